Background: an optimization exercise with open tools, aiming at small area, a short achievable clock period and few clock cycles. Do not read the settings as production practice.
RTL that was checked went through simulation tests only; none was proved equivalent to the original.
Order is by start time. A run may have started before the one above it ended, and the first run may already hold edits.
Not every run is shown, and edits may drop behaviour that the tests do not exercise.
Function not checked in runs 4 to 10, 16, 17, 19, 20, 29, 30 and 33: the RTL went through the layout flow alone.

[flow/design.v]
module convolution_core (
input clk,
input reset,
input [31:0] value0,
input [31:0] value1,
input [31:0] value2,
input [31:0] value3,
input [31:0] value4,
input [31:0] value5,
input [31:0] value6,
input [31:0] value7,
input [31:0] value8,
input caculating_start,
output reg caculating_done,
input res_done,
output reg [31:0] ret
);
	parameter kernel0 = 8'd1;
	parameter kernel1 = 8'd2;
	parameter kernel2 = 8'd3;
	parameter kernel3 = 8'd4;
	parameter kernel4 = 8'd5;
	parameter kernel5 = 8'd6;
	parameter kernel6 = 8'd7;
	parameter kernel7 = 8'd8;
	parameter kernel8 = 8'd9;
	reg [31:0] Add0,Add1,Add2,Add3,Add4,Add5,Add6,Add7,Add8;
	reg [1:0] status;
	reg [31:0] reg_31, reg_32, reg_33;
	always @(posedge clk) begin
		if (reset) begin
			status <= 2'b00;
			ret <= 32'hffffffff;
			caculating_done <= 1'b0;
		end else if (status == 2'b00 && caculating_start) begin
			Add0 <= value0 * kernel0;
			Add1 <= value1 * kernel1;
			Add2 <= value2 * kernel2;
			Add3 <= value3 * kernel3;
			Add4 <= value4 * kernel4;
			Add5 <= value5 * kernel5;
			Add6 <= value6 * kernel6;
			Add7 <= value7 * kernel7;
			Add8 <= value8 * kernel8;
			status <= 1'b01;
		end else if (status == 2'b01 && caculating_start) begin
			reg_31 <= Add0+Add1+Add2;
			reg_32 <= Add3+Add4+Add5;
			reg_33 <= Add6+Add7+Add8;
			status <= 2'b10;
		end else if (status == 2'b10 && caculating_start) begin
			ret <= reg_31 + reg_32 + reg_33;
			status <= 2'b11;  
			caculating_done <= 1'b1;
		end else  if (caculating_start == 1'b0)begin
			caculating_done <= 1'b0;
			status <= 2'b00;
		end
	end 
endmodule
`timescale 1 ps / 1 ps
module chris_slave (
		input  wire [3:0]  avs_s0_address,      
		input  wire        avs_s0_read,         
		output wire [31:0] avs_s0_readdata,     
		input  wire        avs_s0_write,        
		input  wire [31:0] avs_s0_writedata,    
		output wire        avs_s0_waitrequest,  
		input  wire        clock_clk,           
		input  wire        reset_reset,         
		output wire        LEDR                 
	);
	reg [31:0] reg_out;
	assign avs_s0_readdata = reg_out;
   reg			Reg_Status_Read;
   reg			Reg_Status_Write;
	reg 			reg_write_done;
	reg 			reg_read_done;
   reg [31:0] 		reg_value[8:0];
	reg 				led_out;
	reg [31:0] reg_res;
   assign avs_s0_waitrequest = Reg_Status_Read&Reg_Status_Write;
	assign LEDR = led_out;
	reg reg_module_caculation_end;
	reg reg_modue_caculating_start;
	reg reg_module_end;
	reg reg_module_start;
   convolution_core instance_convolution(.clk(clock_clk),
	.reset(reset_reset),
	.value0(reg_value[0]),
	.value1(reg_value[1]),
	.value2(reg_value[2]),
	.value3(reg_value[3]),
	.value4(reg_value[4]),
	.value5(reg_value[5]),
	.value6(reg_value[6]),
	.value7(reg_value[7]),
	.value8(reg_value[8]),
	.caculating_start(reg_modue_caculating_start),
	.caculating_done(reg_module_caculation_end),
	.res_done(reg_module_end),
	.ret(reg_res)
	);
	 reg [3:0] reg_current_status, reg_next_status;
	 parameter IDLE = 4'b0001;
    parameter CALCULATING = 4'b0010;
    parameter WAITTING = 4'b0100;
    parameter FINISH = 4'b1000;
	 always@(posedge clock_clk)
    begin
        if(reset_reset)
            reg_current_status <= IDLE;
        else
            reg_current_status <= reg_next_status;
    end
    always@(reg_current_status or reg_read_done or reg_module_caculation_end or reg_write_done or reset_reset)
    begin
        if(reset_reset)
            reg_next_status = IDLE;
        else
        begin
            case(reg_current_status)
                IDLE:reg_next_status = reg_read_done?CALCULATING:IDLE;
                CALCULATING:reg_next_status = reg_module_caculation_end?WAITTING:CALCULATING;
                WAITTING:reg_next_status = reg_write_done?FINISH:WAITTING;
                FINISH: reg_next_status = IDLE;
                default: reg_next_status = IDLE;
            endcase
        end
    end
	 always@(posedge clock_clk) begin
		if (reset_reset) begin
			led_out <= 1'b0;
			reg_module_start<= 1'b0;
			reg_module_end	<= 1'b0;
			reg_modue_caculating_start <= 1'b0;
		end else begin
		case(reg_current_status)
			IDLE: begin
				reg_module_start<= 1'b0;
				reg_module_end	<= 1'b0;
				reg_modue_caculating_start <= 1'b0;
			end
			CALCULATING: begin
				led_out <= 1'b1;
				reg_module_start <= 1'b1;
				reg_modue_caculating_start <= 1'b1;
			end
			WAITTING:begin
				reg_modue_caculating_start <= 1'b0;
				reg_module_end <= 1'b1;
			end
			FINISH:begin
				reg_module_start <= 1'b0;
				reg_module_end	<= 1'b0;
				reg_modue_caculating_start <= 1'b0;
				led_out <= 1'b0;
			end
			default:begin
			end
		endcase
	 end 
	 end
	always @(posedge clock_clk)
	  if (reset_reset) begin
			Reg_Status_Write <= 1'b1;
			reg_read_done <= 1'b0;
			reg_value[0] <= 32'h00000000;
			reg_value[1] <= 32'h00000000;
			reg_value[2] <= 32'h00000000;
			reg_value[3] <= 32'h00000000;
			reg_value[4] <= 32'h00000000;
			reg_value[5] <= 32'h00000000;
			reg_value[6] <= 32'h00000000;
			reg_value[7] <= 32'h00000000;
			reg_value[8] <= 32'h00000000;			
	  end else if (!avs_s0_waitrequest && avs_s0_write) begin
			case (avs_s0_address[3:0])
				4'b0000: reg_value[0] <= avs_s0_writedata;
				4'b0001: reg_value[1] <= avs_s0_writedata;
				4'b0010: reg_value[2] <= avs_s0_writedata;
				4'b0011: reg_value[3] <= avs_s0_writedata;
				4'b0100: reg_value[4] <= avs_s0_writedata;
				4'b0101: reg_value[5] <= avs_s0_writedata;
				4'b0110: reg_value[6] <= avs_s0_writedata;
				4'b0111: reg_value[7] <= avs_s0_writedata;
				4'b1000:begin
					reg_value[8] <= avs_s0_writedata;
					reg_read_done <= 1'b1;  
				end
			endcase		
			Reg_Status_Write <= 1'b1;
	  end else if (avs_s0_waitrequest && avs_s0_write)begin
			Reg_Status_Write <= 1'b0;
	  end else begin
			if(reg_module_end) begin
				reg_read_done <= 1'b0;
			end 
			Reg_Status_Write <= 1'b1;	
	  end
   always @(posedge clock_clk)
	if (reset_reset) begin
		Reg_Status_Read <= 1'b1;	
		reg_write_done <= 1'b0;
		reg_out <= 32'hffffffff;
	end else if (!avs_s0_waitrequest && avs_s0_read) begin
		Reg_Status_Read <= 1'b1;
		reg_write_done <= 1'b1;	
	end else if(avs_s0_waitrequest && avs_s0_read && reg_current_status == WAITTING) begin
		case (avs_s0_address[3:0])
				4'b0000: reg_out <= reg_value[0];
				4'b0001: reg_out <= reg_value[1];
				4'b0010: reg_out <= reg_value[2];
				4'b0011: reg_out <= reg_value[3];
				4'b0100: reg_out <= reg_value[4];
				4'b0101: reg_out <= reg_value[5];
				4'b0110: reg_out <= reg_value[6];
				4'b0111: reg_out <= reg_value[7];
				4'b1000: reg_out <= reg_value[8];
				4'b1001: reg_out <= reg_res;
			default:reg_out <= 32'hffffffff;
		endcase
		Reg_Status_Read <= 1'b0;	
	end else begin
		Reg_Status_Read <= 1'b1;
		if (reg_module_end) begin
			reg_write_done <= 1'b0;
		end
	end
endmodule
[flow/run.sh]
#!/bin/bash
# synth_recipe.tcl (not shown) runs the flow's synth.tcl, then flattens the netlist and writes it again
# the make line also repeats each setting of config.mk as NAME=value (left out here)
make -C /OpenROAD-flow-scripts/flow DESIGN_CONFIG=/design/flow/config.mk WORK_HOME=/design/flow/orfs CLKGATE_MAP_FILE= SYNTH_SCRIPT=/design/flow/synth_recipe.tcl finish
[flow/config.mk]
export PLATFORM = sky130hd
export DESIGN_NAME = chris_slave
export DESIGN_NICKNAME = chris_slave
export VERILOG_FILES = /design/flow/design.v
export SDC_FILE = /design/flow/constraint.sdc
export NUM_CORES = 4
export LEC_CHECK = 0
export CAP_MARGIN = 20
export CORE_MARGIN = 2
export CORE_UTILIZATION = 40
export SLEW_MARGIN = 20
[flow/constraint.sdc]
create_clock -name core_clock -period 6.0 [get_ports {clock_clk}]
set_input_delay 1.2000 -clock core_clock [delete_from_list [all_inputs] [get_ports {clock_clk}]]
set_output_delay 1.2000 -clock core_clock [all_outputs]
set_load 0.01 [all_outputs]
==> results of run 1 <==
[layout make-up]
| type | count | area (µm²) |
|---|---|---|
| Fill cell | 9829 | 57900 |
| Multi-Input combinational cell | 3204 | 22600 |
| Sequential cell | 743 | 18600 |
| Clock buffer | 108 | 2310 |
| Tap cell | 1391 | 1740 |
| Timing Repair Buffer | 118 | 1110 |
| Clock inverter | 43 | 362 |
| Inverter | 84 | 328 |
| Antenna cell | 2 | 5.00 |
[kinds of logic after synthesis]
logic type	count (synthesis)
AOI/OAI and AO/OA	1224
xor gates and xnor gates	248
adders and majority gates	481
buffers and inverters	287
DFF	743
muxes	3
and+or+nand+nor	1248
[worst min path at each step]
stage | from | endpoint | slack, ns | cells past startpoint
5_1_grt | instance_convolution.Add4[0] | instance_convolution.reg_32[0] | 0.42 | 0
6_report | instance_convolution.Add4[0] | instance_convolution.reg_32[0] | 0.42 | 0
3_3_place_gp | instance_convolution.Add4[0] | instance_convolution.reg_32[0] | 0.40 | 0
2_1_floorplan | instance_convolution.Add4[0] | instance_convolution.reg_32[0] | 0.40 | 0
4_1_cts | instance_convolution.Add4[0] | instance_convolution.reg_32[0] | 0.42 | 0
3_5_place_dp | instance_convolution.Add4[0] | instance_convolution.reg_32[0] | 0.41 | 0
[cell usage after synthesis (14+ instances only)]
cell | count | area (µm²)
edfxtp_1 | 377 | 11300
xor2_1 | 69 | 604
nand2_1 | 777 | 2920
a21o_1 | 136 | 1020
a221oi_1 | 35 | 307
o21ai_0 | 129 | 646
o21bai_1 | 32 | 240
nand3_1 | 48 | 240
nand2b_1 | 29 | 181
inv_1 | 83 | 312
o21ai_1 | 19 | 95.1
fa_1 | 156 | 3120
ha_1 | 325 | 4070
a21oi_1 | 532 | 2660
a211oi_1 | 24 | 180
xnor2_1 | 179 | 1570
clkbuf_1 | 199 | 747
and3_1 | 26 | 163
a31oi_1 | 24 | 150
dfxtp_1 | 366 | 7330
a22oi_1 | 131 | 983
o31ai_1 | 14 | 105
o211ai_1 | 34 | 255
nor2b_1 | 28 | 175
o21a_1 | 22 | 165
nor3_1 | 54 | 270
nor2_1 | 153 | 574
nand4_1 | 57 | 357
[stage by stage]
step	instance area (µm²)	util, %	hold WS [ns]	setup slack [ns]
2_1_floorplan	42300	-	0.400	-2.58
4_1_cts	47100	44.9	0.421	1.85
5_1_grt	47100	44.9	0.423	1.60
6_report	47100	44.9	0.418	1.81
3_3_place_gp	44400	42.3	0.403	1.87
3_5_place_dp	44400	42.3	0.407	1.82
[critical path: cells and delay by family (launching register included)]
family	cells	cell delay, ns
AO/OA/AOI/OAI	7	2.33
adder cells (fa/ha/maj)	3	0.91
flip-flops	1	0.40
XOR/XNOR	1	0.14
buffers and inverters	1	0.08
AND/OR/NAND/NOR	1	0.06
[per-layer routing]
layer | wire [µm] | part of all wire (%) | vias up
met4 | 2780 | 2.1 | 4
met5 | 27 | 0.021 | -
met3 | 11700 | 8.9 | 188
met2 | 56600 | 43 | 1341
li1 | - | - | 15400
met1 | 59700 | 46 | 16000
==> results.py, run 1 <==
metrics = {
    "status": {
        "status": "finished clean",
    },
    "die": {
        "die_area_um2": 108000,
        "die_width_um": 329,
        "die_h_um": 329,
        "start_util_pct": 40.2,
        "std_cell_rows": 119,
        "io_pins": 74,
        "core_area_um2": 105000,
    },
    "synth": {
        "synth_compound_area_share_pct": 18.2,
        "synth_nets": 4755,
        "synth_mux_area_share_pct": 0.0711,
        "ys_ff_latch": 743,
        "avgSynthCellArea_um2": 9.97,
        "synth_xor_xnor_area_share_pct": 5.14,
        "synthSimpleGateAreaFrac_pct": 12.8,
        "synth_cell_types": 80,
        "synth_ff_type": "edfxtp_1",
        "synth_top_family_by_area": "compound AO/OA/AOI/OAI gates",
        "synth_edf_count": 377,
        "ys_seq_area_share_pct": 44.2,
        "synth_warnings": 4,
        "syn-instance-count": 4234,
        "synth_fa_ha_area_share_pct": 17.0,
        "synthArstFlopShare_pct": 0,
        "synth_area_um2": 42200,
    },
    "global_route": {
        "use_met3_pct": 4.88,
        "grt_util_met2_pct": 36.2,
        "grt_pass1_wl_um": 196000,
        "gr-usage-met1_pct": 35.2,
        "groute.usage.overall_pct": 24.0,
        "grt_start_max_net_pins": 97,
        "antenna_found_initial": 4,
        "first_global_vias": 31500,
        "grt-busiest-layer": "met2",
        "grt-ovfl-total": 0,
    },
    "timing": {
        "setup_tns_ns": 0,
        "rsz0062_at_grt": "no",
        "period_share_pct": 69.9,
        "setup_viol": 0,
        "worstMarginPinSlew_ns": 1.19,
        "max_freq_mhz": 239,
        "finalHoldViolCount": 0,
        "fin_skew_ns": 0.0257,
        "maxSlewHeadroom_pct": 20.8,
        "final-max-slew-violation-count": 0,
        "min_period_ns": 4.19,
    },
    "clock_network": {
        "clock_latency_ns": 0.65,
        "ctsHoldBuffers": 0,
        "clkSinkCount": 743,
        "cts_root_buf": "clkbuf_16",
        "htree_num_levels": 3,
        "cts_buffers": 81,
        "clkSlewWorstSetupHoldPaths_ns": 0.06,
        "cts_setup_buffers": 0,
        "clk_path_buf_depth": 3,
        "cts_tree": "yes",
        "cts_resized": 0,
    },
    "finish": {
        "final_common_cell": "nand2_1",
        "drive_gt1_share_pct": 5.42,
        "layout_common_cells": "775 x nand2_1, 532 x a21oi_1, 377 x edfxtp_1, 366 x dfxtp_1, 325 x ha_1",
        "syn2layout_area_growth_pct": 11.6,
        "nNetsFinal": 4753,
        "fin_cells": 5693,
        "top_register": "reg_value",
        "largest_reg_flops": 288,
    },
    "place": {
        "finalWeightedCongestion": 0.910,
        "placedCellCount": 5540,
        "io_buffers": 73,
        "dp_hpwl_um": 96500,
    },
    "routing": {
        "wl_per_cell_um": 23.0,
        "firstDrtPassIters": 6,
        "antenna_left": 0,
        "drt_iter0_drc": 3548,
        "routed_wl_um": 131000,
        "route.vias.total": 32800,
        "via_per_inst": 5.77,
        "drcViolationCount": 0,
    },
    "worst_setup_path": {
        "reg2reg_to": "instance_convolution.reg_32[30]",
        "required_ns": 6.39,
        "timing.rr.start": "instance_convolution.Add5[2]",
        "critPathCapture": "instance_convolution.reg_32[30]",
        "critPathMaxFanout": 3,
        "reg2reg_depth": 13,
        "cp-startpoint": "instance_convolution.Add5[2]",
        "path_cells": "fa_1, ha_1, inv_1, fa_1, nor2b_1, o21ai_1, a211oi_1, o31ai_1, o21ai_1, a2111oi_0, o31a_1, o21ai_1, xor2_1",
        "cp-end-kind": "flop",
        "crit_slowest_cell": "a2111oi_0",
        "crit_arrival_ns": 4.58,
        "cpMostUsedCell": "o21ai_1",
        "rrSetupSlack_ns": 1.81,
        "cpPeakStageDelay_ns": 0.85,
        "cp-start-kind": "flop",
        "critPathKind": "flop to flop",
    },
    "hold_path": {
        "hp-class": "flop to flop",
    },
    "run": {
        "drv_cap": 0,
    },
}
Testbench counts, summed over its fixed seeds: cycles 143,798.
Power of run 1 is not shown: the default activity estimate is doubtful for this run.
==> run 2: changes to the inputs <==
==> flow/design.v (replaced) <==
module convolution_core (
input clk,
input reset,
input add_en,
input [3:0] add_addr,
input [31:0] add_val,
input sub_en,
input [3:0] sub_addr,
input [31:0] sub_val,
output [31:0] ret
);
	reg [31:0] acc_s, acc_c;
	assign ret = acc_s + acc_c;
	function [4:0] wdec;    
		input [3:0] a;
		case (a)
			4'd0: wdec = 5'b00_0_00;    
			4'd1: wdec = 5'b00_0_01;    
			4'd2: wdec = 5'b10_0_01;    
			4'd3: wdec = 5'b00_0_10;    
			4'd4: wdec = 5'b10_0_10;    
			4'd5: wdec = 5'b10_1_10;    
			4'd6: wdec = 5'b11_0_11;    
			4'd7: wdec = 5'b00_0_11;    
			4'd8: wdec = 5'b10_0_11;    
			default: wdec = 5'b00_0_00;
		endcase
	endfunction
	function [31:0] shl;
		input [31:0] x;
		input [1:0] s;
		case (s)
			2'd0: shl = x;
			2'd1: shl = {x[30:0], 1'b0};
			2'd2: shl = {x[29:0], 2'b0};
			default: shl = {x[28:0], 3'b0};
		endcase
	endfunction
	wire       a_on = add_en & ~add_addr[3] | add_en & (add_addr == 4'd8);
	wire [4:0] aw   = wdec(add_addr);
	wire [4:0] sw   = wdec(sub_addr);
	wire [31:0] a1  = a_on ? shl(add_val, aw[1:0]) : 32'd0;
	wire [31:0] a2p = aw[2] ? {add_val[30:0], 1'b0} : add_val;
	wire [31:0] a2  = (a_on & aw[4]) ? (aw[3] ? ~a2p : a2p) : 32'd0;
	wire        a_k = a_on & aw[4] & aw[3];
	wire [31:0] b1  = sub_en ? ~shl(sub_val, sw[1:0]) : 32'd0;
	wire        b1k = sub_en;
	wire [31:0] b2p = sw[2] ? {sub_val[30:0], 1'b0} : sub_val;
	wire [31:0] b2  = (sub_en & sw[4]) ? (sw[3] ? b2p : ~b2p) : 32'd0;
	wire        b2k = sub_en & sw[4] & ~sw[3];
	wire [31:0] s1 = acc_s ^ acc_c ^ b1;
	wire [31:0] c1 = {(acc_s[30:0] & acc_c[30:0]) | (acc_s[30:0] & b1[30:0]) | (acc_c[30:0] & b1[30:0]), b1k};
	wire [31:0] s2 = s1 ^ c1 ^ b2;
	wire [31:0] c2 = {(s1[30:0] & c1[30:0]) | (s1[30:0] & b2[30:0]) | (c1[30:0] & b2[30:0]), b2k};
	wire [31:0] s3 = s2 ^ a1 ^ a2;
	wire [31:0] c3 = {(s2[30:0] & a1[30:0]) | (s2[30:0] & a2[30:0]) | (a1[30:0] & a2[30:0]), a_k};
	wire [31:0] s4 = s3 ^ c3 ^ c2;
	wire [31:0] c4 = {(s3[30:0] & c3[30:0]) | (s3[30:0] & c2[30:0]) | (c3[30:0] & c2[30:0]), 1'b0};
	always @(posedge clk) begin
		if (reset) begin
			acc_s <= 32'd0;
			acc_c <= 32'd0;
		end else begin
			acc_s <= s4;
			acc_c <= c4;
		end
	end
endmodule
`timescale 1 ps / 1 ps
module chris_slave (
		input  wire [3:0]  avs_s0_address,
		input  wire        avs_s0_read,
		output wire [31:0] avs_s0_readdata,
		input  wire        avs_s0_write,
		input  wire [31:0] avs_s0_writedata,
		output wire        avs_s0_waitrequest,
		input  wire        clock_clk,
		input  wire        reset_reset,
		output wire        LEDR
	);
	wire [3:0]  a   = avs_s0_address;
	wire [31:0] wd  = avs_s0_writedata;
	wire        rst = reset_reset;
	reg  [31:0] v0, v1, v2, v3, v4, v5, v6, v7, v8;
	reg  [31:0] rdata;
	reg         wait_q;    
	reg         led_q;     
	reg         rdone;     
	reg         pv;        
	reg  [3:0]  pa;        
	assign avs_s0_readdata    = rdata;
	assign avs_s0_waitrequest = wait_q;
	assign LEDR               = led_q;
	wire [31:0] wdm = wd & {32{~rst}};
	wire        wr  = avs_s0_write;
	always @(posedge clock_clk) begin
		if (rst | (wr && a == 4'd0)) v0 <= wdm;
		if (rst | (wr && a == 4'd1)) v1 <= wdm;
		if (rst | (wr && a == 4'd2)) v2 <= wdm;
		if (rst | (wr && a == 4'd3)) v3 <= wdm;
		if (rst | (wr && a == 4'd4)) v4 <= wdm;
		if (rst | (wr && a == 4'd5)) v5 <= wdm;
		if (rst | (wr && a == 4'd6)) v6 <= wdm;
		if (rst | (wr && a == 4'd7)) v7 <= wdm;
		if (rst | (wr && a == 4'd8)) v8 <= wdm;
	end
	wire [31:0] res;
	wire [3:0] ra = rdone ? 4'd8 : a;
	reg  [31:0] rmux;
	always @(*) begin
		case (ra)
			4'd0: rmux = v0;
			4'd1: rmux = v1;
			4'd2: rmux = v2;
			4'd3: rmux = v3;
			4'd4: rmux = v4;
			4'd5: rmux = v5;
			4'd6: rmux = v6;
			4'd7: rmux = v7;
			4'd8: rmux = v8;
			4'd9: rmux = res;
			default: rmux = 32'hffffffff;
		endcase
	end
	always @(posedge clock_clk) rdata <= rmux;
	always @(posedge clock_clk) begin
		if (rst) begin
			wait_q <= 1'b0;
			led_q  <= 1'b0;
			rdone  <= 1'b0;
			pv     <= 1'b0;
			pa     <= 4'd0;
		end else begin
			if (wr && a == 4'd8) begin
				wait_q <= 1'b1;
				led_q  <= 1'b1;
			end else begin
				if (avs_s0_read && wait_q) wait_q <= 1'b0;
				if (rdone) led_q <= 1'b0;
			end
			rdone <= avs_s0_read && wait_q;
			pv    <= (wr && a[3] == 1'b0) || rdone;
			pa    <= ra;
		end
	end
	convolution_core acc (
		.clk(clock_clk),
		.reset(rst),
		.add_en(wr),
		.add_addr(a),
		.add_val(wd),
		.sub_en(pv),
		.sub_addr(pa),
		.sub_val(rdata),
		.ret(res)
	);
endmodule
==> run 2 against run 1 <==
First-iteration DRC count decreased by 62%. Final area decreased by 47%. Synthesized area is 48% lower. Via count decreased by 56%. Cell count decreased by 56%. Global-route usage fell by 2.7 points. Synthesized cell count decreased by 59%. Die area is 47% lower. Critical path type is now primary input to flop.
==> results.py, run 2 <==
metrics = {
    "worst_setup_path": {
        "required_ns": 6.50,
        "cp_num_buf_inv": 3,
        "timing.rr.start": "acc.sw[0]",
        "cp-start-kind": "primary input",
        "critPathMaxFanout": 34,
        "critPathTopFamily": "XOR/XNOR gates",
        "path_cells": "clkdlybuf4s50_1, inv_1, ha_1, nor2b_1, nand2b_1, a21boi_4, buf_12, mux4_2, nand3_1, fa_1, xor2_1, xnor2_1, xnor2_1, xnor2_1, xnor3_1, nor2_1",
        "cpMostUsedCell": "xnor2_1",
        "cp-end-kind": "flop",
        "cp-startpoint": "avs_s0_address[1]",
        "cpPeakStageDelay_ns": 0.43,
        "rrSetupSlack_ns": 1.92,
        "reg2reg_depth": 10,
        "crit_arrival_ns": 4.90,
        "reg2reg_to": "acc.acc_s[4]",
        "critPathKind": "primary input to flop",
        "crit_slowest_cell": "clkdlybuf4s50_1",
    },
    "clock_network": {
        "clkSinkCount": 392,
        "clock_latency_ns": 0.57,
        "htree_num_levels": 2,
        "clkSlewWorstSetupHoldPaths_ns": 0.06,
        "ctsHoldBuffers": 0,
        "cts_buffers": 41,
        "cts_resized": 0,
        "cts_root_buf": "clkbuf_16",
        "clk_path_buf_depth": 3,
        "cts_setup_buffers": 0,
        "cts_tree": "yes",
    },
    "place": {
        "finalWeightedCongestion": 0.872,
        "dp_hpwl_um": 40000,
        "io_buffers": 73,
        "dp_slack_ns": 0.983,
    },
    "routing": {
        "routed_wl_um": 60200,
        "via_per_inst": 5.67,
        "met3_length_um": 3690,
        "wl_met1_um": 26400,
        "wl_met2_um": 28900,
        "route.vias.total": 14300,
        "antenna_left": 0,
        "drcViolationCount": 0,
        "drt_iter0_drc": 1361,
        "wl_per_cell_um": 23.9,
        "top_layer_used": "met5",
        "firstDrtPassIters": 6,
    },
    "synth": {
        "synth_top_cells_by_count": "288 x edfxtp_1, 133 x inv_1, 124 x fa_1",
        "syn-instance-count": 1748,
        "avgSynthCellArea_um2": 12.6,
        "synth_area_um2": 22000,
        "ys_seq_area_share_pct": 48.8,
        "synthArstFlopShare_pct": 0,
        "synth_nets": 1949,
        "synthMostInstantiatedCell": "edfxtp_1",
        "yosysTopAreaCell": "edfxtp_1",
        "synth_area_leaders": "edfxtp_1 39%, fa_1 11%, dfxtp_1 9.5%",
        "synth_cell_types": 78,
        "synth_edf_count": 288,
        "yosysTopAreaCellShare_pct": 39.3,
        "synth_ff_type": "edfxtp_1",
        "synth_warnings": 2,
        "ys_ff_latch": 392,
    },
    "hold_path": {
        "holdCritStartpoint": "v1[17]",
        "min_path_cells": 2,
        "hp-class": "flop to flop",
        "holdPathEnd": "rdata[17]",
    },
    "timing": {
        "hold-worst-slack_ns": 0.480,
        "setup_ws_ns": 1.59,
        "min_period_ns": 4.41,
        "fin_skew_ns": 0.0428,
        "setup_tns_ns": 0,
        "setup_viol": 0,
        "rsz0062_at_grt": "no",
        "max_freq_mhz": 227,
        "finalHoldViolCount": 0,
        "worstMarginPinSlew_ns": 1.06,
        "maxSlewHeadroom_pct": 29.1,
        "final-max-slew-violation-count": 0,
        "period_share_pct": 73.4,
    },
    "finish": {
        "final_common_cell": "edfxtp_1",
        "layout_common_cells": "288 x edfxtp_1, 133 x inv_1, 124 x fa_1, 119 x nor2b_1, 101 x dfxtp_1",
        "fillCellCount": 4838,
        "final_core_util_pct": 46.0,
        "seqCellArea_um2": 10700,
        "antennaDiodeCount": 0,
        "multi_input_area_um2": 10300,
        "nNetsFinal": 1995,
        "syn2layout_area_growth_pct": 13.1,
        "drive_gt1_share_pct": 11.4,
    },
    "die": {
        "die_width_um": 238,
        "die_h_um": 238,
        "core_area_um2": 54000,
        "start_util_pct": 40.7,
        "die_area_um2": 56800,
        "io_pins": 74,
        "std_cell_rows": 85,
    },
    "global_route": {
        "grt_start_max_net_pins": 66,
        "first_global_vias": 14600,
        "grt-ovfl-total": 0,
        "grt_pass1_wl_um": 91400,
        "groute.usage.overall_pct": 21.3,
        "antenna_found_initial": 3,
    },
    "status": {
        "status": "finished clean",
    },
    "run": {
        "drv_cap": 0,
    },
}
-- run 2: cell types whose count changed in the layout (fill, tap and decap cells not counted), sizes merged, moves of 124 or more --
cell | previous run | this run
nand2 | 777 | 74
a21oi | 532 | 45
ha | 325 | 37
dfxtp | 366 | 104
xnor2 | 179 | 45
a21o | 136 | 12
-- run 2: area by class of cell --
class                           instances  area share (%)
Clock buffer                           53            4.43
Clock inverter                         21            1.02
Inverter                              134            2.02
Multi-Input combinational cell       1113            41.6
Sequential cell                       392            43.2
Tap cell                              696            3.50
Timing Repair Buffer                  112            4.25
-- run 2: worst max path at each step --
stage                                to  slack, ns  cells after the start
after floorplan           acc.acc_s[16]       1.62                     12
after global placement    acc.acc_s[31]       1.04                     16
after detailed placement  acc.acc_s[31]       0.98                     16
after CTS                 acc.acc_s[31]       1.57                     16
after global routing      acc.acc_s[31]       1.32                     16
final                     acc.acc_s[31]       1.59                     16
-- run 2: metal layers --
metal  vias up  GRT usage [%]
li1       6439              -
met1      7314           29.3
met2       459           35.5
met3        84           3.35
met4         2           5.04
met5         -              0
-- run 2: cells by family after synthesis --
family / count (synthesis) / share of synthesized area, %
AND/OR/NAND/NOR: 404 / 9.51
multiplexers: 153 / 9.68
XOR/XNOR: 92 / 3.73
AO/OA/AOI/OAI: 303 / 10.4
adder cells (fa/ha/maj): 161 / 13.4
buffers and inverters: 243 / 4.43
flip-flops: 392 / 48.8
-- run 2: through the flow --
| stage | cell area (µm²) | std cells |
|---|---|---|
| 5_1_grt | 24900 | 2521 |
| 2_1_floorplan | 22000 | 1748 |
| 4_1_cts | 24900 | 2520 |
| 3_5_place_dp | 23500 | 2446 |
| 6_report | 24900 | 2521 |
| 3_3_place_gp | 23500 | 2446 |
-- run 2: worst register-to-register path: cells and delay by family (launching register included) --
kind	cells	cell delay (ns)
simple gates	2	0.27
flops	1	0.72
buf+inv	3	0.67
fa+ha+maj	4	1.70
mux	1	0.57
Testbench counts for the RTL of run 2, summed over its fixed seeds: cycles 55,899.
Power of run 2 is not shown: the default activity estimate is doubtful for this run.
==> run 3: changes to the inputs <==
--- a/flow/config.mk
+++ b/flow/config.mk
@@ -5,7 +5,9 @@
 export SDC_FILE = /design/flow/constraint.sdc
 export NUM_CORES = 4
 export LEC_CHECK = 0
+export ABC_CLOCK_PERIOD_IN_PS = 2000
 export CAP_MARGIN = 20
 export CORE_MARGIN = 2
 export CORE_UTILIZATION = 40
+export SETUP_SLACK_MARGIN = 3.6
 export SLEW_MARGIN = 20
==> run 3 against run 2 <==
Count of clock-buffer cells in the layout fell by 1. Global-route usage up 3.0 points. Critical endpoint is now acc.acc_s[29]. Cell count up 5.4%. Synthesized area did not move. Register-to-register slack better by 0.43 ns. Synthesized cell count stayed put. Still clean. Highest routed layer is now met4. Utilization up 5.8 points. Clock skew fell by 0.026 ns. Worst setup slack better by 0.63 ns.
==> results.py, run 3 <==
metrics = {
    "synth": {
        "synth_nets": 1949,
        "ys_seq_area_share_pct": 48.8,
        "synth_top_cells_by_count": "288 x edfxtp_1, 133 x inv_1, 124 x fa_1",
        "synth_area_um2": 22000,
        "synth_area_leaders": "edfxtp_1 39%, fa_1 11%, dfxtp_1 9.5%",
        "synth_xor_xnor_area_share_pct": 3.73,
        "avgSynthCellArea_um2": 12.6,
        "synth_cell_types": 78,
        "yosysTopAreaCell": "edfxtp_1",
        "synth_compound_area_share_pct": 10.4,
        "synth_warnings": 2,
        "ys_ff_latch": 392,
        "synthMostInstantiatedCell": "edfxtp_1",
        "synthSimpleGateAreaFrac_pct": 9.51,
        "synthArstFlopShare_pct": 0,
        "synth_fa_ha_area_share_pct": 13.4,
        "yosysTopAreaCellShare_pct": 39.3,
        "synth_top_family_by_area": "adder cells",
        "syn-instance-count": 1748,
        "synth_ff_type": "edfxtp_1",
        "synth_mux_area_share_pct": 9.68,
        "synth_edf_count": 288,
    },
    "clock_network": {
        "cts_buffers": 42,
        "cts_root_buf": "clkbuf_16",
        "clk_path_buf_depth": 3,
        "ctsHoldBuffers": 0,
        "clkSlewWorstSetupHoldPaths_ns": 0.06,
        "clkSinkCount": 392,
        "cts_tree": "yes",
        "htree_num_levels": 2,
        "clock_latency_ns": 0.56,
    },
    "status": {
        "status": "finished clean",
    },
    "global_route": {
        "antenna_found_initial": 2,
        "first_global_vias": 15700,
        "grt-ovfl-total": 0,
        "groute.usage.overall_pct": 24.3,
        "grt_pass1_wl_um": 103000,
        "grt_start_max_net_pins": 68,
    },
    "worst_setup_path": {
        "critPathTopFamily": "adder cells",
        "crit_arrival_ns": 4.19,
        "required_ns": 6.42,
        "cp-startpoint": "avs_s0_address[1]",
        "cp-start-kind": "primary input",
        "critPathCapture": "acc.acc_s[29]",
        "reg2reg_to": "acc.acc_s[31]",
        "critPathMaxFanout": 8,
        "path_cells": "buf_8, clkinvlp_4, ha_4, nor2b_4, nand2b_4, a21boi_4, buf_12, buf_12, buf_16, buf_12, mux2_4, nor2_4, a211oi_2, fa_2, fa_2, nor2b_1",
        "cpPeakStageDelay_ns": 0.58,
        "timing.rr.start": "acc.sw[0]",
        "cp.depth": 16,
        "cp-end-kind": "flop",
        "critPathKind": "primary input to flop",
        "cpMostUsedCell": "buf_12",
        "crit_slowest_cell": "fa_2",
        "rrSetupSlack_ns": 2.35,
        "reg2reg_depth": 13,
        "cp_num_buf_inv": 6,
    },
    "routing": {
        "drt_iter0_drc": 1544,
        "via_per_inst": 5.83,
        "firstDrtPassIters": 7,
        "wl_per_cell_um": 26.1,
        "antenna_left": 0,
        "drcViolationCount": 0,
        "routed_wl_um": 69400,
        "route.vias.total": 15500,
    },
    "die": {
        "io_pins": 74,
        "start_util_pct": 40.7,
        "die_area_um2": 56800,
        "core_area_um2": 54000,
        "std_cell_rows": 85,
        "die_width_um": 238,
        "die_h_um": 238,
    },
    "timing": {
        "setup_ws_ns": 2.22,
        "min_period_ns": 3.78,
        "fin_skew_ns": 0.0170,
        "final-max-slew-violation-count": 0,
        "max_freq_mhz": 265,
        "setup_tns_ns": 0,
        "hold-worst-slack_ns": 0.478,
        "period_share_pct": 62.9,
        "worstMarginPinSlew_ns": 1.06,
        "finalHoldViolCount": 0,
        "rsz0062_at_grt": "yes",
        "maxSlewHeadroom_pct": 29.0,
        "setup_viol": 0,
    },
    "hold_path": {
        "hp-class": "flop to flop",
    },
    "place": {
        "io_buffers": 73,
        "dp_slack_ns": 0.893,
        "dp_hpwl_um": 40200,
        "finalWeightedCongestion": 0.908,
    },
    "run": {
        "drv_cap": 0,
    },
    "finish": {
        "final_core_util_pct": 51.9,
        "nNetsFinal": 2128,
        "fillCellCount": 4459,
        "final_common_cell": "edfxtp_1",
        "syn2layout_area_growth_pct": 27.5,
        "layout_common_cells": "288 x edfxtp_1, 128 x inv_1, 102 x nor2b_1, 95 x buf_4",
        "drive_gt1_share_pct": 31.2,
    },
}
run 3: cell counts after synthesis:
Identical to the previous run, type by type.
run 3: worst register-to-register path: stages, from the launching register on:
cell     delay (ns)
dfxtp_4        0.42
buf_12         0.12
mux4_2         0.49
nor2_1         0.15
fa_1           0.47
fa_1           0.50
inv_1          0.06
fa_2           0.37
xor2_2         0.16
xnor2_1        0.14
xnor2_1        0.23
xnor2_1        0.16
xnor3_1        0.23
nor2_1         0.08
run 3: final cells by class:
| cell class | count | area (µm²) | area share [%] |
|---|---|---|---|
| antenna | 1 | 2.50 | 0.00893 |
| clock buffer | 52 | 1120 | 4.00 |
| clock inverter | 26 | 289 | 1.03 |
| inverter | 134 | 518 | 1.85 |
| multi-input combinational | 1115 | 11600 | 41.4 |
| sequential | 392 | 10800 | 38.7 |
| tap | 696 | 871 | 3.11 |
| timing repair buffer | 242 | 2770 | 9.90 |
run 3: repair_timing:
action	4_1_cts	5_1_grt
resized for setup	403	114
pin swaps	78	67
cloned	18	2
setup endpoints to repair	639	529
buffers inserted	91	25
endpoints found under the hold margin	0	0
run 3: kinds of logic (layout without fill, tap and decap cells):
kind of cell | count (synthesis) | count (layout)
simple gates | 404 | 404
mux | 153 | 153
other cells | 0 | 1
flops | 392 | 392
buf+inv | 243 | 454
xor+xnor | 92 | 92
fa+ha+maj | 161 | 161
compound gates | 303 | 305
run 3: per-stage QoR:
step,cell area [µm²],std cells
final,28000,2658
after CTS,27500,2630
after global routing,28000,2658
after detailed placement,23800,2443
after floorplan,22500,1748
after global placement,23800,2443
run 3: worst min-delay path by stage:
stage	from	cells after the start	to	slack [ns]
CTS	led_q	2	led_q	0.48
global route	v3[17]	2	rdata[17]	0.51
floorplan	v8[3]	2	rdata[3]	0.43
global placement	v8[3]	2	rdata[3]	0.45
finish	v8[3]	2	rdata[3]	0.48
detailed placement	v8[3]	2	rdata[3]	0.46
run 3: metal layers:
layer / vias up / track usage [%] / wire (µm)
met2: 673 / 40.8 / 33500
met1: 7954 / 32.8 / 28700
li1: 6724 / - / -
met5: - / 0 / 0
met3: 154 / 2.72 / 4160
met4: 0 / 8.48 / 2970
Power of run 3 is not shown: the default activity estimate is doubtful for this run.
==> run 4: changes to the inputs <==
==> flow/design.v (replaced) <==
module convolution_core (
input clk,
input reset,
input upd,
input [3:0] upd_addr,
input [31:0] new_val,
input [31:0] old_val,
output [31:0] ret
);
	reg [31:0] acc_s, acc_c;
	assign ret = acc_s + acc_c;
	function [31:0] shl;
		input [31:0] x;
		input [1:0] s;
		case (s)
			2'd0: shl = x;
			2'd1: shl = {x[30:0], 1'b0};
			2'd2: shl = {x[29:0], 2'b0};
			default: shl = {x[28:0], 3'b0};
		endcase
	endfunction
	reg [4:0] w;
	always @(*) begin
		case (upd_addr)
			4'd0: w = 5'b00_0_00;    
			4'd1: w = 5'b00_0_01;    
			4'd2: w = 5'b11_0_10;    
			4'd3: w = 5'b00_0_10;    
			4'd4: w = 5'b10_0_10;    
			4'd5: w = 5'b10_1_10;    
			4'd6: w = 5'b11_0_11;    
			4'd7: w = 5'b00_0_11;    
			default: w = 5'b10_0_11;    
		endcase
	end
	wire en  = upd & ~reset;
	wire two = en & w[4];
	wire neg = w[3];
	wire [31:0] n2 = w[2] ? {new_val[30:0], 1'b0} : new_val;
	wire [31:0] t1 = en ? shl(new_val, w[1:0]) : 32'd0;
	wire [31:0] t2 = two ? (neg ? ~n2 : n2) : 32'd0;
	wire [31:0] o2 = w[2] ? {old_val[30:0], 1'b0} : old_val;
	wire [31:0] t3 = en ? ~shl(old_val, w[1:0]) : 32'd0;
	wire [31:0] t4 = two ? (neg ? o2 : ~o2) : 32'd0;
	wire k1 = two & neg;     
	wire k2 = en;            
	wire k3 = two & ~neg;    
	wire [31:0] xs = acc_s & {32{~reset}};
	wire [31:0] xc = acc_c & {32{~reset}};
	wire [31:0] sa = xs ^ xc ^ t1;
	wire [31:0] ca = {(xs[30:0] & xc[30:0]) | (xs[30:0] & t1[30:0]) | (xc[30:0] & t1[30:0]), k1};
	wire [31:0] sb = t2 ^ t3 ^ t4;
	wire [31:0] cb = {(t2[30:0] & t3[30:0]) | (t2[30:0] & t4[30:0]) | (t3[30:0] & t4[30:0]), k2};
	wire [31:0] sc = sa ^ ca ^ sb;
	wire [31:0] cc = {(sa[30:0] & ca[30:0]) | (sa[30:0] & sb[30:0]) | (ca[30:0] & sb[30:0]), k3};
	wire [31:0] sd = sc ^ cc ^ cb;
	wire [31:0] cd = {(sc[30:0] & cc[30:0]) | (sc[30:0] & cb[30:0]) | (cc[30:0] & cb[30:0]), 1'b0};
	always @(posedge clk) begin
		acc_s <= sd;
		acc_c <= cd;
	end
endmodule
`timescale 1 ps / 1 ps
module chris_slave (
		input  wire [3:0]  avs_s0_address,
		input  wire        avs_s0_read,
		output wire [31:0] avs_s0_readdata,
		input  wire        avs_s0_write,
		input  wire [31:0] avs_s0_writedata,
		output wire        avs_s0_waitrequest,
		input  wire        clock_clk,
		input  wire        reset_reset,
		output wire        LEDR
	);
	wire [3:0]  a   = avs_s0_address;
	wire [31:0] wd  = avs_s0_writedata;
	wire        rst = reset_reset;
	wire        wr  = avs_s0_write;
	wire        rd  = avs_s0_read;
	reg  [31:0] v0, v1, v2, v3, v4, v5, v6, v7, v8;
	reg  [31:0] rdata;     
	reg  [31:0] dreg;      
	reg         wait_q;    
	reg         wait2;     
	reg         led_q;     
	reg         pv;        
	reg  [3:0]  pa;        
	assign avs_s0_readdata    = rdata;
	assign avs_s0_waitrequest = wait_q;
	assign LEDR               = led_q;
	wire [31:0] wdm = wd & {32{~rst}};
	always @(posedge clock_clk) begin
		if (rst | (wr && a == 4'd0)) v0 <= wdm;
		if (rst | (wr && a == 4'd1)) v1 <= wdm;
		if (rst | (wr && a == 4'd2)) v2 <= wdm;
		if (rst | (wr && a == 4'd3)) v3 <= wdm;
		if (rst | (wr && a == 4'd4)) v4 <= wdm;
		if (rst | (wr && a == 4'd5)) v5 <= wdm;
		if (rst | (wr && a == 4'd6)) v6 <= wdm;
		if (rst | (wr && a == 4'd7)) v7 <= wdm;
		if (rst | (wr && a == 4'd8)) v8 <= wdm;
	end
	wire [31:0] res;
	reg  [31:0] rmux;
	always @(*) begin
		case (a)
			4'd0: rmux = v0;
			4'd1: rmux = v1;
			4'd2: rmux = v2;
			4'd3: rmux = v3;
			4'd4: rmux = v4;
			4'd5: rmux = v5;
			4'd6: rmux = v6;
			4'd7: rmux = v7;
			4'd8: rmux = v8;
			4'd9: rmux = res;
			default: rmux = 32'hffffffff;
		endcase
	end
	always @(posedge clock_clk) begin
		rdata <= rmux;
		dreg  <= wd;
	end
	always @(posedge clock_clk) begin
		if (rst) begin
			wait_q <= 1'b0;
			wait2  <= 1'b0;
			led_q  <= 1'b0;
			pv     <= 1'b0;
			pa     <= 4'd0;
		end else begin
			if (wr && a == 4'd8) begin
				wait_q <= 1'b1;
				wait2  <= 1'b0;
				led_q  <= 1'b1;
			end else if (rd) begin
				if (wait_q) begin
					wait2 <= 1'b1;
					if (wait2) wait_q <= 1'b0;
				end else begin
					led_q <= 1'b0;
				end
			end
			pv <= wr && (a[3] == 1'b0 || a == 4'd8);
			pa <= a;
		end
	end
	convolution_core acc (
		.clk(clock_clk),
		.reset(rst),
		.upd(pv),
		.upd_addr(pa),
		.new_val(dreg),
		.old_val(rdata),
		.ret(res)
	);
endmodule
--- a/flow/config.mk
+++ b/flow/config.mk
@@ -5,9 +5,9 @@
 export SDC_FILE = /design/flow/constraint.sdc
 export NUM_CORES = 4
 export LEC_CHECK = 0
-export ABC_CLOCK_PERIOD_IN_PS = 2000
+export ABC_CLOCK_PERIOD_IN_PS = 2500
 export CAP_MARGIN = 20
 export CORE_MARGIN = 2
 export CORE_UTILIZATION = 40
-export SETUP_SLACK_MARGIN = 3.6
+export SETUP_SLACK_MARGIN = 3.5
 export SLEW_MARGIN = 20
==> run 4 against run 3 <==
Still clean. First-iteration DRC count grew 12%. Synthesized cell count grew 17%. Critical path depth shrank 3. Critical path type unchanged. Critical endpoint is now acc.acc_s[20]. Highest routed layer is now met5.
==> results.py, run 4 <==
metrics = {
    "status": {
        "status": "finished clean",
    },
    "synth": {
        "avgSynthCellArea_um2": 11.3,
        "synth_fa_ha_area_share_pct": 12.5,
        "synth_cell_types": 77,
        "synthArstFlopShare_pct": 0,
        "synth_top_family_by_area": "compound AO/OA/AOI/OAI gates",
        "synthSimpleGateAreaFrac_pct": 9.30,
        "synth_ff_type": "edfxtp_1",
        "synth_edf_count": 288,
        "synth_warnings": 2,
        "synthMostInstantiatedCell": "edfxtp_1",
        "synth_area_leaders": "edfxtp_1 38%, dfxtp_1 12%, fa_1 11%",
        "synth_area_um2": 23000,
        "syn-instance-count": 2037,
        "synth_nets": 2232,
        "yosysTopAreaCellShare_pct": 37.6,
        "ys_ff_latch": 425,
        "ys_seq_area_share_pct": 49.5,
        "yosysTopAreaCell": "edfxtp_1",
        "synth_mux_area_share_pct": 5.51,
        "synth_top_cells_by_count": "288 x edfxtp_1, 168 x inv_1, 152 x a21oi_1",
        "synth_xor_xnor_area_share_pct": 3.35,
        "synth_compound_area_share_pct": 14.8,
    },
    "global_route": {
        "grt_pass1_wl_um": 112000,
        "grt-ovfl-total": 0,
        "grt_start_max_net_pins": 56,
        "antenna_found_initial": 2,
        "gr-usage-met1_pct": 32.5,
        "groute.usage.overall_pct": 25.2,
        "use_met3_pct": 4.38,
        "first_global_vias": 17300,
        "grt_util_met2_pct": 41.9,
        "grt-busiest-layer": "met2",
    },
    "die": {
        "die_area_um2": 59500,
        "die_h_um": 244,
        "io_pins": 74,
        "die_width_um": 244,
        "start_util_pct": 40.7,
        "std_cell_rows": 87,
        "core_area_um2": 56600,
    },
    "place": {
        "io_buffers": 73,
        "finalWeightedCongestion": 0.891,
        "dp_hpwl_um": 45600,
    },
    "timing": {
        "final-max-slew-violation-count": 0,
        "worstMarginPinSlew_ns": 1.03,
        "setup_viol": 0,
        "rsz0062_at_grt": "yes",
        "max_freq_mhz": 301,
        "min_period_ns": 3.32,
        "period_share_pct": 55.3,
        "maxSlewHeadroom_pct": 31.0,
        "finalHoldViolCount": 0,
        "fin_skew_ns": 0.0167,
        "setup_tns_ns": 0,
    },
    "worst_setup_path": {
        "critPathKind": "primary input to flop",
        "cp-end-kind": "flop",
        "critPathMaxFanout": 5,
        "required_ns": 6.53,
        "cp-start-kind": "primary input",
        "crit_arrival_ns": 3.84,
        "rrSetupSlack_ns": 2.73,
        "reg2reg_depth": 13,
    },
    "clock_network": {
        "clkSinkCount": 425,
        "ctsHoldBuffers": 0,
        "cts_buffers": 46,
        "htree_num_levels": 2,
        "clock_latency_ns": 0.59,
        "cts_root_buf": "clkbuf_16",
        "clk_path_buf_depth": 3,
        "cts_tree": "yes",
        "clkSlewWorstSetupHoldPaths_ns": 0.06,
    },
    "run": {
        "drv_cap": 0,
    },
    "finish": {
        "nNetsFinal": 2355,
        "syn2layout_area_growth_pct": 23.9,
        "drive_gt1_share_pct": 21.3,
        "final_common_cell": "edfxtp_1",
        "layout_common_cells": "288 x edfxtp_1, 155 x inv_1, 143 x a21oi_1, 120 x nor2b_1, 117 x mux2i_1",
        "antennaDiodeCount": 0,
    },
    "routing": {
        "route.vias.total": 17200,
        "routed_wl_um": 75700,
        "drcViolationCount": 0,
        "wl_per_cell_um": 25.6,
        "antenna_left": 0,
        "firstDrtPassIters": 6,
        "drt_iter0_drc": 1736,
        "via_per_inst": 5.83,
    },
    "hold_path": {
        "hp-class": "flop to flop",
        "min_path_cells": 2,
    },
}
[run 4: per-stage QoR]
| step | hold WS [ns] | std cells | utilization (%) | cell area (µm²) | setup WS, ns |
|---|---|---|---|---|---|
| floorplan | 0.426 | 2037 | - | 23400 | 2.47 |
| global placement | 0.441 | 2778 | 43.5 | 24600 | 1.55 |
| detailed placement | 0.451 | 2778 | 43.5 | 24600 | 1.39 |
| CTS | 0.488 | 2942 | 49.4 | 28000 | 2.71 |
| global route | 0.518 | 2953 | 50.4 | 28500 | 2.61 |
| finish | 0.486 | 2953 | 50.4 | 28500 | 2.68 |
[run 4: path summary, 6_finish.rpt]
| check | startpoint | end |
|---|---|---|
| min | wait_q | wait_q |
| max reg2reg | pa[3] | acc.acc_s[31] |
| min reg2reg | wait_q | wait_q |
| max | reset_reset | acc.acc_s[20] |
[run 4: critical path, cell delays in order]
cell	delay (ns)
buf_8	0.10
nor2b_4	0.13
bufinv_16	0.19
nor2_4	0.10
buf_12	0.13
buf_12	0.12
buf_4	0.12
buf_16	0.13
nand2_4	0.05
fa_1	0.49
fa_1	0.50
inv_1	0.06
fa_2	0.51
[run 4: area by class of cell]
cell class | instances | area, µm²
clock inverters | 22 | 229
repair inverters | 1 | 8.76
repair buffers | 190 | 2290
inverters | 168 | 677
multi-input cells | 1328 | 11600
clock buffers | 63 | 1230
flip-flops and latches | 425 | 11500
fillers | 4894 | 28100
well taps | 756 | 946
[run 4: metal layers]
metal  vias up  routed length [µm]
met5         -                  26
met2       790               36500
met4         4                3010
met1      8725               30300
met3       154                5910
li1       7549                   -
[run 4: cells by family (layout without fill, tap and decap cells)]
logic type / after synthesis / after routing
xor gates and xnor gates: 88 / 88
buffers and inverters: 291 / 444
DFF: 425 / 425
adders and majority gates: 155 / 155
and+or+nand+nor: 440 / 447
AOI/OAI and AO/OA: 512 / 512
muxes: 126 / 126
[run 4: repair_timing]
action	in CTS	in global routing
pin swaps	46	52
setup endpoints to repair	421	199
resized for setup	313	112
gates cloned	21	2
setup buffers	58	9
Power of run 4 is not shown: the default activity estimate is doubtful for this run.
==> run 5: changes to the inputs <==
--- a/flow/config.mk
+++ b/flow/config.mk
@@ -5,9 +5,9 @@
 export SDC_FILE = /design/flow/constraint.sdc
 export NUM_CORES = 4
 export LEC_CHECK = 0
-export ABC_CLOCK_PERIOD_IN_PS = 2500
+export ABC_CLOCK_PERIOD_IN_PS = 2200
 export CAP_MARGIN = 20
 export CORE_MARGIN = 2
 export CORE_UTILIZATION = 40
-export SETUP_SLACK_MARGIN = 3.5
+export SETUP_SLACK_MARGIN = 3.8
 export SLEW_MARGIN = 20
==> run 5 against run 4 <==
Die area did not move. Hold slack got worse by 0.043 ns. Global-route usage up 1.9 points. Final area is 11% higher. Maximum frequency rose by 1.7%. Critical path depth unchanged. Routed wire length grew 11%. Clock skew shrank 0.00073 ns. First-iteration DRC count grew 22%. Critical path type unchanged. Critical endpoint is now acc.acc_s[5]. Largest cell class unchanged. Highest routed layer is now met4.
==> results.py, run 5 <==
metrics = {
    "clock_network": {
        "cts_root_buf": "clkbuf_16",
        "clk_path_buf_depth": 3,
        "cts_buffers": 45,
        "clkSinkCount": 425,
        "clkSlewWorstSetupHoldPaths_ns": 0.06,
        "cts_tree": "yes",
        "htree_num_levels": 2,
        "ctsHoldBuffers": 0,
        "clock_latency_ns": 0.59,
    },
    "worst_setup_path": {
        "timing.rr.start": "pa[3]",
        "cp-end-kind": "flop",
        "reg2reg_depth": 9,
        "rrSetupSlack_ns": 2.81,
        "cp-start-kind": "primary input",
        "cp-startpoint": "reset_reset",
        "reg2reg_to": "acc.acc_s[1]",
        "required_ns": 6.53,
        "critPathMaxFanout": 5,
        "crit_arrival_ns": 3.79,
        "critPathKind": "primary input to flop",
    },
    "die": {
        "start_util_pct": 40.7,
        "std_cell_rows": 87,
        "die_area_um2": 59500,
        "die_width_um": 244,
        "core_area_um2": 56600,
        "die_h_um": 244,
        "io_pins": 74,
    },
    "synth": {
        "synth_edf_count": 288,
        "synth_cell_types": 77,
        "ys_ff_latch": 425,
        "yosysTopAreaCellShare_pct": 37.6,
        "synth_warnings": 2,
        "synth_top_cells_by_count": "288 x edfxtp_1, 168 x inv_1, 152 x a21oi_1",
        "synth_area_leaders": "edfxtp_1 38%, dfxtp_1 12%, fa_1 11%",
        "synth_ff_type": "edfxtp_1",
        "syn-instance-count": 2037,
        "avgSynthCellArea_um2": 11.3,
        "ys_seq_area_share_pct": 49.5,
        "synthArstFlopShare_pct": 0,
        "yosysTopAreaCell": "edfxtp_1",
        "synth_nets": 2232,
        "synth_area_um2": 23000,
        "synthMostInstantiatedCell": "edfxtp_1",
    },
    "routing": {
        "drcViolationCount": 0,
        "antenna_left": 0,
        "firstDrtPassIters": 6,
        "wl_per_cell_um": 26.8,
        "route.vias.total": 18400,
        "via_per_inst": 5.86,
        "routed_wl_um": 84200,
        "drt_iter0_drc": 2115,
    },
    "timing": {
        "period_share_pct": 54.4,
        "maxSlewHeadroom_pct": 38.5,
        "fin_skew_ns": 0.0160,
        "final-max-slew-violation-count": 0,
        "setup_tns_ns": 0,
        "rsz0062_at_grt": "yes",
        "worstMarginPinSlew_ns": 0.921,
        "min_period_ns": 3.26,
        "max_freq_mhz": 307,
        "finalHoldViolCount": 0,
        "setup_viol": 0,
    },
    "place": {
        "finalWeightedCongestion": 0.881,
        "placed_area_um2": 25000,
        "dp_hpwl_um": 45600,
        "io_buffers": 73,
    },
    "global_route": {
        "grt_util_met2_pct": 44.9,
        "antenna_found_initial": 4,
        "groute.usage.overall_pct": 27.0,
        "use_met3_pct": 5.21,
        "first_global_vias": 18400,
        "grt-ovfl-total": 0,
        "grt-busiest-layer": "met2",
        "grt_pass1_wl_um": 120000,
        "grt_start_max_net_pins": 44,
        "gr-usage-met1_pct": 34.4,
    },
    "finish": {
        "final_common_cell": "edfxtp_1",
        "nNetsFinal": 2538,
        "postLayoutCellArea_um2": 31700,
        "drive_gt1_share_pct": 32.8,
        "layout_common_cells": "288 x edfxtp_1, 155 x inv_1, 150 x buf_4, 135 x a21oi_1, 116 x nor2b_1",
        "final_core_util_pct": 56.1,
        "syn2layout_area_growth_pct": 37.9,
    },
    "hold_path": {
        "holdPathEnd": "rdata[0]",
        "holdCritStartpoint": "v8[0]",
        "min_path_cells": 2,
        "hp-class": "flop to flop",
    },
    "run": {
        "drv_cap": 0,
    },
    "status": {
        "status": "finished clean",
    },
}
run 5: layout make-up:
class	instances	area (µm²)
clock inverter	29	378
sequential	425	11500
timing repair inverter	1	11.3
antenna	3	7.51
timing repair buffer	366	4480
inverter	168	682
multi-input combinational	1336	12500
tap	756	946
clock buffer	55	1180
fill	4517	24900
run 5: logic make-up after synthesis:
family	share of synthesized area, %
AOI/OAI and AO/OA	14.8
and+or+nand+nor	9.30
DFF	49.5
buffers and inverters	5.01
adders and majority gates	12.5
muxes	5.51
xor gates and xnor gates	3.35
run 5: critical path: stages:
cell	delay (ns)
buf_16	0.11
nor2b_4	0.16
buf_12	0.13
inv_12	0.03
nor2_4	0.12
buf_6	0.15
buf_12	0.12
buf_12	0.13
nand2_4	0.05
fa_1	0.50
fa_1	0.50
inv_1	0.05
fa_2	0.51
run 5: worst max-delay path by stage:
stage	endpoint	slack [ns]	cells past startpoint
final	acc.acc_s[5]	2.74	13
after global routing	acc.acc_s[2]	2.68	13
after CTS	acc.acc_s[17]	2.81	11
after detailed placement	acc.acc_s[16]	1.25	10
after global placement	acc.acc_s[17]	1.40	10
after floorplan	acc.acc_s[24]	2.47	11
run 5: per-stage QoR:
stage / hold slack [ns] / setup slack [ns] / instances
2_1_floorplan: 0.431 / 2.47 / 2037
3_3_place_gp: 0.448 / 1.40 / 2776
3_5_place_dp: 0.445 / 1.25 / 2776
4_1_cts: 0.457 / 2.81 / 3069
5_1_grt: 0.472 / 2.68 / 3136
6_report: 0.443 / 2.74 / 3139
run 5: per-layer routing:
layer	vias to the layer above	share of wire (%)
li1	7915	-
met1	9231	38
met2	1011	48
met3	247	8.6
met4	0	4.9
met5	-	0
run 5: what timing repair did:
action | CTS | global route
setup buffers | 176 | 57
gates cloned | 33 | 10
endpoints found under the setup margin | 639 | 331
resized for setup | 552 | 161
pin swaps | 98 | 84
Power of run 5 is not shown: the default activity estimate is doubtful for this run.
==> run 6: changes to the inputs <==
--- a/flow/design.v
+++ b/flow/design.v
@@ -5,10 +5,17 @@
 input [3:0] upd_addr,
 input [31:0] new_val,
 input [31:0] old_val,
+input [31:0] v8,
 output [31:0] ret
 );
 	reg [31:0] acc_s, acc_c;
-	assign ret = acc_s + acc_c;
+	reg        rst_q;    
+	wire [31:0] v8s = {v8[28:0], 3'b0};
+	wire [31:0] rs1 = acc_s ^ acc_c ^ v8;
+	wire [31:0] rc1 = {(acc_s[30:0] & acc_c[30:0]) | (acc_s[30:0] & v8[30:0]) | (acc_c[30:0] & v8[30:0]), 1'b0};
+	wire [31:0] rs2 = rs1 ^ rc1 ^ v8s;
+	wire [31:0] rc2 = {(rs1[30:0] & rc1[30:0]) | (rs1[30:0] & v8s[30:0]) | (rc1[30:0] & v8s[30:0]), 1'b0};
+	assign ret = rs2 + rc2;
 	function [31:0] shl;
 		input [31:0] x;
 		input [1:0] s;
@@ -29,11 +36,10 @@
 			4'd4: w = 5'b10_0_10;    
 			4'd5: w = 5'b10_1_10;    
 			4'd6: w = 5'b11_0_11;    
-			4'd7: w = 5'b00_0_11;    
-			default: w = 5'b10_0_11;    
+			default: w = 5'b00_0_11;    
 		endcase
 	end
-	wire en  = upd & ~reset;
+	wire en  = upd & ~rst_q;
 	wire two = en & w[4];
 	wire neg = w[3];
 	wire [31:0] n2 = w[2] ? {new_val[30:0], 1'b0} : new_val;
@@ -45,8 +51,8 @@
 	wire k1 = two & neg;     
 	wire k2 = en;            
 	wire k3 = two & ~neg;    
-	wire [31:0] xs = acc_s & {32{~reset}};
-	wire [31:0] xc = acc_c & {32{~reset}};
+	wire [31:0] xs = acc_s & {32{~rst_q}};
+	wire [31:0] xc = acc_c & {32{~rst_q}};
 	wire [31:0] sa = xs ^ xc ^ t1;
 	wire [31:0] ca = {(xs[30:0] & xc[30:0]) | (xs[30:0] & t1[30:0]) | (xc[30:0] & t1[30:0]), k1};
 	wire [31:0] sb = t2 ^ t3 ^ t4;
@@ -56,6 +62,7 @@
 	wire [31:0] sd = sc ^ cc ^ cb;
 	wire [31:0] cd = {(sc[30:0] & cc[30:0]) | (sc[30:0] & cb[30:0]) | (cc[30:0] & cb[30:0]), 1'b0};
 	always @(posedge clk) begin
+		rst_q <= reset;
 		acc_s <= sd;
 		acc_c <= cd;
 	end
@@ -81,7 +88,6 @@
 	reg  [31:0] rdata;     
 	reg  [31:0] dreg;      
 	reg         wait_q;    
-	reg         wait2;     
 	reg         led_q;     
 	reg         pv;        
 	reg  [3:0]  pa;        
@@ -124,24 +130,18 @@
 	always @(posedge clock_clk) begin
 		if (rst) begin
 			wait_q <= 1'b0;
-			wait2  <= 1'b0;
 			led_q  <= 1'b0;
 			pv     <= 1'b0;
 			pa     <= 4'd0;
 		end else begin
 			if (wr && a == 4'd8) begin
 				wait_q <= 1'b1;
-				wait2  <= 1'b0;
 				led_q  <= 1'b1;
 			end else if (rd) begin
-				if (wait_q) begin
-					wait2 <= 1'b1;
-					if (wait2) wait_q <= 1'b0;
-				end else begin
-					led_q <= 1'b0;
-				end
+				if (wait_q) wait_q <= 1'b0;
+				else        led_q  <= 1'b0;
 			end
-			pv <= wr && (a[3] == 1'b0 || a == 4'd8);
+			pv <= wr && a[3] == 1'b0;
 			pa <= a;
 		end
 	end
@@ -152,6 +152,7 @@
 		.upd_addr(pa),
 		.new_val(dreg),
 		.old_val(rdata),
+		.v8(v8),
 		.ret(res)
 	);
 endmodule
--- a/flow/config.mk
+++ b/flow/config.mk
@@ -5,9 +5,9 @@
 export SDC_FILE = /design/flow/constraint.sdc
 export NUM_CORES = 4
 export LEC_CHECK = 0
-export ABC_CLOCK_PERIOD_IN_PS = 2200
+export ABC_CLOCK_PERIOD_IN_PS = 2500
 export CAP_MARGIN = 20
 export CORE_MARGIN = 2
 export CORE_UTILIZATION = 40
-export SETUP_SLACK_MARGIN = 3.8
+export SETUP_SLACK_MARGIN = 3.4
 export SLEW_MARGIN = 20
==> run 6 against run 5 <==
Still clean on timing, DRC and antenna. Count of clock-buffer cells in the layout increased by 2. Routed wire length fell by 5.4%. Utilization is 5.0 points lower. Critical path depth decreased by 1. Via count shrank 6.1%. Flip-flop and latch count fell by 2.
==> results.py, run 6 <==
metrics = {
    "timing": {
        "setup_viol": 0,
        "worstMarginPinSlew_ns": 1.08,
        "max_freq_mhz": 283,
        "period_share_pct": 58.8,
        "rsz0062_at_grt": "yes",
        "finalHoldViolCount": 0,
        "fin_skew_ns": 0.0373,
        "setup_tns_ns": 0,
        "final-max-slew-violation-count": 0,
        "maxSlewHeadroom_pct": 28.1,
        "min_period_ns": 3.53,
    },
    "die": {
        "die_width_um": 248,
        "core_area_um2": 58900,
        "start_util_pct": 40.4,
        "std_cell_rows": 89,
        "io_pins": 74,
        "die_h_um": 248,
        "die_area_um2": 61500,
    },
    "place": {
        "dp_hpwl_um": 47900,
        "finalWeightedCongestion": 0.860,
        "io_buffers": 73,
    },
    "synth": {
        "synth_edf_count": 288,
        "synth_nets": 2239,
        "synthArstFlopShare_pct": 0,
        "synth_top_cells_by_count": "288 x edfxtp_1, 182 x fa_1, 167 x inv_1",
        "synthMostInstantiatedCell": "edfxtp_1",
        "ys_ff_latch": 423,
        "synth_area_um2": 23800,
        "yosysTopAreaCellShare_pct": 36.3,
        "ys_seq_area_share_pct": 47.7,
        "synth_warnings": 2,
        "avgSynthCellArea_um2": 12.0,
        "yosysTopAreaCell": "edfxtp_1",
        "synth_ff_type": "edfxtp_1",
        "syn-instance-count": 1984,
        "synth_area_leaders": "edfxtp_1 36%, fa_1 15%, dfxtp_1 11%",
        "synth_cell_types": 78,
    },
    "worst_setup_path": {
        "crit_arrival_ns": 3.98,
        "reg2reg_to": "rdata[25]",
        "required_ns": 6.45,
        "rrSetupSlack_ns": 2.47,
        "cp-startpoint": "v8[9]",
        "timing.rr.start": "v8[9]",
        "reg2reg_depth": 12,
        "critPathCapture": "rdata[25]",
        "cp-start-kind": "flop",
        "cp-end-kind": "flop",
        "critPathMaxFanout": 5,
        "critPathKind": "flop to flop",
    },
    "clock_network": {
        "cts_buffers": 46,
        "htree_num_levels": 2,
        "cts_tree": "yes",
        "clk_path_buf_depth": 3,
        "clkSlewWorstSetupHoldPaths_ns": 0.06,
        "ctsHoldBuffers": 0,
        "clkSinkCount": 423,
        "clock_latency_ns": 0.60,
        "cts_root_buf": "clkbuf_16",
    },
    "run": {
        "drv_cap": 0,
    },
    "finish": {
        "layout_common_cells": "288 x edfxtp_1, 150 x inv_1, 144 x fa_1, 100 x mux2i_1, 99 x dfxtp_1",
        "nNetsFinal": 2402,
        "final_common_cell": "edfxtp_1",
        "fillCellCount": 4963,
        "syn2layout_area_growth_pct": 26.2,
        "antennaDiodeCount": 0,
        "drive_gt1_share_pct": 24.9,
    },
    "status": {
        "status": "finished clean",
    },
    "global_route": {
        "grt_pass1_wl_um": 115000,
        "grt-busiest-layer": "met2",
        "grt_util_met2_pct": 38.7,
        "gr-usage-met1_pct": 35.6,
        "grt_start_max_net_pins": 63,
        "antenna_found_initial": 4,
        "first_global_vias": 17400,
        "use_met3_pct": 7.18,
        "grt-ovfl-total": 0,
        "groute.usage.overall_pct": 25.9,
    },
    "routing": {
        "via_per_inst": 5.84,
        "firstDrtPassIters": 9,
        "drcViolationCount": 0,
        "drt_iter0_drc": 2040,
        "route.vias.total": 17300,
        "antenna_left": 0,
        "wl_per_cell_um": 26.9,
        "routed_wl_um": 79700,
    },
    "hold_path": {
        "hp-class": "flop to flop",
    },
}
[run 6: changes by cell type in the layout (fill, tap and decap cells not counted), moves of 20 or more]
cell,delta
fa_1,+39
a21oi_1,-42
nor2b_1,-20
buf_4,-67
buf_12,-28
dlygate4sd2_1,+27
a211oi_1,+28
o21ai_1,-24
buf_6,-72
o21ai_0,-52
o221a_2,-24
[run 6: worst min path at each step]
stage          cells after the start  startpoint   endpoint
2_1_floorplan                      2      v1[12]  rdata[12]
3_3_place_gp                       2      v7[10]  rdata[10]
3_5_place_dp                       2      v0[17]  rdata[17]
4_1_cts                            2       v0[7]   rdata[7]
5_1_grt                            2       led_q      led_q
6_report                           2       v0[7]   rdata[7]
[run 6: kinds of logic after synthesis]
logic type      count (synthesis)  synth area share [%]
flops                         423                  47.7
compound gates                404                  12.1
simple gates                  420                  8.79
fa+ha+maj                     215                  17.0
xor+xnor                       95                  3.49
buf+inv                       283                  4.86
mux                           144                  6.08
[run 6: through the flow]
step	cells	hold WS, ns	utilization, %	setup slack (ns)	cell area, µm²
after floorplan	1984	0.429	-	2.81	24600
after global placement	2743	0.456	43.8	1.77	25800
after detailed placement	2744	0.462	43.9	1.64	25800
after CTS	2946	0.463	49.7	2.49	29300
after global routing	2958	0.501	51.0	2.36	30100
final	2958	0.475	51.0	2.47	30100
[run 6: layout make-up]
cell class	count	area [µm²]	share of cell area [%]
inverter	169	657	2.19
multi-input combinational	1290	13000	43.1
clock inverter	29	280	0.933
clock buffer	57	1270	4.21
sequential	423	11500	38.2
timing repair buffer	217	2460	8.19
tap	773	967	3.22
[run 6: what timing repair did]
| action | CTS | global route |
|---|---|---|
| gates cloned | 24 | 1 |
| buffers inserted | 92 | 11 |
| endpoints found under the hold margin | 0 | 0 |
| setup endpoints to repair | 419 | 274 |
| resized for setup | 217 | 142 |
| pin swaps | 88 | 75 |
[run 6: worst max-delay path, stage by stage, from the launching register on]
cell and delay, ns:
edfxtp_1 0.52, fa_1 0.47, fa_1 0.54, ha_2 0.34
a21oi_2 0.24, o211ai_1 0.17, a221oi_2 0.26, buf_4 0.19
nand3_4 0.09, buf_6 0.16, a21boi_2 0.13, xor2_1 0.20
o21ai_1 0.07
[run 6: routing by layer]
metal | routed length (µm) | up-vias
met5 | 225 | -
met4 | 2930 | 8
met3 | 8460 | 179
met2 | 35100 | 944
met1 | 32900 | 8746
li1 | - | 7409
Power of run 6 is not shown: the default activity estimate is doubtful for this run.
==> run 7: changes to the inputs <==
--- a/flow/design.v
+++ b/flow/design.v
@@ -5,17 +5,11 @@
 input [3:0] upd_addr,
 input [31:0] new_val,
 input [31:0] old_val,
-input [31:0] v8,
 output [31:0] ret
 );
 	reg [31:0] acc_s, acc_c;
 	reg        rst_q;    
-	wire [31:0] v8s = {v8[28:0], 3'b0};
-	wire [31:0] rs1 = acc_s ^ acc_c ^ v8;
-	wire [31:0] rc1 = {(acc_s[30:0] & acc_c[30:0]) | (acc_s[30:0] & v8[30:0]) | (acc_c[30:0] & v8[30:0]), 1'b0};
-	wire [31:0] rs2 = rs1 ^ rc1 ^ v8s;
-	wire [31:0] rc2 = {(rs1[30:0] & rc1[30:0]) | (rs1[30:0] & v8s[30:0]) | (rc1[30:0] & v8s[30:0]), 1'b0};
-	assign ret = rs2 + rc2;
+	assign ret = acc_s + acc_c;
 	function [31:0] shl;
 		input [31:0] x;
 		input [1:0] s;
@@ -36,7 +30,8 @@
 			4'd4: w = 5'b10_0_10;    
 			4'd5: w = 5'b10_1_10;    
 			4'd6: w = 5'b11_0_11;    
-			default: w = 5'b00_0_11;    
+			4'd7: w = 5'b00_0_11;    
+			default: w = 5'b10_0_11;    
 		endcase
 	end
 	wire en  = upd & ~rst_q;
@@ -88,6 +83,7 @@
 	reg  [31:0] rdata;     
 	reg  [31:0] dreg;      
 	reg         wait_q;    
+	reg         wait2;     
 	reg         led_q;     
 	reg         pv;        
 	reg  [3:0]  pa;        
@@ -130,18 +126,24 @@
 	always @(posedge clock_clk) begin
 		if (rst) begin
 			wait_q <= 1'b0;
+			wait2  <= 1'b0;
 			led_q  <= 1'b0;
 			pv     <= 1'b0;
 			pa     <= 4'd0;
 		end else begin
 			if (wr && a == 4'd8) begin
 				wait_q <= 1'b1;
+				wait2  <= 1'b0;
 				led_q  <= 1'b1;
 			end else if (rd) begin
-				if (wait_q) wait_q <= 1'b0;
-				else        led_q  <= 1'b0;
+				if (wait_q) begin
+					wait2 <= 1'b1;
+					if (wait2) wait_q <= 1'b0;
+				end else begin
+					led_q <= 1'b0;
+				end
 			end
-			pv <= wr && a[3] == 1'b0;
+			pv <= wr && (a[3] == 1'b0 || a == 4'd8);
 			pa <= a;
 		end
 	end
@@ -152,7 +154,6 @@
 		.upd_addr(pa),
 		.new_val(dreg),
 		.old_val(rdata),
-		.v8(v8),
 		.ret(res)
 	);
 endmodule
==> run 7 against run 6 <==
Hold slack better by 0.0013 ns. Cell count down 0.64%. Global-route usage up 1.0 points. Clock skew down 0.023 ns. Worst setup slack better by 0.43 ns. Non-clock buffer count up 1. Maximum frequency up 14%. Synthesized area down 4.1%. First-iteration DRC count up 1.9%. Routed wire length up 1.1%. Flip-flop and latch count up 3. Critical path depth down 2. Critical endpoint is now acc.acc_s[6]. Largest cell class is now registers.
==> results.py, run 7 <==
metrics = {
    "status": {
        "status": "finished clean",
    },
    "synth": {
        "avgSynthCellArea_um2": 11.4,
        "yosysTopAreaCellShare_pct": 37.9,
        "synth_ff_type": "edfxtp_1",
        "synth_area_leaders": "edfxtp_1 38%, dfxtp_1 12%, fa_1 11%",
        "yosysTopAreaCell": "edfxtp_1",
        "ys_seq_area_share_pct": 50.0,
        "synthMostInstantiatedCell": "edfxtp_1",
        "synth_nets": 2198,
        "synth_edf_count": 288,
        "synth_area_um2": 22800,
        "ys_ff_latch": 426,
        "synth_cell_types": 67,
        "synthArstFlopShare_pct": 0,
        "synth_top_cells_by_count": "288 x edfxtp_1, 165 x inv_1, 149 x a21oi_1",
        "syn-instance-count": 2003,
        "synth_warnings": 2,
    },
    "hold_path": {
        "holdPathEnd": "wait2",
        "hp-class": "flop to flop",
        "min_path_cells": 2,
        "holdCritStartpoint": "wait2",
    },
    "timing": {
        "finalHoldViolCount": 0,
        "fin_skew_ns": 0.0142,
        "period_share_pct": 51.7,
        "rsz0062_at_grt": "yes",
        "maxSlewHeadroom_pct": 34.0,
        "setup_tns_ns": 0,
        "worstMarginPinSlew_ns": 0.987,
        "setup_viol": 0,
        "max_freq_mhz": 323,
        "final-max-slew-violation-count": 0,
        "min_period_ns": 3.10,
    },
    "die": {
        "start_util_pct": 40.5,
        "die_area_um2": 59000,
        "std_cell_rows": 87,
        "die_width_um": 243,
        "core_area_um2": 56400,
        "io_pins": 74,
        "die_h_um": 243,
    },
    "worst_setup_path": {
        "rrSetupSlack_ns": 2.90,
        "reg2reg_to": "acc.acc_s[6]",
        "critPathMaxFanout": 8,
        "cp-start-kind": "flop",
        "cp-end-kind": "flop",
        "reg2reg_depth": 10,
        "crit_arrival_ns": 3.64,
        "required_ns": 6.54,
        "critPathKind": "flop to flop",
    },
    "clock_network": {
        "clk_path_buf_depth": 3,
        "cts_root_buf": "clkbuf_16",
        "cts_buffers": 45,
        "clkSlewWorstSetupHoldPaths_ns": 0.06,
        "cts_tree": "yes",
        "clkSinkCount": 426,
        "htree_num_levels": 2,
        "clock_latency_ns": 0.61,
    },
    "routing": {
        "firstDrtPassIters": 7,
        "drt_iter0_drc": 2078,
        "wl_per_cell_um": 27.4,
        "via_per_inst": 5.94,
        "drcViolationCount": 0,
        "antenna_left": 0,
        "route.vias.total": 17500,
        "routed_wl_um": 80500,
    },
    "finish": {
        "fillCellCount": 4856,
        "final_common_cell": "edfxtp_1",
        "drive_gt1_share_pct": 22.0,
        "syn2layout_area_growth_pct": 25.5,
        "seqCellArea_um2": 11500,
        "nNetsFinal": 2341,
        "layout_common_cells": "288 x edfxtp_1, 142 x inv_1, 142 x a21oi_1, 119 x nor2b_1, 98 x dfxtp_1",
        "multi_input_area_um2": 11200,
    },
    "global_route": {
        "groute.usage.overall_pct": 26.9,
        "antenna_found_initial": 4,
        "first_global_vias": 17600,
        "grt-ovfl-total": 0,
        "grt_start_max_net_pins": 63,
        "grt_pass1_wl_um": 118000,
    },
    "place": {
        "finalWeightedCongestion": 0.917,
        "dp_hpwl_um": 45900,
        "io_buffers": 73,
    },
    "run": {
        "drv_cap": 0,
    },
}
==> run 7: cell types whose count changed after synthesis, moves of 23 or more <==
| cell | delta |
|---|---|
| mux2i_1 | -37 |
| fa_1 | -58 |
| nor2b_1 | +31 |
| buf_2 | -26 |
| o21ai_0 | +57 |
| a21oi_1 | +47 |
| o221a_2 | +28 |
| nand2_1 | -23 |
| clkbuf_1 | +42 |
==> run 7: how the worst max path moves through the flow <==
stage	start	end	slack, ns	cells past startpoint
after global placement	avs_s0_address[0]	rdata[28]	1.80	9
after detailed placement	avs_s0_address[0]	rdata[28]	1.83	9
final	flop	acc.acc_s[6]	2.90	10
after floorplan	flop	acc.acc_s[31]	3.05	14
after global routing	flop	acc.acc_s[5]	2.82	11
after CTS	flop	acc.acc_s[5]	2.95	11
==> run 7: repair_timing <==
action | in CTS | in global routing
gates resized for setup | 277 | 115
endpoints found under the hold margin | 0 | 0
setup endpoints to repair | 420 | 128
buffers inserted | 56 | 29
gates cloned | 29 | 4
hold buffers | 0 | 0
pin swaps | 127 | 64
==> run 7: kinds of logic (layout without fill, tap and decap cells) <==
family,after synthesis,in the layout,synth area share (%)
AO/OA/AOI/OAI,502,508,14.8
XOR/XNOR,89,89,3.41
adder cells (fa/ha/maj),155,155,12.6
buffers and inverters,296,467,4.96
flip-flops,426,426,50.0
multiplexers,110,110,4.87
other,0,1,0
AND/OR/NAND/NOR,425,427,9.44
==> run 7: area by class of cell <==
cell class              count  area share (%)
diodes                      1         0.00874
clock buffers              56            4.33
clock inverters            27            1.05
inverters                 166            2.22
multi-input cells        1289            39.2
flip-flops and latches    426            40.2
well taps                 756            3.30
repair buffers            218            9.62
==> run 7: layer usage <==
metal	GRT usage [%]	share of wire (%)	up-vias
li1	-	-	7500
met5	0	0	-
met4	13.0	5.5	0
met3	4.92	8.9	226
met2	43.7	46	1015
met1	34.8	39	8730
==> run 7: critical path, stage by stage, from the launching register on <==
cell and delay (ns):
dfxtp_4 0.48, buf_12 0.19, buf_16 0.17, mux2i_1 0.19, o21ai_1 0.07, o221a_2 0.27
fa_1 0.52, inv_2 0.04, fa_1 0.52, inv_2 0.05, fa_2 0.51
==> run 7: per-stage QoR <==
step           worst slack [ns]  util (%)  instances  hold slack, ns  instance area [µm²]
6_report                   2.90      50.8       2939           0.476                28600
5_1_grt                    2.82      50.8       2938           0.492                28600
4_1_cts                    2.95      49.6       2905           0.475                28000
3_5_place_dp               1.83      43.5       2737           0.454                24500
3_3_place_gp               1.80      43.5       2736           0.450                24500
2_1_floorplan              3.05         -       2003           0.426                23300
Power of run 7 is not shown: the default activity estimate is doubtful for this run.
==> run 8: changes to the inputs <==
==> flow/design.v (replaced) <==
module convolution_core (
input clk,
input reset,
input [31:0] t1,
input [31:0] t2,
input [31:0] t3,
input [31:0] t4,
input [2:0] k,
output [31:0] ret
);
	reg [31:0] acc_s, acc_c;
	reg        rst_q;
	assign ret = acc_s + acc_c;
	wire [31:0] xs = acc_s & {32{~rst_q}};
	wire [31:0] xc = acc_c & {32{~rst_q}};
	wire [31:0] sa = xs ^ xc ^ t1;
	wire [31:0] ca = {(xs[30:0] & xc[30:0]) | (xs[30:0] & t1[30:0]) | (xc[30:0] & t1[30:0]), k[0]};
	wire [31:0] sb = t2 ^ t3 ^ t4;
	wire [31:0] cb = {(t2[30:0] & t3[30:0]) | (t2[30:0] & t4[30:0]) | (t3[30:0] & t4[30:0]), k[1]};
	wire [31:0] sc = sa ^ ca ^ sb;
	wire [31:0] cc = {(sa[30:0] & ca[30:0]) | (sa[30:0] & sb[30:0]) | (ca[30:0] & sb[30:0]), k[2]};
	wire [31:0] sd = sc ^ cc ^ cb;
	wire [31:0] cd = {(sc[30:0] & cc[30:0]) | (sc[30:0] & cb[30:0]) | (cc[30:0] & cb[30:0]), 1'b0};
	always @(posedge clk) begin
		rst_q <= reset;
		acc_s <= sd;
		acc_c <= cd;
	end
endmodule
`timescale 1 ps / 1 ps
module chris_slave (
		input  wire [3:0]  avs_s0_address,
		input  wire        avs_s0_read,
		output wire [31:0] avs_s0_readdata,
		input  wire        avs_s0_write,
		input  wire [31:0] avs_s0_writedata,
		output wire        avs_s0_waitrequest,
		input  wire        clock_clk,
		input  wire        reset_reset,
		output wire        LEDR
	);
	wire [3:0]  a   = avs_s0_address;
	wire [31:0] wd  = avs_s0_writedata;
	wire        rst = reset_reset;
	wire        wr  = avs_s0_write;
	wire        rd  = avs_s0_read;
	reg  [31:0] v0, v1, v2, v3, v4, v5, v6, v7, v8;
	reg  [31:0] rdata;     
	reg  [31:0] n1, n2, o2;
	reg  [2:0]  k;         
	reg         pv;        
	reg         wait_q;    
	reg         wait2;     
	reg         led_q;     
	assign avs_s0_readdata    = rdata;
	assign avs_s0_waitrequest = wait_q;
	assign LEDR               = led_q;
	wire [31:0] wdm = wd & {32{~rst}};
	always @(posedge clock_clk) begin
		if (rst | (wr && a == 4'd0)) v0 <= wdm;
		if (rst | (wr && a == 4'd1)) v1 <= wdm;
		if (rst | (wr && a == 4'd2)) v2 <= wdm;
		if (rst | (wr && a == 4'd3)) v3 <= wdm;
		if (rst | (wr && a == 4'd4)) v4 <= wdm;
		if (rst | (wr && a == 4'd5)) v5 <= wdm;
		if (rst | (wr && a == 4'd6)) v6 <= wdm;
		if (rst | (wr && a == 4'd7)) v7 <= wdm;
		if (rst | (wr && a == 4'd8)) v8 <= wdm;
	end
	wire [31:0] res;
	reg  [31:0] rmux;
	always @(*) begin
		case (a)
			4'd0: rmux = v0;
			4'd1: rmux = v1;
			4'd2: rmux = v2;
			4'd3: rmux = v3;
			4'd4: rmux = v4;
			4'd5: rmux = v5;
			4'd6: rmux = v6;
			4'd7: rmux = v7;
			4'd8: rmux = v8;
			4'd9: rmux = res;
			default: rmux = 32'hffffffff;
		endcase
	end
	function [31:0] shl;
		input [31:0] x;
		input [1:0] s;
		case (s)
			2'd0: shl = x;
			2'd1: shl = {x[30:0], 1'b0};
			2'd2: shl = {x[29:0], 2'b0};
			default: shl = {x[28:0], 3'b0};
		endcase
	endfunction
	reg [4:0] w;
	always @(*) begin
		case (a)
			4'd0: w = 5'b00_0_00;    
			4'd1: w = 5'b00_0_01;    
			4'd2: w = 5'b11_0_10;    
			4'd3: w = 5'b00_0_10;    
			4'd4: w = 5'b10_0_10;    
			4'd5: w = 5'b10_1_10;    
			4'd6: w = 5'b11_0_11;    
			4'd7: w = 5'b00_0_11;    
			default: w = 5'b10_0_11;    
		endcase
	end
	wire on  = wr && (a[3] == 1'b0 || a == 4'd8);
	wire two = on && w[4];
	wire neg = w[3];
	wire [31:0] wd2  = w[2] ? {wd[30:0], 1'b0} : wd;
	wire [31:0] old2 = w[2] ? {rmux[30:0], 1'b0} : rmux;
	always @(posedge clock_clk) begin
		rdata <= on ? ~shl(rmux, w[1:0]) : rmux;
		n1    <= on ? shl(wd, w[1:0]) : 32'd0;
		n2    <= two ? (neg ? ~wd2 : wd2) : 32'd0;
		o2    <= two ? (neg ? old2 : ~old2) : 32'd0;
		k     <= {two & ~neg, on, two & neg};
		pv    <= on;
	end
	always @(posedge clock_clk) begin
		if (rst) begin
			wait_q <= 1'b0;
			wait2  <= 1'b0;
			led_q  <= 1'b0;
		end else begin
			if (wr && a == 4'd8) begin
				wait_q <= 1'b1;
				wait2  <= 1'b0;
				led_q  <= 1'b1;
			end else if (rd) begin
				if (wait_q) begin
					wait2 <= 1'b1;
					if (wait2) wait_q <= 1'b0;
				end else begin
					led_q <= 1'b0;
				end
			end
		end
	end
	convolution_core acc (
		.clk(clock_clk),
		.reset(rst),
		.t1(n1),
		.t2(n2),
		.t3(rdata & {32{pv}}),
		.t4(o2),
		.k(k),
		.ret(res)
	);
endmodule
--- a/flow/config.mk
+++ b/flow/config.mk
@@ -5,9 +5,9 @@
 export SDC_FILE = /design/flow/constraint.sdc
 export NUM_CORES = 4
 export LEC_CHECK = 0
-export ABC_CLOCK_PERIOD_IN_PS = 2500
+export ABC_CLOCK_PERIOD_IN_PS = 2300
 export CAP_MARGIN = 20
 export CORE_MARGIN = 2
 export CORE_UTILIZATION = 40
-export SETUP_SLACK_MARGIN = 3.4
+export SETUP_SLACK_MARGIN = 3.7
 export SLEW_MARGIN = 20
==> run 8 against run 7 <==
Still clean. Critical path depth rose by 1. Clock skew rose by 0.0054 ns. Sequential share of layout area is 0.80 points lower. Global-route usage is 2.8 points higher. Synthesized area grew 3.9%. Maximum frequency up 2.7%. Final area up 13%. Largest cell class is now multi-input combinational cells.
==> results.py, run 8 <==
metrics = {
    "global_route": {
        "first_global_vias": 18400,
        "antenna_found_initial": 1,
        "groute.usage.overall_pct": 29.7,
        "grt-ovfl-total": 0,
        "grt_start_max_net_pins": 74,
        "grt_pass1_wl_um": 131000,
    },
    "synth": {
        "syn-instance-count": 2036,
        "synth_top_cells_by_count": "288 x edfxtp_1, 214 x nand2_1, 198 x dfxtp_1",
        "ys_seq_area_share_pct": 53.2,
        "synth_nets": 2231,
        "ys_ff_latch": 486,
        "avgSynthCellArea_um2": 11.6,
        "synth_edf_count": 288,
        "yosysTopAreaCellShare_pct": 36.5,
        "synth_ff_type": "edfxtp_1",
        "synthMostInstantiatedCell": "edfxtp_1",
        "synth_area_um2": 23700,
        "synth_area_leaders": "edfxtp_1 36%, dfxtp_1 17%, fa_1 10%",
        "synthArstFlopShare_pct": 0,
        "synth_warnings": 2,
        "yosysTopAreaCell": "edfxtp_1",
        "synth_cell_types": 78,
    },
    "timing": {
        "final-max-slew-violation-count": 0,
        "setup_viol": 0,
        "setup_tns_ns": 0,
        "fin_skew_ns": 0.0196,
        "maxSlewHeadroom_pct": 46.1,
        "min_period_ns": 3.02,
        "worstMarginPinSlew_ns": 0.809,
        "hold-worst-slack_ns": 0.490,
        "finalHoldViolCount": 0,
        "max_freq_mhz": 331,
        "period_share_pct": 50.3,
        "rsz0062_at_grt": "yes",
    },
    "die": {
        "die_width_um": 247,
        "die_area_um2": 61200,
        "std_cell_rows": 89,
        "start_util_pct": 40.3,
        "io_pins": 74,
        "die_h_um": 247,
        "core_area_um2": 58800,
    },
    "routing": {
        "wl_met2_um": 41900,
        "drcViolationCount": 0,
        "top_layer_used": "met4",
        "wl_per_cell_um": 29.9,
        "via_per_inst": 6.15,
        "antenna_left": 0,
        "route.vias.total": 19100,
        "wl_met1_um": 37100,
        "met3_length_um": 9590,
        "firstDrtPassIters": 5,
        "drt_iter0_drc": 2581,
        "routed_wl_um": 92900,
    },
    "worst_setup_path": {
        "cp-end-kind": "flop",
        "crit_arrival_ns": 3.55,
        "critPathTopFamily": "compound AO/OA/AOI/OAI gates",
        "critPathMaxFanout": 4,
        "cp_num_buf_inv": 1,
        "required_ns": 6.53,
        "crit_slowest_cell": "a221o_2",
        "critPathKind": "flop to flop",
        "cpPeakStageDelay_ns": 0.41,
        "cp-start-kind": "flop",
        "path_cells": "ha_4, fa_2, a21o_2, a221o_2, a31oi_4, buf_6, o22ai_4, o21ai_4, mux2i_4, or3_1, a21oi_2",
    },
    "clock_network": {
        "cts_buffers": 52,
        "clkSinkCount": 486,
        "cts_tree": "yes",
        "htree_num_levels": 2,
        "cts_root_buf": "clkbuf_16",
        "clock_latency_ns": 0.62,
        "clkSlewWorstSetupHoldPaths_ns": 0.06,
        "clk_path_buf_depth": 3,
    },
    "finish": {
        "fillCellCount": 4698,
        "nNetsFinal": 2485,
        "antennaDiodeCount": 0,
        "seqCellArea_um2": 12700,
        "multi_input_area_um2": 12900,
        "syn2layout_area_growth_pct": 36.0,
        "final_common_cell": "edfxtp_1",
        "layout_common_cells": "288 x edfxtp_1, 204 x nand2_1, 160 x dfxtp_1, 132 x a21oi_1, 117 x buf_4",
        "drive_gt1_share_pct": 33.7,
        "final_core_util_pct": 54.8,
    },
    "run": {
        "drv_cap": 0,
    },
    "place": {
        "dp_hpwl_um": 54700,
        "finalWeightedCongestion": 0.900,
        "io_buffers": 73,
    },
    "status": {
        "status": "finished clean",
    },
    "hold_path": {
        "hp-class": "flop to flop",
    },
}
-- run 8: cell count changes after synthesis, sizes merged, moves of 32 or more --
cell   delta
a31oi    +36
and2     +34
dfxtp    +60
inv     -137
mux2i    -38
nand2   +120
o21ai    -61
xor2     -32
-- run 8: routing by layer --
layer / up-vias / track usage, %
met2: 1241 / 45.8
met1: 9532 / 41.2
li1: 8092 / -
met4: 0 / 12.6
met5: - / 0
met3: 217 / 5.22
-- run 8: final timing paths --
check	cells after the start	end	start	slack, ns
hold / removal	2	led_q	led_q	0.49
setup / recovery	11	o2[27]	acc.acc_s[1]	2.98
hold reg to reg	2	led_q	led_q	0.49
setup reg to reg	11	o2[27]	acc.acc_s[1]	2.98
-- run 8: layout make-up --
cell class	instances	share of cell area (%)
repair buffers	314	11.8
clock inverters	22	0.598
multi-input cells	1407	40.1
well taps	773	3.00
inverters	29	0.357
flip-flops and latches	486	39.4
clock buffers	72	4.68
-- run 8: worst min-delay path: stages (launching register included) --
cell and delay, ns:
dfxtp_1 0.31, o21ai_0 0.07, a21oi_1 0.07
-- run 8: cell families after synthesis --
group	synth area share, %
buffers and inverters	2.66
and+or+nand+nor	12.2
xor gates and xnor gates	1.15
DFF	53.2
muxes	2.99
AOI/OAI and AO/OA	15.7
adders and majority gates	12.1
-- run 8: timing repair --
| action | CTS | global route |
|---|---|---|
| cloned | 39 | 6 |
| hold buffers | 0 | 0 |
| endpoints found under the setup margin | 528 | 467 |
| setup buffers | 121 | 56 |
| gates resized for setup | 599 | 180 |
| pin swaps | 111 | 91 |
-- run 8: metrics by stage --
step	setup slack [ns]	instances	instance area [µm²]
final	2.98	3103	32200
after global routing	2.93	3103	32200
after CTS	3.00	3041	30900
after detailed placement	1.41	2787	25600
after global placement	1.52	2787	25600
after floorplan	3.02	2036	24600
Power of run 8 is not shown: the default activity estimate is doubtful for this run.
==> run 9: changes to the inputs <==
--- a/flow/config.mk
+++ b/flow/config.mk
@@ -5,9 +5,9 @@
 export SDC_FILE = /design/flow/constraint.sdc
 export NUM_CORES = 4
 export LEC_CHECK = 0
-export ABC_CLOCK_PERIOD_IN_PS = 2300
+export ABC_CLOCK_PERIOD_IN_PS = 2500
 export CAP_MARGIN = 20
 export CORE_MARGIN = 2
 export CORE_UTILIZATION = 40
-export SETUP_SLACK_MARGIN = 3.7
+export SETUP_SLACK_MARGIN = 3.4
 export SLEW_MARGIN = 20
==> run 9 against run 8 <==
Global-route usage decreased by 1.2 points. Flip-flop and latch count unchanged. Utilization decreased by 2.7 points. Synthesized area unchanged. Clock skew increased by 0.013 ns. Maximum frequency decreased by 5.4%. Still clean on timing, DRC and antenna. Cell count decreased by 1.8%.
==> results.py, run 9 <==
metrics = {
    "status": {
        "status": "finished clean",
    },
    "routing": {
        "firstDrtPassIters": 6,
        "wl_per_cell_um": 28.9,
        "drt_iter0_drc": 2677,
        "drcViolationCount": 0,
        "routed_wl_um": 88100,
        "antenna_left": 0,
        "route.vias.total": 18800,
        "via_per_inst": 6.17,
    },
    "die": {
        "core_area_um2": 58800,
        "io_pins": 74,
        "die_h_um": 247,
        "std_cell_rows": 89,
        "start_util_pct": 40.3,
        "die_area_um2": 61200,
        "die_width_um": 247,
    },
    "clock_network": {
        "cts_tree": "yes",
        "clock_latency_ns": 0.64,
        "cts_root_buf": "clkbuf_16",
        "clk_path_buf_depth": 3,
        "cts_buffers": 52,
        "ctsHoldBuffers": 0,
        "clkSinkCount": 486,
        "htree_num_levels": 2,
        "clkSlewWorstSetupHoldPaths_ns": 0.06,
    },
    "synth": {
        "synthArstFlopShare_pct": 0,
        "ys_seq_area_share_pct": 53.2,
        "ys_ff_latch": 486,
        "synth_edf_count": 288,
        "synth_warnings": 2,
        "synth_top_cells_by_count": "288 x edfxtp_1, 214 x nand2_1, 198 x dfxtp_1",
        "avgSynthCellArea_um2": 11.6,
        "yosysTopAreaCell": "edfxtp_1",
        "synth_cell_types": 78,
        "yosysTopAreaCellShare_pct": 36.5,
        "synthMostInstantiatedCell": "edfxtp_1",
        "synth_nets": 2231,
        "synth_area_um2": 23700,
        "synth_ff_type": "edfxtp_1",
        "synth_area_leaders": "edfxtp_1 36%, dfxtp_1 17%, fa_1 10%",
        "syn-instance-count": 2036,
    },
    "timing": {
        "setup_tns_ns": 0,
        "min_period_ns": 3.19,
        "setup_viol": 0,
        "finalHoldViolCount": 0,
        "max_freq_mhz": 313,
        "fin_skew_ns": 0.0325,
        "worstMarginPinSlew_ns": 0.953,
        "final-max-slew-violation-count": 0,
        "period_share_pct": 53.2,
        "maxSlewHeadroom_pct": 36.3,
        "rsz0062_at_grt": "yes",
    },
    "worst_setup_path": {
        "cpPeakStageDelay_ns": 0.40,
        "reg2reg_to": "o2[15]",
        "rrSetupSlack_ns": 2.81,
        "cp-end-kind": "flop",
        "critPathCapture": "o2[15]",
        "cp.depth": 10,
        "timing.rr.start": "acc.acc_s[1]",
        "cp-start-kind": "flop",
        "reg2reg_depth": 10,
        "critPathMaxFanout": 5,
        "crit_slowest_cell": "a221o_2",
        "required_ns": 6.49,
        "crit_arrival_ns": 3.69,
        "critPathKind": "flop to flop",
        "cp-startpoint": "acc.acc_s[1]",
        "critPathTopFamily": "compound AO/OA/AOI/OAI gates",
        "cp_num_buf_inv": 0,
        "path_cells": "ha_4, fa_2, a21o_2, a221o_2, a31o_4, a211oi_4, mux2i_4, a211oi_4, mux2i_1, mux2i_1",
    },
    "finish": {
        "multi_input_area_um2": 12100,
        "seqCellArea_um2": 12600,
        "layout_common_cells": "288 x edfxtp_1, 203 x nand2_1, 181 x dfxtp_1, 140 x a21oi_1, 123 x fa_1",
        "fillCellCount": 4992,
        "fin_cells": 3047,
        "syn2layout_area_growth_pct": 29.2,
        "drive_gt1_share_pct": 23.0,
        "final_common_cell": "edfxtp_1",
        "nNetsFinal": 2424,
    },
    "global_route": {
        "grt-ovfl-total": 0,
        "first_global_vias": 18400,
        "grt_start_max_net_pins": 74,
        "groute.usage.overall_pct": 28.5,
        "antenna_found_initial": 2,
        "grt_pass1_wl_um": 127000,
    },
    "place": {
        "finalWeightedCongestion": 0.949,
        "placedCellCount": 2792,
        "dp_hpwl_um": 54600,
        "io_buffers": 73,
    },
    "hold_path": {
        "min_path_cells": 2,
        "hp-class": "flop to flop",
    },
    "run": {
        "drv_cap": 0,
    },
}
## run 9: repair_timing
action	in CTS	in global routing
pin swaps	87	75
setup endpoints to repair	422	97
buffers inserted	94	45
cloned	16	1
gates resized for setup	282	89
## run 9: worst min-delay path, stage by stage (launching register included)
cell and delay, ns:
dfxtp_1 0.32, a21oi_1 0.04, nor2_1 0.07
## run 9: kinds of logic after synthesis
logic type | Yosys count | share of synthesized area, %
mux | 69 | 2.99
compound gates | 546 | 15.7
xor+xnor | 31 | 1.15
buf+inv | 160 | 2.66
flops | 486 | 53.2
fa+ha+maj | 155 | 12.1
simple gates | 589 | 12.2
## run 9: per-stage QoR
step                      cell area [µm²]  util (%)  hold slack (ns)  worst slack, ns
after global routing                30600      52.1            0.519             2.80
final                               30600      52.1            0.473             2.81
after detailed placement            25700      43.7            0.470             1.57
after global placement              25700      43.7            0.462             1.60
after CTS                           29800      50.7            0.484             2.87
after floorplan                     24500         -            0.432             3.02
## run 9: final cells by class
type / instances / area share (%)
Sequential cell: 486 / 41.3
Antenna cell: 2 / 0.0163
Clock inverter: 29 / 1.11
Tap cell: 773 / 3.16
Clock buffer: 68 / 4.75
Inverter: 29 / 0.388
Multi-Input combinational cell: 1393 / 39.4
Timing Repair Buffer: 267 / 9.90
## run 9: worst min-delay path by stage
| stage | startpoint | endpoint | slack (ns) |
|---|---|---|---|
| 2_1_floorplan | v5[27] | o2[28] | 0.43 |
| 3_3_place_gp | wait2 | wait2 | 0.46 |
| 3_5_place_dp | wait2 | wait2 | 0.47 |
| 4_1_cts | wait2 | wait2 | 0.48 |
| 5_1_grt | wait2 | wait2 | 0.52 |
| 6_report | wait2 | wait2 | 0.47 |
## run 9: per-layer routing
metal | track usage, % | wire (µm) | vias up
met5 | 0 | 0 | -
met4 | 11.4 | 4060 | 0
li1 | - | - | 7931
met2 | 42.9 | 38600 | 1281
met1 | 40.4 | 36000 | 9317
met3 | 5.58 | 9400 | 259
Power of run 9 is not shown: the default activity estimate is doubtful for this run.
==> run 10: changes to the inputs <==
--- a/flow/design.v
+++ b/flow/design.v
@@ -67,23 +67,22 @@
 		if (rst | (wr && a == 4'd7)) v7 <= wdm;
 		if (rst | (wr && a == 4'd8)) v8 <= wdm;
 	end
-	wire [31:0] res;
-	reg  [31:0] rmux;
+	reg  [31:0] vmux;
 	always @(*) begin
 		case (a)
-			4'd0: rmux = v0;
-			4'd1: rmux = v1;
-			4'd2: rmux = v2;
-			4'd3: rmux = v3;
-			4'd4: rmux = v4;
-			4'd5: rmux = v5;
-			4'd6: rmux = v6;
-			4'd7: rmux = v7;
-			4'd8: rmux = v8;
-			4'd9: rmux = res;
-			default: rmux = 32'hffffffff;
+			4'd0: vmux = v0;
+			4'd1: vmux = v1;
+			4'd2: vmux = v2;
+			4'd3: vmux = v3;
+			4'd4: vmux = v4;
+			4'd5: vmux = v5;
+			4'd6: vmux = v6;
+			4'd7: vmux = v7;
+			default: vmux = v8;
 		endcase
 	end
+	wire [31:0] res;
+	wire [31:0] rmux = (a == 4'd9) ? res : (a > 4'd9) ? 32'hffffffff : vmux;
 	function [31:0] shl;
 		input [31:0] x;
 		input [1:0] s;
@@ -112,9 +111,9 @@
 	wire two = on && w[4];
 	wire neg = w[3];
 	wire [31:0] wd2  = w[2] ? {wd[30:0], 1'b0} : wd;
-	wire [31:0] old2 = w[2] ? {rmux[30:0], 1'b0} : rmux;
+	wire [31:0] old2 = w[2] ? {vmux[30:0], 1'b0} : vmux;
 	always @(posedge clock_clk) begin
-		rdata <= on ? ~shl(rmux, w[1:0]) : rmux;
+		rdata <= on ? ~shl(vmux, w[1:0]) : rmux;
 		n1    <= on ? shl(wd, w[1:0]) : 32'd0;
 		n2    <= two ? (neg ? ~wd2 : wd2) : 32'd0;
 		o2    <= two ? (neg ? old2 : ~old2) : 32'd0;
--- a/flow/config.mk
+++ b/flow/config.mk
@@ -5,9 +5,9 @@
 export SDC_FILE = /design/flow/constraint.sdc
 export NUM_CORES = 4
 export LEC_CHECK = 0
-export ABC_CLOCK_PERIOD_IN_PS = 2500
+export ABC_CLOCK_PERIOD_IN_PS = 2300
 export CAP_MARGIN = 20
 export CORE_MARGIN = 2
 export CORE_UTILIZATION = 40
-export SETUP_SLACK_MARGIN = 3.4
+export SETUP_SLACK_MARGIN = 3.6
 export SLEW_MARGIN = 20
==> run 10 against run 9 <==
Critical path depth is the same. Critical endpoint is now rdata[30]. Final area grew 3.5%. Die area shrank 0.13%. Cell count grew 1.9%. Flip-flop and latch count is the same. Highest routed layer unchanged. Synthesized area shrank 0.14%. Utilization grew 1.8 points. First-iteration DRC count grew 18%. Global-route usage shrank 1.0 points. Clock skew shrank 0.013 ns. Synthesized cell count grew 0.69%. Sequential share of layout area shrank 1.3 points.
==> results.py, run 10 <==
metrics = {
    "status": {
        "status": "finished clean",
    },
    "global_route": {
        "grt_start_max_net_pins": 66,
        "first_global_vias": 18400,
        "groute.usage.overall_pct": 27.5,
        "antenna_found_initial": 3,
        "grt-ovfl-total": 0,
        "grt_pass1_wl_um": 123000,
    },
    "routing": {
        "wl_met1_um": 33900,
        "met3_length_um": 10900,
        "wl_per_cell_um": 28.9,
        "route.vias.total": 19100,
        "via_per_inst": 6.16,
        "routed_wl_um": 89900,
        "drt_iter0_drc": 3171,
        "drcViolationCount": 0,
        "firstDrtPassIters": 8,
        "antenna_left": 0,
        "top_layer_used": "met4",
        "wl_met2_um": 40100,
    },
    "synth": {
        "synth_nets": 2245,
        "synthArstFlopShare_pct": 0,
        "syn-instance-count": 2050,
        "yosysTopAreaCellShare_pct": 36.5,
        "synth_area_um2": 23700,
        "ys_seq_area_share_pct": 53.3,
        "yosysTopAreaCell": "edfxtp_1",
        "synth_area_leaders": "edfxtp_1 37%, dfxtp_1 17%, fa_1 10%",
        "synth_edf_count": 288,
        "avgSynthCellArea_um2": 11.5,
        "ys_ff_latch": 486,
        "synth_ff_type": "edfxtp_1",
        "synth_top_cells_by_count": "288 x edfxtp_1, 198 x dfxtp_1, 174 x o21ai_0",
        "synthMostInstantiatedCell": "edfxtp_1",
        "synth_warnings": 2,
        "synth_cell_types": 62,
    },
    "clock_network": {
        "ctsHoldBuffers": 0,
        "clkSlewWorstSetupHoldPaths_ns": 0.06,
        "clock_latency_ns": 0.62,
        "cts_root_buf": "clkbuf_16",
        "htree_num_levels": 2,
        "clkSinkCount": 486,
        "clk_path_buf_depth": 3,
        "cts_buffers": 52,
        "cts_tree": "yes",
    },
    "die": {
        "start_util_pct": 40.3,
        "std_cell_rows": 89,
        "die_width_um": 247,
        "io_pins": 74,
        "die_h_um": 247,
        "core_area_um2": 58800,
        "die_area_um2": 61100,
    },
    "finish": {
        "final_core_util_pct": 53.9,
        "nNetsFinal": 2486,
        "syn2layout_area_growth_pct": 33.9,
        "layout_common_cells": "288 x edfxtp_1, 153 x dfxtp_1, 132 x nand2_1, 128 x buf_4, 124 x a21oi_1",
        "drive_gt1_share_pct": 30.0,
        "final_common_cell": "edfxtp_1",
    },
    "timing": {
        "worstMarginPinSlew_ns": 1.01,
        "rsz0062_at_grt": "yes",
        "setup_ws_ns": 3.17,
        "min_period_ns": 2.83,
        "period_share_pct": 47.2,
        "final-max-slew-violation-count": 0,
        "maxSlewHeadroom_pct": 32.3,
        "setup_tns_ns": 0,
        "finalHoldViolCount": 0,
        "fin_skew_ns": 0.0191,
        "max_freq_mhz": 353,
        "setup_viol": 0,
        "hold-worst-slack_ns": 0.469,
    },
    "worst_setup_path": {
        "critPathTopFamily": "compound AO/OA/AOI/OAI gates",
        "required_ns": 6.49,
        "cp_num_buf_inv": 0,
        "critPathMaxFanout": 4,
        "crit_arrival_ns": 3.32,
        "cp-end-kind": "flop",
        "critPathKind": "flop to flop",
        "cpPeakStageDelay_ns": 0.38,
        "path_cells": "ha_4, a21o_1, a221o_1, o2111ai_4, a31oi_4, a311o_1, a21o_1, a31oi_4, xnor2_2, o22a_1",
        "cp-start-kind": "flop",
        "rrSetupSlack_ns": 3.17,
        "crit_slowest_cell": "a221o_1",
    },
    "place": {
        "dp_slack_ns": 1.57,
        "finalWeightedCongestion": 0.902,
        "io_buffers": 73,
        "dp_hpwl_um": 48900,
    },
    "run": {
        "drv_cap": 0,
    },
    "hold_path": {
        "hp-class": "flop to flop",
    },
}
-- run 10: changes by cell type in the layout (fill, tap and decap cells not counted), sizes merged, moves of 12 or more --
cell           delta
nand2            -70
buf              +38
dlygate4sd2      -34
o211ai           -28
o21ai           +124
nand3            -28
nor2             +27
clkdlybuf4s15    +22
nand4            -12
xnor2            +23
o22ai            +19
-- run 10: final timing paths --
| check | cells past startpoint | from | to |
|---|---|---|---|
| setup / recovery | 10 | acc.acc_c[5] | rdata[30] |
| hold / removal | 2 | wait2 | wait2 |
| setup reg to reg | 10 | acc.acc_c[5] | rdata[30] |
| hold reg to reg | 2 | wait2 | wait2 |
-- run 10: timing repair --
item	CTS	global route
gates resized for setup	416	175
buffers inserted	99	73
cloned	28	15
endpoints found under the setup margin	518	246
hold endpoints to repair	0	0
pin swaps	104	134
-- run 10: metal layers --
metal / up-vias / global-route usage (%)
met5: - / 0
met4: 0 / 11.6
met3: 299 / 6.08
met2: 1391 / 41.8
met1: 9420 / 37.8
li1: 8013 / -
-- run 10: per-stage QoR --
stage	area (µm²)	cells
finish	31700	3105
global route	31700	3105
CTS	30000	3016
detailed placement	25400	2795
global placement	25400	2795
floorplan	24400	2050
-- run 10: layout make-up --
cell class,instances,area (µm²)
Clock inverter,30,282
Fill cell,4778,27100
Multi-Input combinational cell,1400,12300
Sequential cell,486,12700
Clock buffer,64,1410
Timing Repair Buffer,310,3860
Tap cell,773,967
Antenna cell,1,2.50
Inverter,41,175
-- run 10: worst min-delay path, delay by kind of cell, from the launching register on --
| kind | cells | cell delay [ns] |
|---|---|---|
| AOI/OAI and AO/OA | 1 | 0.04 |
| DFF | 1 | 0.32 |
| and+or+nand+nor | 1 | 0.07 |
-- run 10: logic make-up after synthesis --
logic type      count (synthesis)  synth area share, %
fa+ha+maj                     158                 12.3
xor+xnor                       59                 2.18
flops                         486                 53.3
compound gates                618                 16.3
simple gates                  483                 9.79
buf+inv                       178                 2.96
mux                            68                 3.22
Power of run 10 is not shown: the default activity estimate is doubtful for this run.
==> run 11: changes to the inputs <==
--- a/flow/design.v
+++ b/flow/design.v
@@ -10,7 +10,42 @@
 );
 	reg [31:0] acc_s, acc_c;
 	reg        rst_q;
-	assign ret = acc_s + acc_c;
+	wire [31:0] g0 = acc_s & acc_c;
+	wire [31:0] p0 = acc_s ^ acc_c;
+	wire [31:0] g1, p1, g2, p2, g3, p3, g4, p4, g5, p5;
+	genvar i;
+	generate for (i = 0; i < 32; i = i + 1) begin : pfx
+		if (i % 2 == 1) begin
+			assign g1[i] = g0[i] | p0[i] & g0[i-1];
+			assign p1[i] = p0[i] & p0[i-1];
+		end else begin
+			assign g1[i] = g0[i]; assign p1[i] = p0[i];
+		end
+		if (i % 4 >= 2) begin
+			assign g2[i] = g1[i] | p1[i] & g1[(i/4)*4+1];
+			assign p2[i] = p1[i] & p1[(i/4)*4+1];
+		end else begin
+			assign g2[i] = g1[i]; assign p2[i] = p1[i];
+		end
+		if (i % 8 >= 4) begin
+			assign g3[i] = g2[i] | p2[i] & g2[(i/8)*8+3];
+			assign p3[i] = p2[i] & p2[(i/8)*8+3];
+		end else begin
+			assign g3[i] = g2[i]; assign p3[i] = p2[i];
+		end
+		if (i % 16 >= 8) begin
+			assign g4[i] = g3[i] | p3[i] & g3[(i/16)*16+7];
+			assign p4[i] = p3[i] & p3[(i/16)*16+7];
+		end else begin
+			assign g4[i] = g3[i]; assign p4[i] = p3[i];
+		end
+		if (i >= 16) begin
+			assign g5[i] = g4[i] | p4[i] & g4[15];
+		end else begin
+			assign g5[i] = g4[i];
+		end
+	end endgenerate
+	assign ret = p0 ^ {g5[30:0], 1'b0};
 	wire [31:0] xs = acc_s & {32{~rst_q}};
 	wire [31:0] xc = acc_c & {32{~rst_q}};
 	wire [31:0] sa = xs ^ xc ^ t1;
--- a/flow/config.mk
+++ b/flow/config.mk
@@ -5,9 +5,8 @@
 export SDC_FILE = /design/flow/constraint.sdc
 export NUM_CORES = 4
 export LEC_CHECK = 0
-export ABC_CLOCK_PERIOD_IN_PS = 2300
 export CAP_MARGIN = 20
 export CORE_MARGIN = 2
 export CORE_UTILIZATION = 40
-export SETUP_SLACK_MARGIN = 3.6
+export SETUP_SLACK_MARGIN = 3.4
 export SLEW_MARGIN = 20
==> run 11 against run 10 <==
Die area is 4.5% lower. Hold slack improved by 0.0094 ns. Utilization down 3.5 points. Highest routed layer is now met5.
==> results.py, run 11 <==
metrics = {
    "status": {
        "status": "finished clean",
    },
    "worst_setup_path": {
        "timing.rr.start": "acc.acc_s[3]",
        "path_cells": "buf_8, buf_12, nor4bb_4, buf_4, buf_8, a22oi_2, nand4_1, mux2_4, maj3_2, nor2_2, a21oi_2, o21ai_2",
        "cp-startpoint": "avs_s0_address[2]",
        "rrSetupSlack_ns": 3.32,
        "critPathKind": "primary input to flop",
        "cp-end-kind": "flop",
        "crit_arrival_ns": 3.27,
        "critPathTopFamily": "buffers and inverters",
        "cpPeakStageDelay_ns": 0.32,
        "cpMostUsedCell": "buf_8",
        "crit_slowest_cell": "mux2_4",
        "critPathMaxFanout": 7,
        "required_ns": 6.53,
        "cp.depth": 12,
        "cp-start-kind": "primary input",
        "reg2reg_to": "rdata[29]",
        "critPathCapture": "rdata[6]",
        "cp_num_buf_inv": 4,
        "reg2reg_depth": 11,
    },
    "die": {
        "die_h_um": 242,
        "std_cell_rows": 87,
        "io_pins": 74,
        "core_area_um2": 56100,
        "start_util_pct": 40.3,
        "die_area_um2": 58400,
        "die_width_um": 242,
    },
    "routing": {
        "antenna_left": 0,
        "route.vias.total": 15900,
        "drcViolationCount": 0,
        "drt_iter0_drc": 1675,
        "firstDrtPassIters": 8,
        "routed_wl_um": 72100,
        "wl_per_cell_um": 26.3,
        "via_per_inst": 5.81,
    },
    "synth": {
        "synth_edf_count": 288,
        "synth_ff_type": "edfxtp_1",
        "synth_area_leaders": "edfxtp_1 38%, dfxtp_1 18%, fa_1 11%",
        "yosysTopAreaCellShare_pct": 38.3,
        "synth_warnings": 2,
        "synth_nets": 1993,
        "synthMostInstantiatedCell": "edfxtp_1",
        "synth_area_um2": 22600,
        "synth_top_cells_by_count": "288 x edfxtp_1, 198 x dfxtp_1, 153 x nand2_1",
        "syn-instance-count": 1795,
        "synth_cell_types": 68,
        "yosysTopAreaCell": "edfxtp_1",
        "ys_seq_area_share_pct": 55.8,
        "avgSynthCellArea_um2": 12.6,
        "ys_ff_latch": 486,
        "synthArstFlopShare_pct": 0,
    },
    "global_route": {
        "antenna_found_initial": 2,
        "grt_pass1_wl_um": 106000,
        "first_global_vias": 16500,
        "groute.usage.overall_pct": 24.2,
        "grt_start_max_net_pins": 63,
        "grt-ovfl-total": 0,
    },
    "finish": {
        "nNetsFinal": 2142,
        "postLayoutCellArea_um2": 28300,
        "drive_gt1_share_pct": 20.5,
        "final_common_cell": "edfxtp_1",
        "syn2layout_area_growth_pct": 25.1,
        "layout_common_cells": "288 x edfxtp_1, 176 x dfxtp_1, 145 x nand2_1, 127 x fa_1, 83 x nor2b_1",
    },
    "timing": {
        "worstMarginPinSlew_ns": 0.746,
        "final-max-slew-violation-count": 0,
        "setup_ws_ns": 3.26,
        "period_share_pct": 45.7,
        "setup_viol": 0,
        "max_freq_mhz": 365,
        "min_period_ns": 2.74,
        "setup_tns_ns": 0,
        "maxSlewHeadroom_pct": 50.1,
        "fin_skew_ns": 0.0218,
        "finalHoldViolCount": 0,
        "rsz0062_at_grt": "yes",
    },
    "clock_network": {
        "cts_root_buf": "clkbuf_16",
        "ctsHoldBuffers": 0,
        "cts_tree": "yes",
        "clock_latency_ns": 0.61,
        "clkSinkCount": 486,
        "clkSlewWorstSetupHoldPaths_ns": 0.06,
        "clk_path_buf_depth": 3,
        "cts_buffers": 50,
        "htree_num_levels": 2,
    },
    "place": {
        "finalWeightedCongestion": 0.840,
        "placed_area_um2": 24400,
        "dp_hpwl_um": 42200,
        "io_buffers": 73,
        "dp_slack_ns": 1.43,
    },
    "hold_path": {
        "hp-class": "flop to flop",
    },
    "run": {
        "drv_cap": 0,
    },
}
[run 11: changes by cell type after synthesis, moves of 28 or more]
cell	delta
o21ai_0	-92
a21oi_1	-80
nor2_1	-55
a31oi_1	-38
a22oi_1	+37
clkbuf_1	-37
nand4_1	+28
[run 11: worst register-to-register path, stage by stage, from the launching register on]
cell	delay, ns
dfxtp_1	0.34
ha_4	0.29
o211ai_1	0.12
o211a_4	0.28
or4_1	0.52
o211ai_1	0.09
buf_4	0.21
a21o_4	0.18
buf_6	0.11
o21ai_4	0.06
nor3b_4	0.17
o31ai_2	0.21
[run 11: per-stage QoR]
stage                     hold slack [ns]  instances  util, %
after floorplan                     0.437       1795        -
after global placement              0.452       2547     43.6
after detailed placement            0.465       2547     43.6
after CTS                           0.479       2725     49.6
after global routing                0.516       2741     50.4
final                               0.478       2743     50.4
[run 11: worst min path at each step]
stage               slack [ns]     to  cells past startpoint  start
floorplan                 0.44  wait2                      2  wait2
global placement          0.45  wait2                      2  wait2
detailed placement        0.47  wait2                      2  wait2
CTS                       0.48  wait2                      2  wait2
global route              0.52  wait2                      2  wait2
finish                    0.48  wait2                      2  wait2
[run 11: routing by layer]
layer  wire length (µm)  vias up  track usage [%]
li1                   -     6918                -
met4               3140        2             10.6
met5                 12        -                0
met2              34000      810             39.5
met3               6480      171             5.11
met1              28500     8035             31.3
[run 11: cell families after synthesis]
group,Yosys count,share of synthesized area (%)
compound gates,430,13.1
xor+xnor,73,2.83
fa+ha+maj,159,13.0
buf+inv,148,2.75
flops,486,55.8
mux,56,2.49
simple gates,443,9.94
[run 11: area by class of cell]
type | count | area (µm²)
fillers | 4749 | 27800
flip-flops and latches | 486 | 12600
multi-input cells | 1165 | 10500
repair buffers | 208 | 2410
clock buffers | 59 | 1350
well taps | 756 | 946
clock inverters | 34 | 315
inverters | 33 | 126
diodes | 2 | 5.00
[run 11: repair_timing]
item	4_1_cts	5_1_grt
setup endpoints to repair	516	127
resized for setup	209	97
cloned	15	1
pin swaps	57	46
endpoints found under the hold margin	0	0
buffers inserted	70	15
Testbench counts for the RTL of run 11, summed over its fixed seeds: cycles 63,899.
Power of run 11 is not shown: the default activity estimate is doubtful for this run.
==> run 12: changes to the inputs <==
--- a/flow/config.mk
+++ b/flow/config.mk
@@ -8,5 +8,6 @@
 export CAP_MARGIN = 20
 export CORE_MARGIN = 2
 export CORE_UTILIZATION = 40
+export CTS_BUF_LIST = sky130_fd_sc_hd__clkbuf_4 sky130_fd_sc_hd__clkbuf_8
 export SETUP_SLACK_MARGIN = 3.4
 export SLEW_MARGIN = 20
==> run 12 against run 11 <==
Critical path depth increased by 1. Cell count grew 2.4%. Critical endpoint is now rdata[13]. Via count up 3.1%. Still clean on timing, DRC and antenna. Register-to-register slack gained 0.03 ns. Routed wire length increased by 1.7%.
==> results.py, run 12 <==
metrics = {
    "routing": {
        "route.vias.total": 16400,
        "routed_wl_um": 73400,
        "wl_per_cell_um": 26.1,
        "antenna_left": 0,
        "drt_iter0_drc": 1845,
        "drcViolationCount": 0,
        "via_per_inst": 5.85,
        "firstDrtPassIters": 8,
    },
    "worst_setup_path": {
        "cpMostUsedCell": "buf_12",
        "cp-end-kind": "flop",
        "cp_num_buf_inv": 5,
        "critPathKind": "primary input to flop",
        "critPathMaxFanout": 14,
        "cpPeakStageDelay_ns": 0.30,
        "crit_arrival_ns": 3.20,
        "cp-startpoint": "avs_s0_address[1]",
        "timing.rr.start": "acc.acc_s[2]",
        "cp-start-kind": "primary input",
        "crit_slowest_cell": "o2111a_1",
        "required_ns": 6.52,
        "critPathTopFamily": "buffers and inverters",
        "path_cells": "buf_12, buf_12, buf_4, nor4b_4, buf_6, buf_12, nand2_1, and3_1, nand4_1, mux2i_2, o2111a_1, a21oi_2, o32ai_1",
    },
    "synth": {
        "synth_cell_types": 68,
        "synth_area_um2": 22600,
        "yosysTopAreaCellShare_pct": 38.3,
        "yosysTopAreaCell": "edfxtp_1",
        "synth_area_leaders": "edfxtp_1 38%, dfxtp_1 18%, fa_1 11%",
        "synth_edf_count": 288,
        "ys_ff_latch": 486,
        "synthMostInstantiatedCell": "edfxtp_1",
        "synth_ff_type": "edfxtp_1",
        "ys_seq_area_share_pct": 55.8,
        "avgSynthCellArea_um2": 12.6,
        "syn-instance-count": 1795,
        "synthArstFlopShare_pct": 0,
        "synth_top_cells_by_count": "288 x edfxtp_1, 198 x dfxtp_1, 153 x nand2_1",
        "synth_nets": 1993,
        "synth_warnings": 2,
    },
    "global_route": {
        "grt_pass1_wl_um": 106000,
        "grt-ovfl-total": 0,
        "first_global_vias": 16700,
        "antenna_found_initial": 2,
        "grt_start_max_net_pins": 63,
        "grt-busiest-layer": "met2",
        "use_met3_pct": 4.92,
        "groute.usage.overall_pct": 24.2,
        "grt_util_met2_pct": 39.4,
        "gr-usage-met1_pct": 31.4,
    },
    "clock_network": {
        "ctsHoldBuffers": 0,
        "clkSinkCount": 486,
        "cts_tree": "yes",
        "cts_buffers": 81,
        "clkSlewWorstSetupHoldPaths_ns": 0.06,
        "clock_latency_ns": 0.68,
        "clk_path_buf_depth": 3,
        "htree_num_levels": 3,
        "cts_root_buf": "clkbuf_8",
    },
    "place": {
        "finalWeightedCongestion": 0.840,
        "placed_area_um2": 24400,
        "io_buffers": 73,
        "dp_hpwl_um": 42200,
        "dp_slack_ns": 1.43,
    },
    "finish": {
        "postLayoutCellArea_um2": 28400,
        "layout_common_cells": "288 x edfxtp_1, 175 x dfxtp_1, 145 x nand2_1, 126 x fa_1, 84 x buf_4",
        "syn2layout_area_growth_pct": 25.5,
        "final_common_cell": "edfxtp_1",
        "fillCellCount": 4759,
        "drive_gt1_share_pct": 23.5,
        "nNetsFinal": 2184,
    },
    "timing": {
        "fin_skew_ns": 0.0277,
        "setup_viol": 0,
        "maxSlewHeadroom_pct": 50.6,
        "min_period_ns": 2.68,
        "setup_tns_ns": 0,
        "finalHoldViolCount": 0,
        "final-max-slew-violation-count": 0,
        "period_share_pct": 44.6,
        "rsz0062_at_grt": "yes",
        "worstMarginPinSlew_ns": 0.739,
        "max_freq_mhz": 374,
        "setup_ws_ns": 3.32,
    },
    "die": {
        "io_pins": 74,
        "std_cell_rows": 87,
        "core_area_um2": 56100,
        "die_h_um": 242,
        "start_util_pct": 40.3,
        "die_width_um": 242,
        "die_area_um2": 58400,
    },
    "hold_path": {
        "hp-class": "flop to flop",
        "holdCritStartpoint": "wait2",
    },
    "status": {
        "status": "finished clean",
    },
    "run": {
        "drv_cap": 0,
    },
}
-- run 12: changes by cell type in the layout (fill, tap and decap cells not counted), sizes merged --
cell and delta:
a21o +3, clkbuf +53, diode -1, clkdlybuf4s15 +1, bufinv -4, clkinvlp -3
dlygate4sd2 -2, buf +5, bufbuf -2, clkinv +15, inv +2
-- run 12: cells by family after synthesis --
| group | synth area share (%) |
|---|---|
| DFF | 55.8 |
| xor gates and xnor gates | 2.83 |
| buffers and inverters | 2.75 |
| AOI/OAI and AO/OA | 13.1 |
| and+or+nand+nor | 9.94 |
| adders and majority gates | 13.0 |
| muxes | 2.49 |
-- run 12: worst paths after layout --
check | cells past startpoint | slack (ns) | end
hold / removal | 2 | 0.49 | wait2
hold reg to reg | 2 | 0.49 | wait2
setup / recovery | 13 | 3.32 | rdata[13]
setup reg to reg | 10 | 3.35 | rdata[30]
-- run 12: cell type report --
class	instances	area, µm²	share of cell area (%)
well taps	756	946	3.34
inverters	33	129	0.455
clock buffers	106	1320	4.64
diodes	1	2.50	0.00883
flip-flops and latches	486	12600	44.6
multi-input cells	1168	10600	37.5
clock inverters	44	259	0.913
repair buffers	216	2440	8.59
-- run 12: repair_timing --
| action | CTS | global route |
|---|---|---|
| endpoints found under the setup margin | 514 | 165 |
| setup buffers | 59 | 31 |
| cloned | 14 | 8 |
| gates resized for setup | 204 | 132 |
| pin swaps | 59 | 75 |
-- run 12: routing by layer --
| layer | vias to the layer above | wire (µm) |
|---|---|---|
| li1 | 7032 | - |
| met1 | 8300 | 29400 |
| met2 | 892 | 34000 |
| met3 | 213 | 6750 |
| met4 | 0 | 3270 |
| met5 | - | 0 |
-- run 12: metrics by stage --
| step | utilization (%) | cells | hold slack [ns] |
|---|---|---|---|
| 2_1_floorplan | - | 1795 | 0.437 |
| 3_3_place_gp | 43.6 | 2547 | 0.452 |
| 3_5_place_dp | 43.6 | 2547 | 0.465 |
| 4_1_cts | 48.9 | 2770 | 0.478 |
| 5_1_grt | 50.6 | 2810 | 0.515 |
| 6_report | 50.6 | 2810 | 0.488 |
-- run 12: tightest hold or removal path: stages (launching register included) --
cell     delay [ns]
dfxtp_1        0.33
a21oi_1        0.05
nor2_1         0.07
Power of run 12 is not shown: the default activity estimate is doubtful for this run.
==> run 13: changes to the inputs <==
--- a/flow/config.mk
+++ b/flow/config.mk
@@ -8,6 +8,8 @@
 export CAP_MARGIN = 20
 export CORE_MARGIN = 2
 export CORE_UTILIZATION = 40
-export CTS_BUF_LIST = sky130_fd_sc_hd__clkbuf_4 sky130_fd_sc_hd__clkbuf_8
+export CTS_BUF_LIST = sky130_fd_sc_hd__clkbuf_8 sky130_fd_sc_hd__clkbuf_16
+export CTS_CLUSTER_DIAMETER = 80
+export CTS_CLUSTER_SIZE = 24
 export SETUP_SLACK_MARGIN = 3.4
 export SLEW_MARGIN = 20
==> run 13 against run 12 <==
Via count down 3.8%. Final area down 2.7%. Register-to-register slack better by 0.03 ns. Non-clock buffer count down 5. Routed wire length down 1.3%. Sequential share of layout area up 1.3 points. Synthesized cell count unchanged. Hold slack about the same. Clock skew down 0.013 ns. Maximum frequency down 0.61%. Synthesized area unchanged. Flip-flop and latch count unchanged. Critical path type unchanged.
==> results.py, run 13 <==
metrics = {
    "finish": {
        "layout_common_cells": "288 x edfxtp_1, 170 x dfxtp_1, 143 x nand2_1, 127 x fa_1, 83 x nor2b_1",
        "final_common_cell": "edfxtp_1",
        "fillCellCount": 4841,
        "nNetsFinal": 2121,
        "fin_cells": 2697,
        "syn2layout_area_growth_pct": 22.2,
        "drive_gt1_share_pct": 20.2,
    },
    "synth": {
        "avgSynthCellArea_um2": 12.6,
        "synth_cell_types": 68,
        "synth_area_leaders": "edfxtp_1 38%, dfxtp_1 18%, fa_1 11%",
        "synthMostInstantiatedCell": "edfxtp_1",
        "synthArstFlopShare_pct": 0,
        "synth_edf_count": 288,
        "synth_warnings": 2,
        "ys_seq_area_share_pct": 55.8,
        "yosysTopAreaCell": "edfxtp_1",
        "ys_ff_latch": 486,
        "synth_top_cells_by_count": "288 x edfxtp_1, 198 x dfxtp_1, 153 x nand2_1",
        "yosysTopAreaCellShare_pct": 38.3,
        "synth_ff_type": "edfxtp_1",
        "synth_nets": 1993,
        "synth_area_um2": 22600,
        "syn-instance-count": 1795,
    },
    "global_route": {
        "antenna_found_initial": 3,
        "grt_start_max_net_pins": 63,
        "groute.usage.overall_pct": 24.0,
        "grt-ovfl-total": 0,
        "grt_pass1_wl_um": 106000,
        "first_global_vias": 16200,
    },
    "worst_setup_path": {
        "required_ns": 6.50,
        "rrSetupSlack_ns": 3.38,
        "cp-startpoint": "avs_s0_address[2]",
        "critPathMaxFanout": 7,
        "reg2reg_to": "rdata[14]",
        "critPathKind": "primary input to flop",
        "cp-start-kind": "primary input",
        "crit_arrival_ns": 3.20,
        "timing.rr.start": "acc.acc_s[2]",
        "critPathCapture": "rdata[6]",
        "cp-end-kind": "flop",
        "reg2reg_depth": 10,
    },
    "clock_network": {
        "cts_tree": "yes",
        "clk_path_buf_depth": 3,
        "htree_num_levels": 1,
        "cts_buffers": 24,
        "clkSlewWorstSetupHoldPaths_ns": 0.10,
        "cts_root_buf": "clkbuf_16",
        "clock_latency_ns": 0.59,
        "clkSinkCount": 486,
    },
    "routing": {
        "routed_wl_um": 72400,
        "drcViolationCount": 0,
        "firstDrtPassIters": 7,
        "antenna_left": 0,
        "wl_per_cell_um": 26.9,
        "via_per_inst": 5.87,
        "route.vias.total": 15800,
        "drt_iter0_drc": 1888,
    },
    "timing": {
        "maxSlewHeadroom_pct": 44.8,
        "final-max-slew-violation-count": 0,
        "max_freq_mhz": 371,
        "setup_tns_ns": 0,
        "fin_skew_ns": 0.0147,
        "setup_viol": 0,
        "worstMarginPinSlew_ns": 0.827,
        "period_share_pct": 44.9,
        "finalHoldViolCount": 0,
        "rsz0062_at_grt": "yes",
        "min_period_ns": 2.69,
    },
    "die": {
        "die_area_um2": 58400,
        "io_pins": 74,
        "die_width_um": 242,
        "std_cell_rows": 87,
        "die_h_um": 242,
        "core_area_um2": 56100,
        "start_util_pct": 40.3,
    },
    "place": {
        "finalWeightedCongestion": 0.840,
        "io_buffers": 73,
        "placedCellCount": 2547,
        "dp_hpwl_um": 42200,
    },
    "hold_path": {
        "hp-class": "flop to flop",
    },
    "run": {
        "drv_cap": 0,
    },
    "status": {
        "status": "finished clean",
    },
}
[run 13: cell counts after synthesis]
No cell type changed its count.
[run 13: how the worst min path moves through the flow]
stage | start | to | slack (ns) | cells after the start
final | wait2 | wait2 | 0.49 | 2
after CTS | wait2 | wait2 | 0.49 | 2
after floorplan | wait2 | wait2 | 0.44 | 2
after global routing | wait2 | wait2 | 0.53 | 2
after detailed placement | wait2 | wait2 | 0.47 | 2
after global placement | wait2 | wait2 | 0.45 | 2
[run 13: cells by family after synthesis]
group	after synthesis	share of synthesized area (%)
compound gates	430	13.1
fa+ha+maj	159	13.0
mux	56	2.49
flops	486	55.8
buf+inv	148	2.75
xor+xnor	73	2.83
simple gates	443	9.94
[run 13: layout make-up]
cell class,instances,area (µm²),share of cell area [%]
Inverter,33,126,0.458
Sequential cell,486,12700,45.9
Antenna cell,1,2.50,0.00907
Timing Repair Buffer,211,2490,9.02
Tap cell,756,946,3.43
Multi-Input combinational cell,1167,10600,38.5
Clock inverter,18,126,0.458
Clock buffer,25,626,2.27
[run 13: critical path, cell delays in order]
cell and delay [ns]:
buf_8 0.11, buf_12 0.14, nor4bb_4 0.17, buf_4 0.17
buf_8 0.13, a22oi_2 0.16, nand4_1 0.18, mux2_4 0.31
maj3_2 0.30, nor2_2 0.10, a21oi_2 0.05, o21ai_2 0.16
[run 13: what timing repair did]
item | CTS | global route
buffers inserted | 61 | 24
hold buffers | 0 | 0
cloned | 16 | 5
endpoints found under the hold margin | 0 | 0
gates resized for setup | 213 | 130
pin swaps | 53 | 72
setup endpoints to repair | 516 | 119
[run 13: per-stage QoR]
step / instance area, µm² / hold WS, ns / worst slack (ns) / util [%]
floorplan: 23100 / 0.437 / 3.13 / -
global placement: 24400 / 0.452 / 1.47 / 43.6
detailed placement: 24400 / 0.465 / 1.43 / 43.6
CTS: 26700 / 0.488 / 3.28 / 47.6
global route: 27600 / 0.526 / 3.27 / 49.2
finish: 27600 / 0.488 / 3.31 / 49.2
[run 13: per-layer routing]
metal	up-vias	GRT usage (%)	share of wire, %
li1	6852	-	-
met5	-	0	0.015
met3	166	3.64	8.1
met1	7973	31.7	40
met2	826	39.6	47
met4	2	9.57	4.7
Power of run 13 is not shown: the default activity estimate is doubtful for this run.
==> run 14: changes to the inputs <==
--- a/flow/config.mk
+++ b/flow/config.mk
@@ -7,7 +7,7 @@
 export LEC_CHECK = 0
 export CAP_MARGIN = 20
 export CORE_MARGIN = 2
-export CORE_UTILIZATION = 40
+export CORE_UTILIZATION = 55
 export CTS_BUF_LIST = sky130_fd_sc_hd__clkbuf_8 sky130_fd_sc_hd__clkbuf_16
 export CTS_CLUSTER_DIAMETER = 80
 export CTS_CLUSTER_SIZE = 24
==> run 14 against run 13 <==
Worst setup slack improved by 0.023 ns. Sequential share of layout area is 0.48 points higher. Synthesized area unchanged.
==> results.py, run 14 <==
metrics = {
    "die": {
        "die_area_um2": 42700,
        "io_pins": 74,
        "core_area_um2": 40600,
        "die_h_um": 207,
        "std_cell_rows": 74,
        "start_util_pct": 55.6,
        "die_width_um": 207,
    },
    "timing": {
        "maxSlewHeadroom_pct": 47.9,
        "worstMarginPinSlew_ns": 0.780,
        "setup_viol": 0,
        "fin_skew_ns": 0.0295,
        "min_period_ns": 2.67,
        "final-max-slew-violation-count": 0,
        "finalHoldViolCount": 0,
        "setup_ws_ns": 3.33,
        "max_freq_mhz": 375,
        "rsz0062_at_grt": "yes",
        "setup_tns_ns": 0,
        "period_share_pct": 44.5,
    },
    "synth": {
        "synth_area_leaders": "edfxtp_1 38%, dfxtp_1 18%, fa_1 11%",
        "yosysTopAreaCellShare_pct": 38.3,
        "synthMostInstantiatedCell": "edfxtp_1",
        "syn-instance-count": 1795,
        "synth_top_cells_by_count": "288 x edfxtp_1, 198 x dfxtp_1, 153 x nand2_1",
        "avgSynthCellArea_um2": 12.6,
        "synth_edf_count": 288,
        "synth_ff_type": "edfxtp_1",
        "synth_warnings": 2,
        "ys_seq_area_share_pct": 55.8,
        "synth_area_um2": 22600,
        "ys_ff_latch": 486,
        "synth_nets": 1993,
        "synthArstFlopShare_pct": 0,
        "yosysTopAreaCell": "edfxtp_1",
        "synth_cell_types": 68,
    },
    "worst_setup_path": {
        "cp-start-kind": "flop",
        "rrSetupSlack_ns": 3.33,
        "reg2reg_depth": 10,
        "crit_arrival_ns": 3.14,
        "cpPeakStageDelay_ns": 0.54,
        "critPathMaxFanout": 4,
        "cp.depth": 10,
        "critPathCapture": "rdata[26]",
        "critPathTopFamily": "simple AND/OR/NAND/NOR gates",
        "required_ns": 6.47,
        "cpMostUsedCell": "o211ai_1",
        "critPathKind": "flop to flop",
        "cp-startpoint": "acc.acc_s[4]",
        "reg2reg_to": "rdata[26]",
        "cp-end-kind": "flop",
        "timing.rr.start": "acc.acc_s[4]",
        "cp_num_buf_inv": 1,
        "path_cells": "ha_4, o211ai_1, o211a_4, or4_4, o211ai_1, buf_4, o211ai_1, a21boi_1, nor3_1, or3_1",
        "crit_slowest_cell": "or4_4",
    },
    "routing": {
        "antenna_left": 0,
        "wl_per_cell_um": 28.4,
        "routed_wl_um": 70700,
        "route.vias.total": 16100,
        "drt_iter0_drc": 2059,
        "drcViolationCount": 0,
        "via_per_inst": 6.44,
        "firstDrtPassIters": 9,
    },
    "global_route": {
        "antenna_found_initial": 2,
        "grt_start_max_net_pins": 63,
        "groute.usage.overall_pct": 32.3,
        "first_global_vias": 15700,
        "grt_pass1_wl_um": 101000,
        "grt-ovfl-total": 0,
    },
    "hold_path": {
        "hp-class": "flop to flop",
    },
    "place": {
        "dp_hpwl_um": 42500,
        "dp_slack_ns": 1.43,
        "finalWeightedCongestion": 0.855,
        "io_buffers": 73,
    },
    "clock_network": {
        "clk_path_buf_depth": 3,
        "clkSlewWorstSetupHoldPaths_ns": 0.10,
        "ctsHoldBuffers": 0,
        "htree_num_levels": 1,
        "cts_buffers": 27,
        "cts_tree": "yes",
        "cts_root_buf": "clkbuf_16",
        "clkSinkCount": 486,
        "clock_latency_ns": 0.60,
    },
    "finish": {
        "fillCellCount": 2961,
        "seqCellArea_um2": 12700,
        "layout_common_cells": "288 x edfxtp_1, 169 x dfxtp_1, 141 x nand2_1, 126 x fa_1, 98 x buf_4",
        "antennaDiodeCount": 0,
        "final_common_cell": "edfxtp_1",
        "drive_gt1_share_pct": 19.4,
        "multi_input_area_um2": 10500,
        "syn2layout_area_growth_pct": 20.9,
        "nNetsFinal": 2137,
    },
    "status": {
        "status": "finished clean",
    },
    "run": {
        "drv_cap": 0,
    },
}
[run 14: worst register-to-register path, delay by kind of cell, from the launching register on]
kind | cells | cell delay [ns]
AOI/OAI and AO/OA | 5 | 0.81
buffers and inverters | 1 | 0.19
and+or+nand+nor | 3 | 0.92
DFF | 1 | 0.35
adders and majority gates | 1 | 0.26
[run 14: worst min-delay path by stage]
| stage | end | from | cells past startpoint |
|---|---|---|---|
| 4_1_cts | wait2 | wait2 | 2 |
| 6_report | wait2 | wait2 | 2 |
| 5_1_grt | wait2 | wait2 | 2 |
| 3_3_place_gp | wait2 | wait2 | 2 |
| 2_1_floorplan | wait2 | wait2 | 2 |
| 3_5_place_dp | wait2 | wait2 | 2 |
[run 14: cell type report]
type | instances | share of cell area (%)
Timing Repair Buffer | 220 | 8.82
Sequential cell | 486 | 46.3
Clock buffer | 30 | 2.75
Inverter | 33 | 0.467
Multi-Input combinational cell | 1171 | 38.5
Clock inverter | 19 | 0.651
Tap cell | 532 | 2.44
[run 14: kinds of logic (layout without fill, tap and decap cells)]
group	after synthesis	in the layout	synth area share, %
AO/OA/AOI/OAI	430	438	13.1
flip-flops	486	486	55.8
XOR/XNOR	73	73	2.83
AND/OR/NAND/NOR	443	445	9.94
buffers and inverters	148	302	2.75
adder cells (fa/ha/maj)	159	159	13.0
multiplexers	56	56	2.49
[run 14: stage by stage]
step	area [µm²]	hold WS (ns)	util, %	instances
4_1_cts	26300	0.489	64.7	2438
2_1_floorplan	23100	0.437	-	1795
3_5_place_dp	24100	0.466	59.4	2326
5_1_grt	27300	0.527	67.2	2491
6_report	27300	0.486	67.2	2491
3_3_place_gp	24100	0.449	59.4	2326
[run 14: timing repair]
action / CTS / global route
setup endpoints to repair: 509 / 209
setup buffers: 55 / 40
gates cloned: 8 / 13
pin swaps: 43 / 49
gates resized for setup: 202 / 101
[run 14: routing by layer]
layer	global-route usage, %	up-vias	routed length [µm]
li1	-	6902	-
met1	47.8	8201	30600
met2	50.6	839	32500
met3	4.24	108	5880
met4	8.39	0	1720
met5	0	-	0
Power of run 14 is not shown: the default activity estimate is doubtful for this run.
==> run 15: changes to the inputs <==
--- a/flow/config.mk
+++ b/flow/config.mk
@@ -7,9 +7,9 @@
 export LEC_CHECK = 0
 export CAP_MARGIN = 20
 export CORE_MARGIN = 2
-export CORE_UTILIZATION = 55
+export CORE_UTILIZATION = 60
 export CTS_BUF_LIST = sky130_fd_sc_hd__clkbuf_8 sky130_fd_sc_hd__clkbuf_16
 export CTS_CLUSTER_DIAMETER = 80
 export CTS_CLUSTER_SIZE = 24
-export SETUP_SLACK_MARGIN = 3.4
+export SETUP_SLACK_MARGIN = 3.2
 export SLEW_MARGIN = 20
==> run 15 against run 14 <==
Die area is 8.2% lower. Via count about the same. Highest routed layer is now met5. Non-clock buffer count shrank 36. Critical path type is now primary input to flop. Final area decreased by 2.3%. Global-route usage up 3.6 points. Count of clock-buffer cells in the layout is 1 lower. Clock skew is 0.0046 ns higher. Sequential share of layout area grew 1.0 points.
==> results.py, run 15 <==
metrics = {
    "status": {
        "status": "finished clean",
    },
    "place": {
        "placed_area_um2": 24000,
        "io_buffers": 73,
        "finalWeightedCongestion": 0.908,
        "dp_hpwl_um": 43300,
    },
    "finish": {
        "nNetsFinal": 2096,
        "seqCellArea_um2": 12600,
        "syn2layout_area_growth_pct": 18.1,
        "final_common_cell": "edfxtp_1",
        "multi_input_area_um2": 10300,
        "drive_gt1_share_pct": 15.9,
        "layout_common_cells": "288 x edfxtp_1, 181 x dfxtp_1, 148 x nand2_1, 127 x fa_1, 83 x nor2b_1",
        "postLayoutCellArea_um2": 26700,
        "fillCellCount": 2545,
    },
    "die": {
        "die_area_um2": 39200,
        "die_h_um": 198,
        "core_area_um2": 37400,
        "die_width_um": 198,
        "io_pins": 74,
        "std_cell_rows": 71,
        "start_util_pct": 60.4,
    },
    "synth": {
        "synth_cell_types": 68,
        "synth_area_um2": 22600,
        "yosysTopAreaCellShare_pct": 38.3,
        "yosysTopAreaCell": "edfxtp_1",
        "ys_seq_area_share_pct": 55.8,
        "syn-instance-count": 1795,
        "synth_edf_count": 288,
        "synth_area_leaders": "edfxtp_1 38%, dfxtp_1 18%, fa_1 11%",
        "synth_nets": 1993,
        "avgSynthCellArea_um2": 12.6,
        "synth_top_cells_by_count": "288 x edfxtp_1, 198 x dfxtp_1, 153 x nand2_1",
        "ys_ff_latch": 486,
        "synthMostInstantiatedCell": "edfxtp_1",
        "synth_ff_type": "edfxtp_1",
        "synthArstFlopShare_pct": 0,
        "synth_warnings": 2,
    },
    "routing": {
        "via_per_inst": 6.61,
        "drt_iter0_drc": 2165,
        "drcViolationCount": 0,
        "firstDrtPassIters": 10,
        "antenna_left": 0,
        "wl_per_cell_um": 29.1,
        "routed_wl_um": 70800,
        "route.vias.total": 16100,
    },
    "clock_network": {
        "cts_root_buf": "clkbuf_16",
        "cts_buffers": 27,
        "cts_tree": "yes",
        "clock_latency_ns": 0.62,
        "htree_num_levels": 1,
        "ctsHoldBuffers": 0,
        "clk_path_buf_depth": 3,
        "clkSinkCount": 486,
        "clkSlewWorstSetupHoldPaths_ns": 0.10,
    },
    "worst_setup_path": {
        "critPathKind": "primary input to flop",
        "required_ns": 6.51,
        "critPathMaxFanout": 7,
        "cp-start-kind": "primary input",
        "crit_slowest_cell": "or3_1",
        "cpMostUsedCell": "buf_12",
        "path_cells": "buf_12, buf_12, nor4_4, buf_4, buf_12, a22o_1, a221oi_2, nand4_1, mux2i_2, buf_4, o21ai_2, a21oi_1, or3_1",
        "cpPeakStageDelay_ns": 0.38,
        "cp_num_buf_inv": 5,
        "cp-end-kind": "flop",
        "crit_arrival_ns": 3.36,
        "rrSetupSlack_ns": 3.27,
        "cp.depth": 13,
        "reg2reg_depth": 10,
        "critPathTopFamily": "simple AND/OR/NAND/NOR gates",
    },
    "timing": {
        "max_freq_mhz": 351,
        "min_period_ns": 2.85,
        "hold-worst-slack_ns": 0.496,
        "maxSlewHeadroom_pct": 39.8,
        "rsz0062_at_grt": "yes",
        "setup_viol": 0,
        "final-max-slew-violation-count": 0,
        "fin_skew_ns": 0.0341,
        "finalHoldViolCount": 0,
        "setup_tns_ns": 0,
        "worstMarginPinSlew_ns": 0.901,
        "period_share_pct": 47.5,
    },
    "global_route": {
        "groute.usage.overall_pct": 35.9,
        "grt-ovfl-total": 0,
        "grt_pass1_wl_um": 102000,
        "grt_start_max_net_pins": 58,
        "antenna_found_initial": 2,
        "first_global_vias": 15700,
    },
    "run": {
        "drv_cap": 0,
    },
    "hold_path": {
        "min_path_cells": 2,
        "hp-class": "flop to flop",
    },
}
-- run 15: worst reg2reg max path, cell delays in order (launching register included) --
cell and delay (ns):
dfxtp_1 0.38, ha_4 0.23, and3_4 0.19, and2_1 0.19, a221oi_4 0.35, o211ai_1 0.12, buf_4 0.18, o211ai_1 0.27
nor3b_4 0.31, nor3_1 0.08, or3_1 0.34
-- run 15: path summary, 6_finish.rpt --
| check | start | to |
|---|---|---|
| worst max-delay path | avs_s0_address[2] | rdata[26] |
| worst min-delay path | wait2 | wait2 |
| worst max register to register | acc.acc_c[14] | rdata[26] |
| worst min register to register | wait2 | wait2 |
-- run 15: cell families after synthesis --
kind of cell	after synthesis	share of synthesized area, %
AO/OA/AOI/OAI	430	13.1
XOR/XNOR	73	2.83
adder cells (fa/ha/maj)	159	13.0
buffers and inverters	148	2.75
flip-flops	486	55.8
multiplexers	56	2.49
AND/OR/NAND/NOR	443	9.94
-- run 15: repair_timing --
| action | 4_1_cts | 5_1_grt |
|---|---|---|
| endpoints found under the setup margin | 448 | 94 |
| gates resized for setup | 150 | 95 |
| pin swaps | 24 | 36 |
| cloned | 11 | 6 |
| setup buffers | 31 | 28 |
-- run 15: layout make-up --
cell class / instances / area share, %
tap: 511 / 2.40
antenna: 2 / 0.0188
sequential: 486 / 47.4
timing repair buffer: 184 / 7.86
clock buffer: 29 / 2.64
clock inverter: 21 / 0.764
multi-input combinational: 1166 / 38.5
inverter: 33 / 0.478
-- run 15: metal layers --
layer  GRT usage (%)  up-vias  routed length, µm
li1                -     6804                  -
met1            52.7     8071              29300
met2            51.7     1023              30200
met3            10.4      164               8830
met4            11.7        2               2440
met5               0        -                 12
-- run 15: stage by stage --
stage	worst slack [ns]	cells	util, %
floorplan	3.06	1795	-
global placement	1.08	2304	64.1
detailed placement	1.06	2304	64.1
CTS	3.17	2396	69.4
global route	3.12	2430	71.3
finish	3.15	2432	71.3
Power of run 15 is not shown: the default activity estimate is doubtful for this run.
==> run 16: changes to the inputs <==
--- a/flow/design.v
+++ b/flow/design.v
@@ -9,7 +9,6 @@
 output [31:0] ret
 );
 	reg [31:0] acc_s, acc_c;
-	reg        rst_q;
 	wire [31:0] g0 = acc_s & acc_c;
 	wire [31:0] p0 = acc_s ^ acc_c;
 	wire [31:0] g1, p1, g2, p2, g3, p3, g4, p4, g5, p5;
@@ -46,8 +45,8 @@
 		end
 	end endgenerate
 	assign ret = p0 ^ {g5[30:0], 1'b0};
-	wire [31:0] xs = acc_s & {32{~rst_q}};
-	wire [31:0] xc = acc_c & {32{~rst_q}};
+	wire [31:0] xs = acc_s;
+	wire [31:0] xc = acc_c;
 	wire [31:0] sa = xs ^ xc ^ t1;
 	wire [31:0] ca = {(xs[30:0] & xc[30:0]) | (xs[30:0] & t1[30:0]) | (xc[30:0] & t1[30:0]), k[0]};
 	wire [31:0] sb = t2 ^ t3 ^ t4;
@@ -57,9 +56,13 @@
 	wire [31:0] sd = sc ^ cc ^ cb;
 	wire [31:0] cd = {(sc[30:0] & cc[30:0]) | (sc[30:0] & cb[30:0]) | (cc[30:0] & cb[30:0]), 1'b0};
 	always @(posedge clk) begin
-		rst_q <= reset;
-		acc_s <= sd;
-		acc_c <= cd;
+		if (reset) begin
+			acc_s <= 32'd0;
+			acc_c <= 32'd0;
+		end else begin
+			acc_s <= sd;
+			acc_c <= cd;
+		end
 	end
 endmodule
 `timescale 1 ps / 1 ps
@@ -83,6 +86,7 @@
 	reg  [31:0] rdata;     
 	reg  [31:0] n1, n2, o2;
 	reg  [2:0]  k;         
+	reg  [1:0]  s1;        
 	reg         pv;        
 	reg         wait_q;    
 	reg         wait2;     
@@ -148,7 +152,8 @@
 	wire [31:0] wd2  = w[2] ? {wd[30:0], 1'b0} : wd;
 	wire [31:0] old2 = w[2] ? {vmux[30:0], 1'b0} : vmux;
 	always @(posedge clock_clk) begin
-		rdata <= on ? ~shl(vmux, w[1:0]) : rmux;
+		rdata <= rmux;
+		s1    <= w[1:0];
 		n1    <= on ? shl(wd, w[1:0]) : 32'd0;
 		n2    <= two ? (neg ? ~wd2 : wd2) : 32'd0;
 		o2    <= two ? (neg ? old2 : ~old2) : 32'd0;
@@ -180,7 +185,7 @@
 		.reset(rst),
 		.t1(n1),
 		.t2(n2),
-		.t3(rdata & {32{pv}}),
+		.t3(pv ? ~shl(rdata, s1) : 32'd0),
 		.t4(o2),
 		.k(k),
 		.ret(res)
--- a/flow/config.mk
+++ b/flow/config.mk
@@ -7,9 +7,9 @@
 export LEC_CHECK = 0
 export CAP_MARGIN = 20
 export CORE_MARGIN = 2
-export CORE_UTILIZATION = 60
+export CORE_UTILIZATION = 55
 export CTS_BUF_LIST = sky130_fd_sc_hd__clkbuf_8 sky130_fd_sc_hd__clkbuf_16
 export CTS_CLUSTER_DIAMETER = 80
 export CTS_CLUSTER_SIZE = 24
-export SETUP_SLACK_MARGIN = 3.2
+export SETUP_SLACK_MARGIN = 3.4
 export SLEW_MARGIN = 20
==> run 16 against run 15 <==
Still clean on timing, DRC and antenna. Synthesized cell count grew 10%. Highest routed layer is now met4. Flip-flop and latch count grew 1. Cell count grew 8.0%. Critical path type is now flop to flop. Global-route usage shrank 3.9 points. Die area grew 14%.
==> results.py, run 16 <==
metrics = {
    "status": {
        "status": "finished clean",
    },
    "worst_setup_path": {
        "critPathTopFamily": "adder cells",
        "cp-start-kind": "flop",
        "cp-startpoint": "s1[0]",
        "reg2reg_depth": 9,
        "timing.rr.start": "s1[0]",
        "cpPeakStageDelay_ns": 0.53,
        "rrSetupSlack_ns": 2.98,
        "cp.depth": 9,
        "reg2reg_to": "acc.acc_s[29]",
        "crit_slowest_cell": "fa_2",
        "path_cells": "buf_12, buf_12, mux4_2, nand2b_4, fa_1, fa_2, inv_1, fa_2, nor2b_1",
        "required_ns": 6.55,
        "critPathMaxFanout": 5,
        "crit_arrival_ns": 3.57,
        "critPathKind": "flop to flop",
        "cp_num_buf_inv": 3,
        "cp-end-kind": "flop",
    },
    "clock_network": {
        "cts_buffers": 28,
        "clkSinkCount": 487,
        "clock_latency_ns": 0.63,
        "clk_path_buf_depth": 3,
        "ctsHoldBuffers": 0,
        "cts_tree": "yes",
        "cts_root_buf": "clkbuf_16",
        "clkSlewWorstSetupHoldPaths_ns": 0.10,
        "htree_num_levels": 1,
    },
    "synth": {
        "yosysTopAreaCellShare_pct": 36.5,
        "synth_ff_type": "edfxtp_1",
        "synth_warnings": 2,
        "synthMostInstantiatedCell": "edfxtp_1",
        "synth_nets": 2181,
        "avgSynthCellArea_um2": 11.9,
        "synth_top_cells_by_count": "288 x edfxtp_1, 251 x inv_1, 199 x dfxtp_1",
        "yosysTopAreaCell": "edfxtp_1",
        "synth_area_leaders": "edfxtp_1 37%, dfxtp_1 17%, fa_1 11%",
        "syn-instance-count": 1983,
        "ys_seq_area_share_pct": 53.4,
        "synth_edf_count": 288,
        "ys_ff_latch": 487,
        "synthArstFlopShare_pct": 0,
        "synth_cell_types": 79,
        "synth_area_um2": 23700,
    },
    "routing": {
        "route.vias.total": 16100,
        "firstDrtPassIters": 7,
        "drcViolationCount": 0,
        "antenna_left": 0,
        "wl_per_cell_um": 27.3,
        "routed_wl_um": 71600,
        "via_per_inst": 6.12,
        "drt_iter0_drc": 1734,
    },
    "global_route": {
        "groute.usage.overall_pct": 32.0,
        "grt-ovfl-total": 0,
        "grt_pass1_wl_um": 104000,
        "first_global_vias": 15700,
        "grt_start_max_net_pins": 62,
        "antenna_found_initial": 3,
    },
    "place": {
        "finalWeightedCongestion": 0.866,
        "io_buffers": 73,
        "dp_slack_ns": 1.65,
        "placed_area_um2": 25000,
        "dp_hpwl_um": 42900,
    },
    "timing": {
        "rsz0062_at_grt": "yes",
        "setup_viol": 0,
        "setup_ws_ns": 2.98,
        "worstMarginPinSlew_ns": 0.818,
        "min_period_ns": 3.02,
        "fin_skew_ns": 0.0429,
        "finalHoldViolCount": 0,
        "max_freq_mhz": 331,
        "period_share_pct": 50.3,
        "maxSlewHeadroom_pct": 45.5,
        "setup_tns_ns": 0,
        "final-max-slew-violation-count": 0,
    },
    "die": {
        "io_pins": 74,
        "die_h_um": 211,
        "start_util_pct": 56.0,
        "core_area_um2": 42200,
        "die_width_um": 211,
        "die_area_um2": 44700,
        "std_cell_rows": 75,
    },
    "hold_path": {
        "holdCritStartpoint": "led_q",
        "min_path_cells": 2,
        "hp-class": "flop to flop",
        "holdPathEnd": "led_q",
    },
    "finish": {
        "antennaDiodeCount": 0,
        "postLayoutCellArea_um2": 27700,
        "drive_gt1_share_pct": 16.8,
        "layout_common_cells": "288 x edfxtp_1, 254 x inv_1, 172 x dfxtp_1, 104 x nand2_1, 100 x fa_1",
        "syn2layout_area_growth_pct": 17.2,
        "final_common_cell": "edfxtp_1",
        "nNetsFinal": 2264,
        "final_core_util_pct": 65.7,
    },
    "run": {
        "drv_cap": 0,
    },
}
==> run 16: per-stage QoR <==
step / hold WS (ns) / instances
after CTS: 0.490 / 2609
after global routing: 0.528 / 2626
after floorplan: 0.437 / 1983
after global placement: 0.448 / 2507
after detailed placement: 0.468 / 2507
final: 0.482 / 2626
==> run 16: how the worst max path moves through the flow <==
stage                    end  slack [ns]
6_report       acc.acc_s[29]        2.98
3_3_place_gp          n1[12]        1.66
2_1_floorplan  acc.acc_s[19]        3.12
4_1_cts         acc.acc_s[2]        2.96
3_5_place_dp          n1[12]        1.65
5_1_grt        acc.acc_s[14]        2.89
==> run 16: worst register-to-register path, stage by stage (launching register included) <==
cell,delay (ns)
dfxtp_4,0.41
buf_12,0.12
buf_12,0.11
mux4_2,0.48
nand2b_4,0.17
fa_1,0.47
fa_2,0.53
inv_1,0.05
fa_2,0.51
nor2b_1,0.11
==> run 16: kinds of logic after synthesis <==
logic type	share of synthesized area, %
compound gates	10.9
xor+xnor	2.59
fa+ha+maj	12.4
buf+inv	5.96
flops	53.4
mux	5.73
simple gates	9.04
==> run 16: what timing repair did <==
action / 4_1_cts / 5_1_grt
resized for setup: 196 / 85
pin swaps: 61 / 49
endpoints found under the setup margin: 517 / 227
cloned: 12 / 6
buffers inserted: 39 / 11
==> run 16: final cells by class <==
type | instances | area (µm²)
Fill cell | 3223 | 14500
Sequential cell | 487 | 12700
Inverter | 252 | 956
Multi-Input combinational cell | 1140 | 10600
Clock inverter | 22 | 185
Timing Repair inverter | 2 | 15.0
Clock buffer | 29 | 714
Timing Repair Buffer | 155 | 1860
Tap cell | 539 | 674
==> run 16: metal layers <==
| metal | vias up | global-route usage (%) | share of wire (%) |
|---|---|---|---|
| li1 | 7083 | - | - |
| met1 | 8107 | 48.2 | 44 |
| met2 | 768 | 48.3 | 44 |
| met3 | 111 | 6.10 | 9.4 |
| met4 | 0 | 7.75 | 2.5 |
| met5 | - | 0 | 0 |
Power of run 16 is not shown: the default activity estimate is doubtful for this run.
==> run 17: changes to the inputs <==
--- a/flow/design.v
+++ b/flow/design.v
@@ -84,9 +84,9 @@
 	wire        rd  = avs_s0_read;
 	reg  [31:0] v0, v1, v2, v3, v4, v5, v6, v7, v8;
 	reg  [31:0] rdata;     
-	reg  [31:0] n1, n2, o2;
+	reg  [31:0] n1, n2;
 	reg  [2:0]  k;         
-	reg  [1:0]  s1;        
+	reg  [4:0]  wq;        
 	reg         pv;        
 	reg         wait_q;    
 	reg         wait2;     
@@ -150,13 +150,11 @@
 	wire two = on && w[4];
 	wire neg = w[3];
 	wire [31:0] wd2  = w[2] ? {wd[30:0], 1'b0} : wd;
-	wire [31:0] old2 = w[2] ? {vmux[30:0], 1'b0} : vmux;
 	always @(posedge clock_clk) begin
 		rdata <= rmux;
-		s1    <= w[1:0];
+		wq    <= {two, w[3:0]};
 		n1    <= on ? shl(wd, w[1:0]) : 32'd0;
 		n2    <= two ? (neg ? ~wd2 : wd2) : 32'd0;
-		o2    <= two ? (neg ? old2 : ~old2) : 32'd0;
 		k     <= {two & ~neg, on, two & neg};
 		pv    <= on;
 	end
@@ -180,13 +178,14 @@
 			end
 		end
 	end
+	wire [31:0] old2 = wq[2] ? {rdata[30:0], 1'b0} : rdata;
 	convolution_core acc (
 		.clk(clock_clk),
 		.reset(rst),
 		.t1(n1),
 		.t2(n2),
-		.t3(pv ? ~shl(rdata, s1) : 32'd0),
-		.t4(o2),
+		.t3(pv ? ~shl(rdata, wq[1:0]) : 32'd0),
+		.t4(wq[4] ? (wq[3] ? old2 : ~old2) : 32'd0),
 		.k(k),
 		.ret(res)
 	);
==> run 17 against run 16 <==
Still clean on timing, DRC and antenna. Cell count decreased by 6.8%. Clock skew is 0.0086 ns lower. Count of clock-buffer cells in the layout is 1 lower. Register-to-register slack worse by 0.04 ns. Die area fell by 3.9%. Hold slack better by 0.010 ns. Flip-flop and latch count decreased by 29. Non-clock buffer count fell by 19.
==> results.py, run 17 <==
metrics = {
    "status": {
        "status": "finished clean",
    },
    "synth": {
        "synth_mux_area_share_pct": 7.19,
        "ys_ff_latch": 458,
        "ys_seq_area_share_pct": 53.1,
        "synth_top_family_by_area": "adder cells",
        "synth_xor_xnor_area_share_pct": 3.51,
        "synthArstFlopShare_pct": 0,
        "avgSynthCellArea_um2": 12.4,
        "synth_edf_count": 288,
        "synth_area_leaders": "edfxtp_1 38%, dfxtp_1 15%, fa_1 11%",
        "synth_ff_type": "edfxtp_1",
        "synthMostInstantiatedCell": "edfxtp_1",
        "synthSimpleGateAreaFrac_pct": 7.71,
        "yosysTopAreaCellShare_pct": 38.1,
        "synth_nets": 2028,
        "synth_area_um2": 22700,
        "synth_top_cells_by_count": "288 x edfxtp_1, 191 x inv_1, 170 x dfxtp_1",
        "synth_fa_ha_area_share_pct": 12.9,
        "synth_cell_types": 69,
        "synth_warnings": 2,
        "synth_compound_area_share_pct": 10.5,
        "syn-instance-count": 1830,
        "yosysTopAreaCell": "edfxtp_1",
    },
    "global_route": {
        "antenna_found_initial": 1,
        "grt_start_max_net_pins": 63,
        "groute.usage.overall_pct": 30.1,
        "first_global_vias": 15000,
        "grt_pass1_wl_um": 96700,
        "grt-ovfl-total": 0,
    },
    "worst_setup_path": {
        "crit_arrival_ns": 3.51,
        "required_ns": 6.45,
        "critPathMaxFanout": 4,
        "cp-end-kind": "flop",
        "rrSetupSlack_ns": 2.94,
        "crit_slowest_cell": "mux4_2",
        "path_cells": "buf_12, buf_16, mux4_2, nor2_2, fa_1, inv_1, fa_1, inv_2, fa_2, nor2b_1",
        "cp-start-kind": "flop",
        "timing.rr.start": "wq[0]",
        "reg2reg_to": "acc.acc_s[15]",
        "reg2reg_depth": 10,
        "cpMostUsedCell": "fa_1",
        "cpPeakStageDelay_ns": 0.50,
        "critPathKind": "flop to flop",
        "cp-startpoint": "wq[0]",
    },
    "clock_network": {
        "clk_path_buf_depth": 3,
        "cts_root_buf": "clkbuf_16",
        "clock_latency_ns": 0.60,
        "cts_buffers": 27,
        "ctsHoldBuffers": 0,
        "clkSinkCount": 458,
        "htree_num_levels": 1,
        "clkSlewWorstSetupHoldPaths_ns": 0.09,
        "cts_tree": "yes",
    },
    "timing": {
        "max_freq_mhz": 327,
        "worstMarginPinSlew_ns": 0.878,
        "rsz0062_at_grt": "yes",
        "maxSlewHeadroom_pct": 41.4,
        "setup_ws_ns": 2.94,
        "final-max-slew-violation-count": 0,
        "fin_skew_ns": 0.0343,
        "setup_tns_ns": 0,
        "min_period_ns": 3.06,
        "setup_viol": 0,
        "period_share_pct": 51.0,
        "finalHoldViolCount": 0,
    },
    "routing": {
        "antenna_left": 0,
        "via_per_inst": 6.09,
        "routed_wl_um": 64900,
        "drcViolationCount": 0,
        "route.vias.total": 14900,
        "wl_per_cell_um": 26.5,
        "firstDrtPassIters": 7,
        "drt_iter0_drc": 1647,
    },
    "finish": {
        "final_core_util_pct": 64.1,
        "final_common_cell": "edfxtp_1",
        "antennaDiodeCount": 0,
        "syn2layout_area_growth_pct": 15.2,
        "drive_gt1_share_pct": 18.6,
        "layout_common_cells": "288 x edfxtp_1, 180 x inv_1, 130 x dfxtp_1, 106 x a21oi_1, 104 x fa_1",
        "nNetsFinal": 2093,
    },
    "place": {
        "dp_slack_ns": 1.63,
        "dp_hpwl_um": 37100,
        "io_buffers": 73,
        "finalWeightedCongestion": 0.798,
    },
    "die": {
        "die_area_um2": 42900,
        "io_pins": 74,
        "core_area_um2": 40800,
        "std_cell_rows": 74,
        "start_util_pct": 55.6,
        "die_h_um": 207,
        "die_width_um": 207,
    },
    "hold_path": {
        "hp-class": "flop to flop",
        "min_path_cells": 2,
        "holdCritStartpoint": "wait2",
        "holdPathEnd": "wait2",
    },
    "run": {
        "drv_cap": 0,
    },
}
[run 17: per-stage QoR]
| step | area (µm²) | hold WS, ns | std cells |
|---|---|---|---|
| 2_1_floorplan | 23000 | 0.432 | 1830 |
| 3_3_place_gp | 24000 | 0.458 | 2354 |
| 3_5_place_dp | 24000 | 0.472 | 2354 |
| 4_1_cts | 25800 | 0.491 | 2441 |
| 5_1_grt | 26200 | 0.535 | 2447 |
| 6_report | 26200 | 0.492 | 2447 |
[run 17: how the worst max path moves through the flow]
stage / endpoint / slack [ns] / depth (start not counted)
after floorplan: acc.acc_s[30] / 3.17 / 8
after global placement: v1[18] / 1.72 / 5
after detailed placement: v1[31] / 1.63 / 5
after CTS: acc.acc_s[18] / 2.95 / 9
after global routing: acc.acc_s[20] / 2.83 / 11
final: acc.acc_s[15] / 2.94 / 10
[run 17: per-layer routing]
metal	vias to the layer above	wire length, µm	global-route usage (%)
li1	6575	-	-
met1	7576	28100	44.1
met2	657	29300	45.9
met3	83	5900	6.94
met4	0	1640	7.44
met5	-	0	0
[run 17: repair_timing]
item | in CTS | in global routing
gates cloned | 11 | 2
endpoints found under the setup margin | 485 | 279
buffers inserted | 27 | 4
resized for setup | 194 | 88
pin swaps | 20 | 30
[run 17: critical path: cells and delay by family (launching register included)]
kind	cells	cell delay [ns]
fa+ha+maj	3	1.25
buf+inv	4	0.46
flops	1	0.42
mux	1	0.50
simple gates	2	0.29
[run 17: kinds of logic (layout without fill, tap and decap cells)]
logic type	count (synthesis)	count (layout)
AOI/OAI and AO/OA	360	364
xor gates and xnor gates	91	91
adders and majority gates	158	158
buffers and inverters	298	377
DFF	458	458
muxes	126	126
and+or+nand+nor	339	341
[run 17: final cells by class]
type                       count  area [µm²]
fill                        3169       14700
sequential                   458       12200
multi-input combinational   1080       10200
timing repair buffer         136        1520
inverter                     192         727
clock buffer                  28         689
tap                          532         666
clock inverter                21         225
Power of run 17 is not shown: the default activity estimate is doubtful for this run.
==> run 18: changes to the inputs <==
--- a/flow/design.v
+++ b/flow/design.v
@@ -9,6 +9,7 @@
 output [31:0] ret
 );
 	reg [31:0] acc_s, acc_c;
+	reg        rst_q;
 	wire [31:0] g0 = acc_s & acc_c;
 	wire [31:0] p0 = acc_s ^ acc_c;
 	wire [31:0] g1, p1, g2, p2, g3, p3, g4, p4, g5, p5;
@@ -45,8 +46,8 @@
 		end
 	end endgenerate
 	assign ret = p0 ^ {g5[30:0], 1'b0};
-	wire [31:0] xs = acc_s;
-	wire [31:0] xc = acc_c;
+	wire [31:0] xs = acc_s & {32{~rst_q}};
+	wire [31:0] xc = acc_c & {32{~rst_q}};
 	wire [31:0] sa = xs ^ xc ^ t1;
 	wire [31:0] ca = {(xs[30:0] & xc[30:0]) | (xs[30:0] & t1[30:0]) | (xc[30:0] & t1[30:0]), k[0]};
 	wire [31:0] sb = t2 ^ t3 ^ t4;
@@ -56,13 +57,9 @@
 	wire [31:0] sd = sc ^ cc ^ cb;
 	wire [31:0] cd = {(sc[30:0] & cc[30:0]) | (sc[30:0] & cb[30:0]) | (cc[30:0] & cb[30:0]), 1'b0};
 	always @(posedge clk) begin
-		if (reset) begin
-			acc_s <= 32'd0;
-			acc_c <= 32'd0;
-		end else begin
-			acc_s <= sd;
-			acc_c <= cd;
-		end
+		rst_q <= reset;
+		acc_s <= sd;
+		acc_c <= cd;
 	end
 endmodule
 `timescale 1 ps / 1 ps
@@ -84,9 +81,8 @@
 	wire        rd  = avs_s0_read;
 	reg  [31:0] v0, v1, v2, v3, v4, v5, v6, v7, v8;
 	reg  [31:0] rdata;     
-	reg  [31:0] n1, n2;
+	reg  [31:0] n1, n2, o2;
 	reg  [2:0]  k;         
-	reg  [4:0]  wq;        
 	reg         pv;        
 	reg         wait_q;    
 	reg         wait2;     
@@ -150,11 +146,12 @@
 	wire two = on && w[4];
 	wire neg = w[3];
 	wire [31:0] wd2  = w[2] ? {wd[30:0], 1'b0} : wd;
+	wire [31:0] old2 = w[2] ? {vmux[30:0], 1'b0} : vmux;
 	always @(posedge clock_clk) begin
-		rdata <= rmux;
-		wq    <= {two, w[3:0]};
+		rdata <= on ? ~shl(vmux, w[1:0]) : rmux;
 		n1    <= on ? shl(wd, w[1:0]) : 32'd0;
 		n2    <= two ? (neg ? ~wd2 : wd2) : 32'd0;
+		o2    <= two ? (neg ? old2 : ~old2) : 32'd0;
 		k     <= {two & ~neg, on, two & neg};
 		pv    <= on;
 	end
@@ -178,14 +175,13 @@
 			end
 		end
 	end
-	wire [31:0] old2 = wq[2] ? {rdata[30:0], 1'b0} : rdata;
 	convolution_core acc (
 		.clk(clock_clk),
 		.reset(rst),
 		.t1(n1),
 		.t2(n2),
-		.t3(pv ? ~shl(rdata, wq[1:0]) : 32'd0),
-		.t4(wq[4] ? (wq[3] ? old2 : ~old2) : 32'd0),
+		.t3(rdata & {32{pv}}),
+		.t4(o2),
 		.k(k),
 		.ret(res)
 	);
--- a/flow/config.mk
+++ b/flow/config.mk
@@ -5,6 +5,7 @@
 export SDC_FILE = /design/flow/constraint.sdc
 export NUM_CORES = 4
 export LEC_CHECK = 0
+export ABC_AREA = 1
 export CAP_MARGIN = 20
 export CORE_MARGIN = 2
 export CORE_UTILIZATION = 55
==> run 18 against run 17 <==
Routed wire length up 8.4%. Register-to-register slack better by 0.59 ns. Flip-flop and latch count up 28. First-iteration DRC count up 48%. Synthesized cell count up 46%. Global-route usage up 0.25 points. Final area up 4.3%. Count of clock-buffer cells in the layout up 1. Die area up 7.0%. Sequential share of layout area down 0.26 points. Via count up 22%.
==> results.py, run 18 <==
metrics = {
    "status": {
        "status": "finished clean",
    },
    "synth": {
        "synthMostInstantiatedCell": "nand2_1",
        "ys_seq_area_share_pct": 51.8,
        "yosysTopAreaCellShare_pct": 35.5,
        "ys_ff_latch": 486,
        "synth_area_leaders": "edfxtp_1 36%, dfxtp_1 16%, nand2_1 13%",
        "avgSynthCellArea_um2": 9.11,
        "yosysTopAreaCell": "edfxtp_1",
        "syn-instance-count": 2672,
        "synth_edf_count": 288,
        "synthArstFlopShare_pct": 0,
        "synth_nets": 2870,
        "synth_top_cells_by_count": "839 x nand2_1, 288 x edfxtp_1, 271 x inv_1",
        "synth_ff_type": "edfxtp_1",
        "synth_warnings": 2,
        "synth_cell_types": 38,
        "synth_area_um2": 24300,
    },
    "clock_network": {
        "clk_path_buf_depth": 3,
        "clkSlewWorstSetupHoldPaths_ns": 0.09,
        "cts_buffers": 29,
        "clock_latency_ns": 0.62,
        "cts_root_buf": "clkbuf_16",
        "htree_num_levels": 1,
        "clkSinkCount": 486,
        "cts_tree": "yes",
        "ctsHoldBuffers": 0,
    },
    "place": {
        "finalWeightedCongestion": 0.921,
        "io_buffers": 73,
        "dp_hpwl_um": 49500,
        "dp_slack_ns": 1.06,
    },
    "die": {
        "core_area_um2": 43900,
        "die_area_um2": 45900,
        "die_width_um": 214,
        "die_h_um": 214,
        "std_cell_rows": 77,
        "start_util_pct": 55.4,
        "io_pins": 74,
    },
    "routing": {
        "firstDrtPassIters": 7,
        "wl_per_cell_um": 21.1,
        "route.vias.total": 18200,
        "drt_iter0_drc": 2444,
        "antenna_left": 0,
        "drcViolationCount": 0,
        "via_per_inst": 5.46,
        "routed_wl_um": 70400,
    },
    "timing": {
        "period_share_pct": 43.5,
        "maxSlewHeadroom_pct": 33.1,
        "max_freq_mhz": 383,
        "min_period_ns": 2.61,
        "rsz0062_at_grt": "yes",
        "setup_tns_ns": 0,
        "setup_viol": 0,
        "fin_skew_ns": 0.0224,
        "finalHoldViolCount": 0,
        "setup_ws_ns": 3.39,
        "final-max-slew-violation-count": 0,
        "worstMarginPinSlew_ns": 1.00,
    },
    "global_route": {
        "grt_start_max_net_pins": 97,
        "grt-ovfl-total": 0,
        "groute.usage.overall_pct": 30.4,
        "grt_pass1_wl_um": 106000,
        "antenna_found_initial": 2,
        "first_global_vias": 17100,
    },
    "worst_setup_path": {
        "path_cells": "clkdlybuf4s50_1, buf_8, nand2_2, a31oi_4, inv_4, buf_12, a21oi_1",
        "crit_arrival_ns": 3.13,
        "crit_slowest_cell": "clkdlybuf4s50_1",
        "critPathKind": "primary input to flop",
        "cp-end-kind": "flop",
        "cp-startpoint": "avs_s0_write",
        "cp-start-kind": "primary input",
        "cpPeakStageDelay_ns": 0.56,
        "timing.rr.start": "k[1]",
        "reg2reg_depth": 6,
        "required_ns": 6.52,
        "critPathMaxFanout": 39,
    },
    "finish": {
        "layout_common_cells": "826 x nand2_1, 288 x edfxtp_1, 259 x inv_1, 230 x nor2_1, 184 x nand3_1",
        "nNetsFinal": 2926,
        "antennaDiodeCount": 0,
        "syn2layout_area_growth_pct": 12.1,
        "final_common_cell": "nand2_1",
        "drive_gt1_share_pct": 8.57,
    },
    "hold_path": {
        "hp-class": "flop to flop",
        "min_path_cells": 2,
        "holdCritStartpoint": "led_q",
    },
    "run": {
        "drv_cap": 0,
    },
}
-- run 18: area by class of cell --
| class | instances | area (µm²) |
|---|---|---|
| clock buffer | 29 | 726 |
| clock inverter | 17 | 194 |
| fill | 3855 | 16600 |
| inverter | 277 | 1110 |
| multi-input combinational | 1799 | 10500 |
| sequential | 486 | 12600 |
| tap | 592 | 741 |
| timing repair buffer | 133 | 1390 |
| timing repair inverter | 2 | 17.5 |
-- run 18: logic make-up after synthesis --
kind of cell / count (synthesis) / synth area share, %
and+or+nand+nor: 1380 / 23.8
DFF: 486 / 51.8
buffers and inverters: 390 / 6.29
AOI/OAI and AO/OA: 244 / 5.58
adders and majority gates: 158 / 12.0
xor gates and xnor gates: 14 / 0.504
-- run 18: path summary, 6_finish.rpt --
kind / end / slack, ns
max: o2[24] / 3.39
min: led_q / 0.48
max reg2reg: acc.acc_s[9] / 3.53
min reg2reg: led_q / 0.48
-- run 18: per-stage QoR --
| step | area (µm²) | hold WS (ns) | cells | utilization, % |
|---|---|---|---|---|
| 2_1_floorplan | 24500 | 0.451 | 2672 | - |
| 4_1_cts | 27000 | 0.486 | 3326 | 61.5 |
| 3_3_place_gp | 25800 | 0.464 | 3256 | 58.6 |
| 5_1_grt | 27300 | 0.516 | 3335 | 62.1 |
| 6_report | 27300 | 0.482 | 3335 | 62.1 |
| 3_5_place_dp | 25800 | 0.474 | 3256 | 58.6 |
-- run 18: metal layers --
layer  up-vias  global-route usage (%)  wire length, µm
li1       8688                       -                -
met1      8600                    50.4            33900
met2       844                    42.6            28500
met3        75                    4.23             6800
met4         2                    5.05             1200
met5         -                       0                9
-- run 18: critical path: cells and delay by family --
| kind | cells | cell delay [ns] |
|---|---|---|
| buf+inv | 4 | 1.22 |
| compound gates | 2 | 0.48 |
| simple gates | 1 | 0.17 |
-- run 18: timing repair --
action                     CTS  global route
gates resized for setup    114            44
pin swaps                    7             8
setup endpoints to repair  517           100
cloned                       4             2
setup buffers               20             7
Testbench counts for the RTL of run 18, summed over its fixed seeds: cycles 63,899.
Power of run 18 is not shown: the default activity estimate is doubtful for this run.
==> run 19: changes to the inputs <==
--- a/flow/design.v
+++ b/flow/design.v
@@ -9,7 +9,6 @@
 output [31:0] ret
 );
 	reg [31:0] acc_s, acc_c;
-	reg        rst_q;
 	wire [31:0] g0 = acc_s & acc_c;
 	wire [31:0] p0 = acc_s ^ acc_c;
 	wire [31:0] g1, p1, g2, p2, g3, p3, g4, p4, g5, p5;
@@ -46,8 +45,8 @@
 		end
 	end endgenerate
 	assign ret = p0 ^ {g5[30:0], 1'b0};
-	wire [31:0] xs = acc_s & {32{~rst_q}};
-	wire [31:0] xc = acc_c & {32{~rst_q}};
+	wire [31:0] xs = acc_s;
+	wire [31:0] xc = acc_c;
 	wire [31:0] sa = xs ^ xc ^ t1;
 	wire [31:0] ca = {(xs[30:0] & xc[30:0]) | (xs[30:0] & t1[30:0]) | (xc[30:0] & t1[30:0]), k[0]};
 	wire [31:0] sb = t2 ^ t3 ^ t4;
@@ -57,9 +56,13 @@
 	wire [31:0] sd = sc ^ cc ^ cb;
 	wire [31:0] cd = {(sc[30:0] & cc[30:0]) | (sc[30:0] & cb[30:0]) | (cc[30:0] & cb[30:0]), 1'b0};
 	always @(posedge clk) begin
-		rst_q <= reset;
-		acc_s <= sd;
-		acc_c <= cd;
+		if (reset) begin
+			acc_s <= 32'd0;
+			acc_c <= 32'd0;
+		end else begin
+			acc_s <= sd;
+			acc_c <= cd;
+		end
 	end
 endmodule
 `timescale 1 ps / 1 ps
--- a/flow/config.mk
+++ b/flow/config.mk
@@ -5,7 +5,6 @@
 export SDC_FILE = /design/flow/constraint.sdc
 export NUM_CORES = 4
 export LEC_CHECK = 0
-export ABC_AREA = 1
 export CAP_MARGIN = 20
 export CORE_MARGIN = 2
 export CORE_UTILIZATION = 55
==> run 19 against run 18 <==
Critical path type is now flop to flop. Register-to-register slack got worse by 0.32 ns. Via count shrank 5.2%. Critical endpoint is now rdata[25]. Critical path depth is 5 higher.
==> results.py, run 19 <==
metrics = {
    "synth": {
        "ys_seq_area_share_pct": 52.5,
        "yosysTopAreaCellShare_pct": 36.0,
        "synth_ff_type": "edfxtp_1",
        "synth_warnings": 2,
        "yosysTopAreaCell": "edfxtp_1",
        "avgSynthCellArea_um2": 11.9,
        "synth_edf_count": 288,
        "synth_top_cells_by_count": "288 x edfxtp_1, 197 x dfxtp_1, 194 x inv_1",
        "syn-instance-count": 2021,
        "synth_area_um2": 24000,
        "ys_ff_latch": 485,
        "synth_cell_types": 80,
        "synthMostInstantiatedCell": "edfxtp_1",
        "synth_area_leaders": "edfxtp_1 36%, dfxtp_1 16%, fa_1 11%",
        "synth_nets": 2219,
        "synthArstFlopShare_pct": 0,
    },
    "place": {
        "dp_hpwl_um": 44900,
        "placedCellCount": 2588,
        "finalWeightedCongestion": 0.888,
        "dp_slack_ns": 1.34,
        "placed_area_um2": 25400,
        "io_buffers": 73,
    },
    "routing": {
        "routed_wl_um": 77900,
        "drcViolationCount": 0,
        "route.vias.total": 17300,
        "wl_per_cell_um": 27.9,
        "drt_iter0_drc": 2109,
        "antenna_left": 0,
        "firstDrtPassIters": 9,
        "via_per_inst": 6.18,
    },
    "die": {
        "core_area_um2": 43100,
        "die_h_um": 213,
        "std_cell_rows": 76,
        "io_pins": 74,
        "start_util_pct": 55.7,
        "die_area_um2": 45300,
        "die_width_um": 213,
    },
    "clock_network": {
        "clock_latency_ns": 0.61,
        "ctsHoldBuffers": 0,
        "clkSinkCount": 485,
        "cts_tree": "yes",
        "clk_path_buf_depth": 3,
        "htree_num_levels": 1,
        "cts_buffers": 28,
        "clkSlewWorstSetupHoldPaths_ns": 0.10,
        "cts_root_buf": "clkbuf_16",
    },
    "timing": {
        "fin_skew_ns": 0.0228,
        "final-max-slew-violation-count": 0,
        "maxSlewHeadroom_pct": 30.2,
        "setup_viol": 0,
        "rsz0062_at_grt": "yes",
        "setup_tns_ns": 0,
        "period_share_pct": 46.5,
        "finalHoldViolCount": 0,
        "worstMarginPinSlew_ns": 1.04,
        "max_freq_mhz": 358,
        "setup_ws_ns": 3.21,
        "min_period_ns": 2.79,
    },
    "worst_setup_path": {
        "cp-start-kind": "flop",
        "critPathMaxFanout": 4,
        "cp-end-kind": "flop",
        "critPathKind": "flop to flop",
        "crit_arrival_ns": 3.29,
        "required_ns": 6.50,
    },
    "finish": {
        "syn2layout_area_growth_pct": 22.5,
        "layout_common_cells": "288 x edfxtp_1, 186 x inv_1, 178 x dfxtp_1, 132 x nor2_1, 125 x fa_1",
        "nNetsFinal": 2381,
        "fin_cells": 2792,
        "drive_gt1_share_pct": 21.3,
        "postLayoutCellArea_um2": 29400,
        "final_common_cell": "edfxtp_1",
    },
    "status": {
        "status": "finished clean",
    },
    "global_route": {
        "grt-ovfl-total": 0,
        "grt_start_max_net_pins": 71,
        "grt_pass1_wl_um": 110000,
        "groute.usage.overall_pct": 33.6,
        "first_global_vias": 16900,
        "antenna_found_initial": 3,
    },
    "hold_path": {
        "hp-class": "flop to flop",
    },
    "run": {
        "drv_cap": 0,
    },
}
-- run 19: changes by cell type in the layout (fill, tap and decap cells not counted), sizes merged, moves of 38 or more --
| cell | delta |
|---|---|
| a222oi | +38 |
| a22oi | +70 |
| buf | +101 |
| inv | -74 |
| mux2i | +77 |
| nand2 | -747 |
| nand3 | -175 |
| nand3b | -39 |
| nor2 | -104 |
| nor2b | +102 |
| or2 | -63 |
| xnor2 | +68 |
-- run 19: final cells by class --
| cell class | instances | area (µm²) |
|---|---|---|
| antenna | 2 | 5.00 |
| fill | 3188 | 13700 |
| clock inverter | 22 | 185 |
| sequential | 485 | 12600 |
| inverter | 196 | 747 |
| tap | 585 | 732 |
| timing repair buffer | 247 | 2950 |
| clock buffer | 30 | 739 |
| multi-input combinational | 1225 | 11400 |
-- run 19: logic make-up (layout without fill, tap and decap cells) --
group,Yosys count,after routing,share of synthesized area [%]
flip-flops,485,485,52.5
multiplexers,95,95,4.42
other,0,2,0
adder cells (fa/ha/maj),158,158,12.2
AND/OR/NAND/NOR,437,444,9.07
XOR/XNOR,80,80,2.92
AO/OA/AOI/OAI,445,448,13.2
buffers and inverters,321,495,5.72
-- run 19: final timing paths --
path | depth (start not counted) | slack (ns) | start | endpoint
max | 12 | 3.21 | acc.acc_s[5] | rdata[25]
min | 2 | 0.48 | wait2 | wait2
max reg2reg | 12 | 3.21 | acc.acc_s[5] | rdata[25]
min reg2reg | 2 | 0.48 | wait2 | wait2
-- run 19: per-stage QoR --
stage | util, % | hold slack (ns)
6_report | 68.2 | 0.481
3_5_place_dp | 58.9 | 0.461
2_1_floorplan | - | 0.437
3_3_place_gp | 58.9 | 0.453
5_1_grt | 68.2 | 0.505
4_1_cts | 65.5 | 0.484
-- run 19: metal layers --
metal	wire length (µm)	track usage [%]
met5	0	0
met4	2600	10.1
met3	7670	6.71
met2	35300	52.0
met1	32400	48.1
-- run 19: what timing repair did --
action | 4_1_cts | 5_1_grt
pin swaps | 71 | 101
cloned | 18 | 11
buffers inserted | 69 | 52
resized for setup | 231 | 136
setup endpoints to repair | 522 | 165
-- run 19: worst max-delay path: stages, from the launching register on --
cell       delay (ns)
dfxtp_1          0.35
ha_4             0.29
o211ai_1         0.09
buf_4            0.16
nor3_4           0.31
o2111ai_4        0.19
buf_12           0.17
a211oi_4         0.25
buf_6            0.16
nor3b_4          0.05
o21bai_1         0.16
xor2_1           0.16
a221o_1          0.34
Power of run 19 is not shown: the default activity estimate is doubtful for this run.
==> run 20: changes to the inputs <==
--- a/flow/design.v
+++ b/flow/design.v
@@ -9,6 +9,7 @@
 output [31:0] ret
 );
 	reg [31:0] acc_s, acc_c;
+	reg        rst_q;
 	wire [31:0] g0 = acc_s & acc_c;
 	wire [31:0] p0 = acc_s ^ acc_c;
 	wire [31:0] g1, p1, g2, p2, g3, p3, g4, p4, g5, p5;
@@ -56,7 +57,8 @@
 	wire [31:0] sd = sc ^ cc ^ cb;
 	wire [31:0] cd = {(sc[30:0] & cc[30:0]) | (sc[30:0] & cb[30:0]) | (cc[30:0] & cb[30:0]), 1'b0};
 	always @(posedge clk) begin
-		if (reset) begin
+		rst_q <= reset;
+		if (rst_q) begin
 			acc_s <= 32'd0;
 			acc_c <= 32'd0;
 		end else begin
--- a/flow/config.mk
+++ b/flow/config.mk
@@ -5,6 +5,7 @@
 export SDC_FILE = /design/flow/constraint.sdc
 export NUM_CORES = 4
 export LEC_CHECK = 0
+export ABC_AREA = 1
 export CAP_MARGIN = 20
 export CORE_MARGIN = 2
 export CORE_UTILIZATION = 55
==> run 20 against run 19 <==
Die area is 5.4% higher. First-iteration DRC count is 4.4% lower. Flip-flop and latch count is 1 higher. Final area is 3.1% lower. Count of clock-buffer cells in the layout is 1 higher. Still clean. Cell count is 31% higher. Hold slack better by 0.017 ns. Critical endpoint is now v8[16]. Highest routed layer unchanged. Routed wire length is 4.5% lower.
==> results.py, run 20 <==
metrics = {
    "die": {
        "die_width_um": 219,
        "die_h_um": 219,
        "core_area_um2": 45400,
        "std_cell_rows": 78,
        "io_pins": 74,
        "die_area_um2": 47800,
        "start_util_pct": 55.8,
    },
    "status": {
        "status": "finished clean",
    },
    "clock_network": {
        "cts_buffers": 31,
        "cts_root_buf": "clkbuf_16",
        "clkSinkCount": 486,
        "clk_path_buf_depth": 3,
        "clock_latency_ns": 0.63,
        "clkSlewWorstSetupHoldPaths_ns": 0.09,
        "cts_tree": "yes",
        "htree_num_levels": 1,
    },
    "finish": {
        "final_common_cell": "nand2_1",
        "multi_input_area_um2": 10600,
        "nNetsFinal": 3222,
        "fillCellCount": 3840,
        "drive_gt1_share_pct": 8.53,
        "syn2layout_area_growth_pct": 12.4,
        "layout_common_cells": "807 x nand2_1, 489 x inv_1, 297 x nand3_1, 288 x edfxtp_1, 221 x nor2_1",
        "seqCellArea_um2": 12600,
        "antennaDiodeCount": 0,
    },
    "synth": {
        "synthArstFlopShare_pct": 0,
        "yosysTopAreaCellShare_pct": 34.2,
        "ys_ff_latch": 486,
        "synth_area_leaders": "edfxtp_1 34%, dfxtp_1 16%, nand2_1 12%",
        "syn-instance-count": 2960,
        "synth_top_cells_by_count": "818 x nand2_1, 495 x inv_1, 297 x nand3_1",
        "yosysTopAreaCell": "edfxtp_1",
        "synth_warnings": 2,
        "synth_nets": 3158,
        "ys_seq_area_share_pct": 49.8,
        "synth_cell_types": 37,
        "synth_ff_type": "edfxtp_1",
        "synthMostInstantiatedCell": "nand2_1",
        "synth_area_um2": 25300,
        "avgSynthCellArea_um2": 8.55,
        "synth_edf_count": 288,
    },
    "timing": {
        "rsz0062_at_grt": "yes",
        "period_share_pct": 43.4,
        "maxSlewHeadroom_pct": 26.8,
        "max_freq_mhz": 384,
        "worstMarginPinSlew_ns": 1.09,
        "fin_skew_ns": 0.0272,
        "setup_tns_ns": 0,
        "final-max-slew-violation-count": 0,
        "setup_viol": 0,
        "min_period_ns": 2.60,
        "finalHoldViolCount": 0,
    },
    "worst_setup_path": {
        "critPathKind": "primary input to flop",
        "cp-end-kind": "flop",
        "crit_arrival_ns": 2.87,
        "critPathMaxFanout": 33,
        "cp-start-kind": "primary input",
        "required_ns": 6.27,
    },
    "routing": {
        "antenna_left": 0,
        "wl_per_cell_um": 20.4,
        "route.vias.total": 19700,
        "drcViolationCount": 0,
        "via_per_inst": 5.41,
        "firstDrtPassIters": 6,
        "drt_iter0_drc": 2016,
        "routed_wl_um": 74400,
    },
    "global_route": {
        "grt-ovfl-total": 0,
        "grt_start_max_net_pins": 98,
        "grt_pass1_wl_um": 113000,
        "antenna_found_initial": 1,
        "groute.usage.overall_pct": 31.5,
        "first_global_vias": 18900,
    },
    "hold_path": {
        "hp-class": "flop to flop",
    },
    "run": {
        "drv_cap": 0,
    },
    "place": {
        "io_buffers": 73,
        "finalWeightedCongestion": 0.901,
        "dp_hpwl_um": 50700,
    },
}
-- run 20: path summary, 6_finish.rpt --
check / from / to / slack (ns) / cells past startpoint
min reg2reg: wait_q / wait_q / 0.50 / 2
max: avs_s0_write / v8[16] / 3.40 / 6
max reg2reg: k[1] / acc.acc_s[11] / 3.52 / 10
min: wait_q / wait_q / 0.50 / 2
-- run 20: timing repair --
action,4_1_cts,5_1_grt
hold buffers,0,0
pin swaps,6,4
setup buffers,20,15
setup endpoints to repair,456,115
gates resized for setup,101,32
gates cloned,3,1
-- run 20: area by class of cell --
class                           instances  share of cell area (%)
Sequential cell                       486                    44.4
Multi-Input combinational cell       1851                    37.2
Inverter                              502                    6.90
Timing Repair Buffer                  149                    5.05
Clock buffer                           31                    2.72
Tap cell                              600                    2.64
Clock inverter                         27                    1.05
Timing Repair inverter                  3                  0.0791
-- run 20: layer usage --
layer  GRT usage [%]  vias up  share of wire (%)
met5               0        -                  0
met4            8.12        0                2.2
met3            4.83      108                9.0
met2            46.8      854                 43
met1            48.3     9381                 46
li1                -     9402                  -
-- run 20: logic make-up (layout without fill, tap and decap cells) --
kind of cell    after synthesis  in the layout  share of synthesized area (%)
compound gates              259            259                           5.43
fa+ha+maj                   158            158                           11.6
xor+xnor                     12             12                          0.415
buf+inv                     624            712                           9.45
flops                       486            486                           49.8
simple gates               1421           1422                           23.3
-- run 20: metrics by stage --
stage	cells	worst slack (ns)	cell area [µm²]	util, %	hold slack, ns
final	3649	3.40	28500	62.7	0.498
after global routing	3649	3.38	28500	62.7	0.522
after CTS	3633	3.41	28200	62.2	0.497
after global placement	3552	1.32	26900	59.2	0.461
after floorplan	2960	3.08	25600	-	0.451
after detailed placement	3552	1.28	26900	59.2	0.487
-- run 20: critical path, stage by stage --
cell             delay (ns)
clkdlybuf4s18_2        0.55
clkinvlp_4             0.20
buf_4                  0.22
nor2_1                 0.14
inv_1                  0.19
nand2_8                0.36
Power of run 20 is not shown: the default activity estimate is doubtful for this run.
==> run 21: changes to the inputs <==
--- a/flow/design.v
+++ b/flow/design.v
@@ -46,8 +46,8 @@
 		end
 	end endgenerate
 	assign ret = p0 ^ {g5[30:0], 1'b0};
-	wire [31:0] xs = acc_s;
-	wire [31:0] xc = acc_c;
+	wire [31:0] xs = acc_s & {32{~rst_q}};
+	wire [31:0] xc = acc_c & {32{~rst_q}};
 	wire [31:0] sa = xs ^ xc ^ t1;
 	wire [31:0] ca = {(xs[30:0] & xc[30:0]) | (xs[30:0] & t1[30:0]) | (xc[30:0] & t1[30:0]), k[0]};
 	wire [31:0] sb = t2 ^ t3 ^ t4;
@@ -58,13 +58,8 @@
 	wire [31:0] cd = {(sc[30:0] & cc[30:0]) | (sc[30:0] & cb[30:0]) | (cc[30:0] & cb[30:0]), 1'b0};
 	always @(posedge clk) begin
 		rst_q <= reset;
-		if (rst_q) begin
-			acc_s <= 32'd0;
-			acc_c <= 32'd0;
-		end else begin
-			acc_s <= sd;
-			acc_c <= cd;
-		end
+		acc_s <= sd;
+		acc_c <= cd;
 	end
 endmodule
 `timescale 1 ps / 1 ps
--- a/flow/config.mk
+++ b/flow/config.mk
@@ -12,5 +12,5 @@
 export CTS_BUF_LIST = sky130_fd_sc_hd__clkbuf_8 sky130_fd_sc_hd__clkbuf_16
 export CTS_CLUSTER_DIAMETER = 80
 export CTS_CLUSTER_SIZE = 24
-export SETUP_SLACK_MARGIN = 3.4
+export SETUP_SLACK_MARGIN = 4.0
 export SLEW_MARGIN = 20
==> run 21 against run 20 <==
Flip-flop and latch count unchanged. Non-clock buffer count up 283. Sequential share of layout area down 9.0 points. Cell count up 0.52%. Hold slack worse by 0.0058 ns. Clock skew up 0.033 ns. Worst setup slack better by 0.013 ns. Die area down 3.8%. Global-route usage up 11 points. Via count up 17%. Register-to-register slack better by 0.05 ns. Critical endpoint is now rdata[4].
==> results.py, run 21 <==
metrics = {
    "clock_network": {
        "clk_path_buf_depth": 3,
        "cts_buffers": 31,
        "clkSlewWorstSetupHoldPaths_ns": 0.09,
        "clock_latency_ns": 0.69,
        "clkSinkCount": 486,
        "cts_tree": "yes",
        "cts_root_buf": "clkbuf_16",
        "htree_num_levels": 1,
    },
    "die": {
        "die_area_um2": 45900,
        "core_area_um2": 43900,
        "start_util_pct": 55.4,
        "std_cell_rows": 77,
        "die_h_um": 214,
        "die_width_um": 214,
        "io_pins": 74,
    },
    "finish": {
        "fin_cells": 3668,
        "layout_common_cells": "640 x nand2_1, 288 x edfxtp_1, 249 x inv_1, 157 x dfxtp_1, 135 x nand3_1",
        "drive_gt1_share_pct": 39.3,
        "nNetsFinal": 3245,
        "seqCellArea_um2": 12700,
        "syn2layout_area_growth_pct": 47.4,
        "fillCellCount": 2465,
        "multi_input_area_um2": 13800,
        "final_common_cell": "nand2_1",
    },
    "synth": {
        "yosysTopAreaCellShare_pct": 35.5,
        "synth_cell_types": 38,
        "synth_fa_ha_area_share_pct": 12.0,
        "synth_ff_type": "edfxtp_1",
        "synth_top_family_by_area": "simple AND/OR/NAND/NOR gates",
        "synth_edf_count": 288,
        "syn-instance-count": 2672,
        "synthMostInstantiatedCell": "nand2_1",
        "yosysTopAreaCell": "edfxtp_1",
        "synth_xor_xnor_area_share_pct": 0.504,
        "synth_warnings": 2,
        "synth_compound_area_share_pct": 5.58,
        "avgSynthCellArea_um2": 9.11,
        "synthSimpleGateAreaFrac_pct": 23.8,
        "synth_area_leaders": "edfxtp_1 36%, dfxtp_1 16%, nand2_1 13%",
        "synth_nets": 2870,
        "synthArstFlopShare_pct": 0,
        "ys_seq_area_share_pct": 51.8,
        "synth_area_um2": 24300,
        "ys_ff_latch": 486,
        "synth_mux_area_share_pct": 0,
        "synth_top_cells_by_count": "839 x nand2_1, 288 x edfxtp_1, 271 x inv_1",
    },
    "routing": {
        "routed_wl_um": 110000,
        "wl_per_cell_um": 29.9,
        "route.vias.total": 23100,
        "firstDrtPassIters": 7,
        "antenna_left": 0,
        "drcViolationCount": 0,
        "drt_iter0_drc": 3239,
        "via_per_inst": 6.29,
    },
    "timing": {
        "setup_viol": 0,
        "rsz0062_at_grt": "yes",
        "maxSlewHeadroom_pct": 51.8,
        "final-max-slew-violation-count": 0,
        "worstMarginPinSlew_ns": 0.715,
        "period_share_pct": 43.1,
        "hold-worst-slack_ns": 0.493,
        "min_period_ns": 2.59,
        "finalHoldViolCount": 0,
        "fin_skew_ns": 0.0607,
        "max_freq_mhz": 386,
        "setup_tns_ns": 0,
    },
    "global_route": {
        "groute.usage.overall_pct": 42.7,
        "grt-ovfl-total": 0,
        "antenna_found_initial": 2,
        "grt_start_max_net_pins": 46,
        "first_global_vias": 21600,
        "grt_pass1_wl_um": 143000,
    },
    "worst_setup_path": {
        "cp-end-kind": "flop",
        "required_ns": 6.57,
        "crit_arrival_ns": 3.16,
        "critPathMaxFanout": 7,
        "cp-start-kind": "primary input",
        "critPathKind": "primary input to flop",
    },
    "place": {
        "io_buffers": 73,
        "finalWeightedCongestion": 0.928,
        "placedCellCount": 3263,
        "dp_hpwl_um": 50400,
    },
    "run": {
        "drv_cap": 0,
    },
    "hold_path": {
        "hp-class": "flop to flop",
    },
    "status": {
        "status": "finished clean",
    },
}
run 21: cell count changes in the layout (fill, tap and decap cells not counted), moves of 77 or more:
cell	delta
inv_1	-240
nand2_1	-167
nand3_1	-162
nor2_1	-112
nand2_2	+109
a21oi_1	-101
buf_6	+88
nor2_4	+86
a21oi_2	+77
run 21: stage by stage:
step                instance area [µm²]  worst slack, ns  util (%)
floorplan                         25200             3.22         -
global placement                  26200             1.26      59.7
detailed placement                26200             1.24      59.7
CTS                               33800             3.60      76.8
global route                      35900             3.38      81.7
finish                            35900             3.41      81.7
run 21: cell type report:
| class | count | area share (%) |
|---|---|---|
| multi-input cells | 1811 | 38.4 |
| well taps | 592 | 2.06 |
| inverters | 277 | 3.33 |
| repair inverters | 8 | 0.234 |
| repair buffers | 432 | 17.6 |
| flip-flops and latches | 486 | 35.4 |
| clock buffers | 32 | 2.23 |
| clock inverters | 26 | 0.753 |
| diodes | 4 | 0.0279 |
run 21: routing by layer:
| metal | track usage (%) | share of wire [%] | vias to the layer above |
|---|---|---|---|
| met2 | 64.7 | 42 | 2070 |
| met4 | 29.2 | 10 | 0 |
| met5 | 0 | 0 | - |
| met3 | 10.8 | 14 | 752 |
| li1 | - | - | 9391 |
| met1 | 54.3 | 33 | 10900 |
run 21: repair_timing:
action	in CTS	in global routing
resized for setup	960	389
gates cloned	78	8
hold endpoints to repair	0	0
pin swaps	255	259
setup buffers	203	54
endpoints found under the setup margin	807	709
hold buffers	0	0
run 21: worst paths after layout:
| path | start | depth (start not counted) | slack (ns) | endpoint |
|---|---|---|---|---|
| setup / recovery | avs_s0_address[1] | 18 | 3.41 | rdata[4] |
| hold / removal | wait2 | 2 | 0.49 | wait2 |
| setup reg to reg | k[1] | 6 | 3.57 | acc.acc_s[4] |
| hold reg to reg | wait2 | 2 | 0.49 | wait2 |
run 21: critical path: stages:
cell	delay (ns)
buf_12	0.12
inv_12	0.07
buf_6	0.10
nor2_4	0.04
buf_12	0.14
nand2_8	0.15
buf_6	0.14
buf_12	0.15
nor2_4	0.04
nor2_1	0.12
nand3_1	0.14
nand2_2	0.14
buf_4	0.12
nand2_1	0.04
o21ai_0	0.14
nand2_1	0.11
nand2_1	0.11
inv_1	0.06
run 21: cells by family (layout without fill, tap and decap cells):
family / after synthesis / in the layout
other: 0 / 4
AOI/OAI and AO/OA: 244 / 244
adders and majority gates: 158 / 158
DFF: 486 / 486
buffers and inverters: 390 / 775
xor gates and xnor gates: 14 / 14
and+or+nand+nor: 1380 / 1395
Testbench counts for the RTL of run 21, summed over its fixed seeds: cycles 63,899.
Power of run 21 is not shown: the default activity estimate is doubtful for this run.
==> run 22: changes to the inputs <==
--- a/flow/config.mk
+++ b/flow/config.mk
@@ -12,5 +12,5 @@
 export CTS_BUF_LIST = sky130_fd_sc_hd__clkbuf_8 sky130_fd_sc_hd__clkbuf_16
 export CTS_CLUSTER_DIAMETER = 80
 export CTS_CLUSTER_SIZE = 24
-export SETUP_SLACK_MARGIN = 4.0
+export SETUP_SLACK_MARGIN = 3.8
 export SLEW_MARGIN = 20
==> run 22 against run 21 <==
Via count fell by 8.1%. Still clean on timing, DRC and antenna. Synthesized cell count is the same. Worst setup slack improved by 0.083 ns. Register-to-register slack got worse by 0.02 ns. Die area unchanged. Largest cell class is now registers. Critical path depth decreased by 1. Synthesized area did not move. Routed wire length decreased by 14%. Maximum frequency up 3.3%.
==> results.py, run 22 <==
metrics = {
    "synth": {
        "synthMostInstantiatedCell": "nand2_1",
        "synth_area_um2": 24300,
        "ys_seq_area_share_pct": 51.8,
        "ys_ff_latch": 486,
        "synthArstFlopShare_pct": 0,
        "syn-instance-count": 2672,
        "synth_edf_count": 288,
        "avgSynthCellArea_um2": 9.11,
        "synth_area_leaders": "edfxtp_1 36%, dfxtp_1 16%, nand2_1 13%",
        "yosysTopAreaCellShare_pct": 35.5,
        "yosysTopAreaCell": "edfxtp_1",
        "synth_top_cells_by_count": "839 x nand2_1, 288 x edfxtp_1, 271 x inv_1",
        "synth_warnings": 2,
        "synth_cell_types": 38,
        "synth_nets": 2870,
        "synth_ff_type": "edfxtp_1",
    },
    "hold_path": {
        "min_path_cells": 2,
        "holdCritStartpoint": "wait2",
        "holdPathEnd": "wait2",
        "hp-class": "flop to flop",
    },
    "finish": {
        "seqCellArea_um2": 12700,
        "antennaDiodeCount": 0,
        "syn2layout_area_growth_pct": 34.6,
        "fillCellCount": 3072,
        "fin_cells": 3559,
        "layout_common_cells": "680 x nand2_1, 288 x edfxtp_1, 244 x inv_1, 161 x dfxtp_1, 139 x nand3_1",
        "nNetsFinal": 3141,
        "final_common_cell": "nand2_1",
        "drive_gt1_share_pct": 32.5,
        "multi_input_area_um2": 12500,
        "final_core_util_pct": 74.5,
        "postLayoutCellArea_um2": 32700,
    },
    "worst_setup_path": {
        "crit_slowest_cell": "nand3b_1",
        "cp-start-kind": "primary input",
        "timing.rr.start": "acc.rst_q",
        "cp-end-kind": "flop",
        "cpMostUsedCell": "buf_12",
        "rrSetupSlack_ns": 3.55,
        "crit_arrival_ns": 3.07,
        "reg2reg_to": "acc.acc_s[26]",
        "path_cells": "buf_12, buf_12, nand2_8, buf_12, nor2_4, buf_12, buf_6, buf_12, nand2_2, nand2_2, nor2_1, nand3b_1, nand3_1, nand3b_1, nand2_1, nand2_2, inv_1",
        "cp-startpoint": "avs_s0_address[2]",
        "critPathMaxFanout": 5,
        "cpPeakStageDelay_ns": 0.21,
        "critPathKind": "primary input to flop",
        "required_ns": 6.57,
        "reg2reg_depth": 7,
    },
    "routing": {
        "top_layer_used": "met4",
        "wl_per_cell_um": 26.6,
        "antenna_left": 0,
        "via_per_inst": 5.96,
        "route.vias.total": 21200,
        "wl_met1_um": 35100,
        "firstDrtPassIters": 6,
        "drcViolationCount": 0,
        "met3_length_um": 12000,
        "drt_iter0_drc": 2841,
        "routed_wl_um": 94500,
        "wl_met2_um": 41600,
    },
    "clock_network": {
        "cts_buffers": 31,
        "clk_path_buf_depth": 3,
        "clkSlewWorstSetupHoldPaths_ns": 0.10,
        "ctsHoldBuffers": 0,
        "htree_num_levels": 1,
        "clock_latency_ns": 0.63,
        "clkSinkCount": 486,
        "cts_tree": "yes",
        "cts_root_buf": "clkbuf_16",
    },
    "global_route": {
        "antenna_found_initial": 1,
        "grt-ovfl-total": 0,
        "groute.usage.overall_pct": 36.8,
        "grt_start_max_net_pins": 59,
        "grt_pass1_wl_um": 125000,
        "first_global_vias": 19500,
    },
    "run": {
        "drv_cap": 0,
    },
    "place": {
        "placedCellCount": 3262,
        "finalWeightedCongestion": 0.916,
        "placed_area_um2": 25900,
        "io_buffers": 73,
        "dp_hpwl_um": 51900,
    },
    "die": {
        "die_area_um2": 45900,
        "die_width_um": 214,
        "start_util_pct": 55.4,
        "std_cell_rows": 77,
        "die_h_um": 214,
        "io_pins": 74,
        "core_area_um2": 43900,
    },
    "timing": {
        "maxSlewHeadroom_pct": 56.8,
        "setup_viol": 0,
        "rsz0062_at_grt": "yes",
        "worstMarginPinSlew_ns": 0.648,
        "period_share_pct": 41.8,
        "fin_skew_ns": 0.0344,
        "max_freq_mhz": 399,
        "final-max-slew-violation-count": 0,
        "finalHoldViolCount": 0,
        "setup_tns_ns": 0,
        "min_period_ns": 2.51,
    },
    "status": {
        "status": "finished clean",
    },
}
-- run 22: layer usage --
layer / vias up / global-route usage (%)
met4: 0 / 13.2
met1: 10200 / 51.0
met2: 1494 / 57.4
li1: 9162 / -
met5: - / 0
met3: 377 / 8.48
-- run 22: cell type report --
| class | count | share of cell area (%) |
|---|---|---|
| multi-input cells | 1809 | 38.2 |
| inverters | 277 | 3.65 |
| repair inverters | 7 | 0.195 |
| repair buffers | 331 | 13.7 |
| clock inverters | 26 | 0.795 |
| flip-flops and latches | 486 | 38.8 |
| clock buffers | 31 | 2.37 |
| well taps | 592 | 2.26 |
-- run 22: worst max path at each step --
| stage | end | slack [ns] | cells past startpoint |
|---|---|---|---|
| final | rdata[16] | 3.49 | 17 |
| after global routing | rdata[9] | 3.45 | 18 |
| after CTS | acc.acc_s[26] | 3.56 | 7 |
| after detailed placement | rdata[24] | 1.37 | 12 |
| after global placement | rdata[24] | 1.46 | 12 |
| after floorplan | v0[0] | 3.22 | 7 |
-- run 22: cells by family (layout without fill, tap and decap cells) --
logic type	after synthesis	count (layout)	share of synthesized area, %
compound gates	244	244	5.58
xor+xnor	14	14	0.504
fa+ha+maj	158	158	12.0
buf+inv	390	672	6.29
flops	486	486	51.8
simple gates	1380	1393	23.8
-- run 22: worst max-delay path, delay by kind of cell --
kind                   cells  cell delay [ns]
buffers and inverters      7             0.80
AND/OR/NAND/NOR           10             1.07
-- run 22: metrics by stage --
stage	worst slack, ns	hold WS, ns
3_3_place_gp	1.46	0.465
2_1_floorplan	3.22	0.451
3_5_place_dp	1.37	0.484
4_1_cts	3.56	0.506
5_1_grt	3.45	0.519
6_report	3.49	0.507
-- run 22: timing repair --
action / CTS / global route
setup endpoints to repair: 753 / 433
setup buffers: 107 / 73
gates cloned: 33 / 27
resized for setup: 666 / 386
pin swaps: 129 / 212
endpoints found under the hold margin: 0 / 0
Power of run 22 is not shown: the default activity estimate is doubtful for this run.
==> run 23: changes to the inputs <==
--- a/flow/config.mk
+++ b/flow/config.mk
@@ -12,5 +12,5 @@
 export CTS_BUF_LIST = sky130_fd_sc_hd__clkbuf_8 sky130_fd_sc_hd__clkbuf_16
 export CTS_CLUSTER_DIAMETER = 80
 export CTS_CLUSTER_SIZE = 24
-export SETUP_SLACK_MARGIN = 3.8
+export SETUP_SLACK_MARGIN = 3.7
 export SLEW_MARGIN = 20
==> run 23 against run 22 <==
Still clean on timing, DRC and antenna. Count of clock-buffer cells in the layout grew 3. Register-to-register slack gained 0.04 ns. Die area is the same. Sequential share of layout area grew 3.5 points. Global-route usage shrank 3.2 points. Synthesized area is the same. Hold slack lost 0.017 ns. Flip-flop and latch count is the same. Critical path type is now flop to flop.
==> results.py, run 23 <==
metrics = {
    "synth": {
        "synth_cell_types": 38,
        "syn-instance-count": 2672,
        "synth_edf_count": 288,
        "synth_area_um2": 24300,
        "synth_top_cells_by_count": "839 x nand2_1, 288 x edfxtp_1, 271 x inv_1",
        "synth_nets": 2870,
        "yosysTopAreaCellShare_pct": 35.5,
        "ys_ff_latch": 486,
        "synth_ff_type": "edfxtp_1",
        "synth_area_leaders": "edfxtp_1 36%, dfxtp_1 16%, nand2_1 13%",
        "avgSynthCellArea_um2": 9.11,
        "ys_seq_area_share_pct": 51.8,
        "synth_warnings": 2,
        "yosysTopAreaCell": "edfxtp_1",
        "synthMostInstantiatedCell": "nand2_1",
        "synthArstFlopShare_pct": 0,
    },
    "worst_setup_path": {
        "crit_arrival_ns": 2.91,
        "critPathKind": "flop to flop",
        "cp-end-kind": "flop",
        "cp-startpoint": "acc.rst_q",
        "cpMostUsedCell": "fa_2",
        "rrSetupSlack_ns": 3.59,
        "critPathMaxFanout": 14,
        "cpPeakStageDelay_ns": 0.60,
        "cp_num_buf_inv": 1,
        "path_cells": "buf_12, nor2_1, fa_1, fa_2, fa_2",
        "reg2reg_depth": 5,
        "required_ns": 6.50,
        "reg2reg_to": "acc.acc_s[6]",
        "timing.rr.start": "acc.rst_q",
        "crit_slowest_cell": "fa_2",
        "cp-start-kind": "flop",
        "critPathTopFamily": "adder cells",
    },
    "finish": {
        "nNetsFinal": 3036,
        "drive_gt1_share_pct": 22.5,
        "fin_cells": 3454,
        "syn2layout_area_growth_pct": 23.5,
        "fillCellCount": 3504,
        "postLayoutCellArea_um2": 30100,
        "seqCellArea_um2": 12700,
        "final_common_cell": "nand2_1",
        "layout_common_cells": "735 x nand2_1, 288 x edfxtp_1, 259 x inv_1, 181 x nor2_1, 161 x nand3_1",
        "multi_input_area_um2": 11400,
    },
    "timing": {
        "setup_viol": 0,
        "setup_tns_ns": 0,
        "max_freq_mhz": 415,
        "min_period_ns": 2.41,
        "worstMarginPinSlew_ns": 0.804,
        "maxSlewHeadroom_pct": 46.2,
        "finalHoldViolCount": 0,
        "fin_skew_ns": 0.0345,
        "final-max-slew-violation-count": 0,
        "rsz0062_at_grt": "yes",
        "period_share_pct": 40.2,
    },
    "global_route": {
        "antenna_found_initial": 1,
        "grt-ovfl-total": 0,
        "grt_start_max_net_pins": 79,
        "groute.usage.overall_pct": 33.6,
        "first_global_vias": 18500,
        "grt_pass1_wl_um": 115000,
    },
    "clock_network": {
        "htree_num_levels": 1,
        "clkSinkCount": 486,
        "ctsHoldBuffers": 0,
        "cts_buffers": 30,
        "clock_latency_ns": 0.64,
        "cts_root_buf": "clkbuf_16",
        "clkSlewWorstSetupHoldPaths_ns": 0.10,
        "clk_path_buf_depth": 3,
        "cts_tree": "yes",
    },
    "die": {
        "die_h_um": 214,
        "io_pins": 74,
        "die_area_um2": 45900,
        "core_area_um2": 43900,
        "std_cell_rows": 77,
        "die_width_um": 214,
        "start_util_pct": 55.4,
    },
    "routing": {
        "wl_per_cell_um": 23.2,
        "drt_iter0_drc": 2405,
        "firstDrtPassIters": 8,
        "route.vias.total": 19400,
        "via_per_inst": 5.62,
        "routed_wl_um": 80200,
        "drcViolationCount": 0,
        "antenna_left": 0,
    },
    "place": {
        "placedCellCount": 3260,
        "finalWeightedCongestion": 0.921,
        "io_buffers": 73,
        "placed_area_um2": 25900,
        "dp_hpwl_um": 50800,
    },
    "hold_path": {
        "holdCritStartpoint": "wait2",
        "hp-class": "flop to flop",
        "min_path_cells": 2,
        "holdPathEnd": "wait2",
    },
    "status": {
        "status": "finished clean",
    },
    "run": {
        "drv_cap": 0,
    },
}
==> run 23: cell count changes in the layout (fill, tap and decap cells not counted), moves of 22 or more <==
cell	before	now
a21oi_1	74	96
fa_2	58	13
buf_4	116	89
nand3_1	139	161
nand2_1	680	735
nor2_2	75	49
a21oi_2	43	19
nand2_2	108	70
o21ai_0	16	41
fa_1	69	114
buf_12	63	34
nor2_1	129	181
nor2_4	37	11
==> run 23: per-layer routing <==
metal,global-route usage (%),wire length [µm],up-vias
li1,-,-,8934
met1,47.7,33200,9339
met2,52.9,36500,963
met3,6.54,7550,184
met4,10.0,2930,0
met5,0,0,-
==> run 23: stage by stage <==
stage	utilization, %	setup WS, ns	hold slack (ns)
finish	68.4	3.59	0.490
global route	68.4	3.53	0.522
CTS	64.6	3.59	0.492
detailed placement	58.9	1.43	0.469
global placement	58.9	1.42	0.463
floorplan	-	3.22	0.451
==> run 23: tightest hold or removal path: stages, from the launching register on <==
cell and delay (ns):
dfxtp_1 0.34, a21oi_1 0.04, nor2_1 0.08
==> run 23: kinds of logic (layout without fill, tap and decap cells) <==
group | after synthesis | in the layout | synth area share (%)
AOI/OAI and AO/OA | 244 | 244 | 5.58
xor gates and xnor gates | 14 | 14 | 0.504
adders and majority gates | 158 | 158 | 12.0
buffers and inverters | 390 | 577 | 6.29
DFF | 486 | 486 | 51.8
other | 0 | 1 | 0
and+or+nand+nor | 1380 | 1382 | 23.8
==> run 23: area by class of cell <==
cell class              count  area share (%)
flip-flops and latches    486            42.4
multi-input cells        1798            38.1
repair buffers            241            9.69
inverters                 277            3.80
clock buffers              34            2.76
well taps                 592            2.46
clock inverters            21           0.712
repair inverters            4           0.117
diodes                      1         0.00832
==> run 23: worst max-delay path by stage <==
stage / to / cells after the start
after floorplan: v6[0] / 2
after global placement: rdata[11] / 13
after detailed placement: v5[23] / 8
after CTS: acc.acc_s[24] / 5
after global routing: acc.acc_s[30] / 6
final: acc.acc_s[6] / 5
==> run 23: timing repair <==
action | 4_1_cts | 5_1_grt
setup buffers | 60 | 56
endpoints found under the setup margin | 554 | 416
pin swaps | 51 | 127
gates resized for setup | 381 | 311
gates cloned | 15 | 7
Power of run 23 is not shown: the default activity estimate is doubtful for this run.
==> run 24: changes to the inputs <==
--- a/flow/config.mk
+++ b/flow/config.mk
@@ -12,5 +12,5 @@
 export CTS_BUF_LIST = sky130_fd_sc_hd__clkbuf_8 sky130_fd_sc_hd__clkbuf_16
 export CTS_CLUSTER_DIAMETER = 80
 export CTS_CLUSTER_SIZE = 24
-export SETUP_SLACK_MARGIN = 3.7
+export SETUP_SLACK_MARGIN = 3.5
 export SLEW_MARGIN = 20
==> run 24 against run 23 <==
Non-clock buffer count decreased by 101. Hold slack hardly changed. Synthesized area unchanged. First-iteration DRC count shrank 13%. Final area down 7.7%. Still clean. Sequential share of layout area rose by 3.2 points. Critical path type is now flop to primary output. Count of clock-buffer cells in the layout rose by 4. Maximum frequency is 3.6% lower. Clock skew increased by 0.0046 ns. Synthesized cell count is the same. Global-route usage shrank 0.70 points.
==> results.py, run 24 <==
metrics = {
    "die": {
        "die_area_um2": 45900,
        "start_util_pct": 55.4,
        "die_width_um": 214,
        "std_cell_rows": 77,
        "die_h_um": 214,
        "io_pins": 74,
        "core_area_um2": 43900,
    },
    "clock_network": {
        "cts_buffers": 34,
        "cts_tree": "yes",
        "clkSinkCount": 486,
        "clock_latency_ns": 0.59,
        "clk_path_buf_depth": 3,
        "htree_num_levels": 2,
        "cts_root_buf": "clkbuf_16",
        "ctsHoldBuffers": 0,
        "clkSlewWorstSetupHoldPaths_ns": 0.10,
    },
    "place": {
        "dp_slack_ns": 1.27,
        "dp_hpwl_um": 50900,
        "io_buffers": 73,
        "finalWeightedCongestion": 0.929,
    },
    "timing": {
        "worstMarginPinSlew_ns": 0.827,
        "setup_ws_ns": 3.50,
        "period_share_pct": 41.7,
        "final-max-slew-violation-count": 0,
        "rsz0062_at_grt": "yes",
        "maxSlewHeadroom_pct": 44.9,
        "finalHoldViolCount": 0,
        "max_freq_mhz": 400,
        "setup_tns_ns": 0,
        "min_period_ns": 2.50,
        "setup_viol": 0,
        "fin_skew_ns": 0.0390,
    },
    "worst_setup_path": {
        "critPathTopFamily": "flip-flops",
        "crit_arrival_ns": 1.30,
        "critPathKind": "flop to primary output",
        "cp-end-kind": "primary output",
        "cp-start-kind": "flop",
        "path_cells": "dlygate4sd2_1",
        "cp_num_buf_inv": 1,
        "crit_slowest_cell": "dfxtp_2",
        "cpPeakStageDelay_ns": 0.41,
        "critPathMaxFanout": 2,
        "required_ns": 4.80,
    },
    "routing": {
        "drt_iter0_drc": 2095,
        "antenna_left": 0,
        "firstDrtPassIters": 8,
        "routed_wl_um": 75800,
        "route.vias.total": 18700,
        "via_per_inst": 5.58,
        "wl_per_cell_um": 22.6,
        "drcViolationCount": 0,
    },
    "global_route": {
        "grt_start_max_net_pins": 97,
        "grt-ovfl-total": 0,
        "grt_pass1_wl_um": 112000,
        "groute.usage.overall_pct": 32.9,
        "first_global_vias": 17800,
        "antenna_found_initial": 0,
    },
    "run": {
        "drv_cap": 0,
    },
    "finish": {
        "fillCellCount": 3763,
        "syn2layout_area_growth_pct": 14.0,
        "seqCellArea_um2": 12700,
        "layout_common_cells": "823 x nand2_1, 288 x edfxtp_1, 266 x inv_1, 212 x nor2_1, 184 x nand3_1",
        "antennaDiodeCount": 0,
        "nNetsFinal": 2937,
        "final_common_cell": "nand2_1",
        "multi_input_area_um2": 10500,
        "drive_gt1_share_pct": 10.3,
    },
    "synth": {
        "synth_warnings": 2,
        "synth_edf_count": 288,
        "yosysTopAreaCell": "edfxtp_1",
        "synth_ff_type": "edfxtp_1",
        "synth_area_leaders": "edfxtp_1 36%, dfxtp_1 16%, nand2_1 13%",
        "synthArstFlopShare_pct": 0,
        "synth_top_cells_by_count": "839 x nand2_1, 288 x edfxtp_1, 271 x inv_1",
        "avgSynthCellArea_um2": 9.11,
        "ys_seq_area_share_pct": 51.8,
        "syn-instance-count": 2672,
        "ys_ff_latch": 486,
        "synth_nets": 2870,
        "synth_area_um2": 24300,
        "synth_cell_types": 38,
        "synthMostInstantiatedCell": "nand2_1",
        "yosysTopAreaCellShare_pct": 35.5,
    },
    "status": {
        "status": "finished clean",
    },
    "hold_path": {
        "hp-class": "flop to flop",
    },
}
run 24: cell counts after synthesis:
Identical to the previous run, type by type.
run 24: final cells by class:
| type | count | share of cell area (%) |
|---|---|---|
| Sequential cell | 486 | 45.6 |
| Multi-Input combinational cell | 1798 | 37.9 |
| Timing Repair Buffer | 140 | 5.53 |
| Inverter | 277 | 4.00 |
| Clock buffer | 38 | 3.39 |
| Tap cell | 592 | 2.67 |
| Clock inverter | 24 | 0.812 |
| Timing Repair inverter | 2 | 0.0631 |
run 24: metal layers:
| metal | vias up | track usage [%] | wire length, µm |
|---|---|---|---|
| met4 | 0 | 10.3 | 2060 |
| met2 | 967 | 49.0 | 32700 |
| met5 | - | 0 | 0 |
| li1 | 8717 | - | - |
| met1 | 8904 | 48.9 | 32900 |
| met3 | 136 | 6.65 | 8170 |
run 24: final timing paths:
check / slack [ns] / endpoint / startpoint / cells past startpoint
max reg2reg: 3.56 / acc.acc_s[24] / k[1] / 6
min: 0.49 / wait2 / wait2 / 2
max: 3.50 / avs_s0_readdata[30] / rdata[30] / 1
min reg2reg: 0.49 / wait2 / wait2 / 2
run 24: metrics by stage:
step,util [%],hold slack [ns],cell area [µm²],cells
after CTS,62.7,0.492,27500,3354
after global routing,63.2,0.535,27800,3357
after floorplan,-,0.451,24600,2672
after global placement,58.8,0.466,25800,3263
final,63.2,0.490,27800,3357
after detailed placement,58.8,0.472,25800,3263
run 24: worst reg2reg max path: cells and delay by family (launching register included):
| family | cells | cell delay [ns] |
|---|---|---|
| buffers and inverters | 2 | 0.26 |
| adders and majority gates | 3 | 1.49 |
| and+or+nand+nor | 1 | 0.09 |
| DFF | 1 | 0.45 |
run 24: timing repair:
action                     in CTS  in global routing
pin swaps                       8                  4
setup endpoints to repair     573                242
cloned                          6                  1
hold endpoints to repair        0                  0
gates resized for setup       152                 52
buffers inserted               23                  2
run 24: cells by family (layout without fill, tap and decap cells):
logic type | count (synthesis) | after routing | share of synthesized area (%)
buffers and inverters | 390 | 481 | 6.29
AOI/OAI and AO/OA | 244 | 244 | 5.58
adders and majority gates | 158 | 158 | 12.0
DFF | 486 | 486 | 51.8
xor gates and xnor gates | 14 | 14 | 0.504
and+or+nand+nor | 1380 | 1382 | 23.8
Power of run 24 is not shown: the default activity estimate is doubtful for this run.
==> run 25: changes to the inputs <==
--- a/flow/config.mk
+++ b/flow/config.mk
@@ -12,5 +12,6 @@
 export CTS_BUF_LIST = sky130_fd_sc_hd__clkbuf_8 sky130_fd_sc_hd__clkbuf_16
 export CTS_CLUSTER_DIAMETER = 80
 export CTS_CLUSTER_SIZE = 24
-export SETUP_SLACK_MARGIN = 3.5
+export SETUP_SLACK_MARGIN = 3.8
 export SLEW_MARGIN = 20
+export TNS_END_PERCENT = 5
==> run 25 against run 24 <==
Clock skew shrank 0.019 ns. Cell count grew 1.2%. Hold slack gained 0.0052 ns. Routed wire length grew 0.80%. Critical path depth grew 11. Die area is the same. Critical endpoint is now n2[20]. Largest cell class unchanged.
==> results.py, run 25 <==
metrics = {
    "worst_setup_path": {
        "required_ns": 6.52,
        "critPathKind": "primary input to flop",
        "cp-start-kind": "primary input",
        "crit_arrival_ns": 2.95,
        "critPathMaxFanout": 22,
        "cp-end-kind": "flop",
        "reg2reg_depth": 7,
    },
    "routing": {
        "via_per_inst": 5.56,
        "wl_per_cell_um": 22.5,
        "drt_iter0_drc": 2341,
        "drcViolationCount": 0,
        "route.vias.total": 18900,
        "firstDrtPassIters": 6,
        "routed_wl_um": 76400,
        "antenna_left": 0,
    },
    "synth": {
        "ys_seq_area_share_pct": 51.8,
        "ys_ff_latch": 486,
        "syn-instance-count": 2672,
        "avgSynthCellArea_um2": 9.11,
        "synth_ff_type": "edfxtp_1",
        "synth_area_leaders": "edfxtp_1 36%, dfxtp_1 16%, nand2_1 13%",
        "synthMostInstantiatedCell": "nand2_1",
        "synth_nets": 2870,
        "synthArstFlopShare_pct": 0,
        "yosysTopAreaCellShare_pct": 35.5,
        "yosysTopAreaCell": "edfxtp_1",
        "synth_edf_count": 288,
        "synth_cell_types": 38,
        "synth_area_um2": 24300,
        "synth_top_cells_by_count": "839 x nand2_1, 288 x edfxtp_1, 271 x inv_1",
        "synth_warnings": 2,
    },
    "clock_network": {
        "cts_tree": "yes",
        "clkSlewWorstSetupHoldPaths_ns": 0.09,
        "cts_buffers": 29,
        "clock_latency_ns": 0.61,
        "htree_num_levels": 1,
        "cts_root_buf": "clkbuf_16",
        "clk_path_buf_depth": 3,
        "clkSinkCount": 486,
        "ctsHoldBuffers": 0,
    },
    "global_route": {
        "first_global_vias": 17900,
        "groute.usage.overall_pct": 32.9,
        "grt-ovfl-total": 0,
        "antenna_found_initial": 0,
        "grt_pass1_wl_um": 114000,
        "grt_start_max_net_pins": 49,
    },
    "hold_path": {
        "hp-class": "flop to flop",
        "min_path_cells": 2,
    },
    "timing": {
        "fin_skew_ns": 0.0200,
        "final-max-slew-violation-count": 0,
        "finalHoldViolCount": 0,
        "setup_viol": 0,
        "worstMarginPinSlew_ns": 0.945,
        "rsz0062_at_grt": "yes",
        "setup_tns_ns": 0,
        "min_period_ns": 2.43,
        "max_freq_mhz": 412,
        "setup_ws_ns": 3.57,
        "period_share_pct": 40.5,
        "maxSlewHeadroom_pct": 36.7,
    },
    "finish": {
        "postLayoutCellArea_um2": 28700,
        "drive_gt1_share_pct": 16.0,
        "final_common_cell": "nand2_1",
        "fillCellCount": 3589,
        "nNetsFinal": 2984,
        "final_core_util_pct": 65.3,
        "syn2layout_area_growth_pct": 18.0,
        "layout_common_cells": "781 x nand2_1, 288 x edfxtp_1, 259 x inv_1, 223 x nor2_1, 176 x nand3_1",
        "antennaDiodeCount": 0,
    },
    "run": {
        "drv_cap": 0,
    },
    "die": {
        "std_cell_rows": 77,
        "core_area_um2": 43900,
        "die_width_um": 214,
        "start_util_pct": 55.4,
        "io_pins": 74,
        "die_area_um2": 45900,
        "die_h_um": 214,
    },
    "place": {
        "io_buffers": 73,
        "dp_slack_ns": 1.20,
        "placed_area_um2": 25800,
        "dp_hpwl_um": 50400,
        "finalWeightedCongestion": 0.961,
    },
    "status": {
        "status": "finished clean",
    },
}
-- run 25: changes by cell type in the layout (fill, tap and decap cells not counted), moves of 12 or more --
cell / change
clkbuf_2: +24
nand2_2: +33
dfxtp_1: -12
dlygate4sd2_1: -32
a21oi_1: -20
nand2_1: -42
a21oi_2: +17
nor2_2: -13
buf_4: +24
-- run 25: kinds of logic (layout without fill, tap and decap cells) --
logic type	Yosys count	count (layout)	synth area share, %
AO/OA/AOI/OAI	244	244	5.58
XOR/XNOR	14	14	0.504
adder cells (fa/ha/maj)	158	158	12.0
buffers and inverters	390	521	6.29
flip-flops	486	486	51.8
AND/OR/NAND/NOR	1380	1381	23.8
-- run 25: path summary, 6_finish.rpt --
check,start,slack (ns),to
max reg2reg,acc.rst_q,3.64,acc.acc_s[29]
min reg2reg,led_q,0.50,led_q
min,led_q,0.50,led_q
max,avs_s0_address[3],3.57,n2[20]
-- run 25: timing repair --
item | CTS | global route
gates cloned | 15 | 3
gates resized for setup | 219 | 209
pin swaps | 26 | 41
endpoints found under the setup margin | 719 | 680
buffers inserted | 45 | 25
-- run 25: layer usage --
metal,vias up,track usage (%),wire (µm)
met1,8989,52.5,34500
met5,-,0,0
li1,8814,-,-
met4,0,7.75,2000
met3,99,4.47,7870
met2,986,47.7,32100
-- run 25: cell type report --
type | count | area (µm²) | share of cell area, %
Timing Repair inverter | 5 | 40.0 | 0.139
Sequential cell | 486 | 12700 | 44.2
Inverter | 277 | 1120 | 3.91
Clock buffer | 31 | 776 | 2.70
Tap cell | 592 | 741 | 2.58
Timing Repair Buffer | 190 | 2240 | 7.81
Clock inverter | 18 | 215 | 0.750
Multi-Input combinational cell | 1797 | 10900 | 37.9
-- run 25: worst max-delay path: stages --
cell	delay [ns]
buf_16	0.12
inv_16	0.05
nor2_2	0.12
nand2_2	0.11
nand2_4	0.10
buf_12	0.15
nand2_4	0.09
buf_8	0.17
a31oi_4	0.23
inv_8	0.10
bufbuf_16	0.32
a21oi_1	0.16
-- run 25: through the flow --
step / instances / hold slack (ns)
floorplan: 2672 / 0.451
global placement: 3259 / 0.463
detailed placement: 3259 / 0.477
CTS: 3368 / 0.496
global route: 3396 / 0.518
finish: 3396 / 0.495
Power of run 25 is not shown: the default activity estimate is doubtful for this run.
==> run 26: changes to the inputs <==
--- a/flow/config.mk
+++ b/flow/config.mk
@@ -12,6 +12,6 @@
 export CTS_BUF_LIST = sky130_fd_sc_hd__clkbuf_8 sky130_fd_sc_hd__clkbuf_16
 export CTS_CLUSTER_DIAMETER = 80
 export CTS_CLUSTER_SIZE = 24
-export SETUP_SLACK_MARGIN = 3.8
+export SETUP_SLACK_MARGIN = 3.6
 export SLEW_MARGIN = 20
 export TNS_END_PERCENT = 5
==> run 26 against run 25 <==
Flip-flop and latch count did not move. Global-route usage fell by 0.87 points. Routed wire length fell by 2.7%. Die area did not move. Non-clock buffer count fell by 19. Count of clock-buffer cells in the layout did not move. Hold slack got worse by 0.0015 ns. Final area fell by 1.9%. Maximum frequency fell by 3.4%. Sequential share of layout area rose by 0.71 points. Clock skew rose by 0.0025 ns. Utilization fell by 1.3 points.
==> results.py, run 26 <==
metrics = {
    "status": {
        "status": "finished clean",
    },
    "routing": {
        "antenna_left": 0,
        "drcViolationCount": 0,
        "routed_wl_um": 74400,
        "firstDrtPassIters": 6,
        "drt_iter0_drc": 2522,
        "via_per_inst": 5.55,
        "wl_per_cell_um": 22.0,
        "route.vias.total": 18700,
    },
    "synth": {
        "synth_top_cells_by_count": "839 x nand2_1, 288 x edfxtp_1, 271 x inv_1",
        "synthArstFlopShare_pct": 0,
        "synth_cell_types": 38,
        "yosysTopAreaCell": "edfxtp_1",
        "synth_edf_count": 288,
        "yosysTopAreaCellShare_pct": 35.5,
        "synthMostInstantiatedCell": "nand2_1",
        "synth_area_um2": 24300,
        "synth_nets": 2870,
        "synth_ff_type": "edfxtp_1",
        "ys_ff_latch": 486,
        "syn-instance-count": 2672,
        "avgSynthCellArea_um2": 9.11,
        "ys_seq_area_share_pct": 51.8,
        "synth_area_leaders": "edfxtp_1 36%, dfxtp_1 16%, nand2_1 13%",
        "synth_warnings": 2,
    },
    "global_route": {
        "first_global_vias": 17600,
        "antenna_found_initial": 0,
        "grt-ovfl-total": 0,
        "grt_util_met2_pct": 45.9,
        "grt_start_max_net_pins": 49,
        "grt-busiest-layer": "met1",
        "gr-usage-met1_pct": 51.7,
        "groute.usage.overall_pct": 32.1,
        "grt_pass1_wl_um": 111000,
        "use_met3_pct": 4.55,
    },
    "place": {
        "placed_area_um2": 25800,
        "io_buffers": 73,
        "finalWeightedCongestion": 0.961,
        "dp_hpwl_um": 50400,
        "placedCellCount": 3259,
    },
    "worst_setup_path": {
        "cpPeakStageDelay_ns": 0.47,
        "cp-start-kind": "primary input",
        "path_cells": "dlygate4sd2_1, inv_1, buf_4, o31ai_4, buf_4",
        "critPathTopFamily": "buffers and inverters",
        "critPathMaxFanout": 32,
        "critPathKind": "primary input to flop",
        "cpMostUsedCell": "buf_4",
        "cp_num_buf_inv": 4,
        "crit_arrival_ns": 2.75,
        "crit_slowest_cell": "buf_4",
        "required_ns": 6.23,
        "cp-end-kind": "flop",
    },
    "clock_network": {
        "clkSinkCount": 486,
        "clock_latency_ns": 0.61,
        "clk_path_buf_depth": 3,
        "cts_root_buf": "clkbuf_16",
        "cts_buffers": 29,
        "clkSlewWorstSetupHoldPaths_ns": 0.09,
        "ctsHoldBuffers": 0,
        "htree_num_levels": 1,
        "cts_tree": "yes",
    },
    "finish": {
        "fillCellCount": 3691,
        "final_core_util_pct": 64.1,
        "layout_common_cells": "803 x nand2_1, 288 x edfxtp_1, 262 x inv_1, 228 x nor2_1, 181 x nand3_1",
        "antennaDiodeCount": 0,
        "nNetsFinal": 2962,
        "final_common_cell": "nand2_1",
        "fin_cells": 3374,
        "postLayoutCellArea_um2": 28200,
        "drive_gt1_share_pct": 11.4,
        "syn2layout_area_growth_pct": 15.7,
    },
    "timing": {
        "min_period_ns": 2.51,
        "setup_tns_ns": 0,
        "fin_skew_ns": 0.0224,
        "finalHoldViolCount": 0,
        "maxSlewHeadroom_pct": 39.5,
        "period_share_pct": 41.9,
        "worstMarginPinSlew_ns": 0.905,
        "final-max-slew-violation-count": 0,
        "setup_viol": 0,
        "rsz0062_at_grt": "yes",
        "max_freq_mhz": 398,
    },
    "die": {
        "die_area_um2": 45900,
        "die_width_um": 214,
        "start_util_pct": 55.4,
        "io_pins": 74,
        "die_h_um": 214,
        "std_cell_rows": 77,
        "core_area_um2": 43900,
    },
    "run": {
        "drv_cap": 0,
    },
    "hold_path": {
        "hp-class": "flop to flop",
    },
}
[run 26: cell families after synthesis]
kind of cell,share of synthesized area [%]
and+or+nand+nor,23.8
DFF,51.8
buffers and inverters,6.29
AOI/OAI and AO/OA,5.58
adders and majority gates,12.0
xor gates and xnor gates,0.504
[run 26: final cells by class]
| cell class | instances | area [µm²] | area share [%] |
|---|---|---|---|
| repair inverters | 2 | 17.5 | 0.0622 |
| clock buffers | 31 | 776 | 2.76 |
| inverters | 277 | 1130 | 4.03 |
| flip-flops and latches | 486 | 12600 | 44.9 |
| multi-input cells | 1797 | 10700 | 37.9 |
| well taps | 592 | 741 | 2.63 |
| clock inverters | 18 | 215 | 0.764 |
| repair buffers | 171 | 1960 | 6.98 |
[run 26: what timing repair did]
| item | in CTS | in global routing |
|---|---|---|
| setup buffers | 28 | 28 |
| pin swaps | 11 | 29 |
| setup endpoints to repair | 528 | 469 |
| gates cloned | 9 | 1 |
| gates resized for setup | 143 | 96 |
[run 26: worst reg2reg max path, delay by kind of cell (launching register included)]
kind	cells	cell delay, ns
and+or+nand+nor	1	0.12
adders and majority gates	3	1.42
buffers and inverters	2	0.29
DFF	1	0.40
[run 26: metal layers]
metal	wire length [µm]	up-vias
li1	-	8769
met1	34200	8900
met2	31100	952
met3	7310	100
met4	1760	0
met5	0	-
[run 26: final timing paths]
path / to / from / depth (start not counted) / slack (ns)
hold reg to reg: led_q / led_q / 2 / 0.49
setup / recovery: v6[7] / avs_s0_write / 5 / 3.49
setup reg to reg: acc.acc_s[1] / acc.rst_q / 6 / 3.67
hold / removal: led_q / led_q / 2 / 0.49
[run 26: per-stage QoR]
stage               hold slack [ns]  setup WS, ns
floorplan                     0.451          3.22
global placement              0.463          1.13
detailed placement            0.477          1.20
CTS                           0.496          3.40
global route                  0.515          3.47
finish                        0.494          3.49
Power of run 26 is not shown: the default activity estimate is doubtful for this run.
==> run 27: changes to the inputs <==
--- a/flow/config.mk
+++ b/flow/config.mk
@@ -14,4 +14,3 @@
 export CTS_CLUSTER_SIZE = 24
 export SETUP_SLACK_MARGIN = 3.6
 export SLEW_MARGIN = 20
-export TNS_END_PERCENT = 5
==> run 27 against run 26 <==
Sequential share of layout area up 0.42 points. First-iteration DRC count fell by 4.2%. Utilization fell by 0.31 points. Final area shrank 0.48%. Flip-flop and latch count unchanged. Non-clock buffer count shrank 5. Register-to-register slack about the same. Critical path depth decreased by 2. Cell count increased by 0.12%. Clock skew up 0.0062 ns. Die area unchanged. Global-route usage increased by 0.99 points.
==> results.py, run 27 <==
metrics = {
    "status": {
        "status": "finished clean",
    },
    "timing": {
        "fin_skew_ns": 0.0287,
        "worstMarginPinSlew_ns": 0.844,
        "min_period_ns": 2.42,
        "maxSlewHeadroom_pct": 43.5,
        "final-max-slew-violation-count": 0,
        "rsz0062_at_grt": "yes",
        "setup_viol": 0,
        "max_freq_mhz": 413,
        "setup_tns_ns": 0,
        "period_share_pct": 40.3,
        "finalHoldViolCount": 0,
    },
    "finish": {
        "seqCellArea_um2": 12700,
        "syn2layout_area_growth_pct": 15.1,
        "layout_common_cells": "817 x nand2_1, 288 x edfxtp_1, 264 x inv_1, 206 x nor2_1, 181 x nand3_1",
        "fillCellCount": 3788,
        "final_common_cell": "nand2_1",
        "multi_input_area_um2": 10700,
        "drive_gt1_share_pct": 13.6,
        "postLayoutCellArea_um2": 28000,
        "nNetsFinal": 2960,
        "antennaDiodeCount": 0,
    },
    "die": {
        "start_util_pct": 55.4,
        "io_pins": 74,
        "die_width_um": 214,
        "die_h_um": 214,
        "die_area_um2": 45900,
        "std_cell_rows": 77,
        "core_area_um2": 43900,
    },
    "clock_network": {
        "cts_buffers": 31,
        "clk_path_buf_depth": 3,
        "cts_tree": "yes",
        "clkSlewWorstSetupHoldPaths_ns": 0.09,
        "clock_latency_ns": 0.63,
        "clkSinkCount": 486,
        "ctsHoldBuffers": 0,
        "cts_root_buf": "clkbuf_16",
        "htree_num_levels": 1,
    },
    "routing": {
        "antenna_left": 0,
        "drcViolationCount": 0,
        "drt_iter0_drc": 2415,
        "routed_wl_um": 76300,
        "firstDrtPassIters": 5,
        "wl_per_cell_um": 22.6,
        "route.vias.total": 18900,
        "via_per_inst": 5.59,
    },
    "synth": {
        "ys_seq_area_share_pct": 51.8,
        "synthArstFlopShare_pct": 0,
        "synth_cell_types": 38,
        "yosysTopAreaCell": "edfxtp_1",
        "synth_nets": 2870,
        "avgSynthCellArea_um2": 9.11,
        "synth_top_cells_by_count": "839 x nand2_1, 288 x edfxtp_1, 271 x inv_1",
        "synth_ff_type": "edfxtp_1",
        "synth_warnings": 2,
        "ys_ff_latch": 486,
        "synth_edf_count": 288,
        "yosysTopAreaCellShare_pct": 35.5,
        "synth_area_leaders": "edfxtp_1 36%, dfxtp_1 16%, nand2_1 13%",
        "synthMostInstantiatedCell": "nand2_1",
        "syn-instance-count": 2672,
        "synth_area_um2": 24300,
    },
    "global_route": {
        "grt_start_max_net_pins": 80,
        "grt_pass1_wl_um": 113000,
        "grt-ovfl-total": 0,
        "antenna_found_initial": 0,
        "groute.usage.overall_pct": 33.1,
        "first_global_vias": 18200,
    },
    "hold_path": {
        "min_path_cells": 2,
        "hp-class": "flop to flop",
        "holdPathEnd": "led_q",
        "holdCritStartpoint": "led_q",
    },
    "worst_setup_path": {
        "rrSetupSlack_ns": 3.68,
        "critPathMaxFanout": 15,
        "critPathKind": "primary input to flop",
        "timing.rr.start": "acc.acc_c[9]",
        "cp-start-kind": "primary input",
        "reg2reg_depth": 14,
        "required_ns": 6.30,
        "cp-end-kind": "flop",
        "reg2reg_to": "rdata[16]",
        "crit_arrival_ns": 2.72,
    },
    "place": {
        "dp_hpwl_um": 52000,
        "placed_area_um2": 25900,
        "io_buffers": 73,
        "finalWeightedCongestion": 0.911,
    },
    "run": {
        "drv_cap": 0,
    },
}
==> run 27: area by class of cell <==
type	instances	share of cell area, %
tap	592	2.64
inverter	277	4.00
multi-input combinational	1798	38.2
clock buffer	33	2.91
sequential	486	45.3
timing repair inverter	2	0.0625
clock inverter	24	0.915
timing repair buffer	166	5.92
==> run 27: worst max path at each step <==
stage | startpoint | slack, ns | end | cells past startpoint
after floorplan | avs_s0_write | 3.22 | v6[0] | 2
after global placement | avs_s0_address[3] | 1.23 | rdata[24] | 14
after detailed placement | avs_s0_address[3] | 1.21 | rdata[24] | 14
after CTS | reset_reset | 3.53 | v8[19] | 4
after global routing | acc.acc_s[9] | 3.53 | rdata[16] | 14
final | reset_reset | 3.58 | v8[8] | 3
==> run 27: timing repair <==
item,4_1_cts,5_1_grt
buffers inserted,33,16
gates resized for setup,268,72
pin swaps,8,10
setup endpoints to repair,636,292
gates cloned,5,2
==> run 27: metal layers <==
| metal | wire length, µm | part of all wire [%] | track usage (%) | vias up |
|---|---|---|---|---|
| met2 | 33900 | 44 | 50.9 | 936 |
| met4 | 2180 | 2.9 | 8.63 | 0 |
| li1 | - | - | - | 8762 |
| met5 | 0 | 0 | 0 | - |
| met1 | 32900 | 43 | 49.2 | 9058 |
| met3 | 7330 | 9.6 | 5.22 | 139 |
==> run 27: critical path: stages <==
cell	delay [ns]
clkdlybuf4s50_1	0.55
buf_4	0.28
nor2_1	0.67
==> run 27: metrics by stage <==
stage,hold slack (ns),setup slack (ns),utilization (%),std cells
after global routing,0.505,3.53,63.8,3378
after global placement,0.462,1.23,58.9,3265
after detailed placement,0.479,1.21,58.9,3265
after CTS,0.489,3.53,62.8,3360
after floorplan,0.451,3.22,-,2672
final,0.485,3.58,63.8,3378
==> run 27: logic make-up after synthesis <==
family | count (synthesis) | synth area share, %
xor gates and xnor gates | 14 | 0.504
AOI/OAI and AO/OA | 244 | 5.58
adders and majority gates | 158 | 12.0
buffers and inverters | 390 | 6.29
and+or+nand+nor | 1380 | 23.8
DFF | 486 | 51.8
Power of run 27 is not shown: the default activity estimate is doubtful for this run.
==> run 28: changes to the inputs <==
--- a/flow/config.mk
+++ b/flow/config.mk
@@ -8,7 +8,7 @@
 export ABC_AREA = 1
 export CAP_MARGIN = 20
 export CORE_MARGIN = 2
-export CORE_UTILIZATION = 55
+export CORE_UTILIZATION = 65
 export CTS_BUF_LIST = sky130_fd_sc_hd__clkbuf_8 sky130_fd_sc_hd__clkbuf_16
 export CTS_CLUSTER_DIAMETER = 80
 export CTS_CLUSTER_SIZE = 24
==> run 28 against run 27 <==
Count of clock-buffer cells in the layout is 5 lower. Sequential share of layout area hardly changed. Routed wire length decreased by 5.4%. Critical path depth is the same.
==> results.py, run 28 <==
metrics = {
    "timing": {
        "final-max-slew-violation-count": 0,
        "setup_viol": 0,
        "setup_tns_ns": 0,
        "worstMarginPinSlew_ns": 0.941,
        "max_freq_mhz": 384,
        "finalHoldViolCount": 0,
        "hold-worst-slack_ns": 0.482,
        "rsz0062_at_grt": "yes",
        "maxSlewHeadroom_pct": 37.0,
        "fin_skew_ns": 0.0167,
        "min_period_ns": 2.60,
        "period_share_pct": 43.4,
    },
    "place": {
        "dp_hpwl_um": 48300,
        "placedCellCount": 3130,
        "io_buffers": 73,
        "finalWeightedCongestion": 0.927,
        "placed_area_um2": 25700,
    },
    "routing": {
        "route.vias.total": 19300,
        "drt_iter0_drc": 2737,
        "routed_wl_um": 72200,
        "drcViolationCount": 0,
        "wl_per_cell_um": 22.2,
        "via_per_inst": 5.94,
        "antenna_left": 0,
        "firstDrtPassIters": 6,
    },
    "global_route": {
        "grt-ovfl-total": 0,
        "grt_pass1_wl_um": 107000,
        "first_global_vias": 18000,
        "antenna_found_initial": 0,
        "groute.usage.overall_pct": 36.9,
        "grt_start_max_net_pins": 97,
    },
    "finish": {
        "nNetsFinal": 2962,
        "multi_input_area_um2": 10800,
        "fin_cells": 3249,
        "postLayoutCellArea_um2": 28000,
        "antennaDiodeCount": 0,
        "syn2layout_area_growth_pct": 14.9,
        "seqCellArea_um2": 12700,
        "drive_gt1_share_pct": 14.5,
        "fillCellCount": 2472,
        "final_common_cell": "nand2_1",
        "layout_common_cells": "774 x nand2_1, 288 x edfxtp_1, 269 x inv_1, 221 x nor2_1, 177 x nand3_1",
    },
    "synth": {
        "synth_area_um2": 24300,
        "synthMostInstantiatedCell": "nand2_1",
        "synth_cell_types": 38,
        "yosysTopAreaCell": "edfxtp_1",
        "synth_ff_type": "edfxtp_1",
        "yosysTopAreaCellShare_pct": 35.5,
        "synthArstFlopShare_pct": 0,
        "synth_nets": 2870,
        "synth_area_leaders": "edfxtp_1 36%, dfxtp_1 16%, nand2_1 13%",
        "ys_ff_latch": 486,
        "synth_warnings": 2,
        "synth_top_cells_by_count": "839 x nand2_1, 288 x edfxtp_1, 271 x inv_1",
        "synth_edf_count": 288,
        "ys_seq_area_share_pct": 51.8,
        "avgSynthCellArea_um2": 9.11,
        "syn-instance-count": 2672,
    },
    "clock_network": {
        "clkSinkCount": 486,
        "clk_path_buf_depth": 3,
        "clock_latency_ns": 0.58,
        "cts_root_buf": "clkbuf_16",
        "cts_tree": "yes",
        "clkSlewWorstSetupHoldPaths_ns": 0.09,
        "htree_num_levels": 1,
        "cts_buffers": 26,
    },
    "worst_setup_path": {
        "cpPeakStageDelay_ns": 0.78,
        "required_ns": 6.25,
        "critPathTopFamily": "buffers and inverters",
        "cp-end-kind": "flop",
        "cp-start-kind": "primary input",
        "cp_num_buf_inv": 2,
        "crit_arrival_ns": 2.85,
        "crit_slowest_cell": "nor2_1",
        "critPathMaxFanout": 35,
        "critPathKind": "primary input to flop",
        "path_cells": "clkdlybuf4s50_1, buf_4, nor2_1",
    },
    "die": {
        "start_util_pct": 66.3,
        "die_h_um": 197,
        "io_pins": 74,
        "die_area_um2": 39000,
        "die_width_um": 197,
        "std_cell_rows": 70,
        "core_area_um2": 36700,
    },
    "hold_path": {
        "hp-class": "flop to flop",
    },
    "run": {
        "drv_cap": 0,
    },
    "status": {
        "status": "finished clean",
    },
}
-- run 28: changes by cell type in the layout (fill, tap and decap cells not counted), moves of 5 or more --
cell | before | now
nand2_1 | 817 | 774
nand2_2 | 14 | 51
nor2_1 | 206 | 221
buf_2 | 28 | 14
nor2_2 | 27 | 13
clkdlybuf4s15_2 | 7 | 17
dfxtp_2 | 20 | 28
dfxtp_4 | 16 | 10
inv_8 | 7 | 1
a21oi_2 | 4 | 9
inv_1 | 264 | 269
-- run 28: path summary, 6_finish.rpt --
path,start,endpoint,slack (ns),cells past startpoint
worst max-delay path,reset_reset,v1[8],3.40,3
worst min-delay path,wait_q,wait_q,0.48,2
worst max register to register,acc.rst_q,acc.acc_s[1],3.68,6
worst min register to register,wait_q,wait_q,0.48,2
-- run 28: kinds of logic after synthesis --
group	after synthesis	share of synthesized area, %
flip-flops	486	51.8
AO/OA/AOI/OAI	244	5.58
adder cells (fa/ha/maj)	158	12.0
XOR/XNOR	14	0.504
AND/OR/NAND/NOR	1380	23.8
buffers and inverters	390	6.29
-- run 28: area by class of cell --
cell class	instances	share of cell area, %
Sequential cell	486	45.4
Multi-Input combinational cell	1800	38.8
Timing Repair Buffer	170	6.79
Inverter	277	3.98
Clock buffer	28	2.47
Tap cell	468	2.09
Clock inverter	17	0.430
Timing Repair inverter	3	0.0895
-- run 28: timing repair --
action,4_1_cts,5_1_grt
buffers inserted,34,27
endpoints found under the setup margin,666,443
hold buffers,0,0
cloned,8,5
pin swaps,14,58
endpoints found under the hold margin,0,0
resized for setup,221,147
-- run 28: tightest hold or removal path, stage by stage (launching register included) --
cell,delay [ns]
dfxtp_2,0.34
nand2_1,0.06
a21oi_1,0.05
-- run 28: stage by stage --
stage                     util [%]  setup WS [ns]
after floorplan                  -           3.22
after global placement        69.9           1.36
after detailed placement      69.9           1.38
after CTS                     74.1           3.50
after global routing          76.2           3.45
final                         76.2           3.40
-- run 28: per-layer routing --
layer  part of all wire, %  wire [µm]  GRT usage (%)  vias to the layer above
met2                    42      30300           52.9                     1385
met1                    40      29200           58.1                     8992
met4                   2.8       2040           9.13                        0
met3                    15      10600           7.14                      147
met5                     0          0              0                        -
li1                      -          -              -                     8774
Power of run 28 is not shown: the default activity estimate is doubtful for this run.
==> run 29: changes to the inputs <==
--- a/flow/design.v
+++ b/flow/design.v
@@ -81,8 +81,9 @@
 	wire        rd  = avs_s0_read;
 	reg  [31:0] v0, v1, v2, v3, v4, v5, v6, v7, v8;
 	reg  [31:0] rdata;     
-	reg  [31:0] n1, n2, o2;
+	reg  [31:0] n1, n2;
 	reg  [2:0]  k;         
+	reg  [4:0]  wq;        
 	reg         pv;        
 	reg         wait_q;    
 	reg         wait2;     
@@ -146,12 +147,11 @@
 	wire two = on && w[4];
 	wire neg = w[3];
 	wire [31:0] wd2  = w[2] ? {wd[30:0], 1'b0} : wd;
-	wire [31:0] old2 = w[2] ? {vmux[30:0], 1'b0} : vmux;
 	always @(posedge clock_clk) begin
-		rdata <= on ? ~shl(vmux, w[1:0]) : rmux;
+		rdata <= rmux;
+		wq    <= {two, w[3:0]};
 		n1    <= on ? shl(wd, w[1:0]) : 32'd0;
 		n2    <= two ? (neg ? ~wd2 : wd2) : 32'd0;
-		o2    <= two ? (neg ? old2 : ~old2) : 32'd0;
 		k     <= {two & ~neg, on, two & neg};
 		pv    <= on;
 	end
@@ -175,13 +175,14 @@
 			end
 		end
 	end
+	wire [31:0] old2 = wq[2] ? {rdata[30:0], 1'b0} : rdata;
 	convolution_core acc (
 		.clk(clock_clk),
 		.reset(rst),
 		.t1(n1),
 		.t2(n2),
-		.t3(rdata & {32{pv}}),
-		.t4(o2),
+		.t3(pv ? ~shl(rdata, wq[1:0]) : 32'd0),
+		.t4(wq[4] ? (wq[3] ? old2 : ~old2) : 32'd0),
 		.k(k),
 		.ret(res)
 	);
--- a/flow/config.mk
+++ b/flow/config.mk
@@ -8,7 +8,7 @@
 export ABC_AREA = 1
 export CAP_MARGIN = 20
 export CORE_MARGIN = 2
-export CORE_UTILIZATION = 65
+export CORE_UTILIZATION = 55
 export CTS_BUF_LIST = sky130_fd_sc_hd__clkbuf_8 sky130_fd_sc_hd__clkbuf_16
 export CTS_CLUSTER_DIAMETER = 80
 export CTS_CLUSTER_SIZE = 24
==> run 29 against run 28 <==
Die area is 9.6% higher. Via count decreased by 10%. Routed wire length down 2.0%.
==> results.py, run 29 <==
metrics = {
    "status": {
        "status": "finished clean",
    },
    "synth": {
        "synth_compound_area_share_pct": 10.6,
        "synth_edf_count": 288,
        "synthArstFlopShare_pct": 0,
        "yosysTopAreaCell": "edfxtp_1",
        "synth_area_leaders": "edfxtp_1 38%, dfxtp_1 15%, fa_1 11%",
        "avgSynthCellArea_um2": 9.83,
        "synthMostInstantiatedCell": "nand2_1",
        "synth_fa_ha_area_share_pct": 13.0,
        "synth_area_um2": 22600,
        "ys_seq_area_share_pct": 53.4,
        "synth_mux_area_share_pct": 0,
        "synth_top_cells_by_count": "600 x nand2_1, 288 x edfxtp_1, 213 x nor2_1",
        "synth_warnings": 2,
        "synth_nets": 2498,
        "synth_cell_types": 44,
        "yosysTopAreaCellShare_pct": 38.2,
        "synth_xor_xnor_area_share_pct": 0.465,
        "synthSimpleGateAreaFrac_pct": 16.8,
        "synth_ff_type": "edfxtp_1",
        "synth_top_family_by_area": "simple AND/OR/NAND/NOR gates",
        "syn-instance-count": 2300,
        "ys_ff_latch": 459,
    },
    "timing": {
        "max_freq_mhz": 353,
        "setup_ws_ns": 3.17,
        "period_share_pct": 47.2,
        "fin_skew_ns": 0.0367,
        "final-max-slew-violation-count": 0,
        "rsz0062_at_grt": "yes",
        "worstMarginPinSlew_ns": 0.952,
        "setup_tns_ns": 0,
        "finalHoldViolCount": 0,
        "maxSlewHeadroom_pct": 36.5,
        "min_period_ns": 2.83,
        "setup_viol": 0,
    },
    "place": {
        "dp_slack_ns": 1.85,
        "io_buffers": 73,
        "placed_area_um2": 24600,
        "dp_hpwl_um": 43400,
        "finalWeightedCongestion": 0.907,
    },
    "clock_network": {
        "clock_latency_ns": 0.62,
        "cts_tree": "yes",
        "ctsHoldBuffers": 0,
        "cts_root_buf": "clkbuf_16",
        "clk_path_buf_depth": 3,
        "htree_num_levels": 1,
        "clkSinkCount": 459,
        "clkSlewWorstSetupHoldPaths_ns": 0.09,
        "cts_buffers": 26,
    },
    "worst_setup_path": {
        "critPathKind": "flop to flop",
        "required_ns": 6.47,
        "cp-end-kind": "flop",
        "cp-start-kind": "flop",
        "crit_arrival_ns": 3.31,
        "critPathMaxFanout": 6,
    },
    "die": {
        "core_area_um2": 40700,
        "start_util_pct": 55.5,
        "std_cell_rows": 74,
        "io_pins": 74,
        "die_h_um": 207,
        "die_width_um": 207,
        "die_area_um2": 42800,
    },
    "finish": {
        "postLayoutCellArea_um2": 27400,
        "final_core_util_pct": 67.4,
        "drive_gt1_share_pct": 17.2,
        "fillCellCount": 3139,
        "final_common_cell": "nand2_1",
        "layout_common_cells": "584 x nand2_1, 288 x edfxtp_1, 210 x nor2_1, 204 x inv_1, 132 x dfxtp_1",
        "syn2layout_area_growth_pct": 21.4,
        "nNetsFinal": 2620,
    },
    "global_route": {
        "antenna_found_initial": 2,
        "gr-usage-met1_pct": 48.2,
        "use_met3_pct": 4.65,
        "grt_start_max_net_pins": 67,
        "grt_pass1_wl_um": 103000,
        "grt-busiest-layer": "met2",
        "first_global_vias": 16400,
        "grt-ovfl-total": 0,
        "groute.usage.overall_pct": 33.0,
        "grt_util_met2_pct": 52.2,
    },
    "routing": {
        "drt_iter0_drc": 1783,
        "via_per_inst": 5.80,
        "routed_wl_um": 70800,
        "drcViolationCount": 0,
        "firstDrtPassIters": 6,
        "antenna_left": 0,
        "route.vias.total": 17300,
        "wl_per_cell_um": 23.8,
    },
    "run": {
        "drv_cap": 0,
    },
    "hold_path": {
        "hp-class": "flop to flop",
    },
}
[run 29: metal layers]
layer	share of wire, %	wire, µm
met1	43	30600
met2	45	32100
met3	8.8	6210
met4	2.7	1910
met5	0	0
[run 29: cells by family (layout without fill, tap and decap cells)]
group                    count (synthesis)  count (layout)
AO/OA/AOI/OAI                          399             403
other                                    0               2
AND/OR/NAND/NOR                        945             948
flip-flops                             459             459
adder cells (fa/ha/maj)                158             158
XOR/XNOR                                12              12
buffers and inverters                  327             462
[run 29: area by class of cell]
type                            instances  area (µm²)  area share (%)
Antenna cell                            2        5.00          0.0182
Clock buffer                           27         664            2.42
Clock inverter                         21         184           0.670
Inverter                              216         947            3.45
Multi-Input combinational cell       1521       10600            38.6
Sequential cell                       459       12200            44.5
Tap cell                              532         666            2.43
Timing Repair Buffer                  194        2140            7.79
Timing Repair inverter                  4        36.3           0.132
[run 29: final timing paths]
check | start | endpoint | slack [ns] | cells past startpoint
min reg2reg | acc.acc_s[0] | rdata[0] | 0.48 | 2
max | wq[0] | acc.acc_s[15] | 3.17 | 9
min | acc.acc_s[0] | rdata[0] | 0.48 | 2
max reg2reg | wq[0] | acc.acc_s[15] | 3.17 | 9
[run 29: repair_timing]
action,in CTS,in global routing
gates resized for setup,358,96
pin swaps,39,22
endpoints found under the setup margin,735,170
gates cloned,9,7
setup buffers,77,11
[run 29: stage by stage]
| step | std cells | hold WS [ns] |
|---|---|---|
| after floorplan | 2300 | 0.450 |
| after detailed placement | 2822 | 0.476 |
| final | 2976 | 0.483 |
| after global placement | 2822 | 0.468 |
| after CTS | 2956 | 0.482 |
| after global routing | 2976 | 0.515 |
[run 29: critical path: stages (launching register included)]
cell,delay (ns)
dfxtp_4,0.39
buf_12,0.14
nand2_8,0.09
buf_12,0.13
buf_16,0.14
o22ai_4,0.08
a2111oi_4,0.24
fa_1,0.50
fa_2,0.55
fa_2,0.44
Power of run 29 is not shown: the default activity estimate is doubtful for this run.
==> run 30: changes to the inputs <==
--- a/flow/design.v
+++ b/flow/design.v
@@ -46,8 +46,8 @@
 		end
 	end endgenerate
 	assign ret = p0 ^ {g5[30:0], 1'b0};
-	wire [31:0] xs = acc_s & {32{~rst_q}};
-	wire [31:0] xc = acc_c & {32{~rst_q}};
+	wire [31:0] xs = acc_s;
+	wire [31:0] xc = acc_c;
 	wire [31:0] sa = xs ^ xc ^ t1;
 	wire [31:0] ca = {(xs[30:0] & xc[30:0]) | (xs[30:0] & t1[30:0]) | (xc[30:0] & t1[30:0]), k[0]};
 	wire [31:0] sb = t2 ^ t3 ^ t4;
@@ -58,8 +58,13 @@
 	wire [31:0] cd = {(sc[30:0] & cc[30:0]) | (sc[30:0] & cb[30:0]) | (cc[30:0] & cb[30:0]), 1'b0};
 	always @(posedge clk) begin
 		rst_q <= reset;
-		acc_s <= sd;
-		acc_c <= cd;
+		if (rst_q) begin
+			acc_s <= 32'd0;
+			acc_c <= 32'd0;
+		end else begin
+			acc_s <= sd;
+			acc_c <= cd;
+		end
 	end
 endmodule
 `timescale 1 ps / 1 ps
@@ -81,9 +86,8 @@
 	wire        rd  = avs_s0_read;
 	reg  [31:0] v0, v1, v2, v3, v4, v5, v6, v7, v8;
 	reg  [31:0] rdata;     
-	reg  [31:0] n1, n2;
+	reg  [31:0] n1, n2, o2;
 	reg  [2:0]  k;         
-	reg  [4:0]  wq;        
 	reg         pv;        
 	reg         wait_q;    
 	reg         wait2;     
@@ -147,11 +151,12 @@
 	wire two = on && w[4];
 	wire neg = w[3];
 	wire [31:0] wd2  = w[2] ? {wd[30:0], 1'b0} : wd;
+	wire [31:0] old2 = w[2] ? {vmux[30:0], 1'b0} : vmux;
 	always @(posedge clock_clk) begin
-		rdata <= rmux;
-		wq    <= {two, w[3:0]};
+		rdata <= on ? ~shl(vmux, w[1:0]) : rmux;
 		n1    <= on ? shl(wd, w[1:0]) : 32'd0;
 		n2    <= two ? (neg ? ~wd2 : wd2) : 32'd0;
+		o2    <= two ? (neg ? old2 : ~old2) : 32'd0;
 		k     <= {two & ~neg, on, two & neg};
 		pv    <= on;
 	end
@@ -175,14 +180,13 @@
 			end
 		end
 	end
-	wire [31:0] old2 = wq[2] ? {rdata[30:0], 1'b0} : rdata;
 	convolution_core acc (
 		.clk(clock_clk),
 		.reset(rst),
 		.t1(n1),
 		.t2(n2),
-		.t3(pv ? ~shl(rdata, wq[1:0]) : 32'd0),
-		.t4(wq[4] ? (wq[3] ? old2 : ~old2) : 32'd0),
+		.t3(rdata & {32{pv}}),
+		.t4(o2),
 		.k(k),
 		.ret(res)
 	);
==> run 30 against run 29 <==
Still clean. Worst setup slack improved by 0.29 ns. Utilization fell by 1.2 points. Flip-flop and latch count rose by 27. Non-clock buffer count fell by 9. Via count rose by 18%. Critical path type unchanged. Highest routed layer unchanged.
==> results.py, run 30 <==
metrics = {
    "worst_setup_path": {
        "reg2reg_depth": 11,
        "crit_arrival_ns": 3.06,
        "path_cells": "buf_6, buf_12, nand2_4, inv_2, fa_2, inv_2, fa_1, inv_1, fa_2, inv_1, nor2_1",
        "required_ns": 6.51,
        "critPathMaxFanout": 6,
        "crit_slowest_cell": "fa_2",
        "reg2reg_to": "acc.acc_s[7]",
        "timing.rr.start": "k[1]",
        "rrSetupSlack_ns": 3.46,
        "critPathKind": "flop to flop",
        "cp-end-kind": "flop",
        "cpPeakStageDelay_ns": 0.56,
        "cp-start-kind": "flop",
    },
    "hold_path": {
        "holdCritStartpoint": "wait_q",
        "hp-class": "flop to flop",
        "min_path_cells": 2,
        "holdPathEnd": "wait_q",
    },
    "synth": {
        "avgSynthCellArea_um2": 8.55,
        "synth_compound_area_share_pct": 5.43,
        "synth_fa_ha_area_share_pct": 11.6,
        "synthSimpleGateAreaFrac_pct": 23.3,
        "ys_seq_area_share_pct": 49.8,
        "synthArstFlopShare_pct": 0,
        "synth_xor_xnor_area_share_pct": 0.415,
        "synth_top_family_by_area": "simple AND/OR/NAND/NOR gates",
        "yosysTopAreaCellShare_pct": 34.2,
        "synth_cell_types": 37,
        "yosysTopAreaCell": "edfxtp_1",
        "synth_nets": 3158,
        "synthMostInstantiatedCell": "nand2_1",
        "synth_top_cells_by_count": "818 x nand2_1, 495 x inv_1, 297 x nand3_1",
        "synth_area_leaders": "edfxtp_1 34%, dfxtp_1 16%, nand2_1 12%",
        "synth_warnings": 2,
        "ys_ff_latch": 486,
        "syn-instance-count": 2960,
        "synth_mux_area_share_pct": 0,
        "synth_area_um2": 25300,
        "synth_ff_type": "edfxtp_1",
        "synth_edf_count": 288,
    },
    "global_route": {
        "first_global_vias": 18700,
        "grt_pass1_wl_um": 114000,
        "grt_start_max_net_pins": 97,
        "grt-ovfl-total": 0,
        "antenna_found_initial": 0,
        "groute.usage.overall_pct": 31.8,
    },
    "clock_network": {
        "cts_tree": "yes",
        "clkSlewWorstSetupHoldPaths_ns": 0.09,
        "clkSinkCount": 486,
        "cts_buffers": 34,
        "clk_path_buf_depth": 3,
        "htree_num_levels": 2,
        "clock_latency_ns": 0.59,
        "cts_root_buf": "clkbuf_16",
    },
    "timing": {
        "setup_viol": 0,
        "fin_skew_ns": 0.0479,
        "setup_ws_ns": 3.46,
        "finalHoldViolCount": 0,
        "rsz0062_at_grt": "yes",
        "final-max-slew-violation-count": 0,
        "min_period_ns": 2.54,
        "period_share_pct": 42.4,
        "maxSlewHeadroom_pct": 37.9,
        "worstMarginPinSlew_ns": 0.928,
        "hold-worst-slack_ns": 0.487,
        "setup_tns_ns": 0,
        "max_freq_mhz": 393,
    },
    "routing": {
        "routed_wl_um": 77000,
        "drt_iter0_drc": 2641,
        "route.vias.total": 20300,
        "antenna_left": 0,
        "drcViolationCount": 0,
        "wl_per_cell_um": 20.9,
        "firstDrtPassIters": 8,
        "via_per_inst": 5.51,
    },
    "place": {
        "io_buffers": 73,
        "dp_hpwl_um": 50300,
        "finalWeightedCongestion": 0.882,
        "dp_slack_ns": 1.29,
    },
    "finish": {
        "drive_gt1_share_pct": 18.3,
        "nNetsFinal": 3265,
        "multi_input_area_um2": 11300,
        "final_core_util_pct": 66.2,
        "syn2layout_area_growth_pct": 18.6,
        "fillCellCount": 3697,
        "final_common_cell": "nand2_1",
        "antennaDiodeCount": 0,
        "seqCellArea_um2": 12700,
        "layout_common_cells": "750 x nand2_1, 423 x inv_1, 288 x edfxtp_1, 257 x nand3_1, 196 x nor2_1",
    },
    "die": {
        "start_util_pct": 55.8,
        "die_area_um2": 47800,
        "die_width_um": 219,
        "core_area_um2": 45400,
        "std_cell_rows": 78,
        "io_pins": 74,
        "die_h_um": 219,
    },
    "status": {
        "status": "finished clean",
    },
    "run": {
        "drv_cap": 0,
    },
}
-- run 30: cell count changes in the layout (fill, tap and decap cells not counted), moves of 26 or more --
cell       change
buf_6         -36
nand2_1      +166
dfxtp_1       +38
or2_2         +56
dfxtp_4       -30
inv_2         +65
inv_1        +219
nand3_2       +36
a2111oi_4     -26
nand2_2       +36
nand3_1      +187
-- run 30: how the worst max path moves through the flow --
stage,start,endpoint,slack [ns],cells after the start
after floorplan,avs_s0_write,v3[0],3.08,3
after global placement,avs_s0_address[3],rdata[14],1.28,13
after detailed placement,avs_s0_address[3],o2[27],1.29,10
after CTS,k[1],acc.acc_s[17],3.46,11
after global routing,k[1],acc.acc_s[14],3.40,11
final,k[1],acc.acc_s[7],3.46,11
-- run 30: stage by stage --
step                area (µm²)  cells
floorplan                25700   2960
global placement         26800   3541
detailed placement       26800   3541
CTS                      29100   3656
global route             30000   3690
finish                   30000   3690
-- run 30: repair_timing --
item	in CTS	in global routing
buffers inserted	41	25
gates cloned	15	9
gates resized for setup	270	251
hold buffers	0	0
endpoints found under the hold margin	0	0
pin swaps	31	66
setup endpoints to repair	503	395
-- run 30: worst max-delay path, delay by kind of cell, from the launching register on --
kind | cells | cell delay (ns)
adder cells (fa/ha/maj) | 3 | 1.55
buffers and inverters | 6 | 0.43
flip-flops | 1 | 0.39
AND/OR/NAND/NOR | 2 | 0.13
-- run 30: kinds of logic (layout without fill, tap and decap cells) --
kind of cell	Yosys count	count (layout)
xor gates and xnor gates	12	12
DFF	486	486
and+or+nand+nor	1421	1425
AOI/OAI and AO/OA	259	260
buffers and inverters	624	749
adders and majority gates	158	158
-- run 30: area by class of cell --
type / count / share of cell area, %
inverter: 502 / 6.49
tap: 600 / 2.50
timing repair inverter: 3 / 0.0833
timing repair buffer: 185 / 7.17
clock buffer: 38 / 3.13
clock inverter: 21 / 0.758
sequential: 486 / 42.1
multi-input combinational: 1855 / 37.7
-- run 30: per-layer routing --
layer | GRT usage (%) | wire length (µm) | share of wire, %
met1 | 50.9 | 35100 | 46
met2 | 44.1 | 31500 | 41
met3 | 5.71 | 8170 | 11
met5 | 0 | 0 | 0
met4 | 8.23 | 2230 | 2.9
Power of run 30 is not shown: the default activity estimate is doubtful for this run.
==> run 31: changes to the inputs <==
--- a/flow/design.v
+++ b/flow/design.v
@@ -46,8 +46,8 @@
 		end
 	end endgenerate
 	assign ret = p0 ^ {g5[30:0], 1'b0};
-	wire [31:0] xs = acc_s;
-	wire [31:0] xc = acc_c;
+	wire [31:0] xs = acc_s & {32{~rst_q}};
+	wire [31:0] xc = acc_c & {32{~rst_q}};
 	wire [31:0] sa = xs ^ xc ^ t1;
 	wire [31:0] ca = {(xs[30:0] & xc[30:0]) | (xs[30:0] & t1[30:0]) | (xc[30:0] & t1[30:0]), k[0]};
 	wire [31:0] sb = t2 ^ t3 ^ t4;
@@ -58,13 +58,8 @@
 	wire [31:0] cd = {(sc[30:0] & cc[30:0]) | (sc[30:0] & cb[30:0]) | (cc[30:0] & cb[30:0]), 1'b0};
 	always @(posedge clk) begin
 		rst_q <= reset;
-		if (rst_q) begin
-			acc_s <= 32'd0;
-			acc_c <= 32'd0;
-		end else begin
-			acc_s <= sd;
-			acc_c <= cd;
-		end
+		acc_s <= sd;
+		acc_c <= cd;
 	end
 endmodule
 `timescale 1 ps / 1 ps
--- a/flow/config.mk
+++ b/flow/config.mk
@@ -5,7 +5,6 @@
 export SDC_FILE = /design/flow/constraint.sdc
 export NUM_CORES = 4
 export LEC_CHECK = 0
-export ABC_AREA = 1
 export CAP_MARGIN = 20
 export CORE_MARGIN = 2
 export CORE_UTILIZATION = 55
==> run 31 against run 30 <==
Highest routed layer unchanged. Worst setup slack got worse by 0.25 ns. Critical path type is now primary input to flop. Cell count fell by 29%. Maximum frequency fell by 9.0%. Register-to-register slack got worse by 0.22 ns. Hold slack got worse by 0.0057 ns.
==> results.py, run 31 <==
metrics = {
    "status": {
        "status": "finished clean",
    },
    "worst_setup_path": {
        "required_ns": 6.54,
        "critPathKind": "primary input to flop",
        "critPathMaxFanout": 5,
        "cp-end-kind": "flop",
        "cp-start-kind": "primary input",
        "crit_arrival_ns": 3.34,
    },
    "die": {
        "die_width_um": 207,
        "die_area_um2": 42700,
        "io_pins": 74,
        "die_h_um": 207,
        "core_area_um2": 40600,
        "std_cell_rows": 74,
        "start_util_pct": 55.6,
    },
    "synth": {
        "yosysTopAreaCellShare_pct": 38.3,
        "ys_seq_area_share_pct": 55.8,
        "synth_nets": 1993,
        "ys_ff_latch": 486,
        "synth_warnings": 2,
        "yosysTopAreaCell": "edfxtp_1",
        "synthMostInstantiatedCell": "edfxtp_1",
        "synth_area_um2": 22600,
        "synth_top_family_by_area": "compound AO/OA/AOI/OAI gates",
        "synth_ff_type": "edfxtp_1",
        "synthSimpleGateAreaFrac_pct": 9.94,
        "synth_mux_area_share_pct": 2.49,
        "synth_fa_ha_area_share_pct": 13.0,
        "synth_cell_types": 68,
        "avgSynthCellArea_um2": 12.6,
        "synth_edf_count": 288,
        "syn-instance-count": 1795,
        "synth_area_leaders": "edfxtp_1 38%, dfxtp_1 18%, fa_1 11%",
        "synth_compound_area_share_pct": 13.1,
        "synthArstFlopShare_pct": 0,
        "synth_xor_xnor_area_share_pct": 2.83,
        "synth_top_cells_by_count": "288 x edfxtp_1, 198 x dfxtp_1, 153 x nand2_1",
    },
    "routing": {
        "antenna_left": 0,
        "route.vias.total": 17300,
        "wl_per_cell_um": 32.0,
        "via_per_inst": 6.61,
        "firstDrtPassIters": 11,
        "drcViolationCount": 0,
        "routed_wl_um": 83900,
        "drt_iter0_drc": 2640,
    },
    "clock_network": {
        "htree_num_levels": 1,
        "cts_buffers": 28,
        "cts_tree": "yes",
        "clk_path_buf_depth": 3,
        "clkSinkCount": 486,
        "clkSlewWorstSetupHoldPaths_ns": 0.10,
        "clock_latency_ns": 0.62,
        "cts_root_buf": "clkbuf_16",
    },
    "place": {
        "io_buffers": 73,
        "placed_area_um2": 24200,
        "dp_hpwl_um": 41000,
        "finalWeightedCongestion": 0.826,
    },
    "global_route": {
        "groute.usage.overall_pct": 37.9,
        "first_global_vias": 17000,
        "grt_pass1_wl_um": 116000,
        "grt-ovfl-total": 0,
        "grt_start_max_net_pins": 60,
        "antenna_found_initial": 2,
    },
    "timing": {
        "setup_tns_ns": 0,
        "maxSlewHeadroom_pct": 48.4,
        "min_period_ns": 2.80,
        "final-max-slew-violation-count": 0,
        "finalHoldViolCount": 0,
        "worstMarginPinSlew_ns": 0.775,
        "period_share_pct": 46.6,
        "fin_skew_ns": 0.0276,
        "max_freq_mhz": 358,
        "setup_viol": 0,
        "rsz0062_at_grt": "yes",
    },
    "run": {
        "drv_cap": 0,
    },
    "finish": {
        "postLayoutCellArea_um2": 30200,
        "nNetsFinal": 2264,
        "syn2layout_area_growth_pct": 33.6,
        "seqCellArea_um2": 12700,
        "fillCellCount": 2589,
        "final_common_cell": "edfxtp_1",
        "layout_common_cells": "288 x edfxtp_1, 149 x dfxtp_1, 140 x nand2_1, 127 x buf_4, 80 x fa_1",
        "final_core_util_pct": 74.2,
        "drive_gt1_share_pct": 36.4,
        "multi_input_area_um2": 11400,
    },
    "hold_path": {
        "hp-class": "flop to flop",
    },
}
==> run 31: changes by cell type after synthesis, sizes merged, moves of 34 or more <==
cell	change
nor2	-162
a21oi	-55
nand3	-283
mux2i	+54
and2	+34
xnor2	+55
nor2b	+83
or2	-64
nand2	-665
a22oi	+97
inv	-467
==> run 31: final timing paths <==
path | from | to | slack (ns) | cells after the start
setup / recovery | avs_s0_address[1] | rdata[14] | 3.20 | 13
hold / removal | wait_q | wait_q | 0.48 | 2
setup reg to reg | acc.acc_c[1] | rdata[30] | 3.24 | 10
hold reg to reg | wait_q | wait_q | 0.48 | 2
==> run 31: metrics by stage <==
stage	cells	hold slack (ns)	worst slack [ns]
after floorplan	1795	0.437	3.13
after global placement	2326	0.453	1.47
after detailed placement	2326	0.471	1.39
after CTS	2565	0.481	3.34
after global routing	2620	0.497	3.17
final	2621	0.481	3.20
==> run 31: repair_timing <==
item	CTS	global route
pin swaps	162	104
hold buffers	0	0
resized for setup	564	176
endpoints found under the setup margin	518	314
gates cloned	35	9
setup buffers	152	46
==> run 31: area by class of cell <==
| cell class | instances | share of cell area (%) |
|---|---|---|
| antenna | 1 | 0.00829 |
| clock buffer | 31 | 2.50 |
| clock inverter | 21 | 0.643 |
| inverter | 33 | 0.460 |
| multi-input combinational | 1172 | 37.7 |
| sequential | 486 | 42.1 |
| tap | 532 | 2.21 |
| timing repair buffer | 345 | 14.4 |
==> run 31: worst max-delay path, stage by stage <==
cell and delay [ns]:
buf_12 0.11, buf_12 0.13, buf_12 0.11, nor4b_4 0.13, buf_6 0.16, buf_12 0.15, a22oi_2 0.28, nand3_2 0.15
o31ai_4 0.24, o2111a_1 0.22, a21oi_1 0.05, mux2_4 0.29, a22oi_2 0.10
==> run 31: per-layer routing <==
metal	GRT usage, %	wire [µm]	up-vias
li1	-	-	7174
met1	54.0	32600	8762
met2	58.7	37700	1206
met3	7.85	10200	178
met4	12.0	3430	0
met5	0	0	-
==> run 31: cell families (layout without fill, tap and decap cells) <==
kind of cell / after synthesis / after routing
buffers and inverters: 148 / 430
and+or+nand+nor: 443 / 446
other: 0 / 1
DFF: 486 / 486
adders and majority gates: 159 / 159
muxes: 56 / 56
AOI/OAI and AO/OA: 430 / 438
xor gates and xnor gates: 73 / 73
Testbench counts for the RTL of run 31, summed over its fixed seeds: cycles 63,899.
Power of run 31 is not shown: the default activity estimate is doubtful for this run.
==> run 32: changes to the inputs <==
--- a/flow/config.mk
+++ b/flow/config.mk
@@ -5,11 +5,13 @@
 export SDC_FILE = /design/flow/constraint.sdc
 export NUM_CORES = 4
 export LEC_CHECK = 0
+export ABC_AREA = 1
 export CAP_MARGIN = 20
 export CORE_MARGIN = 2
 export CORE_UTILIZATION = 55
 export CTS_BUF_LIST = sky130_fd_sc_hd__clkbuf_8 sky130_fd_sc_hd__clkbuf_16
 export CTS_CLUSTER_DIAMETER = 80
 export CTS_CLUSTER_SIZE = 24
+export PLACE_DENSITY = 0.72
 export SETUP_SLACK_MARGIN = 3.6
 export SLEW_MARGIN = 20
==> run 32 against run 31 <==
Still clean on timing, DRC and antenna. First-iteration DRC count fell by 5.4%. Non-clock buffer count shrank 129. Synthesized area is 7.7% higher. Critical path depth up 1. Global-route usage is 4.8 points lower. Routed wire length decreased by 5.6%. Utilization fell by 7.8 points. Via count up 13%. Clock skew fell by 0.00058 ns. Critical endpoint is now o2[7]. Highest routed layer unchanged.
==> results.py, run 32 <==
metrics = {
    "die": {
        "core_area_um2": 43900,
        "io_pins": 74,
        "die_area_um2": 45900,
        "die_h_um": 214,
        "die_width_um": 214,
        "start_util_pct": 55.4,
        "std_cell_rows": 77,
    },
    "timing": {
        "period_share_pct": 41.1,
        "maxSlewHeadroom_pct": 59.0,
        "rsz0062_at_grt": "yes",
        "setup_tns_ns": 0,
        "worstMarginPinSlew_ns": 0.615,
        "max_freq_mhz": 406,
        "setup_viol": 0,
        "finalHoldViolCount": 0,
        "hold-worst-slack_ns": 0.483,
        "final-max-slew-violation-count": 0,
        "min_period_ns": 2.46,
        "fin_skew_ns": 0.0271,
    },
    "hold_path": {
        "hp-class": "flop to flop",
    },
    "synth": {
        "synthMostInstantiatedCell": "nand2_1",
        "synth_ff_type": "edfxtp_1",
        "ys_seq_area_share_pct": 51.8,
        "yosysTopAreaCellShare_pct": 35.5,
        "synth_edf_count": 288,
        "synth_warnings": 2,
        "synth_top_cells_by_count": "839 x nand2_1, 288 x edfxtp_1, 271 x inv_1",
        "synth_nets": 2870,
        "synthArstFlopShare_pct": 0,
        "synth_area_um2": 24300,
        "synth_area_leaders": "edfxtp_1 36%, dfxtp_1 16%, nand2_1 13%",
        "yosysTopAreaCell": "edfxtp_1",
        "ys_ff_latch": 486,
        "syn-instance-count": 2672,
        "synth_cell_types": 38,
        "avgSynthCellArea_um2": 9.11,
    },
    "finish": {
        "layout_common_cells": "758 x nand2_1, 288 x edfxtp_1, 258 x inv_1, 184 x nor2_1, 164 x nand3_1",
        "drive_gt1_share_pct": 19.2,
        "final_common_cell": "nand2_1",
        "fillCellCount": 3371,
        "postLayoutCellArea_um2": 29200,
        "syn2layout_area_growth_pct": 19.9,
        "nNetsFinal": 3012,
        "multi_input_area_um2": 11200,
        "seqCellArea_um2": 12700,
    },
    "run": {
        "drv_cap": 0,
    },
    "clock_network": {
        "cts_buffers": 30,
        "ctsHoldBuffers": 0,
        "clk_path_buf_depth": 3,
        "htree_num_levels": 1,
        "cts_tree": "yes",
        "cts_root_buf": "clkbuf_16",
        "clkSinkCount": 486,
        "clock_latency_ns": 0.62,
        "clkSlewWorstSetupHoldPaths_ns": 0.09,
    },
    "routing": {
        "firstDrtPassIters": 5,
        "via_per_inst": 5.72,
        "drcViolationCount": 0,
        "wl_per_cell_um": 23.1,
        "route.vias.total": 19600,
        "antenna_left": 0,
        "drt_iter0_drc": 2498,
        "routed_wl_um": 79200,
    },
    "place": {
        "placed_area_um2": 25800,
        "io_buffers": 73,
        "finalWeightedCongestion": 0.923,
        "dp_hpwl_um": 51100,
    },
    "worst_setup_path": {
        "critPathKind": "primary input to flop",
        "crit_arrival_ns": 2.98,
        "cp-end-kind": "flop",
        "critPathMaxFanout": 10,
        "rrSetupSlack_ns": 3.62,
        "required_ns": 6.52,
        "cp-start-kind": "primary input",
    },
    "global_route": {
        "grt-ovfl-total": 0,
        "grt_start_max_net_pins": 57,
        "groute.usage.overall_pct": 33.1,
        "grt_pass1_wl_um": 114000,
        "first_global_vias": 18400,
        "antenna_found_initial": 4,
    },
    "status": {
        "status": "finished clean",
    },
}
[run 32: cell count changes after synthesis, moves of 46 or more]
cell	before	now
nand2_1	153	839
or2_2	0	46
nand3_1	14	185
a22oi_1	97	0
mux2i_1	54	0
inv_1	33	271
nor2b_1	83	0
xnor2_1	61	5
nor2_1	70	232
[run 32: area by class of cell]
type                            instances  area share, %
Sequential cell                       486           43.5
Multi-Input combinational cell       1799           38.5
Timing Repair Buffer                  216           8.03
Inverter                              277           3.87
Clock buffer                           31           2.66
Tap cell                              592           2.54
Clock inverter                         18          0.806
Timing Repair inverter                  4          0.116
Antenna cell                            1        0.00858
[run 32: layer usage]
layer  global-route usage, %  share of wire (%)
met1                    49.9                 41
met4                    10.7                3.7
met5                       0                  0
met3                    7.38                 13
met2                    47.7                 43
[run 32: final timing paths]
| path | startpoint | end | cells past startpoint |
|---|---|---|---|
| max | avs_s0_address[3] | o2[7] | 14 |
| max reg2reg | k[1] | acc.acc_s[9] | 6 |
| min | led_q | led_q | 2 |
| min reg2reg | led_q | led_q | 2 |
[run 32: repair_timing]
item	in CTS	in global routing
resized for setup	314	210
buffers inserted	59	42
endpoints found under the setup margin	785	238
gates cloned	10	6
pin swaps	21	90
[run 32: worst max-delay path, stage by stage]
cell and delay (ns):
buf_16 0.13, inv_16 0.07, nand2_8 0.08, nor2_4 0.13, buf_12 0.14, buf_6 0.15, nand2_1 0.10, nand2_1 0.12
nor2_1 0.06, nand3b_1 0.15, nand3_1 0.14, nand2_1 0.09, nand2_1 0.12, a21oi_4 0.30
[run 32: metrics by stage]
| step | instances | worst slack, ns | util (%) |
|---|---|---|---|
| final | 3424 | 3.54 | 66.4 |
| after global routing | 3423 | 3.50 | 66.4 |
| after detailed placement | 3257 | 1.01 | 58.7 |
| after floorplan | 2672 | 3.22 | - |
| after CTS | 3375 | 3.41 | 63.7 |
| after global placement | 3257 | 1.05 | 58.7 |
[run 32: cells by family (layout without fill, tap and decap cells)]
group / after synthesis / in the layout / synth area share, %
simple gates: 1380 / 1383 / 23.8
flops: 486 / 486 / 51.8
buf+inv: 390 / 546 / 6.29
compound gates: 244 / 244 / 5.58
fa+ha+maj: 158 / 158 / 12.0
xor+xnor: 14 / 14 / 0.504
other cells: 0 / 1 / 0
Power of run 32 is not shown: the default activity estimate is doubtful for this run.
==> run 33: changes to the inputs <==
--- a/flow/design.v
+++ b/flow/design.v
@@ -122,7 +122,6 @@
 		input [31:0] x;
 		input [1:0] s;
 		case (s)
-			2'd0: shl = x;
 			2'd1: shl = {x[30:0], 1'b0};
 			2'd2: shl = {x[29:0], 2'b0};
 			default: shl = {x[28:0], 3'b0};
@@ -131,9 +130,9 @@
 	reg [4:0] w;
 	always @(*) begin
 		case (a)
-			4'd0: w = 5'b00_0_00;    
+			4'd0: w = 5'b11_0_01;    
 			4'd1: w = 5'b00_0_01;    
-			4'd2: w = 5'b11_0_10;    
+			4'd2: w = 5'b10_0_01;    
 			4'd3: w = 5'b00_0_10;    
 			4'd4: w = 5'b10_0_10;    
 			4'd5: w = 5'b10_1_10;    
--- a/flow/config.mk
+++ b/flow/config.mk
@@ -12,6 +12,5 @@
 export CTS_BUF_LIST = sky130_fd_sc_hd__clkbuf_8 sky130_fd_sc_hd__clkbuf_16
 export CTS_CLUSTER_DIAMETER = 80
 export CTS_CLUSTER_SIZE = 24
-export PLACE_DENSITY = 0.72
 export SETUP_SLACK_MARGIN = 3.6
 export SLEW_MARGIN = 20
==> run 33 against run 32 <==
Still clean on timing, DRC and antenna. Cell count is 1.7% lower. Register-to-register slack better by 0.02 ns. Global-route usage shrank 2.5 points. Flip-flop and latch count decreased by 1. Non-clock buffer count fell by 5. Utilization down 0.48 points. Hold slack gained 0.0097 ns. Die area rose by 0.79%. Count of clock-buffer cells in the layout down 3. First-iteration DRC count decreased by 20%. Largest cell class unchanged.
==> results.py, run 33 <==
metrics = {
    "routing": {
        "antenna_left": 0,
        "drcViolationCount": 0,
        "firstDrtPassIters": 5,
        "via_per_inst": 5.58,
        "wl_per_cell_um": 21.9,
        "route.vias.total": 18800,
        "drt_iter0_drc": 1996,
        "routed_wl_um": 73600,
    },
    "die": {
        "die_width_um": 215,
        "die_area_um2": 46300,
        "std_cell_rows": 77,
        "io_pins": 74,
        "start_util_pct": 55.6,
        "core_area_um2": 44100,
        "die_h_um": 215,
    },
    "synth": {
        "syn-instance-count": 2615,
        "synth_top_cells_by_count": "582 x nand2_1, 334 x nor2_1, 305 x inv_1",
        "synth_area_um2": 24500,
        "synth_cell_types": 42,
        "synth_area_leaders": "edfxtp_1 35%, dfxtp_1 16%, fa_1 10%",
        "synth_nets": 2814,
        "yosysTopAreaCell": "edfxtp_1",
        "ys_ff_latch": 485,
        "synthMostInstantiatedCell": "nand2_1",
        "synth_ff_type": "edfxtp_1",
        "synth_warnings": 2,
        "synthArstFlopShare_pct": 0,
        "yosysTopAreaCellShare_pct": 35.3,
        "avgSynthCellArea_um2": 9.38,
        "synth_edf_count": 288,
        "ys_seq_area_share_pct": 51.3,
    },
    "worst_setup_path": {
        "cpPeakStageDelay_ns": 0.23,
        "path_cells": "buf_12, inv_12, nor2_4, buf_4, buf_4, nand2_8, buf_12, nor2_1, nor2_1, nand3_2, nand3_2, nand2_1, nand2_1, a21oi_2",
        "critPathKind": "primary input to flop",
        "cp_num_buf_inv": 5,
        "cp-end-kind": "flop",
        "cp-start-kind": "primary input",
        "rrSetupSlack_ns": 3.64,
        "required_ns": 6.53,
        "critPathTopFamily": "simple AND/OR/NAND/NOR gates",
        "crit_slowest_cell": "a21oi_2",
        "critPathMaxFanout": 10,
        "crit_arrival_ns": 2.92,
    },
    "clock_network": {
        "cts_buffers": 28,
        "cts_root_buf": "clkbuf_16",
        "clock_latency_ns": 0.63,
        "clkSlewWorstSetupHoldPaths_ns": 0.10,
        "clkSinkCount": 485,
        "clk_path_buf_depth": 3,
        "cts_tree": "yes",
        "htree_num_levels": 1,
    },
    "place": {
        "dp_slack_ns": 0.841,
        "dp_hpwl_um": 45400,
        "finalWeightedCongestion": 0.876,
        "io_buffers": 73,
    },
    "timing": {
        "setup_tns_ns": 0,
        "rsz0062_at_grt": "yes",
        "final-max-slew-violation-count": 0,
        "fin_skew_ns": 0.0273,
        "worstMarginPinSlew_ns": 0.902,
        "period_share_pct": 39.9,
        "setup_ws_ns": 3.61,
        "setup_viol": 0,
        "max_freq_mhz": 418,
        "min_period_ns": 2.39,
        "finalHoldViolCount": 0,
        "maxSlewHeadroom_pct": 39.6,
    },
    "status": {
        "status": "finished clean",
    },
    "global_route": {
        "antenna_found_initial": 1,
        "grt_pass1_wl_um": 107000,
        "groute.usage.overall_pct": 30.6,
        "grt_start_max_net_pins": 40,
        "grt-ovfl-total": 0,
        "first_global_vias": 18100,
    },
    "finish": {
        "syn2layout_area_growth_pct": 18.5,
        "drive_gt1_share_pct": 18.6,
        "nNetsFinal": 2960,
        "layout_common_cells": "567 x nand2_1, 323 x nor2_1, 298 x inv_1, 288 x edfxtp_1, 183 x nand3_1",
        "antennaDiodeCount": 0,
        "final_common_cell": "nand2_1",
    },
    "hold_path": {
        "hp-class": "flop to flop",
    },
    "run": {
        "drv_cap": 0,
    },
}
-- run 33: cell types whose count changed after synthesis, moves of 33 or more --
cell,delta
nand2_1,-257
inv_1,+34
nand3_1,+33
nor2_1,+102
o21ai_1,+36
nand3_2,+57
a21oi_1,-45
nand3b_1,-37
-- run 33: cell type report --
| type | instances | area (µm²) |
|---|---|---|
| well taps | 592 | 741 |
| repair inverters | 3 | 28.8 |
| fillers | 3492 | 15000 |
| flip-flops and latches | 485 | 12700 |
| repair buffers | 211 | 2430 |
| clock inverters | 15 | 170 |
| clock buffers | 28 | 701 |
| inverters | 315 | 1280 |
| multi-input cells | 1717 | 11100 |
-- run 33: path summary, 6_finish.rpt --
kind | depth (start not counted) | from | end
worst max-delay path | 14 | avs_s0_address[2] | o2[20]
worst min-delay path | 2 | wait2 | wait2
worst max register to register | 6 | k[1] | acc.acc_s[25]
worst min register to register | 2 | wait2 | wait2
-- run 33: worst reg2reg max path: stages (launching register included) --
cell       delay [ns]
dfxtp_4          0.44
clkbuf_16        0.24
nand2_1          0.07
inv_1            0.07
fa_1             0.45
fa_1             0.57
fa_1             0.41
-- run 33: what timing repair did --
| item | CTS | global route |
|---|---|---|
| endpoints found under the setup margin | 516 | 174 |
| pin swaps | 24 | 33 |
| hold buffers | 0 | 0 |
| gates resized for setup | 287 | 80 |
| setup buffers | 51 | 51 |
| gates cloned | 18 | 13 |
-- run 33: layer usage --
| layer | GRT usage [%] | wire [µm] | vias up | share of wire (%) |
|---|---|---|---|---|
| met5 | 0 | 0 | - | 0 |
| met4 | 8.09 | 1840 | 0 | 2.5 |
| met3 | 4.53 | 6350 | 119 | 8.6 |
| met2 | 47.6 | 33500 | 847 | 46 |
| met1 | 45.2 | 31800 | 9077 | 43 |
| li1 | - | - | 8739 | - |
-- run 33: kinds of logic after synthesis --
family,share of synthesized area [%]
AOI/OAI and AO/OA,5.25
DFF,51.3
xor gates and xnor gates,0.464
and+or+nand+nor,23.7
adders and majority gates,12.0
buffers and inverters,7.30
-- run 33: per-stage QoR --
step                      cells  hold slack (ns)  cell area, µm²  utilization [%]
after floorplan            2615            0.451           25100                -
after global placement     3189            0.463           25900             58.7
after detailed placement   3190            0.476           25900             58.8
after CTS                  3302            0.496           28000             63.4
after global routing       3366            0.535           29100             65.9
final                      3366            0.493           29100             65.9
Power of run 33 is not shown: the default activity estimate is doubtful for this run.
==> run 34: changes to the inputs <==
--- a/flow/design.v
+++ b/flow/design.v
@@ -122,6 +122,7 @@
 		input [31:0] x;
 		input [1:0] s;
 		case (s)
+			2'd0: shl = x;
 			2'd1: shl = {x[30:0], 1'b0};
 			2'd2: shl = {x[29:0], 2'b0};
 			default: shl = {x[28:0], 3'b0};
@@ -130,9 +131,9 @@
 	reg [4:0] w;
 	always @(*) begin
 		case (a)
-			4'd0: w = 5'b11_0_01;    
+			4'd0: w = 5'b00_0_00;    
 			4'd1: w = 5'b00_0_01;    
-			4'd2: w = 5'b10_0_01;    
+			4'd2: w = 5'b11_0_10;    
 			4'd3: w = 5'b00_0_10;    
 			4'd4: w = 5'b10_0_10;    
 			4'd5: w = 5'b10_1_10;    
--- a/flow/config.mk
+++ b/flow/config.mk
@@ -11,6 +11,6 @@
 export CORE_UTILIZATION = 55
 export CTS_BUF_LIST = sky130_fd_sc_hd__clkbuf_8 sky130_fd_sc_hd__clkbuf_16
 export CTS_CLUSTER_DIAMETER = 80
-export CTS_CLUSTER_SIZE = 24
-export SETUP_SLACK_MARGIN = 3.6
+export CTS_CLUSTER_SIZE = 28
+export SETUP_SLACK_MARGIN = 3.65
 export SLEW_MARGIN = 20
==> run 34 against run 33 <==
Flip-flop and latch count rose by 1. Routed wire length rose by 5.1%. Utilization fell by 0.17 points. Synthesized cell count rose by 2.2%. First-iteration DRC count rose by 24%. Still clean. Highest routed layer unchanged. Clock skew fell by 0.0065 ns.
==> results.py, run 34 <==
metrics = {
    "finish": {
        "drive_gt1_share_pct": 17.4,
        "final_common_cell": "nand2_1",
        "syn2layout_area_growth_pct": 18.7,
        "final_core_util_pct": 65.7,
        "postLayoutCellArea_um2": 28900,
        "fillCellCount": 3628,
        "nNetsFinal": 2983,
        "layout_common_cells": "767 x nand2_1, 288 x edfxtp_1, 254 x inv_1, 213 x nor2_1, 170 x nand3_1",
    },
    "synth": {
        "synth_area_um2": 24300,
        "synth_warnings": 2,
        "synthArstFlopShare_pct": 0,
        "synth_edf_count": 288,
        "synth_area_leaders": "edfxtp_1 36%, dfxtp_1 16%, nand2_1 13%",
        "synth_cell_types": 38,
        "avgSynthCellArea_um2": 9.11,
        "syn-instance-count": 2672,
        "synthMostInstantiatedCell": "nand2_1",
        "yosysTopAreaCellShare_pct": 35.5,
        "yosysTopAreaCell": "edfxtp_1",
        "synth_top_cells_by_count": "839 x nand2_1, 288 x edfxtp_1, 271 x inv_1",
        "ys_ff_latch": 486,
        "synth_nets": 2870,
        "synth_ff_type": "edfxtp_1",
        "ys_seq_area_share_pct": 51.8,
    },
    "routing": {
        "drcViolationCount": 0,
        "via_per_inst": 5.62,
        "drt_iter0_drc": 2478,
        "wl_per_cell_um": 22.8,
        "route.vias.total": 19100,
        "routed_wl_um": 77300,
        "antenna_left": 0,
        "firstDrtPassIters": 6,
    },
    "place": {
        "dp_hpwl_um": 50800,
        "finalWeightedCongestion": 0.953,
        "io_buffers": 73,
        "placed_area_um2": 25800,
    },
    "worst_setup_path": {
        "critPathTopFamily": "simple AND/OR/NAND/NOR gates",
        "cp-start-kind": "primary input",
        "crit_slowest_cell": "nor2_1",
        "critPathKind": "primary input to flop",
        "reg2reg_depth": 6,
        "cp-startpoint": "reset_reset",
        "rrSetupSlack_ns": 3.55,
        "path_cells": "clkdlybuf4s50_1, buf_4, nor2_1",
        "critPathMaxFanout": 35,
        "crit_arrival_ns": 2.78,
        "required_ns": 6.29,
        "reg2reg_to": "acc.acc_s[9]",
        "cp_num_buf_inv": 2,
        "cp-end-kind": "flop",
        "timing.rr.start": "acc.rst_q",
        "cpPeakStageDelay_ns": 0.79,
    },
    "timing": {
        "setup_tns_ns": 0,
        "final-max-slew-violation-count": 0,
        "setup_viol": 0,
        "max_freq_mhz": 402,
        "worstMarginPinSlew_ns": 0.946,
        "finalHoldViolCount": 0,
        "period_share_pct": 41.4,
        "maxSlewHeadroom_pct": 36.7,
        "rsz0062_at_grt": "yes",
        "min_period_ns": 2.48,
        "fin_skew_ns": 0.0208,
    },
    "global_route": {
        "grt_pass1_wl_um": 113000,
        "first_global_vias": 18000,
        "antenna_found_initial": 4,
        "groute.usage.overall_pct": 32.5,
        "grt_start_max_net_pins": 58,
        "grt-ovfl-total": 0,
    },
    "clock_network": {
        "clk_path_buf_depth": 3,
        "cts_buffers": 29,
        "cts_root_buf": "clkbuf_16",
        "htree_num_levels": 1,
        "clock_latency_ns": 0.62,
        "ctsHoldBuffers": 0,
        "cts_tree": "yes",
        "clkSlewWorstSetupHoldPaths_ns": 0.11,
        "clkSinkCount": 486,
    },
    "status": {
        "status": "finished clean",
    },
    "hold_path": {
        "hp-class": "flop to flop",
        "holdCritStartpoint": "led_q",
        "min_path_cells": 2,
        "holdPathEnd": "led_q",
    },
    "die": {
        "std_cell_rows": 77,
        "start_util_pct": 55.4,
        "io_pins": 74,
        "die_width_um": 214,
        "die_area_um2": 45900,
        "die_h_um": 214,
        "core_area_um2": 43900,
    },
    "run": {
        "drv_cap": 0,
    },
}
## run 34: cell count changes in the layout (fill, tap and decap cells not counted), moves of 29 or more
| cell | before | now |
|---|---|---|
| o21ai_1 | 71 | 28 |
| a21oi_1 | 62 | 100 |
| nand3b_1 | 2 | 39 |
| nor2_1 | 323 | 213 |
| nand3_2 | 89 | 15 |
| nand2_1 | 567 | 767 |
| inv_1 | 298 | 254 |
| nand2_2 | 28 | 57 |
## run 34: layout make-up
class	instances	area, µm²	area share (%)
Timing Repair inverter	2	17.5	0.0607
Inverter	277	1140	3.93
Sequential cell	486	12700	43.9
Antenna cell	1	2.50	0.00866
Clock inverter	21	310	1.07
Tap cell	592	741	2.56
Clock buffer	30	751	2.60
Timing Repair Buffer	190	2200	7.61
Multi-Input combinational cell	1799	11000	38.2
## run 34: worst max path at each step
stage | endpoint | slack (ns) | depth (start not counted)
after floorplan | v6[0] | 3.22 | 2
after global placement | rdata[11] | 1.25 | 13
after detailed placement | rdata[24] | 1.31 | 13
after CTS | v3[6] | 3.57 | 3
after global routing | v7[17] | 3.50 | 3
final | v4[1] | 3.52 | 3
## run 34: worst min-delay path: cells and delay by family, from the launching register on
| family | cells | cell delay, ns |
|---|---|---|
| AO/OA/AOI/OAI | 2 | 0.12 |
| flip-flops | 1 | 0.33 |
## run 34: what timing repair did
item / 4_1_cts / 5_1_grt
buffers inserted: 41 / 28
resized for setup: 289 / 187
cloned: 9 / 10
pin swaps: 20 / 83
setup endpoints to repair: 610 / 449
## run 34: through the flow
step | setup slack [ns] | cells | hold WS, ns
global route | 3.50 | 3397 | 0.529
CTS | 3.57 | 3359 | 0.489
global placement | 1.25 | 3257 | 0.464
finish | 3.52 | 3398 | 0.486
detailed placement | 1.31 | 3258 | 0.469
floorplan | 3.22 | 2672 | 0.451
## run 34: metal layers
layer | up-vias | track usage, % | part of all wire (%)
met4 | 0 | 8.01 | 2.1
met3 | 100 | 5.80 | 11
li1 | 8813 | - | -
met5 | - | 0 | 0
met2 | 1013 | 46.5 | 42
met1 | 9160 | 51.1 | 44
## run 34: kinds of logic after synthesis
family | synth area share [%]
XOR/XNOR | 0.504
buffers and inverters | 6.29
flip-flops | 51.8
AND/OR/NAND/NOR | 23.8
adder cells (fa/ha/maj) | 12.0
AO/OA/AOI/OAI | 5.58
Testbench counts for the RTL of run 34, summed over its fixed seeds: cycles 63,899.
Power of run 34 is not shown: the default activity estimate is doubtful for this run.
==> run 35: changes to the inputs <==
--- a/flow/config.mk
+++ b/flow/config.mk
@@ -12,5 +12,5 @@
 export CTS_BUF_LIST = sky130_fd_sc_hd__clkbuf_8 sky130_fd_sc_hd__clkbuf_16
 export CTS_CLUSTER_DIAMETER = 80
 export CTS_CLUSTER_SIZE = 28
-export SETUP_SLACK_MARGIN = 3.65
+export SETUP_SLACK_MARGIN = 3.55
 export SLEW_MARGIN = 20
==> run 35 against run 34 <==
Still clean on timing, DRC and antenna. Flip-flop and latch count did not move. Maximum frequency fell by 1.7%. Final area fell by 3.4%. Sequential share of layout area rose by 1.5 points. Global-route usage rose by 0.17 points. First-iteration DRC count fell by 13%. Hold slack improved by 0.0059 ns. Synthesized area did not move. Count of clock-buffer cells in the layout fell by 1. Register-to-register slack improved by 0.04 ns. Critical path type unchanged. Largest cell class unchanged.
==> results.py, run 35 <==
metrics = {
    "clock_network": {
        "cts_buffers": 29,
        "clock_latency_ns": 0.63,
        "ctsHoldBuffers": 0,
        "clk_path_buf_depth": 3,
        "cts_root_buf": "clkbuf_16",
        "clkSinkCount": 486,
        "cts_tree": "yes",
        "htree_num_levels": 1,
        "clkSlewWorstSetupHoldPaths_ns": 0.10,
    },
    "synth": {
        "synth_nets": 2870,
        "yosysTopAreaCellShare_pct": 35.5,
        "synth_area_um2": 24300,
        "synth_warnings": 2,
        "synth_area_leaders": "edfxtp_1 36%, dfxtp_1 16%, nand2_1 13%",
        "synth_ff_type": "edfxtp_1",
        "synth_edf_count": 288,
        "synth_top_cells_by_count": "839 x nand2_1, 288 x edfxtp_1, 271 x inv_1",
        "synthMostInstantiatedCell": "nand2_1",
        "yosysTopAreaCell": "edfxtp_1",
        "synthArstFlopShare_pct": 0,
        "avgSynthCellArea_um2": 9.11,
        "syn-instance-count": 2672,
        "ys_seq_area_share_pct": 51.8,
        "synth_cell_types": 38,
        "ys_ff_latch": 486,
    },
    "place": {
        "dp_hpwl_um": 51200,
        "finalWeightedCongestion": 0.940,
        "io_buffers": 73,
    },
    "timing": {
        "fin_skew_ns": 0.0299,
        "maxSlewHeadroom_pct": 45.6,
        "hold-worst-slack_ns": 0.492,
        "finalHoldViolCount": 0,
        "worstMarginPinSlew_ns": 0.814,
        "max_freq_mhz": 396,
        "min_period_ns": 2.53,
        "final-max-slew-violation-count": 0,
        "setup_tns_ns": 0,
        "rsz0062_at_grt": "yes",
        "period_share_pct": 42.1,
        "setup_viol": 0,
    },
    "die": {
        "die_area_um2": 45900,
        "io_pins": 74,
        "die_h_um": 214,
        "die_width_um": 214,
        "start_util_pct": 55.4,
        "core_area_um2": 43900,
        "std_cell_rows": 77,
    },
    "worst_setup_path": {
        "critPathKind": "primary input to flop",
        "cp-end-kind": "flop",
        "crit_slowest_cell": "nor2_1",
        "cp_num_buf_inv": 2,
        "cp-start-kind": "primary input",
        "critPathTopFamily": "buffers and inverters",
        "required_ns": 6.31,
        "rrSetupSlack_ns": 3.59,
        "crit_arrival_ns": 2.84,
        "critPathMaxFanout": 35,
        "cpPeakStageDelay_ns": 0.71,
        "path_cells": "clkdlybuf4s50_1, buf_4, nor2_1",
    },
    "global_route": {
        "groute.usage.overall_pct": 32.6,
        "grt_start_max_net_pins": 97,
        "grt_pass1_wl_um": 112000,
        "first_global_vias": 17900,
        "grt-ovfl-total": 0,
        "antenna_found_initial": 3,
    },
    "routing": {
        "drt_iter0_drc": 2145,
        "routed_wl_um": 75400,
        "drcViolationCount": 0,
        "antenna_left": 0,
        "via_per_inst": 5.55,
        "route.vias.total": 18700,
        "firstDrtPassIters": 5,
        "wl_per_cell_um": 22.4,
    },
    "finish": {
        "syn2layout_area_growth_pct": 14.7,
        "antennaDiodeCount": 0,
        "layout_common_cells": "815 x nand2_1, 288 x edfxtp_1, 263 x inv_1, 214 x nor2_1, 182 x nand3_1",
        "drive_gt1_share_pct": 12.1,
        "nNetsFinal": 2946,
        "fillCellCount": 3742,
        "final_common_cell": "nand2_1",
    },
    "status": {
        "status": "finished clean",
    },
    "run": {
        "drv_cap": 0,
    },
    "hold_path": {
        "hp-class": "flop to flop",
    },
}
==> run 35: changes by cell type in the layout (fill, tap and decap cells not counted), sizes merged, moves of 2 or more <==
cell / delta
clkinvlp: +2
clkdlybuf4s15: +23
inv: +16
clkinv: -12
nand2: -3
clkbuf: -8
buf: -53
==> run 35: worst register-to-register path, stage by stage (launching register included) <==
cell	delay [ns]
dfxtp_1	0.34
ha_1	0.32
or2_2	0.29
nand3_1	0.10
nand2_2	0.10
buf_4	0.15
fa_1	0.36
xor2_1	0.37
o21ai_0	0.13
nand2_1	0.07
nand2_1	0.07
inv_1	0.05
==> run 35: layer usage <==
layer | vias to the layer above | GRT usage (%) | wire, µm
li1 | 8744 | - | -
met1 | 8883 | 47.8 | 32700
met2 | 909 | 48.7 | 32600
met3 | 123 | 8.17 | 8070
met4 | 2 | 8.89 | 2050
met5 | - | 0 | 13
==> run 35: cells by family after synthesis <==
group	share of synthesized area, %
and+or+nand+nor	23.8
DFF	51.8
buffers and inverters	6.29
AOI/OAI and AO/OA	5.58
adders and majority gates	12.0
xor gates and xnor gates	0.504
==> run 35: stage by stage <==
stage,worst slack (ns),area [µm²],instances,util (%)
final,3.47,27900,3363,63.5
after global routing,3.46,27900,3363,63.5
after CTS,3.49,27600,3348,62.7
after detailed placement,0.882,25800,3259,58.8
after global placement,0.909,25800,3259,58.8
after floorplan,3.22,24600,2672,-
==> run 35: path summary, 6_finish.rpt <==
check	start	to	depth (start not counted)
setup / recovery	reset_reset	v2[9]	3
hold / removal	wait_q	wait_q	2
setup reg to reg	acc.acc_c[3]	rdata[9]	11
hold reg to reg	wait_q	wait_q	2
==> run 35: final cells by class <==
class,instances,area (µm²),share of cell area (%)
sequential,486,12700,45.4
clock buffer,29,726,2.60
tap,592,741,2.65
clock inverter,25,314,1.13
timing repair buffer,154,1710,6.12
timing repair inverter,3,25.0,0.0897
multi-input combinational,1797,10600,38.0
inverter,277,1100,3.95
==> run 35: repair_timing <==
action,4_1_cts,5_1_grt
setup endpoints to repair,576,193
setup buffers,29,13
pin swaps,12,15
cloned,6,2
gates resized for setup,237,70
endpoints found under the hold margin,0,0
Power of run 35 is not shown: the default activity estimate is doubtful for this run.
==> run 36: changes to the inputs <==
--- a/flow/config.mk
+++ b/flow/config.mk
@@ -12,5 +12,5 @@
 export CTS_BUF_LIST = sky130_fd_sc_hd__clkbuf_8 sky130_fd_sc_hd__clkbuf_16
 export CTS_CLUSTER_DIAMETER = 80
 export CTS_CLUSTER_SIZE = 28
-export SETUP_SLACK_MARGIN = 3.55
+export SETUP_SLACK_MARGIN = 3.6
 export SLEW_MARGIN = 20
==> run 36 against run 35 <==
Still clean. Via count up 0.91%. Worst setup slack better by 0.12 ns. Count of clock-buffer cells in the layout up 1. Die area unchanged. First-iteration DRC count up 7.9%. Clock skew up 0.0067 ns. Final area down 0.11%. Maximum frequency up 4.9%. Cell count up 0.15%. Global-route usage up 0.39 points. Critical endpoint is now v1[4].
==> results.py, run 36 <==
metrics = {
    "worst_setup_path": {
        "critPathMaxFanout": 15,
        "cp-end-kind": "flop",
        "timing.rr.start": "acc.acc_c[9]",
        "critPathKind": "primary input to flop",
        "reg2reg_depth": 14,
        "crit_arrival_ns": 2.71,
        "rrSetupSlack_ns": 3.67,
        "required_ns": 6.30,
        "cp-start-kind": "primary input",
        "reg2reg_to": "rdata[16]",
    },
    "place": {
        "dp_slack_ns": 1.21,
        "dp_hpwl_um": 52000,
        "finalWeightedCongestion": 0.911,
        "io_buffers": 73,
        "placedCellCount": 3265,
    },
    "timing": {
        "maxSlewHeadroom_pct": 44.5,
        "finalHoldViolCount": 0,
        "min_period_ns": 2.41,
        "final-max-slew-violation-count": 0,
        "rsz0062_at_grt": "yes",
        "hold-worst-slack_ns": 0.489,
        "setup_ws_ns": 3.59,
        "setup_tns_ns": 0,
        "period_share_pct": 40.1,
        "setup_viol": 0,
        "worstMarginPinSlew_ns": 0.833,
        "max_freq_mhz": 415,
        "fin_skew_ns": 0.0367,
    },
    "die": {
        "io_pins": 74,
        "start_util_pct": 55.4,
        "die_h_um": 214,
        "die_width_um": 214,
        "die_area_um2": 45900,
        "std_cell_rows": 77,
        "core_area_um2": 43900,
    },
    "clock_network": {
        "clkSlewWorstSetupHoldPaths_ns": 0.09,
        "ctsHoldBuffers": 0,
        "cts_buffers": 29,
        "clkSinkCount": 486,
        "cts_root_buf": "clkbuf_16",
        "clock_latency_ns": 0.63,
        "clk_path_buf_depth": 3,
        "cts_tree": "yes",
        "htree_num_levels": 1,
    },
    "synth": {
        "yosysTopAreaCellShare_pct": 35.5,
        "yosysTopAreaCell": "edfxtp_1",
        "syn-instance-count": 2672,
        "synth_edf_count": 288,
        "ys_seq_area_share_pct": 51.8,
        "synthMostInstantiatedCell": "nand2_1",
        "synth_area_leaders": "edfxtp_1 36%, dfxtp_1 16%, nand2_1 13%",
        "synth_top_cells_by_count": "839 x nand2_1, 288 x edfxtp_1, 271 x inv_1",
        "synthArstFlopShare_pct": 0,
        "avgSynthCellArea_um2": 9.11,
        "ys_ff_latch": 486,
        "synth_area_um2": 24300,
        "synth_nets": 2870,
        "synth_warnings": 2,
        "synth_ff_type": "edfxtp_1",
        "synth_cell_types": 38,
    },
    "routing": {
        "antenna_left": 0,
        "drt_iter0_drc": 2314,
        "drcViolationCount": 0,
        "wl_per_cell_um": 22.5,
        "via_per_inst": 5.59,
        "firstDrtPassIters": 6,
        "route.vias.total": 18800,
        "routed_wl_um": 75900,
    },
    "global_route": {
        "antenna_found_initial": 0,
        "grt_start_max_net_pins": 80,
        "grt-ovfl-total": 0,
        "grt_pass1_wl_um": 113000,
        "first_global_vias": 18300,
        "groute.usage.overall_pct": 33.0,
    },
    "hold_path": {
        "min_path_cells": 2,
        "holdCritStartpoint": "led_q",
        "holdPathEnd": "led_q",
        "hp-class": "flop to flop",
    },
    "finish": {
        "syn2layout_area_growth_pct": 14.6,
        "nNetsFinal": 2952,
        "antennaDiodeCount": 0,
        "fin_cells": 3368,
        "final_common_cell": "nand2_1",
        "drive_gt1_share_pct": 13.2,
        "layout_common_cells": "816 x nand2_1, 288 x edfxtp_1, 264 x inv_1, 205 x nor2_1, 180 x nand3_1",
    },
    "status": {
        "status": "finished clean",
    },
    "run": {
        "drv_cap": 0,
    },
}
## run 36: kinds of logic after synthesis
group / count (synthesis) / synth area share, %
simple gates: 1380 / 23.8
xor+xnor: 14 / 0.504
buf+inv: 390 / 6.29
fa+ha+maj: 158 / 12.0
compound gates: 244 / 5.58
flops: 486 / 51.8
## run 36: cell type report
| class | instances | area [µm²] |
|---|---|---|
| fillers | 3807 | 16100 |
| flip-flops and latches | 486 | 12700 |
| multi-input cells | 1798 | 10700 |
| repair buffers | 160 | 1630 |
| inverters | 277 | 1120 |
| well taps | 592 | 741 |
| clock buffers | 30 | 739 |
| clock inverters | 23 | 241 |
| repair inverters | 2 | 17.5 |
## run 36: timing repair
item	CTS	global route
setup buffers	33	10
cloned	5	2
resized for setup	266	71
pin swaps	8	10
endpoints found under the setup margin	636	373
hold endpoints to repair	0	0
## run 36: worst max-delay path by stage
stage / slack (ns) / to / from
final: 3.59 / v1[4] / reset_reset
after detailed placement: 1.21 / rdata[24] / avs_s0_address[3]
after global routing: 3.53 / rdata[16] / acc.acc_s[9]
after CTS: 3.50 / avs_s0_readdata[28] / rdata[28]
after global placement: 1.23 / rdata[24] / avs_s0_address[3]
after floorplan: 3.22 / v6[0] / avs_s0_write
## run 36: per-stage QoR
stage | area (µm²) | utilization (%)
detailed placement | 25900 | 58.9
CTS | 27500 | 62.7
global route | 27900 | 63.5
global placement | 25900 | 58.9
finish | 27900 | 63.5
floorplan | 24600 | -
## run 36: layer usage
layer	vias to the layer above	track usage (%)	part of all wire [%]
met5	-	0	0
met1	9027	48.9	43
met3	148	5.73	10
met4	0	9.49	3.3
li1	8735	-	-
met2	921	50.4	44
## run 36: worst max-delay path, stage by stage
cell,delay [ns]
clkdlybuf4s50_1,0.55
buf_4,0.28
nor2_1,0.65
Power of run 36 is not shown: the default activity estimate is doubtful for this run.
==> run 37: changes to the inputs <==
--- a/flow/config.mk
+++ b/flow/config.mk
@@ -12,5 +12,6 @@
 export CTS_BUF_LIST = sky130_fd_sc_hd__clkbuf_8 sky130_fd_sc_hd__clkbuf_16
 export CTS_CLUSTER_DIAMETER = 80
 export CTS_CLUSTER_SIZE = 28
+export GPL_ROUTABILITY_DRIVEN = 0
 export SETUP_SLACK_MARGIN = 3.6
 export SLEW_MARGIN = 20
==> run 37 against run 36 <==
Worst setup slack lost 0.0084 ns. Still clean on timing, DRC and antenna. Sequential share of layout area shrank 1.4 points. First-iteration DRC count fell by 0.39%. Cell count rose by 1.5%. Register-to-register slack is essentially flat. Clock skew decreased by 0.0056 ns. Die area is the same.
==> results.py, run 37 <==
metrics = {
    "finish": {
        "fillCellCount": 3643,
        "layout_common_cells": "774 x nand2_1, 288 x edfxtp_1, 265 x inv_1, 204 x nor2_1, 174 x nand3_1",
        "nNetsFinal": 3004,
        "syn2layout_area_growth_pct": 18.3,
        "antennaDiodeCount": 0,
        "drive_gt1_share_pct": 17.1,
        "postLayoutCellArea_um2": 28800,
        "final_common_cell": "nand2_1",
    },
    "routing": {
        "via_per_inst": 5.63,
        "firstDrtPassIters": 6,
        "antenna_left": 0,
        "drcViolationCount": 0,
        "drt_iter0_drc": 2305,
        "routed_wl_um": 78600,
        "wl_per_cell_um": 23.0,
        "route.vias.total": 19300,
    },
    "worst_setup_path": {
        "cp-start-kind": "primary input",
        "crit_slowest_cell": "clkdlybuf4s50_1",
        "cpPeakStageDelay_ns": 0.59,
        "cp-end-kind": "flop",
        "rrSetupSlack_ns": 3.66,
        "path_cells": "clkdlybuf4s50_1, buf_4, buf_6, nor2_1",
        "required_ns": 6.32,
        "crit_arrival_ns": 2.74,
        "critPathKind": "primary input to flop",
        "critPathMaxFanout": 19,
    },
    "global_route": {
        "grt-ovfl-total": 0,
        "antenna_found_initial": 1,
        "groute.usage.overall_pct": 33.5,
        "grt_start_max_net_pins": 56,
        "first_global_vias": 18200,
        "grt_pass1_wl_um": 114000,
    },
    "timing": {
        "period_share_pct": 40.3,
        "finalHoldViolCount": 0,
        "setup_viol": 0,
        "fin_skew_ns": 0.0311,
        "min_period_ns": 2.42,
        "maxSlewHeadroom_pct": 45.8,
        "worstMarginPinSlew_ns": 0.809,
        "max_freq_mhz": 414,
        "rsz0062_at_grt": "yes",
        "final-max-slew-violation-count": 0,
        "hold-worst-slack_ns": 0.487,
        "setup_tns_ns": 0,
    },
    "synth": {
        "yosysTopAreaCellShare_pct": 35.5,
        "ys_ff_latch": 486,
        "synth_edf_count": 288,
        "yosysTopAreaCell": "edfxtp_1",
        "synth_top_cells_by_count": "839 x nand2_1, 288 x edfxtp_1, 271 x inv_1",
        "synth_area_um2": 24300,
        "synth_nets": 2870,
        "ys_seq_area_share_pct": 51.8,
        "synth_area_leaders": "edfxtp_1 36%, dfxtp_1 16%, nand2_1 13%",
        "synth_ff_type": "edfxtp_1",
        "synth_warnings": 2,
        "synth_cell_types": 38,
        "synthMostInstantiatedCell": "nand2_1",
        "avgSynthCellArea_um2": 9.11,
        "syn-instance-count": 2672,
        "synthArstFlopShare_pct": 0,
    },
    "die": {
        "io_pins": 74,
        "core_area_um2": 43900,
        "start_util_pct": 55.4,
        "die_area_um2": 45900,
        "die_h_um": 214,
        "std_cell_rows": 77,
        "die_width_um": 214,
    },
    "place": {
        "io_buffers": 73,
        "dp_hpwl_um": 50900,
        "placed_area_um2": 25900,
    },
    "clock_network": {
        "htree_num_levels": 1,
        "clock_latency_ns": 0.61,
        "clkSinkCount": 486,
        "clk_path_buf_depth": 3,
        "clkSlewWorstSetupHoldPaths_ns": 0.10,
        "cts_root_buf": "clkbuf_16",
        "cts_tree": "yes",
        "cts_buffers": 26,
    },
    "status": {
        "status": "finished clean",
    },
    "hold_path": {
        "hp-class": "flop to flop",
    },
    "run": {
        "drv_cap": 0,
    },
}
[run 37: per-layer routing]
metal | GRT usage, % | wire, µm
met1 | 48.4 | 32900
met2 | 51.9 | 34600
met3 | 6.78 | 8390
met4 | 9.03 | 2730
met5 | 0 | 13
[run 37: metrics by stage]
step | instances | setup WS (ns) | util [%]
after global placement | 3266 | 1.16 | 58.9
final | 3418 | 3.58 | 65.5
after global routing | 3418 | 3.55 | 65.5
after CTS | 3372 | 3.56 | 63.4
after detailed placement | 3267 | 1.13 | 59.0
after floorplan | 2672 | 3.22 | -
[run 37: path summary, 6_finish.rpt]
check,startpoint,endpoint,depth (start not counted)
max reg2reg,acc.rst_q,acc.acc_s[17],6
max,reset_reset,v0[30],4
min,wait_q,wait_q,2
min reg2reg,wait_q,wait_q,2
[run 37: logic make-up after synthesis]
group	Yosys count	share of synthesized area, %
DFF	486	51.8
adders and majority gates	158	12.0
xor gates and xnor gates	14	0.504
buffers and inverters	390	6.29
AOI/OAI and AO/OA	244	5.58
and+or+nand+nor	1380	23.8
[run 37: timing repair]
action | in CTS | in global routing
gates resized for setup | 307 | 149
cloned | 8 | 5
buffers inserted | 49 | 41
endpoints found under the setup margin | 591 | 208
pin swaps | 15 | 58
hold buffers | 0 | 0
[run 37: critical path: cells and delay by family]
family | cells | cell delay [ns]
buf+inv | 3 | 1.27
simple gates | 1 | 0.22
[run 37: final cells by class]
type                            instances  area, µm²  area share [%]
Sequential cell                       486      12700            44.1
Multi-Input combinational cell       1800      11000            38.3
Timing Repair Buffer                  212       2300            8.00
Inverter                              277       1110            3.86
Tap cell                              592        741            2.57
Clock buffer                           26        651            2.26
Clock inverter                         22        230           0.800
Timing Repair inverter                  3       25.0          0.0869
Power of run 37 is not shown: the default activity estimate is doubtful for this run.
==> run 38: changes to the inputs <==
--- a/flow/config.mk
+++ b/flow/config.mk
@@ -8,10 +8,9 @@
 export ABC_AREA = 1
 export CAP_MARGIN = 20
 export CORE_MARGIN = 2
-export CORE_UTILIZATION = 55
+export CORE_UTILIZATION = 50
 export CTS_BUF_LIST = sky130_fd_sc_hd__clkbuf_8 sky130_fd_sc_hd__clkbuf_16
 export CTS_CLUSTER_DIAMETER = 80
 export CTS_CLUSTER_SIZE = 28
-export GPL_ROUTABILITY_DRIVEN = 0
 export SETUP_SLACK_MARGIN = 3.6
 export SLEW_MARGIN = 20
==> run 38 against run 37 <==
Worst setup slack gained 0.028 ns. Routed wire length shrank 7.1%. Cell count shrank 0.47%. Utilization shrank 6.4 points. Via count shrank 3.8%. Final area shrank 1.7%. Synthesized cell count is the same. Flip-flop and latch count is the same. Register-to-register slack lost 0.04 ns. Clock skew shrank 0.0067 ns. Critical endpoint is now v8[14].
==> results.py, run 38 <==
metrics = {
    "die": {
        "io_pins": 74,
        "die_h_um": 225,
        "die_width_um": 225,
        "start_util_pct": 50.9,
        "die_area_um2": 50500,
        "std_cell_rows": 80,
        "core_area_um2": 47800,
    },
    "global_route": {
        "first_global_vias": 17600,
        "groute.usage.overall_pct": 28.8,
        "grt_start_max_net_pins": 97,
        "antenna_found_initial": 1,
        "grt_pass1_wl_um": 109000,
        "grt-ovfl-total": 0,
    },
    "finish": {
        "nNetsFinal": 2963,
        "antennaDiodeCount": 0,
        "drive_gt1_share_pct": 14.7,
        "layout_common_cells": "776 x nand2_1, 288 x edfxtp_1, 260 x inv_1, 218 x nor2_1, 180 x nand3_1",
        "final_common_cell": "nand2_1",
        "syn2layout_area_growth_pct": 16.3,
    },
    "synth": {
        "synth_cell_types": 38,
        "synth_nets": 2870,
        "synth_warnings": 2,
        "ys_seq_area_share_pct": 51.8,
        "synthMostInstantiatedCell": "nand2_1",
        "synth_ff_type": "edfxtp_1",
        "syn-instance-count": 2672,
        "yosysTopAreaCell": "edfxtp_1",
        "avgSynthCellArea_um2": 9.11,
        "yosysTopAreaCellShare_pct": 35.5,
        "synthArstFlopShare_pct": 0,
        "synth_edf_count": 288,
        "synth_top_cells_by_count": "839 x nand2_1, 288 x edfxtp_1, 271 x inv_1",
        "synth_area_leaders": "edfxtp_1 36%, dfxtp_1 16%, nand2_1 13%",
        "ys_ff_latch": 486,
        "synth_area_um2": 24300,
    },
    "timing": {
        "setup_tns_ns": 0,
        "final-max-slew-violation-count": 0,
        "period_share_pct": 39.8,
        "fin_skew_ns": 0.0244,
        "setup_viol": 0,
        "rsz0062_at_grt": "yes",
        "finalHoldViolCount": 0,
        "max_freq_mhz": 419,
        "maxSlewHeadroom_pct": 33.5,
        "min_period_ns": 2.39,
        "worstMarginPinSlew_ns": 0.994,
    },
    "place": {
        "io_buffers": 73,
        "finalWeightedCongestion": 0.927,
        "dp_hpwl_um": 51300,
    },
    "routing": {
        "firstDrtPassIters": 6,
        "wl_per_cell_um": 21.5,
        "routed_wl_um": 73100,
        "antenna_left": 0,
        "route.vias.total": 18500,
        "drcViolationCount": 0,
        "via_per_inst": 5.45,
        "drt_iter0_drc": 2013,
    },
    "clock_network": {
        "cts_tree": "yes",
        "cts_buffers": 30,
        "clk_path_buf_depth": 3,
        "clkSinkCount": 486,
        "clock_latency_ns": 0.62,
        "clkSlewWorstSetupHoldPaths_ns": 0.09,
        "ctsHoldBuffers": 0,
        "htree_num_levels": 1,
        "cts_root_buf": "clkbuf_16",
    },
    "run": {
        "drv_cap": 0,
    },
    "status": {
        "status": "finished clean",
    },
    "hold_path": {
        "hp-class": "flop to flop",
    },
    "worst_setup_path": {
        "crit_arrival_ns": 2.68,
        "cp-end-kind": "flop",
        "critPathKind": "primary input to flop",
        "required_ns": 6.29,
        "cp-start-kind": "primary input",
        "critPathMaxFanout": 9,
    },
}
-- run 38: per-layer routing --
| layer | routed length (µm) | GRT usage, % | up-vias |
|---|---|---|---|
| li1 | - | - | 8782 |
| met1 | 35500 | 47.1 | 8846 |
| met2 | 30000 | 40.9 | 802 |
| met3 | 6270 | 3.85 | 100 |
| met4 | 1290 | 5.23 | 2 |
| met5 | 15 | 0 | - |
-- run 38: cell type report --
type	instances	area, µm²
clock buffers	31	776
clock inverters	23	379
fillers	4144	19600
inverters	277	1110
multi-input cells	1798	10800
flip-flops and latches	486	12700
well taps	615	769
repair buffers	169	1730
repair inverters	3	25.0
-- run 38: final timing paths --
check	start	end	slack [ns]	cells after the start
worst max-delay path	avs_s0_writedata[14]	v8[14]	3.61	3
worst min-delay path	led_q	led_q	0.49	2
worst max register to register	acc.rst_q	acc.acc_s[1]	3.62	7
worst min register to register	led_q	led_q	0.49	2
-- run 38: logic make-up after synthesis --
kind of cell,share of synthesized area [%]
and+or+nand+nor,23.8
DFF,51.8
buffers and inverters,6.29
AOI/OAI and AO/OA,5.58
adders and majority gates,12.0
xor gates and xnor gates,0.504
-- run 38: through the flow --
step / worst slack, ns / util, % / hold slack (ns) / cell area [µm²] / cells
2_1_floorplan: 3.22 / - / 0.451 / 24600 / 2672
3_3_place_gp: 1.50 / 54.1 / 0.465 / 25900 / 3286
3_5_place_dp: 1.44 / 54.1 / 0.481 / 25900 / 3286
4_1_cts: 3.60 / 57.8 / 0.489 / 27700 / 3387
5_1_grt: 3.55 / 59.1 / 0.533 / 28300 / 3402
6_report: 3.61 / 59.1 / 0.488 / 28300 / 3402
-- run 38: timing repair --
| item | CTS | global route |
|---|---|---|
| setup buffers | 39 | 12 |
| resized for setup | 247 | 138 |
| pin swaps | 12 | 45 |
| setup endpoints to repair | 519 | 136 |
| gates cloned | 8 | 3 |
-- run 38: critical path, stage by stage --
cell	delay, ns
clkdlybuf4s50_1	0.63
inv_1	0.14
nor2_1	0.70
Power of run 38 is not shown: the default activity estimate is doubtful for this run.
==> run 39: changes to the inputs <==
--- a/flow/config.mk
+++ b/flow/config.mk
@@ -8,7 +8,7 @@
 export ABC_AREA = 1
 export CAP_MARGIN = 20
 export CORE_MARGIN = 2
-export CORE_UTILIZATION = 50
+export CORE_UTILIZATION = 60
 export CTS_BUF_LIST = sky130_fd_sc_hd__clkbuf_8 sky130_fd_sc_hd__clkbuf_16
 export CTS_CLUSTER_DIAMETER = 80
 export CTS_CLUSTER_SIZE = 28
==> run 39 against run 38 <==
Still clean. Maximum frequency shrank 5.7%. Register-to-register slack gained 0.03 ns. Synthesized cell count is the same. Die area shrank 16%. Final area grew 1.6%. First-iteration DRC count grew 41%. Flip-flop and latch count is the same. Critical path type unchanged. Critical endpoint is now v5[12].
==> results.py, run 39 <==
metrics = {
    "worst_setup_path": {
        "crit_arrival_ns": 2.80,
        "timing.rr.start": "k[1]",
        "cp-end-kind": "flop",
        "cp-start-kind": "primary input",
        "cp-startpoint": "reset_reset",
        "cpPeakStageDelay_ns": 0.80,
        "critPathKind": "primary input to flop",
        "cp_num_buf_inv": 2,
        "required_ns": 6.27,
        "critPathTopFamily": "simple AND/OR/NAND/NOR gates",
        "critPathMaxFanout": 35,
        "crit_slowest_cell": "nor2_1",
        "path_cells": "clkdlybuf4s50_1, buf_4, nor2_1",
    },
    "clock_network": {
        "ctsHoldBuffers": 0,
        "cts_buffers": 27,
        "cts_root_buf": "clkbuf_16",
        "clkSlewWorstSetupHoldPaths_ns": 0.10,
        "clock_latency_ns": 0.64,
        "cts_tree": "yes",
        "clk_path_buf_depth": 3,
        "htree_num_levels": 1,
        "clkSinkCount": 486,
    },
    "routing": {
        "drt_iter0_drc": 2842,
        "routed_wl_um": 79000,
        "via_per_inst": 5.88,
        "antenna_left": 0,
        "firstDrtPassIters": 8,
        "route.vias.total": 19700,
        "drcViolationCount": 0,
        "wl_per_cell_um": 23.6,
    },
    "die": {
        "std_cell_rows": 73,
        "io_pins": 74,
        "core_area_um2": 39900,
        "die_width_um": 205,
        "die_area_um2": 42200,
        "start_util_pct": 61.0,
        "die_h_um": 205,
    },
    "finish": {
        "final_core_util_pct": 72.0,
        "fin_cells": 3350,
        "drive_gt1_share_pct": 15.5,
        "final_common_cell": "nand2_1",
        "syn2layout_area_growth_pct": 18.1,
        "nNetsFinal": 3001,
        "layout_common_cells": "784 x nand2_1, 288 x edfxtp_1, 265 x inv_1, 222 x nor2_1, 173 x nand3_1",
    },
    "global_route": {
        "grt-ovfl-total": 0,
        "antenna_found_initial": 0,
        "groute.usage.overall_pct": 36.4,
        "grt_start_max_net_pins": 51,
        "first_global_vias": 18700,
        "grt_pass1_wl_um": 113000,
    },
    "place": {
        "dp_hpwl_um": 49900,
        "io_buffers": 73,
        "placedCellCount": 3193,
        "finalWeightedCongestion": 0.965,
    },
    "timing": {
        "max_freq_mhz": 395,
        "setup_tns_ns": 0,
        "rsz0062_at_grt": "yes",
        "maxSlewHeadroom_pct": 34.0,
        "final-max-slew-violation-count": 0,
        "min_period_ns": 2.53,
        "period_share_pct": 42.2,
        "setup_viol": 0,
        "fin_skew_ns": 0.0458,
        "finalHoldViolCount": 0,
        "worstMarginPinSlew_ns": 0.986,
    },
    "synth": {
        "synth_ff_type": "edfxtp_1",
        "synthMostInstantiatedCell": "nand2_1",
        "synthArstFlopShare_pct": 0,
        "syn-instance-count": 2672,
        "synth_area_um2": 24300,
        "synth_area_leaders": "edfxtp_1 36%, dfxtp_1 16%, nand2_1 13%",
        "avgSynthCellArea_um2": 9.11,
        "yosysTopAreaCellShare_pct": 35.5,
        "synth_top_cells_by_count": "839 x nand2_1, 288 x edfxtp_1, 271 x inv_1",
        "synth_edf_count": 288,
        "synth_cell_types": 38,
        "synth_warnings": 2,
        "yosysTopAreaCell": "edfxtp_1",
        "ys_ff_latch": 486,
        "ys_seq_area_share_pct": 51.8,
        "synth_nets": 2870,
    },
    "status": {
        "status": "finished clean",
    },
    "hold_path": {
        "holdCritStartpoint": "led_q",
        "hp-class": "flop to flop",
    },
    "run": {
        "drv_cap": 0,
    },
}
run 39: cell types whose count changed in the layout (fill, tap and decap cells not counted), moves of 7 or more:
cell / before / now
buf_12: 16 / 23
nand2_4: 5 / 12
buf_4: 56 / 75
nand2_2: 55 / 40
nand3_1: 180 / 173
nand3_2: 5 / 12
nand2_1: 776 / 784
run 39: kinds of logic (layout without fill, tap and decap cells):
logic type	after synthesis	after routing	share of synthesized area, %
flip-flops	486	486	51.8
XOR/XNOR	14	14	0.504
AND/OR/NAND/NOR	1380	1381	23.8
buffers and inverters	390	541	6.29
adder cells (fa/ha/maj)	158	158	12.0
AO/OA/AOI/OAI	244	244	5.58
other	0	1	0
run 39: repair_timing:
action,CTS,global route
pin swaps,16,55
cloned,10,10
gates resized for setup,271,138
endpoints found under the setup margin,528,294
buffers inserted,46,40
endpoints found under the hold margin,0,0
run 39: metal layers:
| metal | track usage [%] | up-vias | wire (µm) |
|---|---|---|---|
| li1 | - | 8848 | - |
| met1 | 52.1 | 9340 | 31800 |
| met2 | 54.9 | 1306 | 33700 |
| met3 | 8.96 | 204 | 10300 |
| met4 | 12.0 | 0 | 3250 |
| met5 | 0 | - | 0 |
run 39: tightest hold or removal path: stages, from the launching register on:
cell,delay (ns)
dfxtp_2,0.33
o21ai_0,0.07
a21oi_1,0.06
run 39: layout make-up:
| type | count | area, µm² |
|---|---|---|
| flip-flops and latches | 486 | 12700 |
| repair buffers | 211 | 2450 |
| inverters | 277 | 1120 |
| repair inverters | 3 | 25.0 |
| clock buffers | 27 | 676 |
| clock inverters | 23 | 297 |
| diodes | 1 | 2.50 |
| fillers | 3000 | 11200 |
| multi-input cells | 1797 | 10800 |
| well taps | 525 | 657 |
run 39: worst paths after layout:
| check | slack [ns] | depth (start not counted) | endpoint |
|---|---|---|---|
| max | 3.47 | 3 | v5[12] |
| min reg2reg | 0.49 | 2 | led_q |
| max reg2reg | 3.65 | 7 | acc.acc_s[27] |
| min | 0.49 | 2 | led_q |
run 39: stage by stage:
| stage | cell area, µm² | worst slack (ns) | hold WS, ns |
|---|---|---|---|
| detailed placement | 25800 | 1.24 | 0.474 |
| floorplan | 24600 | 3.22 | 0.451 |
| global placement | 25800 | 1.28 | 0.462 |
| CTS | 27700 | 3.60 | 0.488 |
| global route | 28700 | 3.54 | 0.523 |
| finish | 28700 | 3.47 | 0.491 |
Power of run 39 is not shown: the default activity estimate is doubtful for this run.

-- port drivers added, routing unchanged --
How much do the figures lean on ideal ports? The routed layouts below were timed once more, with nothing changed but the port constraints. Step 1, drivers: a clkbuf_16 drives clock_clk and a buf_2 each remaining input, both assumed. Step 2 times the ports against the registers' clock, not the clock port: input delays grow and output delays shrink by t, the midpoint of the rising clock arrivals with the driver on. a / b / c = ideal ports / drivers / drivers and shift; a / b = the first two.
| run | shift t [ns] | setup slack, ns | latest minus earliest clock arrival (ns) | cell pins on the clock port's net |
|---|---|---|---|---|
| run 1 | 0.714 | 1.808 / 1.808 / 1.694 | 0.026 / 0.027 | 1 |
| run 2 | 0.610 | 1.595 / 1.636 / 1.026 | 0.043 / 0.044 | 1 |
| run 3 | 0.607 | 2.224 / 2.239 / 1.632 | 0.022 / 0.022 | 1 |
| run 4 | 0.644 | 2.683 / 2.703 / 2.059 | 0.018 / 0.018 | 1 |
| run 5 | 0.646 | 2.738 / 2.647 / 2.001 | 0.020 / 0.020 | 1 |
| run 6 | 0.633 | 2.470 / 2.470 / 2.466 | 0.041 / 0.040 | 1 |
| run 7 | 0.659 | 2.900 / 2.900 / 2.630 | 0.014 / 0.015 | 1 |
| run 8 | 0.665 | 2.982 / 2.871 / 2.205 | 0.022 / 0.023 | 1 |
| run 9 | 0.682 | 2.808 / 2.808 / 2.157 | 0.035 / 0.035 | 1 |
| run 10 | 0.673 | 3.170 / 3.144 / 2.471 | 0.023 / 0.023 | 1 |
| run 11 | 0.656 | 3.259 / 3.202 / 2.546 | 0.024 / 0.024 | 1 |
| run 12 | 0.720 | 3.324 / 3.276 / 2.557 | 0.031 / 0.031 | 1 |
| run 13 | 0.641 | 3.308 / 3.259 / 2.618 | 0.015 / 0.015 | 1 |
| run 14 | 0.643 | 3.330 / 3.266 / 2.623 | 0.030 / 0.030 | 1 |
| run 15 | 0.655 | 3.151 / 3.154 / 2.500 | 0.034 / 0.035 | 1 |
| run 16 | 0.661 | 2.982 / 2.982 / 2.722 | 0.044 / 0.044 | 1 |
| run 17 | 0.645 | 2.938 / 2.938 / 2.787 | 0.037 / 0.037 | 1 |
| run 18 | 0.662 | 3.388 / 3.396 / 2.757 | 0.026 / 0.026 | 1 |
| run 19 | 0.659 | 3.208 / 3.187 / 2.528 | 0.023 / 0.023 | 1 |
| run 20 | 0.677 | 3.399 / 3.407 / 2.751 | 0.031 / 0.031 | 1 |
| run 21 | 0.722 | 3.412 / 3.425 / 2.704 | 0.061 / 0.061 | 1 |
| run 22 | 0.677 | 3.494 / 3.509 / 2.832 | 0.035 / 0.035 | 1 |
| run 23 | 0.679 | 3.589 / 3.567 / 2.934 | 0.036 / 0.037 | 1 |
| run 24 | 0.633 | 3.500 / 3.440 / 2.888 | 0.039 / 0.040 | 1 |
| run 25 | 0.659 | 3.572 / 3.539 / 2.886 | 0.027 / 0.026 | 1 |
| run 26 | 0.659 | 3.488 / 3.434 / 2.836 | 0.027 / 0.026 | 1 |
| run 27 | 0.678 | 3.580 / 3.560 / 2.933 | 0.031 / 0.032 | 1 |
| run 28 | 0.633 | 3.399 / 3.434 / 2.802 | 0.017 / 0.017 | 1 |
| run 29 | 0.655 | 3.168 / 3.168 / 2.974 | 0.037 / 0.038 | 1 |
| run 30 | 0.625 | 3.456 / 3.456 / 2.921 | 0.054 / 0.053 | 1 |
| run 31 | 0.659 | 3.204 / 3.214 / 2.555 | 0.027 / 0.028 | 1 |
| run 32 | 0.667 | 3.535 / 3.528 / 2.861 | 0.030 / 0.031 | 1 |
| run 33 | 0.672 | 3.609 / 3.548 / 2.930 | 0.029 / 0.030 | 1 |
| run 34 | 0.665 | 3.515 / 3.547 / 2.882 | 0.028 / 0.029 | 1 |
| run 35 | 0.675 | 3.473 / 3.501 / 2.830 | 0.031 / 0.031 | 1 |
| run 36 | 0.669 | 3.591 / 3.546 / 2.914 | 0.038 / 0.037 | 1 |
| run 37 | 0.659 | 3.583 / 3.564 / 2.937 | 0.034 / 0.034 | 1 |
| run 38 | 0.663 | 3.611 / 3.570 / 2.950 | 0.027 / 0.027 | 1 |
| run 39 | 0.673 | 3.467 / 3.499 / 2.825 | 0.047 / 0.047 | 1 |
After both steps every run listed still meets setup and hold. The setup slack of run 8, which loses most, moves by -0.111 ns with the drivers and by -0.777 ns with both steps.
